This design comes from an exercise in tuning for small area, a short achievable clock period and few clock cycles on the open sky130 flow, not from production work. RTL that was checked went through simulation tests only; none was proved equivalent to the original. The runs stand in the order in which they began. Some may have run side by side, so a run need not build on the results above it, and the first need not be the original design. Some runs may be left out. An edit can pass the tests and still lose a function that they never use. For runs 3 to 8 and 10 to 20, only the layout was checked, not whether the RTL still works.

--- flow/run.sh ---
#!/bin/bash
# synth_recipe.tcl (not shown) runs the flow's synth.tcl, then flattens the netlist and writes it again
# the make line also repeats each setting of config.mk as NAME=value (left out here)
make -C /OpenROAD-flow-scripts/flow DESIGN_CONFIG=/design/flow/config.mk WORK_HOME=/design/flow/orfs CLKGATE_MAP_FILE= SYNTH_SCRIPT=/design/flow/synth_recipe.tcl finish
--- flow/config.mk ---
export PLATFORM = sky130hd
export DESIGN_NAME = mmm_r2mm_2n
export DESIGN_NICKNAME = mmm_r2mm_2n
export VERILOG_FILES = /design/flow/design.v
export SDC_FILE = /design/flow/constraint.sdc
export NUM_CORES = 8
export LEC_CHECK = 0
export CAP_MARGIN = 20
export CORE_MARGIN = 2
export CORE_UTILIZATION = 40
export SETUP_SLACK_MARGIN = 2
export SLEW_MARGIN = 20
--- flow/constraint.sdc ---
create_clock -name core_clock -period 30.0 [get_ports {clk}]
set_input_delay 6.0000 -clock core_clock [delete_from_list [all_inputs] [get_ports {clk}]]
set_output_delay 6.0000 -clock core_clock [all_outputs]
set_load 0.01 [all_outputs]
--- flow/design.v ---
module mmm_r2mm
#(
    parameter K = 64
)
(
    input   wire            xi  ,
    input   wire [K-1  :0]  y   ,
    input   wire [K-1  :0]  m   ,
    input   wire [K+1-1:0]  si  ,
    output  wire [K+1-1:0]  so  
);
wire [K+2-1:0]a;
wire [K-1  :0]ximuly;
wire [K+2-1:0]buf0;
assign        ximuly =  xi  ==1'd1 ? y            : {(K){1'd0}} ;
assign        a      =  si + {1'd0,ximuly};
assign        buf0   =  a[0]==1'd1 ? ({2'd0,m}+a) : a           ;
assign        so     =  buf0>>1;
endmodule
module mmm_r2mm_2n
#(
    parameter K = 256  
)
(
    input   wire            clk     ,
    input   wire            rst_n   ,
    input   wire [K-1  :0]  x       ,
    input   wire [K-1  :0]  y       ,
    input   wire [K-1  :0]  m       ,
    input   wire            req     ,
    output  reg  [K-1  :0]  res     ,
    output  reg             val     
);
wire [K+1-1 :0]s_mid_w;
wire [K+1-1 :0]s_sid_w;
reg  [K+1-1 :0]s_sid_r;
reg  [12    :0]sel    ;
reg  [1     :0]buf0   ;
wire           req_pp = buf0 == 2'b01;
mmm_r2mm #(.K ( K ))mm_r2mm_0
(
    .xi                      ( x[sel]        ),
    .y                       ( y   [K-1  :0] ),
    .m                       ( m   [K-1  :0] ),
    .si                      ( s_sid_r       ),
    .so                      ( s_mid_w       )
);
mmm_r2mm #(.K ( K ))mm_r2mm_1
(
    .xi                      ( x[sel+1]      ),
    .y                       ( y   [K-1  :0] ),
    .m                       ( m   [K-1  :0] ),
    .si                      ( s_mid_w       ),
    .so                      ( s_sid_w       )
);
always@(posedge clk or negedge rst_n)begin if(!rst_n) buf0 <= 'd0;else buf0 <= {buf0[0],req};end
always@(posedge clk or negedge rst_n)begin
    if(!rst_n)begin
        sel     <= 'd0;
        val     <= 'd0;
        s_sid_r <= {(K+1){1'd0}};
        res     <= {(K  ){1'd0}};
    end else begin
        if (req_pp && sel=='d0) begin
            sel     <= sel + 'd2;
            s_sid_r <= s_sid_w;
        end else if(sel>0)begin
            if(sel==K-2)begin
                res     <= (s_sid_w >= m)? s_sid_w-m : s_sid_w;  
                val     <= 1'd1;
                sel     <=  'd0;
            end else begin
                sel     <= sel + 'd2;
                s_sid_r <= s_sid_w;
            end
        end else begin
            val     <= 1'd0;
            s_sid_r <= {(K+1){1'd0}};
        end
    end
end
endmodule
==> key figures, run 1 <==
Routing
  – Initial DRC Count: ~16000
  – M1 WL: 258000 um
  – DRC violations left: 0
  – Avg WL per Cell: 31.6 um
  – Vias per inst: approximately 6.3
  – Met3 Wirelength: 60800 um
  – Routed wl met2: between 300000 and 400000 um
  – Antenna viol nets, final: 0
  – Max layer used: met5
  – Via Count: 142000
  – Final Routed Wirelength: 707000 um
  – DRT Pass-1 Iters: 29

Global route
  – GRT Resource Usage Total: roughly 45%
  – Initial antenna violation count: between 50 and 60
  – Grt ovf: 0
  – First-pass GRT wire length: 982000 um
  – Largest net degree at the start of global routing: around 140
  – Vias in the first global route: about 140k

Finish
  – Nets: 20400
  – Commonest non-fill, non-tap cells in the layout: a21oi_1, nand2_1, o21ai_0, ha_1, nor2_1
  – Layout cells sized above 1: 9.02%
  – Most common cell after layout, fill and taps aside: a21oi_1
  – Area growth, synth to finish: 19.2%
  – Fin area: 0.141 mm^2

STA
  – Fmax: 0.0359 GHz
  – Unrepaired setup endpoints after global routing: no
  – Final setup viols: 0
  – Max Slew Vio Count: 0
  – Final hold violations: 0
  – Final worst-path cycle share: 92.7%
  – Layout Skew: 0.0882 ns
  – Worst Tran Pin Value: 1.25 ns
  – Setup_tns: 0 ns
  – Rel. slew slack: 15.9%
  – Final Critical Period: 27.82 ns

Critical path
  – Worst Path Max Fanout: 29
  – Max incr delay on CP: 0.91 ns
  – Setup crit end kind: register
  – Crit path DAT: about 28 ns
  – Most used cell, CP: o21ai_0
  – Worst path slowest cell: nor3_1
  – CP Buf/Inv Count: 5
  – Crit start category: input pin
  – WP data required: 30.67 ns
  – Top Family by Delay on Critical Path: compound AO/OA/AOI/OAI gates
  – Critical path type: input pin to register

Floorplanning
  – Io pins: between 1000 and 1500
  – # rows: a little under 200
  – Core footprint: 0.294 mm^2
  – Starting density of the core: approximately 40%
  – Die width: ~550 um
  – DIE HEIGHT: 547 um
  – Die Footprint: 0.300 mm^2

Synth
  – Main synth FF type: dfrtp_1
  – Post-synthesis sequential area ratio: 11.2%
  – Cell area after synthesis: 0.118 mm^2
  – Mean Syn Cell Area: 6.87 um^2
  – Synthesized flop and latch total: roughly 530
  – Synthesized instance count: 17200
  – Post-synthesis cell type count: between 100 and 150
  – Async SR Flop Fraction: 100%
  – Syn. warnings: 1
  – EDFF count, synth: 0

Run
  – Max cap viols: 0

Placement
  – Post-detail-place hpwl: 607000 um
  – Port buffer count: 1027
  – Final Wtd Congestion: around 1.1
  – Placed Area: 0.137 mm^2

Clock tree
  – Reg clk slew, reported paths: 0.06 ns
  – CTS Hold Bufs: 0
  – Skew-Pair Late Insertion Delay: 0.89 ns
  – Root Driver: clkbuf_16
  – Num CTS Buffers: 82
  – Clock Path Buffers: 4
  – Num Clock Sinks: 528
  – TritonCTS clock tree: yes
  – Htree depth: 3

Worst hold path
  – Hold/Removal Path Class: register to register

Outcome
  – Status: no timing/DRC/antenna violations
sequential cells by signal, summed over array words and instances (netlist names):
register and cells:
s_sid_r 257, sel 12, val 1, buf0 2, res 256
synthesized netlist by cell type, drive strengths merged, types with 28 or more instances:
cell type	number	area share, %
or4	29	0.18
or2	47	0.25
nand2	2026	6.5
nand3	203	0.86
and2	322	1.7
a221o	28	0.24
nor4	102	0.54
and4	31	0.23
xor2	447	3.3
mux2i	202	1.7
a21o	596	3.8
dfrtp	528	11
and3	78	0.41
or3	68	0.36
o211ai	76	0.48
o41ai	30	0.24
mux2	231	2.2
o21a	169	1.1
a22o	206	1.5
o21bai	451	2.9
xnor2	821	6.1
o21ai	1742	7.4
clkbuf	833	2.6
nand2b	113	0.60
nor2	1236	3.9
o31ai	103	0.67
a31oi	144	0.78
a211oi	72	0.47
inv	757	2.4
a21oi	2319	9.8
ha	1282	14
nor2b	358	1.9
nand4	605	3.2
nor3	264	1.1
mux4	84	1.6
o221ai	32	0.24
buf	103	0.61
a221oi	47	0.35
a21boi	99	0.63
area by class of cell:
class	count	area (um^2)
fill	30700	153000
antenna	33	82.6
clock inverter	35	572
clock buffer	107	2280
tap	3919	4900
multi-input combinational	14900	98700
inverter	757	2860
timing repair buffer	2040	18200
sequential	528	13200
what timing repair did:
item | in CTS | in global routing
pin swaps | 1 | 11
setup endpoints to repair | 256 | 256
gates resized for setup | 15 | 73
setup buffers | 1 | 14
path summary, 6_finish.rpt:
path,slack [ns],endpoint,depth (start not counted),from
min in group asynchronous,5.13,s_sid_r[247]$_DFFE_PN0P_,1,rst_n
worst max-delay path,2.18,res[166]$_DFFE_PN0P_,70,x[0]
max in group asynchronous,22.07,s_sid_r[91]$_DFFE_PN0P_,4,rst_n
worst min register to register,0.40,buf0[1]$_DFF_PN0_,0,buf0[0]$_DFF_PN0_
worst max register to register,6.23,res[166]$_DFFE_PN0P_,70,sel[1]$_DFFE_PN0P_
worst min-delay path,0.40,buf0[1]$_DFF_PN0_,0,buf0[0]$_DFF_PN0_
logic make-up after synthesis:
group	share of synthesized area [%]
xor gates and xnor gates	9.41
muxes	5.52
adders and majority gates	13.7
and+or+nand+nor	22.1
AOI/OAI and AO/OA	32.4
DFF	11.2
buffers and inverters	5.73
per-stage QoR:
step	worst slack [ns]	utilization, %	cells	hold slack, ns
2_1_floorplan	6.15	-	17200	0.355
3_3_place_gp	-0.995	46.7	22200	0.378
3_5_place_dp	-0.867	46.7	22200	0.384
4_1_cts	2.02	47.7	22300	0.397
5_1_grt	1.95	47.9	22300	0.406
6_report	2.18	47.9	22400	0.398
worst register-to-register path: cells and delay by family (launching register included):
kind / cells / cell delay, ns
compound gates: 29 / 9.80
simple gates: 20 / 6.01
mux: 6 / 2.44
fa+ha+maj: 5 / 2.05
buf+inv: 5 / 1.62
xor+xnor: 5 / 0.88
flops: 1 / 0.81
per-layer routing:
metal  vias to the layer above  track usage, %
met5                         -               0
met4                        22            45.8
met3                      2163            9.28
met2                      7573            69.4
met1                     67300            50.7
li1                      64900               -
Testbench counts, summed over its fixed seeds: cycles 123,848.
Power of run 1 is left out: the tool's default activity adds up to more than one toggle a clock period on the data nets, which glitch-free logic cannot reach.
## Run 2: large edit since run 1, in outline
flow/design.v: 82 -> 10912 lines; modules unchanged: 0
  mmm_fa: new, 10 lines
  mmm_ha: new, 9 lines
  mmm_r2mm_2n: edited, 63 -> 10893 lines, shown in part
  removed: mmm_r2mm
==> module mmm_fa as of run 2 <==
module mmm_fa (
    input  wire a,
    input  wire b,
    input  wire c,
    output wire s,
    output wire co
);
assign s  = a ^ b ^ c;
assign co = (a & b) | (a & c) | (b & c);
endmodule
==> module mmm_ha as of run 2 <==
module mmm_ha (
    input  wire a,
    input  wire b,
    output wire s,
    output wire co
);
assign s  = a ^ b;
assign co = a & b;
endmodule
==> module mmm_r2mm_2n, changes in run 2, first 59 of 10940 lines <==
@@ -1,6 +1,6 @@
 module mmm_r2mm_2n
 #(
-    parameter K = 256  
+    parameter K = 256
 )
 (
     input   wire            clk     ,
@@ -9,55 +9,10885 @@
     input   wire [K-1  :0]  y       ,
     input   wire [K-1  :0]  m       ,
     input   wire            req     ,
-    output  reg  [K-1  :0]  res     ,
+    output  wire [K-1  :0]  res     ,
     output  reg             val     
 );
-wire [K+1-1 :0]s_mid_w;
-wire [K+1-1 :0]s_sid_w;
-reg  [K+1-1 :0]s_sid_r;
-reg  [12    :0]sel    ;
-reg  [1     :0]buf0   ;
-wire           req_pp = buf0 == 2'b01;
-mmm_r2mm #(.K ( K ))mm_r2mm_0
-(
-    .xi                      ( x[sel]        ),
-    .y                       ( y   [K-1  :0] ),
-    .m                       ( m   [K-1  :0] ),
-    .si                      ( s_sid_r       ),
-    .so                      ( s_mid_w       )
-);
-mmm_r2mm #(.K ( K ))mm_r2mm_1
-(
-    .xi                      ( x[sel+1]      ),
-    .y                       ( y   [K-1  :0] ),
-    .m                       ( m   [K-1  :0] ),
-    .si                      ( s_mid_w       ),
-    .so                      ( s_sid_w       )
-);
-always@(posedge clk or negedge rst_n)begin if(!rst_n) buf0 <= 'd0;else buf0 <= {buf0[0],req};end
-always@(posedge clk or negedge rst_n)begin
-    if(!rst_n)begin
-        sel     <= 'd0;
-        val     <= 'd0;
-        s_sid_r <= {(K+1){1'd0}};
-        res     <= {(K  ){1'd0}};
+localparam KD = 8;
+localparam SW = 265;
+reg  [255:0]  Yr, Mr;
+reg  [SW-1:0] Sr, Cr;
+reg           cinr;
+reg  [KD-1:0] Xd, Minv, Minv3;
+reg  [31:0]   sel;
+reg  [5:0]    cnt;
+wire idle  = (cnt == 6'd0);
+wire start = req & idle;
+wire it    = (cnt != 6'd0) && (cnt <= 6'd33);
+wire f1    = (cnt == 6'd34);
+wire f2    = (cnt == 6'd35);
+always @(posedge clk) Mr <= m;
--- a/flow/config.mk
+++ b/flow/config.mk
@@ -7,6 +7,8 @@
 export LEC_CHECK = 0
 export CAP_MARGIN = 20
 export CORE_MARGIN = 2
-export CORE_UTILIZATION = 40
+export CORE_UTILIZATION = 50
 export SETUP_SLACK_MARGIN = 2
 export SLEW_MARGIN = 20
+export SYNTH_HIERARCHICAL = 1
+export SYNTH_MINIMUM_KEEP_SIZE = 0
==> key figures, run 2 <==
Finish
  – Nets: 20200
  – Multi-input gate area in the final layout: roughly 0.12 mm^2
  – Commonest non-fill, non-tap cells in the layout: nand2_1, fa_1, dfxtp_1, clkdlybuf4s50_1, a21oi_1
  – Fill cells: 26500
  – Non-Filler Instances: 19000
  – Regs by FF count: Cr (264), Sr (264)
  – Sequential standard cell area: 0.0221 mm^2
  – Area growth, synth to finish: 11.1%
  – Most common cell after layout, fill and taps aside: nand2_1
  – Final core occ: 55.9%
  – Layout cells sized above 1: 2.76%

Critical path
  – Setup crit end kind: output port
  – Reg-to-reg critical path endpoint: Cr[51]$_SDFF_PP1_
  – Worst Path Max Fanout: 9
  – Critical path type: register to output port
  – CP Buf/Inv Count: 1
  – Reg-to-reg slack, setup: around 22 ns
  – Crit path DAT: 2.51 ns
  – Max incr delay on CP: 0.95 ns
  – R2R cell count: 16
  – Top Family by Delay on Critical Path: flip-flops
  – Worst path slowest cell: dfxtp_1
  – CP cell instances: clkdlybuf4s50_1
  – Reg-to-reg startpoint: Xd[3]$_DFF_P_
  – WP data required: 24.00 ns
  – Crit start category: register

Global route
  – Initial antenna violation count: 44
  – Vias in the first global route: approximately 120k
  – First-pass GRT wire length: 823000 um
  – Grt ovf: 0
  – GRT Resource Usage Total: 36.2%
  – Largest net degree at the start of global routing: 166

Clock tree
  – Post-CTS Setup Inserts: 0
  – Skew-Pair Late Insertion Delay: 0.88 ns
  – Root Driver: clkbuf_16
  – TritonCTS clock tree: yes
  – Htree depth: 4
  – CTS Hold Bufs: 0
  – Post-CTS sizing: 0
  – Num Clock Sinks: roughly 1100
  – Num CTS Buffers: 155
  – Reg clk slew, reported paths: 0.06 ns
  – Clock Path Buffers: 4

Synth
  – Most frequent cell after synthesis: nand2_1
  – Synthesized flop and latch total: 1101
  – Main synth FF type: dfxtp_1
  – Synth area leaders: fa_1, dfxtp_1, nand2_1
  – Cell area after synthesis: 0.151 mm^2
  – Mean Syn Cell Area: 10.1 um^2
  – Synth area leader: fa_1
  – EDFF count, synth: 0
  – Post-synthesis sequential area ratio: 14.7%
  – Post-synthesis cell type count: 74
  – Synthesized instance count: 14900
  – Syn. warnings: 14
  – Async SR Flop Fraction: 0.636%
  – Most frequent cells after synthesis: nand2_1, fa_1, dfxtp_1
  – Yosys top cell area share: 56.3%

STA
  – Rel. slew slack: 17.2%
  – Final setup viols: 0
  – Final hold violations: 0
  – Unrepaired setup endpoints after global routing: no
  – Final worst-path cycle share: 28.4%
  – Final Critical Period: about 8.5 ns
  – Max Slew Vio Count: 0
  – Layout Skew: just over 0.06 ns
  – Setup_tns: 0 ns
  – Worst Tran Pin Value: 1.24 ns
  – Fmax: 0.118 GHz

Routing
  – Final Routed Wirelength: 544000 um
  – DRT Pass-1 Iters: 6
  – DRC violations left: 0
  – Initial DRC Count: 10400
  – Avg WL per Cell: approximately 29 um
  – Vias per inst: 5.98
  – Antenna viol nets, final: 0
  – Via Count: about 110k

Floorplanning
  – DIE HEIGHT: 553 um
  – Starting density of the core: 50.3%
  – Core footprint: 0.300 mm^2
  – Die width: 553 um
  – # rows: 201
  – Io pins: ~1000
  – Die Footprint: just over 0.3 mm^2

Worst hold path
  – Hold path start: cnt[4]$_DFFE_PN0P_
  – Hold/Removal Path Class: register to register
  – Worst hold path cell count: 1
  – Hold EP: cnt[4]$_DFFE_PN0P_

Placement
  – Post-detail-place hpwl: 415000 um
  – Port buffer count: 1027
  – Final Wtd Congestion: 0.965
  – Dpl cells: 18700

Run
  – Max cap viols: 0

Outcome
  – Status: no timing/DRC/antenna violations
-- run 2: cell count changes in the layout (fill, tap and decap cells not counted), sizes merged, moves of 410 or more --
cell,previous run,this run
fa,5,4240
nand2,2026,5245
a21oi,2319,436
o21ai,1742,362
dfxtp,0,1094
ha,1282,294
buf,1014,102
nor2,1236,331
xnor2,821,15
a21o,596,47
nand4,605,58
dfrtp,528,7
o21bai,451,41
-- run 2: modules after synthesis, one instance, submodules excluded --
module,cells inside,area [um^2]
mmm_ha,1,12.5
mmm_r2mm_2n,10800,68400
mmm_fa,1,20.0
-- run 2: area by class of cell --
type	count	area share, %
diodes	25	0.0374
well taps	3958	2.96
repair buffers	1129	6.68
clock buffers	212	2.66
multi-input cells	12100	73.2
clock inverters	61	0.486
flip-flops and latches	1101	13.2
inverters	367	0.823
-- run 2: worst max-delay path by stage --
| stage | startpoint | to | slack (ns) | depth (start not counted) |
|---|---|---|---|---|
| final | Yr[129]$_DFF_P_ | res[129] | 21.49 | 1 |
| after floorplan | x[152] | Xd[0]$_DFF_P_ | 22.91 | 4 |
| after global placement | Xd[3]$_DFF_P_ | Cr[103]$_SDFF_PP1_ | 21.86 | 16 |
| after global routing | Sr[0]$_SDFF_PP1_ | Sr[249]$_SDFF_PP1_ | 21.39 | 21 |
| after detailed placement | Xd[3]$_DFF_P_ | Cr[96]$_SDFF_PP1_ | 21.73 | 16 |
| after CTS | Yr[19]$_DFF_P_ | res[19] | 21.52 | 1 |
-- run 2: logic make-up after synthesis --
group / count (synthesis) / share of synthesized area [%]
xor gates and xnor gates: 149 / 0.866
buffers and inverters: 1664 / 4.14
and+or+nand+nor: 6055 / 15.7
other: 1 / 0.00249
DFF: 1101 / 14.7
AOI/OAI and AO/OA: 1383 / 5.72
adders and majority gates: 4534 / 58.8
muxes: 27 / 0.186
-- run 2: per-layer routing --
metal	routed length, um	global-route usage [%]
met1	222000	50.3
met2	244000	54.5
met3	58400	10.7
met4	19600	12.4
met5	151	0
-- run 2: through the flow --
step / cell area [um^2] / setup slack, ns / hold WS [ns]
after floorplan: 151000 / 22.91 / 0.329
after global placement: 162000 / 21.86 / 0.488
after detailed placement: 162000 / 21.73 / 0.493
after CTS: 167000 / 21.52 / 0.508
after global routing: 167000 / 21.39 / 0.538
final: 167000 / 21.49 / 0.516
Testbench counts for the RTL of run 2, summed over its fixed seeds: cycles 34,568.
Power of run 2 is left out for the same reason.
==> run 3, diff against run 2 <==
--- a/flow/design.v
+++ b/flow/design.v
@@ -1,3 +1,177 @@
+module mmm_q (
+    input  wire [7:0] sr,
+    input  wire [7:0] cr,
+    input  wire       ci,
+    input  wire [7:0] Minv,
+    input  wire [7:0] Minv3,
+    output wire [7:0] q
+);
+wire q_Sr0_0 = sr[0];
+wire q_Sr0_1 = sr[1] ? (sr[0] ? Minv3[1] : Minv[0]) : (sr[0] ? Minv[1] : 1'b0);
+wire q_Sr0_2 = sr[1] ? (sr[0] ? Minv3[2] : Minv[1]) : (sr[0] ? Minv[2] : 1'b0);
+wire q_Sr0_3 = sr[1] ? (sr[0] ? Minv3[3] : Minv[2]) : (sr[0] ? Minv[3] : 1'b0);
+wire q_Sr0_4 = sr[1] ? (sr[0] ? Minv3[4] : Minv[3]) : (sr[0] ? Minv[4] : 1'b0);
+wire q_Sr0_5 = sr[1] ? (sr[0] ? Minv3[5] : Minv[4]) : (sr[0] ? Minv[5] : 1'b0);
+wire q_Sr0_6 = sr[1] ? (sr[0] ? Minv3[6] : Minv[5]) : (sr[0] ? Minv[6] : 1'b0);
+wire q_Sr0_7 = sr[1] ? (sr[0] ? Minv3[7] : Minv[6]) : (sr[0] ? Minv[7] : 1'b0);
+wire q_Sr1_0 = sr[2];
+wire q_Sr1_1 = sr[3] ? (sr[2] ? Minv3[1] : Minv[0]) : (sr[2] ? Minv[1] : 1'b0);
+wire q_Sr1_2 = sr[3] ? (sr[2] ? Minv3[2] : Minv[1]) : (sr[2] ? Minv[2] : 1'b0);
+wire q_Sr1_3 = sr[3] ? (sr[2] ? Minv3[3] : Minv[2]) : (sr[2] ? Minv[3] : 1'b0);
+wire q_Sr1_4 = sr[3] ? (sr[2] ? Minv3[4] : Minv[3]) : (sr[2] ? Minv[4] : 1'b0);
+wire q_Sr1_5 = sr[3] ? (sr[2] ? Minv3[5] : Minv[4]) : (sr[2] ? Minv[5] : 1'b0);
+wire q_Sr2_0 = sr[4];
+wire q_Sr2_1 = sr[5] ? (sr[4] ? Minv3[1] : Minv[0]) : (sr[4] ? Minv[1] : 1'b0);
+wire q_Sr2_2 = sr[5] ? (sr[4] ? Minv3[2] : Minv[1]) : (sr[4] ? Minv[2] : 1'b0);
+wire q_Sr2_3 = sr[5] ? (sr[4] ? Minv3[3] : Minv[2]) : (sr[4] ? Minv[3] : 1'b0);
+wire q_Sr3_0 = sr[6];
+wire q_Sr3_1 = sr[7] ? (sr[6] ? Minv3[1] : Minv[0]) : (sr[6] ? Minv[1] : 1'b0);
+wire q_Cr0_0 = cr[0];
+wire q_Cr0_1 = cr[1] ? (cr[0] ? Minv3[1] : Minv[0]) : (cr[0] ? Minv[1] : 1'b0);
+wire q_Cr0_2 = cr[1] ? (cr[0] ? Minv3[2] : Minv[1]) : (cr[0] ? Minv[2] : 1'b0);
+wire q_Cr0_3 = cr[1] ? (cr[0] ? Minv3[3] : Minv[2]) : (cr[0] ? Minv[3] : 1'b0);
+wire q_Cr0_4 = cr[1] ? (cr[0] ? Minv3[4] : Minv[3]) : (cr[0] ? Minv[4] : 1'b0);
+wire q_Cr0_5 = cr[1] ? (cr[0] ? Minv3[5] : Minv[4]) : (cr[0] ? Minv[5] : 1'b0);
+wire q_Cr0_6 = cr[1] ? (cr[0] ? Minv3[6] : Minv[5]) : (cr[0] ? Minv[6] : 1'b0);
+wire q_Cr0_7 = cr[1] ? (cr[0] ? Minv3[7] : Minv[6]) : (cr[0] ? Minv[7] : 1'b0);
+wire q_Cr1_0 = cr[2];
+wire q_Cr1_1 = cr[3] ? (cr[2] ? Minv3[1] : Minv[0]) : (cr[2] ? Minv[1] : 1'b0);
+wire q_Cr1_2 = cr[3] ? (cr[2] ? Minv3[2] : Minv[1]) : (cr[2] ? Minv[2] : 1'b0);
+wire q_Cr1_3 = cr[3] ? (cr[2] ? Minv3[3] : Minv[2]) : (cr[2] ? Minv[3] : 1'b0);
+wire q_Cr1_4 = cr[3] ? (cr[2] ? Minv3[4] : Minv[3]) : (cr[2] ? Minv[4] : 1'b0);
+wire q_Cr1_5 = cr[3] ? (cr[2] ? Minv3[5] : Minv[4]) : (cr[2] ? Minv[5] : 1'b0);
+wire q_Cr2_0 = cr[4];
+wire q_Cr2_1 = cr[5] ? (cr[4] ? Minv3[1] : Minv[0]) : (cr[4] ? Minv[1] : 1'b0);
+wire q_Cr2_2 = cr[5] ? (cr[4] ? Minv3[2] : Minv[1]) : (cr[4] ? Minv[2] : 1'b0);
+wire q_Cr2_3 = cr[5] ? (cr[4] ? Minv3[3] : Minv[2]) : (cr[4] ? Minv[3] : 1'b0);
+wire q_Cr3_0 = cr[6];
+wire q_Cr3_1 = cr[7] ? (cr[6] ? Minv3[1] : Minv[0]) : (cr[6] ? Minv[1] : 1'b0);
+wire q_ci0 = ~ci;
+wire q_ci1 = ci ? Minv[0] : Minv[1];
+wire q_ci2 = ci ? Minv[1] : Minv[2];
+wire q_ci3 = ci ? Minv[2] : Minv[3];
+wire q_ci4 = ci ? Minv[3] : Minv[4];
+wire q_ci5 = ci ? Minv[4] : Minv[5];
+wire q_ci6 = ci ? Minv[5] : Minv[6];
+wire q_ci7 = ci ? Minv[6] : Minv[7];
+wire q_hs0, q_hc0;
+mmm_ha u_q_hs0 (.a(q_ci0), .b(q_Sr0_0), .s(q_hs0), .co(q_hc0));
+wire q_s0, q_c0;
+mmm_fa u_q_s0 (.a(q_ci1), .b(q_Sr0_1), .c(q_Cr0_1), .s(q_s0), .co(q_c0));
+wire q_s1, q_c1;
+mmm_fa u_q_s1 (.a(q_ci2), .b(q_Sr0_2), .c(q_Sr1_0), .s(q_s1), .co(q_c1));
+wire q_s2, q_c2;
+mmm_fa u_q_s2 (.a(q_Cr0_2), .b(q_Cr1_0), .c(q_c0), .s(q_s2), .co(q_c2));
+wire q_s3, q_c3;
+mmm_fa u_q_s3 (.a(q_ci3), .b(q_Sr0_3), .c(q_Sr1_1), .s(q_s3), .co(q_c3));
+wire q_s4, q_c4;
+mmm_fa u_q_s4 (.a(q_Cr0_3), .b(q_Cr1_1), .c(q_c1), .s(q_s4), .co(q_c4));
+wire q_hs1, q_hc1;
+mmm_ha u_q_hs1 (.a(q_s3), .b(q_c2), .s(q_hs1), .co(q_hc1));
+wire q_s5, q_c5;
+mmm_fa u_q_s5 (.a(q_ci4), .b(q_Sr0_4), .c(q_Sr1_2), .s(q_s5), .co(q_c5));
+wire q_s6, q_c6;
+mmm_fa u_q_s6 (.a(q_Sr2_0), .b(q_Cr0_4), .c(q_Cr1_2), .s(q_s6), .co(q_c6));
+wire q_s7, q_c7;
+mmm_fa u_q_s7 (.a(q_Cr2_0), .b(q_c3), .c(q_s5), .s(q_s7), .co(q_c7));
+wire q_s8, q_c8;
+mmm_fa u_q_s8 (.a(q_s6), .b(q_c4), .c(q_s7), .s(q_s8), .co(q_c8));
+wire q_s9, q_c9;
+mmm_fa u_q_s9 (.a(q_ci5), .b(q_Sr0_5), .c(q_Sr1_3), .s(q_s9), .co(q_c9));
+wire q_s10, q_c10;
+mmm_fa u_q_s10 (.a(q_Sr2_1), .b(q_Cr0_5), .c(q_Cr1_3), .s(q_s10), .co(q_c10));
+wire q_s11, q_c11;
+mmm_fa u_q_s11 (.a(q_Cr2_1), .b(q_c5), .c(q_c6), .s(q_s11), .co(q_c11));
+wire q_s12, q_c12;
+mmm_fa u_q_s12 (.a(q_s9), .b(q_s10), .c(q_c7), .s(q_s12), .co(q_c12));
+wire q_hs2, q_hc2;
+mmm_ha u_q_hs2 (.a(q_s11), .b(q_c8), .s(q_hs2), .co(q_hc2));
+wire q_s13, q_c13;
+mmm_fa u_q_s13 (.a(q_ci6), .b(q_Sr0_6), .c(q_Sr1_4), .s(q_s13), .co(q_c13));
+wire q_s14, q_c14;
+mmm_fa u_q_s14 (.a(q_Sr2_2), .b(q_Sr3_0), .c(q_Cr0_6), .s(q_s14), .co(q_c14));
+wire q_s15, q_c15;
+mmm_fa u_q_s15 (.a(q_Cr1_4), .b(q_Cr2_2), .c(q_Cr3_0), .s(q_s15), .co(q_c15));
+wire q_s16, q_c16;
+mmm_fa u_q_s16 (.a(q_c9), .b(q_c10), .c(q_s13), .s(q_s16), .co(q_c16));
+wire q_s17, q_c17;
+mmm_fa u_q_s17 (.a(q_s14), .b(q_s15), .c(q_c11), .s(q_s17), .co(q_c17));
+wire q_s18, q_c18;
+mmm_fa u_q_s18 (.a(q_s16), .b(q_c12), .c(q_s17), .s(q_s18), .co(q_c18));
+wire q_s19, q_c19;
+mmm_fa u_q_s19 (.a(q_ci7), .b(q_Sr0_7), .c(q_Sr1_5), .s(q_s19), .co(q_c19));
+wire q_s20, q_c20;
+mmm_fa u_q_s20 (.a(q_Sr2_3), .b(q_Sr3_1), .c(q_Cr0_7), .s(q_s20), .co(q_c20));
+wire q_s21, q_c21;
+mmm_fa u_q_s21 (.a(q_Cr1_5), .b(q_Cr2_3), .c(q_Cr3_1), .s(q_s21), .co(q_c21));
+wire q_s22, q_c22;
+mmm_fa u_q_s22 (.a(q_c13), .b(q_c14), .c(q_c15), .s(q_s22), .co(q_c22));
+wire q_s23, q_c23;
+mmm_fa u_q_s23 (.a(q_s19), .b(q_s20), .c(q_s21), .s(q_s23), .co(q_c23));
+wire q_s24, q_c24;
+mmm_fa u_q_s24 (.a(q_c16), .b(q_s22), .c(q_s23), .s(q_s24), .co(q_c24));
+wire q_hs3, q_hc3;
+mmm_ha u_q_hs3 (.a(q_c17), .b(q_s24), .s(q_hs3), .co(q_hc3));
+wire qa_g0 = q_Cr0_0 & q_hs0;
+wire qa_p0 = q_Cr0_0 ^ q_hs0;
+wire qa_g1 = q_hc0 & q_s0;
+wire qa_p1 = q_hc0 ^ q_s0;
+wire qa_g2 = q_s1 & q_s2;
+wire qa_p2 = q_s1 ^ q_s2;
+wire qa_g3 = q_s4 & q_hs1;
+wire qa_p3 = q_s4 ^ q_hs1;
+wire qa_g4 = q_hc1 & q_s8;
+wire qa_p4 = q_hc1 ^ q_s8;
+wire qa_g5 = q_s12 & q_hs2;
+wire qa_p5 = q_s12 ^ q_hs2;
+wire qa_g6 = q_hc2 & q_s18;
+wire qa_p6 = q_hc2 ^ q_s18;
+wire qa_g7 = q_c18 & q_hs3;
+wire qa_p7 = q_c18 ^ q_hs3;
+wire qa_G1 = qa_g7 | (qa_p7 & qa_g6);
+wire qa_P1 = qa_p7 & qa_p6;
+wire qa_G2 = qa_g6 | (qa_p6 & qa_g5);
+wire qa_P2 = qa_p6 & qa_p5;
+wire qa_G3 = qa_g5 | (qa_p5 & qa_g4);
+wire qa_P3 = qa_p5 & qa_p4;
+wire qa_G4 = qa_g4 | (qa_p4 & qa_g3);
+wire qa_P4 = qa_p4 & qa_p3;
+wire qa_G5 = qa_g3 | (qa_p3 & qa_g2);
+wire qa_P5 = qa_p3 & qa_p2;
+wire qa_G6 = qa_g2 | (qa_p2 & qa_g1);
+wire qa_P6 = qa_p2 & qa_p1;
+wire qa_G7 = qa_g1 | (qa_p1 & qa_g0);
+wire qa_P7 = qa_p1 & qa_p0;
+wire qa_G8 = qa_G1 | (qa_P1 & qa_G3);
+wire qa_P8 = qa_P1 & qa_P3;
+wire qa_G9 = qa_G2 | (qa_P2 & qa_G4);
+wire qa_P9 = qa_P2 & qa_P4;
+wire qa_G10 = qa_G3 | (qa_P3 & qa_G5);
+wire qa_P10 = qa_P3 & qa_P5;
+wire qa_G11 = qa_G4 | (qa_P4 & qa_G6);
+wire qa_P11 = qa_P4 & qa_P6;
+wire qa_G12 = qa_G5 | (qa_P5 & qa_G7);
+wire qa_P12 = qa_P5 & qa_P7;
+wire qa_G13 = qa_G6 | (qa_P6 & qa_g0);
+wire qa_P13 = qa_P6 & qa_p0;
+wire qa_G14 = qa_G8 | (qa_P8 & qa_G12);
+wire qa_P14 = qa_P8 & qa_P12;
+wire qa_G15 = qa_G9 | (qa_P9 & qa_G13);
+wire qa_P15 = qa_P9 & qa_P13;
+wire qa_G16 = qa_G10 | (qa_P10 & qa_G7);
+wire qa_P16 = qa_P10 & qa_P7;
+wire qa_G17 = qa_G11 | (qa_P11 & qa_g0);
+wire qa_P17 = qa_P11 & qa_p0;
+wire qa_sum0 = qa_p0;
+wire qa_sum1 = qa_p1 ^ qa_g0;
+wire qa_sum2 = qa_p2 ^ qa_G7;
+wire qa_sum3 = qa_p3 ^ qa_G13;
+wire qa_sum4 = qa_p4 ^ qa_G12;
+wire qa_sum5 = qa_p5 ^ qa_G17;
+wire qa_sum6 = qa_p6 ^ qa_G16;
+wire qa_sum7 = qa_p7 ^ qa_G15;
+assign q = {qa_sum7, qa_sum6, qa_sum5, qa_sum4, qa_sum3, qa_sum2, qa_sum1, qa_sum0};
+endmodule
 module mmm_fa (
     input  wire a,
     input  wire b,
@@ -180,171 +354,14 @@
     endcase
 end
 always @(posedge clk) begin Minv <= inv_t; Minv3 <= inv3_t; end
-wire q_Sr0_0 = Sr[0];
-wire q_Sr0_1 = Sr[1] ? (Sr[0] ? Minv3[1] : Minv[0]) : (Sr[0] ? Minv[1] : 1'b0);
-wire q_Sr0_2 = Sr[1] ? (Sr[0] ? Minv3[2] : Minv[1]) : (Sr[0] ? Minv[2] : 1'b0);
-wire q_Sr0_3 = Sr[1] ? (Sr[0] ? Minv3[3] : Minv[2]) : (Sr[0] ? Minv[3] : 1'b0);
-wire q_Sr0_4 = Sr[1] ? (Sr[0] ? Minv3[4] : Minv[3]) : (Sr[0] ? Minv[4] : 1'b0);
-wire q_Sr0_5 = Sr[1] ? (Sr[0] ? Minv3[5] : Minv[4]) : (Sr[0] ? Minv[5] : 1'b0);
-wire q_Sr0_6 = Sr[1] ? (Sr[0] ? Minv3[6] : Minv[5]) : (Sr[0] ? Minv[6] : 1'b0);
-wire q_Sr0_7 = Sr[1] ? (Sr[0] ? Minv3[7] : Minv[6]) : (Sr[0] ? Minv[7] : 1'b0);
-wire q_Sr1_0 = Sr[2];
-wire q_Sr1_1 = Sr[3] ? (Sr[2] ? Minv3[1] : Minv[0]) : (Sr[2] ? Minv[1] : 1'b0);
-wire q_Sr1_2 = Sr[3] ? (Sr[2] ? Minv3[2] : Minv[1]) : (Sr[2] ? Minv[2] : 1'b0);
-wire q_Sr1_3 = Sr[3] ? (Sr[2] ? Minv3[3] : Minv[2]) : (Sr[2] ? Minv[3] : 1'b0);
-wire q_Sr1_4 = Sr[3] ? (Sr[2] ? Minv3[4] : Minv[3]) : (Sr[2] ? Minv[4] : 1'b0);
-wire q_Sr1_5 = Sr[3] ? (Sr[2] ? Minv3[5] : Minv[4]) : (Sr[2] ? Minv[5] : 1'b0);
-wire q_Sr2_0 = Sr[4];
-wire q_Sr2_1 = Sr[5] ? (Sr[4] ? Minv3[1] : Minv[0]) : (Sr[4] ? Minv[1] : 1'b0);
-wire q_Sr2_2 = Sr[5] ? (Sr[4] ? Minv3[2] : Minv[1]) : (Sr[4] ? Minv[2] : 1'b0);
-wire q_Sr2_3 = Sr[5] ? (Sr[4] ? Minv3[3] : Minv[2]) : (Sr[4] ? Minv[3] : 1'b0);
-wire q_Sr3_0 = Sr[6];
-wire q_Sr3_1 = Sr[7] ? (Sr[6] ? Minv3[1] : Minv[0]) : (Sr[6] ? Minv[1] : 1'b0);
-wire q_Cr0_0 = Cr[0];
-wire q_Cr0_1 = Cr[1] ? (Cr[0] ? Minv3[1] : Minv[0]) : (Cr[0] ? Minv[1] : 1'b0);
-wire q_Cr0_2 = Cr[1] ? (Cr[0] ? Minv3[2] : Minv[1]) : (Cr[0] ? Minv[2] : 1'b0);
-wire q_Cr0_3 = Cr[1] ? (Cr[0] ? Minv3[3] : Minv[2]) : (Cr[0] ? Minv[3] : 1'b0);
-wire q_Cr0_4 = Cr[1] ? (Cr[0] ? Minv3[4] : Minv[3]) : (Cr[0] ? Minv[4] : 1'b0);
-wire q_Cr0_5 = Cr[1] ? (Cr[0] ? Minv3[5] : Minv[4]) : (Cr[0] ? Minv[5] : 1'b0);
-wire q_Cr0_6 = Cr[1] ? (Cr[0] ? Minv3[6] : Minv[5]) : (Cr[0] ? Minv[6] : 1'b0);
-wire q_Cr0_7 = Cr[1] ? (Cr[0] ? Minv3[7] : Minv[6]) : (Cr[0] ? Minv[7] : 1'b0);
-wire q_Cr1_0 = Cr[2];
-wire q_Cr1_1 = Cr[3] ? (Cr[2] ? Minv3[1] : Minv[0]) : (Cr[2] ? Minv[1] : 1'b0);
-wire q_Cr1_2 = Cr[3] ? (Cr[2] ? Minv3[2] : Minv[1]) : (Cr[2] ? Minv[2] : 1'b0);
-wire q_Cr1_3 = Cr[3] ? (Cr[2] ? Minv3[3] : Minv[2]) : (Cr[2] ? Minv[3] : 1'b0);
-wire q_Cr1_4 = Cr[3] ? (Cr[2] ? Minv3[4] : Minv[3]) : (Cr[2] ? Minv[4] : 1'b0);
-wire q_Cr1_5 = Cr[3] ? (Cr[2] ? Minv3[5] : Minv[4]) : (Cr[2] ? Minv[5] : 1'b0);
-wire q_Cr2_0 = Cr[4];
-wire q_Cr2_1 = Cr[5] ? (Cr[4] ? Minv3[1] : Minv[0]) : (Cr[4] ? Minv[1] : 1'b0);
-wire q_Cr2_2 = Cr[5] ? (Cr[4] ? Minv3[2] : Minv[1]) : (Cr[4] ? Minv[2] : 1'b0);
-wire q_Cr2_3 = Cr[5] ? (Cr[4] ? Minv3[3] : Minv[2]) : (Cr[4] ? Minv[3] : 1'b0);
-wire q_Cr3_0 = Cr[6];
-wire q_Cr3_1 = Cr[7] ? (Cr[6] ? Minv3[1] : Minv[0]) : (Cr[6] ? Minv[1] : 1'b0);
-wire q_ci0 = ~cinr;
-wire q_ci1 = cinr ? Minv[0] : Minv[1];
-wire q_ci2 = cinr ? Minv[1] : Minv[2];
-wire q_ci3 = cinr ? Minv[2] : Minv[3];
-wire q_ci4 = cinr ? Minv[3] : Minv[4];
-wire q_ci5 = cinr ? Minv[4] : Minv[5];
-wire q_ci6 = cinr ? Minv[5] : Minv[6];
-wire q_ci7 = cinr ? Minv[6] : Minv[7];
-wire q_hs0, q_hc0;
-mmm_ha u_q_hs0 (.a(q_ci0), .b(q_Sr0_0), .s(q_hs0), .co(q_hc0));
-wire q_s0, q_c0;
-mmm_fa u_q_s0 (.a(q_ci1), .b(q_Sr0_1), .c(q_Cr0_1), .s(q_s0), .co(q_c0));
-wire q_s1, q_c1;
-mmm_fa u_q_s1 (.a(q_ci2), .b(q_Sr0_2), .c(q_Sr1_0), .s(q_s1), .co(q_c1));
-wire q_s2, q_c2;
-mmm_fa u_q_s2 (.a(q_Cr0_2), .b(q_Cr1_0), .c(q_c0), .s(q_s2), .co(q_c2));
-wire q_s3, q_c3;
-mmm_fa u_q_s3 (.a(q_ci3), .b(q_Sr0_3), .c(q_Sr1_1), .s(q_s3), .co(q_c3));
-wire q_s4, q_c4;
-mmm_fa u_q_s4 (.a(q_Cr0_3), .b(q_Cr1_1), .c(q_c1), .s(q_s4), .co(q_c4));
-wire q_hs1, q_hc1;
-mmm_ha u_q_hs1 (.a(q_s3), .b(q_c2), .s(q_hs1), .co(q_hc1));
-wire q_s5, q_c5;
-mmm_fa u_q_s5 (.a(q_ci4), .b(q_Sr0_4), .c(q_Sr1_2), .s(q_s5), .co(q_c5));
-wire q_s6, q_c6;
-mmm_fa u_q_s6 (.a(q_Sr2_0), .b(q_Cr0_4), .c(q_Cr1_2), .s(q_s6), .co(q_c6));
-wire q_s7, q_c7;
-mmm_fa u_q_s7 (.a(q_Cr2_0), .b(q_c3), .c(q_s5), .s(q_s7), .co(q_c7));
-wire q_s8, q_c8;
-mmm_fa u_q_s8 (.a(q_s6), .b(q_c4), .c(q_s7), .s(q_s8), .co(q_c8));
-wire q_s9, q_c9;
-mmm_fa u_q_s9 (.a(q_ci5), .b(q_Sr0_5), .c(q_Sr1_3), .s(q_s9), .co(q_c9));
-wire q_s10, q_c10;
-mmm_fa u_q_s10 (.a(q_Sr2_1), .b(q_Cr0_5), .c(q_Cr1_3), .s(q_s10), .co(q_c10));
-wire q_s11, q_c11;
-mmm_fa u_q_s11 (.a(q_Cr2_1), .b(q_c5), .c(q_c6), .s(q_s11), .co(q_c11));
-wire q_s12, q_c12;
-mmm_fa u_q_s12 (.a(q_s9), .b(q_s10), .c(q_c7), .s(q_s12), .co(q_c12));
-wire q_hs2, q_hc2;
-mmm_ha u_q_hs2 (.a(q_s11), .b(q_c8), .s(q_hs2), .co(q_hc2));
-wire q_s13, q_c13;
-mmm_fa u_q_s13 (.a(q_ci6), .b(q_Sr0_6), .c(q_Sr1_4), .s(q_s13), .co(q_c13));
-wire q_s14, q_c14;
-mmm_fa u_q_s14 (.a(q_Sr2_2), .b(q_Sr3_0), .c(q_Cr0_6), .s(q_s14), .co(q_c14));
-wire q_s15, q_c15;
-mmm_fa u_q_s15 (.a(q_Cr1_4), .b(q_Cr2_2), .c(q_Cr3_0), .s(q_s15), .co(q_c15));
-wire q_s16, q_c16;
-mmm_fa u_q_s16 (.a(q_c9), .b(q_c10), .c(q_s13), .s(q_s16), .co(q_c16));
-wire q_s17, q_c17;
-mmm_fa u_q_s17 (.a(q_s14), .b(q_s15), .c(q_c11), .s(q_s17), .co(q_c17));
-wire q_s18, q_c18;
-mmm_fa u_q_s18 (.a(q_s16), .b(q_c12), .c(q_s17), .s(q_s18), .co(q_c18));
-wire q_s19, q_c19;
-mmm_fa u_q_s19 (.a(q_ci7), .b(q_Sr0_7), .c(q_Sr1_5), .s(q_s19), .co(q_c19));
-wire q_s20, q_c20;
-mmm_fa u_q_s20 (.a(q_Sr2_3), .b(q_Sr3_1), .c(q_Cr0_7), .s(q_s20), .co(q_c20));
-wire q_s21, q_c21;
-mmm_fa u_q_s21 (.a(q_Cr1_5), .b(q_Cr2_3), .c(q_Cr3_1), .s(q_s21), .co(q_c21));
-wire q_s22, q_c22;
-mmm_fa u_q_s22 (.a(q_c13), .b(q_c14), .c(q_c15), .s(q_s22), .co(q_c22));
-wire q_s23, q_c23;
-mmm_fa u_q_s23 (.a(q_s19), .b(q_s20), .c(q_s21), .s(q_s23), .co(q_c23));
-wire q_s24, q_c24;
-mmm_fa u_q_s24 (.a(q_c16), .b(q_s22), .c(q_s23), .s(q_s24), .co(q_c24));
-wire q_hs3, q_hc3;
-mmm_ha u_q_hs3 (.a(q_c17), .b(q_s24), .s(q_hs3), .co(q_hc3));
-wire qa_g0 = q_Cr0_0 & q_hs0;
-wire qa_p0 = q_Cr0_0 ^ q_hs0;
-wire qa_g1 = q_hc0 & q_s0;
-wire qa_p1 = q_hc0 ^ q_s0;
-wire qa_g2 = q_s1 & q_s2;
-wire qa_p2 = q_s1 ^ q_s2;
-wire qa_g3 = q_s4 & q_hs1;
-wire qa_p3 = q_s4 ^ q_hs1;
-wire qa_g4 = q_hc1 & q_s8;
-wire qa_p4 = q_hc1 ^ q_s8;
-wire qa_g5 = q_s12 & q_hs2;
-wire qa_p5 = q_s12 ^ q_hs2;
-wire qa_g6 = q_hc2 & q_s18;
-wire qa_p6 = q_hc2 ^ q_s18;
-wire qa_g7 = q_c18 & q_hs3;
-wire qa_p7 = q_c18 ^ q_hs3;
-wire qa_G1 = qa_g7 | (qa_p7 & qa_g6);
-wire qa_P1 = qa_p7 & qa_p6;
-wire qa_G2 = qa_g6 | (qa_p6 & qa_g5);
-wire qa_P2 = qa_p6 & qa_p5;
-wire qa_G3 = qa_g5 | (qa_p5 & qa_g4);
-wire qa_P3 = qa_p5 & qa_p4;
-wire qa_G4 = qa_g4 | (qa_p4 & qa_g3);
-wire qa_P4 = qa_p4 & qa_p3;
-wire qa_G5 = qa_g3 | (qa_p3 & qa_g2);
-wire qa_P5 = qa_p3 & qa_p2;
-wire qa_G6 = qa_g2 | (qa_p2 & qa_g1);
-wire qa_P6 = qa_p2 & qa_p1;
-wire qa_G7 = qa_g1 | (qa_p1 & qa_g0);
-wire qa_P7 = qa_p1 & qa_p0;
-wire qa_G8 = qa_G1 | (qa_P1 & qa_G3);
-wire qa_P8 = qa_P1 & qa_P3;
-wire qa_G9 = qa_G2 | (qa_P2 & qa_G4);
-wire qa_P9 = qa_P2 & qa_P4;
-wire qa_G10 = qa_G3 | (qa_P3 & qa_G5);
-wire qa_P10 = qa_P3 & qa_P5;
-wire qa_G11 = qa_G4 | (qa_P4 & qa_G6);
-wire qa_P11 = qa_P4 & qa_P6;
-wire qa_G12 = qa_G5 | (qa_P5 & qa_G7);
-wire qa_P12 = qa_P5 & qa_P7;
-wire qa_G13 = qa_G6 | (qa_P6 & qa_g0);
-wire qa_P13 = qa_P6 & qa_p0;
-wire qa_G14 = qa_G8 | (qa_P8 & qa_G12);
-wire qa_P14 = qa_P8 & qa_P12;
-wire qa_G15 = qa_G9 | (qa_P9 & qa_G13);
-wire qa_P15 = qa_P9 & qa_P13;
-wire qa_G16 = qa_G10 | (qa_P10 & qa_G7);
-wire qa_P16 = qa_P10 & qa_P7;
-wire qa_G17 = qa_G11 | (qa_P11 & qa_g0);
-wire qa_P17 = qa_P11 & qa_p0;
-wire qa_sum0 = qa_p0;
-wire qa_sum1 = qa_p1 ^ qa_g0;
-wire qa_sum2 = qa_p2 ^ qa_G7;
-wire qa_sum3 = qa_p3 ^ qa_G13;
-wire qa_sum4 = qa_p4 ^ qa_G12;
-wire qa_sum5 = qa_p5 ^ qa_G17;
-wire qa_sum6 = qa_p6 ^ qa_G16;
-wire qa_sum7 = qa_p7 ^ qa_G15;
-wire [KD-1:0] q = {qa_sum7, qa_sum6, qa_sum5, qa_sum4, qa_sum3, qa_sum2, qa_sum1, qa_sum0};
+wire [KD-1:0] q_0;
+mmm_q u_q0 (.sr(Sr[KD-1:0]), .cr(Cr[KD-1:0]), .ci(cinr), .Minv(Minv), .Minv3(Minv3), .q(q_0));
+wire [KD-1:0] q_1;
+mmm_q u_q1 (.sr(Sr[KD-1:0]), .cr(Cr[KD-1:0]), .ci(cinr), .Minv(Minv), .Minv3(Minv3), .q(q_1));
+wire [KD-1:0] q_2;
+mmm_q u_q2 (.sr(Sr[KD-1:0]), .cr(Cr[KD-1:0]), .ci(cinr), .Minv(Minv), .Minv3(Minv3), .q(q_2));
+wire [KD-1:0] q_3;
+mmm_q u_q3 (.sr(Sr[KD-1:0]), .cr(Cr[KD-1:0]), .ci(cinr), .Minv(Minv), .Minv3(Minv3), .q(q_3));
 integer i;
 reg [KD-1:0] xn;
 always @* begin
@@ -360,7 +377,10 @@
 wire [2047:0] pq, px;
 genvar gj;
 generate for (gj = 0; gj < KD; gj = gj + 1) begin : g_pp
-    assign pq[gj*256 +: 256] = ~({256{q[gj]}}  & Mr);
+    assign pq[gj*256+0 +: 64] = ~({64{q_0[gj]}} & Mr[63:0]);
+    assign pq[gj*256+64 +: 64] = ~({64{q_1[gj]}} & Mr[127:64]);
+    assign pq[gj*256+128 +: 64] = ~({64{q_2[gj]}} & Mr[191:128]);
+    assign pq[gj*256+192 +: 64] = ~({64{q_3[gj]}} & Mr[255:192]);
     assign px[gj*256 +: 256] = ~({256{Xd[gj]}} & Yr);
 end endgenerate
 wire t_s0, t_c0;
==> flow/flow/run.sh (new file) <==
#!/bin/bash
set -uo pipefail
bash standard.sh SETUP_SLACK_MARGIN=22 finish > standard_flow.log 2>&1
==> flow/standard.sh (new file) <==
#!/bin/bash
# synth_recipe.tcl (not shown) runs the flow's synth.tcl, then flattens the netlist and writes it again
# the make line also repeats each setting of config.mk as NAME=value (left out here)
make -C /OpenROAD-flow-scripts/flow DESIGN_CONFIG=/design/flow/config.mk WORK_HOME=/design/flow/orfs CLKGATE_MAP_FILE= SYNTH_SCRIPT=/design/flow/synth_recipe.tcl "${@:-finish}"
--- a/flow/config.mk
+++ b/flow/config.mk
@@ -12,3 +12,4 @@
 export SLEW_MARGIN = 20
 export SYNTH_HIERARCHICAL = 1
 export SYNTH_MINIMUM_KEEP_SIZE = 0
+export TNS_END_PERCENT = 10
removed: flow/run.sh
==> key figures, run 3 <==
Outcome
  – Status: no timing/DRC/antenna violations

Routing
  – Final Routed Wirelength: 565000 um
  – Initial DRC Count: approximately 11000
  – Avg WL per Cell: 28.6 um
  – DRC violations left: 0
  – Vias per inst: 6.01
  – Antenna viol nets, final: 0
  – DRT Pass-1 Iters: 5
  – Via Count: 118000

Critical path
  – CP cell instances: clkdlybuf4s50_1
  – Setup crit end kind: output port
  – Crit path DAT: around 2.3 ns
  – Critical path type: register to output port
  – WP data required: 24.00 ns
  – CP Buf/Inv Count: 1
  – Max incr delay on CP: 0.73 ns
  – Crit start category: register
  – Top Family by Delay on Critical Path: flip-flops
  – Worst path slowest cell: dfxtp_1
  – Worst Path Max Fanout: 9

STA
  – Rel. slew slack: 22.9%
  – Final hold violations: 0
  – Final worst-path cycle share: 27.6%
  – Final setup viols: 0
  – Final Critical Period: slightly above 8 ns
  – Max Slew Vio Count: 0
  – Fmax: 0.121 GHz
  – Layout Skew: 0.0631 ns
  – Setup_tns: 0 ns
  – Unrepaired setup endpoints after global routing: yes
  – Worst Tran Pin Value: 1.16 ns
  – Worst setup margin: 21.72 ns

Global route
  – Largest net degree at the start of global routing: 174
  – Vias in the first global route: approximately 130k
  – First-pass GRT wire length: roughly 850000 um
  – Initial antenna violation count: 79
  – GRT Resource Usage Total: a little over a third
  – Grt ovf: 0

Placement
  – Final Wtd Congestion: 0.977
  – Place WS: ~22 ns
  – Post-detail-place hpwl: 434000 um
  – Port buffer count: about 1000

Clock tree
  – Num Clock Sinks: around 1100
  – Skew-Pair Late Insertion Delay: 0.88 ns
  – Num CTS Buffers: between 150 and 200
  – TritonCTS clock tree: yes
  – Clock Path Buffers: 4
  – CTS Hold Bufs: 0
  – Reg clk slew, reported paths: about 0.070 ns
  – Post-CTS Setup Inserts: 0
  – Htree depth: 4
  – Root Driver: clkbuf_16

Floorplanning
  – # rows: 205
  – Die Footprint: around 0.32 mm^2
  – Die width: 563 um
  – Core footprint: 0.312 mm^2
  – Starting density of the core: 50.2%
  – DIE HEIGHT: 563 um
  – Io pins: 1028

Synth
  – Post-synthesis sequential area ratio: 14.1%
  – Synth area leaders: fa_1, dfxtp_1, nand2_1
  – Synthesized instance count: between 15000 and 20000
  – Most frequent cell after synthesis: nand2_1
  – Syn. warnings: 21
  – Synth area leader: fa_1
  – Cell area after synthesis: 0.156 mm^2
  – Synthesized flop and latch total: 1101
  – Main synth FF type: dfxtp_1
  – Most frequent cells after synthesis: nand2_1, fa_1, dfxtp_1
  – Post-synthesis cell type count: 95
  – Yosys top cell area share: a little under three fifths
  – Mean Syn Cell Area: 10.1 um^2
  – Async SR Flop Fraction: 0.636%
  – EDFF count, synth: 0

Finish
  – Final core occ: 55.8%
  – Layout cells sized above 1: roughly 4.8%
  – Area growth, synth to finish: 11.2%
  – Commonest non-fill, non-tap cells in the layout: nand2_1, fa_1, dfxtp_1, clkdlybuf4s50_1, a21oi_1
  – Most common cell after layout, fill and taps aside: nand2_1
  – Regs by FF count: Cr (264), Sr (264)
  – Nets: 20800
  – Fill cells: 27700

Worst hold path
  – Hold/Removal Path Class: register to register

Run
  – Max cap viols: 0
run 3: changes by cell type after synthesis, moves of 25 or more:
| cell | before | now |
|---|---|---|
| mux2_2 | 8 | 154 |
| clkbuf_1 | 791 | 820 |
| fa_1 | 4240 | 4318 |
| ha_1 | 294 | 327 |
| a21o_1 | 47 | 72 |
| buf_4 | 0 | 36 |
| a22o_1 | 18 | 124 |
| nand2_1 | 5245 | 5271 |
run 3: cell type report:
type | instances | area, um^2 | share of cell area [%]
diodes | 34 | 85.1 | 0.0489
clock buffers | 220 | 4590 | 2.64
clock inverters | 65 | 843 | 0.485
inverters | 369 | 1390 | 0.796
multi-input cells | 12600 | 128000 | 73.5
flip-flops and latches | 1101 | 22200 | 12.8
well taps | 4140 | 5180 | 2.98
repair buffers | 1200 | 11700 | 6.73
run 3: final timing paths:
kind,to,cells after the start,slack [ns],startpoint
setup / recovery,res[29],1,21.72,Yr[29]$_DFF_P_
hold / removal,sel[11]$_SDFF_PP0_,1,0.46,sel[10]$_SDFF_PP0_
setup reg to reg,Cr[188]$_SDFF_PP1_,16,21.93,Xd[2]$_DFF_P_
hold reg to reg,sel[11]$_SDFF_PP0_,1,0.46,sel[10]$_SDFF_PP0_
max in group asynchronous,val$_DFF_PN0_,1,23.96,rst_n
min in group asynchronous,cnt[1]$_DFFE_PN0P_,1,5.59,rst_n
run 3: per-module statistics from Yosys (local to each module, per instance):
module / cells inside / flip-flops and latches
mmm_r2mm_2n: 10700 / 1101
mmm_q: 143 / 0
mmm_ha: 1 / 0
mmm_fa: 1 / 0
run 3: routing by layer:
layer | vias to the layer above | GRT usage (%) | wire [um]
met4 | 68 | 12.0 | 19800
met2 | 6593 | 53.4 | 247000
met5 | - | 0 | 568
met3 | 1042 | 12.9 | 69100
li1 | 48100 | - | -
met1 | 62700 | 49.9 | 228000
run 3: cells by family after synthesis:
kind of cell             Yosys count  share of synthesized area, %
multiplexers                     159                          1.14
AND/OR/NAND/NOR                 6125                          15.4
AO/OA/AOI/OAI                   1493                          6.24
other                              1                       0.00240
adder cells (fa/ha/maj)         4645                          57.9
XOR/XNOR                         166                         0.930
buffers and inverters           1735                          4.27
flip-flops                      1101                          14.1
run 3: per-stage QoR:
step / hold slack (ns) / cells / instance area [um^2]
global route: 0.484 / 19700 / 174000
floorplan: 0.329 / 15400 / 156000
finish: 0.457 / 19700 / 174000
detailed placement: 0.443 / 19400 / 168000
global placement: 0.435 / 19400 / 168000
CTS: 0.459 / 19700 / 174000
run 3: repair_timing:
action,4_1_cts,5_1_grt
pin swaps,0,0
setup endpoints to repair,254,311
gates resized for setup,48,52
Power of run 3 is left out for the same reason.
==> run 4: too many edits to list; what changed since run 3 <==
flow/design.v: 10932 -> 10964 lines; modules unchanged: 2
  mmm_q: edited, 174 -> 183 lines
  mmm_inv: new, 139 lines
  mmm_dreg: new, 7 lines
  mmm_r2mm_2n: edited, 10739 -> 10616 lines, shown in part
==> module mmm_q, changes in run 4 <==
@@ -1,11 +1,20 @@
 module mmm_q (
-    input  wire [7:0] sr,
-    input  wire [7:0] cr,
-    input  wire       ci,
-    input  wire [7:0] Minv,
-    input  wire [7:0] Minv3,
+    input  wire       clk,
+    input  wire       clr,
+    input  wire [7:0] ns,
+    input  wire [7:0] nc,
+    input  wire       ncin,
+    input  wire [7:0] inv,
+    input  wire [7:0] inv3,
     output wire [7:0] q
 );
+reg [7:0] sr, cr, Minv, Minv3;
+reg       ci;
+always @(posedge clk) begin
+    Minv <= inv; Minv3 <= inv3;
+    if (clr) begin sr <= {8{1'b1}}; cr <= {8{1'b1}}; ci <= 1'b1; end
+    else begin sr <= ns; cr <= nc; ci <= ncin; end
+end
 wire q_Sr0_0 = sr[0];
 wire q_Sr0_1 = sr[1] ? (sr[0] ? Minv3[1] : Minv[0]) : (sr[0] ? Minv[1] : 1'b0);
 wire q_Sr0_2 = sr[1] ? (sr[0] ? Minv3[2] : Minv[1]) : (sr[0] ? Minv[2] : 1'b0);
==> module mmm_inv as of run 4 <==
module mmm_inv (
    input  wire [6:0] a,
    output reg  [7:0] inv,
    output reg  [7:0] inv3
);
always @* begin
    case (a)
    7'd0: begin inv = 8'd1; inv3 = 8'd3; end
    7'd1: begin inv = 8'd171; inv3 = 8'd1; end
    7'd2: begin inv = 8'd205; inv3 = 8'd103; end
    7'd3: begin inv = 8'd183; inv3 = 8'd37; end
    7'd4: begin inv = 8'd57; inv3 = 8'd171; end
    7'd5: begin inv = 8'd163; inv3 = 8'd233; end
    7'd6: begin inv = 8'd197; inv3 = 8'd79; end
    7'd7: begin inv = 8'd239; inv3 = 8'd205; end
    7'd8: begin inv = 8'd241; inv3 = 8'd211; end
    7'd9: begin inv = 8'd27; inv3 = 8'd81; end
    7'd10: begin inv = 8'd61; inv3 = 8'd183; end
    7'd11: begin inv = 8'd167; inv3 = 8'd245; end
    7'd12: begin inv = 8'd41; inv3 = 8'd123; end
    7'd13: begin inv = 8'd19; inv3 = 8'd57; end
    7'd14: begin inv = 8'd53; inv3 = 8'd159; end
    7'd15: begin inv = 8'd223; inv3 = 8'd157; end
    7'd16: begin inv = 8'd225; inv3 = 8'd163; end
    7'd17: begin inv = 8'd139; inv3 = 8'd161; end
    7'd18: begin inv = 8'd173; inv3 = 8'd7; end
    7'd19: begin inv = 8'd151; inv3 = 8'd197; end
    7'd20: begin inv = 8'd25; inv3 = 8'd75; end
    7'd21: begin inv = 8'd131; inv3 = 8'd137; end
    7'd22: begin inv = 8'd165; inv3 = 8'd239; end
    7'd23: begin inv = 8'd207; inv3 = 8'd109; end
    7'd24: begin inv = 8'd209; inv3 = 8'd115; end
    7'd25: begin inv = 8'd251; inv3 = 8'd241; end
    7'd26: begin inv = 8'd29; inv3 = 8'd87; end
    7'd27: begin inv = 8'd135; inv3 = 8'd149; end
    7'd28: begin inv = 8'd9; inv3 = 8'd27; end
    7'd29: begin inv = 8'd243; inv3 = 8'd217; end
    7'd30: begin inv = 8'd21; inv3 = 8'd63; end
    7'd31: begin inv = 8'd191; inv3 = 8'd61; end
    7'd32: begin inv = 8'd193; inv3 = 8'd67; end
    7'd33: begin inv = 8'd107; inv3 = 8'd65; end
    7'd34: begin inv = 8'd141; inv3 = 8'd167; end
    7'd35: begin inv = 8'd119; inv3 = 8'd101; end
    7'd36: begin inv = 8'd249; inv3 = 8'd235; end
    7'd37: begin inv = 8'd99; inv3 = 8'd41; end
    7'd38: begin inv = 8'd133; inv3 = 8'd143; end
    7'd39: begin inv = 8'd175; inv3 = 8'd13; end
    7'd40: begin inv = 8'd177; inv3 = 8'd19; end
    7'd41: begin inv = 8'd219; inv3 = 8'd145; end
    7'd42: begin inv = 8'd253; inv3 = 8'd247; end
    7'd43: begin inv = 8'd103; inv3 = 8'd53; end
    7'd44: begin inv = 8'd233; inv3 = 8'd187; end
    7'd45: begin inv = 8'd211; inv3 = 8'd121; end
    7'd46: begin inv = 8'd245; inv3 = 8'd223; end
    7'd47: begin inv = 8'd159; inv3 = 8'd221; end
    7'd48: begin inv = 8'd161; inv3 = 8'd227; end
    7'd49: begin inv = 8'd75; inv3 = 8'd225; end
    7'd50: begin inv = 8'd109; inv3 = 8'd71; end
    7'd51: begin inv = 8'd87; inv3 = 8'd5; end
    7'd52: begin inv = 8'd217; inv3 = 8'd139; end
    7'd53: begin inv = 8'd67; inv3 = 8'd201; end
    7'd54: begin inv = 8'd101; inv3 = 8'd47; end
    7'd55: begin inv = 8'd143; inv3 = 8'd173; end
    7'd56: begin inv = 8'd145; inv3 = 8'd179; end
    7'd57: begin inv = 8'd187; inv3 = 8'd49; end
    7'd58: begin inv = 8'd221; inv3 = 8'd151; end
    7'd59: begin inv = 8'd71; inv3 = 8'd213; end
    7'd60: begin inv = 8'd201; inv3 = 8'd91; end
    7'd61: begin inv = 8'd179; inv3 = 8'd25; end
    7'd62: begin inv = 8'd213; inv3 = 8'd127; end
    7'd63: begin inv = 8'd127; inv3 = 8'd125; end
    7'd64: begin inv = 8'd129; inv3 = 8'd131; end
    7'd65: begin inv = 8'd43; inv3 = 8'd129; end
    7'd66: begin inv = 8'd77; inv3 = 8'd231; end
    7'd67: begin inv = 8'd55; inv3 = 8'd165; end
    7'd68: begin inv = 8'd185; inv3 = 8'd43; end
    7'd69: begin inv = 8'd35; inv3 = 8'd105; end
    7'd70: begin inv = 8'd69; inv3 = 8'd207; end
    7'd71: begin inv = 8'd111; inv3 = 8'd77; end
    7'd72: begin inv = 8'd113; inv3 = 8'd83; end
    7'd73: begin inv = 8'd155; inv3 = 8'd209; end
    7'd74: begin inv = 8'd189; inv3 = 8'd55; end
    7'd75: begin inv = 8'd39; inv3 = 8'd117; end
    7'd76: begin inv = 8'd169; inv3 = 8'd251; end
    7'd77: begin inv = 8'd147; inv3 = 8'd185; end
    7'd78: begin inv = 8'd181; inv3 = 8'd31; end
    7'd79: begin inv = 8'd95; inv3 = 8'd29; end
    7'd80: begin inv = 8'd97; inv3 = 8'd35; end
    7'd81: begin inv = 8'd11; inv3 = 8'd33; end
    7'd82: begin inv = 8'd45; inv3 = 8'd135; end
    7'd83: begin inv = 8'd23; inv3 = 8'd69; end
    7'd84: begin inv = 8'd153; inv3 = 8'd203; end
    7'd85: begin inv = 8'd3; inv3 = 8'd9; end
    7'd86: begin inv = 8'd37; inv3 = 8'd111; end
    7'd87: begin inv = 8'd79; inv3 = 8'd237; end
    7'd88: begin inv = 8'd81; inv3 = 8'd243; end
    7'd89: begin inv = 8'd123; inv3 = 8'd113; end
    7'd90: begin inv = 8'd157; inv3 = 8'd215; end
    7'd91: begin inv = 8'd7; inv3 = 8'd21; end
    7'd92: begin inv = 8'd137; inv3 = 8'd155; end
    7'd93: begin inv = 8'd115; inv3 = 8'd89; end
    7'd94: begin inv = 8'd149; inv3 = 8'd191; end
    7'd95: begin inv = 8'd63; inv3 = 8'd189; end
    7'd96: begin inv = 8'd65; inv3 = 8'd195; end
    7'd97: begin inv = 8'd235; inv3 = 8'd193; end
    7'd98: begin inv = 8'd13; inv3 = 8'd39; end
    7'd99: begin inv = 8'd247; inv3 = 8'd229; end
    7'd100: begin inv = 8'd121; inv3 = 8'd107; end
    7'd101: begin inv = 8'd227; inv3 = 8'd169; end
    7'd102: begin inv = 8'd5; inv3 = 8'd15; end
    7'd103: begin inv = 8'd47; inv3 = 8'd141; end
    7'd104: begin inv = 8'd49; inv3 = 8'd147; end
    7'd105: begin inv = 8'd91; inv3 = 8'd17; end
    7'd106: begin inv = 8'd125; inv3 = 8'd119; end
    7'd107: begin inv = 8'd231; inv3 = 8'd181; end
    7'd108: begin inv = 8'd105; inv3 = 8'd59; end
    7'd109: begin inv = 8'd83; inv3 = 8'd249; end
    7'd110: begin inv = 8'd117; inv3 = 8'd95; end
    7'd111: begin inv = 8'd31; inv3 = 8'd93; end
    7'd112: begin inv = 8'd33; inv3 = 8'd99; end
    7'd113: begin inv = 8'd203; inv3 = 8'd97; end
    7'd114: begin inv = 8'd237; inv3 = 8'd199; end
    7'd115: begin inv = 8'd215; inv3 = 8'd133; end
    7'd116: begin inv = 8'd89; inv3 = 8'd11; end
    7'd117: begin inv = 8'd195; inv3 = 8'd73; end
    7'd118: begin inv = 8'd229; inv3 = 8'd175; end
    7'd119: begin inv = 8'd15; inv3 = 8'd45; end
    7'd120: begin inv = 8'd17; inv3 = 8'd51; end
    7'd121: begin inv = 8'd59; inv3 = 8'd177; end
    7'd122: begin inv = 8'd93; inv3 = 8'd23; end
    7'd123: begin inv = 8'd199; inv3 = 8'd85; end
    7'd124: begin inv = 8'd73; inv3 = 8'd219; end
    7'd125: begin inv = 8'd51; inv3 = 8'd153; end
    7'd126: begin inv = 8'd85; inv3 = 8'd255; end
    7'd127: begin inv = 8'd255; inv3 = 8'd253; end
    default: begin inv = 8'd0; inv3 = 8'd0; end
    endcase
end
endmodule
==> module mmm_dreg as of run 4 <==
module mmm_dreg #(parameter W = 8) (
    input  wire         clk,
    input  wire [W-1:0] d,
    output reg  [W-1:0] q
);
always @(posedge clk) q <= d;
endmodule
==> module mmm_r2mm_2n, changes in run 4, first 45 of 6297 lines <==
@@ -14,168 +14,44 @@
 );
 localparam KD = 8;
 localparam SW = 265;
-reg  [255:0]  Yr, Mr;
+reg  [255:0]  Yr, Mr, Rr;
 reg  [SW-1:0] Sr, Cr;
 reg           cinr;
-reg  [KD-1:0] Xd, Minv, Minv3;
 reg  [31:0]   sel;
 reg  [5:0]    cnt;
+wire [SW-1:0] ns, nc;
+wire ncin;
 wire idle  = (cnt == 6'd0);
 wire start = req & idle;
 wire it    = (cnt != 6'd0) && (cnt <= 6'd33);
 wire f1    = (cnt == 6'd34);
 wire f2    = (cnt == 6'd35);
-always @(posedge clk) Mr <= m;
-reg [KD-1:0] inv_t, inv3_t;
-always @* begin
-    case (Mr[KD-1:1])
-    7'd0: begin inv_t = 8'd1; inv3_t = 8'd3; end
-    7'd1: begin inv_t = 8'd171; inv3_t = 8'd1; end
-    7'd2: begin inv_t = 8'd205; inv3_t = 8'd103; end
-    7'd3: begin inv_t = 8'd183; inv3_t = 8'd37; end
-    7'd4: begin inv_t = 8'd57; inv3_t = 8'd171; end
-    7'd5: begin inv_t = 8'd163; inv3_t = 8'd233; end
-    7'd6: begin inv_t = 8'd197; inv3_t = 8'd79; end
-    7'd7: begin inv_t = 8'd239; inv3_t = 8'd205; end
-    7'd8: begin inv_t = 8'd241; inv3_t = 8'd211; end
-    7'd9: begin inv_t = 8'd27; inv3_t = 8'd81; end
-    7'd10: begin inv_t = 8'd61; inv3_t = 8'd183; end
-    7'd11: begin inv_t = 8'd167; inv3_t = 8'd245; end
-    7'd12: begin inv_t = 8'd41; inv3_t = 8'd123; end
-    7'd13: begin inv_t = 8'd19; inv3_t = 8'd57; end
-    7'd14: begin inv_t = 8'd53; inv3_t = 8'd159; end
-    7'd15: begin inv_t = 8'd223; inv3_t = 8'd157; end
-    7'd16: begin inv_t = 8'd225; inv3_t = 8'd163; end
-    7'd17: begin inv_t = 8'd139; inv3_t = 8'd161; end
-    7'd18: begin inv_t = 8'd173; inv3_t = 8'd7; end
-    7'd19: begin inv_t = 8'd151; inv3_t = 8'd197; end
-    7'd20: begin inv_t = 8'd25; inv3_t = 8'd75; end
-    7'd21: begin inv_t = 8'd131; inv3_t = 8'd137; end
-    7'd22: begin inv_t = 8'd165; inv3_t = 8'd239; end
==> flow/flow/run.sh (replaced) <==
#!/bin/bash
set -uo pipefail
bash standard.sh SETUP_SLACK_MARGIN=22.5 MATCH_CELL_FOOTPRINT=0 \
  'BUFFER_PORTS_ARGS=-buffer_cell sky130_fd_sc_hd__buf_2' finish > standard_flow.log 2>&1
--- a/flow/config.mk
+++ b/flow/config.mk
@@ -7,9 +7,11 @@
 export LEC_CHECK = 0
 export CAP_MARGIN = 20
 export CORE_MARGIN = 2
-export CORE_UTILIZATION = 50
+export CORE_UTILIZATION = 55
+export CTS_CLUSTER_DIAMETER = 100
+export CTS_CLUSTER_SIZE = 30
 export SETUP_SLACK_MARGIN = 2
 export SLEW_MARGIN = 20
 export SYNTH_HIERARCHICAL = 1
 export SYNTH_MINIMUM_KEEP_SIZE = 0
-export TNS_END_PERCENT = 10
+export TNS_END_PERCENT = 5
==> key figures, run 4 <==
Clock tree
  – TritonCTS clock tree: yes
  – Clock Path Buffers: 4
  – Skew-Pair Late Insertion Delay: 0.99 ns
  – Num CTS Buffers: 107
  – Htree depth: 3
  – Num Clock Sinks: 1496
  – CTS Hold Bufs: 0
  – Reg clk slew, reported paths: 0.11 ns
  – Root Driver: clkbuf_16

Critical path
  – CP Buf/Inv Count: 1
  – Worst path slowest cell: dfxtp_4
  – Reg-to-reg critical path endpoint: Rr[77]$_DFF_P_
  – CP cell instances: buf_4
  – R2R cell count: 20
  – Reg-to-reg slack, setup: 22.51 ns
  – Critical path type: register to output port
  – Setup crit end kind: output port
  – WP data required: 24.00 ns
  – Top Family by Delay on Critical Path: flip-flops
  – Reg-to-reg startpoint: Sr[0]$_SDFF_PP1_
  – Max incr delay on CP: 0.45 ns
  – Crit start category: register
  – Crit path DAT: 1.60 ns
  – Worst Path Max Fanout: 1

Floorplanning
  – Die width: 548 um
  – Starting density of the core: 55.3%
  – Die Footprint: between 0.2 and 0.3 mm^2
  – Core footprint: a little under 0.3 mm^2
  – # rows: 199
  – DIE HEIGHT: roughly 550 um
  – Io pins: about 1000

Worst hold path
  – Hold path start: Sr[99]$_SDFF_PP1_
  – Hold/Removal Path Class: register to register
  – Hold EP: Rr[99]$_DFF_P_
  – Worst hold path cell count: 1

Finish
  – Fill cells: 24900
  – Regs by FF count: Cr (264), Sr (264)
  – Nets: 20700
  – Final core occ: 59.3%
  – Most common cell after layout, fill and taps aside: nand2_1
  – Commonest non-fill, non-tap cells in the layout: nand2_1, fa_1, dfxtp_1, buf_2, inv_1
  – Area growth, synth to finish: 7.31%
  – Layout cells sized above 1: 11.4%
  – Sequential standard cell area: 0.0301 mm^2
  – Multi-input gate area in the final layout: between 0.1 and 0.15 mm^2

STA
  – Final Critical Period: 7.60 ns
  – Layout Skew: about 0.11 ns
  – Fmax: between 0.1 and 0.15 GHz
  – Final worst-path cycle share: 25.3%
  – Unrepaired setup endpoints after global routing: yes
  – Max Slew Vio Count: 0
  – Worst Tran Pin Value: 1.39 ns
  – Final setup viols: 0
  – Setup_tns: 0 ns
  – Rel. slew slack: 7.12%
  – Final hold violations: 0

Synth
  – Mean Syn Cell Area: ~11 um^2
  – Cell area after synthesis: 0.163 mm^2
  – Syn. warnings: 10
  – Synthesized instance count: 15300

Global route
  – Vias in the first global route: 133000
  – Largest net degree at the start of global routing: 171
  – First-pass GRT wire length: 891000 um
  – GRT Resource Usage Total: 41.1%
  – Initial antenna violation count: 124
  – Grt ovf: 0

Outcome
  – Status: no timing/DRC/antenna violations

Run
  – Max cap viols: 0

Routing
  – Final Routed Wirelength: 604000 um
  – Avg WL per Cell: around 31 um
  – DRT Pass-1 Iters: 6
  – Vias per inst: between 6 and 7
  – Initial DRC Count: 11000
  – Via Count: 119000
  – Antenna viol nets, final: 0
  – DRC violations left: 0

Placement
  – Final Wtd Congestion: approximately 1.0
  – Post-detail-place hpwl: 461000 um
  – Port buffer count: between 1000 and 1500
==> run 4: per-layer routing <==
metal  up-vias  GRT usage [%]  routed length [um]
li1      47700              -                   -
met1     62700           50.3              216000
met2      7220           60.5              268000
met3      1570           12.6               62400
met4        58           33.1               56700
met5         -              0                 402
==> run 4: what timing repair did <==
action,4_1_cts,5_1_grt
endpoints found under the setup margin,125,377
buffers inserted,1,0
pin swaps,1,0
gates cloned,0,0
resized for setup,23,25
==> run 4: through the flow <==
stage | instance area (um^2) | worst slack, ns | instances | hold slack, ns
2_1_floorplan | 163000 | 22.84 | 15300 | 0.464
3_3_place_gp | 169000 | 21.38 | 19100 | 0.482
3_5_place_dp | 169000 | 21.75 | 19100 | 0.483
4_1_cts | 173000 | 22.37 | 19300 | 0.500
5_1_grt | 174000 | 22.38 | 19600 | 0.510
6_report | 174000 | 22.40 | 19700 | 0.498
==> run 4: how the worst max path moves through the flow <==
stage / depth (start not counted) / to / slack, ns / startpoint
2_1_floorplan: 4 / u_xd0.q[0]$_DFF_P_ / 22.84 / x[176]
3_3_place_gp: 4 / u_xd3.q[0]$_DFF_P_ / 21.38 / x[80]
3_5_place_dp: 4 / u_xd3.q[2]$_DFF_P_ / 21.75 / x[90]
4_1_cts: 1 / val / 22.37 / val$_DFF_PN0_
5_1_grt: 1 / res[152] / 22.38 / Rr[152]$_DFF_P_
6_report: 1 / res[135] / 22.40 / Rr[135]$_DFF_P_
==> run 4: cell type report <==
class	count	share of cell area (%)
multi-input combinational	12200	72.4
antenna	359	0.515
tap	3919	2.81
clock buffer	111	1.58
clock inverter	84	0.908
sequential	1496	17.2
timing repair buffer	1181	3.69
inverter	384	0.826
==> run 4: worst register-to-register path, stage by stage, from the launching register on <==
cell,delay (ns)
dfxtp_1,0.45
fa_1,0.26
inv_1,0.07
fa_1,0.41
nand2b_1,0.21
a21oi_2,0.30
o211ai_1,0.23
a21oi_2,0.34
o2111ai_4,0.27
a2111oi_2,0.59
buf_4,0.27
o2111ai_4,0.12
buf_4,0.28
o31ai_4,0.52
a32oi_2,0.23
a31oi_2,0.35
a211oi_1,0.17
fa_4,0.74
buf_4,0.45
buf_12,0.36
mux2i_1,0.77
Power of run 4 is left out for the same reason.
--- run 5: outline of the changes from run 4 ---
flow/design.v: 10964 -> 8990 lines; modules unchanged: 5
  mmm_xb: new, 26 lines
  mmm_r2mm_2n: edited, 10616 -> 8616 lines, shown in part
==> module mmm_xb as of run 5 <==
module mmm_xb (
    input  wire       clk,
    input  wire       clr,
    input  wire [7:0] xn,
    input  wire [7:0] mn,
    input  wire       x255,
    output wire [3:0] one,
    output wire [3:0] two,
    output wire [3:0] neg
);
reg [7:0] xd, md;
reg       s255, bor, ptop;
wire [8:0] d = {1'b0, xd} - {1'b0, md & {8{s255}}} - {8'd0, bor};
wire [8:0] e = {d[7:0], ptop};
genvar g;
generate for (g = 0; g < 4; g = g + 1) begin : g_b
    assign one[g] = e[2*g+1] ^ e[2*g];
    assign two[g] = (e[2*g+2] & ~e[2*g+1] & ~e[2*g]) | (~e[2*g+2] & e[2*g+1] & e[2*g]);
    assign neg[g] = e[2*g+2];
end endgenerate
always @(posedge clk) begin
    xd <= xn; md <= mn; s255 <= x255;
    if (clr) begin bor <= 1'b0; ptop <= 1'b0; end
    else begin bor <= d[8]; ptop <= d[7]; end
end
endmodule
==> module mmm_r2mm_2n, changes in run 5, first 40 of 15406 lines <==
@@ -44,31 +44,60 @@
     xn = {KD{1'b0}};
     for (i = 0; i < 32; i = i + 1) xn = xn | ({KD{sel[i]}} & x[i*KD +: KD]);
 end
-wire [KD-1:0] xd_0;
-mmm_dreg #(.W(KD)) u_xd0 (.clk(clk), .d(xn), .q(xd_0));
-wire [KD-1:0] xd_1;
-mmm_dreg #(.W(KD)) u_xd1 (.clk(clk), .d(xn), .q(xd_1));
-wire [KD-1:0] xd_2;
-mmm_dreg #(.W(KD)) u_xd2 (.clk(clk), .d(xn), .q(xd_2));
-wire [KD-1:0] xd_3;
-mmm_dreg #(.W(KD)) u_xd3 (.clk(clk), .d(xn), .q(xd_3));
+reg [KD-1:0] mn;
+always @* begin
+    mn = {KD{1'b0}};
+    for (i = 0; i < 32; i = i + 1) mn = mn | ({KD{sel[i]}} & m[i*KD +: KD]);
+end
+wire [3:0] bo_0, bt_0, bn_0;
+mmm_xb u_xb0 (.clk(clk), .clr(clr), .xn(xn), .mn(mn), .x255(x[255]), .one(bo_0), .two(bt_0), .neg(bn_0));
+wire [3:0] bo_1, bt_1, bn_1;
+mmm_xb u_xb1 (.clk(clk), .clr(clr), .xn(xn), .mn(mn), .x255(x[255]), .one(bo_1), .two(bt_1), .neg(bn_1));
+wire [3:0] bo_2, bt_2, bn_2;
+mmm_xb u_xb2 (.clk(clk), .clr(clr), .xn(xn), .mn(mn), .x255(x[255]), .one(bo_2), .two(bt_2), .neg(bn_2));
+wire [3:0] bo_3, bt_3, bn_3;
+mmm_xb u_xb3 (.clk(clk), .clr(clr), .xn(xn), .mn(mn), .x255(x[255]), .one(bo_3), .two(bt_3), .neg(bn_3));
 always @(posedge clk) begin
     if (start) sel <= {{30{1'b0}}, 2'b10};
     else if (it) sel <= {sel[30:0], 1'b0};
     else sel <= {{31{1'b0}}, 1'b1};
 end
-wire [2047:0] pq, px;
+wire [2047:0] pq;
 genvar gj;
 generate for (gj = 0; gj < KD; gj = gj + 1) begin : g_pp
     assign pq[gj*256+0 +: 64] = ~({64{q_0[gj]}} & Mr[63:0]);
     assign pq[gj*256+64 +: 64] = ~({64{q_1[gj]}} & Mr[127:64]);
     assign pq[gj*256+128 +: 64] = ~({64{q_2[gj]}} & Mr[191:128]);
     assign pq[gj*256+192 +: 64] = ~({64{q_3[gj]}} & Mr[255:192]);
-    assign px[gj*256+0 +: 64] = ~({64{xd_0[gj]}} & Yr[63:0]);
-    assign px[gj*256+64 +: 64] = ~({64{xd_1[gj]}} & Yr[127:64]);
==> key figures, run 5 <==
Outcome
  – Status: no timing/DRC/antenna violations

Routing
  – DRC violations left: 0
  – Via Count: 127000
  – Initial DRC Count: around 16000
  – Vias per inst: 6.66
  – Antenna viol nets, final: 0
  – Avg WL per Cell: roughly 36 um
  – Final Routed Wirelength: 694000 um
  – DRT Pass-1 Iters: 9

Critical path
  – Reg-to-reg startpoint: u_xb1.s255$_DFF_P_
  – CP cell instances: buf_2 -> a22oi_1 -> nand4_1 -> or4_1
  – WP data required: between 30 and 40 ns
  – R2R cell count: 22
  – Max incr delay on CP: between 0.9 and 1 ns
  – Reg-to-reg slack, setup: 22.46 ns
  – Crit path DAT: around 8.5 ns
  – Setup crit end kind: register
  – Worst Path Max Fanout: 4
  – CP Buf/Inv Count: 1
  – Top Family by Delay on Critical Path: simple AND/OR/NAND/NOR gates
  – Reg-to-reg critical path endpoint: Sr[135]$_SDFF_PP1_
  – Critical path type: input pin to register
  – Worst path slowest cell: or4_1
  – Crit start category: input pin

STA
  – Final hold violations: 0
  – Worst setup margin: 22.30 ns
  – Final Critical Period: 7.70 ns
  – Setup_tns: 0 ns
  – Rel. slew slack: between 5 and 6%
  – Final setup viols: 0
  – Max Slew Vio Count: 0
  – Final worst-path cycle share: 25.7%
  – Worst hold slack: ~0.52 ns
  – Unrepaired setup endpoints after global routing: yes
  – Fmax: approximately 0.13 GHz
  – Worst Tran Pin Value: 1.42 ns
  – Layout Skew: 0.0661 ns

Finish
  – Nets: 19500
  – Area growth, synth to finish: 8.55%
  – Regs by FF count: Cr (265), Sr (265)
  – Fin area: about 0.17 mm^2
  – Most common cell after layout, fill and taps aside: nand2_1
  – Commonest non-fill, non-tap cells in the layout: nand2_1, fa_1, dfxtp_1, a22oi_1, xor2_1
  – Layout cells sized above 1: 14.0%

Global route
  – Initial antenna violation count: 167
  – Grt ovf: 0
  – Vias in the first global route: 131000
  – First-pass GRT wire length: 971000 um
  – Largest net degree at the start of global routing: 174
  – GRT Resource Usage Total: 46.7%

Worst hold path
  – Hold/Removal Path Class: register to register
  – Worst hold path cell count: 1
  – Hold path start: Sr[197]$_SDFF_PP1_
  – Hold EP: Rr[197]$_DFF_P_

Synth
  – Synthesized instance count: about 15000
  – Cell area after synthesis: around 0.16 mm^2
  – Mean Syn Cell Area: between 10 and 15 um^2
  – Syn. warnings: 10

Floorplanning
  – Die Footprint: 0.293 mm^2
  – Die width: 541 um
  – DIE HEIGHT: 541 um
  – Starting density of the core: 55.2%
  – Io pins: 1028
  – # rows: 197
  – Core footprint: 0.287 mm^2

Run
  – Max cap viols: 0

Placement
  – Port buffer count: 1027
  – Final Wtd Congestion: 1.10
  – Place WS: 19.66 ns
  – Placed Area: 0.164 mm^2
  – Post-detail-place hpwl: 511000 um

Clock tree
  – Num Clock Sinks: approximately 1500
  – Skew-Pair Late Insertion Delay: approximately 0.96 ns
  – Num CTS Buffers: 104
  – Clock Path Buffers: 4
  – Root Driver: clkbuf_16
  – Reg clk slew, reported paths: 0.10 ns
  – TritonCTS clock tree: yes
  – Htree depth: 3
-- run 5: changes by cell type in the layout (fill, tap and decap cells not counted), sizes merged, moves of 161 or more --
cell and delta:
nand2 -1721, a22oi +1119, xor2 +1040, fa -1004, xnor2 +290, nor2 -223, inv -196, nand3 +161
-- run 5: final cells by class --
cell class              instances  area [um^2]
multi-input cells           11900       123000
fillers                     24100       115000
flip-flops and latches       1542        31000
repair buffers               1307         8400
well taps                    3781         4730
clock buffers                 107         2660
clock inverters                80         1450
inverters                     179          716
diodes                        205          513
-- run 5: timing repair --
action                     in CTS  in global routing
setup buffers                  19                 42
setup endpoints to repair     892                839
resized for setup             212                203
gates cloned                   26                 24
pin swaps                      13                 48
hold buffers                    0                  0
-- run 5: worst max path at each step --
stage | start | end | slack (ns) | depth (start not counted)
after floorplan | m[144] | u_xb0.md[0]$_DFF_P_ | 22.84 | 4
after global routing | u_xb3.s255$_DFF_P_ | Cr[201]$_SDFF_PP1_ | 22.38 | 22
after global placement | cnt[0]$_DFFE_PN0P_ | Rr[64]$_DFF_P_ | 19.95 | 27
after CTS | Rr[251]$_DFF_P_ | res[251] | 22.41 | 1
after detailed placement | cnt[0]$_DFFE_PN0P_ | Rr[69]$_DFF_P_ | 19.66 | 27
final | x[60] | u_xb3.xd[4]$_DFF_P_ | 22.30 | 4
-- run 5: metrics by stage --
stage	utilization, %	cells
4_1_cts	59.1	18800
3_5_place_dp	57.2	18600
6_report	59.9	19100
5_1_grt	59.8	19000
2_1_floorplan	-	15100
3_3_place_gp	57.1	18600
-- run 5: worst register-to-register path, stage by stage, from the launching register on --
cell and delay, ns:
dfxtp_2 0.38, and2_1 0.15, ha_1 0.26, inv_1 0.06, ha_1 0.24, or3_1 0.40, o22ai_2 0.23, xor2_2 0.25
and2_4 0.33, nor2_4 0.07, buf_12 0.18, a22oi_1 0.56, xor2_1 0.13, fa_1 0.44, fa_1 0.43, fa_1 0.73
fa_1 0.52, fa_1 0.42, fa_1 0.42, fa_1 0.46, fa_1 0.37, nand2_1 0.18, o211ai_1 0.14
-- run 5: metal layers --
metal	global-route usage, %	part of all wire (%)
met5	0.263	0.087
met4	42.0	10
met3	18.2	13
met2	65.0	42
met1	55.9	35
Power of run 5 is left out for the same reason.
==> run 6, diff against run 5 <==
==> flow/flow/run.sh (replaced) <==
#!/bin/bash
set -uo pipefail
bash standard.sh SETUP_SLACK_MARGIN=22.7 MATCH_CELL_FOOTPRINT=0 \
  'BUFFER_PORTS_ARGS=-buffer_cell sky130_fd_sc_hd__buf_2' finish > standard_flow.log 2>&1
--- a/flow/config.mk
+++ b/flow/config.mk
@@ -8,10 +8,8 @@
 export CAP_MARGIN = 20
 export CORE_MARGIN = 2
 export CORE_UTILIZATION = 55
-export CTS_CLUSTER_DIAMETER = 100
-export CTS_CLUSTER_SIZE = 30
 export SETUP_SLACK_MARGIN = 2
 export SLEW_MARGIN = 20
 export SYNTH_HIERARCHICAL = 1
 export SYNTH_MINIMUM_KEEP_SIZE = 0
-export TNS_END_PERCENT = 5
+export TNS_END_PERCENT = 100
==> key figures, run 6 <==
Clock tree
  – Num Clock Sinks: 1542
  – Root Driver: clkbuf_16
  – TritonCTS clock tree: yes
  – Clock Path Buffers: 4
  – CTS Hold Bufs: 0
  – Skew-Pair Late Insertion Delay: 0.93 ns
  – Htree depth: 4
  – Reg clk slew, reported paths: 0.07 ns
  – Num CTS Buffers: 194

Floorplanning
  – Core footprint: around 0.29 mm^2
  – Die width: 541 um
  – DIE HEIGHT: 541 um
  – Io pins: 1028
  – Starting density of the core: 55.2%
  – Die Footprint: 0.293 mm^2
  – # rows: roughly 200

Finish
  – Area growth, synth to finish: 14.5%
  – Sequential standard cell area: 0.0314 mm^2
  – Non-Filler Instances: between 15000 and 20000
  – Fin area: 0.182 mm^2
  – Regs by FF count: Cr (265), Sr (265)
  – Layout cells sized above 1: 20.7%
  – Fill cells: roughly 23000
  – Multi-input gate area in the final layout: about 0.12 mm^2
  – Nets: roughly 20000
  – Most common cell after layout, fill and taps aside: nand2_1
  – Commonest non-fill, non-tap cells in the layout: nand2_1, fa_1, dfxtp_1, a22oi_1, xor2_1

STA
  – Layout Skew: roughly 0.063 ns
  – Worst Tran Pin Value: 1.34 ns
  – Final worst-path cycle share: approximately 25%
  – Fmax: 0.133 GHz
  – Worst hold slack: between 0.5 and 0.6 ns
  – Setup_tns: 0 ns
  – Final hold violations: 0
  – Rel. slew slack: 10.5%
  – Unrepaired setup endpoints after global routing: yes
  – Final Critical Period: 7.52 ns
  – Max Slew Vio Count: 0
  – Final setup viols: 0

Routing
  – Via Count: 130000
  – Avg WL per Cell: 37.2 um
  – DRT Pass-1 Iters: 8
  – Antenna viol nets, final: 0
  – Initial DRC Count: 16200
  – Final Routed Wirelength: 724000 um
  – DRC violations left: 0
  – Vias per inst: 6.71

Placement
  – Placed Area: approximately 0.16 mm^2
  – Dpl cells: 18600
  – Final Wtd Congestion: 1.10
  – Port buffer count: 1027
  – Post-detail-place hpwl: 511000 um

Critical path
  – Crit start category: register
  – R2R cell count: 24
  – CP cell instances: buf_6
  – CP Depth: 1
  – Worst Path Max Fanout: 2
  – CP Buf/Inv Count: 1
  – Top Family by Delay on Critical Path: flip-flops
  – Setup crit end kind: output port
  – Crit path DAT: ~1.5 ns
  – Critical path type: register to output port
  – Worst path slowest cell: dfxtp_4
  – Max incr delay on CP: around 0.44 ns
  – WP data required: 24.00 ns

Synth
  – Mean Syn Cell Area: 10.5 um^2
  – Cell area after synthesis: 0.159 mm^2
  – Syn. warnings: 10
  – Synthesized instance count: 15100

Run
  – Max cap viols: 0

Global route
  – GRT Resource Usage Total: just under 50%
  – First-pass GRT wire length: 995000 um
  – Initial antenna violation count: 158
  – Vias in the first global route: 133000
  – Largest net degree at the start of global routing: between 150 and 200
  – Grt ovf: 0

Outcome
  – Status: no timing/DRC/antenna violations

Worst hold path
  – Hold/Removal Path Class: register to register
  – Worst hold path cell count: 1
## run 6: layout make-up
type                    count  area share [%]
diodes                    203           0.280
repair inverters            1         0.00482
clock inverters           108           0.835
multi-input cells       11900            68.8
repair buffers           1456            6.74
clock buffers             249            2.98
well taps                3781            2.61
inverters                 179           0.418
flip-flops and latches   1542            17.3
## run 6: final timing paths
check                                    from                 end  slack [ns]
setup / recovery              Rr[254]$_DFF_P_            res[254]       22.48
min in group asynchronous               rst_n       val$_DFF_PN0_        4.94
hold / removal             cnt[4]$_DFFE_PN0P_  cnt[4]$_DFFE_PN0P_        0.52
max in group asynchronous               rst_n       val$_DFF_PN0_       24.84
hold reg to reg            cnt[4]$_DFFE_PN0P_  cnt[4]$_DFFE_PN0P_        0.52
setup reg to reg           u_xb1.s255$_DFF_P_   Cr[75]$_SDFF_PP1_       22.71
## run 6: repair_timing
action	CTS	global route
resized for setup	777	854
cloned	53	43
buffers inserted	56	130
pin swaps	41	356
setup endpoints to repair	1072	1056
## run 6: through the flow
stage	setup slack (ns)	util, %
3_5_place_dp	19.66	57.2
5_1_grt	22.51	63.1
3_3_place_gp	19.95	57.1
6_report	22.48	63.2
4_1_cts	22.46	61.1
2_1_floorplan	22.84	-
## run 6: routing by layer
layer,share of wire (%),wire [um],vias up,GRT usage (%)
met5,0.10,744,-,1.15
met4,11,81500,54,45.1
met3,14,98900,2921,19.6
met2,41,298000,10700,65.9
li1,-,-,50000,-
met1,34,245000,66600,56.9
Power of run 6 is left out for the same reason.
==> run 7, diff against run 6 <==
--- a/flow/design.v
+++ b/flow/design.v
@@ -320,32 +320,6 @@
     endcase
 end
 endmodule
-module mmm_xb (
-    input  wire       clk,
-    input  wire       clr,
-    input  wire [7:0] xn,
-    input  wire [7:0] mn,
-    input  wire       x255,
-    output wire [3:0] one,
-    output wire [3:0] two,
-    output wire [3:0] neg
-);
-reg [7:0] xd, md;
-reg       s255, bor, ptop;
-wire [8:0] d = {1'b0, xd} - {1'b0, md & {8{s255}}} - {8'd0, bor};
-wire [8:0] e = {d[7:0], ptop};
-genvar g;
-generate for (g = 0; g < 4; g = g + 1) begin : g_b
-    assign one[g] = e[2*g+1] ^ e[2*g];
-    assign two[g] = (e[2*g+2] & ~e[2*g+1] & ~e[2*g]) | (~e[2*g+2] & e[2*g+1] & e[2*g]);
-    assign neg[g] = e[2*g+2];
-end endgenerate
-always @(posedge clk) begin
-    xd <= xn; md <= mn; s255 <= x255;
-    if (clr) begin bor <= 1'b0; ptop <= 1'b0; end
-    else begin bor <= d[8]; ptop <= d[7]; end
-end
-endmodule
 module mmm_dreg #(parameter W = 8) (
     input  wire         clk,
     input  wire [W-1:0] d,
@@ -413,28 +387,41 @@
 wire [KD-1:0] q_3;
 mmm_q u_q3 (.clk(clk), .clr(clr), .ns(ns[KD-1:0]), .nc(nc[KD-1:0]), .ncin(ncin), .inv(inv_t), .inv3(inv3_t), .q(q_3));
 integer i;
-reg [KD-1:0] xn;
-always @* begin
-    xn = {KD{1'b0}};
-    for (i = 0; i < 32; i = i + 1) xn = xn | ({KD{sel[i]}} & x[i*KD +: KD]);
-end
-reg [KD-1:0] mn;
+reg [KD-1:0] xn, mn;
 always @* begin
-    mn = {KD{1'b0}};
-    for (i = 0; i < 32; i = i + 1) mn = mn | ({KD{sel[i]}} & m[i*KD +: KD]);
+    xn = {KD{1'b0}}; mn = {KD{1'b0}};
+    for (i = 1; i < 32; i = i + 1) begin
+        xn = xn | ({KD{sel[i]}} & x[i*KD +: KD]);
+        mn = mn | ({KD{sel[i]}} & m[i*KD +: KD]);
+    end
 end
+reg [KD-1:0] xd, md;
+reg          s255, bor, ptop;
+always @(posedge clk) begin xd <= xn; md <= mn; s255 <= x[255]; end
+wire [KD:0] dp = {1'b0, xd} - {1'b0, md & {KD{s255}}} - {{KD{1'b0}}, bor};
+wire [KD:0] d0 = {1'b0, x[KD-1:0]} - {1'b0, m[KD-1:0] & {KD{x[255]}}};
+wire [KD:0] dd = idle ? d0 : dp;
+wire [KD:0] be = {dd[KD-1:0], ~idle & ptop};
+always @(posedge clk) begin bor <= dd[KD]; ptop <= dd[KD-1]; end
+wire [3:0] b_one, b_two, b_neg;
+genvar gb;
+generate for (gb = 0; gb < 4; gb = gb + 1) begin : g_booth
+    assign b_one[gb] = be[2*gb+1] ^ be[2*gb];
+    assign b_two[gb] = (be[2*gb+2] & ~be[2*gb+1] & ~be[2*gb]) | (~be[2*gb+2] & be[2*gb+1] & be[2*gb]);
+    assign b_neg[gb] = be[2*gb+2];
+end endgenerate
 wire [3:0] bo_0, bt_0, bn_0;
-mmm_xb u_xb0 (.clk(clk), .clr(clr), .xn(xn), .mn(mn), .x255(x[255]), .one(bo_0), .two(bt_0), .neg(bn_0));
+mmm_dreg #(.W(12)) u_bd0 (.clk(clk), .d({b_neg, b_two, b_one}), .q({bn_0, bt_0, bo_0}));
 wire [3:0] bo_1, bt_1, bn_1;
-mmm_xb u_xb1 (.clk(clk), .clr(clr), .xn(xn), .mn(mn), .x255(x[255]), .one(bo_1), .two(bt_1), .neg(bn_1));
+mmm_dreg #(.W(12)) u_bd1 (.clk(clk), .d({b_neg, b_two, b_one}), .q({bn_1, bt_1, bo_1}));
 wire [3:0] bo_2, bt_2, bn_2;
-mmm_xb u_xb2 (.clk(clk), .clr(clr), .xn(xn), .mn(mn), .x255(x[255]), .one(bo_2), .two(bt_2), .neg(bn_2));
+mmm_dreg #(.W(12)) u_bd2 (.clk(clk), .d({b_neg, b_two, b_one}), .q({bn_2, bt_2, bo_2}));
 wire [3:0] bo_3, bt_3, bn_3;
-mmm_xb u_xb3 (.clk(clk), .clr(clr), .xn(xn), .mn(mn), .x255(x[255]), .one(bo_3), .two(bt_3), .neg(bn_3));
+mmm_dreg #(.W(12)) u_bd3 (.clk(clk), .d({b_neg, b_two, b_one}), .q({bn_3, bt_3, bo_3}));
 always @(posedge clk) begin
-    if (start) sel <= {{30{1'b0}}, 2'b10};
+    if (start) sel <= {{29{1'b0}}, 3'b100};
     else if (it) sel <= {sel[30:0], 1'b0};
-    else sel <= {{31{1'b0}}, 1'b1};
+    else sel <= {{30{1'b0}}, 2'b10};
 end
 wire [2047:0] pq;
 genvar gj;
==> flow/flow/run.sh (replaced) <==
#!/bin/bash
set -uo pipefail
bash standard.sh SETUP_SLACK_MARGIN=22.5 MATCH_CELL_FOOTPRINT=0 \
  'BUFFER_PORTS_ARGS=-buffer_cell sky130_fd_sc_hd__buf_2' finish > standard_flow.log 2>&1
--- a/flow/config.mk
+++ b/flow/config.mk
@@ -12,4 +12,4 @@
 export SLEW_MARGIN = 20
 export SYNTH_HIERARCHICAL = 1
 export SYNTH_MINIMUM_KEEP_SIZE = 0
-export TNS_END_PERCENT = 100
+export TNS_END_PERCENT = 5
==> key figures, run 7 <==
Synth
  – Syn. warnings: 10
  – Cell area after synthesis: about 0.16 mm^2
  – Synthesized instance count: 14800
  – Mean Syn Cell Area: 10.6 um^2

Floorplanning
  – Io pins: 1028
  – # rows: 195
  – Starting density of the core: approximately 55%
  – DIE HEIGHT: 537 um
  – Die width: roughly 540 um

Clock tree
  – Root Driver: clkbuf_16
  – CTS Hold Bufs: 0
  – Num Clock Sinks: 1532
  – Post-CTS Setup Inserts: 9
  – Htree depth: 4
  – Post-CTS sizing: 68
  – Clock Path Buffers: 4
  – Num CTS Buffers: 193

Outcome
  – Stop err: [ERROR DRT-1231] Pin _18150_/B does not have access point
  – Status: stopped before the end
  – Failing step: 5_2_route

Placement
  – Place WS: 19.46 ns
  – Final Wtd Congestion: about 1.1
  – Port buffer count: 1027
  – Post-detail-place hpwl: just over 500000 um

Global route
  – Largest net degree at the start of global routing: ~170

STA
  – GRT worst endpoint: u_q0.cr[3]$_SDFF_PP1_/D
  – Worst EP kind: sequential cell input
==> run 7: worst max path at each step <==
| stage | startpoint | endpoint | slack [ns] |
|---|---|---|---|
| global route | u_q3.sr[1]$_SDFF_PP1_ | Cr[250]$_SDFF_PP1_ | 22.28 |
| CTS | Rr[200]$_DFF_P_ | res[200] | 22.36 |
| detailed placement | cnt[2]$_DFFE_PN0P_ | Rr[67]$_DFF_P_ | 19.46 |
| global placement | cnt[2]$_DFFE_PN0P_ | Rr[94]$_DFF_P_ | 19.72 |
| floorplan | x[255] | u_bd0.q[7]$_DFF_P_ | 22.03 |
==> run 7: per-stage QoR <==
step	area, um^2	cells
3_3_place_gp	162000	18200
4_1_cts	169000	18600
2_1_floorplan	156000	14800
3_5_place_dp	162000	18200
==> run 8, diff against run 7 <==
--- a/flow/design.v
+++ b/flow/design.v
@@ -386,19 +386,19 @@
 mmm_q u_q2 (.clk(clk), .clr(clr), .ns(ns[KD-1:0]), .nc(nc[KD-1:0]), .ncin(ncin), .inv(inv_t), .inv3(inv3_t), .q(q_2));
 wire [KD-1:0] q_3;
 mmm_q u_q3 (.clk(clk), .clr(clr), .ns(ns[KD-1:0]), .nc(nc[KD-1:0]), .ncin(ncin), .inv(inv_t), .inv3(inv3_t), .q(q_3));
+reg  [255:0] Xr;
+always @(posedge clk) Xr <= x;
 integer i;
 reg [KD-1:0] xn, mn;
 always @* begin
     xn = {KD{1'b0}}; mn = {KD{1'b0}};
     for (i = 1; i < 32; i = i + 1) begin
-        xn = xn | ({KD{sel[i]}} & x[i*KD +: KD]);
-        mn = mn | ({KD{sel[i]}} & m[i*KD +: KD]);
+        xn = xn | ({KD{sel[i]}} & Xr[i*KD +: KD]);
+        mn = mn | ({KD{sel[i]}} & Mr[i*KD +: KD]);
     end
 end
-reg [KD-1:0] xd, md;
-reg          s255, bor, ptop;
-always @(posedge clk) begin xd <= xn; md <= mn; s255 <= x[255]; end
-wire [KD:0] dp = {1'b0, xd} - {1'b0, md & {KD{s255}}} - {{KD{1'b0}}, bor};
+reg          bor, ptop;
+wire [KD:0] dp = {1'b0, xn} - {1'b0, mn & {KD{Xr[255]}}} - {{KD{1'b0}}, bor};
 wire [KD:0] d0 = {1'b0, x[KD-1:0]} - {1'b0, m[KD-1:0] & {KD{x[255]}}};
 wire [KD:0] dd = idle ? d0 : dp;
 wire [KD:0] be = {dd[KD-1:0], ~idle & ptop};
@@ -419,9 +419,9 @@
 wire [3:0] bo_3, bt_3, bn_3;
 mmm_dreg #(.W(12)) u_bd3 (.clk(clk), .d({b_neg, b_two, b_one}), .q({bn_3, bt_3, bo_3}));
 always @(posedge clk) begin
-    if (start) sel <= {{29{1'b0}}, 3'b100};
+    if (start) sel <= {{30{1'b0}}, 2'b10};
     else if (it) sel <= {sel[30:0], 1'b0};
-    else sel <= {{30{1'b0}}, 2'b10};
+    else sel <= {32{1'b0}};
 end
 wire [2047:0] pq;
 genvar gj;
==> key figures, run 8 <==
Finish
  – Nets: 19400
  – Commonest non-fill, non-tap cells in the layout: fa_1, nand2_1, dfxtp_1, a22oi_1, xor2_1
  – Layout cells sized above 1: 13.7%
  – Area growth, synth to finish: 8.87%
  – Fill cells: 24200
  – Final core occ: around three fifths
  – Most common cell after layout, fill and taps aside: fa_1
  – Regs by FF count: Cr (265), Sr (265)

Routing
  – DRT Pass-1 Iters: 9
  – Antenna viol nets, final: 0
  – Avg WL per Cell: 34.5 um
  – Initial DRC Count: ~14000
  – DRC violations left: 0
  – Final Routed Wirelength: 658000 um
  – Via Count: 124000
  – Vias per inst: 6.50

Global route
  – GRT Resource Usage Total: between 40 and 50%
  – First-pass GRT wire length: roughly 940000 um
  – Initial antenna violation count: 90
  – Vias in the first global route: ~130k
  – Grt ovf: 0
  – Largest net degree at the start of global routing: 168

Floorplanning
  – Core footprint: 0.291 mm^2
  – Io pins: 1028
  – Die width: 545 um
  – Die Footprint: 0.297 mm^2
  – # rows: 198
  – DIE HEIGHT: 545 um
  – Starting density of the core: 55.3%

Clock tree
  – CTS Hold Bufs: 0
  – Skew-Pair Late Insertion Delay: 0.96 ns
  – Htree depth: 4
  – Reg clk slew, reported paths: 0.07 ns
  – Num Clock Sinks: approximately 1800
  – Clock Path Buffers: 4
  – Num CTS Buffers: 212
  – TritonCTS clock tree: yes
  – Root Driver: clkbuf_16

Critical path
  – Setup crit end kind: output port
  – CP Buf/Inv Count: 1
  – CP cell instances: buf_2
  – Crit start category: register
  – Critical path type: register to output port
  – Worst Path Max Fanout: 2
  – Max incr delay on CP: 0.51 ns
  – Top Family by Delay on Critical Path: flip-flops
  – Worst path slowest cell: dfxtp_2
  – Crit path DAT: 1.68 ns
  – WP data required: 24.00 ns

STA
  – Fmax: 0.130 GHz
  – Unrepaired setup endpoints after global routing: yes
  – Final setup viols: 0
  – Max Slew Vio Count: 0
  – Layout Skew: 0.0775 ns
  – Final worst-path cycle share: 25.6%
  – Final hold violations: 0
  – Worst Tran Pin Value: ~1.4 ns
  – Rel. slew slack: slightly above 8%
  – Setup_tns: 0 ns
  – Final Critical Period: 7.68 ns

Placement
  – Post-detail-place hpwl: 495000 um
  – Final Wtd Congestion: about 1.1
  – Port buffer count: 1027

Outcome
  – Status: no timing/DRC/antenna violations

Run
  – Max cap viols: 0

Synth
  – Cell area after synthesis: 0.161 mm^2
  – Mean Syn Cell Area: about 11 um^2
  – Synthesized instance count: 15000
  – Syn. warnings: 10

Worst hold path
  – Hold/Removal Path Class: register to register
==> run 8: worst paths after layout <==
| check | start | slack, ns | cells past startpoint | end |
|---|---|---|---|---|
| worst max-delay path | Rr[191]$_DFF_P_ | 22.32 | 1 | res[191] |
| worst min-delay path | Mr[3]$_DFF_P_ | 0.46 | 0 | u_q1.Minv3[3]$_DFF_P_ |
| worst max register to register | cnt[3]$_DFFE_PN0P_ | 22.62 | 26 | Rr[161]$_DFF_P_ |
| worst min register to register | Mr[3]$_DFF_P_ | 0.46 | 0 | u_q1.Minv3[3]$_DFF_P_ |
| max in group asynchronous | rst_n | 24.91 | 1 | cnt[3]$_DFFE_PN0P_ |
| min in group asynchronous | rst_n | 4.91 | 1 | val$_DFF_PN0_ |
==> run 8: layout make-up <==
class,instances,area [um^2],share of cell area (%)
multi-input combinational,11600,120000,68.3
sequential,1763,35500,20.3
timing repair buffer,1247,7250,4.14
clock buffer,263,5830,3.33
tap,3900,4880,2.79
clock inverter,130,1560,0.892
inverter,97,369,0.211
antenna,52,130,0.0743
==> run 8: repair_timing <==
action / CTS / global route
buffers inserted: 9 / 12
setup endpoints to repair: 720 / 721
cloned: 14 / 1
resized for setup: 61 / 49
pin swaps: 6 / 5
==> run 8: metal layers <==
metal | wire [um] | vias up | GRT usage, % | share of wire (%)
met2 | 278000 | 9004 | 63.5 | 42
met1 | 237000 | 64000 | 54.8 | 36
met4 | 58100 | 80 | 33.2 | 8.8
met5 | 560 | - | 0 | 0.085
li1 | - | 48900 | - | -
met3 | 85400 | 1974 | 16.8 | 13
==> run 8: metrics by stage <==
step	cell area (um^2)	instances	setup WS (ns)	hold slack (ns)
floorplan	161000	15000	22.10	0.468
global placement	167000	18600	19.88	0.442
detailed placement	167000	18600	19.55	0.445
CTS	175000	19000	22.33	0.461
global route	175000	19000	22.36	0.480
finish	175000	19100	22.32	0.456
Power of run 8 is left out for the same reason.
--- run 9: outline of the changes from run 8 ---
flow/design.v: 8977 -> 10964 lines; modules unchanged: 5
  mmm_r2mm_2n: edited, 8629 -> 10616 lines, shown in part
==> module mmm_r2mm_2n, changes in run 9, first 48 of 15449 lines <==
@@ -14,7 +14,7 @@
 );
 localparam KD = 8;
 localparam SW = 265;
-reg  [255:0]  Yr, Mr, Rr;
+reg  [255:0]  Yr, Mr;
 reg  [SW-1:0] Sr, Cr;
 reg           cinr;
 reg  [31:0]   sel;
@@ -27,7 +27,7 @@
 wire f1    = (cnt == 6'd34);
 wire f2    = (cnt == 6'd35);
 wire clr   = idle | f2;
-always @(posedge clk) begin Yr <= y; Mr <= m; end
+always @(posedge clk) Mr <= m;
 wire [KD-1:0] inv_t, inv3_t;
 mmm_inv u_inv (.a(Mr[KD-1:1]), .inv(inv_t), .inv3(inv3_t));
 wire [KD-1:0] q_0;
@@ -38,79 +38,37 @@
 mmm_q u_q2 (.clk(clk), .clr(clr), .ns(ns[KD-1:0]), .nc(nc[KD-1:0]), .ncin(ncin), .inv(inv_t), .inv3(inv3_t), .q(q_2));
 wire [KD-1:0] q_3;
 mmm_q u_q3 (.clk(clk), .clr(clr), .ns(ns[KD-1:0]), .nc(nc[KD-1:0]), .ncin(ncin), .inv(inv_t), .inv3(inv3_t), .q(q_3));
-reg  [255:0] Xr;
-always @(posedge clk) Xr <= x;
 integer i;
-reg [KD-1:0] xn, mn;
+reg [KD-1:0] xn;
 always @* begin
-    xn = {KD{1'b0}}; mn = {KD{1'b0}};
-    for (i = 1; i < 32; i = i + 1) begin
-        xn = xn | ({KD{sel[i]}} & Xr[i*KD +: KD]);
-        mn = mn | ({KD{sel[i]}} & Mr[i*KD +: KD]);
-    end
+    xn = {KD{1'b0}};
+    for (i = 0; i < 32; i = i + 1) xn = xn | ({KD{sel[i]}} & x[i*KD +: KD]);
 end
-reg          bor, ptop;
-wire [KD:0] dp = {1'b0, xn} - {1'b0, mn & {KD{Xr[255]}}} - {{KD{1'b0}}, bor};
-wire [KD:0] d0 = {1'b0, x[KD-1:0]} - {1'b0, m[KD-1:0] & {KD{x[255]}}};
-wire [KD:0] dd = idle ? d0 : dp;
-wire [KD:0] be = {dd[KD-1:0], ~idle & ptop};
-always @(posedge clk) begin bor <= dd[KD]; ptop <= dd[KD-1]; end
-wire [3:0] b_one, b_two, b_neg;
-genvar gb;
-generate for (gb = 0; gb < 4; gb = gb + 1) begin : g_booth
-    assign b_one[gb] = be[2*gb+1] ^ be[2*gb];
-    assign b_two[gb] = (be[2*gb+2] & ~be[2*gb+1] & ~be[2*gb]) | (~be[2*gb+2] & be[2*gb+1] & be[2*gb]);
-    assign b_neg[gb] = be[2*gb+2];
==> key figures, run 9 <==
STA
  – Unrepaired setup endpoints after global routing: yes
  – Rel. slew slack: 19.6%
  – Fmax: 0.132 GHz
  – Final hold violations: 0
  – Final setup viols: 0
  – Setup_tns: 0 ns
  – Worst Tran Pin Value: 1.20 ns
  – Final Critical Period: approximately 7.6 ns
  – Worst hold slack: around 0.52 ns
  – Max Slew Vio Count: 0
  – Layout Skew: 0.0651 ns
  – Final worst-path cycle share: 25.3%

Outcome
  – Status: no timing/DRC/antenna violations

Clock tree
  – CTS Hold Bufs: 0
  – Root Driver: clkbuf_16
  – Skew-Pair Late Insertion Delay: 0.92 ns
  – TritonCTS clock tree: yes
  – Reg clk slew, reported paths: 0.06 ns
  – Htree depth: 4
  – Num CTS Buffers: between 150 and 200
  – Num Clock Sinks: 1240
  – Clock Path Buffers: 4

Floorplanning
  – Die width: 543 um
  – Die Footprint: 0.295 mm^2
  – DIE HEIGHT: 543 um
  – # rows: 197
  – Core footprint: approximately 0.29 mm^2
  – Io pins: around 1000
  – Starting density of the core: a little under three fifths

Routing
  – Vias per inst: roughly 6.2
  – Avg WL per Cell: 30.7 um
  – Initial DRC Count: 12000
  – Via Count: 123000
  – Final Routed Wirelength: roughly 600000 um
  – DRT Pass-1 Iters: 6
  – Antenna viol nets, final: 0
  – DRC violations left: 0

Critical path
  – Reg-to-reg startpoint: u_q2.sr[1]$_SDFF_PP1_
  – Setup crit end kind: output port
  – Crit path DAT: 1.59 ns
  – Worst path slowest cell: dfxtp_2
  – Top Family by Delay on Critical Path: flip-flops
  – Max incr delay on CP: 0.50 ns
  – WP data required: 24.00 ns
  – CP Buf/Inv Count: 1
  – R2R cell count: 18
  – Critical path type: register to output port
  – Crit start category: register
  – Reg-to-reg critical path endpoint: Cr[140]$_SDFF_PP1_
  – CP cell instances: buf_2
  – Reg-to-reg slack, setup: 22.63 ns
  – Worst Path Max Fanout: 9

Synth
  – Cell area after synthesis: 0.160 mm^2
  – Syn. warnings: 10
  – Synthesized instance count: 15700
  – Mean Syn Cell Area: 10.2 um^2

Placement
  – Post-detail-place hpwl: 460000 um
  – Port buffer count: 1027
  – Final Wtd Congestion: between 1 and 1.5

Worst hold path
  – Hold path start: cnt[4]$_DFFE_PN0P_
  – Hold EP: cnt[4]$_DFFE_PN0P_
  – Worst hold path cell count: 1
  – Hold/Removal Path Class: register to register

Finish
  – Layout cells sized above 1: between 10% and 20%
  – Area growth, synth to finish: 8.24%
  – Most common cell after layout, fill and taps aside: nand2_1
  – Commonest non-fill, non-tap cells in the layout: nand2_1, fa_1, buf_2, dfxtp_1, a21oi_1
  – Nets: 21100
  – Regs by FF count: Cr (264), Sr (264)
  – Fill cells: 24400

Global route
  – Grt ovf: 0
  – First-pass GRT wire length: a little under 900000 um
  – GRT Resource Usage Total: 41.5%
  – Largest net degree at the start of global routing: 201
  – Initial antenna violation count: 68
  – Vias in the first global route: ~130k

Run
  – Max cap viols: 0
-- run 9: cell types whose count changed in the layout (fill, tap and decap cells not counted), moves of 291 or more --
cell / previous run / this run
fa_1: 3302 / 4313
xor2_1: 1042 / 135
inv_1: 90 / 381
nand2_1: 3228 / 5270
a22oi_1: 1107 / 96
dfxtp_1: 1667 / 943
a21oi_1: 129 / 437
xnor2_1: 400 / 8
-- run 9: metrics by stage --
step / cell area [um^2] / util [%] / setup slack [ns] / instances
final: 173000 / 59.9 / 22.41 / 19700
after floorplan: 160000 / - / 22.84 / 15700
after detailed placement: 166000 / 57.4 / 20.58 / 19200
after CTS: 172000 / 59.8 / 22.39 / 19500
after global placement: 166000 / 57.4 / 20.73 / 19200
after global routing: 173000 / 59.9 / 22.39 / 19600
-- run 9: worst reg2reg max path: stages, from the launching register on --
cell,delay [ns]
dfxtp_1,0.62
mux2_2,0.40
a22o_1,0.20
fa_1,0.43
fa_1,0.38
ha_1,0.29
ha_1,0.33
o21ai_0,0.12
nor2_1,0.13
nor2_4,0.84
buf_4,0.61
nand2_1,0.18
fa_1,0.48
fa_1,0.40
fa_1,0.44
fa_1,0.54
fa_1,0.42
nand2_1,0.09
nand3_1,0.24
-- run 9: what timing repair did --
action,CTS,global route
pin swaps,2,0
endpoints found under the setup margin,369,587
setup buffers,7,0
resized for setup,458,30
-- run 9: how the worst max path moves through the flow --
stage,depth (start not counted),end,slack (ns),start
CTS,1,res[243],22.39,Yr[243]$_DFF_P_
global placement,21,Yr[111]$_DFF_P_,20.73,Sr[0]$_SDFF_PP1_
global route,1,res[234],22.39,Yr[234]$_DFF_P_
floorplan,4,u_xd0.q[0]$_DFF_P_,22.84,x[184]
finish,1,res[144],22.41,Yr[144]$_DFF_P_
detailed placement,21,Yr[125]$_DFF_P_,20.58,Sr[0]$_SDFF_PP1_
-- run 9: routing by layer --
| layer | global-route usage (%) | vias up | part of all wire (%) |
|---|---|---|---|
| li1 | - | 48800 | - |
| met1 | 54.1 | 64800 | 38 |
| met2 | 61.3 | 7503 | 44 |
| met3 | 11.8 | 1335 | 11 |
| met4 | 26.5 | 30 | 7.6 |
| met5 | 0 | - | 0.030 |
-- run 9: cell type report --
type	instances	area [um^2]	area share [%]
clock buffer	209	4560	2.64
antenna	132	330	0.191
sequential	1240	25600	14.8
multi-input combinational	12700	128000	74.3
timing repair buffer	1182	6570	3.80
clock inverter	84	1250	0.722
inverter	384	1440	0.834
tap	3781	4730	2.74
Testbench counts for the RTL of run 9, summed over its fixed seeds: cycles 34,568.
Power of run 9 is left out for the same reason.
--- run 10: outline of the changes from run 9 ---
flow/design.v: 10964 -> 8977 lines; modules unchanged: 5
  mmm_r2mm_2n: edited, 10616 -> 8629 lines, shown in part
==> module mmm_r2mm_2n, changes in run 10, first 45 of 15438 lines <==
@@ -27,7 +27,7 @@
 wire f1    = (cnt == 6'd34);
 wire f2    = (cnt == 6'd35);
 wire clr   = idle | f2;
-always @(posedge clk) Mr <= m;
+always @(posedge clk) begin Mr <= m; end
 wire [KD-1:0] inv_t, inv3_t;
 mmm_inv u_inv (.a(Mr[KD-1:1]), .inv(inv_t), .inv3(inv3_t));
 wire [KD-1:0] q_0;
@@ -39,36 +39,78 @@
 wire [KD-1:0] q_3;
 mmm_q u_q3 (.clk(clk), .clr(clr), .ns(ns[KD-1:0]), .nc(nc[KD-1:0]), .ncin(ncin), .inv(inv_t), .inv3(inv3_t), .q(q_3));
 integer i;
-reg [KD-1:0] xn;
+reg [KD-1:0] xn, mn;
 always @* begin
-    xn = {KD{1'b0}};
-    for (i = 0; i < 32; i = i + 1) xn = xn | ({KD{sel[i]}} & x[i*KD +: KD]);
+    xn = {KD{1'b0}}; mn = {KD{1'b0}};
+    for (i = 1; i < 32; i = i + 1) begin
+        xn = xn | ({KD{sel[i]}} & x[i*KD +: KD]);
+        mn = mn | ({KD{sel[i]}} & m[i*KD +: KD]);
+    end
 end
-wire [KD-1:0] xd_0;
-mmm_dreg #(.W(KD)) u_xd0 (.clk(clk), .d(xn), .q(xd_0));
-wire [KD-1:0] xd_1;
-mmm_dreg #(.W(KD)) u_xd1 (.clk(clk), .d(xn), .q(xd_1));
-wire [KD-1:0] xd_2;
-mmm_dreg #(.W(KD)) u_xd2 (.clk(clk), .d(xn), .q(xd_2));
-wire [KD-1:0] xd_3;
-mmm_dreg #(.W(KD)) u_xd3 (.clk(clk), .d(xn), .q(xd_3));
+reg [KD-1:0] xd, md;
+reg          s255, bor, ptop;
+always @(posedge clk) begin xd <= xn; md <= mn; s255 <= x[255]; end
+wire [KD:0] dp = {1'b0, xd} - {1'b0, md & {KD{s255}}} - {{KD{1'b0}}, bor};
+wire [KD:0] d0 = {1'b0, x[KD-1:0]} - {1'b0, m[KD-1:0] & {KD{x[255]}}};
+wire [KD:0] dd = idle ? d0 : dp;
+wire [KD:0] be = {dd[KD-1:0], ~idle & ptop};
+always @(posedge clk) begin bor <= dd[KD]; ptop <= dd[KD-1]; end
+wire [3:0] b_one, b_two, b_neg;
+genvar gb;
+generate for (gb = 0; gb < 4; gb = gb + 1) begin : g_booth
+    assign b_one[gb] = be[2*gb+1] ^ be[2*gb];
+    assign b_two[gb] = (be[2*gb+2] & ~be[2*gb+1] & ~be[2*gb]) | (~be[2*gb+2] & be[2*gb+1] & be[2*gb]);
--- a/flow/config.mk
+++ b/flow/config.mk
@@ -6,6 +6,7 @@
 export NUM_CORES = 8
 export LEC_CHECK = 0
 export CAP_MARGIN = 20
+export CELL_PAD_IN_SITES_DETAIL_PLACEMENT = 1
 export CORE_MARGIN = 2
 export CORE_UTILIZATION = 55
 export SETUP_SLACK_MARGIN = 2
==> key figures, run 10 <==
Outcome
  – Status: no timing/DRC/antenna violations

Critical path
  – CP cell instances: buf_2 -> a22o_1 -> a221oi_1 -> nand3_1 -> or4_1
  – Top Family by Delay on Critical Path: compound AO/OA/AOI/OAI gates
  – Max incr delay on CP: about 1.1 ns
  – Setup crit start: m[213]
  – Crit path DAT: between 8 and 9 ns
  – WP data required: 30.74 ns
  – Worst Path Max Fanout: 2
  – Worst path slowest cell: a221oi_1
  – Reg-to-reg startpoint: u_q2.sr[1]$_SDFF_PP1_
  – CP Buf/Inv Count: 1
  – Crit start category: input pin
  – Critical path type: input pin to register
  – Setup crit end kind: register
  – Reg-to-reg slack, setup: 22.42 ns

Worst hold path
  – Hold path start: sel[21]$_SDFF_PP0_
  – Hold/Removal Path Class: register to register

Finish
  – Fill cells: approximately 30000
  – Commonest non-fill, non-tap cells in the layout: nand2_1, fa_1, a22oi_1, buf_2, dfxtp_1
  – Most common cell after layout, fill and taps aside: nand2_1
  – Nets: 19700
  – Area growth, synth to finish: 9.07%
  – Layout cells sized above 1: 14.7%
  – Regs by FF count: Cr (265), Sr (265)

Floorplanning
  – Die Footprint: roughly 0.28 mm^2
  – Starting density of the core: 55.2%
  – Die width: 533 um
  – DIE HEIGHT: 533 um
  – Io pins: 1028
  – Core footprint: 0.279 mm^2
  – # rows: ~190

Routing
  – Vias per inst: 7.08
  – Avg WL per Cell: ~40 um
  – Antenna viol nets, final: 0
  – Via Count: 137000
  – Initial DRC Count: ~18000
  – DRT Pass-1 Iters: 11
  – Final Routed Wirelength: 778000 um
  – DRC violations left: 0

Global route
  – Vias in the first global route: 144000
  – Initial antenna violation count: 206
  – Grt ovf: 0
  – Largest net degree at the start of global routing: 157
  – GRT Resource Usage Total: 54.3%
  – First-pass GRT wire length: 1090000 um

STA
  – Setup_tns: 0 ns
  – Max Slew Vio Count: 0
  – Worst hold slack: 0.490 ns
  – Worst Tran Pin Value: approximately 1.4 ns
  – Final worst-path cycle share: 26.9%
  – Unrepaired setup endpoints after global routing: yes
  – Layout Skew: 0.0439 ns
  – Final hold violations: 0
  – Final Critical Period: 8.06 ns
  – Fmax: around 0.12 GHz
  – Final setup viols: 0
  – Rel. slew slack: 4.98%

Synth
  – Syn. warnings: 10
  – Synthesized instance count: about 15000
  – Cell area after synthesis: 0.154 mm^2
  – Mean Syn Cell Area: about 10 um^2

Clock tree
  – Num Clock Sinks: 1276
  – Num CTS Buffers: 170
  – TritonCTS clock tree: yes
  – Reg clk slew, reported paths: 0.07 ns
  – Clock Path Buffers: 4
  – Skew-Pair Late Insertion Delay: between 0.9 and 1 ns
  – Htree depth: 4
  – Root Driver: clkbuf_16

Placement
  – Port buffer count: 1027
  – Final Wtd Congestion: about 1.1
  – Post-detail-place hpwl: ~570000 um

Run
  – Max cap viols: 0
[run 10: final timing paths]
path                                 endpoint  cells past startpoint
min in group asynchronous  cnt[4]$_DFFE_PN0P_                      1
hold / removal             sel[22]$_SDFF_PP0_                      1
setup reg to reg           Cr[179]$_SDFF_PP1_                     20
hold reg to reg            sel[22]$_SDFF_PP0_                      1
max in group asynchronous  cnt[0]$_DFFE_PN0P_                      1
setup / recovery                md[5]$_DFF_P_                      5
[run 10: layout make-up]
class	count	area, um^2	area share [%]
multi-input combinational	12400	122000	72.9
timing repair buffer	1284	7810	4.66
clock inverter	82	991	0.591
sequential	1276	26000	15.5
clock buffer	226	4900	2.92
inverter	106	410	0.245
antenna	246	616	0.367
tap	3724	4660	2.78
[run 10: metal layers]
layer	vias up	wire [um]	GRT usage, %
met5	-	982	1.59
li1	50200	-	-
met1	70500	250000	61.0
met2	12600	328000	76.7
met3	3795	112000	25.7
met4	86	86000	48.3
[run 10: repair_timing]
action                     CTS  global route
gates resized for setup    394            47
hold buffers                 0             0
setup endpoints to repair  820           922
gates cloned                17             8
buffers inserted            29            22
pin swaps                   21            14
[run 10: stage by stage]
| step | instances | setup slack, ns | util, % | area [um^2] |
|---|---|---|---|---|
| after global routing | 19300 | 22.12 | 60.1 | 167000 |
| after global placement | 18700 | 18.02 | 57.1 | 159000 |
| final | 19400 | 21.94 | 60.2 | 168000 |
| after detailed placement | 18700 | 17.51 | 57.1 | 159000 |
| after CTS | 19100 | 22.33 | 59.7 | 166000 |
| after floorplan | 15400 | 22.03 | - | 154000 |
[run 10: worst register-to-register path, delay by kind of cell, from the launching register on]
| kind | cells | cell delay [ns] |
|---|---|---|
| DFF | 1 | 0.61 |
| adders and majority gates | 9 | 4.20 |
| xor gates and xnor gates | 1 | 0.14 |
| buffers and inverters | 1 | 0.52 |
| muxes | 1 | 0.39 |
| and+or+nand+nor | 4 | 0.73 |
| AOI/OAI and AO/OA | 4 | 0.68 |
Power of run 10 is left out for the same reason.
==> run 11, diff against run 10 <==
--- a/flow/design.v
+++ b/flow/design.v
@@ -382,10 +382,6 @@
 mmm_q u_q0 (.clk(clk), .clr(clr), .ns(ns[KD-1:0]), .nc(nc[KD-1:0]), .ncin(ncin), .inv(inv_t), .inv3(inv3_t), .q(q_0));
 wire [KD-1:0] q_1;
 mmm_q u_q1 (.clk(clk), .clr(clr), .ns(ns[KD-1:0]), .nc(nc[KD-1:0]), .ncin(ncin), .inv(inv_t), .inv3(inv3_t), .q(q_1));
-wire [KD-1:0] q_2;
-mmm_q u_q2 (.clk(clk), .clr(clr), .ns(ns[KD-1:0]), .nc(nc[KD-1:0]), .ncin(ncin), .inv(inv_t), .inv3(inv3_t), .q(q_2));
-wire [KD-1:0] q_3;
-mmm_q u_q3 (.clk(clk), .clr(clr), .ns(ns[KD-1:0]), .nc(nc[KD-1:0]), .ncin(ncin), .inv(inv_t), .inv3(inv3_t), .q(q_3));
 integer i;
 reg [KD-1:0] xn, mn;
 always @* begin
@@ -414,10 +410,6 @@
 mmm_dreg #(.W(12)) u_bd0 (.clk(clk), .d({b_neg, b_two, b_one}), .q({bn_0, bt_0, bo_0}));
 wire [3:0] bo_1, bt_1, bn_1;
 mmm_dreg #(.W(12)) u_bd1 (.clk(clk), .d({b_neg, b_two, b_one}), .q({bn_1, bt_1, bo_1}));
-wire [3:0] bo_2, bt_2, bn_2;
-mmm_dreg #(.W(12)) u_bd2 (.clk(clk), .d({b_neg, b_two, b_one}), .q({bn_2, bt_2, bo_2}));
-wire [3:0] bo_3, bt_3, bn_3;
-mmm_dreg #(.W(12)) u_bd3 (.clk(clk), .d({b_neg, b_two, b_one}), .q({bn_3, bt_3, bo_3}));
 always @(posedge clk) begin
     if (start) sel <= {{29{1'b0}}, 3'b100};
     else if (it) sel <= {sel[30:0], 1'b0};
@@ -426,39 +418,29 @@
 wire [2047:0] pq;
 genvar gj;
 generate for (gj = 0; gj < KD; gj = gj + 1) begin : g_pp
-    assign pq[gj*256+0 +: 64] = ~({64{q_0[gj]}} & Mr[63:0]);
-    assign pq[gj*256+64 +: 64] = ~({64{q_1[gj]}} & Mr[127:64]);
-    assign pq[gj*256+128 +: 64] = ~({64{q_2[gj]}} & Mr[191:128]);
-    assign pq[gj*256+192 +: 64] = ~({64{q_3[gj]}} & Mr[255:192]);
+    assign pq[gj*256+0 +: 128] = ~({128{q_0[gj]}} & Mr[127:0]);
+    assign pq[gj*256+128 +: 128] = ~({128{q_1[gj]}} & Mr[255:128]);
 end endgenerate
 wire [1027:0] px;
 wire [3:0] pxn, pxs;
 wire [256:0] y1 = {1'b0, Yr};
 wire [256:0] y2 = {Yr, 1'b0};
-assign px[63:0] = ~(({64{bo_0[0]}} & y1[63:0]) | ({64{bt_0[0]}} & y2[63:0])) ^ {64{bn_0[0]}};
-assign px[320:257] = ~(({64{bo_0[1]}} & y1[63:0]) | ({64{bt_0[1]}} & y2[63:0])) ^ {64{bn_0[1]}};
-assign px[577:514] = ~(({64{bo_0[2]}} & y1[63:0]) | ({64{bt_0[2]}} & y2[63:0])) ^ {64{bn_0[2]}};
-assign px[834:771] = ~(({64{bo_0[3]}} & y1[63:0]) | ({64{bt_0[3]}} & y2[63:0])) ^ {64{bn_0[3]}};
-assign px[127:64] = ~(({64{bo_1[0]}} & y1[127:64]) | ({64{bt_1[0]}} & y2[127:64])) ^ {64{bn_1[0]}};
-assign px[384:321] = ~(({64{bo_1[1]}} & y1[127:64]) | ({64{bt_1[1]}} & y2[127:64])) ^ {64{bn_1[1]}};
-assign px[641:578] = ~(({64{bo_1[2]}} & y1[127:64]) | ({64{bt_1[2]}} & y2[127:64])) ^ {64{bn_1[2]}};
-assign px[898:835] = ~(({64{bo_1[3]}} & y1[127:64]) | ({64{bt_1[3]}} & y2[127:64])) ^ {64{bn_1[3]}};
-assign px[191:128] = ~(({64{bo_2[0]}} & y1[191:128]) | ({64{bt_2[0]}} & y2[191:128])) ^ {64{bn_2[0]}};
-assign px[448:385] = ~(({64{bo_2[1]}} & y1[191:128]) | ({64{bt_2[1]}} & y2[191:128])) ^ {64{bn_2[1]}};
-assign px[705:642] = ~(({64{bo_2[2]}} & y1[191:128]) | ({64{bt_2[2]}} & y2[191:128])) ^ {64{bn_2[2]}};
-assign px[962:899] = ~(({64{bo_2[3]}} & y1[191:128]) | ({64{bt_2[3]}} & y2[191:128])) ^ {64{bn_2[3]}};
-assign px[256:192] = ~(({65{bo_3[0]}} & y1[256:192]) | ({65{bt_3[0]}} & y2[256:192])) ^ {65{bn_3[0]}};
-assign px[513:449] = ~(({65{bo_3[1]}} & y1[256:192]) | ({65{bt_3[1]}} & y2[256:192])) ^ {65{bn_3[1]}};
-assign px[770:706] = ~(({65{bo_3[2]}} & y1[256:192]) | ({65{bt_3[2]}} & y2[256:192])) ^ {65{bn_3[2]}};
-assign px[1027:963] = ~(({65{bo_3[3]}} & y1[256:192]) | ({65{bt_3[3]}} & y2[256:192])) ^ {65{bn_3[3]}};
+assign px[127:0] = ~(({128{bo_0[0]}} & y1[127:0]) | ({128{bt_0[0]}} & y2[127:0])) ^ {128{bn_0[0]}};
+assign px[384:257] = ~(({128{bo_0[1]}} & y1[127:0]) | ({128{bt_0[1]}} & y2[127:0])) ^ {128{bn_0[1]}};
+assign px[641:514] = ~(({128{bo_0[2]}} & y1[127:0]) | ({128{bt_0[2]}} & y2[127:0])) ^ {128{bn_0[2]}};
+assign px[898:771] = ~(({128{bo_0[3]}} & y1[127:0]) | ({128{bt_0[3]}} & y2[127:0])) ^ {128{bn_0[3]}};
+assign px[256:128] = ~(({129{bo_1[0]}} & y1[256:128]) | ({129{bt_1[0]}} & y2[256:128])) ^ {129{bn_1[0]}};
+assign px[513:385] = ~(({129{bo_1[1]}} & y1[256:128]) | ({129{bt_1[1]}} & y2[256:128])) ^ {129{bn_1[1]}};
+assign px[770:642] = ~(({129{bo_1[2]}} & y1[256:128]) | ({129{bt_1[2]}} & y2[256:128])) ^ {129{bn_1[2]}};
+assign px[1027:899] = ~(({129{bo_1[3]}} & y1[256:128]) | ({129{bt_1[3]}} & y2[256:128])) ^ {129{bn_1[3]}};
 assign pxn[0] = ~bn_0[0];
-assign pxs[0] = bn_3[0];
+assign pxs[0] = bn_1[0];
 assign pxn[1] = ~bn_0[1];
-assign pxs[1] = bn_3[1];
+assign pxs[1] = bn_1[1];
 assign pxn[2] = ~bn_0[2];
-assign pxs[2] = bn_3[2];
+assign pxs[2] = bn_1[2];
 assign pxn[3] = ~bn_0[3];
-assign pxs[3] = bn_3[3];
+assign pxs[3] = bn_1[3];
 wire t_s0, t_c0;
 mmm_fa u_t_s0 (.a(Sr[0]), .b(Cr[0]), .c(cinr), .s(t_s0), .co(t_c0));
 wire t_s1, t_c1;
==> key figures, run 11 <==
Clock tree
  – CTS Hold Bufs: 0
  – Num Clock Sinks: 1188
  – Reg clk slew, reported paths: 0.06 ns
  – Clock Path Buffers: 4
  – TritonCTS clock tree: yes
  – Root Driver: clkbuf_16
  – Num CTS Buffers: 162
  – Htree depth: 4
  – Skew-Pair Late Insertion Delay: 0.95 ns

Outcome
  – Status: no timing/DRC/antenna violations

Global route
  – GRT Resource Usage Total: between 50 and 60%
  – Largest net degree at the start of global routing: around 160
  – First-pass GRT wire length: 1060000 um
  – Vias in the first global route: approximately 140k
  – Initial antenna violation count: 183
  – Grt ovf: 0

Critical path
  – Crit path DAT: 8.63 ns
  – WP data required: 30.68 ns
  – Setup crit end kind: register
  – Critical path type: input pin to register
  – Worst Path Max Fanout: 3
  – CP cell instances: buf_2 -> a22oi_1 -> nand3_1 -> or4_1
  – Max incr delay on CP: 0.98 ns
  – Worst path slowest cell: a22oi_1
  – Reg-to-reg slack, setup: 22.20 ns
  – Top Family by Delay on Critical Path: simple AND/OR/NAND/NOR gates
  – Crit start category: input pin
  – CP Buf/Inv Count: 1

Floorplanning
  – # rows: between 150 and 200
  – Core footprint: between 0.2 and 0.3 mm^2
  – Die width: 523 um
  – Io pins: 1028
  – Starting density of the core: 55.3%
  – DIE HEIGHT: 523 um
  – Die Footprint: 0.274 mm^2

STA
  – Unrepaired setup endpoints after global routing: yes
  – Fmax: 0.126 GHz
  – Final Critical Period: 7.95 ns
  – Final setup viols: 0
  – Setup_tns: 0 ns
  – Final worst-path cycle share: 26.5%
  – Worst Tran Pin Value: 1.40 ns
  – Layout Skew: approximately 0.07 ns
  – Worst hold slack: 0.537 ns
  – Max Slew Vio Count: 0
  – Rel. slew slack: 6.66%
  – Final hold violations: 0

Run
  – Max cap viols: 0

Finish
  – Layout cells sized above 1: 14.1%
  – Regs by FF count: Cr (265), Sr (265)
  – Nets: ~19000
  – Most common cell after layout, fill and taps aside: nand2_1
  – Commonest non-fill, non-tap cells in the layout: nand2_1, fa_1, a22oi_1, buf_2, dfxtp_1
  – Area growth, synth to finish: 9.37%

Routing
  – Via Count: 134000
  – Final Routed Wirelength: approximately 760000 um
  – DRT Pass-1 Iters: 10
  – Vias per inst: between 7 and 8
  – DRC violations left: 0
  – Antenna viol nets, final: 0
  – Avg WL per Cell: 40.3 um
  – Initial DRC Count: approximately 18000

Placement
  – Final Wtd Congestion: 1.08
  – Post-detail-place hpwl: 554000 um
  – Port buffer count: 1027

Worst hold path
  – Hold/Removal Path Class: register to register

Synth
  – Mean Syn Cell Area: about 10 um^2
  – Cell area after synthesis: roughly 0.15 mm^2
  – Syn. warnings: 10
  – Synthesized instance count: 14900
## run 11: final timing paths
path | depth (start not counted) | endpoint | start
hold / removal | 1 | sel[16]$_SDFF_PP0_ | sel[15]$_SDFF_PP0_
min in group asynchronous | 1 | cnt[4]$_DFFE_PN0P_ | rst_n
setup reg to reg | 16 | Cr[74]$_SDFF_PP1_ | u_q0.sr[0]$_SDFF_PP1_
setup / recovery | 4 | md[7]$_DFF_P_ | m[223]
hold reg to reg | 1 | sel[16]$_SDFF_PP0_ | sel[15]$_SDFF_PP0_
max in group asynchronous | 1 | cnt[3]$_DFFE_PN0P_ | rst_n
## run 11: final cells by class
cell class | count | area, um^2
Antenna cell | 238 | 596
Multi-Input combinational cell | 12100 | 119000
Tap cell | 3552 | 4440
Fill cell | 28800 | 106000
Clock inverter | 76 | 1070
Sequential cell | 1188 | 24200
Inverter | 105 | 417
Timing Repair Buffer | 1291 | 8080
Clock buffer | 214 | 4620
## run 11: through the flow
| stage | worst slack (ns) | utilization [%] | instances | cell area [um^2] |
|---|---|---|---|---|
| after floorplan | 22.08 | - | 14900 | 148000 |
| after global placement | 17.55 | 57.3 | 18100 | 154000 |
| after detailed placement | 16.87 | 57.3 | 18100 | 154000 |
| after CTS | 22.31 | 60.0 | 18500 | 161000 |
| after global routing | 22.21 | 60.4 | 18600 | 162000 |
| final | 22.05 | 60.5 | 18700 | 162000 |
## run 11: metal layers
layer / routed length [um] / track usage, %
met2: 313000 / 75.9
met4: 84100 / 48.8
met3: 113000 / 26.8
met5: 478 / 1.59
met1: 246000 / 62.8
## run 11: timing repair
action                                  in CTS  in global routing
endpoints found under the setup margin     857                958
gates cloned                                30                  7
resized for setup                          314                 72
setup buffers                               30                 23
pin swaps                                   16                 28
Power of run 11 is left out for the same reason.
==> run 12, diff against run 11 <==
--- a/flow/design.v
+++ b/flow/design.v
@@ -320,6 +320,22 @@
     endcase
 end
 endmodule
+module mmm_bd (
+    input  wire       clk,
+    input  wire [8:0] d,
+    output wire [3:0] one,
+    output wire [3:0] two,
+    output wire [3:0] neg
+);
+reg [8:0] e;
+always @(posedge clk) e <= d;
+genvar g;
+generate for (g = 0; g < 4; g = g + 1) begin : g_b
+    assign one[g] = e[2*g+1] ^ e[2*g];
+    assign two[g] = (e[2*g+2] & ~e[2*g+1] & ~e[2*g]) | (~e[2*g+2] & e[2*g+1] & e[2*g]);
+    assign neg[g] = e[2*g+2];
+end endgenerate
+endmodule
 module mmm_dreg #(parameter W = 8) (
     input  wire         clk,
     input  wire [W-1:0] d,
@@ -367,6 +383,7 @@
 reg           cinr;
 reg  [31:0]   sel;
 reg  [5:0]    cnt;
+reg           s32;
 wire [SW-1:0] ns, nc;
 wire ncin;
 wire idle  = (cnt == 6'd0);
@@ -382,34 +399,37 @@
 mmm_q u_q0 (.clk(clk), .clr(clr), .ns(ns[KD-1:0]), .nc(nc[KD-1:0]), .ncin(ncin), .inv(inv_t), .inv3(inv3_t), .q(q_0));
 wire [KD-1:0] q_1;
 mmm_q u_q1 (.clk(clk), .clr(clr), .ns(ns[KD-1:0]), .nc(nc[KD-1:0]), .ncin(ncin), .inv(inv_t), .inv3(inv3_t), .q(q_1));
+wire [KD-1:0] q_2;
+mmm_q u_q2 (.clk(clk), .clr(clr), .ns(ns[KD-1:0]), .nc(nc[KD-1:0]), .ncin(ncin), .inv(inv_t), .inv3(inv3_t), .q(q_2));
+wire [KD-1:0] q_3;
+mmm_q u_q3 (.clk(clk), .clr(clr), .ns(ns[KD-1:0]), .nc(nc[KD-1:0]), .ncin(ncin), .inv(inv_t), .inv3(inv3_t), .q(q_3));
 integer i;
 reg [KD-1:0] xn, mn;
 always @* begin
     xn = {KD{1'b0}}; mn = {KD{1'b0}};
     for (i = 1; i < 32; i = i + 1) begin
         xn = xn | ({KD{sel[i]}} & x[i*KD +: KD]);
-        mn = mn | ({KD{sel[i]}} & m[i*KD +: KD]);
+        if (i < 31) mn = mn | ({KD{sel[i+1]}} & Mr[i*KD +: KD]);
+        else mn = mn | ({KD{s32}} & Mr[i*KD +: KD]);
     end
 end
-reg [KD-1:0] xd, md;
+always @(posedge clk) s32 <= it & sel[31];
+reg [KD-1:0] xd;
 reg          s255, bor, ptop;
-always @(posedge clk) begin xd <= xn; md <= mn; s255 <= x[255]; end
-wire [KD:0] dp = {1'b0, xd} - {1'b0, md & {KD{s255}}} - {{KD{1'b0}}, bor};
+always @(posedge clk) begin xd <= xn; s255 <= x[255]; end
+wire [KD:0] dp = {1'b0, xd} - {1'b0, mn & {KD{s255}}} - {{KD{1'b0}}, bor};
 wire [KD:0] d0 = {1'b0, x[KD-1:0]} - {1'b0, m[KD-1:0] & {KD{x[255]}}};
 wire [KD:0] dd = idle ? d0 : dp;
 wire [KD:0] be = {dd[KD-1:0], ~idle & ptop};
 always @(posedge clk) begin bor <= dd[KD]; ptop <= dd[KD-1]; end
-wire [3:0] b_one, b_two, b_neg;
-genvar gb;
-generate for (gb = 0; gb < 4; gb = gb + 1) begin : g_booth
-    assign b_one[gb] = be[2*gb+1] ^ be[2*gb];
-    assign b_two[gb] = (be[2*gb+2] & ~be[2*gb+1] & ~be[2*gb]) | (~be[2*gb+2] & be[2*gb+1] & be[2*gb]);
-    assign b_neg[gb] = be[2*gb+2];
-end endgenerate
 wire [3:0] bo_0, bt_0, bn_0;
-mmm_dreg #(.W(12)) u_bd0 (.clk(clk), .d({b_neg, b_two, b_one}), .q({bn_0, bt_0, bo_0}));
+mmm_bd u_bd0 (.clk(clk), .d(be), .one(bo_0), .two(bt_0), .neg(bn_0));
 wire [3:0] bo_1, bt_1, bn_1;
-mmm_dreg #(.W(12)) u_bd1 (.clk(clk), .d({b_neg, b_two, b_one}), .q({bn_1, bt_1, bo_1}));
+mmm_bd u_bd1 (.clk(clk), .d(be), .one(bo_1), .two(bt_1), .neg(bn_1));
+wire [3:0] bo_2, bt_2, bn_2;
+mmm_bd u_bd2 (.clk(clk), .d(be), .one(bo_2), .two(bt_2), .neg(bn_2));
+wire [3:0] bo_3, bt_3, bn_3;
+mmm_bd u_bd3 (.clk(clk), .d(be), .one(bo_3), .two(bt_3), .neg(bn_3));
 always @(posedge clk) begin
     if (start) sel <= {{29{1'b0}}, 3'b100};
     else if (it) sel <= {sel[30:0], 1'b0};
@@ -418,29 +438,39 @@
 wire [2047:0] pq;
 genvar gj;
 generate for (gj = 0; gj < KD; gj = gj + 1) begin : g_pp
-    assign pq[gj*256+0 +: 128] = ~({128{q_0[gj]}} & Mr[127:0]);
-    assign pq[gj*256+128 +: 128] = ~({128{q_1[gj]}} & Mr[255:128]);
+    assign pq[gj*256+0 +: 64] = ~({64{q_0[gj]}} & Mr[63:0]);
+    assign pq[gj*256+64 +: 64] = ~({64{q_1[gj]}} & Mr[127:64]);
+    assign pq[gj*256+128 +: 64] = ~({64{q_2[gj]}} & Mr[191:128]);
+    assign pq[gj*256+192 +: 64] = ~({64{q_3[gj]}} & Mr[255:192]);
 end endgenerate
 wire [1027:0] px;
 wire [3:0] pxn, pxs;
 wire [256:0] y1 = {1'b0, Yr};
 wire [256:0] y2 = {Yr, 1'b0};
-assign px[127:0] = ~(({128{bo_0[0]}} & y1[127:0]) | ({128{bt_0[0]}} & y2[127:0])) ^ {128{bn_0[0]}};
-assign px[384:257] = ~(({128{bo_0[1]}} & y1[127:0]) | ({128{bt_0[1]}} & y2[127:0])) ^ {128{bn_0[1]}};
-assign px[641:514] = ~(({128{bo_0[2]}} & y1[127:0]) | ({128{bt_0[2]}} & y2[127:0])) ^ {128{bn_0[2]}};
-assign px[898:771] = ~(({128{bo_0[3]}} & y1[127:0]) | ({128{bt_0[3]}} & y2[127:0])) ^ {128{bn_0[3]}};
-assign px[256:128] = ~(({129{bo_1[0]}} & y1[256:128]) | ({129{bt_1[0]}} & y2[256:128])) ^ {129{bn_1[0]}};
-assign px[513:385] = ~(({129{bo_1[1]}} & y1[256:128]) | ({129{bt_1[1]}} & y2[256:128])) ^ {129{bn_1[1]}};
-assign px[770:642] = ~(({129{bo_1[2]}} & y1[256:128]) | ({129{bt_1[2]}} & y2[256:128])) ^ {129{bn_1[2]}};
-assign px[1027:899] = ~(({129{bo_1[3]}} & y1[256:128]) | ({129{bt_1[3]}} & y2[256:128])) ^ {129{bn_1[3]}};
+assign px[63:0] = ~(({64{bo_0[0]}} & y1[63:0]) | ({64{bt_0[0]}} & y2[63:0])) ^ {64{bn_0[0]}};
+assign px[320:257] = ~(({64{bo_0[1]}} & y1[63:0]) | ({64{bt_0[1]}} & y2[63:0])) ^ {64{bn_0[1]}};
+assign px[577:514] = ~(({64{bo_0[2]}} & y1[63:0]) | ({64{bt_0[2]}} & y2[63:0])) ^ {64{bn_0[2]}};
+assign px[834:771] = ~(({64{bo_0[3]}} & y1[63:0]) | ({64{bt_0[3]}} & y2[63:0])) ^ {64{bn_0[3]}};
+assign px[127:64] = ~(({64{bo_1[0]}} & y1[127:64]) | ({64{bt_1[0]}} & y2[127:64])) ^ {64{bn_1[0]}};
+assign px[384:321] = ~(({64{bo_1[1]}} & y1[127:64]) | ({64{bt_1[1]}} & y2[127:64])) ^ {64{bn_1[1]}};
+assign px[641:578] = ~(({64{bo_1[2]}} & y1[127:64]) | ({64{bt_1[2]}} & y2[127:64])) ^ {64{bn_1[2]}};
+assign px[898:835] = ~(({64{bo_1[3]}} & y1[127:64]) | ({64{bt_1[3]}} & y2[127:64])) ^ {64{bn_1[3]}};
+assign px[191:128] = ~(({64{bo_2[0]}} & y1[191:128]) | ({64{bt_2[0]}} & y2[191:128])) ^ {64{bn_2[0]}};
+assign px[448:385] = ~(({64{bo_2[1]}} & y1[191:128]) | ({64{bt_2[1]}} & y2[191:128])) ^ {64{bn_2[1]}};
+assign px[705:642] = ~(({64{bo_2[2]}} & y1[191:128]) | ({64{bt_2[2]}} & y2[191:128])) ^ {64{bn_2[2]}};
+assign px[962:899] = ~(({64{bo_2[3]}} & y1[191:128]) | ({64{bt_2[3]}} & y2[191:128])) ^ {64{bn_2[3]}};
+assign px[256:192] = ~(({65{bo_3[0]}} & y1[256:192]) | ({65{bt_3[0]}} & y2[256:192])) ^ {65{bn_3[0]}};
+assign px[513:449] = ~(({65{bo_3[1]}} & y1[256:192]) | ({65{bt_3[1]}} & y2[256:192])) ^ {65{bn_3[1]}};
+assign px[770:706] = ~(({65{bo_3[2]}} & y1[256:192]) | ({65{bt_3[2]}} & y2[256:192])) ^ {65{bn_3[2]}};
+assign px[1027:963] = ~(({65{bo_3[3]}} & y1[256:192]) | ({65{bt_3[3]}} & y2[256:192])) ^ {65{bn_3[3]}};
 assign pxn[0] = ~bn_0[0];
-assign pxs[0] = bn_1[0];
+assign pxs[0] = bn_3[0];
 assign pxn[1] = ~bn_0[1];
-assign pxs[1] = bn_1[1];
+assign pxs[1] = bn_3[1];
 assign pxn[2] = ~bn_0[2];
-assign pxs[2] = bn_1[2];
+assign pxs[2] = bn_3[2];
 assign pxn[3] = ~bn_0[3];
-assign pxs[3] = bn_1[3];
+assign pxs[3] = bn_3[3];
 wire t_s0, t_c0;
 mmm_fa u_t_s0 (.a(Sr[0]), .b(Cr[0]), .c(cinr), .s(t_s0), .co(t_c0));
 wire t_s1, t_c1;
==> key figures, run 12 <==
Floorplanning
  – Starting density of the core: 55.2%
  – DIE HEIGHT: about 530 um
  – # rows: 194
  – Die width: 533 um
  – Die Footprint: 0.284 mm^2
  – Core footprint: between 0.2 and 0.3 mm^2
  – Io pins: 1028

Critical path
  – Worst Path Max Fanout: 1
  – Reg-to-reg startpoint: u_bd2.e[6]$_DFF_P_
  – Top Family by Delay on Critical Path: compound AO/OA/AOI/OAI gates
  – CP cell instances: buf_2 -> a22o_1 -> a221oi_1 -> nand3_1 -> or4_1
  – Critical path type: input pin to register
  – Reg-to-reg slack, setup: between 20 and 25 ns
  – Crit path DAT: 8.53 ns
  – CP Buf/Inv Count: 1
  – Reg-to-reg critical path endpoint: Cr[198]$_SDFF_PP1_
  – Max incr delay on CP: 1.12 ns
  – Setup crit start: x[127]
  – R2R cell count: 16
  – Setup crit end kind: register
  – Worst path slowest cell: a221oi_1
  – WP data required: 30.70 ns
  – Crit start category: input pin

STA
  – Final setup viols: 0
  – Max Slew Vio Count: 63
  – Worst setup margin: 22.17 ns
  – Layout Skew: 0.0567 ns
  – Worst Tran Pin Value: 1.60 ns
  – Rel. slew slack: -6.63%
  – Final worst-path cycle share: 26.1%
  – Unrepaired setup endpoints after global routing: yes
  – Fmax: 0.128 GHz
  – Worst hold slack: 0.559 ns
  – Setup_tns: 0 ns
  – Final Critical Period: 7.83 ns
  – Final hold violations: 0

Global route
  – First-pass GRT wire length: 1040000 um
  – GRT Resource Usage Total: 50.9%
  – Vias in the first global route: between 100k and 150k
  – Grt ovf: 0
  – Largest net degree at the start of global routing: 197
  – Initial antenna violation count: between 90 and 100

Routing
  – DRC violations left: 0
  – Via Count: 134000
  – Avg WL per Cell: ~38 um
  – Initial DRC Count: 16700
  – Antenna viol nets, final: 0
  – Final Routed Wirelength: 738000 um
  – Vias per inst: 6.96
  – DRT Pass-1 Iters: 8

Clock tree
  – Root Driver: clkbuf_16
  – Htree depth: 4
  – Num CTS Buffers: 166
  – Reg clk slew, reported paths: 0.06 ns
  – Skew-Pair Late Insertion Delay: 0.91 ns
  – Num Clock Sinks: between 1000 and 1500
  – CTS Hold Bufs: 0
  – TritonCTS clock tree: yes
  – Clock Path Buffers: 4

Worst hold path
  – Hold EP: cnt[4]$_DFFE_PN0P_
  – Hold/Removal Path Class: register to register
  – Hold path start: cnt[4]$_DFFE_PN0P_
  – Worst hold path cell count: 1

Finish
  – Layout cells sized above 1: between 10% and 20%
  – Nets: 19800
  – Most common cell after layout, fill and taps aside: nand2_1
  – Fill cells: 30000
  – Regs by FF count: Cr (265), Sr (265)
  – Sequential standard cell area: 0.0256 mm^2
  – Multi-input gate area in the final layout: 0.123 mm^2
  – Area growth, synth to finish: 8.94%
  – Commonest non-fill, non-tap cells in the layout: nand2_1, fa_1, a22oi_1, buf_2, dfxtp_1

Synth
  – Mean Syn Cell Area: 9.97 um^2
  – Synthesized instance count: approximately 15000
  – Syn. warnings: 10
  – Cell area after synthesis: 0.154 mm^2

Placement
  – Post-detail-place hpwl: 541000 um
  – Final Wtd Congestion: 1.05
  – Place WS: 18.17 ns
  – Port buffer count: just over 1000

Outcome
  – Status: finished with violations
  – Failing Checks: max-slew violations

Run
  – Max cap viols: 0
[run 12: changes by cell type in the layout (fill, tap and decap cells not counted), sizes merged, moves of 31 or more]
| cell | delta |
|---|---|
| fa | +52 |
| a22oi | -42 |
| diode | -140 |
| mux2 | +77 |
| a21oi | +34 |
| a22o | +76 |
| xnor2 | -250 |
| nand2 | +31 |
| o21ai | +34 |
| xor2 | +276 |
| dfxtp | +69 |
[run 12: through the flow]
step	instances	cell area (um^2)	utilization, %
6_report	19300	168000	60.1
3_3_place_gp	18800	160000	57.3
5_1_grt	19200	167000	60.0
3_5_place_dp	18800	160000	57.3
2_1_floorplan	15400	154000	-
4_1_cts	19200	166000	59.7
[run 12: worst max path at each step]
stage	depth (start not counted)	end
final	5	xd[7]$_DFF_P_
after floorplan	14	bor$_DFF_P_
after detailed placement	29	Yr[99]$_DFF_P_
after CTS	1	res[60]
after global placement	29	Yr[112]$_DFF_P_
after global routing	16	Cr[235]$_SDFF_PP1_
[run 12: area by class of cell]
type                    count  share of cell area (%)
repair buffers           1308                    4.78
clock buffers             219                    2.85
flip-flops and latches   1257                    15.3
multi-input cells       12500                    73.4
clock inverters            77                   0.523
diodes                     98                   0.146
well taps                3724                    2.78
inverters                 112                   0.256
[run 12: metal layers]
layer / track usage (%) / vias up / share of wire, %
met4: 39.4 / 60 / 9.5
li1: - / 50300 / -
met5: 0.933 / - / 0.10
met1: 60.4 / 69700 / 34
met2: 73.1 / 11200 / 42
met3: 21.2 / 3120 / 14
[run 12: what timing repair did]
item | in CTS | in global routing
endpoints found under the setup margin | 1034 | 1039
gates resized for setup | 197 | 229
buffers inserted | 23 | 17
gates cloned | 8 | 13
pin swaps | 9 | 15
Power of run 12 is left out for the same reason.
==> run 13, diff against run 12 <==
==> flow/design.v: back to that of run 11 <==
--- a/flow/config.mk
+++ b/flow/config.mk
@@ -13,4 +13,4 @@
 export SLEW_MARGIN = 20
 export SYNTH_HIERARCHICAL = 1
 export SYNTH_MINIMUM_KEEP_SIZE = 0
-export TNS_END_PERCENT = 5
+export TNS_END_PERCENT = 25
==> key figures, run 13 <==
Synth
  – Cell area after synthesis: 0.148 mm^2
  – Synthesized instance count: 14900
  – Mean Syn Cell Area: 9.96 um^2
  – Syn. warnings: 10

Routing
  – DRC violations left: 0
  – Antenna viol nets, final: 0
  – Vias per inst: around 7
  – Via Count: 132000
  – DRT Pass-1 Iters: 7
  – Met3 Wirelength: 108000 um
  – Max layer used: met5
  – Avg WL per Cell: 39.6 um
  – Final Routed Wirelength: 743000 um
  – Routed wl met2: 310000 um
  – M1 WL: ~250000 um
  – Initial DRC Count: around 17000

STA
  – Final worst-path cycle share: a little over a quarter
  – Max Slew Vio Count: 0
  – Unrepaired setup endpoints after global routing: yes
  – Final hold violations: 0
  – Layout Skew: about 0.064 ns
  – Rel. slew slack: under 10%
  – Setup_tns: 0 ns
  – Final Critical Period: 7.85 ns
  – Final setup viols: 0
  – Fmax: 0.127 GHz
  – Worst Tran Pin Value: between 1 and 1.5 ns

Global route
  – Largest net degree at the start of global routing: 165
  – Vias in the first global route: 138000
  – GRT Resource Usage Total: 53.7%
  – Initial antenna violation count: 192
  – Grt ovf: 0
  – First-pass GRT wire length: 1040000 um

Clock tree
  – Num Clock Sinks: 1188
  – Num CTS Buffers: 164
  – Root Driver: clkbuf_16
  – Skew-Pair Late Insertion Delay: 0.93 ns
  – Clock Path Buffers: 4
  – Reg clk slew, reported paths: 0.07 ns
  – CTS Hold Bufs: 0
  – TritonCTS clock tree: yes
  – Htree depth: 4

Floorplanning
  – Core footprint: 0.268 mm^2
  – Die Footprint: approximately 0.27 mm^2
  – Io pins: 1028
  – # rows: 190
  – DIE HEIGHT: 523 um
  – Starting density of the core: ~55%
  – Die width: 523 um

Placement
  – Final Wtd Congestion: 1.08
  – Post-detail-place hpwl: 548000 um
  – Port buffer count: 1027

Critical path
  – CP Buf/Inv Count: 1
  – Reg-to-reg slack, setup: approximately 22 ns
  – CP cell instances: buf_2 -> a22oi_1 -> nand4_1 -> or4_1
  – Setup crit start: m[87]
  – Crit start category: input pin
  – Critical path type: input pin to register
  – Setup crit end kind: register
  – Worst path slowest cell: a22oi_1
  – Max incr delay on CP: 1.08 ns
  – Worst Path Max Fanout: 2
  – Top Family by Delay on Critical Path: simple AND/OR/NAND/NOR gates
  – Reg-to-reg startpoint: cnt[3]$_DFFE_PN0P_
  – WP data required: about 31 ns
  – Crit path DAT: 8.58 ns

Finish
  – Commonest non-fill, non-tap cells in the layout: nand2_1, fa_1, a22oi_1, buf_2, dfxtp_1
  – Most common cell after layout, fill and taps aside: nand2_1
  – Fill cells: 29000
  – Multi-input gate area in the final layout: 0.119 mm^2
  – Regs by FF count: Cr (265), Sr (265)
  – Layout cells sized above 1: between 10% and 20%
  – Final core occ: 60.6%
  – Sequential standard cell area: around 0.024 mm^2
  – Nets: approximately 19000
  – Area growth, synth to finish: 9.52%

Run
  – Max cap viols: 0

Worst hold path
  – Hold path start: sel[10]$_SDFF_PP0_
  – Hold/Removal Path Class: register to register

Outcome
  – Status: no timing/DRC/antenna violations
## run 13: metrics by stage
step	area, um^2	setup WS, ns	instances	hold WS (ns)
2_1_floorplan	148000	22.08	14900	0.467
3_3_place_gp	153000	18.24	18100	0.484
3_5_place_dp	154000	17.74	18100	0.487
4_1_cts	161000	22.32	18500	0.510
5_1_grt	162000	22.30	18600	0.538
6_report	162000	22.15	18800	0.524
## run 13: final cells by class
| cell class | instances | share of cell area (%) |
|---|---|---|
| well taps | 3552 | 2.74 |
| flip-flops and latches | 1188 | 14.9 |
| clock inverters | 83 | 0.662 |
| inverters | 105 | 0.257 |
| clock buffers | 212 | 2.82 |
| multi-input cells | 12100 | 73.1 |
| diodes | 232 | 0.358 |
| repair buffers | 1295 | 5.12 |
## run 13: what timing repair did
| item | in CTS | in global routing |
|---|---|---|
| gates cloned | 25 | 17 |
| pin swaps | 10 | 24 |
| gates resized for setup | 335 | 93 |
| buffers inserted | 26 | 24 |
| setup endpoints to repair | 983 | 987 |
## run 13: worst paths after layout
check	endpoint	cells after the start
worst min-delay path	sel[11]$_SDFF_PP0_	1
worst max register to register	Yr[108]$_DFF_P_	31
worst min register to register	sel[11]$_SDFF_PP0_	1
worst max-delay path	md[7]$_DFF_P_	4
max in group asynchronous	cnt[0]$_DFFE_PN0P_	1
min in group asynchronous	cnt[4]$_DFFE_PN0P_	1
## run 13: per-layer routing
| metal | up-vias | track usage [%] |
|---|---|---|
| met4 | 68 | 45.6 |
| met2 | 12000 | 74.6 |
| met1 | 67800 | 62.6 |
| met5 | - | 0.450 |
| met3 | 3323 | 25.1 |
| li1 | 48600 | - |
Power of run 13 is left out for the same reason.
==> run 14, diff against run 13 <==
--- a/flow/config.mk
+++ b/flow/config.mk
@@ -9,8 +9,9 @@
 export CELL_PAD_IN_SITES_DETAIL_PLACEMENT = 1
 export CORE_MARGIN = 2
 export CORE_UTILIZATION = 55
+export GPL_TIMING_DRIVEN = 0
 export SETUP_SLACK_MARGIN = 2
 export SLEW_MARGIN = 20
 export SYNTH_HIERARCHICAL = 1
 export SYNTH_MINIMUM_KEEP_SIZE = 0
-export TNS_END_PERCENT = 25
+export TNS_END_PERCENT = 5
==> key figures, run 14 <==
Routing
  – Initial DRC Count: about 21000
  – DRT Pass-1 Iters: 10
  – Final Routed Wirelength: between 800000 and 900000 um
  – Vias per inst: 7.04
  – Antenna viol nets, final: 0
  – Avg WL per Cell: 41.0 um
  – Via Count: 142000
  – DRC violations left: 0

Clock tree
  – Skew-Pair Late Insertion Delay: 0.98 ns
  – Htree depth: 4
  – Num Clock Sinks: 1188
  – Reg clk slew, reported paths: 0.07 ns
  – Num CTS Buffers: 163
  – TritonCTS clock tree: yes
  – Root Driver: clkbuf_16
  – CTS Hold Bufs: 0
  – Clock Path Buffers: 4

Floorplanning
  – Starting density of the core: between 50% and 60%
  – DIE HEIGHT: 523 um
  – Io pins: 1028
  – # rows: 190
  – Die width: between 500 and 600 um
  – Core footprint: 0.268 mm^2
  – Die Footprint: ~0.27 mm^2

Finish
  – Most common cell after layout, fill and taps aside: nand2_1
  – Commonest non-fill, non-tap cells in the layout: nand2_1, fa_1, dfxtp_1, a22oi_1, buf_2
  – Fill cells: 29600
  – Nets: 20600
  – Non-Filler Instances: 20200
  – Area growth, synth to finish: 13.5%
  – Sequential standard cell area: 0.0238 mm^2
  – Fin area: 0.168 mm^2
  – Multi-input gate area in the final layout: around 0.12 mm^2
  – Layout cells sized above 1: 13.4%
  – Regs by FF count: Cr (265), Sr (265)

STA
  – Setup_tns: 0 ns
  – Worst Tran Pin Value: 1.38 ns
  – Final setup viols: 0
  – Unrepaired setup endpoints after global routing: yes
  – Final worst-path cycle share: 27.1%
  – Final Critical Period: 8.12 ns
  – Rel. slew slack: 7.82%
  – Max Slew Vio Count: 0
  – Layout Skew: around 0.066 ns
  – Fmax: 0.123 GHz
  – Final hold violations: 0

Global route
  – Grt ovf: 0
  – Largest net degree at the start of global routing: 21
  – Initial antenna violation count: about 240
  – Vias in the first global route: 147000
  – First-pass GRT wire length: 1130000 um
  – GRT Resource Usage Total: 59.8%

Synth
  – Cell area after synthesis: 0.148 mm^2
  – Syn. warnings: 10
  – Synthesized instance count: 14900
  – Mean Syn Cell Area: 9.96 um^2

Critical path
  – Setup crit end kind: register
  – CP cell instances: buf_2 -> a22oi_1 -> nand3_1 -> or4_1
  – Max incr delay on CP: 1.07 ns
  – WP data required: 30.83 ns
  – Reg-to-reg slack, setup: 22.14 ns
  – Worst Path Max Fanout: 3
  – Crit start category: input pin
  – Reg-to-reg critical path endpoint: Yr[129]$_DFF_P_
  – R2R cell count: 32
  – Worst path slowest cell: nand3_1
  – Crit path DAT: 8.95 ns
  – Reg-to-reg startpoint: cnt[4]$_DFFE_PN0P_
  – Critical path type: input pin to register

Placement
  – Final Wtd Congestion: 1.09
  – Post-detail-place hpwl: 647000 um
  – Dpl cells: 19600
  – Placed Area: 0.160 mm^2
  – Port buffer count: between 1000 and 1500

Worst hold path
  – Hold path start: cnt[3]$_DFFE_PN0P_
  – Hold/Removal Path Class: register to register
  – Hold EP: cnt[3]$_DFFE_PN0P_
  – Worst hold path cell count: 1

Run
  – Max cap viols: 0

Outcome
  – Status: no timing/DRC/antenna violations
==> run 14: layout make-up <==
type	instances	area share, %
Multi-Input combinational cell	12100	70.7
Sequential cell	1188	14.2
Timing Repair Buffer	1162	4.54
Buffer	1519	4.00
Clock buffer	212	2.70
Tap cell	3552	2.64
Clock inverter	73	0.548
Antenna cell	313	0.466
Inverter	105	0.240
==> run 14: worst max-delay path: cells and delay by family <==
family | cells | cell delay, ns
AOI/OAI and AO/OA | 1 | 0.97
and+or+nand+nor | 2 | 1.85
buffers and inverters | 1 | 0.12
==> run 14: layer usage <==
layer / GRT usage, % / vias to the layer above / routed length (um)
li1: - / 51500 / -
met1: 64.3 / 71300 / 255000
met2: 81.0 / 14500 / 331000
met3: 33.3 / 4729 / 135000
met4: 59.0 / 74 / 105000
met5: 3.47 / - / 1030
==> run 14: through the flow <==
step                hold slack, ns  utilization, %  worst slack (ns)
CTS                          0.526            62.2             22.29
detailed placement           0.514            59.7             17.45
global route                 0.551            62.6             22.08
floorplan                    0.467               -             22.08
finish                       0.532            62.8             21.88
global placement             0.485            58.9             14.87
==> run 14: timing repair <==
action	CTS	global route
endpoints found under the setup margin	801	881
gates cloned	0	3
resized for setup	418	243
endpoints found under the hold margin	0	0
buffers inserted	18	20
pin swaps	19	29
==> run 14: how the worst max path moves through the flow <==
| stage | slack (ns) | to | start | cells past startpoint |
|---|---|---|---|---|
| 2_1_floorplan | 22.08 | u_bd0.q[7]$_DFF_P_ | x[255] | 14 |
| 3_3_place_gp | 14.87 | Yr[128]$_DFF_P_ | cnt[0]$_DFFE_PN0P_ | 29 |
| 3_5_place_dp | 17.45 | Yr[128]$_DFF_P_ | cnt[2]$_DFFE_PN0P_ | 30 |
| 4_1_cts | 22.29 | u_bd0.q[6]$_DFF_P_ | x[255] | 13 |
| 5_1_grt | 22.08 | Cr[7]$_SDFF_PP1_ | u_q0.sr[1]$_SDFF_PP1_ | 20 |
| 6_report | 21.88 | xd[2]$_DFF_P_ | x[50] | 4 |
Power of run 14 is left out for the same reason.
==> run 15, diff against run 14 <==
--- a/flow/config.mk
+++ b/flow/config.mk
@@ -9,9 +9,8 @@
 export CELL_PAD_IN_SITES_DETAIL_PLACEMENT = 1
 export CORE_MARGIN = 2
 export CORE_UTILIZATION = 55
-export GPL_TIMING_DRIVEN = 0
 export SETUP_SLACK_MARGIN = 2
 export SLEW_MARGIN = 20
 export SYNTH_HIERARCHICAL = 1
 export SYNTH_MINIMUM_KEEP_SIZE = 0
-export TNS_END_PERCENT = 5
+export TNS_END_PERCENT = 60
==> key figures, run 15 <==
Global route
  – First-pass GRT wire length: 1030000 um
  – Vias in the first global route: between 100k and 150k
  – Grt ovf: 0
  – GRT Resource Usage Total: 53.4%
  – Initial antenna violation count: 169
  – Largest net degree at the start of global routing: 144

STA
  – Fmax: about 0.13 GHz
  – Final setup viols: 0
  – Layout Skew: 0.0631 ns
  – Worst hold slack: 0.574 ns
  – Rel. slew slack: 7.84%
  – Setup_tns: 0 ns
  – Final worst-path cycle share: around a quarter
  – Max Slew Vio Count: 0
  – Unrepaired setup endpoints after global routing: yes
  – Worst Tran Pin Value: 1.38 ns
  – Final Critical Period: 7.75 ns
  – Final hold violations: 0

Critical path
  – Crit start category: register
  – Critical path type: register to register
  – Crit path DAT: 8.48 ns
  – Worst path slowest cell: a21oi_1
  – Most used cell, CP: buf_4
  – Worst Path Max Fanout: 29
  – Max incr delay on CP: 0.51 ns
  – WP data required: 30.73 ns
  – Setup crit end kind: register

Finish
  – Regs by FF count: Cr (265), Sr (265)
  – Area growth, synth to finish: 9.36%
  – Fill cells: about 29000
  – Layout cells sized above 1: 14.4%
  – Most common cell after layout, fill and taps aside: nand2_1
  – Nets: 19200
  – Non-Filler Instances: approximately 19000
  – Commonest non-fill, non-tap cells in the layout: nand2_1, fa_1, a22oi_1, buf_2, xnor2_1

Clock tree
  – Skew-Pair Late Insertion Delay: 0.90 ns
  – Clock Path Buffers: 4
  – TritonCTS clock tree: yes
  – Htree depth: 4
  – Reg clk slew, reported paths: 0.07 ns
  – Num Clock Sinks: 1188
  – CTS Hold Bufs: 0
  – Num CTS Buffers: 167
  – Root Driver: clkbuf_16

Routing
  – Final Routed Wirelength: 734000 um
  – Avg WL per Cell: 39.2 um
  – Via Count: 130000
  – Vias per inst: about 7.0
  – Antenna viol nets, final: 0
  – DRT Pass-1 Iters: 9
  – DRC violations left: 0
  – Initial DRC Count: 17200

Synth
  – Syn. warnings: 10
  – Synthesized instance count: 14900
  – Cell area after synthesis: between 0.1 and 0.15 mm^2
  – Mean Syn Cell Area: 9.96 um^2

Floorplanning
  – Io pins: 1028
  – # rows: between 150 and 200
  – DIE HEIGHT: 523 um
  – Starting density of the core: roughly 55%
  – Die Footprint: ~0.27 mm^2
  – Die width: 523 um
  – Core footprint: 0.268 mm^2

Placement
  – Post-detail-place hpwl: 550000 um
  – Port buffer count: ~1000
  – Final Wtd Congestion: 1.08
  – Dpl cells: approximately 18000

Run
  – Max cap viols: 0

Outcome
  – Status: no timing/DRC/antenna violations

Worst hold path
  – Hold/Removal Path Class: register to register
[run 15: layer usage]
metal  share of wire, %  vias to the layer above  track usage (%)
met2                 42                    11200             74.4
met4                 10                       82             44.6
met1                 33                    67100             62.4
li1                   -                    48600                -
met5               0.12                        -             2.44
met3                 15                     3136             24.6
[run 15: stage by stage]
step	setup WS (ns)	utilization (%)	area [um^2]
3_3_place_gp	18.42	57.3	154000
5_1_grt	22.33	60.4	162000
2_1_floorplan	22.08	-	148000
6_report	22.25	60.5	162000
4_1_cts	22.35	59.9	160000
3_5_place_dp	17.52	57.3	154000
[run 15: worst paths after layout]
check | from | cells after the start | slack, ns | to
setup / recovery | cnt[2]$_DFFE_PN0P_ | 30 | 22.25 | Yr[243]$_DFF_P_
hold / removal | cnt[4]$_DFFE_PN0P_ | 1 | 0.57 | cnt[4]$_DFFE_PN0P_
setup reg to reg | cnt[2]$_DFFE_PN0P_ | 30 | 22.25 | Yr[243]$_DFF_P_
hold reg to reg | cnt[4]$_DFFE_PN0P_ | 1 | 0.57 | cnt[4]$_DFFE_PN0P_
max in group asynchronous | rst_n | 1 | 24.75 | cnt[5]$_DFFE_PN0P_
min in group asynchronous | rst_n | 1 | 5.00 | cnt[0]$_DFFE_PN0P_
[run 15: area by class of cell]
cell class / instances / area (um^2) / area share [%]
multi-input combinational: 12100 / 119000 / 73.2
sequential: 1188 / 24400 / 15.0
timing repair buffer: 1299 / 8110 / 5.00
clock buffer: 219 / 4690 / 2.89
tap: 3552 / 4440 / 2.74
clock inverter: 71 / 875 / 0.540
antenna: 185 / 463 / 0.286
inverter: 105 / 418 / 0.258
[run 15: repair_timing]
item                                    CTS  global route
pin swaps                                10            23
gates resized for setup                 343           178
endpoints found under the hold margin     0             0
setup buffers                            25            43
endpoints found under the setup margin  952           866
gates cloned                             13             5
[run 15: worst max-delay path, delay by kind of cell, from the launching register on]
kind / cells / cell delay (ns)
flip-flops: 1 / 0.45
XOR/XNOR: 2 / 0.43
buffers and inverters: 9 / 1.86
AND/OR/NAND/NOR: 7 / 1.42
adder cells (fa/ha/maj): 2 / 0.79
AO/OA/AOI/OAI: 10 / 2.50
Power of run 15 is left out for the same reason.
==> run 16, diff against run 15 <==
--- a/flow/design.v
+++ b/flow/design.v
@@ -320,6 +320,22 @@
     endcase
 end
 endmodule
+module mmm_bd (
+    input  wire       clk,
+    input  wire [8:0] d,
+    output wire [3:0] one,
+    output wire [3:0] two,
+    output wire [3:0] neg
+);
+reg [8:0] e;
+always @(posedge clk) e <= d;
+genvar g;
+generate for (g = 0; g < 4; g = g + 1) begin : g_b
+    assign one[g] = e[2*g+1] ^ e[2*g];
+    assign two[g] = (e[2*g+2] & ~e[2*g+1] & ~e[2*g]) | (~e[2*g+2] & e[2*g+1] & e[2*g]);
+    assign neg[g] = e[2*g+2];
+end endgenerate
+endmodule
 module mmm_dreg #(parameter W = 8) (
     input  wire         clk,
     input  wire [W-1:0] d,
@@ -367,6 +383,7 @@
 reg           cinr;
 reg  [31:0]   sel;
 reg  [5:0]    cnt;
+reg           s32;
 wire [SW-1:0] ns, nc;
 wire ncin;
 wire idle  = (cnt == 6'd0);
@@ -388,28 +405,23 @@
     xn = {KD{1'b0}}; mn = {KD{1'b0}};
     for (i = 1; i < 32; i = i + 1) begin
         xn = xn | ({KD{sel[i]}} & x[i*KD +: KD]);
-        mn = mn | ({KD{sel[i]}} & m[i*KD +: KD]);
+        if (i < 31) mn = mn | ({KD{sel[i+1]}} & Mr[i*KD +: KD]);
+        else mn = mn | ({KD{s32}} & Mr[i*KD +: KD]);
     end
 end
-reg [KD-1:0] xd, md;
+always @(posedge clk) s32 <= it & sel[31];
+reg [KD-1:0] xd;
 reg          s255, bor, ptop;
-always @(posedge clk) begin xd <= xn; md <= mn; s255 <= x[255]; end
-wire [KD:0] dp = {1'b0, xd} - {1'b0, md & {KD{s255}}} - {{KD{1'b0}}, bor};
+always @(posedge clk) begin xd <= xn; s255 <= x[255]; end
+wire [KD:0] dp = {1'b0, xd} - {1'b0, mn & {KD{s255}}} - {{KD{1'b0}}, bor};
 wire [KD:0] d0 = {1'b0, x[KD-1:0]} - {1'b0, m[KD-1:0] & {KD{x[255]}}};
 wire [KD:0] dd = idle ? d0 : dp;
 wire [KD:0] be = {dd[KD-1:0], ~idle & ptop};
 always @(posedge clk) begin bor <= dd[KD]; ptop <= dd[KD-1]; end
-wire [3:0] b_one, b_two, b_neg;
-genvar gb;
-generate for (gb = 0; gb < 4; gb = gb + 1) begin : g_booth
-    assign b_one[gb] = be[2*gb+1] ^ be[2*gb];
-    assign b_two[gb] = (be[2*gb+2] & ~be[2*gb+1] & ~be[2*gb]) | (~be[2*gb+2] & be[2*gb+1] & be[2*gb]);
-    assign b_neg[gb] = be[2*gb+2];
-end endgenerate
 wire [3:0] bo_0, bt_0, bn_0;
-mmm_dreg #(.W(12)) u_bd0 (.clk(clk), .d({b_neg, b_two, b_one}), .q({bn_0, bt_0, bo_0}));
+mmm_bd u_bd0 (.clk(clk), .d(be), .one(bo_0), .two(bt_0), .neg(bn_0));
 wire [3:0] bo_1, bt_1, bn_1;
-mmm_dreg #(.W(12)) u_bd1 (.clk(clk), .d({b_neg, b_two, b_one}), .q({bn_1, bt_1, bo_1}));
+mmm_bd u_bd1 (.clk(clk), .d(be), .one(bo_1), .two(bt_1), .neg(bn_1));
 always @(posedge clk) begin
     if (start) sel <= {{29{1'b0}}, 3'b100};
     else if (it) sel <= {sel[30:0], 1'b0};
--- a/flow/config.mk
+++ b/flow/config.mk
@@ -13,4 +13,4 @@
 export SLEW_MARGIN = 20
 export SYNTH_HIERARCHICAL = 1
 export SYNTH_MINIMUM_KEEP_SIZE = 0
-export TNS_END_PERCENT = 60
+export TNS_END_PERCENT = 50
==> key figures, run 16 <==
Finish
  – Layout cells sized above 1: around 14%
  – Nets: a little under 20000
  – Regs by FF count: Cr (265), Sr (265)
  – Most common cell after layout, fill and taps aside: nand2_1
  – Area growth, synth to finish: 9.63%
  – Commonest non-fill, non-tap cells in the layout: nand2_1, fa_1, a22oi_1, buf_2, xnor2_1

Global route
  – First-pass GRT wire length: 1030000 um
  – Vias in the first global route: about 140k
  – Largest net degree at the start of global routing: 169
  – GRT Resource Usage Total: 52.8%
  – Grt ovf: 0
  – Initial antenna violation count: 180

Routing
  – DRT Pass-1 Iters: 8
  – Antenna viol nets, final: 0
  – Met3 Wirelength: about 110000 um
  – Routed wl met2: 307000 um
  – Initial DRC Count: 16600
  – Final Routed Wirelength: 732000 um
  – Max layer used: met5
  – Avg WL per Cell: 39.1 um
  – Via Count: ~130k
  – M1 WL: 240000 um
  – DRC violations left: 0
  – Vias per inst: 6.97

STA
  – Rel. slew slack: 9.92%
  – Final worst-path cycle share: 25.7%
  – Final setup viols: 0
  – Fmax: 0.130 GHz
  – Unrepaired setup endpoints after global routing: yes
  – Worst Tran Pin Value: between 1 and 1.5 ns
  – Layout Skew: 0.0543 ns
  – Setup_tns: 0 ns
  – Final hold violations: 0
  – Final Critical Period: 7.70 ns
  – Max Slew Vio Count: 0

Clock tree
  – Clock Path Buffers: 4
  – Htree depth: 4
  – TritonCTS clock tree: yes
  – Skew-Pair Late Insertion Delay: just over 0.9 ns
  – Root Driver: clkbuf_16
  – CTS Hold Bufs: 0
  – Reg clk slew, reported paths: 0.06 ns
  – Num CTS Buffers: 156
  – Num Clock Sinks: 1175

Synth
  – Syn. warnings: 10
  – Mean Syn Cell Area: 9.92 um^2
  – Synthesized instance count: 14900
  – Cell area after synthesis: 0.148 mm^2

Floorplanning
  – Die width: 523 um
  – Die Footprint: 0.274 mm^2
  – Io pins: between 1000 and 1500
  – DIE HEIGHT: 523 um
  – # rows: 190
  – Core footprint: ~0.27 mm^2
  – Starting density of the core: 55.3%

Worst hold path
  – Hold/Removal Path Class: register to register

Placement
  – Final Wtd Congestion: ~1.1
  – Port buffer count: approximately 1000
  – Post-detail-place hpwl: around 530000 um

Critical path
  – CP cell instances: buf_2
  – Max incr delay on CP: 0.49 ns
  – Worst path slowest cell: dfxtp_4
  – Crit start category: register
  – Setup crit end kind: output port
  – Critical path type: register to output port
  – WP data required: 24.00 ns
  – Top Family by Delay on Critical Path: flip-flops
  – Worst Path Max Fanout: 9
  – Crit path DAT: around 1.7 ns
  – CP Buf/Inv Count: 1

Run
  – Max cap viols: 0

Outcome
  – Status: no timing/DRC/antenna violations
[run 16: worst paths after layout]
check                      slack, ns  cells past startpoint                from                  to
min reg2reg                     0.52                      1        ptop$_DFF_P_  u_bd1.e[0]$_DFF_P_
min in group asynchronous       4.94                      1               rst_n  cnt[3]$_DFFE_PN0P_
min                             0.52                      1        ptop$_DFF_P_  u_bd1.e[0]$_DFF_P_
max                            22.30                      1     Yr[129]$_DFF_P_            res[129]
max reg2reg                    22.42                     15  u_bd0.e[4]$_DFF_P_   Cr[92]$_SDFF_PP1_
max in group asynchronous      24.82                      1               rst_n  cnt[5]$_DFFE_PN0P_
[run 16: what timing repair did]
item / 4_1_cts / 5_1_grt
gates resized for setup: 311 / 379
buffers inserted: 26 / 48
cloned: 14 / 8
setup endpoints to repair: 1002 / 846
pin swaps: 14 / 11
[run 16: metal layers]
metal	global-route usage, %	up-vias
met4	44.6	110
met5	1.87	-
met2	74.1	11200
met1	60.4	67500
met3	25.3	3202
li1	-	48700
[run 16: metrics by stage]
step                      std cells  hold WS [ns]  utilization [%]  worst slack [ns]  area [um^2]
final                         18700         0.516             60.6             22.30       162000
after detailed placement      18200         0.496             57.4             18.14       154000
after global placement        18200         0.484             57.4             18.71       154000
after floorplan               14900         0.422                -             22.27       148000
after CTS                     18500         0.511             59.9             22.26       160000
after global routing          18700         0.537             60.6             22.34       162000
[run 16: final cells by class]
cell class	instances	area [um^2]
well taps	3552	4440
repair buffers	1322	8540
fillers	28800	105000
diodes	170	425
clock inverters	76	893
multi-input cells	12100	119000
inverters	108	429
flip-flops and latches	1175	24300
clock buffers	202	4370
Power of run 16 is left out for the same reason.
==> run 17, diff against run 16 <==
--- a/flow/design.v
+++ b/flow/design.v
@@ -422,6 +422,10 @@
 mmm_bd u_bd0 (.clk(clk), .d(be), .one(bo_0), .two(bt_0), .neg(bn_0));
 wire [3:0] bo_1, bt_1, bn_1;
 mmm_bd u_bd1 (.clk(clk), .d(be), .one(bo_1), .two(bt_1), .neg(bn_1));
+wire [3:0] bo_2, bt_2, bn_2;
+mmm_bd u_bd2 (.clk(clk), .d(be), .one(bo_2), .two(bt_2), .neg(bn_2));
+wire [3:0] bo_3, bt_3, bn_3;
+mmm_bd u_bd3 (.clk(clk), .d(be), .one(bo_3), .two(bt_3), .neg(bn_3));
 always @(posedge clk) begin
     if (start) sel <= {{29{1'b0}}, 3'b100};
     else if (it) sel <= {sel[30:0], 1'b0};
@@ -437,22 +441,30 @@
 wire [3:0] pxn, pxs;
 wire [256:0] y1 = {1'b0, Yr};
 wire [256:0] y2 = {Yr, 1'b0};
-assign px[127:0] = ~(({128{bo_0[0]}} & y1[127:0]) | ({128{bt_0[0]}} & y2[127:0])) ^ {128{bn_0[0]}};
-assign px[384:257] = ~(({128{bo_0[1]}} & y1[127:0]) | ({128{bt_0[1]}} & y2[127:0])) ^ {128{bn_0[1]}};
-assign px[641:514] = ~(({128{bo_0[2]}} & y1[127:0]) | ({128{bt_0[2]}} & y2[127:0])) ^ {128{bn_0[2]}};
-assign px[898:771] = ~(({128{bo_0[3]}} & y1[127:0]) | ({128{bt_0[3]}} & y2[127:0])) ^ {128{bn_0[3]}};
-assign px[256:128] = ~(({129{bo_1[0]}} & y1[256:128]) | ({129{bt_1[0]}} & y2[256:128])) ^ {129{bn_1[0]}};
-assign px[513:385] = ~(({129{bo_1[1]}} & y1[256:128]) | ({129{bt_1[1]}} & y2[256:128])) ^ {129{bn_1[1]}};
-assign px[770:642] = ~(({129{bo_1[2]}} & y1[256:128]) | ({129{bt_1[2]}} & y2[256:128])) ^ {129{bn_1[2]}};
-assign px[1027:899] = ~(({129{bo_1[3]}} & y1[256:128]) | ({129{bt_1[3]}} & y2[256:128])) ^ {129{bn_1[3]}};
+assign px[63:0] = ~(({64{bo_0[0]}} & y1[63:0]) | ({64{bt_0[0]}} & y2[63:0])) ^ {64{bn_0[0]}};
+assign px[320:257] = ~(({64{bo_0[1]}} & y1[63:0]) | ({64{bt_0[1]}} & y2[63:0])) ^ {64{bn_0[1]}};
+assign px[577:514] = ~(({64{bo_0[2]}} & y1[63:0]) | ({64{bt_0[2]}} & y2[63:0])) ^ {64{bn_0[2]}};
+assign px[834:771] = ~(({64{bo_0[3]}} & y1[63:0]) | ({64{bt_0[3]}} & y2[63:0])) ^ {64{bn_0[3]}};
+assign px[127:64] = ~(({64{bo_1[0]}} & y1[127:64]) | ({64{bt_1[0]}} & y2[127:64])) ^ {64{bn_1[0]}};
+assign px[384:321] = ~(({64{bo_1[1]}} & y1[127:64]) | ({64{bt_1[1]}} & y2[127:64])) ^ {64{bn_1[1]}};
+assign px[641:578] = ~(({64{bo_1[2]}} & y1[127:64]) | ({64{bt_1[2]}} & y2[127:64])) ^ {64{bn_1[2]}};
+assign px[898:835] = ~(({64{bo_1[3]}} & y1[127:64]) | ({64{bt_1[3]}} & y2[127:64])) ^ {64{bn_1[3]}};
+assign px[191:128] = ~(({64{bo_2[0]}} & y1[191:128]) | ({64{bt_2[0]}} & y2[191:128])) ^ {64{bn_2[0]}};
+assign px[448:385] = ~(({64{bo_2[1]}} & y1[191:128]) | ({64{bt_2[1]}} & y2[191:128])) ^ {64{bn_2[1]}};
+assign px[705:642] = ~(({64{bo_2[2]}} & y1[191:128]) | ({64{bt_2[2]}} & y2[191:128])) ^ {64{bn_2[2]}};
+assign px[962:899] = ~(({64{bo_2[3]}} & y1[191:128]) | ({64{bt_2[3]}} & y2[191:128])) ^ {64{bn_2[3]}};
+assign px[256:192] = ~(({65{bo_3[0]}} & y1[256:192]) | ({65{bt_3[0]}} & y2[256:192])) ^ {65{bn_3[0]}};
+assign px[513:449] = ~(({65{bo_3[1]}} & y1[256:192]) | ({65{bt_3[1]}} & y2[256:192])) ^ {65{bn_3[1]}};
+assign px[770:706] = ~(({65{bo_3[2]}} & y1[256:192]) | ({65{bt_3[2]}} & y2[256:192])) ^ {65{bn_3[2]}};
+assign px[1027:963] = ~(({65{bo_3[3]}} & y1[256:192]) | ({65{bt_3[3]}} & y2[256:192])) ^ {65{bn_3[3]}};
 assign pxn[0] = ~bn_0[0];
-assign pxs[0] = bn_1[0];
+assign pxs[0] = bn_3[0];
 assign pxn[1] = ~bn_0[1];
-assign pxs[1] = bn_1[1];
+assign pxs[1] = bn_3[1];
 assign pxn[2] = ~bn_0[2];
-assign pxs[2] = bn_1[2];
+assign pxs[2] = bn_3[2];
 assign pxn[3] = ~bn_0[3];
-assign pxs[3] = bn_1[3];
+assign pxs[3] = bn_3[3];
 wire t_s0, t_c0;
 mmm_fa u_t_s0 (.a(Sr[0]), .b(Cr[0]), .c(cinr), .s(t_s0), .co(t_c0));
 wire t_s1, t_c1;
@@ -548,11 +560,11 @@
 wire t_s39, t_c39;
 mmm_fa u_t_s39 (.a(t_c29), .b(t_s38), .c(t_c30), .s(t_s39), .co(t_c39));
 wire t_s40, t_c40;
-mmm_fa u_t_s40 (.a(pq[9]), .b(pq[264]), .c(pq[519]), .s(t_s40), .co(t_c40));
+mmm_fa u_t_s40 (.a(t_s39), .b(pq[9]), .c(pq[264]), .s(t_s40), .co(t_c40));
 wire t_s41, t_c41;
-mmm_fa u_t_s41 (.a(pq[774]), .b(pq[1029]), .c(pq[1284]), .s(t_s41), .co(t_c41));
+mmm_fa u_t_s41 (.a(pq[519]), .b(pq[774]), .c(pq[1029]), .s(t_s41), .co(t_c41));
 wire t_s42, t_c42;
-mmm_fa u_t_s42 (.a(pq[1539]), .b(pq[1794]), .c(t_s39), .s(t_s42), .co(t_c42));
+mmm_fa u_t_s42 (.a(pq[1284]), .b(pq[1539]), .c(pq[1794]), .s(t_s42), .co(t_c42));
 wire t_s43, t_c43;
 mmm_fa u_t_s43 (.a(t_c31), .b(t_c32), .c(t_c33), .s(t_s43), .co(t_c43));
 wire t_s44, t_c44;
@@ -566,21 +578,21 @@
 wire t_s48, t_c48;
 mmm_fa u_t_s48 (.a(px[257]), .b(pxn[1]), .c(t_c38), .s(t_s48), .co(t_c48));
 wire t_s49, t_c49;
-mmm_fa u_t_s49 (.a(t_s47), .b(t_s48), .c(pq[10]), .s(t_s49), .co(t_c49));
+mmm_fa u_t_s49 (.a(t_s47), .b(t_s48), .c(t_c39), .s(t_s49), .co(t_c49));
 wire t_s50, t_c50;
-mmm_fa u_t_s50 (.a(pq[265]), .b(pq[520]), .c(pq[775]), .s(t_s50), .co(t_c50));
+mmm_fa u_t_s50 (.a(pq[10]), .b(pq[265]), .c(pq[520]), .s(t_s50), .co(t_c50));
 wire t_s51, t_c51;
-mmm_fa u_t_s51 (.a(pq[1030]), .b(pq[1285]), .c(pq[1540]), .s(t_s51), .co(t_c51));
+mmm_fa u_t_s51 (.a(pq[775]), .b(pq[1030]), .c(pq[1285]), .s(t_s51), .co(t_c51));
 wire t_s52, t_c52;
-mmm_fa u_t_s52 (.a(pq[1795]), .b(t_c39), .c(t_c40), .s(t_s52), .co(t_c52));
+mmm_fa u_t_s52 (.a(pq[1540]), .b(pq[1795]), .c(t_s49), .s(t_s52), .co(t_c52));
 wire t_s53, t_c53;
-mmm_fa u_t_s53 (.a(t_c41), .b(t_s49), .c(t_s50), .s(t_s53), .co(t_c53));
+mmm_fa u_t_s53 (.a(t_c40), .b(t_c41), .c(t_c42), .s(t_s53), .co(t_c53));
 wire t_s54, t_c54;
-mmm_fa u_t_s54 (.a(t_s51), .b(t_c42), .c(t_c43), .s(t_s54), .co(t_c54));
+mmm_fa u_t_s54 (.a(t_s50), .b(t_s51), .c(t_s52), .s(t_s54), .co(t_c54));
 wire t_s55, t_c55;
-mmm_fa u_t_s55 (.a(t_s52), .b(t_s53), .c(t_c44), .s(t_s55), .co(t_c55));
+mmm_fa u_t_s55 (.a(t_c43), .b(t_c44), .c(t_s53), .s(t_s55), .co(t_c55));
 wire t_s56, t_c56;
-mmm_fa u_t_s56 (.a(t_c45), .b(t_s54), .c(t_s55), .s(t_s56), .co(t_c56));
+mmm_fa u_t_s56 (.a(t_s54), .b(t_c45), .c(t_s55), .s(t_s56), .co(t_c56));
 wire t_s57, t_c57;
 mmm_fa u_t_s57 (.a(Sr[11]), .b(Cr[11]), .c(px[3]), .s(t_s57), .co(t_c57));
 wire t_s58, t_c58;
@@ -600,7 +612,7 @@
 wire t_s65, t_c65;
 mmm_fa u_t_s65 (.a(t_s62), .b(t_s63), .c(t_c54), .s(t_s65), .co(t_c65));
 wire t_s66, t_c66;
-mmm_fa u_t_s66 (.a(t_s64), .b(t_c55), .c(t_s65), .s(t_s66), .co(t_c66));
+mmm_fa u_t_s66 (.a(t_c55), .b(t_s64), .c(t_s65), .s(t_s66), .co(t_c66));
 wire t_s67, t_c67;
 mmm_fa u_t_s67 (.a(Sr[12]), .b(Cr[12]), .c(px[4]), .s(t_s67), .co(t_c67));
 wire t_s68, t_c68;
--- a/flow/config.mk
+++ b/flow/config.mk
@@ -13,4 +13,4 @@
 export SLEW_MARGIN = 20
 export SYNTH_HIERARCHICAL = 1
 export SYNTH_MINIMUM_KEEP_SIZE = 0
-export TNS_END_PERCENT = 50
+export TNS_END_PERCENT = 25
==> key figures, run 17 <==
STA
  – Final setup viols: 0
  – Rel. slew slack: 8.51%
  – Max Slew Vio Count: 0
  – Final hold violations: 0
  – Unrepaired setup endpoints after global routing: yes
  – Layout Skew: just under 0.07 ns
  – Setup_tns: 0 ns
  – Worst Tran Pin Value: 1.37 ns
  – Worst hold slack: 0.574 ns
  – Final Critical Period: between 7 and 8 ns
  – Fmax: 0.128 GHz
  – Final worst-path cycle share: a little over a quarter

Critical path
  – R2R cell count: 17
  – Top Family by Delay on Critical Path: simple AND/OR/NAND/NOR gates
  – Worst Path Max Fanout: 1
  – Max incr delay on CP: 0.96 ns
  – Worst path slowest cell: or4_1
  – CP cell instances: buf_2 -> a22oi_1 -> nand3_2 -> or4_1
  – CP Buf/Inv Count: 1
  – Crit start category: input pin
  – Reg-to-reg slack, setup: 22.51 ns
  – Worst Setup EP: xd[2]$_DFF_P_
  – Critical path type: input pin to register
  – Setup crit start: x[50]
  – CP Depth: 4
  – WP data required: 30.71 ns
  – Crit path DAT: 8.52 ns
  – Setup crit end kind: register
  – Reg-to-reg startpoint: u_bd3.e[6]$_DFF_P_
  – Reg-to-reg critical path endpoint: Cr[200]$_SDFF_PP1_

Synth
  – Cell area after synthesis: 0.149 mm^2
  – Synthesized instance count: 14900
  – Mean Syn Cell Area: 9.98 um^2
  – Syn. warnings: 10

Routing
  – Via Count: 132000
  – Vias per inst: 7.09
  – DRT Pass-1 Iters: 8
  – Initial DRC Count: around 17000
  – DRC violations left: 0
  – Antenna viol nets, final: 0
  – Avg WL per Cell: ~40 um
  – Final Routed Wirelength: 746000 um

Finish
  – Regs by FF count: Cr (265), Sr (265)
  – Fill cells: 28900
  – Nets: ~19000
  – Area growth, synth to finish: 9.42%
  – Layout cells sized above 1: 14.1%
  – Most common cell after layout, fill and taps aside: nand2_1
  – Commonest non-fill, non-tap cells in the layout: nand2_1, fa_1, a22oi_1, buf_2, dfxtp_1

Global route
  – Vias in the first global route: 142000
  – Largest net degree at the start of global routing: 165
  – Grt ovf: 0
  – Initial antenna violation count: 147
  – GRT met3 Usage: 25.3%
  – Most Used Layer, Global Route: met2
  – Met2 usage: 75.4%
  – GRT Resource Usage Total: 53.9%
  – Met1 Track Usage GR: 60.5%
  – First-pass GRT wire length: between 1000000 and 1500000 um

Worst hold path
  – Hold/Removal Path Class: register to register

Clock tree
  – Skew-Pair Late Insertion Delay: between 0.9 and 1 ns
  – Reg clk slew, reported paths: roughly 0.06 ns
  – Clock Path Buffers: 4
  – Num CTS Buffers: 161
  – Htree depth: 4
  – Num Clock Sinks: 1193
  – Root Driver: clkbuf_16
  – TritonCTS clock tree: yes

Floorplanning
  – # rows: 190
  – Die width: 524 um
  – Starting density of the core: 55.4%
  – Die Footprint: 0.275 mm^2
  – Io pins: 1028
  – Core footprint: 0.268 mm^2
  – DIE HEIGHT: around 520 um

Outcome
  – Status: no timing/DRC/antenna violations

Placement
  – Final Wtd Congestion: 1.04
  – Post-detail-place hpwl: between 500000 and 600000 um
  – Port buffer count: 1027

Run
  – Max cap viols: 0
-- run 17: routing by layer --
metal / part of all wire (%) / vias to the layer above
met1: 32 / 68200
li1: - / 48600
met5: 0.18 / -
met4: 11 / 110
met3: 14 / 3606
met2: 42 / 11700
-- run 17: worst min path at each step --
stage | start | endpoint | cells after the start
floorplan | ptop$_DFF_P_ | u_bd0.e[0]$_DFF_P_ | 1
global placement | cnt[4]$_DFFE_PN0P_ | cnt[4]$_DFFE_PN0P_ | 1
detailed placement | cnt[4]$_DFFE_PN0P_ | cnt[4]$_DFFE_PN0P_ | 1
CTS | cnt[4]$_DFFE_PN0P_ | cnt[4]$_DFFE_PN0P_ | 1
global route | cnt[4]$_DFFE_PN0P_ | cnt[4]$_DFFE_PN0P_ | 1
finish | cnt[4]$_DFFE_PN0P_ | cnt[4]$_DFFE_PN0P_ | 1
-- run 17: layout make-up --
class                      instances  area, um^2  share of cell area (%)
antenna                          118         295                   0.181
clock buffer                     211        4580                    2.81
clock inverter                    78        1180                   0.726
inverter                          85         328                   0.201
multi-input combinational      12100      120000                    73.4
sequential                      1193       24300                    14.9
tap                             3552        4440                    2.73
timing repair buffer            1307        8130                    4.99
-- run 17: through the flow --
step	setup slack, ns	utilization [%]	std cells	cell area, um^2
floorplan	22.27	-	14900	149000
global placement	18.12	57.6	18100	154000
detailed placement	18.04	57.6	18200	155000
CTS	22.29	60.2	18500	161000
global route	22.26	60.6	18600	163000
finish	22.19	60.7	18600	163000
-- run 17: timing repair --
action,in CTS,in global routing
buffers inserted,24,29
gates cloned,18,14
endpoints found under the setup margin,922,971
endpoints found under the hold margin,0,0
hold buffers,0,0
pin swaps,11,26
gates resized for setup,279,114
Power of run 17 is left out for the same reason.
==> run 18, diff against run 17 <==
--- a/flow/config.mk
+++ b/flow/config.mk
@@ -8,7 +8,7 @@
 export CAP_MARGIN = 20
 export CELL_PAD_IN_SITES_DETAIL_PLACEMENT = 1
 export CORE_MARGIN = 2
-export CORE_UTILIZATION = 55
+export CORE_UTILIZATION = 62
 export SETUP_SLACK_MARGIN = 2
 export SLEW_MARGIN = 20
 export SYNTH_HIERARCHICAL = 1
==> key figures, run 18 <==
Outcome
  – Status: stopped before the end
  – Failing step: 5_1_grt
  – Stop err: [ERROR GRT-0116] Global routing finished with congestion. Check the congestion regions in the DRC Viewer.

Placement
  – Final Wtd Congestion: 1.07
  – Port buffer count: 1027
  – Post-detail-place hpwl: 563000 um

Clock tree
  – Htree depth: 4
  – CTS Hold Bufs: 0
  – Clock Path Buffers: 3
  – Num CTS Buffers: 149
  – Num Clock Sinks: 1193
  – Root Driver: clkbuf_16

Floorplanning
  – DIE HEIGHT: between 400 and 500 um
  – Die width: 494 um
  – # rows: 179
  – Starting density of the core: 62.4%
  – Io pins: 1028

Synth
  – Mean Syn Cell Area: 9.98 um^2
  – Syn. warnings: 10
  – Cell area after synthesis: 0.149 mm^2
  – Synthesized instance count: 14900

Global route
  – Largest net degree at the start of global routing: 197
run 18: repair_timing:
item,4_1_cts
cloned,20
setup endpoints to repair,920
setup buffers,29
gates resized for setup,216
endpoints found under the hold margin,0
pin swaps,12
run 18: how the worst max path moves through the flow:
stage	start	end
floorplan	x[255]	bor$_DFF_P_
global placement	cnt[2]$_DFFE_PN0P_	Yr[162]$_DFF_P_
detailed placement	cnt[2]$_DFFE_PN0P_	Yr[151]$_DFF_P_
CTS	Yr[158]$_DFF_P_	res[158]
run 18: per-stage QoR:
step           hold slack, ns  cells  instance area [um^2]  worst slack (ns)
2_1_floorplan           0.451  14900                149000             22.27
3_3_place_gp            0.484  17800                154000             19.56
3_5_place_dp            0.514  17800                154000             18.83
4_1_cts                 0.577  18100                160000             22.25
==> run 19, diff against run 18 <==
--- a/flow/design.v
+++ b/flow/design.v
@@ -410,9 +410,45 @@
     end
 end
 always @(posedge clk) s32 <= it & sel[31];
-reg [KD-1:0] xd;
 reg          s255, bor, ptop;
-always @(posedge clk) begin xd <= xn; s255 <= x[255]; end
+always @(posedge clk) s255 <= x[255];
+reg [31:0] xg, xgn;
+always @* begin
+    xgn = {32{1'b0}};
+    xgn[7:0] = xgn[7:0] | ({KD{sel[1]}} & x[15:8]);
+    xgn[7:0] = xgn[7:0] | ({KD{sel[2]}} & x[23:16]);
+    xgn[7:0] = xgn[7:0] | ({KD{sel[3]}} & x[31:24]);
+    xgn[7:0] = xgn[7:0] | ({KD{sel[4]}} & x[39:32]);
+    xgn[7:0] = xgn[7:0] | ({KD{sel[5]}} & x[47:40]);
+    xgn[7:0] = xgn[7:0] | ({KD{sel[6]}} & x[55:48]);
+    xgn[7:0] = xgn[7:0] | ({KD{sel[7]}} & x[63:56]);
+    xgn[15:8] = xgn[15:8] | ({KD{sel[8]}} & x[71:64]);
+    xgn[15:8] = xgn[15:8] | ({KD{sel[9]}} & x[79:72]);
+    xgn[15:8] = xgn[15:8] | ({KD{sel[10]}} & x[87:80]);
+    xgn[15:8] = xgn[15:8] | ({KD{sel[11]}} & x[95:88]);
+    xgn[15:8] = xgn[15:8] | ({KD{sel[12]}} & x[103:96]);
+    xgn[15:8] = xgn[15:8] | ({KD{sel[13]}} & x[111:104]);
+    xgn[15:8] = xgn[15:8] | ({KD{sel[14]}} & x[119:112]);
+    xgn[15:8] = xgn[15:8] | ({KD{sel[15]}} & x[127:120]);
+    xgn[23:16] = xgn[23:16] | ({KD{sel[16]}} & x[135:128]);
+    xgn[23:16] = xgn[23:16] | ({KD{sel[17]}} & x[143:136]);
+    xgn[23:16] = xgn[23:16] | ({KD{sel[18]}} & x[151:144]);
+    xgn[23:16] = xgn[23:16] | ({KD{sel[19]}} & x[159:152]);
+    xgn[23:16] = xgn[23:16] | ({KD{sel[20]}} & x[167:160]);
+    xgn[23:16] = xgn[23:16] | ({KD{sel[21]}} & x[175:168]);
+    xgn[23:16] = xgn[23:16] | ({KD{sel[22]}} & x[183:176]);
+    xgn[23:16] = xgn[23:16] | ({KD{sel[23]}} & x[191:184]);
+    xgn[31:24] = xgn[31:24] | ({KD{sel[24]}} & x[199:192]);
+    xgn[31:24] = xgn[31:24] | ({KD{sel[25]}} & x[207:200]);
+    xgn[31:24] = xgn[31:24] | ({KD{sel[26]}} & x[215:208]);
+    xgn[31:24] = xgn[31:24] | ({KD{sel[27]}} & x[223:216]);
+    xgn[31:24] = xgn[31:24] | ({KD{sel[28]}} & x[231:224]);
+    xgn[31:24] = xgn[31:24] | ({KD{sel[29]}} & x[239:232]);
+    xgn[31:24] = xgn[31:24] | ({KD{sel[30]}} & x[247:240]);
+    xgn[31:24] = xgn[31:24] | ({KD{sel[31]}} & x[255:248]);
+end
+always @(posedge clk) xg <= xgn;
+wire [KD-1:0] xd = xg[7:0] | xg[15:8] | xg[23:16] | xg[31:24];
 wire [KD:0] dp = {1'b0, xd} - {1'b0, mn & {KD{s255}}} - {{KD{1'b0}}, bor};
 wire [KD:0] d0 = {1'b0, x[KD-1:0]} - {1'b0, m[KD-1:0] & {KD{x[255]}}};
 wire [KD:0] dd = idle ? d0 : dp;
@@ -422,10 +458,6 @@
 mmm_bd u_bd0 (.clk(clk), .d(be), .one(bo_0), .two(bt_0), .neg(bn_0));
 wire [3:0] bo_1, bt_1, bn_1;
 mmm_bd u_bd1 (.clk(clk), .d(be), .one(bo_1), .two(bt_1), .neg(bn_1));
-wire [3:0] bo_2, bt_2, bn_2;
-mmm_bd u_bd2 (.clk(clk), .d(be), .one(bo_2), .two(bt_2), .neg(bn_2));
-wire [3:0] bo_3, bt_3, bn_3;
-mmm_bd u_bd3 (.clk(clk), .d(be), .one(bo_3), .two(bt_3), .neg(bn_3));
 always @(posedge clk) begin
     if (start) sel <= {{29{1'b0}}, 3'b100};
     else if (it) sel <= {sel[30:0], 1'b0};
@@ -441,30 +473,22 @@
 wire [3:0] pxn, pxs;
 wire [256:0] y1 = {1'b0, Yr};
 wire [256:0] y2 = {Yr, 1'b0};
-assign px[63:0] = ~(({64{bo_0[0]}} & y1[63:0]) | ({64{bt_0[0]}} & y2[63:0])) ^ {64{bn_0[0]}};
-assign px[320:257] = ~(({64{bo_0[1]}} & y1[63:0]) | ({64{bt_0[1]}} & y2[63:0])) ^ {64{bn_0[1]}};
-assign px[577:514] = ~(({64{bo_0[2]}} & y1[63:0]) | ({64{bt_0[2]}} & y2[63:0])) ^ {64{bn_0[2]}};
-assign px[834:771] = ~(({64{bo_0[3]}} & y1[63:0]) | ({64{bt_0[3]}} & y2[63:0])) ^ {64{bn_0[3]}};
-assign px[127:64] = ~(({64{bo_1[0]}} & y1[127:64]) | ({64{bt_1[0]}} & y2[127:64])) ^ {64{bn_1[0]}};
-assign px[384:321] = ~(({64{bo_1[1]}} & y1[127:64]) | ({64{bt_1[1]}} & y2[127:64])) ^ {64{bn_1[1]}};
-assign px[641:578] = ~(({64{bo_1[2]}} & y1[127:64]) | ({64{bt_1[2]}} & y2[127:64])) ^ {64{bn_1[2]}};
-assign px[898:835] = ~(({64{bo_1[3]}} & y1[127:64]) | ({64{bt_1[3]}} & y2[127:64])) ^ {64{bn_1[3]}};
-assign px[191:128] = ~(({64{bo_2[0]}} & y1[191:128]) | ({64{bt_2[0]}} & y2[191:128])) ^ {64{bn_2[0]}};
-assign px[448:385] = ~(({64{bo_2[1]}} & y1[191:128]) | ({64{bt_2[1]}} & y2[191:128])) ^ {64{bn_2[1]}};
-assign px[705:642] = ~(({64{bo_2[2]}} & y1[191:128]) | ({64{bt_2[2]}} & y2[191:128])) ^ {64{bn_2[2]}};
-assign px[962:899] = ~(({64{bo_2[3]}} & y1[191:128]) | ({64{bt_2[3]}} & y2[191:128])) ^ {64{bn_2[3]}};
-assign px[256:192] = ~(({65{bo_3[0]}} & y1[256:192]) | ({65{bt_3[0]}} & y2[256:192])) ^ {65{bn_3[0]}};
-assign px[513:449] = ~(({65{bo_3[1]}} & y1[256:192]) | ({65{bt_3[1]}} & y2[256:192])) ^ {65{bn_3[1]}};
-assign px[770:706] = ~(({65{bo_3[2]}} & y1[256:192]) | ({65{bt_3[2]}} & y2[256:192])) ^ {65{bn_3[2]}};
-assign px[1027:963] = ~(({65{bo_3[3]}} & y1[256:192]) | ({65{bt_3[3]}} & y2[256:192])) ^ {65{bn_3[3]}};
+assign px[127:0] = ~(({128{bo_0[0]}} & y1[127:0]) | ({128{bt_0[0]}} & y2[127:0])) ^ {128{bn_0[0]}};
+assign px[384:257] = ~(({128{bo_0[1]}} & y1[127:0]) | ({128{bt_0[1]}} & y2[127:0])) ^ {128{bn_0[1]}};
+assign px[641:514] = ~(({128{bo_0[2]}} & y1[127:0]) | ({128{bt_0[2]}} & y2[127:0])) ^ {128{bn_0[2]}};
+assign px[898:771] = ~(({128{bo_0[3]}} & y1[127:0]) | ({128{bt_0[3]}} & y2[127:0])) ^ {128{bn_0[3]}};
+assign px[256:128] = ~(({129{bo_1[0]}} & y1[256:128]) | ({129{bt_1[0]}} & y2[256:128])) ^ {129{bn_1[0]}};
+assign px[513:385] = ~(({129{bo_1[1]}} & y1[256:128]) | ({129{bt_1[1]}} & y2[256:128])) ^ {129{bn_1[1]}};
+assign px[770:642] = ~(({129{bo_1[2]}} & y1[256:128]) | ({129{bt_1[2]}} & y2[256:128])) ^ {129{bn_1[2]}};
+assign px[1027:899] = ~(({129{bo_1[3]}} & y1[256:128]) | ({129{bt_1[3]}} & y2[256:128])) ^ {129{bn_1[3]}};
 assign pxn[0] = ~bn_0[0];
-assign pxs[0] = bn_3[0];
+assign pxs[0] = bn_1[0];
 assign pxn[1] = ~bn_0[1];
-assign pxs[1] = bn_3[1];
+assign pxs[1] = bn_1[1];
 assign pxn[2] = ~bn_0[2];
-assign pxs[2] = bn_3[2];
+assign pxs[2] = bn_1[2];
 assign pxn[3] = ~bn_0[3];
-assign pxs[3] = bn_3[3];
+assign pxs[3] = bn_1[3];
 wire t_s0, t_c0;
 mmm_fa u_t_s0 (.a(Sr[0]), .b(Cr[0]), .c(cinr), .s(t_s0), .co(t_c0));
 wire t_s1, t_c1;
@@ -560,11 +584,11 @@
 wire t_s39, t_c39;
 mmm_fa u_t_s39 (.a(t_c29), .b(t_s38), .c(t_c30), .s(t_s39), .co(t_c39));
 wire t_s40, t_c40;
-mmm_fa u_t_s40 (.a(t_s39), .b(pq[9]), .c(pq[264]), .s(t_s40), .co(t_c40));
+mmm_fa u_t_s40 (.a(pq[9]), .b(pq[264]), .c(pq[519]), .s(t_s40), .co(t_c40));
 wire t_s41, t_c41;
-mmm_fa u_t_s41 (.a(pq[519]), .b(pq[774]), .c(pq[1029]), .s(t_s41), .co(t_c41));
+mmm_fa u_t_s41 (.a(pq[774]), .b(pq[1029]), .c(pq[1284]), .s(t_s41), .co(t_c41));
 wire t_s42, t_c42;
-mmm_fa u_t_s42 (.a(pq[1284]), .b(pq[1539]), .c(pq[1794]), .s(t_s42), .co(t_c42));
+mmm_fa u_t_s42 (.a(pq[1539]), .b(pq[1794]), .c(t_s39), .s(t_s42), .co(t_c42));
 wire t_s43, t_c43;
 mmm_fa u_t_s43 (.a(t_c31), .b(t_c32), .c(t_c33), .s(t_s43), .co(t_c43));
 wire t_s44, t_c44;
@@ -578,21 +602,21 @@
 wire t_s48, t_c48;
 mmm_fa u_t_s48 (.a(px[257]), .b(pxn[1]), .c(t_c38), .s(t_s48), .co(t_c48));
 wire t_s49, t_c49;
-mmm_fa u_t_s49 (.a(t_s47), .b(t_s48), .c(t_c39), .s(t_s49), .co(t_c49));
+mmm_fa u_t_s49 (.a(t_s47), .b(t_s48), .c(pq[10]), .s(t_s49), .co(t_c49));
 wire t_s50, t_c50;
-mmm_fa u_t_s50 (.a(pq[10]), .b(pq[265]), .c(pq[520]), .s(t_s50), .co(t_c50));
+mmm_fa u_t_s50 (.a(pq[265]), .b(pq[520]), .c(pq[775]), .s(t_s50), .co(t_c50));
 wire t_s51, t_c51;
-mmm_fa u_t_s51 (.a(pq[775]), .b(pq[1030]), .c(pq[1285]), .s(t_s51), .co(t_c51));
+mmm_fa u_t_s51 (.a(pq[1030]), .b(pq[1285]), .c(pq[1540]), .s(t_s51), .co(t_c51));
 wire t_s52, t_c52;
-mmm_fa u_t_s52 (.a(pq[1540]), .b(pq[1795]), .c(t_s49), .s(t_s52), .co(t_c52));
+mmm_fa u_t_s52 (.a(pq[1795]), .b(t_c39), .c(t_c40), .s(t_s52), .co(t_c52));
 wire t_s53, t_c53;
-mmm_fa u_t_s53 (.a(t_c40), .b(t_c41), .c(t_c42), .s(t_s53), .co(t_c53));
+mmm_fa u_t_s53 (.a(t_c41), .b(t_s49), .c(t_s50), .s(t_s53), .co(t_c53));
 wire t_s54, t_c54;
-mmm_fa u_t_s54 (.a(t_s50), .b(t_s51), .c(t_s52), .s(t_s54), .co(t_c54));
+mmm_fa u_t_s54 (.a(t_s51), .b(t_c42), .c(t_c43), .s(t_s54), .co(t_c54));
 wire t_s55, t_c55;
-mmm_fa u_t_s55 (.a(t_c43), .b(t_c44), .c(t_s53), .s(t_s55), .co(t_c55));
+mmm_fa u_t_s55 (.a(t_s52), .b(t_s53), .c(t_c44), .s(t_s55), .co(t_c55));
 wire t_s56, t_c56;
-mmm_fa u_t_s56 (.a(t_s54), .b(t_c45), .c(t_s55), .s(t_s56), .co(t_c56));
+mmm_fa u_t_s56 (.a(t_c45), .b(t_s54), .c(t_s55), .s(t_s56), .co(t_c56));
 wire t_s57, t_c57;
 mmm_fa u_t_s57 (.a(Sr[11]), .b(Cr[11]), .c(px[3]), .s(t_s57), .co(t_c57));
 wire t_s58, t_c58;
@@ -612,7 +636,7 @@
 wire t_s65, t_c65;
 mmm_fa u_t_s65 (.a(t_s62), .b(t_s63), .c(t_c54), .s(t_s65), .co(t_c65));
 wire t_s66, t_c66;
-mmm_fa u_t_s66 (.a(t_c55), .b(t_s64), .c(t_s65), .s(t_s66), .co(t_c66));
+mmm_fa u_t_s66 (.a(t_s64), .b(t_c55), .c(t_s65), .s(t_s66), .co(t_c66));
 wire t_s67, t_c67;
 mmm_fa u_t_s67 (.a(Sr[12]), .b(Cr[12]), .c(px[4]), .s(t_s67), .co(t_c67));
 wire t_s68, t_c68;
--- a/flow/config.mk
+++ b/flow/config.mk
@@ -8,7 +8,7 @@
 export CAP_MARGIN = 20
 export CELL_PAD_IN_SITES_DETAIL_PLACEMENT = 1
 export CORE_MARGIN = 2
-export CORE_UTILIZATION = 62
+export CORE_UTILIZATION = 55
 export SETUP_SLACK_MARGIN = 2
 export SLEW_MARGIN = 20
 export SYNTH_HIERARCHICAL = 1
==> key figures, run 19 <==
Outcome
  – Status: no timing/DRC/antenna violations

Critical path
  – CP Buf/Inv Count: 1
  – Crit start category: register
  – Reg-to-reg slack, setup: 22.39 ns
  – Reg-to-reg startpoint: u_bd1.e[2]$_DFF_P_
  – Crit path DAT: 1.67 ns
  – WP data required: between 20 and 25 ns
  – Worst Path Max Fanout: 9
  – Critical path type: register to output port
  – R2R cell count: 17
  – Setup crit end kind: output port
  – Max incr delay on CP: 0.49 ns
  – Top Family by Delay on Critical Path: flip-flops
  – Worst path slowest cell: dfxtp_2
  – CP cell instances: buf_2
  – Reg-to-reg critical path endpoint: Sr[235]$_SDFF_PP1_

Worst hold path
  – Hold path start: ptop$_DFF_P_
  – Hold EP: u_bd1.e[0]$_DFF_P_
  – Worst hold path cell count: 1
  – Hold/Removal Path Class: register to register

Placement
  – Port buffer count: 1027
  – Dpl cells: 17900
  – Post-detail-place hpwl: 512000 um
  – Final Wtd Congestion: 1.01

Floorplanning
  – Io pins: 1028
  – Die Footprint: 0.274 mm^2
  – Die width: 523 um
  – Core footprint: approximately 0.27 mm^2
  – # rows: 190
  – Starting density of the core: 55.4%
  – DIE HEIGHT: ~520 um

STA
  – Worst Tran Pin Value: 1.35 ns
  – Final worst-path cycle share: 25.6%
  – Layout Skew: approximately 0.07 ns
  – Max Slew Vio Count: 0
  – Rel. slew slack: 10.0%
  – Fmax: 0.130 GHz
  – Final setup viols: 0
  – Setup_tns: 0 ns
  – Final Critical Period: around 7.7 ns
  – Unrepaired setup endpoints after global routing: yes
  – Final hold violations: 0

Global route
  – Largest net degree at the start of global routing: 188
  – First-pass GRT wire length: 992000 um
  – Vias in the first global route: 138000
  – Initial antenna violation count: 111
  – GRT Resource Usage Total: between 50% and 60%
  – Grt ovf: 0

Synth
  – Mean Syn Cell Area: 10.2 um^2
  – Syn. warnings: 10
  – Synthesized instance count: ~15000
  – Cell area after synthesis: 0.148 mm^2

Clock tree
  – Num CTS Buffers: 165
  – Clock Path Buffers: 4
  – Htree depth: 4
  – TritonCTS clock tree: yes
  – Num Clock Sinks: 1199
  – Root Driver: clkbuf_16
  – CTS Hold Bufs: 0
  – Reg clk slew, reported paths: approximately 0.060 ns
  – Skew-Pair Late Insertion Delay: 0.93 ns

Routing
  – Initial DRC Count: 15500
  – DRC violations left: 0
  – DRT Pass-1 Iters: 7
  – Via Count: 127000
  – Antenna viol nets, final: 0
  – Avg WL per Cell: 38.4 um
  – Final Routed Wirelength: 705000 um
  – Vias per inst: about 7

Finish
  – Nets: 18900
  – Layout cells sized above 1: between 10% and 20%
  – Most common cell after layout, fill and taps aside: nand2_1
  – Fill cells: 28800
  – Regs by FF count: Cr (265), Sr (265)
  – Area growth, synth to finish: 9.50%
  – Non-Filler Instances: 18400
  – Commonest non-fill, non-tap cells in the layout: nand2_1, fa_1, a22oi_1, buf_2, dfxtp_1

Run
  – Max cap viols: 0
==> run 19: per-stage QoR <==
stage / area (um^2) / hold slack, ns / worst slack [ns] / utilization (%)
4_1_cts: 161000 / 0.468 / 22.34 / 60.1
3_3_place_gp: 154000 / 0.458 / 17.35 / 57.4
6_report: 163000 / 0.510 / 22.33 / 60.6
3_5_place_dp: 154000 / 0.459 / 16.79 / 57.4
2_1_floorplan: 148000 / 0.443 / 22.36 / -
5_1_grt: 162000 / 0.523 / 22.35 / 60.6
==> run 19: metal layers <==
metal / wire (um) / global-route usage [%]
met4: 66100 / 38.6
met5: 738 / 1.02
met2: 297000 / 72.0
met3: 98300 / 19.8
met1: 243000 / 62.0
==> run 19: what timing repair did <==
item / CTS / global route
pin swaps: 8 / 23
gates cloned: 19 / 17
setup endpoints to repair: 1043 / 1020
setup buffers: 28 / 49
gates resized for setup: 380 / 111
==> run 19: worst max path at each step <==
stage / from / endpoint / slack (ns) / depth (start not counted)
global placement: cnt[0]$_DFFE_PN0P_ / Yr[96]$_DFF_P_ / 17.35 / 28
floorplan: x[255] / bor$_DFF_P_ / 22.36 / 13
global route: Yr[45]$_DFF_P_ / res[45] / 22.35 / 1
finish: Yr[49]$_DFF_P_ / res[49] / 22.33 / 1
CTS: Yr[47]$_DFF_P_ / res[47] / 22.34 / 1
detailed placement: cnt[0]$_DFFE_PN0P_ / Yr[106]$_DFF_P_ / 16.79 / 28
==> run 19: area by class of cell <==
cell class | instances | area [um^2] | share of cell area (%)
multi-input cells | 11800 | 119000 | 73.1
flip-flops and latches | 1199 | 24500 | 15.1
repair buffers | 1322 | 8580 | 5.28
clock buffers | 215 | 4670 | 2.87
well taps | 3552 | 4440 | 2.73
clock inverters | 72 | 968 | 0.596
inverters | 94 | 377 | 0.232
diodes | 99 | 248 | 0.152
Power of run 19 is left out for the same reason.
==> run 20, diff against run 19 <==
--- a/flow/design.v
+++ b/flow/design.v
@@ -410,45 +410,9 @@
     end
 end
 always @(posedge clk) s32 <= it & sel[31];
+reg [KD-1:0] xd;
 reg          s255, bor, ptop;
-always @(posedge clk) s255 <= x[255];
-reg [31:0] xg, xgn;
-always @* begin
-    xgn = {32{1'b0}};
-    xgn[7:0] = xgn[7:0] | ({KD{sel[1]}} & x[15:8]);
-    xgn[7:0] = xgn[7:0] | ({KD{sel[2]}} & x[23:16]);
-    xgn[7:0] = xgn[7:0] | ({KD{sel[3]}} & x[31:24]);
-    xgn[7:0] = xgn[7:0] | ({KD{sel[4]}} & x[39:32]);
-    xgn[7:0] = xgn[7:0] | ({KD{sel[5]}} & x[47:40]);
-    xgn[7:0] = xgn[7:0] | ({KD{sel[6]}} & x[55:48]);
-    xgn[7:0] = xgn[7:0] | ({KD{sel[7]}} & x[63:56]);
-    xgn[15:8] = xgn[15:8] | ({KD{sel[8]}} & x[71:64]);
-    xgn[15:8] = xgn[15:8] | ({KD{sel[9]}} & x[79:72]);
-    xgn[15:8] = xgn[15:8] | ({KD{sel[10]}} & x[87:80]);
-    xgn[15:8] = xgn[15:8] | ({KD{sel[11]}} & x[95:88]);
-    xgn[15:8] = xgn[15:8] | ({KD{sel[12]}} & x[103:96]);
-    xgn[15:8] = xgn[15:8] | ({KD{sel[13]}} & x[111:104]);
-    xgn[15:8] = xgn[15:8] | ({KD{sel[14]}} & x[119:112]);
-    xgn[15:8] = xgn[15:8] | ({KD{sel[15]}} & x[127:120]);
-    xgn[23:16] = xgn[23:16] | ({KD{sel[16]}} & x[135:128]);
-    xgn[23:16] = xgn[23:16] | ({KD{sel[17]}} & x[143:136]);
-    xgn[23:16] = xgn[23:16] | ({KD{sel[18]}} & x[151:144]);
-    xgn[23:16] = xgn[23:16] | ({KD{sel[19]}} & x[159:152]);
-    xgn[23:16] = xgn[23:16] | ({KD{sel[20]}} & x[167:160]);
-    xgn[23:16] = xgn[23:16] | ({KD{sel[21]}} & x[175:168]);
-    xgn[23:16] = xgn[23:16] | ({KD{sel[22]}} & x[183:176]);
-    xgn[23:16] = xgn[23:16] | ({KD{sel[23]}} & x[191:184]);
-    xgn[31:24] = xgn[31:24] | ({KD{sel[24]}} & x[199:192]);
-    xgn[31:24] = xgn[31:24] | ({KD{sel[25]}} & x[207:200]);
-    xgn[31:24] = xgn[31:24] | ({KD{sel[26]}} & x[215:208]);
-    xgn[31:24] = xgn[31:24] | ({KD{sel[27]}} & x[223:216]);
-    xgn[31:24] = xgn[31:24] | ({KD{sel[28]}} & x[231:224]);
-    xgn[31:24] = xgn[31:24] | ({KD{sel[29]}} & x[239:232]);
-    xgn[31:24] = xgn[31:24] | ({KD{sel[30]}} & x[247:240]);
-    xgn[31:24] = xgn[31:24] | ({KD{sel[31]}} & x[255:248]);
-end
-always @(posedge clk) xg <= xgn;
-wire [KD-1:0] xd = xg[7:0] | xg[15:8] | xg[23:16] | xg[31:24];
+always @(posedge clk) begin xd <= xn; s255 <= x[255]; end
 wire [KD:0] dp = {1'b0, xd} - {1'b0, mn & {KD{s255}}} - {{KD{1'b0}}, bor};
 wire [KD:0] d0 = {1'b0, x[KD-1:0]} - {1'b0, m[KD-1:0] & {KD{x[255]}}};
 wire [KD:0] dd = idle ? d0 : dp;
--- a/flow/config.mk
+++ b/flow/config.mk
@@ -8,7 +8,7 @@
 export CAP_MARGIN = 20
 export CELL_PAD_IN_SITES_DETAIL_PLACEMENT = 1
 export CORE_MARGIN = 2
-export CORE_UTILIZATION = 55
+export CORE_UTILIZATION = 58
 export SETUP_SLACK_MARGIN = 2
 export SLEW_MARGIN = 20
 export SYNTH_HIERARCHICAL = 1
==> key figures, run 20 <==
Critical path
  – CP cell instances: buf_6 -> xor2_4 -> buf_12 -> a22oi_1 -> xor2_1 -> fa_1 -> fa_1 -> fa_1 -> fa_1 -> fa_1 -> fa_1 -> fa_1 -> fa_1 -> nand2_1 -> nand3_1
  – CP Buf/Inv Count: 2
  – Worst path slowest cell: dfxtp_4
  – Max incr delay on CP: 0.89 ns
  – Worst Path Max Fanout: roughly 130
  – Setup crit end kind: register
  – Critical path type: register to register
  – WP data required: 30.71 ns
  – Crit path DAT: between 8 and 9 ns
  – Crit start category: register
  – Top Family by Delay on Critical Path: adder cells
  – Most used cell, CP: fa_1

Routing
  – Via Count: 139000
  – Final Routed Wirelength: 780000 um
  – Avg WL per Cell: roughly 42 um
  – DRT Pass-1 Iters: 10
  – DRC violations left: 0
  – Antenna viol nets, final: 0
  – Vias per inst: ~7.5
  – Initial DRC Count: 21500

Floorplanning
  – Starting density of the core: 58.3%
  – Die Footprint: 0.260 mm^2
  – # rows: about 190
  – Core footprint: 0.254 mm^2
  – Die width: 509 um
  – Io pins: 1028
  – DIE HEIGHT: 509 um

Placement
  – Post-detail-place hpwl: 547000 um
  – Port buffer count: 1027
  – Final Wtd Congestion: 1.11

STA
  – Final hold violations: 0
  – Final worst-path cycle share: 26.1%
  – Layout Skew: 0.0618 ns
  – Rel. slew slack: 3.17%
  – Unrepaired setup endpoints after global routing: yes
  – Worst Tran Pin Value: between 1 and 1.5 ns
  – Fmax: between 0.1 and 0.15 GHz
  – Final Critical Period: between 7 and 8 ns
  – Max Slew Vio Count: 0
  – Final setup viols: 0
  – Setup_tns: 0 ns

Global route
  – First-pass GRT wire length: 1070000 um
  – GRT Resource Usage Total: 58.2%
  – Vias in the first global route: approximately 150k
  – Largest net degree at the start of global routing: ~180
  – Initial antenna violation count: between 150 and 200
  – Grt ovf: 0

Finish
  – Nets: about 19000
  – Fill cells: 27000
  – Area growth, synth to finish: 9.29%
  – Multi-input gate area in the final layout: 0.119 mm^2
  – Sequential standard cell area: about 0.024 mm^2
  – Regs by FF count: Cr (265), Sr (265)
  – Commonest non-fill, non-tap cells in the layout: nand2_1, fa_1, a22oi_1, buf_2, xnor2_1
  – Layout cells sized above 1: 13.9%
  – Most common cell after layout, fill and taps aside: nand2_1

Clock tree
  – Skew-Pair Late Insertion Delay: 0.92 ns
  – Num Clock Sinks: 1175
  – CTS Hold Bufs: 0
  – TritonCTS clock tree: yes
  – Reg clk slew, reported paths: 0.07 ns
  – Num CTS Buffers: 165
  – Htree depth: 4
  – Root Driver: clkbuf_16
  – Clock Path Buffers: 4

Synth
  – Cell area after synthesis: between 0.1 and 0.15 mm^2
  – Mean Syn Cell Area: 9.92 um^2
  – Syn. warnings: 10
  – Synthesized instance count: 14900

Run
  – Max cap viols: 0

Outcome
  – Status: no timing/DRC/antenna violations

Worst hold path
  – Hold/Removal Path Class: register to register
-- run 20: cell types whose count changed in the layout (fill, tap and decap cells not counted), sizes merged, moves of 20 or more --
cell / delta
diode: +37
mux2: -130
nand3: +32
nor2: +386
a21oi: +20
a21o: -28
nand2: +29
dfxtp: -24
buf: -27
-- run 20: layout make-up --
cell class,count,share of cell area [%]
Clock inverter,75,0.558
Tap cell,3366,2.60
Antenna cell,136,0.210
Sequential cell,1175,14.8
Timing Repair Buffer,1304,5.20
Clock buffer,214,2.84
Inverter,108,0.265
Multi-Input combinational cell,12100,73.5
-- run 20: repair_timing --
action | CTS | global route
buffers inserted | 15 | 36
pin swaps | 9 | 22
setup endpoints to repair | 1022 | 1058
resized for setup | 138 | 372
cloned | 16 | 13
-- run 20: final timing paths --
path,start,endpoint,slack [ns],cells past startpoint
setup / recovery,u_bd1.e[2]$_DFF_P_,Cr[227]$_SDFF_PP1_,22.16,15
hold / removal,ptop$_DFF_P_,u_bd1.e[0]$_DFF_P_,0.53,1
setup reg to reg,u_bd1.e[2]$_DFF_P_,Cr[227]$_SDFF_PP1_,22.16,15
hold reg to reg,ptop$_DFF_P_,u_bd1.e[0]$_DFF_P_,0.53,1
max in group asynchronous,rst_n,cnt[5]$_DFFE_PN0P_,24.85,1
min in group asynchronous,rst_n,val$_DFF_PN0_,4.93,1
-- run 20: routing by layer --
layer / global-route usage, % / up-vias / wire length [um]
li1: - / 48700 / -
met1: 63.3 / 69600 / 236000
met2: 81.6 / 15000 / 319000
met3: 30.3 / 5543 / 129000
met4: 53.4 / 138 / 94500
met5: 1.92 / - / 1450
-- run 20: worst reg2reg max path: stages (launching register included) --
cell and delay, ns:
dfxtp_4 0.89, buf_6 0.64, xor2_4 0.21, buf_12 0.52, a22oi_1 0.69, xor2_1 0.23
fa_1 0.59, fa_1 0.55, fa_1 0.66, fa_1 0.53, fa_1 0.45, fa_1 0.45
fa_1 0.55, fa_1 0.46, nand2_1 0.09, nand3_1 0.12
-- run 20: per-stage QoR --
stage | std cells | area [um^2] | setup WS, ns | utilization (%) | hold WS (ns)
after floorplan | 14900 | 148000 | 22.27 | - | 0.422
after global placement | 18000 | 154000 | 18.99 | 60.4 | 0.436
after detailed placement | 18000 | 154000 | 18.55 | 60.5 | 0.485
after CTS | 18300 | 160000 | 22.21 | 63.0 | 0.525
after global routing | 18400 | 162000 | 22.27 | 63.6 | 0.547
final | 18500 | 162000 | 22.16 | 63.7 | 0.530
Power of run 20 is left out for the same reason.
==> run 21, diff against run 20 <==
--- a/flow/design.v
+++ b/flow/design.v
@@ -397,8 +397,6 @@
 mmm_inv u_inv (.a(Mr[KD-1:1]), .inv(inv_t), .inv3(inv3_t));
 wire [KD-1:0] q_0;
 mmm_q u_q0 (.clk(clk), .clr(clr), .ns(ns[KD-1:0]), .nc(nc[KD-1:0]), .ncin(ncin), .inv(inv_t), .inv3(inv3_t), .q(q_0));
-wire [KD-1:0] q_1;
-mmm_q u_q1 (.clk(clk), .clr(clr), .ns(ns[KD-1:0]), .nc(nc[KD-1:0]), .ncin(ncin), .inv(inv_t), .inv3(inv3_t), .q(q_1));
 integer i;
 reg [KD-1:0] xn, mn;
 always @* begin
@@ -410,9 +408,45 @@
     end
 end
 always @(posedge clk) s32 <= it & sel[31];
-reg [KD-1:0] xd;
 reg          s255, bor, ptop;
-always @(posedge clk) begin xd <= xn; s255 <= x[255]; end
+always @(posedge clk) s255 <= x[255];
+reg [31:0] xg, xgn;
+always @* begin
+    xgn = {32{1'b0}};
+    xgn[7:0] = xgn[7:0] | ({KD{sel[1]}} & x[15:8]);
+    xgn[7:0] = xgn[7:0] | ({KD{sel[2]}} & x[23:16]);
+    xgn[7:0] = xgn[7:0] | ({KD{sel[3]}} & x[31:24]);
+    xgn[7:0] = xgn[7:0] | ({KD{sel[4]}} & x[39:32]);
+    xgn[7:0] = xgn[7:0] | ({KD{sel[5]}} & x[47:40]);
+    xgn[7:0] = xgn[7:0] | ({KD{sel[6]}} & x[55:48]);
+    xgn[7:0] = xgn[7:0] | ({KD{sel[7]}} & x[63:56]);
+    xgn[15:8] = xgn[15:8] | ({KD{sel[8]}} & x[71:64]);
+    xgn[15:8] = xgn[15:8] | ({KD{sel[9]}} & x[79:72]);
+    xgn[15:8] = xgn[15:8] | ({KD{sel[10]}} & x[87:80]);
+    xgn[15:8] = xgn[15:8] | ({KD{sel[11]}} & x[95:88]);
+    xgn[15:8] = xgn[15:8] | ({KD{sel[12]}} & x[103:96]);
+    xgn[15:8] = xgn[15:8] | ({KD{sel[13]}} & x[111:104]);
+    xgn[15:8] = xgn[15:8] | ({KD{sel[14]}} & x[119:112]);
+    xgn[15:8] = xgn[15:8] | ({KD{sel[15]}} & x[127:120]);
+    xgn[23:16] = xgn[23:16] | ({KD{sel[16]}} & x[135:128]);
+    xgn[23:16] = xgn[23:16] | ({KD{sel[17]}} & x[143:136]);
+    xgn[23:16] = xgn[23:16] | ({KD{sel[18]}} & x[151:144]);
+    xgn[23:16] = xgn[23:16] | ({KD{sel[19]}} & x[159:152]);
+    xgn[23:16] = xgn[23:16] | ({KD{sel[20]}} & x[167:160]);
+    xgn[23:16] = xgn[23:16] | ({KD{sel[21]}} & x[175:168]);
+    xgn[23:16] = xgn[23:16] | ({KD{sel[22]}} & x[183:176]);
+    xgn[23:16] = xgn[23:16] | ({KD{sel[23]}} & x[191:184]);
+    xgn[31:24] = xgn[31:24] | ({KD{sel[24]}} & x[199:192]);
+    xgn[31:24] = xgn[31:24] | ({KD{sel[25]}} & x[207:200]);
+    xgn[31:24] = xgn[31:24] | ({KD{sel[26]}} & x[215:208]);
+    xgn[31:24] = xgn[31:24] | ({KD{sel[27]}} & x[223:216]);
+    xgn[31:24] = xgn[31:24] | ({KD{sel[28]}} & x[231:224]);
+    xgn[31:24] = xgn[31:24] | ({KD{sel[29]}} & x[239:232]);
+    xgn[31:24] = xgn[31:24] | ({KD{sel[30]}} & x[247:240]);
+    xgn[31:24] = xgn[31:24] | ({KD{sel[31]}} & x[255:248]);
+end
+always @(posedge clk) xg <= xgn;
+wire [KD-1:0] xd = xg[7:0] | xg[15:8] | xg[23:16] | xg[31:24];
 wire [KD:0] dp = {1'b0, xd} - {1'b0, mn & {KD{s255}}} - {{KD{1'b0}}, bor};
 wire [KD:0] d0 = {1'b0, x[KD-1:0]} - {1'b0, m[KD-1:0] & {KD{x[255]}}};
 wire [KD:0] dd = idle ? d0 : dp;
@@ -430,8 +464,7 @@
 wire [2047:0] pq;
 genvar gj;
 generate for (gj = 0; gj < KD; gj = gj + 1) begin : g_pp
-    assign pq[gj*256+0 +: 128] = ~({128{q_0[gj]}} & Mr[127:0]);
-    assign pq[gj*256+128 +: 128] = ~({128{q_1[gj]}} & Mr[255:128]);
+    assign pq[gj*256+0 +: 256] = ~({256{q_0[gj]}} & Mr[255:0]);
 end endgenerate
 wire [1027:0] px;
 wire [3:0] pxn, pxs;
--- a/flow/config.mk
+++ b/flow/config.mk
@@ -8,7 +8,7 @@
 export CAP_MARGIN = 20
 export CELL_PAD_IN_SITES_DETAIL_PLACEMENT = 1
 export CORE_MARGIN = 2
-export CORE_UTILIZATION = 58
+export CORE_UTILIZATION = 55
 export SETUP_SLACK_MARGIN = 2
 export SLEW_MARGIN = 20
 export SYNTH_HIERARCHICAL = 1
==> key figures, run 21 <==
Run
  – Max cap viols: 0

Routing
  – Final Routed Wirelength: 687000 um
  – Vias per inst: slightly below 7
  – DRT Pass-1 Iters: 6
  – Avg WL per Cell: 38.0 um
  – Via Count: between 100k and 150k
  – Antenna viol nets, final: 0
  – Initial DRC Count: 16200
  – DRC violations left: 0

Floorplanning
  – Die width: 519 um
  – DIE HEIGHT: 519 um
  – Core footprint: 0.264 mm^2
  – Die Footprint: 0.269 mm^2
  – Starting density of the core: between 50% and 60%
  – Io pins: 1028
  – # rows: 189

Critical path
  – WP data required: about 31 ns
  – Crit start category: input pin
  – Setup crit end kind: register
  – Crit path DAT: between 8 and 9 ns
  – Worst Path Max Fanout: 10
  – Critical path type: input pin to register

STA
  – Fmax: approximately 0.13 GHz
  – Final Critical Period: 7.68 ns
  – Unrepaired setup endpoints after global routing: yes
  – Max Slew Vio Count: 0
  – Worst Tran Pin Value: around 1.3 ns
  – Final worst-path cycle share: 25.6%
  – Final hold violations: 0
  – Final setup viols: 0
  – Layout Skew: 0.0460 ns
  – Rel. slew slack: 10.3%
  – Setup_tns: 0 ns

Global route
  – GRT Resource Usage Total: approximately half
  – GRT met3 Usage: 20.5%
  – Met1 Track Usage GR: 61.2%
  – Most Used Layer, Global Route: met2
  – First-pass GRT wire length: 972000 um
  – Largest net degree at the start of global routing: 182
  – Initial antenna violation count: ~110
  – Met2 usage: 71.0%
  – Vias in the first global route: 135000
  – Grt ovf: 0

Finish
  – Nets: 18700
  – Most common cell after layout, fill and taps aside: nand2_1
  – Sequential standard cell area: 0.0239 mm^2
  – Fill cells: 28200
  – Layout cells sized above 1: between 10 and 15%
  – Multi-input gate area in the final layout: 0.117 mm^2
  – Final core occ: 60.4%
  – Regs by FF count: Cr (265), Sr (265)
  – Area growth, synth to finish: 9.49%
  – Commonest non-fill, non-tap cells in the layout: nand2_1, fa_1, a22oi_1, buf_2, xnor2_1

Worst hold path
  – Hold/Removal Path Class: register to register

Clock tree
  – CTS Hold Bufs: 0
  – Num CTS Buffers: 160
  – Clock Path Buffers: 4
  – Num Clock Sinks: 1167
  – Htree depth: 4
  – Reg clk slew, reported paths: 0.06 ns
  – Root Driver: clkbuf_16
  – Skew-Pair Late Insertion Delay: 0.92 ns
  – TritonCTS clock tree: yes

Placement
  – Post-detail-place hpwl: 497000 um
  – Port buffer count: 1027
  – Final Wtd Congestion: roughly 1.1

Synth
  – Synthesized instance count: 14400
  – Syn. warnings: 10
  – Mean Syn Cell Area: 10.1 um^2
  – Cell area after synthesis: 0.146 mm^2

Outcome
  – Status: no timing/DRC/antenna violations
[run 21: cell type report]
cell class / instances / share of cell area (%)
inverters: 98 / 0.245
multi-input cells: 11600 / 73.3
clock inverters: 85 / 0.719
flip-flops and latches: 1167 / 15.0
clock buffers: 201 / 2.80
repair buffers: 1283 / 5.09
well taps: 3533 / 2.77
diodes: 90 / 0.141
[run 21: what timing repair did]
action                     in CTS  in global routing
gates resized for setup       410                 52
setup endpoints to repair     974                848
setup buffers                  18                 31
pin swaps                       9                 18
cloned                         16                 21
[run 21: worst max-delay path, stage by stage]
cell and delay (ns):
buf_4 0.31, nand2_1 0.14, ha_1 0.30, nor2b_1 0.13, o21ai_1 0.17, a21oi_1 0.12
o21ai_1 0.20, nand2b_1 0.12, xnor2_1 0.54, a21oi_1 0.33
[run 21: path summary, 6_finish.rpt]
check,start,slack [ns],cells past startpoint,to
min,ptop$_DFF_P_,0.50,1,u_bd1.e[0]$_DFF_P_
max in group asynchronous,rst_n,24.86,1,cnt[0]$_DFFE_PN0P_
min reg2reg,ptop$_DFF_P_,0.50,1,u_bd1.e[0]$_DFF_P_
min in group asynchronous,rst_n,4.93,1,cnt[4]$_DFFE_PN0P_
max,x[255],22.32,10,u_bd1.e[6]$_DFF_P_
max reg2reg,u_bd1.e[2]$_DFF_P_,22.42,15,Cr[230]$_SDFF_PP1_
[run 21: metrics by stage]
stage	setup WS [ns]	hold slack [ns]	cells	instance area (um^2)
after detailed placement	18.21	0.477	17600	151000
after CTS	22.37	0.489	17900	158000
final	22.32	0.497	18100	160000
after global routing	22.32	0.501	18000	160000
after global placement	18.65	0.474	17600	151000
after floorplan	22.36	0.443	14400	146000
[run 21: per-layer routing]
| metal | wire (um) | part of all wire, % | vias to the layer above |
|---|---|---|---|
| li1 | - | - | 47000 |
| met1 | 239000 | 35 | 65500 |
| met2 | 291000 | 42 | 10400 |
| met3 | 97300 | 14 | 2608 |
| met4 | 60000 | 8.7 | 58 |
| met5 | 355 | 0.052 | - |
Testbench counts for the RTL of run 21, summed over its fixed seeds: cycles 34,568.
Power of run 21 is left out for the same reason.
==> run 22, diff against run 21 <==
--- a/flow/config.mk
+++ b/flow/config.mk
@@ -9,8 +9,9 @@
 export CELL_PAD_IN_SITES_DETAIL_PLACEMENT = 1
 export CORE_MARGIN = 2
 export CORE_UTILIZATION = 55
+export GPL_ROUTABILITY_DRIVEN = 0
 export SETUP_SLACK_MARGIN = 2
 export SLEW_MARGIN = 20
 export SYNTH_HIERARCHICAL = 1
 export SYNTH_MINIMUM_KEEP_SIZE = 0
-export TNS_END_PERCENT = 25
+export TNS_END_PERCENT = 40
==> key figures, run 22 <==
STA
  – Final Critical Period: 7.69 ns
  – Unrepaired setup endpoints after global routing: yes
  – Worst Tran Pin Value: 1.36 ns
  – Setup_tns: 0 ns
  – Fmax: 0.130 GHz
  – Final worst-path cycle share: between 20 and 30%
  – Final hold violations: 0
  – Layout Skew: 0.0533 ns
  – Max Slew Vio Count: 0
  – Final setup viols: 0
  – Rel. slew slack: 9.12%

Critical path
  – Crit start category: input pin
  – Critical path type: input pin to register
  – Setup crit end kind: register
  – CP Buf/Inv Count: 1
  – Crit path DAT: 8.36 ns
  – WP data required: 30.67 ns
  – Worst Path Max Fanout: 11
  – CP cell instances: buf_6 -> and2_4 -> ha_4 -> fa_2 -> nor2b_1 -> o21ai_1 -> a21oi_1 -> o21ai_1 -> nand2b_1 -> xnor2_1 -> a21oi_1
  – Worst path slowest cell: xnor2_1
  – Max incr delay on CP: 0.55 ns
  – Top Family by Delay on Critical Path: compound AO/OA/AOI/OAI gates

Placement
  – Post-detail-place hpwl: 493000 um
  – Port buffer count: 1027
  – Placed Area: 0.151 mm^2
  – Dpl cells: 17600

Clock tree
  – Reg clk slew, reported paths: 0.06 ns
  – Htree depth: 4
  – TritonCTS clock tree: yes
  – Num Clock Sinks: between 1000 and 1500
  – Num CTS Buffers: 159
  – Root Driver: clkbuf_16
  – Skew-Pair Late Insertion Delay: 0.93 ns
  – Clock Path Buffers: 4

Floorplanning
  – DIE HEIGHT: approximately 520 um
  – Core footprint: 0.264 mm^2
  – Die width: 519 um
  – Starting density of the core: between 50% and 60%
  – # rows: 189
  – Die Footprint: 0.269 mm^2
  – Io pins: 1028

Global route
  – Grt ovf: 0
  – First-pass GRT wire length: 964000 um
  – Initial antenna violation count: 95
  – Vias in the first global route: 134000
  – GRT Resource Usage Total: a little under 50%
  – Largest net degree at the start of global routing: approximately 210

Finish
  – Commonest non-fill, non-tap cells in the layout: nand2_1, fa_1, a22oi_1, buf_2, xnor2_1
  – Fin area: roughly 0.16 mm^2
  – Nets: 18600
  – Area growth, synth to finish: 9.13%
  – Most common cell after layout, fill and taps aside: nand2_1
  – Layout cells sized above 1: 14.5%
  – Non-Filler Instances: 18000
  – Regs by FF count: Cr (265), Sr (265)

Synth
  – Cell area after synthesis: 0.146 mm^2
  – Syn. warnings: 10
  – Mean Syn Cell Area: a little over 10 um^2
  – Synthesized instance count: 14400

Routing
  – Final Routed Wirelength: 678000 um
  – Initial DRC Count: approximately 16000
  – Avg WL per Cell: 37.6 um
  – Antenna viol nets, final: 0
  – DRC violations left: 0
  – DRT Pass-1 Iters: 10
  – Vias per inst: ~6.9
  – Via Count: around 120k

Run
  – Max cap viols: 0

Worst hold path
  – Hold/Removal Path Class: register to register

Outcome
  – Status: no timing/DRC/antenna violations
==> run 22: what timing repair did <==
action / CTS / global route
resized for setup: 413 / 51
hold buffers: 0 / 0
pin swaps: 10 / 11
buffers inserted: 17 / 28
cloned: 13 / 15
setup endpoints to repair: 1020 / 990
endpoints found under the hold margin: 0 / 0
==> run 22: path summary, 6_finish.rpt <==
check	from	end	slack, ns	cells past startpoint
worst max register to register	cnt[0]$_DFFE_PN0P_	Yr[135]$_DFF_P_	22.44	25
min in group asynchronous	rst_n	cnt[4]$_DFFE_PN0P_	4.95	1
max in group asynchronous	rst_n	cnt[5]$_DFFE_PN0P_	24.85	1
worst max-delay path	x[255]	u_bd0.e[7]$_DFF_P_	22.31	11
worst min register to register	ptop$_DFF_P_	u_bd0.e[0]$_DFF_P_	0.52	1
worst min-delay path	ptop$_DFF_P_	u_bd0.e[0]$_DFF_P_	0.52	1
==> run 22: area by class of cell <==
type / instances / area (um^2)
clock buffers: 207 / 4490
well taps: 3533 / 4420
fillers: 28300 / 105000
clock inverters: 76 / 955
inverters: 98 / 392
multi-input cells: 11600 / 117000
repair buffers: 1254 / 7940
diodes: 61 / 153
flip-flops and latches: 1167 / 23900
==> run 22: metrics by stage <==
| stage | setup slack [ns] | util [%] | hold slack, ns |
|---|---|---|---|
| 2_1_floorplan | 22.36 | - | 0.443 |
| 3_3_place_gp | 18.89 | 57.2 | 0.485 |
| 3_5_place_dp | 18.49 | 57.2 | 0.502 |
| 4_1_cts | 22.37 | 59.8 | 0.509 |
| 5_1_grt | 22.33 | 60.2 | 0.517 |
| 6_report | 22.31 | 60.2 | 0.523 |
==> run 22: metal layers <==
| metal | GRT usage [%] | wire length, um | vias up |
|---|---|---|---|
| met4 | 34.8 | 59800 | 72 |
| met5 | 0.622 | 740 | - |
| li1 | - | - | 46900 |
| met2 | 70.3 | 286000 | 10400 |
| met3 | 20.4 | 98600 | 2500 |
| met1 | 60.4 | 234000 | 65100 |
==> run 22: worst reg2reg max path, delay by kind of cell (launching register included) <==
family	cells	cell delay, ns
compound gates	13	3.89
xor+xnor	1	0.40
fa+ha+maj	4	1.57
buf+inv	3	0.55
flops	1	0.46
simple gates	4	0.61
Power of run 22 is left out for the same reason.
==> run 23, diff against run 22 <==
--- a/flow/config.mk
+++ b/flow/config.mk
@@ -9,9 +9,9 @@
 export CELL_PAD_IN_SITES_DETAIL_PLACEMENT = 1
 export CORE_MARGIN = 2
 export CORE_UTILIZATION = 55
-export GPL_ROUTABILITY_DRIVEN = 0
+export PLACE_DENSITY = 0.7
 export SETUP_SLACK_MARGIN = 2
 export SLEW_MARGIN = 20
 export SYNTH_HIERARCHICAL = 1
 export SYNTH_MINIMUM_KEEP_SIZE = 0
-export TNS_END_PERCENT = 40
+export TNS_END_PERCENT = 25
==> key figures, run 23 <==
Outcome
  – Status: finished with violations
  – Failing Checks: max-capacitance violations, max-slew violations

Clock tree
  – Num CTS Buffers: ~160
  – Root Driver: clkbuf_16
  – Reg clk slew, reported paths: 0.07 ns
  – Skew-Pair Late Insertion Delay: 0.95 ns
  – Htree depth: 4
  – Num Clock Sinks: 1167
  – Clock Path Buffers: 4
  – CTS Hold Bufs: 0
  – TritonCTS clock tree: yes

STA
  – Final hold violations: 0
  – Setup_tns: 0 ns
  – Final Critical Period: 8.85 ns
  – Worst Tran Pin Value: between 1.5 and 2 ns
  – Final setup viols: 0
  – Layout Skew: roughly 0.073 ns
  – Max Slew Vio Count: 30
  – Fmax: 0.113 GHz
  – Unrepaired setup endpoints after global routing: yes
  – Rel. slew slack: -3.67%
  – Final worst-path cycle share: 29.5%

Finish
  – Commonest non-fill, non-tap cells in the layout: nand2_1, fa_1, a22oi_1, buf_2, xnor2_1
  – Most common cell after layout, fill and taps aside: nand2_1
  – Regs by FF count: Cr (265), Sr (265)
  – Area growth, synth to finish: 9.99%
  – Multi-input gate area in the final layout: 0.117 mm^2
  – Sequential standard cell area: 0.0240 mm^2
  – Fill cells: 28000
  – Nets: ~19000
  – Layout cells sized above 1: 15.1%
  – Fin area: 0.160 mm^2

Routing
  – Initial DRC Count: 20900
  – Avg WL per Cell: 41.5 um
  – Via Count: around 130k
  – Vias per inst: 7.43
  – DRC violations left: 0
  – Antenna viol nets, final: 0
  – Final Routed Wirelength: 750000 um
  – DRT Pass-1 Iters: 14

Critical path
  – WP data required: 30.75 ns
  – Crit start category: register
  – Crit path DAT: a little under 10 ns
  – Worst Path Max Fanout: 16
  – Max incr delay on CP: 1.22 ns
  – Critical path type: register to register
  – Setup crit end kind: register
  – Worst path slowest cell: a21oi_1

Synth
  – Mean Syn Cell Area: 10.1 um^2
  – Syn. warnings: 10
  – Cell area after synthesis: 0.146 mm^2
  – Synthesized instance count: 14400

Floorplanning
  – Die Footprint: 0.269 mm^2
  – DIE HEIGHT: 519 um
  – Core footprint: approximately 0.26 mm^2
  – Die width: a little over 500 um
  – # rows: between 150 and 200
  – Io pins: 1028
  – Starting density of the core: around 55%

Run
  – Max cap viols: 2

Worst hold path
  – Hold/Removal Path Class: register to register

Placement
  – Final Wtd Congestion: 1.02
  – Port buffer count: 1027
  – Placed Area: 0.151 mm^2
  – Post-detail-place hpwl: 500000 um

Global route
  – Largest net degree at the start of global routing: 164
  – First-pass GRT wire length: between 1000000 and 1500000 um
  – Grt ovf: 0
  – Initial antenna violation count: 96
  – GRT Resource Usage Total: 52.8%
  – Vias in the first global route: 141000
[run 23: worst max-delay path, delay by kind of cell (launching register included)]
kind	cells	cell delay, ns
buffers and inverters	7	1.45
muxes	1	0.39
DFF	1	0.45
adders and majority gates	3	0.91
xor gates and xnor gates	2	0.34
and+or+nand+nor	3	0.39
AOI/OAI and AO/OA	13	4.69
[run 23: timing repair]
action	in CTS	in global routing
setup buffers	37	57
pin swaps	16	34
endpoints found under the hold margin	0	0
resized for setup	444	147
setup endpoints to repair	950	918
cloned	15	25
[run 23: through the flow]
stage	hold slack [ns]	setup slack, ns	util [%]	std cells
floorplan	0.443	22.36	-	14400
global placement	0.459	18.18	57.3	17600
detailed placement	0.471	17.74	57.3	17600
CTS	0.464	22.36	60.0	18000
global route	0.462	21.11	60.6	18000
finish	0.458	21.15	60.7	18100
[run 23: metal layers]
layer  part of all wire (%)  global-route usage [%]
met2                     40                    74.6
met5                   0.16                       0
met3                     18                    27.6
met4                     10                    38.0
met1                     31                    61.1
[run 23: area by class of cell]
class / count / area share, %
timing repair buffer: 1317 / 5.47
clock inverter: 72 / 0.594
sequential: 1167 / 14.9
clock buffer: 221 / 2.92
inverter: 98 / 0.244
tap: 3533 / 2.76
antenna: 65 / 0.101
multi-input combinational: 11600 / 73.0
[run 23: path summary, 6_finish.rpt]
check / endpoint / start / slack (ns) / depth (start not counted)
setup / recovery: Yr[100]$_DFF_P_ / cnt[1]$_DFFE_PN0P_ / 21.15 / 29
hold / removal: u_bd0.e[0]$_DFF_P_ / ptop$_DFF_P_ / 0.46 / 1
setup reg to reg: Yr[100]$_DFF_P_ / cnt[1]$_DFFE_PN0P_ / 21.15 / 29
hold reg to reg: u_bd0.e[0]$_DFF_P_ / ptop$_DFF_P_ / 0.46 / 1
max in group asynchronous: cnt[3]$_DFFE_PN0P_ / rst_n / 24.79 / 1
min in group asynchronous: cnt[4]$_DFFE_PN0P_ / rst_n / 4.96 / 1
Power of run 23 is left out for the same reason.
==> run 24, diff against run 23 <==
--- a/flow/design.v
+++ b/flow/design.v
@@ -381,9 +381,9 @@
 reg  [255:0]  Yr, Mr;
 reg  [SW-1:0] Sr, Cr;
 reg           cinr;
-reg  [31:0]   sel;
+wire [31:0]   sel;
 reg  [5:0]    cnt;
-reg           s32;
+wire           s32;
 wire [SW-1:0] ns, nc;
 wire ncin;
 wire idle  = (cnt == 6'd0);
@@ -407,7 +407,11 @@
         else mn = mn | ({KD{s32}} & Mr[i*KD +: KD]);
     end
 end
-always @(posedge clk) s32 <= it & sel[31];
+genvar gs;
+generate for (gs = 0; gs < 32; gs = gs + 1) begin : g_sel
+    assign sel[gs] = (cnt == gs - 1);
+end endgenerate
+assign s32 = (cnt == 6'd31);
 reg          s255, bor, ptop;
 always @(posedge clk) s255 <= x[255];
 reg [31:0] xg, xgn;
@@ -456,11 +460,6 @@
 mmm_bd u_bd0 (.clk(clk), .d(be), .one(bo_0), .two(bt_0), .neg(bn_0));
 wire [3:0] bo_1, bt_1, bn_1;
 mmm_bd u_bd1 (.clk(clk), .d(be), .one(bo_1), .two(bt_1), .neg(bn_1));
-always @(posedge clk) begin
-    if (start) sel <= {{29{1'b0}}, 3'b100};
-    else if (it) sel <= {sel[30:0], 1'b0};
-    else sel <= {{30{1'b0}}, 2'b10};
-end
 wire [2047:0] pq;
 genvar gj;
 generate for (gj = 0; gj < KD; gj = gj + 1) begin : g_pp
--- a/flow/config.mk
+++ b/flow/config.mk
@@ -9,7 +9,6 @@
 export CELL_PAD_IN_SITES_DETAIL_PLACEMENT = 1
 export CORE_MARGIN = 2
 export CORE_UTILIZATION = 55
-export PLACE_DENSITY = 0.7
 export SETUP_SLACK_MARGIN = 2
 export SLEW_MARGIN = 20
 export SYNTH_HIERARCHICAL = 1
==> key figures, run 24 <==
STA
  – Final worst-path cycle share: 25.5%
  – Max Slew Vio Count: 0
  – Unrepaired setup endpoints after global routing: yes
  – Rel. slew slack: just over 8%
  – Final setup viols: 0
  – Layout Skew: 0.0571 ns
  – Final Critical Period: about 7.7 ns
  – Final hold violations: 0
  – Setup_tns: 0 ns
  – Worst Tran Pin Value: ~1.4 ns
  – Fmax: 0.131 GHz

Global route
  – First-pass GRT wire length: 973000 um
  – Met1 Track Usage GR: between 50% and 60%
  – GRT met3 Usage: around a fifth
  – Largest net degree at the start of global routing: about 170
  – Initial antenna violation count: 111
  – Grt ovf: 0
  – Met2 usage: 73.5%
  – Vias in the first global route: about 140k
  – Most Used Layer, Global Route: met2
  – GRT Resource Usage Total: 50.2%

Placement
  – Port buffer count: ~1000
  – Post-detail-place hpwl: 495000 um
  – Final Wtd Congestion: 1.04
  – Placed Area: 0.151 mm^2

Finish
  – Layout cells sized above 1: 14.9%
  – Commonest non-fill, non-tap cells in the layout: nand2_1, fa_1, a22oi_1, buf_2, xnor2_1
  – Area growth, synth to finish: 9.58%
  – Most common cell after layout, fill and taps aside: nand2_1
  – Regs by FF count: Cr (265), Sr (265)
  – Fin area: 0.159 mm^2
  – Nets: 18700

Floorplanning
  – # rows: 188
  – Core footprint: 0.263 mm^2
  – Starting density of the core: between 50% and 60%
  – Io pins: 1028
  – Die Footprint: 0.268 mm^2
  – Die width: 518 um
  – DIE HEIGHT: 518 um

Clock tree
  – Num CTS Buffers: 161
  – Root Driver: clkbuf_16
  – TritonCTS clock tree: yes
  – Skew-Pair Late Insertion Delay: 0.91 ns
  – Clock Path Buffers: 4
  – Num Clock Sinks: 1135
  – Htree depth: 4
  – Reg clk slew, reported paths: 0.07 ns

Critical path
  – Top Family by Delay on Critical Path: flip-flops
  – Setup crit start: Yr[237]$_DFF_P_
  – Reg-to-reg startpoint: u_q0.sr[0]$_SDFF_PP1_
  – CP Buf/Inv Count: 1
  – Reg-to-reg slack, setup: 22.35 ns
  – Crit path DAT: 1.66 ns
  – Max incr delay on CP: 0.56 ns
  – Setup crit end kind: output port
  – Crit start category: register
  – CP cell instances: buf_2
  – Worst path slowest cell: dfxtp_2
  – Worst Path Max Fanout: 9
  – WP data required: approximately 24 ns
  – Critical path type: register to output port

Run
  – Max cap viols: 0

Routing
  – Via Count: between 100k and 150k
  – DRC violations left: 0
  – Final Routed Wirelength: about 700000 um
  – DRT Pass-1 Iters: 8
  – Antenna viol nets, final: 0
  – Initial DRC Count: 16200
  – Avg WL per Cell: about 39 um
  – Vias per inst: 7.03

Synth
  – Cell area after synthesis: 0.145 mm^2
  – Mean Syn Cell Area: between 10 and 15 um^2
  – Synthesized instance count: 14400
  – Syn. warnings: 10

Worst hold path
  – Hold/Removal Path Class: register to register
  – Hold path start: ptop$_DFF_P_

Outcome
  – Status: no timing/DRC/antenna violations
[run 24: cell type report]
type | instances | area, um^2
Antenna cell | 57 | 143
Multi-Input combinational cell | 11700 | 117000
Clock buffer | 208 | 4480
Sequential cell | 1135 | 23200
Inverter | 87 | 357
Fill cell | 28100 | 103000
Tap cell | 3515 | 4400
Timing Repair Buffer | 1284 | 8300
Clock inverter | 66 | 990
[run 24: metal layers]
| metal | part of all wire, % | up-vias |
|---|---|---|
| li1 | - | 47000 |
| met1 | 33 | 66100 |
| met2 | 43 | 10600 |
| met3 | 14 | 3028 |
| met4 | 9.5 | 106 |
| met5 | 0.19 | - |
[run 24: worst paths after layout]
| check | end | cells after the start |
|---|---|---|
| worst max-delay path | res[237] | 1 |
| worst min-delay path | u_bd0.e[0]$_DFF_P_ | 1 |
| worst max register to register | Cr[89]$_SDFF_PP1_ | 18 |
| worst min register to register | u_bd0.e[0]$_DFF_P_ | 1 |
| max in group asynchronous | cnt[2]$_DFFE_PN0P_ | 1 |
| min in group asynchronous | val$_DFF_PN0_ | 1 |
[run 24: timing repair]
| action | 4_1_cts | 5_1_grt |
|---|---|---|
| resized for setup | 269 | 216 |
| pin swaps | 13 | 26 |
| cloned | 16 | 25 |
| buffers inserted | 26 | 35 |
| endpoints found under the hold margin | 0 | 0 |
| hold buffers | 0 | 0 |
| setup endpoints to repair | 969 | 1018 |
[run 24: per-stage QoR]
step / hold slack, ns / setup WS, ns / cells / utilization (%)
CTS: 0.498 / 22.28 / 17900 / 60.0
global placement: 0.444 / 18.55 / 17600 / 57.5
finish: 0.511 / 22.34 / 18000 / 60.6
global route: 0.515 / 22.38 / 18000 / 60.6
detailed placement: 0.479 / 18.10 / 17600 / 57.5
floorplan: 0.422 / 22.28 / 14400 / -
Testbench counts for the RTL of run 24, summed over its fixed seeds: cycles 34,568.
Power of run 24 is left out for the same reason.
==> run 25, diff against run 24 <==
==> flow/flow/run.sh (replaced) <==
#!/bin/bash
set -uo pipefail
bash standard.sh SETUP_SLACK_MARGIN=22.5 MATCH_CELL_FOOTPRINT=0 \
  'BUFFER_PORTS_ARGS=-inputs -buffer_cell sky130_fd_sc_hd__buf_1' \
  "PRE_RESIZE_TCL=$PWD/flow/pre_resize.tcl" finish > standard_flow.log 2>&1
==> flow/flow/pre_resize.tcl (new file) <==
# Output ports get their buffers here (buf_2); input ports got buf_1 buffers at global
# placement (BUFFER_PORTS_ARGS).  Every port is buffered, as in the standard flow.
buffer_ports -outputs -buffer_cell sky130_fd_sc_hd__buf_2
--- a/flow/config.mk
+++ b/flow/config.mk
@@ -9,8 +9,9 @@
 export CELL_PAD_IN_SITES_DETAIL_PLACEMENT = 1
 export CORE_MARGIN = 2
 export CORE_UTILIZATION = 55
+export GPL_ROUTABILITY_DRIVEN = 0
 export SETUP_SLACK_MARGIN = 2
 export SLEW_MARGIN = 20
 export SYNTH_HIERARCHICAL = 1
 export SYNTH_MINIMUM_KEEP_SIZE = 0
-export TNS_END_PERCENT = 25
+export TNS_END_PERCENT = 40
==> key figures, run 25 <==
Clock tree
  – Clock Path Buffers: 4
  – Num Clock Sinks: 1135
  – Reg clk slew, reported paths: 0.07 ns
  – Num CTS Buffers: 158
  – CTS Hold Bufs: 0
  – Skew-Pair Late Insertion Delay: 0.92 ns
  – Htree depth: 4
  – Root Driver: clkbuf_16
  – TritonCTS clock tree: yes

Routing
  – Avg WL per Cell: 38.1 um
  – DRC violations left: 0
  – Initial DRC Count: 16100
  – Final Routed Wirelength: 687000 um
  – Via Count: 128000
  – DRT Pass-1 Iters: 13
  – Vias per inst: 7.07
  – Antenna viol nets, final: 0

Floorplanning
  – # rows: 188
  – Die Footprint: between 0.2 and 0.3 mm^2
  – DIE HEIGHT: 518 um
  – Io pins: 1028
  – Core footprint: 0.263 mm^2
  – Starting density of the core: 55.3%
  – Die width: 518 um

Run
  – Max cap viols: 0

Finish
  – Most common cell after layout, fill and taps aside: nand2_1
  – Commonest non-fill, non-tap cells in the layout: nand2_1, fa_1, a22oi_1, xnor2_1, dfxtp_1
  – Regs by FF count: Cr (265), Sr (265)
  – Area growth, synth to finish: 8.93%
  – Final core occ: 60.3%
  – Fin area: between 0.15 and 0.2 mm^2
  – Nets: 18700
  – Layout cells sized above 1: 9.65%

STA
  – Final Critical Period: 7.70 ns
  – Layout Skew: between 0.07 and 0.08 ns
  – Fmax: 0.130 GHz
  – Final setup viols: 0
  – Unrepaired setup endpoints after global routing: yes
  – Final worst-path cycle share: 25.7%
  – Worst Tran Pin Value: 1.53 ns
  – Max Slew Vio Count: 20
  – Setup_tns: 0 ns
  – Final hold violations: 0
  – Worst hold slack: 0.490 ns
  – Rel. slew slack: -1.88%

Critical path
  – CP cell instances: buf_2
  – Worst Path Max Fanout: 9
  – WP data required: 24.00 ns
  – Setup crit end kind: output port
  – CP Buf/Inv Count: 1
  – Crit path DAT: 1.70 ns
  – Reg-to-reg startpoint: cnt[0]$_DFFE_PN0P_
  – Worst path slowest cell: dfxtp_2
  – Max incr delay on CP: 0.57 ns
  – Critical path type: register to output port
  – Top Family by Delay on Critical Path: flip-flops
  – Setup crit start: Yr[5]$_DFF_P_
  – Crit start category: register

Worst hold path
  – Hold path start: ptop$_DFF_P_
  – Hold/Removal Path Class: register to register

Global route
  – Vias in the first global route: 138000
  – Initial antenna violation count: 96
  – Largest net degree at the start of global routing: 222
  – GRT Resource Usage Total: about half
  – Grt ovf: 0
  – First-pass GRT wire length: approximately 970000 um

Outcome
  – Failing Checks: max-slew violations
  – Status: finished with violations

Placement
  – Post-detail-place hpwl: 490000 um
  – Port buffer count: 770
  – Placed Area: 0.150 mm^2

Synth
  – Synthesized instance count: 14400
  – Cell area after synthesis: roughly 0.15 mm^2
  – Mean Syn Cell Area: 10.1 um^2
  – Syn. warnings: 10
## run 25: area by class of cell
| cell class | instances | area [um^2] |
|---|---|---|
| Antenna cell | 48 | 120 |
| Clock buffer | 202 | 4350 |
| Clock inverter | 76 | 1040 |
| Fill cell | 28200 | 104000 |
| Inverter | 87 | 358 |
| Multi-Input combinational cell | 11700 | 117000 |
| Sequential cell | 1135 | 23200 |
| Tap cell | 3515 | 4400 |
| Timing Repair Buffer | 1304 | 7490 |
## run 25: worst paths after layout
| check | end | slack (ns) | cells after the start |
|---|---|---|---|
| max reg2reg | Yr[208]$_DFF_P_ | 22.32 | 30 |
| min in group asynchronous | cnt[1]$_DFFE_PN0P_ | 5.02 | 1 |
| min reg2reg | u_bd1.e[0]$_DFF_P_ | 0.49 | 1 |
| max in group asynchronous | cnt[5]$_DFFE_PN0P_ | 24.67 | 1 |
| min | u_bd1.e[0]$_DFF_P_ | 0.49 | 1 |
| max | res[5] | 22.30 | 1 |
## run 25: metrics by stage
step | setup slack [ns] | std cells
2_1_floorplan | 22.28 | 14400
3_3_place_gp | 18.46 | 17300
3_5_place_dp | 17.87 | 17600
4_1_cts | 22.31 | 17900
5_1_grt | 22.28 | 18000
6_report | 22.30 | 18000
## run 25: repair_timing
action / CTS / global route
gates resized for setup: 297 / 204
pin swaps: 10 / 27
gates cloned: 14 / 20
setup endpoints to repair: 983 / 974
setup buffers: 22 / 54
## run 25: per-layer routing
| metal | GRT usage, % | routed length (um) | up-vias | part of all wire (%) |
|---|---|---|---|---|
| met5 | 0.800 | 1200 | - | 0.17 |
| met4 | 39.2 | 67200 | 94 | 9.8 |
| met3 | 20.9 | 99200 | 3180 | 14 |
| met2 | 71.4 | 290000 | 10900 | 42 |
| met1 | 58.5 | 229000 | 66300 | 33 |
| li1 | - | - | 47000 | - |
Power of run 25 is left out for the same reason.
==> run 26, diff against run 25 <==
==> flow/flow/run.sh (replaced) <==
#!/bin/bash
set -uo pipefail
bash standard.sh SETUP_SLACK_MARGIN=22.5 MATCH_CELL_FOOTPRINT=0 \
  'BUFFER_PORTS_ARGS=-buffer_cell sky130_fd_sc_hd__buf_2' finish > standard_flow.log 2>&1
--- a/flow/config.mk
+++ b/flow/config.mk
@@ -11,7 +11,7 @@
 export CORE_UTILIZATION = 55
 export GPL_ROUTABILITY_DRIVEN = 0
 export SETUP_SLACK_MARGIN = 2
-export SLEW_MARGIN = 20
+export SLEW_MARGIN = 30
 export SYNTH_HIERARCHICAL = 1
 export SYNTH_MINIMUM_KEEP_SIZE = 0
 export TNS_END_PERCENT = 40
removed: flow/flow/pre_resize.tcl
==> key figures, run 26 <==
Outcome
  – Status: no timing/DRC/antenna violations

Finish
  – Area growth, synth to finish: 9.51%
  – Most common cell after layout, fill and taps aside: nand2_1
  – Sequential standard cell area: 0.0232 mm^2
  – Multi-input gate area in the final layout: roughly 0.12 mm^2
  – Nets: around 19000
  – Regs by FF count: Cr (265), Sr (265)
  – Final core occ: 60.6%
  – Commonest non-fill, non-tap cells in the layout: nand2_1, fa_1, a22oi_1, buf_2, xnor2_1
  – Layout cells sized above 1: about 15%
  – Fill cells: 28100

Global route
  – GRT Resource Usage Total: 49.5%
  – First-pass GRT wire length: 965000 um
  – Most Used Layer, Global Route: met2
  – Vias in the first global route: 138000
  – Met2 usage: 71.2%
  – Largest net degree at the start of global routing: 202
  – Grt ovf: 0
  – GRT met3 Usage: between 20% and 30%
  – Initial antenna violation count: 97
  – Met1 Track Usage GR: 57.8%

Floorplanning
  – Starting density of the core: 55.3%
  – Io pins: 1028
  – Die Footprint: 0.268 mm^2
  – Die width: ~520 um
  – # rows: 188
  – DIE HEIGHT: 518 um
  – Core footprint: 0.263 mm^2

Critical path
  – Crit path DAT: 1.70 ns
  – CP cell instances: buf_2
  – Critical path type: register to output port
  – WP data required: 24.00 ns
  – Setup crit end kind: output port
  – Setup crit start: Yr[118]$_DFF_P_
  – Worst Setup EP: res[118]
  – Reg-to-reg slack, setup: 22.36 ns
  – Reg-to-reg critical path endpoint: Yr[9]$_DFF_P_
  – Worst path slowest cell: dfxtp_2
  – R2R cell count: 28
  – Reg-to-reg startpoint: cnt[2]$_DFFE_PN0P_
  – Worst Path Max Fanout: 9
  – Max incr delay on CP: 0.52 ns
  – Top Family by Delay on Critical Path: flip-flops
  – CP Depth: 1
  – Crit start category: register
  – CP Buf/Inv Count: 1

Clock tree
  – Clock Path Buffers: 4
  – Htree depth: 4
  – CTS Hold Bufs: 0
  – Num CTS Buffers: between 150 and 200
  – Skew-Pair Late Insertion Delay: 0.95 ns
  – Reg clk slew, reported paths: 0.07 ns
  – Num Clock Sinks: between 1000 and 1500
  – TritonCTS clock tree: yes
  – Root Driver: clkbuf_16

Routing
  – Final Routed Wirelength: 675000 um
  – Vias per inst: 6.99
  – Avg WL per Cell: 37.5 um
  – DRT Pass-1 Iters: 17
  – Initial DRC Count: 15100
  – Via Count: 126000
  – Antenna viol nets, final: 0
  – DRC violations left: 0

STA
  – Fmax: 0.130 GHz
  – Layout Skew: between 0.08 and 0.09 ns
  – Unrepaired setup endpoints after global routing: yes
  – Final hold violations: 0
  – Final worst-path cycle share: 25.7%
  – Worst hold slack: 0.464 ns
  – Final Critical Period: 7.70 ns
  – Final setup viols: 0
  – Rel. slew slack: under 10%
  – Worst Tran Pin Value: 1.40 ns
  – Setup_tns: 0 ns
  – Max Slew Vio Count: 0
  – Worst setup margin: 22.30 ns

Synth
  – Syn. warnings: 10
  – Synthesized instance count: ~14000
  – Cell area after synthesis: between 0.1 and 0.15 mm^2
  – Mean Syn Cell Area: ~10 um^2

Placement
  – Post-detail-place hpwl: around 490000 um
  – Place WS: 18.62 ns
  – Port buffer count: 1027

Run
  – Max cap viols: 0

Worst hold path
  – Hold/Removal Path Class: register to register
## run 26: area by class of cell
cell class              instances  share of cell area [%]
multi-input cells           11700                    73.7
well taps                    3515                    2.77
inverters                      87                   0.221
clock buffers                 204                    2.85
diodes                         60                  0.0944
clock inverters                82                   0.655
repair buffers               1262                    5.12
flip-flops and latches       1135                    14.6
## run 26: per-layer routing
metal	vias up	wire length, um
li1	47000	-
met1	65500	226000
met2	10200	288000
met3	3108	95200
met4	92	65500
met5	-	1120
## run 26: worst min path at each step
stage | startpoint | to | slack, ns | cells after the start
after floorplan | ptop$_DFF_P_ | u_bd0.e[0]$_DFF_P_ | 0.42 | 1
after global placement | ptop$_DFF_P_ | u_bd0.e[0]$_DFF_P_ | 0.44 | 1
after detailed placement | ptop$_DFF_P_ | u_bd0.e[0]$_DFF_P_ | 0.45 | 1
after CTS | ptop$_DFF_P_ | u_bd0.e[0]$_DFF_P_ | 0.46 | 1
after global routing | ptop$_DFF_P_ | u_bd0.e[0]$_DFF_P_ | 0.48 | 1
final | ptop$_DFF_P_ | u_bd0.e[0]$_DFF_P_ | 0.46 | 1
## run 26: repair_timing
item / CTS / global route
setup endpoints to repair: 964 / 889
setup buffers: 31 / 27
resized for setup: 383 / 89
gates cloned: 12 / 7
pin swaps: 15 / 21
## run 26: stage by stage
stage | cell area, um^2 | instances
floorplan | 145000 | 14400
global placement | 151000 | 17600
detailed placement | 151000 | 17600
CTS | 158000 | 17900
global route | 159000 | 18000
finish | 159000 | 18000
Power of run 26 is left out for the same reason.
==> run 27, diff against run 26 <==
--- a/flow/config.mk
+++ b/flow/config.mk
@@ -11,7 +11,7 @@
 export CORE_UTILIZATION = 55
 export GPL_ROUTABILITY_DRIVEN = 0
 export SETUP_SLACK_MARGIN = 2
-export SLEW_MARGIN = 30
+export SLEW_MARGIN = 20
 export SYNTH_HIERARCHICAL = 1
 export SYNTH_MINIMUM_KEEP_SIZE = 0
 export TNS_END_PERCENT = 40
==> key figures, run 27 <==
Critical path
  – CP Buf/Inv Count: 1
  – Worst path slowest cell: dfxtp_2
  – Top Family by Delay on Critical Path: flip-flops
  – Crit path DAT: 1.69 ns
  – CP cell instances: buf_2
  – Setup crit end kind: output port
  – Crit start category: register
  – Setup crit start: Yr[126]$_DFF_P_
  – Worst Path Max Fanout: 9
  – Reg-to-reg startpoint: cnt[3]$_DFFE_PN0P_
  – Max incr delay on CP: 0.50 ns
  – WP data required: 24.00 ns
  – Critical path type: register to output port

Placement
  – Port buffer count: 1027
  – Post-detail-place hpwl: 486000 um

Finish
  – Most common cell after layout, fill and taps aside: nand2_1
  – Layout cells sized above 1: 14.8%
  – Nets: 18600
  – Regs by FF count: Cr (265), Sr (265)
  – Area growth, synth to finish: 9.46%
  – Fill cells: 28100
  – Commonest non-fill, non-tap cells in the layout: nand2_1, fa_1, a22oi_1, buf_2, xnor2_1

Routing
  – DRC violations left: 0
  – Final Routed Wirelength: between 600000 and 700000 um
  – DRT Pass-1 Iters: 10
  – Via Count: 127000
  – Vias per inst: 7.02
  – Avg WL per Cell: 37.7 um
  – Initial DRC Count: 15300
  – Antenna viol nets, final: 0

Outcome
  – Status: no timing/DRC/antenna violations

Floorplanning
  – Die width: around 520 um
  – # rows: 188
  – DIE HEIGHT: 518 um
  – Starting density of the core: 55.3%
  – Core footprint: 0.263 mm^2
  – Io pins: approximately 1000
  – Die Footprint: 0.268 mm^2

Global route
  – Largest net degree at the start of global routing: 202
  – Vias in the first global route: 138000
  – Grt ovf: 0
  – GRT Resource Usage Total: 49.7%
  – Initial antenna violation count: about 110
  – First-pass GRT wire length: slightly below 1000000 um

Synth
  – Synthesized instance count: 14400
  – Mean Syn Cell Area: 10.1 um^2
  – Syn. warnings: 10
  – Cell area after synthesis: 0.145 mm^2

STA
  – Layout Skew: 0.0629 ns
  – Unrepaired setup endpoints after global routing: yes
  – Setup_tns: 0 ns
  – Final hold violations: 0
  – Final setup viols: 0
  – Final Critical Period: 7.69 ns
  – Worst Tran Pin Value: 1.43 ns
  – Final worst-path cycle share: 25.6%
  – Rel. slew slack: under 10%
  – Fmax: 0.130 GHz
  – Max Slew Vio Count: 0

Clock tree
  – Num CTS Buffers: approximately 160
  – Skew-Pair Late Insertion Delay: between 0.9 and 1 ns
  – Reg clk slew, reported paths: roughly 0.06 ns
  – CTS Hold Bufs: 0
  – TritonCTS clock tree: yes
  – Htree depth: 4
  – Num Clock Sinks: 1135
  – Root Driver: clkbuf_16
  – Clock Path Buffers: 4

Run
  – Max cap viols: 0

Worst hold path
  – Hold path start: ptop$_DFF_P_
  – Hold/Removal Path Class: register to register
-- run 27: what timing repair did --
action | in CTS | in global routing
cloned | 15 | 10
pin swaps | 14 | 21
endpoints found under the setup margin | 965 | 867
gates resized for setup | 403 | 102
setup buffers | 29 | 35
-- run 27: final cells by class --
class	count	area [um^2]	share of cell area [%]
antenna	60	150	0.0944
tap	3515	4400	2.77
multi-input combinational	11700	117000	73.8
inverter	87	352	0.221
clock buffer	206	4480	2.82
timing repair buffer	1262	8090	5.09
sequential	1135	23200	14.6
clock inverter	74	1030	0.651
-- run 27: path summary, 6_finish.rpt --
check | endpoint | slack (ns) | cells past startpoint
setup reg to reg | Yr[0]$_DFF_P_ | 22.43 | 29
hold reg to reg | u_bd1.e[0]$_DFF_P_ | 0.47 | 1
hold / removal | u_bd1.e[0]$_DFF_P_ | 0.47 | 1
setup / recovery | res[126] | 22.31 | 1
min in group asynchronous | val$_DFF_PN0_ | 4.99 | 1
max in group asynchronous | cnt[2]$_DFFE_PN0P_ | 24.70 | 1
-- run 27: through the flow --
stage / std cells / util (%) / cell area (um^2) / worst slack, ns / hold slack, ns
2_1_floorplan: 14400 / - / 145000 / 22.28 / 0.422
3_3_place_gp: 17600 / 57.5 / 151000 / 19.04 / 0.444
3_5_place_dp: 17600 / 57.5 / 151000 / 18.65 / 0.453
4_1_cts: 17900 / 60.1 / 158000 / 22.37 / 0.467
5_1_grt: 18000 / 60.5 / 159000 / 22.33 / 0.487
6_report: 18000 / 60.6 / 159000 / 22.31 / 0.468
-- run 27: layer usage --
layer / share of wire [%] / global-route usage [%] / vias up
met1: 33 / 58.1 / 65600
met2: 42 / 71.0 / 10700
li1: - / - / 47000
met5: 0.21 / 2.10 / -
met3: 14 / 20.9 / 3147
met4: 10 / 40.7 / 86
Power of run 27 is left out for the same reason.
==> run 28, diff against run 27 <==
--- a/flow/config.mk
+++ b/flow/config.mk
@@ -8,7 +8,7 @@
 export CAP_MARGIN = 20
 export CELL_PAD_IN_SITES_DETAIL_PLACEMENT = 1
 export CORE_MARGIN = 2
-export CORE_UTILIZATION = 55
+export CORE_UTILIZATION = 52
 export GPL_ROUTABILITY_DRIVEN = 0
 export SETUP_SLACK_MARGIN = 2
 export SLEW_MARGIN = 20
==> key figures, run 28 <==
Outcome
  – Status: no timing/DRC/antenna violations

Routing
  – Initial DRC Count: 15400
  – Avg WL per Cell: 37.9 um
  – Antenna viol nets, final: 0
  – Vias per inst: ~6.9
  – DRC violations left: 0
  – Final Routed Wirelength: 691000 um
  – Via Count: 126000
  – DRT Pass-1 Iters: 9

Global route
  – GRT Resource Usage Total: 47.8%
  – GRT met3 Usage: 19.8%
  – Initial antenna violation count: 122
  – Met1 Track Usage GR: 55.4%
  – First-pass GRT wire length: ~980000 um
  – Met2 usage: slightly below 70%
  – Vias in the first global route: ~140k
  – Most Used Layer, Global Route: met2
  – Largest net degree at the start of global routing: 183
  – Grt ovf: 0

Critical path
  – Setup crit start: Yr[120]$_DFF_P_
  – WP data required: approximately 24 ns
  – CP Buf/Inv Count: 1
  – Top Family by Delay on Critical Path: flip-flops
  – Crit start category: register
  – Worst path slowest cell: dfxtp_2
  – Setup crit end kind: output port
  – Crit path DAT: 1.65 ns
  – Reg-to-reg startpoint: u_q0.ci$_SDFF_PP1_
  – Critical path type: register to output port
  – Worst Path Max Fanout: 9
  – CP cell instances: buf_2
  – Max incr delay on CP: 0.50 ns

STA
  – Final worst-path cycle share: approximately 25%
  – Layout Skew: about 0.069 ns
  – Final Critical Period: 7.65 ns
  – Fmax: 0.131 GHz
  – Worst setup margin: 22.35 ns
  – Unrepaired setup endpoints after global routing: yes
  – Final hold violations: 0
  – Final setup viols: 0
  – Rel. slew slack: 9.02%
  – Setup_tns: 0 ns
  – Worst Tran Pin Value: roughly 1.4 ns
  – Max Slew Vio Count: 0

Finish
  – Most common cell after layout, fill and taps aside: nand2_1
  – Commonest non-fill, non-tap cells in the layout: nand2_1, fa_1, a22oi_1, buf_2, xnor2_1
  – Regs by FF count: Cr (265), Sr (265)
  – Fin area: around 0.16 mm^2
  – Nets: 18600
  – Fill cells: 30000
  – Area growth, synth to finish: 9.52%
  – Layout cells sized above 1: 14.9%

Clock tree
  – Num Clock Sinks: 1135
  – CTS Hold Bufs: 0
  – Reg clk slew, reported paths: 0.06 ns
  – Skew-Pair Late Insertion Delay: 0.91 ns
  – Num CTS Buffers: 155
  – Root Driver: clkbuf_16
  – Htree depth: 4
  – Clock Path Buffers: 4
  – TritonCTS clock tree: yes

Floorplanning
  – DIE HEIGHT: around 530 um
  – Die width: 532 um
  – Io pins: 1028
  – Die Footprint: 0.284 mm^2
  – # rows: ~190
  – Core footprint: 0.279 mm^2
  – Starting density of the core: 52.1%

Synth
  – Cell area after synthesis: 0.145 mm^2
  – Syn. warnings: 10
  – Synthesized instance count: 14400
  – Mean Syn Cell Area: 10.1 um^2

Worst hold path
  – Hold path start: ptop$_DFF_P_
  – Hold/Removal Path Class: register to register

Placement
  – Post-detail-place hpwl: 496000 um
  – Port buffer count: 1027
  – Place WS: 18.35 ns
  – Placed Area: 0.151 mm^2

Run
  – Max cap viols: 0
-- run 28: path summary, 6_finish.rpt --
kind,to,slack [ns],cells after the start
worst max-delay path,res[120],22.35,1
worst min-delay path,u_bd1.e[0]$_DFF_P_,0.46,1
worst max register to register,Cr[94]$_SDFF_PP1_,22.52,20
max in group asynchronous,cnt[3]$_DFFE_PN0P_,24.69,1
min in group asynchronous,val$_DFF_PN0_,5.01,1
worst min register to register,u_bd1.e[0]$_DFF_P_,0.46,1
-- run 28: area by class of cell --
class | instances | area (um^2) | area share (%)
multi-input combinational | 11700 | 117000 | 73.7
sequential | 1135 | 23300 | 14.6
timing repair buffer | 1279 | 8190 | 5.15
tap | 3724 | 4660 | 2.93
clock buffer | 211 | 4420 | 2.78
clock inverter | 64 | 815 | 0.512
inverter | 87 | 352 | 0.221
antenna | 51 | 128 | 0.0802
-- run 28: through the flow --
step	hold WS [ns]	utilization, %	std cells
after floorplan	0.422	-	14400
after CTS	0.461	56.7	18100
after global routing	0.485	57.0	18200
after detailed placement	0.447	54.3	17800
final	0.460	57.1	18200
after global placement	0.439	54.2	17800
-- run 28: metal layers --
metal	wire, um	part of all wire, %
met3	96400	14
met4	70600	10
met2	293000	42
met5	1060	0.15
met1	230000	33
-- run 28: timing repair --
item	in CTS	in global routing
endpoints found under the setup margin	1009	913
gates cloned	15	14
pin swaps	13	13
gates resized for setup	455	71
setup buffers	23	26
Power of run 28 is left out for the same reason.
==> run 29, diff against run 28 <==
--- a/flow/config.mk
+++ b/flow/config.mk
@@ -8,7 +8,7 @@
 export CAP_MARGIN = 20
 export CELL_PAD_IN_SITES_DETAIL_PLACEMENT = 1
 export CORE_MARGIN = 2
-export CORE_UTILIZATION = 52
+export CORE_UTILIZATION = 49
 export GPL_ROUTABILITY_DRIVEN = 0
 export SETUP_SLACK_MARGIN = 2
 export SLEW_MARGIN = 20
==> key figures, run 29 <==
Floorplanning
  – Io pins: roughly 1000
  – Die width: 548 um
  – Core footprint: 0.294 mm^2
  – # rows: 199
  – Starting density of the core: between 40% and 50%
  – DIE HEIGHT: 548 um
  – Die Footprint: approximately 0.30 mm^2

Routing
  – Max layer used: met5
  – Final Routed Wirelength: 679000 um
  – Routed wl met2: around 290000 um
  – Initial DRC Count: ~15000
  – DRC violations left: 0
  – M1 WL: around 240000 um
  – Vias per inst: approximately 6.7
  – DRT Pass-1 Iters: 6
  – Antenna viol nets, final: 0
  – Met3 Wirelength: about 90000 um
  – Via Count: 123000
  – Avg WL per Cell: 36.9 um

Run
  – Max cap viols: 0

STA
  – Layout Skew: 0.0650 ns
  – Final hold violations: 0
  – Final Critical Period: 7.67 ns
  – Rel. slew slack: 13.3%
  – Final setup viols: 0
  – Final worst-path cycle share: 25.6%
  – Fmax: 0.130 GHz
  – Setup_tns: 0 ns
  – Unrepaired setup endpoints after global routing: yes
  – Max Slew Vio Count: 0
  – Worst Tran Pin Value: 1.30 ns

Critical path
  – Worst Path Max Fanout: 9
  – Crit start category: register
  – CP cell instances: buf_2
  – Setup crit end kind: output port
  – Crit path DAT: 1.67 ns
  – CP Buf/Inv Count: 1
  – Top Family by Delay on Critical Path: flip-flops
  – Worst path slowest cell: dfxtp_2
  – Max incr delay on CP: 0.57 ns
  – WP data required: 24.00 ns
  – Critical path type: register to output port

Global route
  – GRT Resource Usage Total: 44.4%
  – Grt ovf: 0
  – Largest net degree at the start of global routing: around 190
  – Initial antenna violation count: 90
  – First-pass GRT wire length: approximately 960000 um
  – Vias in the first global route: between 100k and 150k

Clock tree
  – Root Driver: clkbuf_16
  – Clock Path Buffers: 4
  – Htree depth: 4
  – Num CTS Buffers: 159
  – Skew-Pair Late Insertion Delay: 0.91 ns
  – Num Clock Sinks: 1135
  – Reg clk slew, reported paths: about 0.06 ns
  – TritonCTS clock tree: yes

Finish
  – Most common cell after layout, fill and taps aside: nand2_1
  – Non-Filler Instances: 18400
  – Area growth, synth to finish: 9.54%
  – Commonest non-fill, non-tap cells in the layout: nand2_1, fa_1, a22oi_1, buf_2, xnor2_1
  – Nets: 18600
  – Fill cells: 31900
  – Layout cells sized above 1: 14.6%
  – Regs by FF count: Cr (265), Sr (265)
  – Final core occ: 54.1%

Worst hold path
  – Hold/Removal Path Class: register to register

Synth
  – Synthesized instance count: 14400
  – Mean Syn Cell Area: around 10 um^2
  – Syn. warnings: 10
  – Cell area after synthesis: about 0.15 mm^2

Placement
  – Dpl cells: 18000
  – Port buffer count: approximately 1000
  – Post-detail-place hpwl: 491000 um

Outcome
  – Status: no timing/DRC/antenna violations
run 29: worst paths after layout:
kind / startpoint / end / slack [ns] / cells past startpoint
setup / recovery: Yr[3]$_DFF_P_ / res[3] / 22.33 / 1
hold / removal: ptop$_DFF_P_ / u_bd1.e[0]$_DFF_P_ / 0.47 / 1
setup reg to reg: cnt[3]$_DFFE_PN0P_ / Yr[198]$_DFF_P_ / 22.47 / 30
hold reg to reg: ptop$_DFF_P_ / u_bd1.e[0]$_DFF_P_ / 0.47 / 1
max in group asynchronous: rst_n / cnt[5]$_DFFE_PN0P_ / 24.51 / 1
min in group asynchronous: rst_n / val$_DFF_PN0_ / 5.09 / 1
run 29: layer usage:
metal / vias up / global-route usage, %
met4: 70 / 31.2
met5: - / 0
li1: 47000 / -
met3: 2316 / 17.3
met2: 8866 / 64.7
met1: 64800 / 53.8
run 29: cell type report:
class                   instances  area (um^2)  share of cell area (%)
clock inverters                66          818                   0.514
diodes                         44          110                  0.0692
flip-flops and latches       1135        23200                    14.6
inverters                      87          360                   0.227
repair buffers               1252         7880                    4.96
well taps                    3919         4900                    3.08
multi-input cells           11700       117000                    73.7
clock buffers                 218         4530                    2.85
run 29: timing repair:
| action | 4_1_cts | 5_1_grt |
|---|---|---|
| resized for setup | 412 | 61 |
| hold buffers | 0 | 0 |
| setup buffers | 29 | 18 |
| cloned | 17 | 9 |
| setup endpoints to repair | 913 | 961 |
| pin swaps | 12 | 15 |
run 29: through the flow:
step	setup WS, ns	instance area, um^2	hold slack [ns]
after floorplan	22.28	145000	0.422
after global placement	18.55	151000	0.444
after detailed placement	18.20	151000	0.458
after CTS	22.35	158000	0.473
after global routing	22.34	159000	0.499
final	22.33	159000	0.475
Power of run 29 is left out for the same reason.

port drivers added, routing unchanged:
No port has a modelled driver above. Below, the same layouts with a new extraction and two added sets of constraints. Step 1: set_driving_cell puts a clkbuf_16 on clk and a buf_2 on each other input, an assumption about the parent block. Step 2 times the ports against the registers' clock, not the clock port: input delays grow and output delays shrink by t, the midpoint of the rising clock arrivals with the driver on. Slacks: ideal / step 1 / step 2; pairs: ideal / step 1.
run | shift t [ns] | setup WS [ns] | worst hold slack (ns)
run 1 | 0.969 | 2.175 / 2.281 / 1.312 | 0.398 / 0.398 / 0.398
run 2 | 0.949 | 21.493 / 21.394 / 21.503 | 0.516 / 0.516 / 0.516
run 3 | 0.968 | 21.721 / 21.605 / 21.767 | 0.457 / 0.457 / 0.457
run 4 | 1.053 | 22.398 / 22.282 / 21.444 | 0.498 / 0.498 / 0.498
run 5 | 1.047 | 22.298 / 22.304 / 21.352 | 0.524 / 0.524 / 0.524
run 6 | 1.031 | 22.482 / 22.354 / 21.523 | 0.518 / 0.518 / 0.518
run 8 | 1.049 | 22.319 / 22.196 / 21.478 | 0.456 / 0.456 / 0.456
run 9 | 1.008 | 22.410 / 22.291 / 21.679 | 0.516 / 0.516 / 0.516
run 10 | 1.031 | 21.942 / 22.042 / 21.011 | 0.490 / 0.490 / 0.490
run 11 | 1.037 | 22.047 / 22.116 / 21.107 | 0.537 / 0.537 / 0.537
run 12 | 0.998 | 22.171 / 22.193 / 21.260 | 0.559 / 0.559 / 0.559
run 13 | 1.023 | 22.150 / 22.140 / 21.217 | 0.524 / 0.524 / 0.524
run 14 | 1.067 | 21.879 / 21.977 / 20.910 | 0.532 / 0.532 / 0.532
run 15 | 0.994 | 22.247 / 22.221 / 21.348 | 0.574 / 0.574 / 0.574
run 16 | 1.010 | 22.301 / 22.181 / 21.525 | 0.516 / 0.516 / 0.516
run 17 | 1.020 | 22.188 / 22.083 / 21.201 | 0.574 / 0.574 / 0.574
run 19 | 1.014 | 22.333 / 22.213 / 21.655 | 0.510 / 0.510 / 0.510
run 20 | 1.008 | 22.159 / 22.159 / 21.233 | 0.530 / 0.530 / 0.530
run 21 | 1.016 | 22.321 / 22.207 / 21.385 | 0.497 / 0.497 / 0.497
run 22 | 1.024 | 22.308 / 22.194 / 21.354 | 0.523 / 0.523 / 0.523
run 23 | 1.024 | 21.148 / 21.148 / 21.148 | 0.458 / 0.458 / 0.458
run 24 | 0.992 | 22.337 / 22.224 / 21.528 | 0.511 / 0.511 / 0.511
run 25 | 0.992 | 22.304 / 22.190 / 21.566 | 0.490 / 0.490 / 0.490
run 26 | 1.003 | 22.295 / 22.201 / 21.690 | 0.464 / 0.464 / 0.464
run 27 | 0.996 | 22.312 / 22.190 / 21.689 | 0.468 / 0.468 / 0.468
run 28 | 0.986 | 22.350 / 22.242 / 21.607 | 0.460 / 0.460 / 0.460
run 29 | 0.992 | 22.327 / 22.216 / 21.662 | 0.475 / 0.475 / 0.475
For run 17, which loses most, drivers alone change the setup slack by -0.105 ns; drivers and shift together by -0.987 ns.
